From an optimization exercise on the open Yosys and OpenROAD flow, aimed at small area, a short achievable clock period and few clock cycles per item; shortcuts taken in it are not production practice. Where RTL was checked, it was by simulation tests only, not by an equivalence proof against the original. Order is by start time. A run may have started before the one above it ended, and the first run may already hold edits. Not every run is shown, and edits may drop behaviour that the tests do not exercise. Function not checked in runs 3, 4, 9, 11 to 17, 19 and 22: the RTL went through the layout flow alone. No activity file was given, so power comes from the tool's default toggle rates.

<file path="flow/config.mk">
export PLATFORM = sky130hd
export DESIGN_NAME = HW3_FPMUL_754SP
export DESIGN_NICKNAME = HW3_FPMUL_754SP
export VERILOG_FILES = /design/flow/design.v
export SDC_FILE = /design/flow/constraint.sdc
export NUM_CORES = 4
export LEC_CHECK = 0
export CAP_MARGIN = 20
export CORE_MARGIN = 2
export CORE_UTILIZATION = 40
export SLEW_MARGIN = 20
</file>
<file path="flow/constraint.sdc">
create_clock -name core_clock -period 8.6 [get_ports {Clk}]
set_input_delay 1.7200 -clock core_clock [delete_from_list [all_inputs] [get_ports {Clk}]]
set_output_delay 1.7200 -clock core_clock [all_outputs]
set_load 0.01 [all_outputs]
</file>
<file path="flow/design.v">
module HW3_FPMUL_754SP(Clk, Rst, St, FPmplier, FPmcand, Done, Ovf, Unf, FPproduct);
	input Clk, Rst, St;
	input [31:0] FPmplier, FPmcand;
	output reg [31:0] FPproduct;
	output reg Ovf, Unf, Done;
	wire [47:0] mult_out;
	wire [8:0] expo_out;		 
	reg [22:0] F;
	reg [8:0] E, E_biased;
	reg S;
	reg [1:0] state;
	assign mult_out = ({1'b1, FPmplier[22:0]}) * ({1'b1, FPmcand[22:0]});
	assign expo_out = (FPmplier[30:23] - 8'd127) + (FPmcand[30:23] - 8'd127);
	always @ (posedge Clk)	begin
		Done <= 1'b0;
		Ovf <= 1'b0;
		Unf <= 1'b0;
		if(Rst == 1'b1) begin
			state <= 2'b00;
		end
		else
		case(state)
			0: begin
				if(St == 1'b0)
					state <= 2'b00;
				else
					state <= 2'b01;
			end
			1: begin
				state <= 2'b10;
				S <= FPmplier[31] ^ FPmcand[31];
				if(FPmplier == 32'b0 || FPmcand == 32'b0) begin
					E <= 9'b0;
					E_biased <= 9'b0;
					F <= mult_out[45:23];
				end
				else if(mult_out[47] == 1'b1) begin
					E <= expo_out + 9'b1;
					E_biased <= expo_out + 9'd128;
					F <= mult_out[46:24];
				end
				else begin
					E <= expo_out;
					E_biased <= expo_out + 9'd127;
					F <= mult_out[45:23];
				end
			end
			2: begin
				state <= 2'b0;
				Done <= 1'b1;
				if(E_biased > 8'b11111110)
					Ovf <= 1'b1;
				if(E_biased < 8'b00000001)
					Unf <= 1'b1;
				FPproduct <= {S, E_biased[7:0], F};
			end
			default: begin
				if(St == 1'b0)
					state <= 2'b00;
				else
					state <= 2'b01;
			end
		endcase
	end
endmodule
</file>
<file path="flow/run.sh">
#!/bin/bash
# synth_recipe.tcl (not shown) runs the flow's synth.tcl, then flattens the netlist and writes it again
# the make line also repeats each setting of config.mk as NAME=value (left out here)
make -C /OpenROAD-flow-scripts/flow DESIGN_CONFIG=/design/flow/config.mk WORK_HOME=/design/flow/orfs CLKGATE_MAP_FILE= SYNTH_SCRIPT=/design/flow/synth_recipe.tcl finish
</file>
==> impl_table.tex, run 1 <==
\begin{tabular}{lr}
\hline
Metric & Value \\
\hline
\multicolumn{2}{l}{\textbf{Global routing}} \\
\quad Grt total ovfl & 0 \\
\quad Pin count of the biggest net entering global routing & 35 \\
\quad Antenna violations before repair & 6 \\
\quad Global-route wire length before repair & 107 mm \\
\quad Via count of the first global-routing pass & approximately 19000 \\
\quad Global-route usage over all layers & 25.0\% \\
\multicolumn{2}{l}{\textbf{Setup path}} \\
\quad CP max stage cell & fa\_2 \\
\quad Endpoint of the most critical register-to-register path & Unf \\
\quad Crit. End Element & flip-flop \\
\quad Peak per-stage delay on the critical path & around 590 ps \\
\quad Startpoint type of the worst setup path & input pin \\
\quad Classification of the worst setup path & in -> reg \\
\quad Critical path fanouts, max & 5 \\
\quad Critical path data arrival time & 8660 ps \\
\quad CP required & 8750 ps \\
\quad Reg2reg setup slack & between 7000 and 8000 ps \\
\quad Reg2reg path depth & 6 \\
\quad Delay-heaviest family, CP & adder cells \\
\quad Dominant cell type by count on the critical path & fa\_1 \\
\quad Critical path buffer and inverter count & 7 \\
\quad Critical register-to-register path startpoint & state[0] \\
\multicolumn{2}{l}{\textbf{Clock tree}} \\
\quad Buffers from clock root to sink, at most & 2 \\
\quad Clock latency of the later-clocked register in the worst-skew pair & approximately 330 ps \\
\quad Clock tree from TritonCTS & done \\
\quad Clock root buffer & clkbuf\_16 \\
\quad Number of buffers added by the clock tree synthesis step & 9 \\
\quad H-Tree Depth & 3 \\
\quad Reg clk slew, reported paths & about 50 ps \\
\quad Sinks on the clock net & 70 \\
\multicolumn{2}{l}{\textbf{Min path}} \\
\quad Hold path startpoint & F[19] \\
\quad Worst Hold Depth & 0 \\
\quad Hold path endpoint & FPproduct[19] \\
\quad Tightest Hold Check Type & reg -> reg \\
\multicolumn{2}{l}{\textbf{Yosys}} \\
\quad Sequential element share of the synthesized area & 9.47\% \\
\quad Share of the synthesized area in the top cell type & 44.5\% \\
\quad Post-Synthesis Cells & 2346 \\
\quad Async set-or-reset flop fraction in the synthesized netlist & 0\% \\
\quad Leading post-synthesis cells by cell area & fa\_1 (45\%), ha\_1 (11\%), inv\_1 (10\%) \\
\quad Area of the mapped netlist & 21700 µm² \\
\quad Per-instance average area after synthesis & 9.24 µm² \\
\quad Compound-Gate Fraction of Synth Area & 4.70\% \\
\quad Cell with the most instances after synthesis & inv\_1 \\
\quad Flip-flop cell with the highest count after synthesis & edfxtp\_1 \\
\quad Mux share of post-synthesis cell area & 0.779\% \\
\quad Number of unique standard cell types used by synthesis & 63 \\
\quad Number of register bits inferred by synthesis & 70 \\
\quad Synth Area in Adders & 55.4\% \\
\quad Most used standard cells in the synthesized netlist & inv\_1 (601), fa\_1 (482), nand2\_1 (291) \\
\quad Dominant combinational cell family by area after synthesis & adder cells \\
\quad Most area-hungry cell type in the Yosys netlist & fa\_1 \\
\quad Count of flip-flops with a built-in enable after synthesis & 65 \\
\quad XOR/XNOR Fraction of Synth Area & 1.45\% \\
\quad Synth Area in Simple Gates & 15.9\% \\
\quad Synthesis warning total & 1 \\
\multicolumn{2}{l}{\textbf{STA}} \\
\quad Maximum achievable frequency & 118 MHz \\
\quad Unrepaired setup endpoints after global routing & yes \\
\quad Final Hold Viols & 0 \\
\quad Final critical-path required period & 8510 ps \\
\quad Worst Clk Skew & about 11 ps \\
\quad Final setup violation count & 0 \\
\quad Tightest slew margin relative to the limit & 34.9\% \\
\quad Number of pins with negative max-slew slack in the final report & 0 \\
\quad Hold Slack & 412 ps \\
\quad Crit share post-route & 99.0\% \\
\quad Measured slew at the worst slew-check pin & 977 ps \\
\multicolumn{2}{l}{\textbf{Final layout}} \\
\quad Fraction of layout instances using a drive strength above 1 & 19.9\% \\
\quad Post-Layout Cell Count & 3407 \\
\quad Post-synthesis to final-layout area growth & 27.3\% \\
\quad Net count of the finished layout & 3442 \\
\quad Final instance area & 27600 µm² \\
\multicolumn{2}{l}{\textbf{Place}} \\
\quad Post-DP Area & $\sim$26000 µm² \\
\quad Port Buffers & 101 \\
\quad Placed cell count & 3316 \\
\quad HPWL after detailed placement & about 55 mm \\
\quad Global placement routability congestion & 0.921 \\
\multicolumn{2}{l}{\textbf{Routing}} \\
\quad Detailed Routing Iterations Pass 1 & 7 \\
\quad DRC marker count from the first detailed-route iteration & between 1000 and 1500 \\
\quad Count of antenna-violating nets left after detailed routing & 0 \\
\quad Wire length reported by the detailed router & between 60 and 70 mm \\
\quad Post-detailed-route wirelength per cell & 20.3 µm \\
\quad Vias post-DR & 17500 \\
\quad Via count normalized by instance count & around 5.1 \\
\quad Total DRC errors in the routed layout & 0 \\
\multicolumn{2}{l}{\textbf{Floorplan}} \\
\quad Height of the chip & around 240 µm \\
\quad Area of the placeable core & 53700 µm² \\
\quad Ports placed on the boundary & slightly above 100 \\
\quad Initial cell density of the core & 40.4\% \\
\quad Die Width & 237 µm \\
\quad Num rows & 85 \\
\quad Overall die area & between 50000 and 60000 µm² \\
\multicolumn{2}{l}{\textbf{Run}} \\
\quad Max\_cap viols & 0 \\
\multicolumn{2}{l}{\textbf{Status}} \\
\quad Outcome & timing/DRC/antenna clean \\
\hline
\end{tabular}
[cells by family (layout without fill, tap and decap cells)]
group | count (synthesis) | count (layout)
XOR/XNOR | 36 | 36
adder cells (fa/ha/maj) | 670 | 670
AND/OR/NAND/NOR | 698 | 698
multiplexers | 16 | 16
buffers and inverters | 708 | 1072
other | 0 | 1
flip-flops | 70 | 70
AO/OA/AOI/OAI | 148 | 148
[worst reg2reg max path, cell delays in order (launching register included)]
cell	delay, ps
dfxtp_1	320
inv_1	60
ha_1	150
nor2b_2	130
buf_4	410
nand3_1	160
nor4_1	180
[worst max path at each step]
stage	startpoint	to	depth (start not counted)
after floorplan	FPmplier[22]	F[17]	26
after global placement	FPmcand[8]	F[22]	29
after detailed placement	FPmcand[8]	F[22]	27
after CTS	FPmcand[9]	F[17]	26
after global routing	FPmplier[21]	F[17]	26
final	FPmplier[5]	F[17]	26
[final cells by class]
class                   count  area (µm²)
diodes                      1        2.50
clock buffers              10         229
clock inverters             6        63.8
multi-input cells        1568       17500
flip-flops and latches     70        2050
fillers                  4882       26100
well taps                 696         871
repair buffers            453        4560
inverters                 603        2270
[cell usage in the layout, fill, tap and decap left out, drive strengths merged, types with 9 or more instances in the layout]
cell type	n
and2	241
buf	352
ha	188
fa	482
inv	601
a21o	19
nor2b	10
nor3	10
mux2i	9
xnor2	22
nor2	77
xor2	14
nor4	21
a21oi	45
clkdlybuf4s50	56
nand2	292
o21ai	26
nand4	17
edfxtp	65
clkbuf	35
[flip-flops by register name (all words and copies together) (netlist names)]
name / count
Ovf: 1
Unf: 1
Done: 1
E_biased: 9
FPproduct: 32
S: 1
state: 2
F: 23
[per-stage QoR]
stage                     worst slack (ps)  setup TNS [ps]  util, %
after floorplan                       89.6               0        -
after global placement                -666          -16330     47.8
after detailed placement              -760          -19150     47.8
after CTS                             3.00               0     50.1
after global routing                 -60.0            -186     51.4
final                                 90.0               0     51.4
[metal layers]
| metal | wire length [µm] | GRT usage [%] | vias up | part of all wire [%] |
|---|---|---|---|---|
| met5 | 26 | 0 | - | 0.038 |
| met2 | 32800 | 41.5 | 646 | 47 |
| met4 | 2550 | 7.35 | 4 | 3.7 |
| met3 | 5480 | 4.39 | 136 | 7.9 |
| met1 | 28500 | 33.5 | 9009 | 41 |
| li1 | - | - | 7677 | - |
[timing repair]
| action | in CTS | in global routing |
|---|---|---|
| cloned | 17 | 5 |
| setup buffers | 31 | 23 |
| pin swaps | 31 | 89 |
| hold buffers | 0 | 0 |
| setup endpoints to repair | 32 | 32 |
| resized for setup | 160 | 201 |
Testbench counts, summed over its fixed seeds: cycles 36,000, ops 12,000.
Power of run 1 is left out: the tool's default activity adds up to more than one toggle a clock period on the data nets, which glitch-free logic cannot reach.
==> run 2: changes to the inputs <==
==> flow/design.v (replaced) <==
module HW3_FPMUL_754SP(Clk, Rst, St, FPmplier, FPmcand, Done, Ovf, Unf, FPproduct);
	input Clk, Rst, St;
	input [31:0] FPmplier, FPmcand;
	output reg [31:0] FPproduct;
	output reg Ovf, Unf, Done;
	wire [47:0] mult_out;
	wire [8:0] esum, E;
	wire zero;
	assign mult_out = ({1'b1, FPmplier[22:0]}) * ({1'b1, FPmcand[22:0]});
	assign esum = {1'b0, FPmplier[30:23]} + {1'b0, FPmcand[30:23]} - 9'd127 + {8'd0, mult_out[47]};
	assign zero = (FPmplier == 32'b0) || (FPmcand == 32'b0);
	assign E = zero ? 9'd0 : esum;
	always @ (posedge Clk) begin
		Done <= St & ~Rst;
		if (St) begin
			Ovf <= (E > 9'd254);
			Unf <= (E == 9'd0);
			FPproduct <= {FPmplier[31] ^ FPmcand[31], E[7:0],
			              mult_out[47] ? mult_out[46:24] : mult_out[45:23]};
		end
	end
endmodule
==> impl_table.tex, run 2 <==
\begin{tabular}{lr}
\hline
Metric & Value \\
\hline
\multicolumn{2}{l}{\textbf{STA}} \\
\quad Final critical-path required period & 9450 ps \\
\quad Final setup violation count & 8 \\
\quad Tightest slew margin relative to the limit & around 34\% \\
\quad Crit share post-route & 110\% \\
\quad Maximum achievable frequency & 106 MHz \\
\quad Number of pins with negative max-slew slack in the final report & 0 \\
\quad Final Hold Viols & 0 \\
\quad Measured slew at the worst slew-check pin & 986 ps \\
\quad Unrepaired setup endpoints after global routing & yes \\
\quad Final worst slack & -849 ps \\
\multicolumn{2}{l}{\textbf{Floorplan}} \\
\quad Overall die area & 52800 µm² \\
\quad Ports placed on the boundary & $\sim$100 \\
\quad Area of the placeable core & 50300 µm² \\
\quad Die Width & about 230 µm \\
\quad Initial cell density of the core & 40.6\% \\
\quad Num rows & between 80 and 90 \\
\quad Height of the chip & 230 µm \\
\multicolumn{2}{l}{\textbf{Routing}} \\
\quad Detailed Routing Iterations Pass 1 & 5 \\
\quad DRC marker count from the first detailed-route iteration & 1273 \\
\quad Total DRC errors in the routed layout & 0 \\
\quad Post-detailed-route wirelength per cell & 20.7 µm \\
\quad Via count normalized by instance count & 5.13 \\
\quad Wire length reported by the detailed router & 69.1 mm \\
\quad Vias post-DR & $\sim$17000 \\
\quad Count of antenna-violating nets left after detailed routing & 0 \\
\multicolumn{2}{l}{\textbf{Final layout}} \\
\quad Fraction of layout instances using a drive strength above 1 & 25.6\% \\
\quad Final instance area & 27600 µm² \\
\quad Net count of the finished layout & 3400 \\
\quad Fraction of the core area covered by cells at the end of the flow & 54.8\% \\
\quad Count of fill cells added during filler insertion & 4471 \\
\quad Area occupied by multi-input gates & 17600 µm² \\
\quad Largest register FFs & 32 \\
\quad Top reg by flops & FPproduct \\
\quad Ant. Diodes & 0 \\
\quad Sequential cell area & about 1000 µm² \\
\quad Post-synthesis to final-layout area growth & 35.1\% \\
\quad Commonest non-fill, non-tap cell in the layout & inv\_1 \\
\quad Commonest non-fill, non-tap cells in the layout & inv\_1 (544), fa\_1 (446), buf\_4 (303), nand2\_1 (299), and2\_1 (187) \\
\multicolumn{2}{l}{\textbf{Setup path}} \\
\quad CP required & 8640 ps \\
\quad Startpoint type of the worst setup path & input pin \\
\quad Critical path fanouts, max & 4 \\
\quad Classification of the worst setup path & in -> reg \\
\quad Dominant cell type by count on the critical path & fa\_1 \\
\quad Crit. End Element & flip-flop \\
\quad Critical path data arrival time & 9480 ps \\
\quad CP max stage cell & fa\_1 \\
\quad Peak per-stage delay on the critical path & 560 ps \\
\multicolumn{2}{l}{\textbf{Yosys}} \\
\quad Count of flip-flops with a built-in enable after synthesis & 34 \\
\quad Area of the mapped netlist & approximately 20000 µm² \\
\quad Flip-flop cell with the highest count after synthesis & edfxtp\_1 \\
\quad Number of unique standard cell types used by synthesis & 77 \\
\quad Async set-or-reset flop fraction in the synthesized netlist & 0\% \\
\quad Synthesis warning total & 1 \\
\quad Per-instance average area after synthesis & 9.08 µm² \\
\quad Most area-hungry cell type in the Yosys netlist & fa\_1 \\
\quad Share of the synthesized area in the top cell type & 47.3\% \\
\quad Compound-Gate Fraction of Synth Area & roughly 5.5\% \\
\quad Post-Synthesis Cells & approximately 2200 \\
\quad Most used standard cells in the synthesized netlist & inv\_1 (577), fa\_1 (482), nand2\_1 (320) \\
\quad Dominant combinational cell family by area after synthesis & adder cells \\
\quad Synth Area in Simple Gates & 16.2\% \\
\quad Leading post-synthesis cells by cell area & fa\_1 (47\%), ha\_1 (11\%), inv\_1 (11\%) \\
\quad Number of register bits inferred by synthesis & 35 \\
\quad XOR/XNOR Fraction of Synth Area & 1.32\% \\
\quad Sequential element share of the synthesized area & 5.10\% \\
\quad Mux share of post-synthesis cell area & less than 1\% \\
\quad Synth Area in Adders & 58.6\% \\
\quad Cell with the most instances after synthesis & inv\_1 \\
\multicolumn{2}{l}{\textbf{Global routing}} \\
\quad Global-route usage over all layers & 27.0\% \\
\quad Antenna violations before repair & 3 \\
\quad Grt total ovfl & 0 \\
\quad Pin count of the biggest net entering global routing & 36 \\
\quad Via count of the first global-routing pass & 19200 \\
\quad Global-route wire length before repair & roughly 110 mm \\
\multicolumn{2}{l}{\textbf{Status}} \\
\quad Outcome & complete, but fails checks \\
\quad Layout check failures & setup timing \\
\multicolumn{2}{l}{\textbf{Place}} \\
\quad HPWL after detailed placement & roughly 52 mm \\
\quad Port Buffers & 101 \\
\quad Post-DP Area & 25100 µm² \\
\quad Global placement routability congestion & 0.925 \\
\multicolumn{2}{l}{\textbf{Min path}} \\
\quad Tightest Hold Check Type & in -> reg \\
\multicolumn{2}{l}{\textbf{Run}} \\
\quad Max\_cap viols & 0 \\
\multicolumn{2}{l}{\textbf{Clock tree}} \\
\quad Clock root buffer & clkbuf\_16 \\
\quad Sinks on the clock net & 35 \\
\quad Clock tree from TritonCTS & done \\
\quad Buffers from clock root to sink, at most & 2 \\
\quad H-Tree Depth & 2 \\
\quad Number of buffers added by the clock tree synthesis step & 5 \\
\quad Reg clk slew, reported paths & 50 ps \\
\hline
\end{tabular}
==> run 2: through the flow <==
stage                     hold WS (ps)  cells  worst slack [ps]  setup TNS, ps
final                             1980   3340              -849          -3820
after global routing              2000   3340             -1110          -5890
after CTS                         1970   3333              -725          -3170
after detailed placement          2270   3227             -1510         -17650
after global placement            2250   3227             -1400         -15730
after floorplan                   1790   2245              -587          -1410
==> run 2: final timing paths <==
check         from    to  slack [ps]  depth (start not counted)
max    FPmcand[15]   Unf        -850                         34
min            Rst  Done        1980                          2
==> run 2: critical path: cells and delay by family <==
kind / cells / cell delay [ps]
adders and majority gates: 10 / 4400
AOI/OAI and AO/OA: 11 / 1660
and+or+nand+nor: 6 / 670
buffers and inverters: 5 / 640
xor gates and xnor gates: 2 / 360
==> run 2: cell families (layout without fill, tap and decap cells) <==
group / Yosys count / after routing
buf+inv: 678 / 1101
simple gates: 676 / 676
fa+ha+maj: 666 / 666
compound gates: 149 / 149
flops: 35 / 35
xor+xnor: 29 / 29
mux: 12 / 12
==> run 2: routing by layer <==
layer / vias to the layer above / wire (µm) / GRT usage [%]
li1: 7496 / - / -
met1: 8702 / 26300 / 34.0
met2: 727 / 33200 / 45.6
met3: 213 / 6080 / 5.22
met4: 2 / 3530 / 10.9
met5: - / 13 / 0
==> run 2: final cells by class <==
class                      count  share of cell area [%]
clock inverter                 2                   0.127
tap                          672                    3.05
inverter                     579                    8.04
clock buffer                   6                   0.504
multi-input combinational   1532                    64.0
timing repair buffer         514                    20.5
sequential                    35                    3.78
==> run 2: timing repair <==
action	CTS	global route
hold buffers	0	0
gates resized for setup	341	78
hold endpoints to repair	0	0
pin swaps	137	33
setup endpoints to repair	23	22
setup buffers	69	8
cloned	32	1
Testbench counts for the RTL of run 2, summed over its fixed seeds: cycles 12,000, ops 12,000.
Power of run 2 is left out for the same reason.
## Run 3: large edit since run 2, in outline
flow/design.v: 22 -> 2795 lines; modules unchanged: 0
  HW3_FPMUL_754SP: edited, 22 -> 2795 lines, shown in part
==> module HW3_FPMUL_754SP, changes in run 3, first 106 of 2811 lines <==
@@ -1,22 +1,2795 @@
 module HW3_FPMUL_754SP(Clk, Rst, St, FPmplier, FPmcand, Done, Ovf, Unf, FPproduct);
 	input Clk, Rst, St;
 	input [31:0] FPmplier, FPmcand;
-	output reg [31:0] FPproduct;
-	output reg Ovf, Unf, Done;
-	wire [47:0] mult_out;
-	wire [8:0] esum, E;
-	wire zero;
-	assign mult_out = ({1'b1, FPmplier[22:0]}) * ({1'b1, FPmcand[22:0]});
-	assign esum = {1'b0, FPmplier[30:23]} + {1'b0, FPmcand[30:23]} - 9'd127 + {8'd0, mult_out[47]};
-	assign zero = (FPmplier == 32'b0) || (FPmcand == 32'b0);
-	assign E = zero ? 9'd0 : esum;
+	output [31:0] FPproduct;
+	output Ovf, Unf;
+	output reg Done;
+	reg [34:0] rx, ry;
+	reg rcin, rzero, rs;
+	reg [8:0] re0;
+	wire one1;
+	wire two2;
+	wire neg3;
+	wire bp4;
+	wire bp5;
+	wire bp6;
+	wire bp7;
+	wire bp8;
+	wire bp9;
+	wire bp10;
+	wire bp11;
+	wire bp12;
+	wire bp13;
+	wire bp14;
+	wire bp15;
+	wire bp16;
+	wire bp17;
+	wire bp18;
+	wire bp19;
+	wire bp20;
+	wire bp21;
+	wire bp22;
+	wire bp23;
+	wire bp24;
+	wire bp25;
+	wire bp26;
+	wire bp27;
+	wire bp28;
+	wire ns29;
+	wire one30;
+	wire two31;
+	wire neg32;
+	wire bp33;
+	wire bp34;
+	wire bp35;
+	wire bp36;
+	wire bp37;
+	wire bp38;
+	wire bp39;
+	wire bp40;
+	wire bp41;
+	wire bp42;
+	wire bp43;
+	wire bp44;
+	wire bp45;
+	wire bp46;
+	wire bp47;
+	wire bp48;
+	wire bp49;
+	wire bp50;
+	wire bp51;
+	wire bp52;
+	wire bp53;
+	wire bp54;
+	wire bp55;
+	wire bp56;
+	wire bp57;
+	wire ns58;
+	wire one59;
+	wire two60;
+	wire neg61;
+	wire bp62;
+	wire bp63;
+	wire bp64;
+	wire bp65;
+	wire bp66;
+	wire bp67;
+	wire bp68;
+	wire bp69;
+	wire bp70;
+	wire bp71;
+	wire bp72;
+	wire bp73;
+	wire bp74;
+	wire bp75;
+	wire bp76;
+	wire bp77;
+	wire bp78;
+	wire bp79;
+	wire bp80;
+	wire bp81;
+	wire bp82;
+	wire bp83;
+	wire bp84;
+	wire bp85;
+	wire bp86;
+	wire ns87;
==> impl_table.tex, run 3 <==
\begin{tabular}{lr}
\hline
Metric & Value \\
\hline
\multicolumn{2}{l}{\textbf{Final layout}} \\
\quad Commonest non-fill, non-tap cells in the layout & xnor2\_1 (285), inv\_1 (283), fa\_1 (252), a22oi\_1 (245), ha\_1 (108) \\
\quad Net count of the finished layout & about 2400 \\
\quad Largest register FFs & 35 \\
\quad Count of fill cells added during filler insertion & about 4000 \\
\quad Top Registers & ry: 35 flops, rx: 34 flops, re0: 9 flops \\
\quad Fraction of the core area covered by cells at the end of the flow & 45.0\% \\
\quad Post-synthesis to final-layout area growth & 10.5\% \\
\quad Top reg by flops & ry \\
\quad Fraction of layout instances using a drive strength above 1 & approximately 5.4\% \\
\quad Ant. Diodes & 0 \\
\quad Commonest non-fill, non-tap cell in the layout & xnor2\_1 \\
\multicolumn{2}{l}{\textbf{STA}} \\
\quad Final critical-path required period & 6970 ps \\
\quad Total negative slack for setup checks & 0 ps \\
\quad Measured slew at the worst slew-check pin & 1120 ps \\
\quad Number of pins with negative max-slew slack in the final report & 0 \\
\quad Crit share post-route & 81.0\% \\
\quad Maximum achievable frequency & approximately 140 MHz \\
\quad Tightest slew margin relative to the limit & 24.8\% \\
\quad Final Hold Viols & 0 \\
\quad Final setup violation count & 0 \\
\quad Unrepaired setup endpoints after global routing & no \\
\multicolumn{2}{l}{\textbf{Clock tree}} \\
\quad Post-CTS setup buffer count & 0 \\
\quad Reg clk slew, reported paths & 70 ps \\
\quad Sinks on the clock net & 82 \\
\quad Post-cts gate resize count & 0 \\
\quad Clock tree from TritonCTS & done \\
\quad Clock root buffer & clkbuf\_16 \\
\quad Number of buffers added by the clock tree synthesis step & 9 \\
\quad Buffers from clock root to sink, at most & 2 \\
\quad H-Tree Depth & 3 \\
\quad Number of buffers inserted for hold repair after clock tree synthesis & 0 \\
\multicolumn{2}{l}{\textbf{Run}} \\
\quad Max\_cap viols & 0 \\
\multicolumn{2}{l}{\textbf{Routing}} \\
\quad Detailed Routing Iterations Pass 1 & 6 \\
\quad Count of antenna-violating nets left after detailed routing & 0 \\
\quad Wire length reported by the detailed router & about 56 mm \\
\quad Via count normalized by instance count & 5.80 \\
\quad Post-detailed-route wirelength per cell & 22.6 µm \\
\quad DRC marker count from the first detailed-route iteration & 1460 \\
\quad Vias post-DR & 14400 \\
\quad Total DRC errors in the routed layout & 0 \\
\multicolumn{2}{l}{\textbf{Setup path}} \\
\quad Dominant cell type by count on the critical path & fa\_1 \\
\quad Crit. End Element & flip-flop \\
\quad Critical path data arrival time & about 7200 ps \\
\quad Classification of the worst setup path & in -> reg \\
\quad Startpoint type of the worst setup path & input pin \\
\quad CP max stage cell & buf\_2 \\
\quad Peak per-stage delay on the critical path & 670 ps \\
\quad CP required & $\sim$8900 ps \\
\quad Critical path fanouts, max & 35 \\
\quad Cell-by-cell trace of the critical path & buf\_2 > ha\_1 > nand2b\_1 > inv\_2 > xnor2\_1 > fa\_1 > inv\_1 > fa\_1 > fa\_1 > fa\_1 > inv\_1 > fa\_1 > ha\_1 > ha\_1 \\
\multicolumn{2}{l}{\textbf{Min path}} \\
\quad Tightest Hold Check Type & in -> reg \\
\multicolumn{2}{l}{\textbf{Floorplan}} \\
\quad Height of the chip & 211 µm \\
\quad Ports placed on the boundary & 102 \\
\quad Overall die area & 44500 µm² \\
\quad Num rows & 75 \\
\quad Area of the placeable core & 42100 µm² \\
\quad Die Width & roughly 210 µm \\
\quad Initial cell density of the core & 40.7\% \\
\multicolumn{2}{l}{\textbf{Power}} \\
\quad Power, Total & 0.00766 W \\
\quad Worst vdd ir & approximately 200 µV \\
\quad Total power density per cell area & around 400 nW/µm² \\
\quad Leakage Power & 7.99 nW \\
\multicolumn{2}{l}{\textbf{Yosys}} \\
\quad Async set-or-reset flop fraction in the synthesized netlist & 0\% \\
\quad Per-instance average area after synthesis & 8.88 µm² \\
\quad Cell with the most instances after synthesis & xnor2\_1 \\
\quad Leading post-synthesis cells by cell area & fa\_1 (29\%), xnor2\_1 (15\%), a22oi\_1 (11\%) \\
\quad Most used standard cells in the synthesized netlist & xnor2\_1 (285), inv\_1 (283), fa\_1 (252) \\
\quad Synthesis warning total & 1 \\
\quad Post-Synthesis Cells & 1930 \\
\quad Area of the mapped netlist & 17100 µm² \\
\quad Count of flip-flops with a built-in enable after synthesis & 0 \\
\quad Number of unique standard cell types used by synthesis & 73 \\
\quad Share of the synthesized area in the top cell type & 29.4\% \\
\quad Sequential element share of the synthesized area & 9.58\% \\
\quad Most area-hungry cell type in the Yosys netlist & fa\_1 \\
\quad Number of register bits inferred by synthesis & between 80 and 90 \\
\quad Flip-flop cell with the highest count after synthesis & dfxtp\_1 \\
\multicolumn{2}{l}{\textbf{Global routing}} \\
\quad Global-route usage over all layers & 25.5\% \\
\quad Antenna violations before repair & 0 \\
\quad Global-route wire length before repair & between 80 and 90 mm \\
\quad Pin count of the biggest net entering global routing & 36 \\
\quad Via count of the first global-routing pass & 14500 \\
\quad Grt total ovfl & 0 \\
\multicolumn{2}{l}{\textbf{Place}} \\
\quad HPWL after detailed placement & 43.6 mm \\
\quad Port Buffers & 101 \\
\quad Global placement routability congestion & approximately 0.97 \\
\multicolumn{2}{l}{\textbf{Status}} \\
\quad Outcome & timing/DRC/antenna clean \\
\hline
\end{tabular}
## run 3: power by group
part / internal [W] / switching, W / total, W
logic: 0.00286 / 0.00346 / 0.00633
registers: 0.000716 / 0.000202 / 0.000918
clock network: 0.000230 / 0.000185 / 0.000415
total: 0.00381 / 0.00385 / 0.00766
## run 3: routing by layer
metal / vias up / track usage, % / routed length [µm] / share of wire (%)
li1: 6401 / - / - / -
met5: - / 0 / 0 / 0
met3: 135 / 5.77 / 5650 / 10
met2: 782 / 39.2 / 24400 / 44
met1: 7052 / 34.7 / 23700 / 42
met4: 0 / 10.4 / 2280 / 4.1
## run 3: worst paths after layout
kind | from | to | slack [ps] | cells past startpoint
setup / recovery | FPmcand[1] | ry[7] | 1630 | 14
hold / removal | Rst | Done | 1880 | 2
## run 3: per-stage QoR
stage                     cells  setup WS [ps]  hold slack [ps]  instance area [µm²]
after floorplan            1930           2330             1790                17100
after global placement     2460           1330             2250                18600
after detailed placement   2460           1230             2260                18600
after CTS                  2476           1650             1870                18900
after global routing       2476           1410             1910                18900
final                      2476           1630             1880                18900
## run 3: critical path, delay by kind of cell
family,cells,cell delay (ps)
xor gates and xnor gates,1,280
buffers and inverters,4,1240
adders and majority gates,8,3330
and+or+nand+nor,1,650
## run 3: cell families after synthesis
| group | share of synthesized area, % |
|---|---|
| buffers and inverters | 10.3 |
| AO/OA/AOI/OAI | 18.8 |
| adder cells (fa/ha/maj) | 37.4 |
| XOR/XNOR | 16.5 |
| AND/OR/NAND/NOR | 7.01 |
| flip-flops | 9.58 |
| multiplexers | 0.482 |
## run 3: final cells by class
type / count / area, µm² / share of cell area [%]
multi-input cells: 1385 / 13700 / 72.5
flip-flops and latches: 82 / 1640 / 8.67
repair buffers: 167 / 1500 / 7.93
inverters: 287 / 1080 / 5.69
well taps: 539 / 674 / 3.56
clock buffers: 9 / 225 / 1.19
clock inverters: 7 / 83.8 / 0.443
==> run 4: changes to the inputs <==
--- a/flow/design.v
+++ b/flow/design.v
@@ -4,7 +4,7 @@
 	output [31:0] FPproduct;
 	output Ovf, Unf;
 	output reg Done;
-	reg [34:0] rx, ry;
+	reg [47:0] rx, ry;
 	reg rcin, rzero, rs;
 	reg [8:0] re0;
 	wire one1;
@@ -1046,32 +1046,32 @@
 	wire g1037;
 	wire p1038;
 	wire g1039;
-	wire p1040;
-	wire g1041;
-	wire p1042;
-	wire g1043;
-	wire p1044;
-	wire g1045;
-	wire p1046;
-	wire g1047;
-	wire p1048;
-	wire g1049;
-	wire p1050;
-	wire g1051;
-	wire p1052;
-	wire g1053;
-	wire p1054;
-	wire g1055;
-	wire p1056;
-	wire g1057;
-	wire p1058;
-	wire g1059;
-	wire p1060;
-	wire g1061;
-	wire p1062;
-	wire g1063;
-	wire p1064;
-	wire g1065;
+	wire g1040;
+	wire p1041;
+	wire g1042;
+	wire p1043;
+	wire g1044;
+	wire p1045;
+	wire g1046;
+	wire p1047;
+	wire g1048;
+	wire p1049;
+	wire g1050;
+	wire p1051;
+	wire g1052;
+	wire p1053;
+	wire g1054;
+	wire p1055;
+	wire g1056;
+	wire p1057;
+	wire g1058;
+	wire p1059;
+	wire g1060;
+	wire p1061;
+	wire g1062;
+	wire p1063;
+	wire g1064;
+	wire p1065;
 	wire g1066;
 	wire p1067;
 	wire g1068;
@@ -1366,31 +1366,161 @@
 	wire p1357;
 	wire g1358;
 	wire p1359;
-	wire sum1360;
-	wire sum1361;
-	wire sum1362;
-	wire sum1363;
-	wire sum1364;
-	wire sum1365;
-	wire sum1366;
-	wire sum1367;
-	wire sum1368;
-	wire sum1369;
-	wire sum1370;
-	wire sum1371;
-	wire sum1372;
-	wire sum1373;
-	wire sum1374;
-	wire sum1375;
-	wire sum1376;
-	wire sum1377;
-	wire sum1378;
-	wire sum1379;
-	wire sum1380;
-	wire sum1381;
-	wire sum1382;
-	wire sum1383;
-	wire sum1384;
+	wire g1360;
+	wire p1361;
+	wire g1362;
+	wire p1363;
+	wire g1364;
+	wire p1365;
+	wire g1366;
+	wire p1367;
+	wire g1368;
+	wire p1369;
+	wire g1370;
+	wire p1371;
+	wire g1372;
+	wire p1373;
+	wire g1374;
+	wire p1375;
+	wire g1376;
+	wire p1377;
+	wire g1378;
+	wire p1379;
+	wire g1380;
+	wire p1381;
+	wire g1382;
+	wire p1383;
+	wire g1384;
+	wire p1385;
+	wire g1386;
+	wire p1387;
+	wire g1388;
+	wire p1389;
+	wire g1390;
+	wire p1391;
+	wire g1392;
+	wire p1393;
+	wire g1394;
+	wire p1395;
+	wire g1396;
+	wire p1397;
+	wire g1398;
+	wire p1399;
+	wire g1400;
+	wire p1401;
+	wire g1402;
+	wire p1403;
+	wire g1404;
+	wire p1405;
+	wire g1406;
+	wire p1407;
+	wire g1408;
+	wire p1409;
+	wire g1410;
+	wire p1411;
+	wire g1412;
+	wire p1413;
+	wire g1414;
+	wire p1415;
+	wire g1416;
+	wire p1417;
+	wire g1418;
+	wire p1419;
+	wire g1420;
+	wire p1421;
+	wire g1422;
+	wire p1423;
+	wire g1424;
+	wire p1425;
+	wire g1426;
+	wire p1427;
+	wire g1428;
+	wire p1429;
+	wire g1430;
+	wire p1431;
+	wire g1432;
+	wire p1433;
+	wire g1434;
+	wire p1435;
+	wire g1436;
+	wire p1437;
+	wire g1438;
+	wire p1439;
+	wire g1440;
+	wire p1441;
+	wire g1442;
+	wire p1443;
+	wire g1444;
+	wire p1445;
+	wire g1446;
+	wire p1447;
+	wire g1448;
+	wire p1449;
+	wire g1450;
+	wire p1451;
+	wire g1452;
+	wire p1453;
+	wire g1454;
+	wire p1455;
+	wire g1456;
+	wire p1457;
+	wire g1458;
+	wire p1459;
+	wire g1460;
+	wire p1461;
+	wire g1462;
+	wire p1463;
+	wire g1464;
+	wire p1465;
+	wire g1466;
+	wire p1467;
+	wire g1468;
+	wire p1469;
+	wire g1470;
+	wire p1471;
+	wire g1472;
+	wire p1473;
+	wire g1474;
+	wire p1475;
+	wire g1476;
+	wire p1477;
+	wire g1478;
+	wire p1479;
+	wire g1480;
+	wire p1481;
+	wire g1482;
+	wire p1483;
+	wire g1484;
+	wire p1485;
+	wire g1486;
+	wire p1487;
+	wire g1488;
+	wire p1489;
+	wire sum1490;
+	wire sum1491;
+	wire sum1492;
+	wire sum1493;
+	wire sum1494;
+	wire sum1495;
+	wire sum1496;
+	wire sum1497;
+	wire sum1498;
+	wire sum1499;
+	wire sum1500;
+	wire sum1501;
+	wire sum1502;
+	wire sum1503;
+	wire sum1504;
+	wire sum1505;
+	wire sum1506;
+	wire sum1507;
+	wire sum1508;
+	wire sum1509;
+	wire sum1510;
+	wire sum1511;
+	wire sum1512;
+	wire sum1513;
+	wire sum1514;
 	assign one1 = FPmcand[0] ^ 1'b0;
 	assign two2 = (FPmcand[1] & ~FPmcand[0] & ~1'b0) | (~FPmcand[1] & FPmcand[0] & 1'b0);
 	assign neg3 = FPmcand[1] & ~(FPmcand[0] & 1'b0);
@@ -2336,457 +2466,587 @@
 	assign s943 = 1'b1 ^ ns348 ^ c940;
 	assign c944 = (1'b1 & ns348) | (1'b1 & c940) | (ns348 & c940);
 	assign g945 = neg3 & bp4;
-	assign p946 = neg3 | bp4;
-	assign g947 = bp5 & 1'b0;
-	assign p948 = bp5 | 1'b0;
-	assign g949 = bp33 & s349;
-	assign p950 = bp33 | s349;
-	assign g951 = c350 & s351;
-	assign p952 = c350 | s351;
-	assign g953 = s353 & s355;
-	assign p954 = s353 | s355;
-	assign g955 = s357 & s359;
-	assign p956 = s357 | s359;
-	assign g957 = s363 & s365;
-	assign p958 = s363 | s365;
-	assign g959 = s369 & s371;
-	assign p960 = s369 | s371;
-	assign g961 = c372 & s379;
-	assign p962 = c372 | s379;
-	assign g963 = s385 & s387;
-	assign p964 = s385 | s387;
-	assign g965 = s395 & s397;
-	assign p966 = s395 | s397;
-	assign g967 = c398 & s407;
-	assign p968 = c398 | s407;
-	assign g969 = c408 & s419;
-	assign p970 = c408 | s419;
-	assign g971 = g949 | (p950 & g947);
-	assign p972 = p950 & p948;
-	assign g973 = g971 | (p972 & g945);
-	assign p974 = p972 & p946;
-	assign g975 = g955 | (p956 & g953);
-	assign p976 = p956 & p954;
-	assign g977 = g975 | (p976 & g951);
-	assign p978 = p976 & p952;
-	assign g979 = g977 | (p978 & g973);
-	assign p980 = p978 & p974;
-	assign g981 = g961 | (p962 & g959);
-	assign p982 = p962 & p960;
-	assign g983 = g981 | (p982 & g957);
-	assign p984 = p982 & p958;
-	assign g985 = g965 | (p966 & g963);
-	assign p986 = p966 & p964;
-	assign g987 = g969 | (p970 & g967);
-	assign p988 = p970 & p968;
-	assign g989 = g987 | (p988 & g985);
-	assign p990 = p988 & p986;
-	assign g991 = g989 | (p990 & g983);
-	assign p992 = p990 & p984;
-	assign g993 = g991 | (p992 & g979);
-	assign p994 = p992 & p980;
-	assign g995 = s429 & s431;
-	assign p996 = s429 ^ s431;
-	assign g997 = c432 & s445;
-	assign p998 = c432 ^ s445;
-	assign g999 = c446 & s459;
-	assign p1000 = c446 ^ s459;
-	assign g1001 = c460 & s475;
-	assign p1002 = c460 ^ s475;
-	assign g1003 = c476 & s491;
-	assign p1004 = c476 ^ s491;
-	assign g1005 = c492 & s509;
-	assign p1006 = c492 ^ s509;
-	assign g1007 = c510 & s527;
-	assign p1008 = c510 ^ s527;
-	assign g1009 = c528 & s547;
-	assign p1010 = c528 ^ s547;
-	assign g1011 = c548 & s567;
-	assign p1012 = c548 ^ s567;
-	assign g1013 = c568 & s589;
-	assign p1014 = c568 ^ s589;
-	assign g1015 = c590 & s611;
-	assign p1016 = c590 ^ s611;
-	assign g1017 = c612 & s633;
-	assign p1018 = c612 ^ s633;
-	assign g1019 = c634 & s657;
-	assign p1020 = c634 ^ s657;
-	assign g1021 = c658 & s681;
-	assign p1022 = c658 ^ s681;
-	assign g1023 = c682 & s703;
-	assign p1024 = c682 ^ s703;
-	assign g1025 = s725 & c704;
-	assign p1026 = s725 ^ c704;
-	assign g1027 = c726 & s745;
-	assign p1028 = c726 ^ s745;
-	assign g1029 = c746 & s765;
-	assign p1030 = c746 ^ s765;
-	assign g1031 = c766 & s783;
-	assign p1032 = c766 ^ s783;
-	assign g1033 = c784 & s801;
-	assign p1034 = c784 ^ s801;
-	assign g1035 = c802 & s817;
-	assign p1036 = c802 ^ s817;
-	assign g1037 = s833 & c818;
-	assign p1038 = s833 ^ c818;
-	assign g1039 = c834 & s847;
-	assign p1040 = c834 ^ s847;
-	assign g1041 = c848 & s861;
-	assign p1042 = c848 ^ s861;
-	assign g1043 = c862 & s873;
-	assign p1044 = c862 ^ s873;
-	assign g1045 = s885 & c874;
-	assign p1046 = s885 ^ c874;
-	assign g1047 = c886 & s895;
-	assign p1048 = c886 ^ s895;
-	assign g1049 = s905 & c896;
-	assign p1050 = s905 ^ c896;
-	assign g1051 = c906 & s913;
-	assign p1052 = c906 ^ s913;
-	assign g1053 = s921 & c914;
-	assign p1054 = s921 ^ c914;
-	assign g1055 = c922 & s927;
-	assign p1056 = c922 ^ s927;
-	assign g1057 = s933 & c928;
-	assign p1058 = s933 ^ c928;
-	assign g1059 = c934 & s937;
-	assign p1060 = c934 ^ s937;
-	assign g1061 = s941 & c938;
-	assign p1062 = s941 ^ c938;
-	assign g1063 = c942 & s943;
-	assign p1064 = c942 ^ s943;
-	assign g1065 = rx[0] | (ry[0] & rcin);
-	assign g1066 = rx[1] | (ry[1] & g1065);
-	assign p1067 = ry[1] & ry[0];
-	assign g1068 = rx[2] | (ry[2] & rx[1]);
-	assign p1069 = ry[2] & ry[1];
-	assign g1070 = rx[3] | (ry[3] & rx[2]);
-	assign p1071 = ry[3] & ry[2];
-	assign g1072 = rx[4] | (ry[4] & rx[3]);
-	assign p1073 = ry[4] & ry[3];
-	assign g1074 = rx[5] | (ry[5] & rx[4]);
-	assign p1075 = ry[5] & ry[4];
-	assign g1076 = rx[6] | (ry[6] & rx[5]);
-	assign p1077 = ry[6] & ry[5];
-	assign g1078 = rx[7] | (ry[7] & rx[6]);
-	assign p1079 = ry[7] & ry[6];
-	assign g1080 = rx[8] | (ry[8] & rx[7]);
-	assign p1081 = ry[8] & ry[7];
-	assign g1082 = rx[9] | (ry[9] & rx[8]);
-	assign p1083 = ry[9] & ry[8];
-	assign g1084 = rx[10] | (ry[10] & rx[9]);
-	assign p1085 = ry[10] & ry[9];
-	assign g1086 = rx[11] | (ry[11] & rx[10]);
-	assign p1087 = ry[11] & ry[10];
-	assign g1088 = rx[12] | (ry[12] & rx[11]);
-	assign p1089 = ry[12] & ry[11];
-	assign g1090 = rx[13] | (ry[13] & rx[12]);
-	assign p1091 = ry[13] & ry[12];
-	assign g1092 = rx[14] | (ry[14] & rx[13]);
-	assign p1093 = ry[14] & ry[13];
-	assign g1094 = rx[15] | (ry[15] & rx[14]);
-	assign p1095 = ry[15] & ry[14];
-	assign g1096 = rx[16] | (ry[16] & rx[15]);
-	assign p1097 = ry[16] & ry[15];
-	assign g1098 = rx[17] | (ry[17] & rx[16]);
-	assign p1099 = ry[17] & ry[16];
-	assign g1100 = rx[18] | (ry[18] & rx[17]);
-	assign p1101 = ry[18] & ry[17];
-	assign g1102 = rx[19] | (ry[19] & rx[18]);
-	assign p1103 = ry[19] & ry[18];
-	assign g1104 = rx[20] | (ry[20] & rx[19]);
-	assign p1105 = ry[20] & ry[19];
-	assign g1106 = rx[21] | (ry[21] & rx[20]);
-	assign p1107 = ry[21] & ry[20];
-	assign g1108 = rx[22] | (ry[22] & rx[21]);
-	assign p1109 = ry[22] & ry[21];
-	assign g1110 = rx[23] | (ry[23] & rx[22]);
-	assign p1111 = ry[23] & ry[22];
-	assign g1112 = rx[24] | (ry[24] & rx[23]);
-	assign p1113 = ry[24] & ry[23];
-	assign g1114 = rx[25] | (ry[25] & rx[24]);
-	assign p1115 = ry[25] & ry[24];
-	assign g1116 = rx[26] | (ry[26] & rx[25]);
-	assign p1117 = ry[26] & ry[25];
-	assign g1118 = rx[27] | (ry[27] & rx[26]);
-	assign p1119 = ry[27] & ry[26];
-	assign g1120 = rx[28] | (ry[28] & rx[27]);
-	assign p1121 = ry[28] & ry[27];
-	assign g1122 = rx[29] | (ry[29] & rx[28]);
-	assign p1123 = ry[29] & ry[28];
-	assign g1124 = rx[30] | (ry[30] & rx[29]);
-	assign p1125 = ry[30] & ry[29];
-	assign g1126 = rx[31] | (ry[31] & rx[30]);
-	assign p1127 = ry[31] & ry[30];
-	assign g1128 = rx[32] | (ry[32] & rx[31]);
-	assign p1129 = ry[32] & ry[31];
-	assign g1130 = rx[33] | (ry[33] & rx[32]);
-	assign p1131 = ry[33] & ry[32];
-	assign g1132 = rx[34] | (ry[34] & rx[33]);
-	assign p1133 = ry[34] & ry[33];
-	assign g1134 = g1068 | (p1069 & g1065);
-	assign p1135 = p1069 & ry[0];
-	assign g1136 = g1070 | (p1071 & g1066);
-	assign p1137 = p1071 & p1067;
-	assign g1138 = g1072 | (p1073 & g1068);
-	assign p1139 = p1073 & p1069;
-	assign g1140 = g1074 | (p1075 & g1070);
-	assign p1141 = p1075 & p1071;
-	assign g1142 = g1076 | (p1077 & g1072);
-	assign p1143 = p1077 & p1073;
-	assign g1144 = g1078 | (p1079 & g1074);
-	assign p1145 = p1079 & p1075;
-	assign g1146 = g1080 | (p1081 & g1076);
-	assign p1147 = p1081 & p1077;
-	assign g1148 = g1082 | (p1083 & g1078);
-	assign p1149 = p1083 & p1079;
-	assign g1150 = g1084 | (p1085 & g1080);
-	assign p1151 = p1085 & p1081;
-	assign g1152 = g1086 | (p1087 & g1082);
-	assign p1153 = p1087 & p1083;
-	assign g1154 = g1088 | (p1089 & g1084);
-	assign p1155 = p1089 & p1085;
-	assign g1156 = g1090 | (p1091 & g1086);
-	assign p1157 = p1091 & p1087;
-	assign g1158 = g1092 | (p1093 & g1088);
-	assign p1159 = p1093 & p1089;
-	assign g1160 = g1094 | (p1095 & g1090);
-	assign p1161 = p1095 & p1091;
-	assign g1162 = g1096 | (p1097 & g1092);
-	assign p1163 = p1097 & p1093;
-	assign g1164 = g1098 | (p1099 & g1094);
-	assign p1165 = p1099 & p1095;
-	assign g1166 = g1100 | (p1101 & g1096);
-	assign p1167 = p1101 & p1097;
-	assign g1168 = g1102 | (p1103 & g1098);
-	assign p1169 = p1103 & p1099;
-	assign g1170 = g1104 | (p1105 & g1100);
-	assign p1171 = p1105 & p1101;
-	assign g1172 = g1106 | (p1107 & g1102);
-	assign p1173 = p1107 & p1103;
-	assign g1174 = g1108 | (p1109 & g1104);
-	assign p1175 = p1109 & p1105;
-	assign g1176 = g1110 | (p1111 & g1106);
-	assign p1177 = p1111 & p1107;
-	assign g1178 = g1112 | (p1113 & g1108);
-	assign p1179 = p1113 & p1109;
-	assign g1180 = g1114 | (p1115 & g1110);
-	assign p1181 = p1115 & p1111;
-	assign g1182 = g1116 | (p1117 & g1112);
-	assign p1183 = p1117 & p1113;
-	assign g1184 = g1118 | (p1119 & g1114);
-	assign p1185 = p1119 & p1115;
-	assign g1186 = g1120 | (p1121 & g1116);
-	assign p1187 = p1121 & p1117;
-	assign g1188 = g1122 | (p1123 & g1118);
-	assign p1189 = p1123 & p1119;
-	assign g1190 = g1124 | (p1125 & g1120);
-	assign p1191 = p1125 & p1121;
-	assign g1192 = g1126 | (p1127 & g1122);
-	assign p1193 = p1127 & p1123;
-	assign g1194 = g1128 | (p1129 & g1124);
-	assign p1195 = p1129 & p1125;
-	assign g1196 = g1130 | (p1131 & g1126);
-	assign p1197 = p1131 & p1127;
-	assign g1198 = g1132 | (p1133 & g1128);
-	assign p1199 = p1133 & p1129;
-	assign g1200 = g1138 | (p1139 & g1065);
-	assign p1201 = p1139 & ry[0];
-	assign g1202 = g1140 | (p1141 & g1066);
-	assign p1203 = p1141 & p1067;
-	assign g1204 = g1142 | (p1143 & g1134);
-	assign p1205 = p1143 & p1135;
-	assign g1206 = g1144 | (p1145 & g1136);
-	assign p1207 = p1145 & p1137;
-	assign g1208 = g1146 | (p1147 & g1138);
-	assign p1209 = p1147 & p1139;
-	assign g1210 = g1148 | (p1149 & g1140);
-	assign p1211 = p1149 & p1141;
-	assign g1212 = g1150 | (p1151 & g1142);
-	assign p1213 = p1151 & p1143;
-	assign g1214 = g1152 | (p1153 & g1144);
-	assign p1215 = p1153 & p1145;
-	assign g1216 = g1154 | (p1155 & g1146);
-	assign p1217 = p1155 & p1147;
-	assign g1218 = g1156 | (p1157 & g1148);
-	assign p1219 = p1157 & p1149;
-	assign g1220 = g1158 | (p1159 & g1150);
-	assign p1221 = p1159 & p1151;
-	assign g1222 = g1160 | (p1161 & g1152);
-	assign p1223 = p1161 & p1153;
-	assign g1224 = g1162 | (p1163 & g1154);
-	assign p1225 = p1163 & p1155;
-	assign g1226 = g1164 | (p1165 & g1156);
-	assign p1227 = p1165 & p1157;
-	assign g1228 = g1166 | (p1167 & g1158);
-	assign p1229 = p1167 & p1159;
-	assign g1230 = g1168 | (p1169 & g1160);
-	assign p1231 = p1169 & p1161;
-	assign g1232 = g1170 | (p1171 & g1162);
-	assign p1233 = p1171 & p1163;
-	assign g1234 = g1172 | (p1173 & g1164);
-	assign p1235 = p1173 & p1165;
-	assign g1236 = g1174 | (p1175 & g1166);
-	assign p1237 = p1175 & p1167;
-	assign g1238 = g1176 | (p1177 & g1168);
-	assign p1239 = p1177 & p1169;
-	assign g1240 = g1178 | (p1179 & g1170);
-	assign p1241 = p1179 & p1171;
-	assign g1242 = g1180 | (p1181 & g1172);
-	assign p1243 = p1181 & p1173;
-	assign g1244 = g1182 | (p1183 & g1174);
-	assign p1245 = p1183 & p1175;
-	assign g1246 = g1184 | (p1185 & g1176);
-	assign p1247 = p1185 & p1177;
-	assign g1248 = g1186 | (p1187 & g1178);
-	assign p1249 = p1187 & p1179;
-	assign g1250 = g1188 | (p1189 & g1180);
-	assign p1251 = p1189 & p1181;
-	assign g1252 = g1190 | (p1191 & g1182);
-	assign p1253 = p1191 & p1183;
-	assign g1254 = g1192 | (p1193 & g1184);
-	assign p1255 = p1193 & p1185;
-	assign g1256 = g1194 | (p1195 & g1186);
-	assign p1257 = p1195 & p1187;
-	assign g1258 = g1196 | (p1197 & g1188);
-	assign p1259 = p1197 & p1189;
-	assign g1260 = g1198 | (p1199 & g1190);
-	assign p1261 = p1199 & p1191;
-	assign g1262 = g1208 | (p1209 & g1065);
-	assign p1263 = p1209 & ry[0];
-	assign g1264 = g1210 | (p1211 & g1066);
-	assign p1265 = p1211 & p1067;
-	assign g1266 = g1212 | (p1213 & g1134);
-	assign p1267 = p1213 & p1135;
-	assign g1268 = g1214 | (p1215 & g1136);
-	assign p1269 = p1215 & p1137;
-	assign g1270 = g1216 | (p1217 & g1200);
-	assign p1271 = p1217 & p1201;
-	assign g1272 = g1218 | (p1219 & g1202);
-	assign p1273 = p1219 & p1203;
-	assign g1274 = g1220 | (p1221 & g1204);
-	assign p1275 = p1221 & p1205;
-	assign g1276 = g1222 | (p1223 & g1206);
-	assign p1277 = p1223 & p1207;
-	assign g1278 = g1224 | (p1225 & g1208);
-	assign p1279 = p1225 & p1209;
-	assign g1280 = g1226 | (p1227 & g1210);
-	assign p1281 = p1227 & p1211;
-	assign g1282 = g1228 | (p1229 & g1212);
-	assign p1283 = p1229 & p1213;
-	assign g1284 = g1230 | (p1231 & g1214);
-	assign p1285 = p1231 & p1215;
-	assign g1286 = g1232 | (p1233 & g1216);
-	assign p1287 = p1233 & p1217;
-	assign g1288 = g1234 | (p1235 & g1218);
-	assign p1289 = p1235 & p1219;
-	assign g1290 = g1236 | (p1237 & g1220);
-	assign p1291 = p1237 & p1221;
-	assign g1292 = g1238 | (p1239 & g1222);
-	assign p1293 = p1239 & p1223;
-	assign g1294 = g1240 | (p1241 & g1224);
-	assign p1295 = p1241 & p1225;
-	assign g1296 = g1242 | (p1243 & g1226);
-	assign p1297 = p1243 & p1227;
-	assign g1298 = g1244 | (p1245 & g1228);
-	assign p1299 = p1245 & p1229;
-	assign g1300 = g1246 | (p1247 & g1230);
-	assign p1301 = p1247 & p1231;
-	assign g1302 = g1248 | (p1249 & g1232);
-	assign p1303 = p1249 & p1233;
-	assign g1304 = g1250 | (p1251 & g1234);
-	assign p1305 = p1251 & p1235;
-	assign g1306 = g1252 | (p1253 & g1236);
-	assign p1307 = p1253 & p1237;
-	assign g1308 = g1254 | (p1255 & g1238);
-	assign p1309 = p1255 & p1239;
-	assign g1310 = g1256 | (p1257 & g1240);
-	assign p1311 = p1257 & p1241;
-	assign g1312 = g1258 | (p1259 & g1242);
-	assign p1313 = p1259 & p1243;
-	assign g1314 = g1260 | (p1261 & g1244);
-	assign p1315 = p1261 & p1245;
-	assign g1316 = g1278 | (p1279 & g1065);
-	assign p1317 = p1279 & ry[0];
-	assign g1318 = g1280 | (p1281 & g1066);
-	assign p1319 = p1281 & p1067;
-	assign g1320 = g1282 | (p1283 & g1134);
-	assign p1321 = p1283 & p1135;
-	assign g1322 = g1284 | (p1285 & g1136);
-	assign p1323 = p1285 & p1137;
-	assign g1324 = g1286 | (p1287 & g1200);
-	assign p1325 = p1287 & p1201;
-	assign g1326 = g1288 | (p1289 & g1202);
-	assign p1327 = p1289 & p1203;
-	assign g1328 = g1290 | (p1291 & g1204);
-	assign p1329 = p1291 & p1205;
-	assign g1330 = g1292 | (p1293 & g1206);
-	assign p1331 = p1293 & p1207;
-	assign g1332 = g1294 | (p1295 & g1262);
-	assign p1333 = p1295 & p1263;
-	assign g1334 = g1296 | (p1297 & g1264);
-	assign p1335 = p1297 & p1265;
-	assign g1336 = g1298 | (p1299 & g1266);
-	assign p1337 = p1299 & p1267;
-	assign g1338 = g1300 | (p1301 & g1268);
-	assign p1339 = p1301 & p1269;
-	assign g1340 = g1302 | (p1303 & g1270);
-	assign p1341 = p1303 & p1271;
-	assign g1342 = g1304 | (p1305 & g1272);
-	assign p1343 = p1305 & p1273;
-	assign g1344 = g1306 | (p1307 & g1274);
-	assign p1345 = p1307 & p1275;
-	assign g1346 = g1308 | (p1309 & g1276);
-	assign p1347 = p1309 & p1277;
-	assign g1348 = g1310 | (p1311 & g1278);
-	assign p1349 = p1311 & p1279;
-	assign g1350 = g1312 | (p1313 & g1280);
-	assign p1351 = p1313 & p1281;
-	assign g1352 = g1314 | (p1315 & g1282);
-	assign p1353 = p1315 & p1283;
-	assign g1354 = g1348 | (p1349 & g1065);
-	assign p1355 = p1349 & ry[0];
-	assign g1356 = g1350 | (p1351 & g1066);
-	assign p1357 = p1351 & p1067;
-	assign g1358 = g1352 | (p1353 & g1134);
-	assign p1359 = p1353 & p1135;
-	assign sum1360 = ry[10] ^ g1264;
-	assign sum1361 = ry[11] ^ g1266;
-	assign sum1362 = ry[12] ^ g1268;
-	assign sum1363 = ry[13] ^ g1270;
-	assign sum1364 = ry[14] ^ g1272;
-	assign sum1365 = ry[15] ^ g1274;
-	assign sum1366 = ry[16] ^ g1276;
-	assign sum1367 = ry[17] ^ g1316;
-	assign sum1368 = ry[18] ^ g1318;
-	assign sum1369 = ry[19] ^ g1320;
-	assign sum1370 = ry[20] ^ g1322;
-	assign sum1371 = ry[21] ^ g1324;
-	assign sum1372 = ry[22] ^ g1326;
-	assign sum1373 = ry[23] ^ g1328;
-	assign sum1374 = ry[24] ^ g1330;
-	assign sum1375 = ry[25] ^ g1332;
-	assign sum1376 = ry[26] ^ g1334;
-	assign sum1377 = ry[27] ^ g1336;
-	assign sum1378 = ry[28] ^ g1338;
-	assign sum1379 = ry[29] ^ g1340;
-	assign sum1380 = ry[30] ^ g1342;
-	assign sum1381 = ry[31] ^ g1344;
-	assign sum1382 = ry[32] ^ g1346;
-	assign sum1383 = ry[33] ^ g1354;
-	assign sum1384 = ry[34] ^ g1356;
-	wire [34:0] nx = {g1063, g1061, g1059, g1057, g1055, g1053, g1051, g1049, g1047, g1045, g1043, g1041, g1039, g1037, g1035, g1033, g1031, g1029, g1027, g1025, g1023, g1021, g1019, g1017, g1015, g1013, g1011, g1009, g1007, g1005, g1003, g1001, g999, g997, g995};
-	wire [34:0] ny = {p1064, p1062, p1060, p1058, p1056, p1054, p1052, p1050, p1048, p1046, p1044, p1042, p1040, p1038, p1036, p1034, p1032, p1030, p1028, p1026, p1024, p1022, p1020, p1018, p1016, p1014, p1012, p1010, p1008, p1006, p1004, p1002, p1000, p998, p996};
+	assign p946 = neg3 ^ bp4;
+	assign g947 = bp33 & s349;
+	assign p948 = bp33 ^ s349;
+	assign g949 = c350 & s351;
+	assign p950 = c350 ^ s351;
+	assign g951 = s353 & s355;
+	assign p952 = s353 ^ s355;
+	assign g953 = s357 & s359;
+	assign p954 = s357 ^ s359;
+	assign g955 = s363 & s365;
+	assign p956 = s363 ^ s365;
+	assign g957 = s369 & s371;
+	assign p958 = s369 ^ s371;
+	assign g959 = c372 & s379;
+	assign p960 = c372 ^ s379;
+	assign g961 = s385 & s387;
+	assign p962 = s385 ^ s387;
+	assign g963 = s395 & s397;
+	assign p964 = s395 ^ s397;
+	assign g965 = c398 & s407;
+	assign p966 = c398 ^ s407;
+	assign g967 = c408 & s419;
+	assign p968 = c408 ^ s419;
+	assign g969 = s429 & s431;
+	assign p970 = s429 ^ s431;
+	assign g971 = c432 & s445;
+	assign p972 = c432 ^ s445;
+	assign g973 = c446 & s459;
+	assign p974 = c446 ^ s459;
+	assign g975 = c460 & s475;
+	assign p976 = c460 ^ s475;
+	assign g977 = c476 & s491;
+	assign p978 = c476 ^ s491;
+	assign g979 = c492 & s509;
+	assign p980 = c492 ^ s509;
+	assign g981 = c510 & s527;
+	assign p982 = c510 ^ s527;
+	assign g983 = c528 & s547;
+	assign p984 = c528 ^ s547;
+	assign g985 = c548 & s567;
+	assign p986 = c548 ^ s567;
+	assign g987 = c568 & s589;
+	assign p988 = c568 ^ s589;
+	assign g989 = c590 & s611;
+	assign p990 = c590 ^ s611;
+	assign g991 = c612 & s633;
+	assign p992 = c612 ^ s633;
+	assign g993 = c634 & s657;
+	assign p994 = c634 ^ s657;
+	assign g995 = c658 & s681;
+	assign p996 = c658 ^ s681;
+	assign g997 = c682 & s703;
+	assign p998 = c682 ^ s703;
+	assign g999 = s725 & c704;
+	assign p1000 = s725 ^ c704;
+	assign g1001 = c726 & s745;
+	assign p1002 = c726 ^ s745;
+	assign g1003 = c746 & s765;
+	assign p1004 = c746 ^ s765;
+	assign g1005 = c766 & s783;
+	assign p1006 = c766 ^ s783;
+	assign g1007 = c784 & s801;
+	assign p1008 = c784 ^ s801;
+	assign g1009 = c802 & s817;
+	assign p1010 = c802 ^ s817;
+	assign g1011 = s833 & c818;
+	assign p1012 = s833 ^ c818;
+	assign g1013 = c834 & s847;
+	assign p1014 = c834 ^ s847;
+	assign g1015 = c848 & s861;
+	assign p1016 = c848 ^ s861;
+	assign g1017 = c862 & s873;
+	assign p1018 = c862 ^ s873;
+	assign g1019 = s885 & c874;
+	assign p1020 = s885 ^ c874;
+	assign g1021 = c886 & s895;
+	assign p1022 = c886 ^ s895;
+	assign g1023 = s905 & c896;
+	assign p1024 = s905 ^ c896;
+	assign g1025 = c906 & s913;
+	assign p1026 = c906 ^ s913;
+	assign g1027 = s921 & c914;
+	assign p1028 = s921 ^ c914;
+	assign g1029 = c922 & s927;
+	assign p1030 = c922 ^ s927;
+	assign g1031 = s933 & c928;
+	assign p1032 = s933 ^ c928;
+	assign g1033 = c934 & s937;
+	assign p1034 = c934 ^ s937;
+	assign g1035 = s941 & c938;
+	assign p1036 = s941 ^ c938;
+	assign g1037 = c942 & s943;
+	assign p1038 = c942 ^ s943;
+	assign g1039 = rx[0] | (ry[0] & rcin);
+	assign g1040 = rx[1] | (ry[1] & g1039);
+	assign p1041 = ry[1] & ry[0];
+	assign g1042 = rx[2] | (ry[2] & rx[1]);
+	assign p1043 = ry[2] & ry[1];
+	assign g1044 = rx[3] | (ry[3] & rx[2]);
+	assign p1045 = ry[3] & ry[2];
+	assign g1046 = rx[4] | (ry[4] & rx[3]);
+	assign p1047 = ry[4] & ry[3];
+	assign g1048 = rx[5] | (ry[5] & rx[4]);
+	assign p1049 = ry[5] & ry[4];
+	assign g1050 = rx[6] | (ry[6] & rx[5]);
+	assign p1051 = ry[6] & ry[5];
+	assign g1052 = rx[7] | (ry[7] & rx[6]);
+	assign p1053 = ry[7] & ry[6];
+	assign g1054 = rx[8] | (ry[8] & rx[7]);
+	assign p1055 = ry[8] & ry[7];
+	assign g1056 = rx[9] | (ry[9] & rx[8]);
+	assign p1057 = ry[9] & ry[8];
+	assign g1058 = rx[10] | (ry[10] & rx[9]);
+	assign p1059 = ry[10] & ry[9];
+	assign g1060 = rx[11] | (ry[11] & rx[10]);
+	assign p1061 = ry[11] & ry[10];
+	assign g1062 = rx[12] | (ry[12] & rx[11]);
+	assign p1063 = ry[12] & ry[11];
+	assign g1064 = rx[13] | (ry[13] & rx[12]);
+	assign p1065 = ry[13] & ry[12];
+	assign g1066 = rx[14] | (ry[14] & rx[13]);
+	assign p1067 = ry[14] & ry[13];
+	assign g1068 = rx[15] | (ry[15] & rx[14]);
+	assign p1069 = ry[15] & ry[14];
+	assign g1070 = rx[16] | (ry[16] & rx[15]);
+	assign p1071 = ry[16] & ry[15];
+	assign g1072 = rx[17] | (ry[17] & rx[16]);
+	assign p1073 = ry[17] & ry[16];
+	assign g1074 = rx[18] | (ry[18] & rx[17]);
+	assign p1075 = ry[18] & ry[17];
+	assign g1076 = rx[19] | (ry[19] & rx[18]);
+	assign p1077 = ry[19] & ry[18];
+	assign g1078 = rx[20] | (ry[20] & rx[19]);
+	assign p1079 = ry[20] & ry[19];
+	assign g1080 = rx[21] | (ry[21] & rx[20]);
+	assign p1081 = ry[21] & ry[20];
+	assign g1082 = rx[22] | (ry[22] & rx[21]);
+	assign p1083 = ry[22] & ry[21];
+	assign g1084 = rx[23] | (ry[23] & rx[22]);
+	assign p1085 = ry[23] & ry[22];
+	assign g1086 = rx[24] | (ry[24] & rx[23]);
+	assign p1087 = ry[24] & ry[23];
+	assign g1088 = rx[25] | (ry[25] & rx[24]);
+	assign p1089 = ry[25] & ry[24];
+	assign g1090 = rx[26] | (ry[26] & rx[25]);
+	assign p1091 = ry[26] & ry[25];
+	assign g1092 = rx[27] | (ry[27] & rx[26]);
+	assign p1093 = ry[27] & ry[26];
+	assign g1094 = rx[28] | (ry[28] & rx[27]);
+	assign p1095 = ry[28] & ry[27];
+	assign g1096 = rx[29] | (ry[29] & rx[28]);
+	assign p1097 = ry[29] & ry[28];
+	assign g1098 = rx[30] | (ry[30] & rx[29]);
+	assign p1099 = ry[30] & ry[29];
+	assign g1100 = rx[31] | (ry[31] & rx[30]);
+	assign p1101 = ry[31] & ry[30];
+	assign g1102 = rx[32] | (ry[32] & rx[31]);
+	assign p1103 = ry[32] & ry[31];
+	assign g1104 = rx[33] | (ry[33] & rx[32]);
+	assign p1105 = ry[33] & ry[32];
+	assign g1106 = rx[34] | (ry[34] & rx[33]);
+	assign p1107 = ry[34] & ry[33];
+	assign g1108 = rx[35] | (ry[35] & rx[34]);
+	assign p1109 = ry[35] & ry[34];
+	assign g1110 = rx[36] | (ry[36] & rx[35]);
+	assign p1111 = ry[36] & ry[35];
+	assign g1112 = rx[37] | (ry[37] & rx[36]);
+	assign p1113 = ry[37] & ry[36];
+	assign g1114 = rx[38] | (ry[38] & rx[37]);
+	assign p1115 = ry[38] & ry[37];
+	assign g1116 = rx[39] | (ry[39] & rx[38]);
+	assign p1117 = ry[39] & ry[38];
+	assign g1118 = rx[40] | (ry[40] & rx[39]);
+	assign p1119 = ry[40] & ry[39];
+	assign g1120 = rx[41] | (ry[41] & rx[40]);
+	assign p1121 = ry[41] & ry[40];
+	assign g1122 = rx[42] | (ry[42] & rx[41]);
+	assign p1123 = ry[42] & ry[41];
+	assign g1124 = rx[43] | (ry[43] & rx[42]);
+	assign p1125 = ry[43] & ry[42];
+	assign g1126 = rx[44] | (ry[44] & rx[43]);
+	assign p1127 = ry[44] & ry[43];
+	assign g1128 = rx[45] | (ry[45] & rx[44]);
+	assign p1129 = ry[45] & ry[44];
+	assign g1130 = rx[46] | (ry[46] & rx[45]);
+	assign p1131 = ry[46] & ry[45];
+	assign g1132 = rx[47] | (ry[47] & rx[46]);
+	assign p1133 = ry[47] & ry[46];
+	assign g1134 = g1042 | (p1043 & g1039);
+	assign p1135 = p1043 & ry[0];
+	assign g1136 = g1044 | (p1045 & g1040);
+	assign p1137 = p1045 & p1041;
+	assign g1138 = g1046 | (p1047 & g1042);
+	assign p1139 = p1047 & p1043;
+	assign g1140 = g1048 | (p1049 & g1044);
+	assign p1141 = p1049 & p1045;
+	assign g1142 = g1050 | (p1051 & g1046);
+	assign p1143 = p1051 & p1047;
+	assign g1144 = g1052 | (p1053 & g1048);
+	assign p1145 = p1053 & p1049;
+	assign g1146 = g1054 | (p1055 & g1050);
+	assign p1147 = p1055 & p1051;
+	assign g1148 = g1056 | (p1057 & g1052);
+	assign p1149 = p1057 & p1053;
+	assign g1150 = g1058 | (p1059 & g1054);
+	assign p1151 = p1059 & p1055;
+	assign g1152 = g1060 | (p1061 & g1056);
+	assign p1153 = p1061 & p1057;
+	assign g1154 = g1062 | (p1063 & g1058);
+	assign p1155 = p1063 & p1059;
+	assign g1156 = g1064 | (p1065 & g1060);
+	assign p1157 = p1065 & p1061;
+	assign g1158 = g1066 | (p1067 & g1062);
+	assign p1159 = p1067 & p1063;
+	assign g1160 = g1068 | (p1069 & g1064);
+	assign p1161 = p1069 & p1065;
+	assign g1162 = g1070 | (p1071 & g1066);
+	assign p1163 = p1071 & p1067;
+	assign g1164 = g1072 | (p1073 & g1068);
+	assign p1165 = p1073 & p1069;
+	assign g1166 = g1074 | (p1075 & g1070);
+	assign p1167 = p1075 & p1071;
+	assign g1168 = g1076 | (p1077 & g1072);
+	assign p1169 = p1077 & p1073;
+	assign g1170 = g1078 | (p1079 & g1074);
+	assign p1171 = p1079 & p1075;
+	assign g1172 = g1080 | (p1081 & g1076);
+	assign p1173 = p1081 & p1077;
+	assign g1174 = g1082 | (p1083 & g1078);
+	assign p1175 = p1083 & p1079;
+	assign g1176 = g1084 | (p1085 & g1080);
+	assign p1177 = p1085 & p1081;
+	assign g1178 = g1086 | (p1087 & g1082);
+	assign p1179 = p1087 & p1083;
+	assign g1180 = g1088 | (p1089 & g1084);
+	assign p1181 = p1089 & p1085;
+	assign g1182 = g1090 | (p1091 & g1086);
+	assign p1183 = p1091 & p1087;
+	assign g1184 = g1092 | (p1093 & g1088);
+	assign p1185 = p1093 & p1089;
+	assign g1186 = g1094 | (p1095 & g1090);
+	assign p1187 = p1095 & p1091;
+	assign g1188 = g1096 | (p1097 & g1092);
+	assign p1189 = p1097 & p1093;
+	assign g1190 = g1098 | (p1099 & g1094);
+	assign p1191 = p1099 & p1095;
+	assign g1192 = g1100 | (p1101 & g1096);
+	assign p1193 = p1101 & p1097;
+	assign g1194 = g1102 | (p1103 & g1098);
+	assign p1195 = p1103 & p1099;
+	assign g1196 = g1104 | (p1105 & g1100);
+	assign p1197 = p1105 & p1101;
+	assign g1198 = g1106 | (p1107 & g1102);
+	assign p1199 = p1107 & p1103;
+	assign g1200 = g1108 | (p1109 & g1104);
+	assign p1201 = p1109 & p1105;
+	assign g1202 = g1110 | (p1111 & g1106);
+	assign p1203 = p1111 & p1107;
+	assign g1204 = g1112 | (p1113 & g1108);
+	assign p1205 = p1113 & p1109;
+	assign g1206 = g1114 | (p1115 & g1110);
+	assign p1207 = p1115 & p1111;
+	assign g1208 = g1116 | (p1117 & g1112);
+	assign p1209 = p1117 & p1113;
+	assign g1210 = g1118 | (p1119 & g1114);
+	assign p1211 = p1119 & p1115;
+	assign g1212 = g1120 | (p1121 & g1116);
+	assign p1213 = p1121 & p1117;
+	assign g1214 = g1122 | (p1123 & g1118);
+	assign p1215 = p1123 & p1119;
+	assign g1216 = g1124 | (p1125 & g1120);
+	assign p1217 = p1125 & p1121;
+	assign g1218 = g1126 | (p1127 & g1122);
+	assign p1219 = p1127 & p1123;
+	assign g1220 = g1128 | (p1129 & g1124);
+	assign p1221 = p1129 & p1125;
+	assign g1222 = g1130 | (p1131 & g1126);
+	assign p1223 = p1131 & p1127;
+	assign g1224 = g1132 | (p1133 & g1128);
+	assign p1225 = p1133 & p1129;
+	assign g1226 = g1138 | (p1139 & g1039);
+	assign p1227 = p1139 & ry[0];
+	assign g1228 = g1140 | (p1141 & g1040);
+	assign p1229 = p1141 & p1041;
+	assign g1230 = g1142 | (p1143 & g1134);
+	assign p1231 = p1143 & p1135;
+	assign g1232 = g1144 | (p1145 & g1136);
+	assign p1233 = p1145 & p1137;
+	assign g1234 = g1146 | (p1147 & g1138);
+	assign p1235 = p1147 & p1139;
+	assign g1236 = g1148 | (p1149 & g1140);
+	assign p1237 = p1149 & p1141;
+	assign g1238 = g1150 | (p1151 & g1142);
+	assign p1239 = p1151 & p1143;
+	assign g1240 = g1152 | (p1153 & g1144);
+	assign p1241 = p1153 & p1145;
+	assign g1242 = g1154 | (p1155 & g1146);
+	assign p1243 = p1155 & p1147;
+	assign g1244 = g1156 | (p1157 & g1148);
+	assign p1245 = p1157 & p1149;
+	assign g1246 = g1158 | (p1159 & g1150);
+	assign p1247 = p1159 & p1151;
+	assign g1248 = g1160 | (p1161 & g1152);
+	assign p1249 = p1161 & p1153;
+	assign g1250 = g1162 | (p1163 & g1154);
+	assign p1251 = p1163 & p1155;
+	assign g1252 = g1164 | (p1165 & g1156);
+	assign p1253 = p1165 & p1157;
+	assign g1254 = g1166 | (p1167 & g1158);
+	assign p1255 = p1167 & p1159;
+	assign g1256 = g1168 | (p1169 & g1160);
+	assign p1257 = p1169 & p1161;
+	assign g1258 = g1170 | (p1171 & g1162);
+	assign p1259 = p1171 & p1163;
+	assign g1260 = g1172 | (p1173 & g1164);
+	assign p1261 = p1173 & p1165;
+	assign g1262 = g1174 | (p1175 & g1166);
+	assign p1263 = p1175 & p1167;
+	assign g1264 = g1176 | (p1177 & g1168);
+	assign p1265 = p1177 & p1169;
+	assign g1266 = g1178 | (p1179 & g1170);
+	assign p1267 = p1179 & p1171;
+	assign g1268 = g1180 | (p1181 & g1172);
+	assign p1269 = p1181 & p1173;
+	assign g1270 = g1182 | (p1183 & g1174);
+	assign p1271 = p1183 & p1175;
+	assign g1272 = g1184 | (p1185 & g1176);
+	assign p1273 = p1185 & p1177;
+	assign g1274 = g1186 | (p1187 & g1178);
+	assign p1275 = p1187 & p1179;
+	assign g1276 = g1188 | (p1189 & g1180);
+	assign p1277 = p1189 & p1181;
+	assign g1278 = g1190 | (p1191 & g1182);
+	assign p1279 = p1191 & p1183;
+	assign g1280 = g1192 | (p1193 & g1184);
+	assign p1281 = p1193 & p1185;
+	assign g1282 = g1194 | (p1195 & g1186);
+	assign p1283 = p1195 & p1187;
+	assign g1284 = g1196 | (p1197 & g1188);
+	assign p1285 = p1197 & p1189;
+	assign g1286 = g1198 | (p1199 & g1190);
+	assign p1287 = p1199 & p1191;
+	assign g1288 = g1200 | (p1201 & g1192);
+	assign p1289 = p1201 & p1193;
+	assign g1290 = g1202 | (p1203 & g1194);
+	assign p1291 = p1203 & p1195;
+	assign g1292 = g1204 | (p1205 & g1196);
+	assign p1293 = p1205 & p1197;
+	assign g1294 = g1206 | (p1207 & g1198);
+	assign p1295 = p1207 & p1199;
+	assign g1296 = g1208 | (p1209 & g1200);
+	assign p1297 = p1209 & p1201;
+	assign g1298 = g1210 | (p1211 & g1202);
+	assign p1299 = p1211 & p1203;
+	assign g1300 = g1212 | (p1213 & g1204);
+	assign p1301 = p1213 & p1205;
+	assign g1302 = g1214 | (p1215 & g1206);
+	assign p1303 = p1215 & p1207;
+	assign g1304 = g1216 | (p1217 & g1208);
+	assign p1305 = p1217 & p1209;
+	assign g1306 = g1218 | (p1219 & g1210);
+	assign p1307 = p1219 & p1211;
+	assign g1308 = g1220 | (p1221 & g1212);
+	assign p1309 = p1221 & p1213;
+	assign g1310 = g1222 | (p1223 & g1214);
+	assign p1311 = p1223 & p1215;
+	assign g1312 = g1224 | (p1225 & g1216);
+	assign p1313 = p1225 & p1217;
+	assign g1314 = g1234 | (p1235 & g1039);
+	assign p1315 = p1235 & ry[0];
+	assign g1316 = g1236 | (p1237 & g1040);
+	assign p1317 = p1237 & p1041;
+	assign g1318 = g1238 | (p1239 & g1134);
+	assign p1319 = p1239 & p1135;
+	assign g1320 = g1240 | (p1241 & g1136);
+	assign p1321 = p1241 & p1137;
+	assign g1322 = g1242 | (p1243 & g1226);
+	assign p1323 = p1243 & p1227;
+	assign g1324 = g1244 | (p1245 & g1228);
+	assign p1325 = p1245 & p1229;
+	assign g1326 = g1246 | (p1247 & g1230);
+	assign p1327 = p1247 & p1231;
+	assign g1328 = g1248 | (p1249 & g1232);
+	assign p1329 = p1249 & p1233;
+	assign g1330 = g1250 | (p1251 & g1234);
+	assign p1331 = p1251 & p1235;
+	assign g1332 = g1252 | (p1253 & g1236);
+	assign p1333 = p1253 & p1237;
+	assign g1334 = g1254 | (p1255 & g1238);
+	assign p1335 = p1255 & p1239;
+	assign g1336 = g1256 | (p1257 & g1240);
+	assign p1337 = p1257 & p1241;
+	assign g1338 = g1258 | (p1259 & g1242);
+	assign p1339 = p1259 & p1243;
+	assign g1340 = g1260 | (p1261 & g1244);
+	assign p1341 = p1261 & p1245;
+	assign g1342 = g1262 | (p1263 & g1246);
+	assign p1343 = p1263 & p1247;
+	assign g1344 = g1264 | (p1265 & g1248);
+	assign p1345 = p1265 & p1249;
+	assign g1346 = g1266 | (p1267 & g1250);
+	assign p1347 = p1267 & p1251;
+	assign g1348 = g1268 | (p1269 & g1252);
+	assign p1349 = p1269 & p1253;
+	assign g1350 = g1270 | (p1271 & g1254);
+	assign p1351 = p1271 & p1255;
+	assign g1352 = g1272 | (p1273 & g1256);
+	assign p1353 = p1273 & p1257;
+	assign g1354 = g1274 | (p1275 & g1258);
+	assign p1355 = p1275 & p1259;
+	assign g1356 = g1276 | (p1277 & g1260);
+	assign p1357 = p1277 & p1261;
+	assign g1358 = g1278 | (p1279 & g1262);
+	assign p1359 = p1279 & p1263;
+	assign g1360 = g1280 | (p1281 & g1264);
+	assign p1361 = p1281 & p1265;
+	assign g1362 = g1282 | (p1283 & g1266);
+	assign p1363 = p1283 & p1267;
+	assign g1364 = g1284 | (p1285 & g1268);
+	assign p1365 = p1285 & p1269;
+	assign g1366 = g1286 | (p1287 & g1270);
+	assign p1367 = p1287 & p1271;
+	assign g1368 = g1288 | (p1289 & g1272);
+	assign p1369 = p1289 & p1273;
+	assign g1370 = g1290 | (p1291 & g1274);
+	assign p1371 = p1291 & p1275;
+	assign g1372 = g1292 | (p1293 & g1276);
+	assign p1373 = p1293 & p1277;
+	assign g1374 = g1294 | (p1295 & g1278);
+	assign p1375 = p1295 & p1279;
+	assign g1376 = g1296 | (p1297 & g1280);
+	assign p1377 = p1297 & p1281;
+	assign g1378 = g1298 | (p1299 & g1282);
+	assign p1379 = p1299 & p1283;
+	assign g1380 = g1300 | (p1301 & g1284);
+	assign p1381 = p1301 & p1285;
+	assign g1382 = g1302 | (p1303 & g1286);
+	assign p1383 = p1303 & p1287;
+	assign g1384 = g1304 | (p1305 & g1288);
+	assign p1385 = p1305 & p1289;
+	assign g1386 = g1306 | (p1307 & g1290);
+	assign p1387 = p1307 & p1291;
+	assign g1388 = g1308 | (p1309 & g1292);
+	assign p1389 = p1309 & p1293;
+	assign g1390 = g1310 | (p1311 & g1294);
+	assign p1391 = p1311 & p1295;
+	assign g1392 = g1312 | (p1313 & g1296);
+	assign p1393 = p1313 & p1297;
+	assign g1394 = g1330 | (p1331 & g1039);
+	assign p1395 = p1331 & ry[0];
+	assign g1396 = g1332 | (p1333 & g1040);
+	assign p1397 = p1333 & p1041;
+	assign g1398 = g1334 | (p1335 & g1134);
+	assign p1399 = p1335 & p1135;
+	assign g1400 = g1336 | (p1337 & g1136);
+	assign p1401 = p1337 & p1137;
+	assign g1402 = g1338 | (p1339 & g1226);
+	assign p1403 = p1339 & p1227;
+	assign g1404 = g1340 | (p1341 & g1228);
+	assign p1405 = p1341 & p1229;
+	assign g1406 = g1342 | (p1343 & g1230);
+	assign p1407 = p1343 & p1231;
+	assign g1408 = g1344 | (p1345 & g1232);
+	assign p1409 = p1345 & p1233;
+	assign g1410 = g1346 | (p1347 & g1314);
+	assign p1411 = p1347 & p1315;
+	assign g1412 = g1348 | (p1349 & g1316);
+	assign p1413 = p1349 & p1317;
+	assign g1414 = g1350 | (p1351 & g1318);
+	assign p1415 = p1351 & p1319;
+	assign g1416 = g1352 | (p1353 & g1320);
+	assign p1417 = p1353 & p1321;
+	assign g1418 = g1354 | (p1355 & g1322);
+	assign p1419 = p1355 & p1323;
+	assign g1420 = g1356 | (p1357 & g1324);
+	assign p1421 = p1357 & p1325;
+	assign g1422 = g1358 | (p1359 & g1326);
+	assign p1423 = p1359 & p1327;
+	assign g1424 = g1360 | (p1361 & g1328);
+	assign p1425 = p1361 & p1329;
+	assign g1426 = g1362 | (p1363 & g1330);
+	assign p1427 = p1363 & p1331;
+	assign g1428 = g1364 | (p1365 & g1332);
+	assign p1429 = p1365 & p1333;
+	assign g1430 = g1366 | (p1367 & g1334);
+	assign p1431 = p1367 & p1335;
+	assign g1432 = g1368 | (p1369 & g1336);
+	assign p1433 = p1369 & p1337;
+	assign g1434 = g1370 | (p1371 & g1338);
+	assign p1435 = p1371 & p1339;
+	assign g1436 = g1372 | (p1373 & g1340);
+	assign p1437 = p1373 & p1341;
+	assign g1438 = g1374 | (p1375 & g1342);
+	assign p1439 = p1375 & p1343;
+	assign g1440 = g1376 | (p1377 & g1344);
+	assign p1441 = p1377 & p1345;
+	assign g1442 = g1378 | (p1379 & g1346);
+	assign p1443 = p1379 & p1347;
+	assign g1444 = g1380 | (p1381 & g1348);
+	assign p1445 = p1381 & p1349;
+	assign g1446 = g1382 | (p1383 & g1350);
+	assign p1447 = p1383 & p1351;
+	assign g1448 = g1384 | (p1385 & g1352);
+	assign p1449 = p1385 & p1353;
+	assign g1450 = g1386 | (p1387 & g1354);
+	assign p1451 = p1387 & p1355;
+	assign g1452 = g1388 | (p1389 & g1356);
+	assign p1453 = p1389 & p1357;
+	assign g1454 = g1390 | (p1391 & g1358);
+	assign p1455 = p1391 & p1359;
+	assign g1456 = g1392 | (p1393 & g1360);
+	assign p1457 = p1393 & p1361;
+	assign g1458 = g1426 | (p1427 & g1039);
+	assign p1459 = p1427 & ry[0];
+	assign g1460 = g1428 | (p1429 & g1040);
+	assign p1461 = p1429 & p1041;
+	assign g1462 = g1430 | (p1431 & g1134);
+	assign p1463 = p1431 & p1135;
+	assign g1464 = g1432 | (p1433 & g1136);
+	assign p1465 = p1433 & p1137;
+	assign g1466 = g1434 | (p1435 & g1226);
+	assign p1467 = p1435 & p1227;
+	assign g1468 = g1436 | (p1437 & g1228);
+	assign p1469 = p1437 & p1229;
+	assign g1470 = g1438 | (p1439 & g1230);
+	assign p1471 = p1439 & p1231;
+	assign g1472 = g1440 | (p1441 & g1232);
+	assign p1473 = p1441 & p1233;
+	assign g1474 = g1442 | (p1443 & g1314);
+	assign p1475 = p1443 & p1315;
+	assign g1476 = g1444 | (p1445 & g1316);
+	assign p1477 = p1445 & p1317;
+	assign g1478 = g1446 | (p1447 & g1318);
+	assign p1479 = p1447 & p1319;
+	assign g1480 = g1448 | (p1449 & g1320);
+	assign p1481 = p1449 & p1321;
+	assign g1482 = g1450 | (p1451 & g1322);
+	assign p1483 = p1451 & p1323;
+	assign g1484 = g1452 | (p1453 & g1324);
+	assign p1485 = p1453 & p1325;
+	assign g1486 = g1454 | (p1455 & g1326);
+	assign p1487 = p1455 & p1327;
+	assign g1488 = g1456 | (p1457 & g1328);
+	assign p1489 = p1457 & p1329;
+	assign sum1490 = ry[23] ^ g1406;
+	assign sum1491 = ry[24] ^ g1408;
+	assign sum1492 = ry[25] ^ g1410;
+	assign sum1493 = ry[26] ^ g1412;
+	assign sum1494 = ry[27] ^ g1414;
+	assign sum1495 = ry[28] ^ g1416;
+	assign sum1496 = ry[29] ^ g1418;
+	assign sum1497 = ry[30] ^ g1420;
+	assign sum1498 = ry[31] ^ g1422;
+	assign sum1499 = ry[32] ^ g1424;
+	assign sum1500 = ry[33] ^ g1458;
+	assign sum1501 = ry[34] ^ g1460;
+	assign sum1502 = ry[35] ^ g1462;
+	assign sum1503 = ry[36] ^ g1464;
+	assign sum1504 = ry[37] ^ g1466;
+	assign sum1505 = ry[38] ^ g1468;
+	assign sum1506 = ry[39] ^ g1470;
+	assign sum1507 = ry[40] ^ g1472;
+	assign sum1508 = ry[41] ^ g1474;
+	assign sum1509 = ry[42] ^ g1476;
+	assign sum1510 = ry[43] ^ g1478;
+	assign sum1511 = ry[44] ^ g1480;
+	assign sum1512 = ry[45] ^ g1482;
+	assign sum1513 = ry[46] ^ g1484;
+	assign sum1514 = ry[47] ^ g1486;
+	wire [47:0] nx = {g1037, g1035, g1033, g1031, g1029, g1027, g1025, g1023, g1021, g1019, g1017, g1015, g1013, g1011, g1009, g1007, g1005, g1003, g1001, g999, g997, g995, g993, g991, g989, g987, g985, g983, g981, g979, g977, g975, g973, g971, g969, g967, g965, g963, g961, g959, g957, g955, g953, g951, g949, g947, 1'b0, g945};
+	wire [47:0] ny = {p1038, p1036, p1034, p1032, p1030, p1028, p1026, p1024, p1022, p1020, p1018, p1016, p1014, p1012, p1010, p1008, p1006, p1004, p1002, p1000, p998, p996, p994, p992, p990, p988, p986, p984, p982, p980, p978, p976, p974, p972, p970, p968, p966, p964, p962, p960, p958, p956, p954, p952, p950, p948, bp5, p946};
 	always @ (posedge Clk) begin
 		Done <= St & ~Rst;
 		rx <= nx;
 		ry <= ny;
-		rcin <= g993;
+		rcin <= 1'b0;
 		rzero <= (FPmplier == 32'b0) || (FPmcand == 32'b0);
 		rs <= FPmplier[31] ^ FPmcand[31];
 		re0 <= {1'b0, FPmplier[30:23]} + {1'b0, FPmcand[30:23]} - 9'd127;
 	end
-	wire [47:23] m = {sum1384, sum1383, sum1382, sum1381, sum1380, sum1379, sum1378, sum1377, sum1376, sum1375, sum1374, sum1373, sum1372, sum1371, sum1370, sum1369, sum1368, sum1367, sum1366, sum1365, sum1364, sum1363, sum1362, sum1361, sum1360};
+	wire [47:23] m = {sum1514, sum1513, sum1512, sum1511, sum1510, sum1509, sum1508, sum1507, sum1506, sum1505, sum1504, sum1503, sum1502, sum1501, sum1500, sum1499, sum1498, sum1497, sum1496, sum1495, sum1494, sum1493, sum1492, sum1491, sum1490};
 	wire [8:0] re1 = re0 + 9'd1;
 	wire [8:0] E = rzero ? 9'd0 : (m[47] ? re1 : re0);
 	assign Ovf = (E > 9'd254);
==> impl_table.tex, run 4 <==
\begin{tabular}{lr}
\hline
Metric & Value \\
\hline
\multicolumn{2}{l}{\textbf{Status}} \\
\quad Outcome & timing/DRC/antenna clean \\
\multicolumn{2}{l}{\textbf{Clock tree}} \\
\quad Post-cts gate resize count & 0 \\
\quad Reg clk slew, reported paths & 70 ps \\
\quad Clock tree from TritonCTS & done \\
\quad Number of buffers inserted for hold repair after clock tree synthesis & 0 \\
\quad H-Tree Depth & 3 \\
\quad Post-CTS setup buffer count & 0 \\
\quad Number of buffers added by the clock tree synthesis step & 9 \\
\quad Buffers from clock root to sink, at most & 2 \\
\quad Clock root buffer & clkbuf\_16 \\
\quad Sinks on the clock net & 105 \\
\multicolumn{2}{l}{\textbf{Min path}} \\
\quad Tightest Hold Check Type & in -> reg \\
\multicolumn{2}{l}{\textbf{Floorplan}} \\
\quad Height of the chip & between 200 and 250 µm \\
\quad Area of the placeable core & 44100 µm² \\
\quad Initial cell density of the core & about two fifths \\
\quad Ports placed on the boundary & 102 \\
\quad Overall die area & 46300 µm² \\
\quad Die Width & between 200 and 250 µm \\
\quad Num rows & just under 80 \\
\multicolumn{2}{l}{\textbf{Yosys}} \\
\quad Most area-hungry cell type in the Yosys netlist & fa\_1 \\
\quad Most used standard cells in the synthesized netlist & inv\_1 (283), xnor2\_1 (283), fa\_1 (252) \\
\quad Number of unique standard cell types used by synthesis & 70 \\
\quad Async set-or-reset flop fraction in the synthesized netlist & 0\% \\
\quad Post-Synthesis Cells & 1981 \\
\quad Per-instance average area after synthesis & $\sim$9.0 µm² \\
\quad Synthesis warning total & 1 \\
\quad Share of the synthesized area in the top cell type & between 20\% and 30\% \\
\quad Sequential element share of the synthesized area & 11.8\% \\
\quad Number of register bits inferred by synthesis & 105 \\
\quad Count of flip-flops with a built-in enable after synthesis & 0 \\
\quad Flip-flop cell with the highest count after synthesis & dfxtp\_1 \\
\quad Area of the mapped netlist & between 15000 and 20000 µm² \\
\quad Leading post-synthesis cells by cell area & fa\_1 (28\%), xnor2\_1 (14\%), dfxtp\_1 (12\%) \\
\multicolumn{2}{l}{\textbf{Global routing}} \\
\quad Via count of the first global-routing pass & 14900 \\
\quad Pin count of the biggest net entering global routing & 50 \\
\quad Global-route usage over all layers & 25.2\% \\
\quad Global-route wire length before repair & just under 90 mm \\
\quad Grt total ovfl & 0 \\
\quad Antenna violations before repair & 0 \\
\multicolumn{2}{l}{\textbf{Routing}} \\
\quad Vias post-DR & 14600 \\
\quad Detailed Routing Iterations Pass 1 & 8 \\
\quad Post-detailed-route wirelength per cell & 22.2 µm \\
\quad DRC marker count from the first detailed-route iteration & 1516 \\
\quad Total DRC errors in the routed layout & 0 \\
\quad Wire length reported by the detailed router & between 50 and 60 mm \\
\quad Via count normalized by instance count & 5.64 \\
\quad Count of antenna-violating nets left after detailed routing & 0 \\
\multicolumn{2}{l}{\textbf{Final layout}} \\
\quad Top Registers & ry: 47 flops, rx: 44 flops, re0: 9 flops \\
\quad Top reg by flops & ry \\
\quad Count of fill cells added during filler insertion & 4351 \\
\quad Largest register FFs & 47 \\
\quad Post-Layout Cell Count & 2587 \\
\quad Commonest non-fill, non-tap cells in the layout & inv\_1 (283), xnor2\_1 (283), fa\_1 (252), a22oi\_1 (244), ha\_1 (119) \\
\quad Fraction of layout instances using a drive strength above 1 & 6.27\% \\
\quad Post-synthesis to final-layout area growth & 10.5\% \\
\quad Net count of the finished layout & 2428 \\
\quad Fraction of the core area covered by cells at the end of the flow & between 40 and 50\% \\
\quad Ant. Diodes & 0 \\
\multicolumn{2}{l}{\textbf{Place}} \\
\quad Global placement routability congestion & roughly 0.97 \\
\quad HPWL after detailed placement & 45.0 mm \\
\quad Placed cell count & about 2600 \\
\quad Port Buffers & 101 \\
\quad Pre-CTS setup slack & 1440 ps \\
\multicolumn{2}{l}{\textbf{STA}} \\
\quad Number of pins with negative max-slew slack in the final report & 0 \\
\quad Final Hold Viols & 0 \\
\quad Crit share post-route & 79.4\% \\
\quad Measured slew at the worst slew-check pin & $\sim$1200 ps \\
\quad Tightest slew margin relative to the limit & about 22\% \\
\quad Final critical-path required period & approximately 7000 ps \\
\quad Total negative slack for setup checks & 0 ps \\
\quad Maximum achievable frequency & 146 MHz \\
\quad Final worst slack & 1770 ps \\
\quad Unrepaired setup endpoints after global routing & no \\
\quad Final setup violation count & 0 \\
\multicolumn{2}{l}{\textbf{Setup path}} \\
\quad Classification of the worst setup path & in -> reg \\
\quad Startpoint type of the worst setup path & input pin \\
\quad Dominant cell type by count on the critical path & fa\_1 \\
\quad Delay-heaviest family, CP & adder cells \\
\quad CP max stage cell & o21ai\_1 \\
\quad CP required & 8860 ps \\
\quad Critical path fanouts, max & 14 \\
\quad Peak per-stage delay on the critical path & 780 ps \\
\quad Crit. End Element & flip-flop \\
\quad Critical path buffer and inverter count & 5 \\
\quad Critical path data arrival time & 7090 ps \\
\quad Cell-by-cell trace of the critical path & clkdlybuf4s50\_1 > nand2\_1 > o21ai\_1 > buf\_4 > a22oi\_1 > xnor2\_1 > fa\_1 > fa\_1 > inv\_1 > fa\_1 > inv\_1 > fa\_1 > fa\_1 > fa\_1 > inv\_1 > ha\_1 \\
\multicolumn{2}{l}{\textbf{Run}} \\
\quad Max\_cap viols & 0 \\
\hline
\end{tabular}
==> run 4: cell count changes in the layout (fill, tap and decap cells not counted), sizes merged, moves of 7 or more <==
| cell | previous run | this run |
|---|---|---|
| xor2 | 37 | 30 |
| dfxtp | 82 | 105 |
| o21ai | 34 | 67 |
| nand3 | 10 | 23 |
| ha | 108 | 119 |
| mux2i | 6 | 13 |
| nand2 | 63 | 86 |
| o31ai | 11 | 4 |
| nor3 | 23 | 13 |
| a21oi | 80 | 64 |
| nand2b | 10 | 18 |
==> run 4: layer usage <==
layer  routed length [µm]  vias to the layer above  GRT usage (%)
met2                25700                      711           39.8
met4                 1840                        0           8.21
li1                     -                     6549              -
met5                    0                        -              0
met3                 5330                      102           5.34
met1                24700                     7230           34.5
==> run 4: final timing paths <==
| kind | start | to | depth (start not counted) |
|---|---|---|---|
| worst min-delay path | Rst | Done | 2 |
| worst max-delay path | FPmcand[13] | ry[29] | 16 |
==> run 4: cell families after synthesis <==
family                     after synthesis  share of synthesized area (%)
and+or+nand+nor                        260                           7.26
xor gates and xnor gates               314                           15.5
muxes                                   15                          0.856
AOI/OAI and AO/OA                      457                           18.0
adders and majority gates              371                           36.6
buffers and inverters                  459                           9.91
DFF                                    105                           11.8
==> run 4: metrics by stage <==
step	hold WS, ps	cell area [µm²]
2_1_floorplan	1790	17800
3_3_place_gp	2250	19400
3_5_place_dp	2270	19400
4_1_cts	1860	19700
5_1_grt	1880	19700
6_report	1880	19700
==> run 4: cell type report <==
class | count | area (µm²) | area share, %
multi-input combinational | 1417 | 14000 | 70.9
timing repair buffer | 171 | 1530 | 7.75
sequential | 105 | 2100 | 10.7
inverter | 286 | 1070 | 5.45
clock buffer | 10 | 239 | 1.21
clock inverter | 6 | 47.5 | 0.241
tap | 592 | 741 | 3.76
Power of run 4 is not shown: the default activity estimate is doubtful for this run.
--- run 5: outline of the changes from run 4 ---
flow/design.v: 3055 -> 2522 lines; modules unchanged: 0
  HW3_FPMUL_754SP: edited, 3055 -> 2510 lines, shown in part
  fpm_fa: new, 6 lines
  fpm_ha: new, 6 lines
==> module HW3_FPMUL_754SP, changes in run 5, first 123 of 2168 lines <==
@@ -4,7 +4,7 @@
 	output [31:0] FPproduct;
 	output Ovf, Unf;
 	output reg Done;
-	reg [47:0] rx, ry;
+	reg [34:0] rx, ry;
 	reg rcin, rzero, rs;
 	reg [8:0] re0;
 	wire one1;
@@ -1046,32 +1046,32 @@
 	wire g1037;
 	wire p1038;
 	wire g1039;
-	wire g1040;
-	wire p1041;
-	wire g1042;
-	wire p1043;
-	wire g1044;
-	wire p1045;
-	wire g1046;
-	wire p1047;
-	wire g1048;
-	wire p1049;
-	wire g1050;
-	wire p1051;
-	wire g1052;
-	wire p1053;
-	wire g1054;
-	wire p1055;
-	wire g1056;
-	wire p1057;
-	wire g1058;
-	wire p1059;
-	wire g1060;
-	wire p1061;
-	wire g1062;
-	wire p1063;
-	wire g1064;
-	wire p1065;
+	wire p1040;
+	wire g1041;
+	wire p1042;
+	wire g1043;
+	wire p1044;
+	wire g1045;
+	wire p1046;
+	wire g1047;
+	wire p1048;
+	wire g1049;
+	wire p1050;
+	wire g1051;
+	wire p1052;
+	wire g1053;
+	wire p1054;
+	wire g1055;
+	wire p1056;
+	wire g1057;
+	wire p1058;
+	wire g1059;
+	wire p1060;
+	wire g1061;
+	wire p1062;
+	wire g1063;
+	wire p1064;
+	wire g1065;
 	wire g1066;
 	wire p1067;
 	wire g1068;
@@ -1366,161 +1366,31 @@
 	wire p1357;
 	wire g1358;
 	wire p1359;
-	wire g1360;
-	wire p1361;
-	wire g1362;
-	wire p1363;
-	wire g1364;
-	wire p1365;
-	wire g1366;
-	wire p1367;
-	wire g1368;
-	wire p1369;
-	wire g1370;
-	wire p1371;
-	wire g1372;
-	wire p1373;
-	wire g1374;
-	wire p1375;
-	wire g1376;
-	wire p1377;
-	wire g1378;
-	wire p1379;
-	wire g1380;
-	wire p1381;
-	wire g1382;
-	wire p1383;
-	wire g1384;
-	wire p1385;
-	wire g1386;
-	wire p1387;
-	wire g1388;
-	wire p1389;
-	wire g1390;
-	wire p1391;
-	wire g1392;
-	wire p1393;
-	wire g1394;
-	wire p1395;
-	wire g1396;
-	wire p1397;
-	wire g1398;
-	wire p1399;
-	wire g1400;
-	wire p1401;
-	wire g1402;
-	wire p1403;
-	wire g1404;
-	wire p1405;
-	wire g1406;
-	wire p1407;
-	wire g1408;
-	wire p1409;
-	wire g1410;
==> module fpm_fa as of run 5 <==
module fpm_fa(a, b, c, s, co);
	input a, b, c;
	output s, co;
	assign s = a ^ b ^ c;
	assign co = (a & b) | (a & c) | (b & c);
endmodule
==> module fpm_ha as of run 5 <==
module fpm_ha(a, b, s, co);
	input a, b;
	output s, co;
	assign s = a ^ b;
	assign co = a & b;
endmodule
--- a/flow/config.mk
+++ b/flow/config.mk
@@ -8,4 +8,7 @@
 export CAP_MARGIN = 20
 export CORE_MARGIN = 2
 export CORE_UTILIZATION = 40
+export SETUP_SLACK_MARGIN = 0
 export SLEW_MARGIN = 20
+export SYNTH_HIERARCHICAL = 1
+export SYNTH_MINIMUM_KEEP_SIZE = 0
==> impl_table.tex, run 5 <==
\begin{tabular}{lr}
\hline
Metric & Value \\
\hline
\multicolumn{2}{l}{\textbf{Setup path}} \\
\quad CP max stage cell & ha\_1 \\
\quad Crit. End Element & flip-flop \\
\quad Cell-by-cell trace of the critical path & clkdlybuf4s50\_1 > ha\_1 > a22oi\_1 > xnor2\_1 > fa\_1 > fa\_1 > fa\_1 > fa\_1 > fa\_1 > fa\_1 > ha\_1 \\
\quad Peak per-stage delay on the critical path & 1070 ps \\
\quad Delay-heaviest family, CP & adder cells \\
\quad Critical path launch point & FPmcand[13] \\
\quad Critical path data arrival time & 6910 ps \\
\quad CP required & 8860 ps \\
\quad Startpoint type of the worst setup path & input pin \\
\quad Dominant cell type by count on the critical path & fa\_1 \\
\quad Critical path fanouts, max & 24 \\
\quad Classification of the worst setup path & in -> reg \\
\quad Critical path buffer and inverter count & 1 \\
\multicolumn{2}{l}{\textbf{Yosys}} \\
\quad Most area-hungry cell type in the Yosys netlist & fa\_1 \\
\quad Mux share of post-synthesis cell area & 1.63\% \\
\quad Number of register bits inferred by synthesis & 82 \\
\quad Leading post-synthesis cells by cell area & fa\_1 (31\%), xnor2\_1 (15\%), a22oi\_1 (11\%) \\
\quad Sequential element share of the synthesized area & 10.2\% \\
\quad Count of flip-flops with a built-in enable after synthesis & 0 \\
\quad Post-Synthesis Cells & 1636 \\
\quad Compound-Gate Fraction of Synth Area & around a fifth \\
\quad Share of the synthesized area in the top cell type & 31.3\% \\
\quad Number of unique standard cell types used by synthesis & 69 \\
\quad Async set-or-reset flop fraction in the synthesized netlist & 0\% \\
\quad XOR/XNOR Fraction of Synth Area & $\sim$17\% \\
\quad Dominant combinational cell family by area after synthesis & adder cells \\
\quad Synth Area in Adders & 39.9\% \\
\quad Synth Area in Simple Gates & under 10\% \\
\quad Area of the mapped netlist & roughly 16000 µm² \\
\quad Most used standard cells in the synthesized netlist & xnor2\_1 (284), fa\_1 (252), a22oi\_1 (242) \\
\quad Flip-flop cell with the highest count after synthesis & dfxtp\_1 \\
\quad Cell with the most instances after synthesis & xnor2\_1 \\
\quad Per-instance average area after synthesis & 9.84 µm² \\
\quad Synthesis warning total & 7 \\
\multicolumn{2}{l}{\textbf{STA}} \\
\quad Final Hold Viols & 0 \\
\quad Final setup violation count & 0 \\
\quad Maximum achievable frequency & 150 MHz \\
\quad Crit share post-route & 77.3\% \\
\quad Final worst slack & 1960 ps \\
\quad Unrepaired setup endpoints after global routing & no \\
\quad Total negative slack for setup checks & 0 ps \\
\quad Tightest slew margin relative to the limit & 23.3\% \\
\quad Measured slew at the worst slew-check pin & approximately 1100 ps \\
\quad Final critical-path required period & 6640 ps \\
\quad Number of pins with negative max-slew slack in the final report & 0 \\
\quad Hold Slack & 1880 ps \\
\multicolumn{2}{l}{\textbf{Clock tree}} \\
\quad Clock tree from TritonCTS & done \\
\quad H-Tree Depth & 3 \\
\quad Reg clk slew, reported paths & 60 ps \\
\quad Clock root buffer & clkbuf\_16 \\
\quad Number of buffers added by the clock tree synthesis step & 9 \\
\quad Post-CTS setup buffer count & 0 \\
\quad Sinks on the clock net & between 80 and 90 \\
\quad Post-cts gate resize count & 0 \\
\quad Number of buffers inserted for hold repair after clock tree synthesis & 0 \\
\quad Buffers from clock root to sink, at most & 2 \\
\multicolumn{2}{l}{\textbf{Routing}} \\
\quad Total DRC errors in the routed layout & 0 \\
\quad Detailed Routing Iterations Pass 1 & 6 \\
\quad Wire length reported by the detailed router & 51.3 mm \\
\quad Vias post-DR & 13100 \\
\quad DRC marker count from the first detailed-route iteration & 1494 \\
\quad Count of antenna-violating nets left after detailed routing & 0 \\
\quad Via count normalized by instance count & 6.01 \\
\quad Post-detailed-route wirelength per cell & 23.6 µm \\
\multicolumn{2}{l}{\textbf{Final layout}} \\
\quad Commonest non-fill, non-tap cells in the layout & xnor2\_1 (284), fa\_1 (252), a22oi\_1 (242), ha\_1 (108), clkdlybuf4s50\_1 (101) \\
\quad Net count of the finished layout & 2070 \\
\quad Fraction of the core area covered by cells at the end of the flow & a little under half \\
\quad Ant. Diodes & 0 \\
\quad Commonest non-fill, non-tap cell in the layout & xnor2\_1 \\
\quad Largest register FFs & 35 \\
\quad Post-synthesis to final-layout area growth & 11.0\% \\
\quad Top reg by flops & ry \\
\quad Fraction of layout instances using a drive strength above 1 & 6.37\% \\
\quad Top Registers & ry: 35 flops, rx: 34 flops, re0: 9 flops \\
\multicolumn{2}{l}{\textbf{Global routing}} \\
\quad Grt total ovfl & 0 \\
\quad Global-route wire length before repair & roughly 80 mm \\
\quad Global-route usage over all layers & 25.0\% \\
\quad Pin count of the biggest net entering global routing & 43 \\
\quad Via count of the first global-routing pass & 13200 \\
\quad Antenna violations before repair & 0 \\
\multicolumn{2}{l}{\textbf{Min path}} \\
\quad Tightest Hold Check Type & in -> reg \\
\quad Hold path startpoint & Rst \\
\multicolumn{2}{l}{\textbf{Floorplan}} \\
\quad Ports placed on the boundary & 102 \\
\quad Overall die area & about 42000 µm² \\
\quad Initial cell density of the core & 40.5\% \\
\quad Die Width & 205 µm \\
\quad Height of the chip & 205 µm \\
\quad Num rows & 73 \\
\quad Area of the placeable core & 39700 µm² \\
\multicolumn{2}{l}{\textbf{Power}} \\
\quad Leakage Power & 6.82 nW \\
\quad Power, Total & roughly 0.0075 W \\
\quad Total power density per cell area & 421 nW/µm² \\
\quad Worst vdd ir & 225 µV \\
\multicolumn{2}{l}{\textbf{Place}} \\
\quad Global placement routability congestion & 0.908 \\
\quad Pre-CTS setup slack & between 1500 and 2000 ps \\
\quad Port Buffers & between 100 and 150 \\
\quad HPWL after detailed placement & 39.0 mm \\
\multicolumn{2}{l}{\textbf{Status}} \\
\quad Outcome & timing/DRC/antenna clean \\
\multicolumn{2}{l}{\textbf{Run}} \\
\quad Max\_cap viols & 0 \\
\hline
\end{tabular}
[run 5: Yosys stat by module (local to each module, per instance)]
module,cells inside,copies in the design,flops+latches
fpm_ha,1,34,0
HW3_FPMUL_754SP,1351,1,82
fpm_fa,1,251,0
[run 5: cell families (layout without fill, tap and decap cells)]
| logic type | count (synthesis) | after routing |
|---|---|---|
| AO/OA/AOI/OAI | 438 | 438 |
| XOR/XNOR | 308 | 308 |
| adder cells (fa/ha/maj) | 363 | 363 |
| buffers and inverters | 227 | 239 |
| flip-flops | 82 | 82 |
| multiplexers | 26 | 26 |
| AND/OR/NAND/NOR | 192 | 192 |
[run 5: metal layers]
metal,global-route usage (%),up-vias,wire length [µm]
li1,-,5733,-
met1,35.2,6502,21900
met2,39.5,750,23300
met3,4.74,77,4920
met4,6.26,0,1080
met5,0,-,0
[run 5: final timing paths]
path                  slack (ps)  endpoint  cells past startpoint
worst min-delay path        1880      Done                      2
worst max-delay path        1960    ry[16]                     11
[run 5: layout make-up]
cell class / instances / area (µm²)
clock buffers: 9 / 225
clock inverters: 7 / 76.3
fillers: 3811 / 21800
inverters: 65 / 244
multi-input cells: 1327 / 13600
flip-flops and latches: 82 / 1640
well taps: 525 / 657
repair buffers: 158 / 1440
[run 5: stage by stage]
step | instance area, µm² | cells
floorplan | 16100 | 1636
global placement | 17600 | 2157
global route | 17900 | 2173
detailed placement | 17600 | 2157
finish | 17900 | 2173
CTS | 17900 | 2173
[run 5: power breakdown]
| group | switching (W) | internal (W) |
|---|---|---|
| Clock | 0.000195 | 0.000207 |
| Combinational | 0.00328 | 0.00295 |
| Sequential | 0.000179 | 0.000716 |
| Total | 0.00365 | 0.00388 |
Testbench counts for the RTL of run 5, summed over its fixed seeds: cycles 12,000, ops 12,000.
==> run 6: changes to the inputs <==
--- a/flow/config.mk
+++ b/flow/config.mk
@@ -8,7 +8,7 @@
 export CAP_MARGIN = 20
 export CORE_MARGIN = 2
 export CORE_UTILIZATION = 40
-export SETUP_SLACK_MARGIN = 0
+export SETUP_SLACK_MARGIN = 2
 export SLEW_MARGIN = 20
 export SYNTH_HIERARCHICAL = 1
 export SYNTH_MINIMUM_KEEP_SIZE = 0
==> impl_table.tex, run 6 <==
\begin{tabular}{lr}
\hline
Metric & Value \\
\hline
\multicolumn{2}{l}{\textbf{Yosys}} \\
\quad Async set-or-reset flop fraction in the synthesized netlist & 0\% \\
\quad Number of unique standard cell types used by synthesis & 69 \\
\quad XOR/XNOR Fraction of Synth Area & around 17\% \\
\quad Post-Synthesis Cells & $\sim$1600 \\
\quad Synth Area in Adders & approximately two fifths \\
\quad Cell with the most instances after synthesis & xnor2\_1 \\
\quad Most area-hungry cell type in the Yosys netlist & fa\_1 \\
\quad Leading post-synthesis cells by cell area & fa\_1 (31\%), xnor2\_1 (15\%), a22oi\_1 (11\%) \\
\quad Share of the synthesized area in the top cell type & between 30\% and 40\% \\
\quad Per-instance average area after synthesis & 9.84 µm² \\
\quad Sequential element share of the synthesized area & 10.2\% \\
\quad Dominant combinational cell family by area after synthesis & adder cells \\
\quad Flip-flop cell with the highest count after synthesis & dfxtp\_1 \\
\quad Compound-Gate Fraction of Synth Area & 19.5\% \\
\quad Synth Area in Simple Gates & about 6.3\% \\
\quad Mux share of post-synthesis cell area & 1.63\% \\
\quad Area of the mapped netlist & 16100 µm² \\
\quad Count of flip-flops with a built-in enable after synthesis & 0 \\
\quad Number of register bits inferred by synthesis & 82 \\
\quad Synthesis warning total & 7 \\
\quad Most used standard cells in the synthesized netlist & xnor2\_1 (284), fa\_1 (252), a22oi\_1 (242) \\
\multicolumn{2}{l}{\textbf{Final layout}} \\
\quad Net count of the finished layout & 2070 \\
\quad Count of fill cells added during filler insertion & roughly 3800 \\
\quad Largest register FFs & 35 \\
\quad Top reg by flops & ry \\
\quad Top Registers & ry: 35 flops, rx: 34 flops, re0: 9 flops \\
\quad Fraction of the core area covered by cells at the end of the flow & between 40\% and 50\% \\
\quad Commonest non-fill, non-tap cell in the layout & xnor2\_1 \\
\quad Post-synthesis to final-layout area growth & 11.2\% \\
\quad Fraction of layout instances using a drive strength above 1 & around 6.6\% \\
\quad Commonest non-fill, non-tap cells in the layout & xnor2\_1 (284), fa\_1 (252), a22oi\_1 (242), ha\_1 (105), clkdlybuf4s50\_1 (101) \\
\quad Ant. Diodes & 0 \\
\multicolumn{2}{l}{\textbf{Clock tree}} \\
\quad Number of buffers added by the clock tree synthesis step & 9 \\
\quad Number of buffers inserted for hold repair after clock tree synthesis & 0 \\
\quad Clock tree from TritonCTS & done \\
\quad Clock root buffer & clkbuf\_16 \\
\quad Buffers from clock root to sink, at most & 2 \\
\quad Sinks on the clock net & 82 \\
\quad Reg clk slew, reported paths & 60 ps \\
\quad H-Tree Depth & 3 \\
\multicolumn{2}{l}{\textbf{Routing}} \\
\quad Total DRC errors in the routed layout & 0 \\
\quad Post-detailed-route wirelength per cell & 23.6 µm \\
\quad Wire length reported by the detailed router & slightly above 50 mm \\
\quad Vias post-DR & 13100 \\
\quad Via count normalized by instance count & 6.03 \\
\quad DRC marker count from the first detailed-route iteration & 1465 \\
\quad Count of antenna-violating nets left after detailed routing & 0 \\
\quad Detailed Routing Iterations Pass 1 & 6 \\
\multicolumn{2}{l}{\textbf{Global routing}} \\
\quad Pin count of the biggest net entering global routing & 43 \\
\quad Via count of the first global-routing pass & around 13000 \\
\quad Global-route usage over all layers & 25.0\% \\
\quad Global-route wire length before repair & 80.0 mm \\
\quad Antenna violations before repair & 0 \\
\quad Grt total ovfl & 0 \\
\multicolumn{2}{l}{\textbf{Power}} \\
\quad Worst vdd ir & 224 µV \\
\quad Internal Power & 0.00388 W \\
\quad Combinational fraction of design power & 82.8\% \\
\quad Leakage Power & 6.81 nW \\
\quad Clock Power Share & approximately 5.4\% \\
\quad Net load switching power & roughly 0.0037 W \\
\quad Part of the power in registers & a little under an eighth \\
\quad Total power density per cell area & 420 nW/µm² \\
\quad Switching power share of the total & 48.5\% \\
\multicolumn{2}{l}{\textbf{STA}} \\
\quad Unrepaired setup endpoints after global routing & no \\
\quad Tightest slew margin relative to the limit & between 20\% and 30\% \\
\quad Final setup violation count & 0 \\
\quad Final critical-path required period & around 6500 ps \\
\quad Measured slew at the worst slew-check pin & around 1100 ps \\
\quad Number of pins with negative max-slew slack in the final report & 0 \\
\quad Maximum achievable frequency & 154 MHz \\
\quad Crit share post-route & 75.5\% \\
\quad Final Hold Viols & 0 \\
\quad Total negative slack for setup checks & 0 ps \\
\multicolumn{2}{l}{\textbf{Setup path}} \\
\quad Crit. End Element & flip-flop \\
\quad Classification of the worst setup path & in -> reg \\
\quad Critical path data arrival time & between 6000 and 7000 ps \\
\quad Startpoint type of the worst setup path & input pin \\
\quad CP required & 8860 ps \\
\quad Critical path fanouts, max & 17 \\
\multicolumn{2}{l}{\textbf{Run}} \\
\quad Max\_cap viols & 0 \\
\multicolumn{2}{l}{\textbf{Floorplan}} \\
\quad Overall die area & about 42000 µm² \\
\quad Die Width & roughly 200 µm \\
\quad Height of the chip & 205 µm \\
\quad Initial cell density of the core & 40.5\% \\
\quad Ports placed on the boundary & 102 \\
\quad Num rows & 73 \\
\quad Area of the placeable core & 39700 µm² \\
\multicolumn{2}{l}{\textbf{Place}} \\
\quad Port Buffers & 101 \\
\quad HPWL after detailed placement & 39.0 mm \\
\quad Global placement routability congestion & 0.908 \\
\multicolumn{2}{l}{\textbf{Min path}} \\
\quad Tightest Hold Check Type & in -> reg \\
\multicolumn{2}{l}{\textbf{Status}} \\
\quad Outcome & timing/DRC/antenna clean \\
\hline
\end{tabular}
[run 6: cell counts after synthesis]
No cell type changed its count.
[run 6: modules after synthesis (local to each module, per instance)]
module	area, µm²	copies in the design
HW3_FPMUL_754SP	10700	1
fpm_ha	12.5	34
fpm_fa	20.0	251
[run 6: per-layer routing]
layer	vias up	global-route usage, %	wire length (µm)
met5	-	0	0
met4	0	6.26	1150
met3	77	4.74	4910
met2	751	39.5	23300
met1	6542	35.2	22000
li1	5730	-	-
[run 6: kinds of logic (layout without fill, tap and decap cells)]
group / after synthesis / after routing
xor gates and xnor gates: 308 / 308
buffers and inverters: 227 / 239
adders and majority gates: 363 / 363
muxes: 26 / 26
DFF: 82 / 82
and+or+nand+nor: 192 / 192
AOI/OAI and AO/OA: 438 / 438
[run 6: what timing repair did]
item / 4_1_cts / 5_1_grt
setup buffers: 0 / 0
resized for setup: 0 / 13
endpoints found under the setup margin: 0 / 22
[run 6: worst paths after layout]
path	from	end	depth (start not counted)
hold / removal	Rst	Done	2
setup / recovery	FPmcand[0]	ry[11]	11
[run 6: per-stage QoR]
step	hold WS [ps]	power, W	instance area [µm²]	std cells	setup WS, ps
6_report	1880	0.00753	17900	2173	2110
5_1_grt	1870	0.00853	17900	2173	2000
4_1_cts	1860	0.00766	17900	2173	2030
3_5_place_dp	2260	0.00720	17600	2157	1630
3_3_place_gp	2250	0.00692	17600	2157	1670
2_1_floorplan	1790	0.00509	16100	1636	2650
[run 6: worst max-delay path: stages]
cell,delay [ps]
clkdlybuf4s50_1,970
nor2b_1,400
buf_4,200
a22o_1,280
fa_1,570
fa_1,470
fa_1,450
fa_1,490
fa_1,430
fa_1,480
ha_1,270
[run 6: power by group through the flow]
stage	clock, W	combinational [W]	sequential (W)
after floorplan	0	0.00427	0.000816
after global placement	0	0.00603	0.000894
after detailed placement	0	0.00630	0.000899
after CTS	0.000419	0.00635	0.000890
after global routing	0.000430	0.00718	0.000918
final	0.000403	0.00623	0.000895
[run 6: cell type report]
type,instances,area [µm²],share of cell area (%)
Multi-Input combinational cell,1327,13600,76.0
Sequential cell,82,1640,9.16
Timing Repair Buffer,158,1440,8.03
Tap cell,525,657,3.67
Inverter,65,254,1.42
Clock buffer,9,225,1.26
Clock inverter,7,76.3,0.426
==> run 7: changes to the inputs <==
--- a/flow/config.mk
+++ b/flow/config.mk
@@ -8,7 +8,7 @@
 export CAP_MARGIN = 20
 export CORE_MARGIN = 2
 export CORE_UTILIZATION = 40
-export SETUP_SLACK_MARGIN = 2
+export SETUP_SLACK_MARGIN = 3.5
 export SLEW_MARGIN = 20
 export SYNTH_HIERARCHICAL = 1
 export SYNTH_MINIMUM_KEEP_SIZE = 0
==> impl_table.tex, run 7 <==
\begin{tabular}{lr}
\hline
Metric & Value \\
\hline
\multicolumn{2}{l}{\textbf{Yosys}} \\
\quad Flip-flop cell with the highest count after synthesis & dfxtp\_1 \\
\quad Area of the mapped netlist & approximately 16000 µm² \\
\quad Most used standard cells in the synthesized netlist & xnor2\_1 (284), fa\_1 (252), a22oi\_1 (242) \\
\quad Per-instance average area after synthesis & 9.84 µm² \\
\quad Async set-or-reset flop fraction in the synthesized netlist & 0\% \\
\quad Synthesis warning total & 7 \\
\quad Share of the synthesized area in the top cell type & 31.3\% \\
\quad Count of flip-flops with a built-in enable after synthesis & 0 \\
\quad Post-Synthesis Cells & $\sim$1600 \\
\quad Number of register bits inferred by synthesis & 82 \\
\quad Leading post-synthesis cells by cell area & fa\_1 (31\%), xnor2\_1 (15\%), a22oi\_1 (11\%) \\
\quad Cell with the most instances after synthesis & xnor2\_1 \\
\quad Most area-hungry cell type in the Yosys netlist & fa\_1 \\
\quad Sequential element share of the synthesized area & 10.2\% \\
\quad Number of unique standard cell types used by synthesis & a little under 70 \\
\multicolumn{2}{l}{\textbf{Global routing}} \\
\quad Busiest metal layer after global routing & met2 \\
\quad Met3 usage in global routing & 10.0\% \\
\quad Global-route wire length before repair & 94.1 mm \\
\quad Global-route usage over all layers & 30.3\% \\
\quad Pin count of the biggest net entering global routing & 28 \\
\quad Global-route track usage on met2 & about 46\% \\
\quad Antenna violations before repair & 0 \\
\quad Via count of the first global-routing pass & about 15000 \\
\quad Grt total ovfl & 0 \\
\quad GR met1 Demand/Resource & approximately 38\% \\
\multicolumn{2}{l}{\textbf{Clock tree}} \\
\quad Clock tree from TritonCTS & done \\
\quad Clock root buffer & clkbuf\_16 \\
\quad H-Tree Depth & 3 \\
\quad Number of buffers inserted for hold repair after clock tree synthesis & 0 \\
\quad Reg clk slew, reported paths & 80 ps \\
\quad Buffers from clock root to sink, at most & 2 \\
\quad Number of buffers added by the clock tree synthesis step & 9 \\
\quad Sinks on the clock net & 82 \\
\multicolumn{2}{l}{\textbf{Floorplan}} \\
\quad Ports placed on the boundary & 102 \\
\quad Num rows & 73 \\
\quad Height of the chip & between 200 and 250 µm \\
\quad Initial cell density of the core & 40.5\% \\
\quad Overall die area & 41900 µm² \\
\quad Area of the placeable core & 39700 µm² \\
\quad Die Width & 205 µm \\
\multicolumn{2}{l}{\textbf{STA}} \\
\quad Final setup violation count & 0 \\
\quad Number of pins with negative max-slew slack in the final report & 0 \\
\quad Measured slew at the worst slew-check pin & about 680 ps \\
\quad Maximum achievable frequency & 187 MHz \\
\quad Final worst slack & 3240 ps \\
\quad Total negative slack for setup checks & 0 ps \\
\quad Tightest slew margin relative to the limit & 54.3\% \\
\quad Final critical-path required period & between 5000 and 6000 ps \\
\quad Final Hold Viols & 0 \\
\quad Unrepaired setup endpoints after global routing & yes \\
\quad Crit share post-route & 62.3\% \\
\multicolumn{2}{l}{\textbf{Power}} \\
\quad Leakage Power & 8.54 nW \\
\quad Power, Total & 0.00982 W \\
\quad Internal Power & 0.00523 W \\
\quad Net load switching power & around 0.0046 W \\
\quad Worst vdd ir & around 430 µV \\
\quad Combinational fraction of design power & 86.4\% \\
\quad Switching power share of the total & between 40\% and 50\% \\
\quad Clock Power Share & 4.2\% \\
\quad Total power density per cell area & 441 nW/µm² \\
\quad Part of the power in registers & 9.4\% \\
\multicolumn{2}{l}{\textbf{Routing}} \\
\quad Count of antenna-violating nets left after detailed routing & 0 \\
\quad Post-detailed-route wirelength per cell & 27.4 µm \\
\quad Total DRC errors in the routed layout & 0 \\
\quad Via count normalized by instance count & 6.35 \\
\quad Wire length reported by the detailed router & 64.4 mm \\
\quad Detailed Routing Iterations Pass 1 & 6 \\
\quad Vias post-DR & 14900 \\
\quad DRC marker count from the first detailed-route iteration & 1933 \\
\multicolumn{2}{l}{\textbf{Setup path}} \\
\quad Classification of the worst setup path & in -> reg \\
\quad Critical path data arrival time & 5630 ps \\
\quad Crit. End Element & flip-flop \\
\quad Startpoint type of the worst setup path & input pin \\
\quad Critical path fanouts, max & 7 \\
\quad CP required & 8870 ps \\
\multicolumn{2}{l}{\textbf{Final layout}} \\
\quad Post-synthesis to final-layout area growth & 38.4\% \\
\quad Commonest non-fill, non-tap cells in the layout & xnor2\_1 (244), a22oi\_1 (174), buf\_4 (134), fa\_2 (130), fa\_1 (122) \\
\quad Top reg by flops & ry \\
\quad Net count of the finished layout & around 2200 \\
\quad Largest register FFs & 35 \\
\quad Top Registers & ry: 35 flops, rx: 34 flops, re0: 9 flops \\
\quad Fraction of layout instances using a drive strength above 1 & 36.1\% \\
\quad Commonest non-fill, non-tap cell in the layout & xnor2\_1 \\
\multicolumn{2}{l}{\textbf{Min path}} \\
\quad Tightest Hold Check Type & in -> reg \\
\multicolumn{2}{l}{\textbf{Place}} \\
\quad Global placement routability congestion & 0.904 \\
\quad HPWL after detailed placement & roughly 37 mm \\
\quad Pre-CTS setup slack & between 1500 and 2000 ps \\
\quad Port Buffers & 101 \\
\multicolumn{2}{l}{\textbf{Status}} \\
\quad Outcome & timing/DRC/antenna clean \\
\multicolumn{2}{l}{\textbf{Run}} \\
\quad Max\_cap viols & 0 \\
\hline
\end{tabular}
[run 7: cell types whose count changed in the layout (fill, tap and decap cells not counted), moves of 40 or more]
cell             previous run  this run
a22oi_1                   242       174
buf_6                       0        45
fa_1                      252       122
xnor2_1                   284       244
buf_4                      57       134
buf_12                      0        47
xnor2_2                     1        41
clkdlybuf4s50_1           101        35
fa_2                        0       130
a22oi_2                     1        69
[run 7: kinds of logic after synthesis]
kind of cell               after synthesis  synth area share (%)
AOI/OAI and AO/OA                      438                  19.5
adders and majority gates              363                  39.9
xor gates and xnor gates               308                  16.9
buffers and inverters                  227                  5.54
and+or+nand+nor                        192                  6.30
DFF                                     82                  10.2
muxes                                   26                  1.63
[run 7: critical path, stage by stage]
cell and delay [ps]:
buf_12 110, nand3b_1 200, o21ai_4 100, buf_12 150
buf_12 150, buf_8 110, a22oi_2 50, xnor2_1 290
fa_2 510, fa_2 380, fa_2 550, fa_1 460
fa_2 640, ha_4 220
[run 7: through the flow]
step / instances / instance area (µm²) / hold slack, ps / util (%)
2_1_floorplan: 1636 / 17200 / 1790 / -
3_3_place_gp: 2131 / 17900 / 2260 / 45.2
3_5_place_dp: 2132 / 18000 / 2270 / 45.2
4_1_cts: 2315 / 21400 / 1650 / 53.8
5_1_grt: 2351 / 22300 / 1650 / 56.1
6_report: 2352 / 22300 / 1650 / 56.1
[run 7: repair_timing]
item / 4_1_cts / 5_1_grt
gates resized for setup: 494 / 144
setup buffers: 146 / 34
endpoints found under the hold margin: 0 / 0
pin swaps: 180 / 121
cloned: 21 / 2
setup endpoints to repair: 101 / 81
[run 7: power groups by stage]
| stage | Combinational, W | Clock [W] | Sequential [W] |
|---|---|---|---|
| floorplan | 0.00474 | 0 | 0.000817 |
| global placement | 0.00661 | 0 | 0.000899 |
| detailed placement | 0.00680 | 0 | 0.000903 |
| CTS | 0.00795 | 0.000426 | 0.000905 |
| global route | 0.00948 | 0.000435 | 0.000941 |
| finish | 0.00848 | 0.000415 | 0.000922 |
[run 7: Yosys stat by module, one instance, submodules excluded]
module | times used | cell area, µm² | flip-flops and latches | cells inside
HW3_FPMUL_754SP | 1 | 10700 | 82 | 1351
fpm_fa | 251 | 20.0 | 0 | 1
fpm_ha | 34 | 12.5 | 0 | 1
[run 7: cell type report]
type	count	area, µm²
Antenna cell	1	2.50
Clock buffer	9	225
Clock inverter	7	76.3
Fill cell	3301	17400
Inverter	65	373
Multi-Input combinational cell	1332	15500
Sequential cell	82	1650
Tap cell	525	657
Timing Repair Buffer	327	3750
Timing Repair inverter	4	35.0
[run 7: worst paths after layout]
check / from / end / slack [ps] / cells after the start
max: FPmcand[11] / ry[20] / 3240 / 14
min: FPmcand[6] / rzero / 1650 / 4
[run 7: routing by layer]
| metal | vias to the layer above | wire length, µm |
|---|---|---|
| li1 | 6133 | - |
| met5 | - | 0 |
| met1 | 7406 | 23800 |
| met4 | 0 | 4440 |
| met2 | 1098 | 27900 |
| met3 | 304 | 8330 |
==> run 8: changes to the inputs <==
--- a/flow/config.mk
+++ b/flow/config.mk
@@ -8,7 +8,7 @@
 export CAP_MARGIN = 20
 export CORE_MARGIN = 2
 export CORE_UTILIZATION = 40
-export SETUP_SLACK_MARGIN = 3.5
+export SETUP_SLACK_MARGIN = 5
 export SLEW_MARGIN = 20
 export SYNTH_HIERARCHICAL = 1
 export SYNTH_MINIMUM_KEEP_SIZE = 0
==> impl_table.tex, run 8 <==
\begin{tabular}{lr}
\hline
Metric & Value \\
\hline
\multicolumn{2}{l}{\textbf{Status}} \\
\quad Outcome & timing/DRC/antenna clean \\
\multicolumn{2}{l}{\textbf{STA}} \\
\quad Crit share post-route & 63.9\% \\
\quad Measured slew at the worst slew-check pin & 736 ps \\
\quad Maximum achievable frequency & between 150 and 200 MHz \\
\quad Final Hold Viols & 0 \\
\quad Total negative slack for setup checks & 0 ps \\
\quad Hold Slack & approximately 1700 ps \\
\quad Tightest slew margin relative to the limit & 50.8\% \\
\quad Number of pins with negative max-slew slack in the final report & 0 \\
\quad Final setup violation count & 0 \\
\quad Final critical-path required period & 5490 ps \\
\quad Unrepaired setup endpoints after global routing & yes \\
\multicolumn{2}{l}{\textbf{Place}} \\
\quad Port Buffers & a little over 100 \\
\quad Post-DP Area & $\sim$18000 µm² \\
\quad Global placement routability congestion & 0.866 \\
\quad HPWL after detailed placement & approximately 37 mm \\
\multicolumn{2}{l}{\textbf{Global routing}} \\
\quad GR met1 Demand/Resource & 40.6\% \\
\quad Grt total ovfl & 0 \\
\quad Global-route track usage on met2 & 49.1\% \\
\quad Global-route usage over all layers & 32.1\% \\
\quad Pin count of the biggest net entering global routing & 28 \\
\quad Antenna violations before repair & 0 \\
\quad Busiest metal layer after global routing & met2 \\
\quad Via count of the first global-routing pass & approximately 16000 \\
\quad Met3 usage in global routing & 9.35\% \\
\quad Global-route wire length before repair & 100 mm \\
\multicolumn{2}{l}{\textbf{Setup path}} \\
\quad Critical path launch point & FPmcand[5] \\
\quad Critical path data arrival time & $\sim$5800 ps \\
\quad Startpoint type of the worst setup path & input pin \\
\quad CP required & 8870 ps \\
\quad Classification of the worst setup path & in -> reg \\
\quad CP max stage cell & fa\_2 \\
\quad Peak per-stage delay on the critical path & roughly 540 ps \\
\quad Crit. End Element & flip-flop \\
\quad Critical path capture point & ry[14] \\
\quad Delay-heaviest family, CP & adder cells \\
\quad Cell-by-cell trace of the critical path & buf\_12 > nand3b\_1 > o21ai\_4 > buf\_12 > buf\_16 > a22oi\_2 > xnor2\_1 > fa\_1 > fa\_2 > fa\_1 > fa\_2 > fa\_2 > fa\_2 > ha\_2 \\
\quad Dominant cell type by count on the critical path & fa\_2 \\
\quad Stages on the worst setup path & 14 \\
\quad Critical path buffer and inverter count & 3 \\
\quad Critical path fanouts, max & 6 \\
\multicolumn{2}{l}{\textbf{Final layout}} \\
\quad Top reg by flops & ry \\
\quad Top Registers & ry: 35 flops, rx: 34 flops, re0: 9 flops \\
\quad Commonest non-fill, non-tap cell in the layout & xnor2\_1 \\
\quad Final instance area & between 20000 and 25000 µm² \\
\quad Net count of the finished layout & 2351 \\
\quad Commonest non-fill, non-tap cells in the layout & xnor2\_1 (232), a22oi\_1 (162), fa\_2 (162), buf\_4 (153), buf\_6 (95) \\
\quad Post-synthesis to final-layout area growth & 53.3\% \\
\quad Ant. Diodes & 0 \\
\quad Fraction of layout instances using a drive strength above 1 & 49.2\% \\
\quad Largest register FFs & 35 \\
\multicolumn{2}{l}{\textbf{Clock tree}} \\
\quad Sinks on the clock net & 82 \\
\quad Number of buffers added by the clock tree synthesis step & 9 \\
\quad Buffers from clock root to sink, at most & 2 \\
\quad Reg clk slew, reported paths & $\sim$80 ps \\
\quad Clock tree from TritonCTS & done \\
\quad Clock root buffer & clkbuf\_16 \\
\quad H-Tree Depth & 3 \\
\quad Number of buffers inserted for hold repair after clock tree synthesis & 0 \\
\multicolumn{2}{l}{\textbf{Yosys}} \\
\quad Share of the synthesized area in the top cell type & 31.3\% \\
\quad Sequential element share of the synthesized area & 10.2\% \\
\quad Number of unique standard cell types used by synthesis & 69 \\
\quad Area of the mapped netlist & 16100 µm² \\
\quad Post-Synthesis Cells & 1636 \\
\quad Per-instance average area after synthesis & 9.84 µm² \\
\quad Most used standard cells in the synthesized netlist & xnor2\_1 (284), fa\_1 (252), a22oi\_1 (242) \\
\quad Leading post-synthesis cells by cell area & fa\_1 (31\%), xnor2\_1 (15\%), a22oi\_1 (11\%) \\
\quad Number of register bits inferred by synthesis & 82 \\
\quad Most area-hungry cell type in the Yosys netlist & fa\_1 \\
\quad Async set-or-reset flop fraction in the synthesized netlist & 0\% \\
\quad Count of flip-flops with a built-in enable after synthesis & 0 \\
\quad Synthesis warning total & 7 \\
\quad Flip-flop cell with the highest count after synthesis & dfxtp\_1 \\
\quad Cell with the most instances after synthesis & xnor2\_1 \\
\multicolumn{2}{l}{\textbf{Run}} \\
\quad Max\_cap viols & 0 \\
\multicolumn{2}{l}{\textbf{Routing}} \\
\quad Wire length reported by the detailed router & 68.2 mm \\
\quad Post-detailed-route wirelength per cell & 27.8 µm \\
\quad Vias post-DR & 15600 \\
\quad Count of antenna-violating nets left after detailed routing & 0 \\
\quad DRC marker count from the first detailed-route iteration & $\sim$1800 \\
\quad Detailed Routing Iterations Pass 1 & 9 \\
\quad Total DRC errors in the routed layout & 0 \\
\quad Via count normalized by instance count & 6.35 \\
\multicolumn{2}{l}{\textbf{Floorplan}} \\
\quad Initial cell density of the core & around 41\% \\
\quad Height of the chip & 205 µm \\
\quad Area of the placeable core & 39700 µm² \\
\quad Ports placed on the boundary & 102 \\
\quad Overall die area & 41900 µm² \\
\quad Die Width & 205 µm \\
\quad Num rows & 73 \\
\multicolumn{2}{l}{\textbf{Min path}} \\
\quad Tightest Hold Check Type & in -> reg \\
\hline
\end{tabular}
-- run 8: cell count changes in the layout (fill, tap and decap cells not counted), moves of 13 or more --
cell,before,now
ha_4,32,57
fa_1,122,90
clkdlybuf4s50_1,35,21
fa_2,130,162
buf_12,47,71
a21oi_1,46,27
buf_2,8,30
buf_4,134,153
buf_6,45,95
ha_1,73,45
nand2_1,52,39
-- run 8: cell families after synthesis --
family | count (synthesis) | synth area share [%]
AND/OR/NAND/NOR | 192 | 6.30
multiplexers | 26 | 1.63
buffers and inverters | 227 | 5.54
XOR/XNOR | 308 | 16.9
AO/OA/AOI/OAI | 438 | 19.5
adder cells (fa/ha/maj) | 363 | 39.9
flip-flops | 82 | 10.2
-- run 8: layout make-up --
type,instances,area (µm²)
clock inverter,7,81.3
sequential,82,1660
inverter,65,372
fill,2966,15000
timing repair inverter,3,23.8
clock buffer,9,225
tap,525,657
timing repair buffer,430,5130
multi-input combinational,1333,16500
-- run 8: routing by layer --
| metal | up-vias | part of all wire (%) | routed length, µm |
|---|---|---|---|
| met5 | - | 0.073 | 50 |
| met4 | 2 | 6.4 | 4390 |
| met3 | 335 | 12 | 8250 |
| met2 | 1142 | 44 | 30100 |
| met1 | 7768 | 37 | 25400 |
| li1 | 6345 | - | - |
-- run 8: worst min-delay path by stage --
stage	from	to	slack, ps	cells past startpoint
2_1_floorplan	Rst	Done	1790	1
3_3_place_gp	Rst	Done	2250	2
3_5_place_dp	Rst	Done	2250	2
4_1_cts	FPmcand[14]	rzero	1670	4
5_1_grt	FPmcand[10]	rzero	1690	4
6_report	FPmcand[15]	rzero	1690	4
-- run 8: through the flow --
step | instances | utilization [%] | worst slack (ps)
floorplan | 1636 | - | 3140
global placement | 2131 | 46.5 | 1810
detailed placement | 2131 | 46.5 | 1750
CTS | 2386 | 58.4 | 3250
global route | 2454 | 62.1 | 3020
finish | 2454 | 62.1 | 3110
-- run 8: Yosys stat by module (local to each module, per instance) --
| module | area [µm²] | cells |
|---|---|---|
| HW3_FPMUL_754SP | 10700 | 1351 |
| fpm_fa | 20.0 | 1 |
| fpm_ha | 12.5 | 1 |
-- run 8: timing repair --
action	4_1_cts	5_1_grt
gates cloned	29	1
resized for setup	754	188
setup endpoints to repair	105	104
setup buffers	210	67
pin swaps	264	187
Power of run 8 is not shown: the default activity estimate is doubtful for this run.
==> run 9: too many edits to list; what changed since run 8 <==
flow/design.v: 2522 -> 2529 lines; modules unchanged: 2
  HW3_FPMUL_754SP: edited, 2510 -> 1871 lines, shown in part
  fpm_cpa: new, 646 lines, not shown
==> module HW3_FPMUL_754SP, changes in run 9, first 127 of 664 lines <==
@@ -1071,326 +1071,6 @@
 	wire p1062;
 	wire g1063;
 	wire p1064;
-	wire g1065;
-	wire g1066;
-	wire p1067;
-	wire g1068;
-	wire p1069;
-	wire g1070;
-	wire p1071;
-	wire g1072;
-	wire p1073;
-	wire g1074;
-	wire p1075;
-	wire g1076;
-	wire p1077;
-	wire g1078;
-	wire p1079;
-	wire g1080;
-	wire p1081;
-	wire g1082;
-	wire p1083;
-	wire g1084;
-	wire p1085;
-	wire g1086;
-	wire p1087;
-	wire g1088;
-	wire p1089;
-	wire g1090;
-	wire p1091;
-	wire g1092;
-	wire p1093;
-	wire g1094;
-	wire p1095;
-	wire g1096;
-	wire p1097;
-	wire g1098;
-	wire p1099;
-	wire g1100;
-	wire p1101;
-	wire g1102;
-	wire p1103;
-	wire g1104;
-	wire p1105;
-	wire g1106;
-	wire p1107;
-	wire g1108;
-	wire p1109;
-	wire g1110;
-	wire p1111;
-	wire g1112;
-	wire p1113;
-	wire g1114;
-	wire p1115;
-	wire g1116;
-	wire p1117;
-	wire g1118;
-	wire p1119;
-	wire g1120;
-	wire p1121;
-	wire g1122;
-	wire p1123;
-	wire g1124;
-	wire p1125;
-	wire g1126;
-	wire p1127;
-	wire g1128;
-	wire p1129;
-	wire g1130;
-	wire p1131;
-	wire g1132;
-	wire p1133;
-	wire g1134;
-	wire p1135;
-	wire g1136;
-	wire p1137;
-	wire g1138;
-	wire p1139;
-	wire g1140;
-	wire p1141;
-	wire g1142;
-	wire p1143;
-	wire g1144;
-	wire p1145;
-	wire g1146;
-	wire p1147;
-	wire g1148;
-	wire p1149;
-	wire g1150;
-	wire p1151;
-	wire g1152;
-	wire p1153;
-	wire g1154;
-	wire p1155;
-	wire g1156;
-	wire p1157;
-	wire g1158;
-	wire p1159;
-	wire g1160;
-	wire p1161;
-	wire g1162;
-	wire p1163;
-	wire g1164;
-	wire p1165;
-	wire g1166;
-	wire p1167;
-	wire g1168;
-	wire p1169;
-	wire g1170;
-	wire p1171;
-	wire g1172;
-	wire p1173;
-	wire g1174;
-	wire p1175;
-	wire g1176;
-	wire p1177;
-	wire g1178;
-	wire p1179;
-	wire g1180;
-	wire p1181;
-	wire g1182;
-	wire p1183;
-	wire g1184;
-	wire p1185;
-	wire g1186;
-	wire p1187;
--- a/flow/config.mk
+++ b/flow/config.mk
@@ -8,7 +8,7 @@
 export CAP_MARGIN = 20
 export CORE_MARGIN = 2
 export CORE_UTILIZATION = 40
-export SETUP_SLACK_MARGIN = 5
+export SETUP_SLACK_MARGIN = 2
 export SLEW_MARGIN = 20
 export SYNTH_HIERARCHICAL = 1
 export SYNTH_MINIMUM_KEEP_SIZE = 0
==> impl_table.tex, run 9 <==
\begin{tabular}{lr}
\hline
Metric & Value \\
\hline
\multicolumn{2}{l}{\textbf{Global routing}} \\
\quad Busiest metal layer after global routing & met2 \\
\quad Grt total ovfl & 0 \\
\quad Antenna violations before repair & 0 \\
\quad Met3 usage in global routing & 5.02\% \\
\quad Global-route wire length before repair & 76.9 mm \\
\quad Global-route track usage on met2 & 37.3\% \\
\quad Global-route usage over all layers & around 24\% \\
\quad Via count of the first global-routing pass & 12900 \\
\quad GR met1 Demand/Resource & 33.2\% \\
\quad Pin count of the biggest net entering global routing & 30 \\
\multicolumn{2}{l}{\textbf{Clock tree}} \\
\quad Sinks on the clock net & 82 \\
\quad Number of buffers inserted for hold repair after clock tree synthesis & 0 \\
\quad Clock tree from TritonCTS & done \\
\quad Clock root buffer & clkbuf\_16 \\
\quad Buffers from clock root to sink, at most & 2 \\
\quad Reg clk slew, reported paths & 60 ps \\
\quad H-Tree Depth & 3 \\
\quad Number of buffers added by the clock tree synthesis step & 9 \\
\multicolumn{2}{l}{\textbf{Routing}} \\
\quad Post-detailed-route wirelength per cell & $\sim$23 µm \\
\quad Total DRC errors in the routed layout & 0 \\
\quad Wire length reported by the detailed router & 49.2 mm \\
\quad Via count normalized by instance count & 5.96 \\
\quad DRC marker count from the first detailed-route iteration & 1282 \\
\quad Detailed Routing Iterations Pass 1 & 5 \\
\quad Count of antenna-violating nets left after detailed routing & 0 \\
\quad Vias post-DR & 12700 \\
\multicolumn{2}{l}{\textbf{Floorplan}} \\
\quad Initial cell density of the core & 40.5\% \\
\quad Height of the chip & 204 µm \\
\quad Die Width & $\sim$200 µm \\
\quad Ports placed on the boundary & 102 \\
\quad Overall die area & between 40000 and 50000 µm² \\
\quad Num rows & 73 \\
\quad Area of the placeable core & 39600 µm² \\
\multicolumn{2}{l}{\textbf{Final layout}} \\
\quad Top Registers & ry: 35 flops, rx: 34 flops, re0: 9 flops \\
\quad Ant. Diodes & 0 \\
\quad Net count of the finished layout & 2025 \\
\quad Largest register FFs & 35 \\
\quad Top reg by flops & ry \\
\quad Commonest non-fill, non-tap cells in the layout & xnor2\_1 (282), fa\_1 (252), a22oi\_1 (243), ha\_1 (106), clkdlybuf4s50\_1 (101) \\
\quad Post-synthesis to final-layout area growth & 10.1\% \\
\quad Fraction of layout instances using a drive strength above 1 & 8.00\% \\
\quad Commonest non-fill, non-tap cell in the layout & xnor2\_1 \\
\multicolumn{2}{l}{\textbf{Yosys}} \\
\quad Area of the mapped netlist & 16100 µm² \\
\quad Post-Synthesis Cells & $\sim$1600 \\
\quad Per-instance average area after synthesis & 10.0 µm² \\
\quad Synthesis warning total & 7 \\
\multicolumn{2}{l}{\textbf{STA}} \\
\quad Tightest slew margin relative to the limit & between 20\% and 30\% \\
\quad Number of pins with negative max-slew slack in the final report & 0 \\
\quad Final critical-path required period & around 6500 ps \\
\quad Final setup violation count & 0 \\
\quad Unrepaired setup endpoints after global routing & no \\
\quad Maximum achievable frequency & 155 MHz \\
\quad Measured slew at the worst slew-check pin & between 1000 and 1500 ps \\
\quad Hold Slack & 1890 ps \\
\quad Final Hold Viols & 0 \\
\quad Crit share post-route & $\sim$75\% \\
\quad Total negative slack for setup checks & 0 ps \\
\multicolumn{2}{l}{\textbf{Power}} \\
\quad Worst vdd ir & around 210 µV \\
\quad Combinational fraction of design power & 83.1\% \\
\quad Internal Power & 0.00389 W \\
\quad Leakage Power & 6.64 nW \\
\quad Clock Power Share & 5.1\% \\
\quad Part of the power in registers & a little under an eighth \\
\quad Total power density per cell area & around 420 nW/µm² \\
\quad Net load switching power & 0.00347 W \\
\quad Switching power share of the total & 47.1\% \\
\multicolumn{2}{l}{\textbf{Min path}} \\
\quad Hold path startpoint & Rst \\
\quad Tightest Hold Check Type & in -> reg \\
\multicolumn{2}{l}{\textbf{Status}} \\
\quad Outcome & timing/DRC/antenna clean \\
\multicolumn{2}{l}{\textbf{Setup path}} \\
\quad Critical path data arrival time & 6700 ps \\
\quad Crit. End Element & flip-flop \\
\quad CP required & between 8000 and 9000 ps \\
\quad Critical path fanouts, max & 17 \\
\quad Classification of the worst setup path & in -> reg \\
\quad Startpoint type of the worst setup path & input pin \\
\quad Critical path launch point & FPmcand[7] \\
\multicolumn{2}{l}{\textbf{Place}} \\
\quad HPWL after detailed placement & 36.8 mm \\
\quad Global placement routability congestion & around 0.9 \\
\quad Port Buffers & 101 \\
\multicolumn{2}{l}{\textbf{Run}} \\
\quad Max\_cap viols & 0 \\
\hline
\end{tabular}
## run 9: path summary, 6_finish.rpt
path | slack [ps] | cells after the start | to
max | 2140 | 11 | ry[18]
min | 1890 | 2 | Done
## run 9: routing by layer
| layer | wire, µm | vias to the layer above |
|---|---|---|
| met3 | 5090 | 91 |
| met2 | 22000 | 712 |
| met1 | 20500 | 6302 |
| li1 | - | 5557 |
| met4 | 1570 | 0 |
| met5 | 0 | - |
## run 9: layout make-up
type	count	area (µm²)
clock buffers	10	239
clock inverters	5	38.8
fillers	3835	22000
inverters	63	251
multi-input cells	1282	13400
flip-flops and latches	82	1640
well taps	525	657
repair buffers	159	1450
## run 9: power groups by stage
stage / clock network [W] / registers [W] / logic [W]
4_1_cts: 0.000390 / 0.000863 / 0.00618
3_3_place_gp: 0 / 0.000871 / 0.00597
6_report: 0.000378 / 0.000865 / 0.00612
3_5_place_dp: 0 / 0.000873 / 0.00610
2_1_floorplan: 0 / 0.000823 / 0.00434
5_1_grt: 0.000404 / 0.000888 / 0.00715
## run 9: through the flow
step,setup slack [ps],power (W),cells,utilization (%),area (µm²)
floorplan,2860,0.00517,1601,-,16100
global placement,1670,0.00684,2107,43.7,17300
detailed placement,1630,0.00698,2107,43.7,17300
CTS,2020,0.00743,2122,44.4,17600
global route,2020,0.00845,2126,44.6,17700
finish,2140,0.00736,2126,44.6,17700
## run 9: critical path: stages
cell and delay, ps:
clkdlybuf4s50_1 510, ha_1 910, a22oi_1 230, xnor2_1 270
fa_1 480, fa_1 410, fa_1 440, fa_1 500
fa_1 410, fa_1 520, ha_1 290
## run 9: what timing repair did
item | in CTS | in global routing
pin swaps | 0 | 1
setup buffers | 0 | 4
endpoints found under the setup margin | 2 | 25
resized for setup | 1 | 20
==> run 10: changes to the inputs <==
==> flow/design.v: back to that of run 5 <==
==> flow/flow/run.sh (new file) <==
#!/bin/bash
set -euo pipefail
export BUFFER_PORTS_ARGS="-buffer_cell sky130_fd_sc_hd__buf_1"
bash standard.sh > standard.log 2>&1
==> flow/standard.sh (new file) <==
#!/bin/bash
# synth_recipe.tcl (not shown) runs the flow's synth.tcl, then flattens the netlist and writes it again
# the make line also repeats each setting of config.mk as NAME=value (left out here)
make -C /OpenROAD-flow-scripts/flow DESIGN_CONFIG=/design/flow/config.mk WORK_HOME=/design/flow/orfs CLKGATE_MAP_FILE= SYNTH_SCRIPT=/design/flow/synth_recipe.tcl "${@:-finish}"
removed: flow/run.sh
==> impl_table.tex, run 10 <==
\begin{tabular}{lr}
\hline
Metric & Value \\
\hline
\multicolumn{2}{l}{\textbf{STA}} \\
\quad Final setup violation count & 0 \\
\quad Total negative slack for setup checks & 0 ps \\
\quad Measured slew at the worst slew-check pin & 1210 ps \\
\quad Tightest slew margin relative to the limit & between 10\% and 20\% \\
\quad Final critical-path required period & 6310 ps \\
\quad Crit share post-route & 73.4\% \\
\quad Number of pins with negative max-slew slack in the final report & 0 \\
\quad Unrepaired setup endpoints after global routing & no \\
\quad Maximum achievable frequency & between 150 and 200 MHz \\
\quad Final Hold Viols & 0 \\
\multicolumn{2}{l}{\textbf{Power}} \\
\quad Total power density per cell area & 419 nW/µm² \\
\quad Leakage Power & 6.50 nW \\
\quad Worst vdd ir & 201 µV \\
\multicolumn{2}{l}{\textbf{Floorplan}} \\
\quad Area of the placeable core & 39700 µm² \\
\quad Height of the chip & 205 µm \\
\quad Die Width & 205 µm \\
\quad Initial cell density of the core & roughly two fifths \\
\quad Ports placed on the boundary & 102 \\
\quad Overall die area & 41900 µm² \\
\quad Num rows & 73 \\
\multicolumn{2}{l}{\textbf{Global routing}} \\
\quad Global-route wire length before repair & 79.6 mm \\
\quad Via count of the first global-routing pass & 13500 \\
\quad Antenna violations before repair & 2 \\
\quad Met3 usage in global routing & under 10\% \\
\quad Global-route track usage on met2 & a little under two fifths \\
\quad Global-route usage over all layers & between 20\% and 30\% \\
\quad GR met1 Demand/Resource & about a third \\
\quad Pin count of the biggest net entering global routing & 35 \\
\quad Busiest metal layer after global routing & met2 \\
\quad Grt total ovfl & 0 \\
\multicolumn{2}{l}{\textbf{Setup path}} \\
\quad Cell-by-cell trace of the critical path & buf\_1 > nand2b\_1 > o21ai\_2 > buf\_4 > a22oi\_1 > xnor2\_1 > fa\_1 > fa\_1 > fa\_1 > fa\_1 > fa\_1 > fa\_1 > ha\_1 \\
\quad Critical path fanouts, max & 13 \\
\quad Crit. End Element & flip-flop \\
\quad CP max stage cell & o21ai\_2 \\
\quad Critical path data arrival time & 6580 ps \\
\quad Classification of the worst setup path & in -> reg \\
\quad Startpoint type of the worst setup path & input pin \\
\quad Critical path launch point & FPmcand[13] \\
\quad Peak per-stage delay on the critical path & 710 ps \\
\quad CP required & 8870 ps \\
\quad Dominant cell type by count on the critical path & fa\_1 \\
\multicolumn{2}{l}{\textbf{Clock tree}} \\
\quad Reg clk slew, reported paths & 70 ps \\
\quad H-Tree Depth & 3 \\
\quad Buffers from clock root to sink, at most & 2 \\
\quad Number of buffers inserted for hold repair after clock tree synthesis & 0 \\
\quad Number of buffers added by the clock tree synthesis step & 9 \\
\quad Clock tree from TritonCTS & done \\
\quad Sinks on the clock net & 82 \\
\quad Post-cts gate resize count & 0 \\
\quad Clock root buffer & clkbuf\_16 \\
\quad Post-CTS setup buffer count & 0 \\
\multicolumn{2}{l}{\textbf{Yosys}} \\
\quad Number of unique standard cell types used by synthesis & between 60 and 70 \\
\quad Cell with the most instances after synthesis & xnor2\_1 \\
\quad Most area-hungry cell type in the Yosys netlist & fa\_1 \\
\quad Flip-flop cell with the highest count after synthesis & dfxtp\_1 \\
\quad Per-instance average area after synthesis & 9.84 µm² \\
\quad Number of register bits inferred by synthesis & 82 \\
\quad Count of flip-flops with a built-in enable after synthesis & 0 \\
\quad Area of the mapped netlist & approximately 16000 µm² \\
\quad Share of the synthesized area in the top cell type & 31.3\% \\
\quad Synthesis warning total & 7 \\
\quad Post-Synthesis Cells & $\sim$1600 \\
\quad Sequential element share of the synthesized area & between 10\% and 20\% \\
\quad Leading post-synthesis cells by cell area & fa\_1 (31\%), xnor2\_1 (15\%), a22oi\_1 (11\%) \\
\quad Async set-or-reset flop fraction in the synthesized netlist & 0\% \\
\quad Most used standard cells in the synthesized netlist & xnor2\_1 (284), fa\_1 (252), a22oi\_1 (242) \\
\multicolumn{2}{l}{\textbf{Final layout}} \\
\quad Post-synthesis to final-layout area growth & 6.73\% \\
\quad Top Registers & ry: 35 flops, rx: 34 flops, re0: 9 flops \\
\quad Count of fill cells added during filler insertion & approximately 3900 \\
\quad Commonest non-fill, non-tap cell in the layout & xnor2\_1 \\
\quad Sequential cell area & $\sim$1600 µm² \\
\quad Commonest non-fill, non-tap cells in the layout & xnor2\_1 (284), fa\_1 (252), a22oi\_1 (242), ha\_1 (108), buf\_1 (94) \\
\quad Largest register FFs & 35 \\
\quad Top reg by flops & ry \\
\quad Net count of the finished layout & just over 2000 \\
\quad Area occupied by multi-input gates & $\sim$14000 µm² \\
\quad Final instance area & 17200 µm² \\
\quad Fraction of layout instances using a drive strength above 1 & 6.18\% \\
\multicolumn{2}{l}{\textbf{Routing}} \\
\quad Wire length reported by the detailed router & $\sim$51 mm \\
\quad Vias post-DR & roughly 13000 \\
\quad DRC marker count from the first detailed-route iteration & 1245 \\
\quad Detailed Routing Iterations Pass 1 & 7 \\
\quad Via count normalized by instance count & 6.06 \\
\quad Post-detailed-route wirelength per cell & roughly 24 µm \\
\quad Total DRC errors in the routed layout & 0 \\
\quad Count of antenna-violating nets left after detailed routing & 0 \\
\multicolumn{2}{l}{\textbf{Min path}} \\
\quad Tightest Hold Check Type & in -> reg \\
\quad Hold path startpoint & Rst \\
\multicolumn{2}{l}{\textbf{Place}} \\
\quad Global placement routability congestion & 0.893 \\
\quad Port Buffers & 101 \\
\quad HPWL after detailed placement & 37.9 mm \\
\quad Post-DP Area & 16900 µm² \\
\multicolumn{2}{l}{\textbf{Status}} \\
\quad Outcome & timing/DRC/antenna clean \\
\multicolumn{2}{l}{\textbf{Run}} \\
\quad Max\_cap viols & 0 \\
\hline
\end{tabular}
[run 10: cell families (layout without fill, tap and decap cells)]
| kind of cell | Yosys count | in the layout | share of synthesized area (%) |
|---|---|---|---|
| multiplexers | 26 | 26 | 1.63 |
| other | 0 | 2 | 0 |
| buffers and inverters | 227 | 226 | 5.54 |
| XOR/XNOR | 308 | 308 | 16.9 |
| AO/OA/AOI/OAI | 438 | 438 | 19.5 |
| AND/OR/NAND/NOR | 192 | 192 | 6.30 |
| flip-flops | 82 | 82 | 10.2 |
| adder cells (fa/ha/maj) | 363 | 363 | 39.9 |
[run 10: metal layers]
layer	wire, µm	up-vias
li1	-	5711
met1	21900	6617
met2	23100	683
met3	4640	92
met4	1560	0
met5	0	-
[run 10: cell type report]
class	count	share of cell area (%)
Clock buffer	9	1.31
Clock inverter	7	0.473
Sequential cell	82	9.55
Inverter	65	1.42
Tap cell	525	3.82
Multi-Input combinational cell	1327	79.2
Timing Repair Buffer	145	4.18
Antenna cell	2	0.0291
[run 10: through the flow]
| step | hold slack [ps] | power, W | utilization [%] | cells | setup WS [ps] |
|---|---|---|---|---|---|
| after floorplan | 1790 | 0.00509 | - | 1636 | 2650 |
| after global placement | 1870 | 0.00666 | 42.5 | 2144 | 2030 |
| after detailed placement | 1880 | 0.00683 | 42.5 | 2144 | 1960 |
| after CTS | 1470 | 0.00731 | 43.2 | 2160 | 2370 |
| after global routing | 1480 | 0.00823 | 43.3 | 2162 | 2090 |
| final | 1490 | 0.00720 | 43.3 | 2162 | 2290 |
[run 10: worst paths after layout]
path                      to  slack, ps  cells after the start
worst max-delay path  ry[14]       2290                     13
worst min-delay path    Done       1490                      2
[run 10: where the power goes]
part / internal (W) / switching [W]
combinational: 0.00266 / 0.00324
clock: 0.000207 / 0.000197
sequential: 0.000716 / 0.000177
[run 10: Yosys stat by module (local to each module, per instance)]
module,cells,copies in the design,flops+latches,area [µm²]
fpm_ha,1,34,0,12.5
fpm_fa,1,251,0,20.0
HW3_FPMUL_754SP,1351,1,82,10700
[run 10: worst max-delay path: cells and delay by family]
kind	cells	cell delay (ps)
compound gates	2	810
buf+inv	2	630
fa+ha+maj	7	3020
xor+xnor	1	280
simple gates	1	120
Testbench counts for the RTL of run 10, summed over its fixed seeds: cycles 12,000, ops 12,000.
==> run 11: too many edits to list; what changed since run 10 <==
flow/design.v: 2522 -> 2520 lines; modules unchanged: 2
  HW3_FPMUL_754SP: edited, 2510 -> 1862 lines, shown in part
  fpm_cpa: new, 646 lines, not shown
==> module HW3_FPMUL_754SP, changes in run 11, first 128 of 1266 lines <==
@@ -947,10 +947,10 @@
 	wire c938;
 	wire s939;
 	wire c940;
-	wire s941;
-	wire c942;
-	wire s943;
-	wire c944;
+	wire g941;
+	wire p942;
+	wire g943;
+	wire p944;
 	wire g945;
 	wire p946;
 	wire g947;
@@ -1067,330 +1067,6 @@
 	wire p1058;
 	wire g1059;
 	wire p1060;
-	wire g1061;
-	wire p1062;
-	wire g1063;
-	wire p1064;
-	wire g1065;
-	wire g1066;
-	wire p1067;
-	wire g1068;
-	wire p1069;
-	wire g1070;
-	wire p1071;
-	wire g1072;
-	wire p1073;
-	wire g1074;
-	wire p1075;
-	wire g1076;
-	wire p1077;
-	wire g1078;
-	wire p1079;
-	wire g1080;
-	wire p1081;
-	wire g1082;
-	wire p1083;
-	wire g1084;
-	wire p1085;
-	wire g1086;
-	wire p1087;
-	wire g1088;
-	wire p1089;
-	wire g1090;
-	wire p1091;
-	wire g1092;
-	wire p1093;
-	wire g1094;
-	wire p1095;
-	wire g1096;
-	wire p1097;
-	wire g1098;
-	wire p1099;
-	wire g1100;
-	wire p1101;
-	wire g1102;
-	wire p1103;
-	wire g1104;
-	wire p1105;
-	wire g1106;
-	wire p1107;
-	wire g1108;
-	wire p1109;
-	wire g1110;
-	wire p1111;
-	wire g1112;
-	wire p1113;
-	wire g1114;
-	wire p1115;
-	wire g1116;
-	wire p1117;
-	wire g1118;
-	wire p1119;
-	wire g1120;
-	wire p1121;
-	wire g1122;
-	wire p1123;
-	wire g1124;
-	wire p1125;
-	wire g1126;
-	wire p1127;
-	wire g1128;
-	wire p1129;
-	wire g1130;
-	wire p1131;
-	wire g1132;
-	wire p1133;
-	wire g1134;
-	wire p1135;
-	wire g1136;
-	wire p1137;
-	wire g1138;
-	wire p1139;
-	wire g1140;
-	wire p1141;
-	wire g1142;
-	wire p1143;
-	wire g1144;
-	wire p1145;
-	wire g1146;
-	wire p1147;
-	wire g1148;
-	wire p1149;
-	wire g1150;
-	wire p1151;
-	wire g1152;
-	wire p1153;
-	wire g1154;
-	wire p1155;
-	wire g1156;
-	wire p1157;
-	wire g1158;
-	wire p1159;
-	wire g1160;
-	wire p1161;
-	wire g1162;
-	wire p1163;
-	wire g1164;
-	wire p1165;
-	wire g1166;
-	wire p1167;
-	wire g1168;
-	wire p1169;
==> impl_table.tex, run 11 <==
\begin{tabular}{lr}
\hline
Metric & Value \\
\hline
\multicolumn{2}{l}{\textbf{Power}} \\
\quad Part of the power in registers & about an eighth \\
\quad Leakage Power & 6.30 nW \\
\quad Internal Power & between 0.003 and 0.004 W \\
\quad Clock Power Share & under 10\% \\
\quad Total power density per cell area & just over 400 nW/µm² \\
\quad Switching power share of the total & 48.6\% \\
\quad Combinational fraction of design power & about four fifths \\
\quad Worst vdd ir & 227 µV \\
\quad Net load switching power & 0.00343 W \\
\multicolumn{2}{l}{\textbf{Routing}} \\
\quad Wire length reported by the detailed router & 50.5 mm \\
\quad Detailed Routing Iterations Pass 1 & 8 \\
\quad Post-detailed-route wirelength per cell & around 24 µm \\
\quad Via count normalized by instance count & 6.05 \\
\quad Vias post-DR & between 10000 and 15000 \\
\quad Total DRC errors in the routed layout & 0 \\
\quad DRC marker count from the first detailed-route iteration & about 1400 \\
\quad Count of antenna-violating nets left after detailed routing & 0 \\
\multicolumn{2}{l}{\textbf{Floorplan}} \\
\quad Ports placed on the boundary & 102 \\
\quad Overall die area & 41800 µm² \\
\quad Die Width & 204 µm \\
\quad Area of the placeable core & 39700 µm² \\
\quad Initial cell density of the core & 40.4\% \\
\quad Num rows & 73 \\
\quad Height of the chip & 204 µm \\
\multicolumn{2}{l}{\textbf{Yosys}} \\
\quad Post-Synthesis Cells & 1624 \\
\quad Area of the mapped netlist & between 15000 and 20000 µm² \\
\quad Per-instance average area after synthesis & 9.89 µm² \\
\quad Synthesis warning total & 7 \\
\multicolumn{2}{l}{\textbf{Final layout}} \\
\quad Fraction of layout instances using a drive strength above 1 & 7.60\% \\
\quad Top Registers & ry: 35 flops, rx: 34 flops, re0: 9 flops \\
\quad Top reg by flops & ry \\
\quad Commonest non-fill, non-tap cells in the layout & xnor2\_1 (282), fa\_1 (254), a22oi\_1 (243), ha\_1 (107), buf\_1 (95) \\
\quad Post-synthesis to final-layout area growth & 5.99\% \\
\quad Commonest non-fill, non-tap cell in the layout & xnor2\_1 \\
\quad Ant. Diodes & 0 \\
\quad Count of fill cells added during filler insertion & about 3900 \\
\quad Largest register FFs & 35 \\
\quad Net count of the finished layout & 2042 \\
\multicolumn{2}{l}{\textbf{Min path}} \\
\quad Worst Hold Depth & 2 \\
\quad Hold path startpoint & Rst \\
\quad Hold path endpoint & Done \\
\quad Tightest Hold Check Type & in -> reg \\
\multicolumn{2}{l}{\textbf{Setup path}} \\
\quad Peak per-stage delay on the critical path & 520 ps \\
\quad Cell-by-cell trace of the critical path & a2111oi\_1 > o21a\_1 > or4\_1 > nand3\_1 > o21ai\_2 > o2111ai\_1 > a21oi\_1 > xnor2\_2 > nand4\_1 > xor2\_1 > nor2\_1 > nor4\_1 > o21ai\_0 > nor4\_1 > buf\_1 \\
\quad Critical path fanouts, max & 8 \\
\quad Startpoint type of the worst setup path & flip-flop \\
\quad Classification of the worst setup path & reg -> out \\
\quad CP required & 6880 ps \\
\quad Crit. End Element & output pin \\
\quad CP max stage cell & a2111oi\_1 \\
\quad Dominant cell type by count on the critical path & nor4\_1 \\
\quad Critical path data arrival time & 4380 ps \\
\multicolumn{2}{l}{\textbf{Clock tree}} \\
\quad Sinks on the clock net & 82 \\
\quad Number of buffers inserted for hold repair after clock tree synthesis & 0 \\
\quad Reg clk slew, reported paths & roughly 60 ps \\
\quad Number of buffers added by the clock tree synthesis step & 9 \\
\quad Clock root buffer & clkbuf\_16 \\
\quad Buffers from clock root to sink, at most & 2 \\
\quad H-Tree Depth & 3 \\
\quad Clock tree from TritonCTS & done \\
\multicolumn{2}{l}{\textbf{STA}} \\
\quad Final worst slack & 2500 ps \\
\quad Number of pins with negative max-slew slack in the final report & 0 \\
\quad Crit share post-route & 71.0\% \\
\quad Hold Slack & 1510 ps \\
\quad Final setup violation count & 0 \\
\quad Unrepaired setup endpoints after global routing & no \\
\quad Final critical-path required period & 6100 ps \\
\quad Measured slew at the worst slew-check pin & 1030 ps \\
\quad Maximum achievable frequency & 164 MHz \\
\quad Tightest slew margin relative to the limit & 31.4\% \\
\quad Final Hold Viols & 0 \\
\quad Total negative slack for setup checks & 0 ps \\
\multicolumn{2}{l}{\textbf{Place}} \\
\quad HPWL after detailed placement & 37.4 mm \\
\quad Global placement routability congestion & 0.911 \\
\quad Port Buffers & between 100 and 150 \\
\quad Pre-CTS setup slack & 2190 ps \\
\multicolumn{2}{l}{\textbf{Global routing}} \\
\quad Global-route wire length before repair & approximately 78 mm \\
\quad Antenna violations before repair & 0 \\
\quad Pin count of the biggest net entering global routing & 48 \\
\quad Global-route usage over all layers & 24.5\% \\
\quad Grt total ovfl & 0 \\
\quad Via count of the first global-routing pass & 13000 \\
\multicolumn{2}{l}{\textbf{Run}} \\
\quad Max\_cap viols & 0 \\
\multicolumn{2}{l}{\textbf{Status}} \\
\quad Outcome & timing/DRC/antenna clean \\
\hline
\end{tabular}
-- run 11: cell types whose count changed in the layout (fill, tap and decap cells not counted), sizes merged, moves of 8 or more --
cell	change
o21ai	+11
mux2i	-20
a21o	-10
a21oi	-8
buf	+12
xor2	+8
nand3	+8
nand2b	+8
mux2	+21
inv	-8
a22o	-18
-- run 11: routing by layer --
| metal | vias to the layer above | GRT usage, % | routed length, µm |
|---|---|---|---|
| met5 | - | 0 | 0 |
| met4 | 0 | 8.62 | 1390 |
| met3 | 86 | 5.40 | 5510 |
| met2 | 794 | 37.7 | 22600 |
| met1 | 6497 | 33.9 | 21000 |
| li1 | 5604 | - | - |
-- run 11: how the worst max path moves through the flow --
stage | start | endpoint | slack, ps | depth (start not counted)
after detailed placement | FPmcand[3] | ry[18] | 2190 | 12
after global routing | ry[5] | Unf | 2090 | 15
after CTS | ry[5] | Unf | 2120 | 15
after global placement | FPmcand[15] | ry[18] | 2180 | 11
final | ry[5] | Unf | 2500 | 15
after floorplan | FPmcand[1] | ry[11] | 2850 | 13
-- run 11: area by class of cell --
cell class / instances / area (µm²) / share of cell area (%)
Timing Repair Buffer: 156 / 803 / 4.72
Clock inverter: 6 / 90.1 / 0.529
Tap cell: 525 / 657 / 3.86
Sequential cell: 82 / 1640 / 9.64
Multi-Input combinational cell: 1305 / 13400 / 78.6
Clock buffer: 10 / 229 / 1.34
Inverter: 60 / 225 / 1.32
-- run 11: worst max-delay path: cells and delay by family (launching register included) --
family	cells	cell delay [ps]
DFF	1	320
and+or+nand+nor	6	1140
AOI/OAI and AO/OA	6	1930
xor gates and xnor gates	2	420
buffers and inverters	1	180
-- run 11: per-stage QoR --
| stage | util, % | instances | power [W] | area [µm²] |
|---|---|---|---|---|
| 2_1_floorplan | - | 1624 | 0.00512 | 16100 |
| 5_1_grt | 42.9 | 2144 | 0.00803 | 17000 |
| 6_report | 42.9 | 2144 | 0.00705 | 17000 |
| 3_5_place_dp | 42.0 | 2127 | 0.00665 | 16700 |
| 4_1_cts | 42.8 | 2143 | 0.00715 | 17000 |
| 3_3_place_gp | 42.0 | 2127 | 0.00654 | 16700 |
-- run 11: power by group through the flow --
| stage | Combinational (W) | Sequential, W | Clock, W |
|---|---|---|---|
| floorplan | 0.00430 | 0.000821 | 0 |
| global placement | 0.00567 | 0.000869 | 0 |
| detailed placement | 0.00578 | 0.000872 | 0 |
| CTS | 0.00585 | 0.000863 | 0.000432 |
| global route | 0.00669 | 0.000886 | 0.000450 |
| finish | 0.00576 | 0.000866 | 0.000421 |
-- run 11: timing repair --
action,in CTS,in global routing
endpoints found under the setup margin,0,2
setup buffers,0,0
resized for setup,0,2
==> run 12: too many edits to list; what changed since run 11 <==
flow/design.v: 2520 -> 2549 lines; modules unchanged: 2
  HW3_FPMUL_754SP: edited, 1862 -> 1744 lines, shown in part
  fpm_cpa: edited, 646 -> 786 lines, not shown
  fpm_benc: new, 7 lines
==> module HW3_FPMUL_754SP, changes in run 12, first 130 of 3197 lines <==
@@ -10,9 +10,9 @@
 	wire one1;
 	wire two2;
 	wire neg3;
-	wire bp4;
-	wire bp5;
-	wire bp6;
+	wire one4;
+	wire two5;
+	wire neg6;
 	wire bp7;
 	wire bp8;
 	wire bp9;
@@ -35,16 +35,16 @@
 	wire bp26;
 	wire bp27;
 	wire bp28;
-	wire ns29;
-	wire one30;
-	wire two31;
-	wire neg32;
-	wire bp33;
-	wire bp34;
-	wire bp35;
-	wire bp36;
-	wire bp37;
-	wire bp38;
+	wire bp29;
+	wire bp30;
+	wire bp31;
+	wire ns32;
+	wire one33;
+	wire two34;
+	wire neg35;
+	wire one36;
+	wire two37;
+	wire neg38;
 	wire bp39;
 	wire bp40;
 	wire bp41;
@@ -64,19 +64,19 @@
 	wire bp55;
 	wire bp56;
 	wire bp57;
-	wire ns58;
-	wire one59;
-	wire two60;
-	wire neg61;
+	wire bp58;
+	wire bp59;
+	wire bp60;
+	wire bp61;
 	wire bp62;
 	wire bp63;
-	wire bp64;
-	wire bp65;
-	wire bp66;
-	wire bp67;
-	wire bp68;
-	wire bp69;
-	wire bp70;
+	wire ns64;
+	wire one65;
+	wire two66;
+	wire neg67;
+	wire one68;
+	wire two69;
+	wire neg70;
 	wire bp71;
 	wire bp72;
 	wire bp73;
@@ -93,22 +93,22 @@
 	wire bp84;
 	wire bp85;
 	wire bp86;
-	wire ns87;
-	wire one88;
-	wire two89;
-	wire neg90;
+	wire bp87;
+	wire bp88;
+	wire bp89;
+	wire bp90;
 	wire bp91;
 	wire bp92;
 	wire bp93;
 	wire bp94;
 	wire bp95;
-	wire bp96;
-	wire bp97;
-	wire bp98;
-	wire bp99;
-	wire bp100;
-	wire bp101;
-	wire bp102;
+	wire ns96;
+	wire one97;
+	wire two98;
+	wire neg99;
+	wire one100;
+	wire two101;
+	wire neg102;
 	wire bp103;
 	wire bp104;
 	wire bp105;
@@ -122,10 +122,10 @@
 	wire bp113;
 	wire bp114;
 	wire bp115;
-	wire ns116;
-	wire one117;
-	wire two118;
-	wire neg119;
+	wire bp116;
+	wire bp117;
+	wire bp118;
+	wire bp119;
 	wire bp120;
 	wire bp121;
 	wire bp122;
@@ -134,13 +134,13 @@
 	wire bp125;
 	wire bp126;
 	wire bp127;
-	wire bp128;
-	wire bp129;
-	wire bp130;
-	wire bp131;
-	wire bp132;
-	wire bp133;
==> module fpm_benc as of run 12 <==
module fpm_benc(b2, b1, b0, one, two, neg);
	input b2, b1, b0;
	output one, two, neg;
	assign one = b1 ^ b0;
	assign two = (b2 & ~b1 & ~b0) | (~b2 & b1 & b0);
	assign neg = b2 & ~(b1 & b0);
endmodule
==> impl_table.tex, run 12 <==
\begin{tabular}{lr}
\hline
Metric & Value \\
\hline
\multicolumn{2}{l}{\textbf{Final layout}} \\
\quad Count of fill cells added during filler insertion & around 4100 \\
\quad Net count of the finished layout & 2153 \\
\quad Area occupied by multi-input gates & 14200 µm² \\
\quad Top Registers & rx: 35 flops, ry: 35 flops, re0: 9 flops \\
\quad Sequential cell area & 1660 µm² \\
\quad Post-synthesis to final-layout area growth & 5.51\% \\
\quad Commonest non-fill, non-tap cells in the layout & xnor2\_1 (318), a22oi\_1 (263), fa\_1 (254), ha\_1 (118), buf\_1 (100) \\
\quad Ant. Diodes & 0 \\
\quad Fraction of layout instances using a drive strength above 1 & 8.20\% \\
\quad Post-Layout Cell Count & 2258 \\
\quad Commonest non-fill, non-tap cell in the layout & xnor2\_1 \\
\quad Final instance area & between 15000 and 20000 µm² \\
\multicolumn{2}{l}{\textbf{Yosys}} \\
\quad Synth Area in Adders & 38.7\% \\
\quad Flip-flop cell with the highest count after synthesis & dfxtp\_1 \\
\quad Async set-or-reset flop fraction in the synthesized netlist & 0\% \\
\quad Most area-hungry cell type in the Yosys netlist & fa\_1 \\
\quad Area of the mapped netlist & 16900 µm² \\
\quad Synthesis warning total & 7 \\
\quad Post-Synthesis Cells & 1743 \\
\quad Sequential element share of the synthesized area & 9.81\% \\
\quad Most used standard cells in the synthesized netlist & xnor2\_1 (319), a22oi\_1 (263), fa\_1 (254) \\
\quad Dominant combinational cell family by area after synthesis & adder cells \\
\quad Leading post-synthesis cells by cell area & fa\_1 (30\%), xnor2\_1 (16\%), a22oi\_1 (12\%) \\
\quad Cell with the most instances after synthesis & xnor2\_1 \\
\quad Share of the synthesized area in the top cell type & 30.0\% \\
\quad Number of register bits inferred by synthesis & 83 \\
\quad XOR/XNOR Fraction of Synth Area & 17.2\% \\
\quad Compound-Gate Fraction of Synth Area & 19.1\% \\
\quad Number of unique standard cell types used by synthesis & 69 \\
\quad Mux share of post-synthesis cell area & under 10\% \\
\quad Per-instance average area after synthesis & 9.72 µm² \\
\quad Count of flip-flops with a built-in enable after synthesis & 0 \\
\quad Synth Area in Simple Gates & 7.11\% \\
\multicolumn{2}{l}{\textbf{STA}} \\
\quad Final critical-path required period & 6140 ps \\
\quad Tightest slew margin relative to the limit & 31.2\% \\
\quad Number of pins with negative max-slew slack in the final report & 0 \\
\quad Unrepaired setup endpoints after global routing & no \\
\quad Final worst slack & 2460 ps \\
\quad Crit share post-route & a little under three quarters \\
\quad Maximum achievable frequency & 163 MHz \\
\quad Measured slew at the worst slew-check pin & 1030 ps \\
\quad Total negative slack for setup checks & 0 ps \\
\quad Final setup violation count & 0 \\
\quad Final Hold Viols & 0 \\
\multicolumn{2}{l}{\textbf{Routing}} \\
\quad DRC marker count from the first detailed-route iteration & 1337 \\
\quad Via count normalized by instance count & around 5.9 \\
\quad Vias post-DR & 13400 \\
\quad Wire length reported by the detailed router & 51.4 mm \\
\quad Detailed Routing Iterations Pass 1 & 6 \\
\quad Total DRC errors in the routed layout & 0 \\
\quad Count of antenna-violating nets left after detailed routing & 0 \\
\quad Post-detailed-route wirelength per cell & 22.8 µm \\
\multicolumn{2}{l}{\textbf{Place}} \\
\quad HPWL after detailed placement & 39.1 mm \\
\quad Post-DP Area & 17500 µm² \\
\quad Placed cell count & 2242 \\
\quad Port Buffers & approximately 100 \\
\quad Global placement routability congestion & 0.894 \\
\quad Pre-CTS setup slack & 2150 ps \\
\multicolumn{2}{l}{\textbf{Global routing}} \\
\quad Global-route usage over all layers & 23.8\% \\
\quad Grt total ovfl & 0 \\
\quad Met3 usage in global routing & 4.92\% \\
\quad Global-route track usage on met2 & 36.7\% \\
\quad Via count of the first global-routing pass & 13800 \\
\quad Busiest metal layer after global routing & met2 \\
\quad Global-route wire length before repair & approximately 81 mm \\
\quad Pin count of the biggest net entering global routing & 27 \\
\quad GR met1 Demand/Resource & 33.1\% \\
\quad Antenna violations before repair & 0 \\
\multicolumn{2}{l}{\textbf{Setup path}} \\
\quad Startpoint type of the worst setup path & input pin \\
\quad Critical path fanouts, max & 13 \\
\quad Critical path data arrival time & between 6000 and 7000 ps \\
\quad CP required & 8830 ps \\
\quad Crit. End Element & flip-flop \\
\quad Classification of the worst setup path & in -> reg \\
\multicolumn{2}{l}{\textbf{Floorplan}} \\
\quad Ports placed on the boundary & 102 \\
\quad Die Width & 210 µm \\
\quad Initial cell density of the core & around two fifths \\
\quad Overall die area & 44000 µm² \\
\quad Area of the placeable core & 41900 µm² \\
\quad Num rows & 75 \\
\quad Height of the chip & 210 µm \\
\multicolumn{2}{l}{\textbf{Status}} \\
\quad Outcome & timing/DRC/antenna clean \\
\multicolumn{2}{l}{\textbf{Clock tree}} \\
\quad Buffers from clock root to sink, at most & 2 \\
\quad Number of buffers added by the clock tree synthesis step & 9 \\
\quad Sinks on the clock net & 83 \\
\quad Number of buffers inserted for hold repair after clock tree synthesis & 0 \\
\quad H-Tree Depth & 3 \\
\quad Clock root buffer & clkbuf\_16 \\
\quad Clock tree from TritonCTS & done \\
\quad Post-cts gate resize count & 0 \\
\quad Post-CTS setup buffer count & 0 \\
\quad Reg clk slew, reported paths & 60 ps \\
\multicolumn{2}{l}{\textbf{Power}} \\
\quad Total power density per cell area & 413 nW/µm² \\
\quad Worst vdd ir & between 200 and 250 µV \\
\quad Leakage Power & between 6 and 7 nW \\
\multicolumn{2}{l}{\textbf{Run}} \\
\quad Max\_cap viols & 0 \\
\multicolumn{2}{l}{\textbf{Min path}} \\
\quad Tightest Hold Check Type & in -> reg \\
\hline
\end{tabular}
[run 12: path summary, 6_finish.rpt]
check / startpoint / endpoint / depth (start not counted)
setup / recovery: FPmcand[1] / ry[11] / 11
hold / removal: Rst / Done / 2
[run 12: Yosys stat by module, one instance, submodules excluded]
module / flops+latches / area (µm²) / times used
HW3_FPMUL_754SP: 83 / 8540 / 1
fpm_cpa: 0 / 2020 / 1
fpm_benc: 0 / 41.3 / 22
fpm_fa: 0 / 20.0 / 253
fpm_ha: 0 / 12.5 / 33
[run 12: cell families after synthesis]
family,after synthesis
other,1
AOI/OAI and AO/OA,438
and+or+nand+nor,235
adders and majority gates,372
muxes,25
DFF,83
xor gates and xnor gates,333
buffers and inverters,256
[run 12: power breakdown]
| group | switching [W] | internal, W | leakage (nW) |
|---|---|---|---|
| Clock | 0.000174 | 0.000259 | 0.159 |
| Sequential | 0.0000641 | 0.000685 | 0.697 |
| Combinational | 0.00349 | 0.00271 | 5.69 |
| Total | 0.00372 | 0.00365 | 6.55 |
[run 12: layout make-up]
type | instances | share of cell area [%]
tap | 539 | 3.77
clock inverter | 7 | 0.588
multi-input combinational | 1409 | 79.7
timing repair buffer | 146 | 4.02
clock buffer | 9 | 1.26
inverter | 65 | 1.37
sequential | 83 | 9.30
[run 12: critical path, stage by stage]
cell     delay [ps]
buf_1           600
nand2_1         140
o22ai_2         620
a22oi_1         180
xnor2_1         350
fa_1            520
fa_1            460
fa_1            430
fa_1            430
fa_1            430
fa_1            460
[run 12: through the flow]
step | util [%] | hold slack [ps] | power (W)
after floorplan | - | 1790 | 0.00538
after global placement | 41.9 | 1880 | 0.00683
after detailed placement | 41.9 | 1880 | 0.00695
after CTS | 42.7 | 1490 | 0.00744
after global routing | 42.7 | 1510 | 0.00823
final | 42.7 | 1510 | 0.00738
[run 12: metal layers]
layer  up-vias  part of all wire, %
met5         -                    0
met3       101                   10
li1       5967                    -
met2       718                   45
met1      6642                   42
met4         0                  2.9
==> run 13: changes to the inputs <==
--- a/flow/design.v
+++ b/flow/design.v
@@ -1030,6 +1030,76 @@
 	wire p1021;
 	wire g1022;
 	wire p1023;
+	wire g1024;
+	wire p1025;
+	wire g1026;
+	wire p1027;
+	wire g1028;
+	wire p1029;
+	wire g1030;
+	wire p1031;
+	wire g1032;
+	wire p1033;
+	wire g1034;
+	wire p1035;
+	wire g1036;
+	wire p1037;
+	wire g1038;
+	wire p1039;
+	wire g1040;
+	wire p1041;
+	wire g1042;
+	wire p1043;
+	wire g1044;
+	wire p1045;
+	wire g1046;
+	wire p1047;
+	wire g1048;
+	wire p1049;
+	wire g1050;
+	wire p1051;
+	wire g1052;
+	wire p1053;
+	wire g1054;
+	wire p1055;
+	wire g1056;
+	wire p1057;
+	wire g1058;
+	wire p1059;
+	wire g1060;
+	wire p1061;
+	wire g1062;
+	wire p1063;
+	wire g1064;
+	wire p1065;
+	wire g1066;
+	wire p1067;
+	wire g1068;
+	wire p1069;
+	wire g1070;
+	wire p1071;
+	wire g1072;
+	wire p1073;
+	wire g1074;
+	wire p1075;
+	wire g1076;
+	wire p1077;
+	wire g1078;
+	wire p1079;
+	wire g1080;
+	wire p1081;
+	wire g1082;
+	wire p1083;
+	wire g1084;
+	wire p1085;
+	wire g1086;
+	wire p1087;
+	wire g1088;
+	wire p1089;
+	wire g1090;
+	wire p1091;
+	wire g1092;
+	wire p1093;
 	assign bp7 = ((one1 & FPmplier[0])) ^ neg3;
 	assign bp8 = ((one1 & FPmplier[1]) | (two2 & FPmplier[0])) ^ neg3;
 	assign bp9 = ((one1 & FPmplier[2]) | (two2 & FPmplier[1])) ^ neg3;
@@ -1415,6 +1485,76 @@
 	assign p1021 = p1019 & p1013;
 	assign g1022 = g1020 | (p1021 & g1008);
 	assign p1023 = p1021 & p1009;
+	assign g1024 = s462 & s464;
+	assign p1025 = s462 ^ s464;
+	assign g1026 = c465 & s478;
+	assign p1027 = c465 ^ s478;
+	assign g1028 = c479 & s492;
+	assign p1029 = c479 ^ s492;
+	assign g1030 = c493 & s508;
+	assign p1031 = c493 ^ s508;
+	assign g1032 = c509 & s524;
+	assign p1033 = c509 ^ s524;
+	assign g1034 = c525 & s542;
+	assign p1035 = c525 ^ s542;
+	assign g1036 = c543 & s560;
+	assign p1037 = c543 ^ s560;
+	assign g1038 = c561 & s580;
+	assign p1039 = c561 ^ s580;
+	assign g1040 = c581 & s600;
+	assign p1041 = c581 ^ s600;
+	assign g1042 = c601 & s622;
+	assign p1043 = c601 ^ s622;
+	assign g1044 = c623 & s644;
+	assign p1045 = c623 ^ s644;
+	assign g1046 = c645 & s666;
+	assign p1047 = c645 ^ s666;
+	assign g1048 = c667 & s688;
+	assign p1049 = c667 ^ s688;
+	assign g1050 = s710 & c689;
+	assign p1051 = s710 ^ c689;
+	assign g1052 = c711 & s732;
+	assign p1053 = c711 ^ s732;
+	assign g1054 = s752 & s754;
+	assign p1055 = s752 ^ s754;
+	assign g1056 = c755 & s774;
+	assign p1057 = c755 ^ s774;
+	assign g1058 = c775 & s794;
+	assign p1059 = c775 ^ s794;
+	assign g1060 = c795 & s812;
+	assign p1061 = c795 ^ s812;
+	assign g1062 = c813 & s830;
+	assign p1063 = c813 ^ s830;
+	assign g1064 = c831 & s846;
+	assign p1065 = c831 ^ s846;
+	assign g1066 = s862 & c847;
+	assign p1067 = s862 ^ c847;
+	assign g1068 = c863 & s876;
+	assign p1069 = c863 ^ s876;
+	assign g1070 = c877 & s890;
+	assign p1071 = c877 ^ s890;
+	assign g1072 = c891 & s902;
+	assign p1073 = c891 ^ s902;
+	assign g1074 = s914 & c903;
+	assign p1075 = s914 ^ c903;
+	assign g1076 = c915 & s924;
+	assign p1077 = c915 ^ s924;
+	assign g1078 = s934 & c925;
+	assign p1079 = s934 ^ c925;
+	assign g1080 = c935 & s942;
+	assign p1081 = c935 ^ s942;
+	assign g1082 = s950 & c943;
+	assign p1083 = s950 ^ c943;
+	assign g1084 = c951 & s956;
+	assign p1085 = c951 ^ s956;
+	assign g1086 = s962 & c957;
+	assign p1087 = s962 ^ c957;
+	assign g1088 = c963 & s966;
+	assign p1089 = c963 ^ s966;
+	assign g1090 = s970 & c967;
+	assign p1091 = s970 ^ c967;
+	assign g1092 = s972 & c971;
+	assign p1093 = s972 ^ c971;
 	fpm_benc ue0_0 (.b2(FPmcand[1]), .b1(FPmcand[0]), .b0(1'b0), .one(one1), .two(two2), .neg(neg3));
 	fpm_benc ue0_1 (.b2(FPmcand[1]), .b1(FPmcand[0]), .b0(1'b0), .one(one4), .two(two5), .neg(neg6));
 	fpm_benc ue1_0 (.b2(FPmcand[3]), .b1(FPmcand[2]), .b0(FPmcand[1]), .one(one33), .two(two34), .neg(neg35));
@@ -1723,8 +1863,8 @@
 	fpm_fa us966 (.a(c959), .b(s964), .c(c961), .s(s966), .co(c967));
 	fpm_ha us970 (.a(c965), .b(s968), .s(s970), .co(c971));
 	fpm_ha us972 (.a(neg355), .b(c969), .s(s972), .co(c973));
-	wire [34:0] nx = {s972, s970, c963, s962, c951, s950, c935, s934, c915, s914, c891, c877, c863, s862, c831, c813, c795, c775, c755, s752, c711, s710, c667, c645, c623, c601, c581, c561, c543, c525, c509, c493, c479, c465, s462};
-	wire [34:0] ny = {c971, c967, s966, c957, s956, c943, s942, c925, s924, c903, s902, s890, s876, c847, s846, s830, s812, s794, s774, s754, s732, c689, s688, s666, s644, s622, s600, s580, s560, s542, s524, s508, s492, s478, s464};
+	wire [34:0] nx = {g1092, g1090, g1088, g1086, g1084, g1082, g1080, g1078, g1076, g1074, g1072, g1070, g1068, g1066, g1064, g1062, g1060, g1058, g1056, g1054, g1052, g1050, g1048, g1046, g1044, g1042, g1040, g1038, g1036, g1034, g1032, g1030, g1028, g1026, g1024};
+	wire [34:0] ny = {p1093, p1091, p1089, p1087, p1085, p1083, p1081, p1079, p1077, p1075, p1073, p1071, p1069, p1067, p1065, p1063, p1061, p1059, p1057, p1055, p1053, p1051, p1049, p1047, p1045, p1043, p1041, p1039, p1037, p1035, p1033, p1031, p1029, p1027, p1025};
 	always @ (posedge Clk) begin
 		Done <= St & ~Rst;
 		rx <= nx;
@@ -1746,76 +1886,6 @@
 	input [34:0] rx, ry;
 	input rcin;
 	output [47:23] m;
-	wire g1024;
-	wire p1025;
-	wire g1026;
-	wire p1027;
-	wire g1028;
-	wire p1029;
-	wire g1030;
-	wire p1031;
-	wire g1032;
-	wire p1033;
-	wire g1034;
-	wire p1035;
-	wire g1036;
-	wire p1037;
-	wire g1038;
-	wire p1039;
-	wire g1040;
-	wire p1041;
-	wire g1042;
-	wire p1043;
-	wire g1044;
-	wire p1045;
-	wire g1046;
-	wire p1047;
-	wire g1048;
-	wire p1049;
-	wire g1050;
-	wire p1051;
-	wire g1052;
-	wire p1053;
-	wire g1054;
-	wire p1055;
-	wire g1056;
-	wire p1057;
-	wire g1058;
-	wire p1059;
-	wire g1060;
-	wire p1061;
-	wire g1062;
-	wire p1063;
-	wire g1064;
-	wire p1065;
-	wire g1066;
-	wire p1067;
-	wire g1068;
-	wire p1069;
-	wire g1070;
-	wire p1071;
-	wire g1072;
-	wire p1073;
-	wire g1074;
-	wire p1075;
-	wire g1076;
-	wire p1077;
-	wire g1078;
-	wire p1079;
-	wire g1080;
-	wire p1081;
-	wire g1082;
-	wire p1083;
-	wire g1084;
-	wire p1085;
-	wire g1086;
-	wire p1087;
-	wire g1088;
-	wire p1089;
-	wire g1090;
-	wire p1091;
-	wire g1092;
-	wire p1093;
 	wire g1094;
 	wire g1095;
 	wire p1096;
@@ -2136,147 +2206,77 @@
 	wire sum1411;
 	wire sum1412;
 	wire sum1413;
-	assign g1024 = rx[0] & ry[0];
-	assign p1025 = rx[0] ^ ry[0];
-	assign g1026 = rx[1] & ry[1];
-	assign p1027 = rx[1] ^ ry[1];
-	assign g1028 = rx[2] & ry[2];
-	assign p1029 = rx[2] ^ ry[2];
-	assign g1030 = rx[3] & ry[3];
-	assign p1031 = rx[3] ^ ry[3];
-	assign g1032 = rx[4] & ry[4];
-	assign p1033 = rx[4] ^ ry[4];
-	assign g1034 = rx[5] & ry[5];
-	assign p1035 = rx[5] ^ ry[5];
-	assign g1036 = rx[6] & ry[6];
-	assign p1037 = rx[6] ^ ry[6];
-	assign g1038 = rx[7] & ry[7];
-	assign p1039 = rx[7] ^ ry[7];
-	assign g1040 = rx[8] & ry[8];
-	assign p1041 = rx[8] ^ ry[8];
-	assign g1042 = rx[9] & ry[9];
-	assign p1043 = rx[9] ^ ry[9];
-	assign g1044 = rx[10] & ry[10];
-	assign p1045 = rx[10] ^ ry[10];
-	assign g1046 = rx[11] & ry[11];
-	assign p1047 = rx[11] ^ ry[11];
-	assign g1048 = rx[12] & ry[12];
-	assign p1049 = rx[12] ^ ry[12];
-	assign g1050 = rx[13] & ry[13];
-	assign p1051 = rx[13] ^ ry[13];
-	assign g1052 = rx[14] & ry[14];
-	assign p1053 = rx[14] ^ ry[14];
-	assign g1054 = rx[15] & ry[15];
-	assign p1055 = rx[15] ^ ry[15];
-	assign g1056 = rx[16] & ry[16];
-	assign p1057 = rx[16] ^ ry[16];
-	assign g1058 = rx[17] & ry[17];
-	assign p1059 = rx[17] ^ ry[17];
-	assign g1060 = rx[18] & ry[18];
-	assign p1061 = rx[18] ^ ry[18];
-	assign g1062 = rx[19] & ry[19];
-	assign p1063 = rx[19] ^ ry[19];
-	assign g1064 = rx[20] & ry[20];
-	assign p1065 = rx[20] ^ ry[20];
-	assign g1066 = rx[21] & ry[21];
-	assign p1067 = rx[21] ^ ry[21];
-	assign g1068 = rx[22] & ry[22];
-	assign p1069 = rx[22] ^ ry[22];
-	assign g1070 = rx[23] & ry[23];
-	assign p1071 = rx[23] ^ ry[23];
-	assign g1072 = rx[24] & ry[24];
-	assign p1073 = rx[24] ^ ry[24];
-	assign g1074 = rx[25] & ry[25];
-	assign p1075 = rx[25] ^ ry[25];
-	assign g1076 = rx[26] & ry[26];
-	assign p1077 = rx[26] ^ ry[26];
-	assign g1078 = rx[27] & ry[27];
-	assign p1079 = rx[27] ^ ry[27];
-	assign g1080 = rx[28] & ry[28];
-	assign p1081 = rx[28] ^ ry[28];
-	assign g1082 = rx[29] & ry[29];
-	assign p1083 = rx[29] ^ ry[29];
-	assign g1084 = rx[30] & ry[30];
-	assign p1085 = rx[30] ^ ry[30];
-	assign g1086 = rx[31] & ry[31];
-	assign p1087 = rx[31] ^ ry[31];
-	assign g1088 = rx[32] & ry[32];
-	assign p1089 = rx[32] ^ ry[32];
-	assign g1090 = rx[33] & ry[33];
-	assign p1091 = rx[33] ^ ry[33];
-	assign g1092 = rx[34] & ry[34];
-	assign p1093 = rx[34] ^ ry[34];
-	assign g1094 = g1024 | (p1025 & rcin);
-	assign g1095 = g1026 | (p1027 & g1094);
-	assign p1096 = p1027 & p1025;
-	assign g1097 = g1028 | (p1029 & g1026);
-	assign p1098 = p1029 & p1027;
-	assign g1099 = g1030 | (p1031 & g1028);
-	assign p1100 = p1031 & p1029;
-	assign g1101 = g1032 | (p1033 & g1030);
-	assign p1102 = p1033 & p1031;
-	assign g1103 = g1034 | (p1035 & g1032);
-	assign p1104 = p1035 & p1033;
-	assign g1105 = g1036 | (p1037 & g1034);
-	assign p1106 = p1037 & p1035;
-	assign g1107 = g1038 | (p1039 & g1036);
-	assign p1108 = p1039 & p1037;
-	assign g1109 = g1040 | (p1041 & g1038);
-	assign p1110 = p1041 & p1039;
-	assign g1111 = g1042 | (p1043 & g1040);
-	assign p1112 = p1043 & p1041;
-	assign g1113 = g1044 | (p1045 & g1042);
-	assign p1114 = p1045 & p1043;
-	assign g1115 = g1046 | (p1047 & g1044);
-	assign p1116 = p1047 & p1045;
-	assign g1117 = g1048 | (p1049 & g1046);
-	assign p1118 = p1049 & p1047;
-	assign g1119 = g1050 | (p1051 & g1048);
-	assign p1120 = p1051 & p1049;
-	assign g1121 = g1052 | (p1053 & g1050);
-	assign p1122 = p1053 & p1051;
-	assign g1123 = g1054 | (p1055 & g1052);
-	assign p1124 = p1055 & p1053;
-	assign g1125 = g1056 | (p1057 & g1054);
-	assign p1126 = p1057 & p1055;
-	assign g1127 = g1058 | (p1059 & g1056);
-	assign p1128 = p1059 & p1057;
-	assign g1129 = g1060 | (p1061 & g1058);
-	assign p1130 = p1061 & p1059;
-	assign g1131 = g1062 | (p1063 & g1060);
-	assign p1132 = p1063 & p1061;
-	assign g1133 = g1064 | (p1065 & g1062);
-	assign p1134 = p1065 & p1063;
-	assign g1135 = g1066 | (p1067 & g1064);
-	assign p1136 = p1067 & p1065;
-	assign g1137 = g1068 | (p1069 & g1066);
-	assign p1138 = p1069 & p1067;
-	assign g1139 = g1070 | (p1071 & g1068);
-	assign p1140 = p1071 & p1069;
-	assign g1141 = g1072 | (p1073 & g1070);
-	assign p1142 = p1073 & p1071;
-	assign g1143 = g1074 | (p1075 & g1072);
-	assign p1144 = p1075 & p1073;
-	assign g1145 = g1076 | (p1077 & g1074);
-	assign p1146 = p1077 & p1075;
-	assign g1147 = g1078 | (p1079 & g1076);
-	assign p1148 = p1079 & p1077;
-	assign g1149 = g1080 | (p1081 & g1078);
-	assign p1150 = p1081 & p1079;
-	assign g1151 = g1082 | (p1083 & g1080);
-	assign p1152 = p1083 & p1081;
-	assign g1153 = g1084 | (p1085 & g1082);
-	assign p1154 = p1085 & p1083;
-	assign g1155 = g1086 | (p1087 & g1084);
-	assign p1156 = p1087 & p1085;
-	assign g1157 = g1088 | (p1089 & g1086);
-	assign p1158 = p1089 & p1087;
-	assign g1159 = g1090 | (p1091 & g1088);
-	assign p1160 = p1091 & p1089;
-	assign g1161 = g1092 | (p1093 & g1090);
-	assign p1162 = p1093 & p1091;
+	assign g1094 = rx[0] | (ry[0] & rcin);
+	assign g1095 = rx[1] | (ry[1] & g1094);
+	assign p1096 = ry[1] & ry[0];
+	assign g1097 = rx[2] | (ry[2] & rx[1]);
+	assign p1098 = ry[2] & ry[1];
+	assign g1099 = rx[3] | (ry[3] & rx[2]);
+	assign p1100 = ry[3] & ry[2];
+	assign g1101 = rx[4] | (ry[4] & rx[3]);
+	assign p1102 = ry[4] & ry[3];
+	assign g1103 = rx[5] | (ry[5] & rx[4]);
+	assign p1104 = ry[5] & ry[4];
+	assign g1105 = rx[6] | (ry[6] & rx[5]);
+	assign p1106 = ry[6] & ry[5];
+	assign g1107 = rx[7] | (ry[7] & rx[6]);
+	assign p1108 = ry[7] & ry[6];
+	assign g1109 = rx[8] | (ry[8] & rx[7]);
+	assign p1110 = ry[8] & ry[7];
+	assign g1111 = rx[9] | (ry[9] & rx[8]);
+	assign p1112 = ry[9] & ry[8];
+	assign g1113 = rx[10] | (ry[10] & rx[9]);
+	assign p1114 = ry[10] & ry[9];
+	assign g1115 = rx[11] | (ry[11] & rx[10]);
+	assign p1116 = ry[11] & ry[10];
+	assign g1117 = rx[12] | (ry[12] & rx[11]);
+	assign p1118 = ry[12] & ry[11];
+	assign g1119 = rx[13] | (ry[13] & rx[12]);
+	assign p1120 = ry[13] & ry[12];
+	assign g1121 = rx[14] | (ry[14] & rx[13]);
+	assign p1122 = ry[14] & ry[13];
+	assign g1123 = rx[15] | (ry[15] & rx[14]);
+	assign p1124 = ry[15] & ry[14];
+	assign g1125 = rx[16] | (ry[16] & rx[15]);
+	assign p1126 = ry[16] & ry[15];
+	assign g1127 = rx[17] | (ry[17] & rx[16]);
+	assign p1128 = ry[17] & ry[16];
+	assign g1129 = rx[18] | (ry[18] & rx[17]);
+	assign p1130 = ry[18] & ry[17];
+	assign g1131 = rx[19] | (ry[19] & rx[18]);
+	assign p1132 = ry[19] & ry[18];
+	assign g1133 = rx[20] | (ry[20] & rx[19]);
+	assign p1134 = ry[20] & ry[19];
+	assign g1135 = rx[21] | (ry[21] & rx[20]);
+	assign p1136 = ry[21] & ry[20];
+	assign g1137 = rx[22] | (ry[22] & rx[21]);
+	assign p1138 = ry[22] & ry[21];
+	assign g1139 = rx[23] | (ry[23] & rx[22]);
+	assign p1140 = ry[23] & ry[22];
+	assign g1141 = rx[24] | (ry[24] & rx[23]);
+	assign p1142 = ry[24] & ry[23];
+	assign g1143 = rx[25] | (ry[25] & rx[24]);
+	assign p1144 = ry[25] & ry[24];
+	assign g1145 = rx[26] | (ry[26] & rx[25]);
+	assign p1146 = ry[26] & ry[25];
+	assign g1147 = rx[27] | (ry[27] & rx[26]);
+	assign p1148 = ry[27] & ry[26];
+	assign g1149 = rx[28] | (ry[28] & rx[27]);
+	assign p1150 = ry[28] & ry[27];
+	assign g1151 = rx[29] | (ry[29] & rx[28]);
+	assign p1152 = ry[29] & ry[28];
+	assign g1153 = rx[30] | (ry[30] & rx[29]);
+	assign p1154 = ry[30] & ry[29];
+	assign g1155 = rx[31] | (ry[31] & rx[30]);
+	assign p1156 = ry[31] & ry[30];
+	assign g1157 = rx[32] | (ry[32] & rx[31]);
+	assign p1158 = ry[32] & ry[31];
+	assign g1159 = rx[33] | (ry[33] & rx[32]);
+	assign p1160 = ry[33] & ry[32];
+	assign g1161 = rx[34] | (ry[34] & rx[33]);
+	assign p1162 = ry[34] & ry[33];
 	assign g1163 = g1097 | (p1098 & g1094);
-	assign p1164 = p1098 & p1025;
+	assign p1164 = p1098 & ry[0];
 	assign g1165 = g1099 | (p1100 & g1095);
 	assign p1166 = p1100 & p1096;
 	assign g1167 = g1101 | (p1102 & g1097);
@@ -2342,7 +2342,7 @@
 	assign g1227 = g1161 | (p1162 & g1157);
 	assign p1228 = p1162 & p1158;
 	assign g1229 = g1167 | (p1168 & g1094);
-	assign p1230 = p1168 & p1025;
+	assign p1230 = p1168 & ry[0];
 	assign g1231 = g1169 | (p1170 & g1095);
 	assign p1232 = p1170 & p1096;
 	assign g1233 = g1171 | (p1172 & g1163);
@@ -2404,7 +2404,7 @@
 	assign g1289 = g1227 | (p1228 & g1219);
 	assign p1290 = p1228 & p1220;
 	assign g1291 = g1237 | (p1238 & g1094);
-	assign p1292 = p1238 & p1025;
+	assign p1292 = p1238 & ry[0];
 	assign g1293 = g1239 | (p1240 & g1095);
 	assign p1294 = p1240 & p1096;
 	assign g1295 = g1241 | (p1242 & g1163);
@@ -2458,7 +2458,7 @@
 	assign g1343 = g1289 | (p1290 & g1273);
 	assign p1344 = p1290 & p1274;
 	assign g1345 = g1307 | (p1308 & g1094);
-	assign p1346 = p1308 & p1025;
+	assign p1346 = p1308 & ry[0];
 	assign g1347 = g1309 | (p1310 & g1095);
 	assign p1348 = p1310 & p1096;
 	assign g1349 = g1311 | (p1312 & g1163);
@@ -2496,36 +2496,36 @@
 	assign g1381 = g1343 | (p1344 & g1311);
 	assign p1382 = p1344 & p1312;
 	assign g1383 = g1377 | (p1378 & g1094);
-	assign p1384 = p1378 & p1025;
+	assign p1384 = p1378 & ry[0];
 	assign g1385 = g1379 | (p1380 & g1095);
 	assign p1386 = p1380 & p1096;
 	assign g1387 = g1381 | (p1382 & g1163);
 	assign p1388 = p1382 & p1164;
-	assign sum1389 = p1045 ^ g1293;
-	assign sum1390 = p1047 ^ g1295;
-	assign sum1391 = p1049 ^ g1297;
-	assign sum1392 = p1051 ^ g1299;
-	assign sum1393 = p1053 ^ g1301;
-	assign sum1394 = p1055 ^ g1303;
-	assign sum1395 = p1057 ^ g1305;
-	assign sum1396 = p1059 ^ g1345;
-	assign sum1397 = p1061 ^ g1347;
-	assign sum1398 = p1063 ^ g1349;
-	assign sum1399 = p1065 ^ g1351;
-	assign sum1400 = p1067 ^ g1353;
-	assign sum1401 = p1069 ^ g1355;
-	assign sum1402 = p1071 ^ g1357;
-	assign sum1403 = p1073 ^ g1359;
-	assign sum1404 = p1075 ^ g1361;
-	assign sum1405 = p1077 ^ g1363;
-	assign sum1406 = p1079 ^ g1365;
-	assign sum1407 = p1081 ^ g1367;
-	assign sum1408 = p1083 ^ g1369;
-	assign sum1409 = p1085 ^ g1371;
-	assign sum1410 = p1087 ^ g1373;
-	assign sum1411 = p1089 ^ g1375;
-	assign sum1412 = p1091 ^ g1383;
-	assign sum1413 = p1093 ^ g1385;
+	assign sum1389 = ry[10] ^ g1293;
+	assign sum1390 = ry[11] ^ g1295;
+	assign sum1391 = ry[12] ^ g1297;
+	assign sum1392 = ry[13] ^ g1299;
+	assign sum1393 = ry[14] ^ g1301;
+	assign sum1394 = ry[15] ^ g1303;
+	assign sum1395 = ry[16] ^ g1305;
+	assign sum1396 = ry[17] ^ g1345;
+	assign sum1397 = ry[18] ^ g1347;
+	assign sum1398 = ry[19] ^ g1349;
+	assign sum1399 = ry[20] ^ g1351;
+	assign sum1400 = ry[21] ^ g1353;
+	assign sum1401 = ry[22] ^ g1355;
+	assign sum1402 = ry[23] ^ g1357;
+	assign sum1403 = ry[24] ^ g1359;
+	assign sum1404 = ry[25] ^ g1361;
+	assign sum1405 = ry[26] ^ g1363;
+	assign sum1406 = ry[27] ^ g1365;
+	assign sum1407 = ry[28] ^ g1367;
+	assign sum1408 = ry[29] ^ g1369;
+	assign sum1409 = ry[30] ^ g1371;
+	assign sum1410 = ry[31] ^ g1373;
+	assign sum1411 = ry[32] ^ g1375;
+	assign sum1412 = ry[33] ^ g1383;
+	assign sum1413 = ry[34] ^ g1385;
 	assign m = {sum1413, sum1412, sum1411, sum1410, sum1409, sum1408, sum1407, sum1406, sum1405, sum1404, sum1403, sum1402, sum1401, sum1400, sum1399, sum1398, sum1397, sum1396, sum1395, sum1394, sum1393, sum1392, sum1391, sum1390, sum1389};
 endmodule
 module fpm_benc(b2, b1, b0, one, two, neg);
==> impl_table.tex, run 13 <==
\begin{tabular}{lr}
\hline
Metric & Value \\
\hline
\multicolumn{2}{l}{\textbf{Status}} \\
\quad Outcome & timing/DRC/antenna clean \\
\multicolumn{2}{l}{\textbf{Setup path}} \\
\quad CP required & 8860 ps \\
\quad Critical path launch point & FPmcand[13] \\
\quad Delay-heaviest family, CP & adder cells \\
\quad Classification of the worst setup path & in -> reg \\
\quad CP max stage cell & o22ai\_2 \\
\quad Cell-by-cell trace of the critical path & buf\_1 > nand2b\_1 > o22ai\_2 > a22oi\_1 > xnor2\_1 > fa\_1 > fa\_1 > fa\_1 > fa\_1 > fa\_1 > fa\_1 > ha\_1 \\
\quad Crit. End Element & flip-flop \\
\quad Critical path buffer and inverter count & 1 \\
\quad Startpoint type of the worst setup path & input pin \\
\quad Dominant cell type by count on the critical path & fa\_1 \\
\quad Critical path fanouts, max & 13 \\
\quad Peak per-stage delay on the critical path & 640 ps \\
\quad Critical path data arrival time & approximately 6600 ps \\
\quad Stages on the worst setup path & 12 \\
\multicolumn{2}{l}{\textbf{Run}} \\
\quad Max\_cap viols & 0 \\
\multicolumn{2}{l}{\textbf{Final layout}} \\
\quad Largest register FFs & 35 \\
\quad Count of fill cells added during filler insertion & 3947 \\
\quad Post-synthesis to final-layout area growth & 5.44\% \\
\quad Top reg by flops & ry \\
\quad Commonest non-fill, non-tap cell in the layout & xnor2\_1 \\
\quad Commonest non-fill, non-tap cells in the layout & xnor2\_1 (307), a22oi\_1 (264), fa\_1 (254), ha\_1 (119), buf\_1 (96) \\
\quad Fraction of the core area covered by cells at the end of the flow & 42.9\% \\
\quad Top Registers & ry: 35 flops, rx: 34 flops, re0: 9 flops \\
\quad Fraction of layout instances using a drive strength above 1 & 8.18\% \\
\quad Ant. Diodes & 0 \\
\quad Net count of the finished layout & 2098 \\
\multicolumn{2}{l}{\textbf{STA}} \\
\quad Unrepaired setup endpoints after global routing & no \\
\quad Tightest slew margin relative to the limit & $\sim$28\% \\
\quad Final Hold Viols & 0 \\
\quad Number of pins with negative max-slew slack in the final report & 0 \\
\quad Crit share post-route & 73.7\% \\
\quad Maximum achievable frequency & 158 MHz \\
\quad Hold Slack & 1490 ps \\
\quad Final critical-path required period & 6330 ps \\
\quad Final setup violation count & 0 \\
\quad Total negative slack for setup checks & 0 ps \\
\quad Measured slew at the worst slew-check pin & about 1100 ps \\
\multicolumn{2}{l}{\textbf{Place}} \\
\quad Port Buffers & just over 100 \\
\quad HPWL after detailed placement & 38.0 mm \\
\quad Global placement routability congestion & roughly 0.93 \\
\multicolumn{2}{l}{\textbf{Routing}} \\
\quad Wire length reported by the detailed router & about 50 mm \\
\quad Met2 Wirelength & 22.1 mm \\
\quad Count of antenna-violating nets left after detailed routing & 0 \\
\quad Total DRC errors in the routed layout & 0 \\
\quad Vias post-DR & 13000 \\
\quad Highest layer used for signal routing & met4 \\
\quad Detailed Routing Iterations Pass 1 & 6 \\
\quad Post-detailed-route wirelength per cell & between 20 and 25 µm \\
\quad DRC marker count from the first detailed-route iteration & 1397 \\
\quad Routed metal-1 wirelength & between 20 and 25 mm \\
\quad Met3 Wirelength & 4.66 mm \\
\quad Via count normalized by instance count & 5.94 \\
\multicolumn{2}{l}{\textbf{Clock tree}} \\
\quad Buffers from clock root to sink, at most & 2 \\
\quad Number of buffers inserted for hold repair after clock tree synthesis & 0 \\
\quad Clock root buffer & clkbuf\_16 \\
\quad Post-cts gate resize count & 0 \\
\quad Post-CTS setup buffer count & 0 \\
\quad Clock tree from TritonCTS & done \\
\quad Sinks on the clock net & 82 \\
\quad Number of buffers added by the clock tree synthesis step & 9 \\
\quad H-Tree Depth & 3 \\
\quad Reg clk slew, reported paths & 70 ps \\
\multicolumn{2}{l}{\textbf{Power}} \\
\quad Leakage Power & between 6 and 7 nW \\
\quad Worst vdd ir & 249 µV \\
\quad Total power density per cell area & 415 nW/µm² \\
\multicolumn{2}{l}{\textbf{Floorplan}} \\
\quad Initial cell density of the core & between 40\% and 50\% \\
\quad Num rows & 74 \\
\quad Die Width & approximately 210 µm \\
\quad Height of the chip & 208 µm \\
\quad Area of the placeable core & 41000 µm² \\
\quad Overall die area & 43400 µm² \\
\quad Ports placed on the boundary & just over 100 \\
\multicolumn{2}{l}{\textbf{Global routing}} \\
\quad Global-route wire length before repair & 77.9 mm \\
\quad Via count of the first global-routing pass & $\sim$13000 \\
\quad Grt total ovfl & 0 \\
\quad Global-route usage over all layers & 23.2\% \\
\quad Pin count of the biggest net entering global routing & 27 \\
\quad Antenna violations before repair & 0 \\
\multicolumn{2}{l}{\textbf{Min path}} \\
\quad Tightest Hold Check Type & in -> reg \\
\quad Worst Hold Depth & 2 \\
\quad Hold path startpoint & Rst \\
\multicolumn{2}{l}{\textbf{Yosys}} \\
\quad Area of the mapped netlist & 16700 µm² \\
\quad Synthesis warning total & 7 \\
\quad Per-instance average area after synthesis & 9.93 µm² \\
\quad Post-Synthesis Cells & 1680 \\
\hline
\end{tabular}
[run 13: cell type report]
class                           count  area, µm²  share of cell area (%)
Multi-Input combinational cell   1354      14000                    79.5
Clock inverter                      6       97.6                   0.555
Timing Repair Buffer              149        746                    4.24
Inverter                           62        233                    1.32
Tap cell                          532        666                    3.78
Clock buffer                       10        229                    1.30
Sequential cell                    82       1640                    9.33
[run 13: path summary, 6_finish.rpt]
check	to	slack [ps]
min	Done	1490
max	ry[16]	2270
[run 13: metrics by stage]
step	cells	power, W	area (µm²)	worst slack, ps
after floorplan	1685	0.00528	16700	2840
after global placement	2179	0.00673	17300	2000
after detailed placement	2179	0.00688	17300	1890
after CTS	2195	0.00741	17600	2290
after global routing	2195	0.00830	17600	2080
final	2195	0.00730	17600	2270
[run 13: metal layers]
| layer | vias up | global-route usage, % |
|---|---|---|
| met1 | 6546 | 32.8 |
| met5 | - | 0 |
| met3 | 70 | 4.33 |
| met2 | 679 | 35.5 |
| li1 | 5752 | - |
| met4 | 0 | 7.89 |
[run 13: report_power, final]
group,total [W],internal (W),switching [W]
Sequential,0.000871,0.000720,0.000151
Clock,0.000427,0.000258,0.000169
Combinational,0.00600,0.00276,0.00325
## Run 14: large edit since run 13, in outline
flow/design.v: 2549 -> 2515 lines; modules unchanged: 2
  HW3_FPMUL_754SP: edited, 1884 -> 2503 lines, shown in part
  removed: fpm_cpa, fpm_benc
==> module HW3_FPMUL_754SP, changes in run 14, first 130 of 3934 lines <==
@@ -10,9 +10,9 @@
 	wire one1;
 	wire two2;
 	wire neg3;
-	wire one4;
-	wire two5;
-	wire neg6;
+	wire bp4;
+	wire bp5;
+	wire bp6;
 	wire bp7;
 	wire bp8;
 	wire bp9;
@@ -35,16 +35,16 @@
 	wire bp26;
 	wire bp27;
 	wire bp28;
-	wire bp29;
-	wire bp30;
-	wire bp31;
-	wire ns32;
-	wire one33;
-	wire two34;
-	wire neg35;
-	wire one36;
-	wire two37;
-	wire neg38;
+	wire ns29;
+	wire one30;
+	wire two31;
+	wire neg32;
+	wire bp33;
+	wire bp34;
+	wire bp35;
+	wire bp36;
+	wire bp37;
+	wire bp38;
 	wire bp39;
 	wire bp40;
 	wire bp41;
@@ -64,19 +64,19 @@
 	wire bp55;
 	wire bp56;
 	wire bp57;
-	wire bp58;
-	wire bp59;
-	wire bp60;
-	wire bp61;
+	wire ns58;
+	wire one59;
+	wire two60;
+	wire neg61;
 	wire bp62;
 	wire bp63;
-	wire ns64;
-	wire one65;
-	wire two66;
-	wire neg67;
-	wire one68;
-	wire two69;
-	wire neg70;
+	wire bp64;
+	wire bp65;
+	wire bp66;
+	wire bp67;
+	wire bp68;
+	wire bp69;
+	wire bp70;
 	wire bp71;
 	wire bp72;
 	wire bp73;
@@ -93,22 +93,22 @@
 	wire bp84;
 	wire bp85;
 	wire bp86;
-	wire bp87;
-	wire bp88;
-	wire bp89;
-	wire bp90;
+	wire ns87;
+	wire one88;
+	wire two89;
+	wire neg90;
 	wire bp91;
 	wire bp92;
 	wire bp93;
 	wire bp94;
 	wire bp95;
-	wire ns96;
-	wire one97;
-	wire two98;
-	wire neg99;
-	wire one100;
-	wire two101;
-	wire neg102;
+	wire bp96;
+	wire bp97;
+	wire bp98;
+	wire bp99;
+	wire bp100;
+	wire bp101;
+	wire bp102;
 	wire bp103;
 	wire bp104;
 	wire bp105;
@@ -122,10 +122,10 @@
 	wire bp113;
 	wire bp114;
 	wire bp115;
-	wire bp116;
-	wire bp117;
-	wire bp118;
-	wire bp119;
+	wire ns116;
+	wire one117;
+	wire two118;
+	wire neg119;
 	wire bp120;
 	wire bp121;
 	wire bp122;
@@ -134,13 +134,13 @@
 	wire bp125;
 	wire bp126;
 	wire bp127;
-	wire ns128;
-	wire one129;
-	wire two130;
-	wire neg131;
-	wire one132;
-	wire two133;
==> impl_table.tex, run 14 <==
\begin{tabular}{lr}
\hline
Metric & Value \\
\hline
\multicolumn{2}{l}{\textbf{Global routing}} \\
\quad Via count of the first global-routing pass & 13600 \\
\quad Global-route usage over all layers & 25.7\% \\
\quad Antenna violations before repair & 2 \\
\quad Grt total ovfl & 0 \\
\quad Pin count of the biggest net entering global routing & 52 \\
\quad Global-route wire length before repair & 81.6 mm \\
\multicolumn{2}{l}{\textbf{STA}} \\
\quad Total negative slack for setup checks & 0 ps \\
\quad Final setup violation count & 0 \\
\quad Maximum achievable frequency & 161 MHz \\
\quad Measured slew at the worst slew-check pin & 1160 ps \\
\quad Crit share post-route & around 72\% \\
\quad Tightest slew margin relative to the limit & 22.9\% \\
\quad Unrepaired setup endpoints after global routing & no \\
\quad Final critical-path required period & 6220 ps \\
\quad Number of pins with negative max-slew slack in the final report & 0 \\
\quad Final Hold Viols & 0 \\
\multicolumn{2}{l}{\textbf{Place}} \\
\quad HPWL after detailed placement & 39.3 mm \\
\quad Port Buffers & 101 \\
\quad Global placement routability congestion & around 0.9 \\
\multicolumn{2}{l}{\textbf{Setup path}} \\
\quad CP max stage cell & ha\_1 \\
\quad Classification of the worst setup path & in -> reg \\
\quad Peak per-stage delay on the critical path & 1000 ps \\
\quad Critical path data arrival time & 6470 ps \\
\quad Dominant cell type by count on the critical path & fa\_1 \\
\quad Crit. End Element & flip-flop \\
\quad Critical path fanouts, max & 19 \\
\quad Critical path buffer and inverter count & 1 \\
\quad Startpoint type of the worst setup path & input pin \\
\quad CP required & 8850 ps \\
\quad Delay-heaviest family, CP & adder cells \\
\quad Cell-by-cell trace of the critical path & buf\_1 > ha\_1 > a22oi\_1 > xnor2\_1 > fa\_1 > fa\_1 > fa\_1 > fa\_1 > fa\_1 > fa\_1 > ha\_1 \\
\multicolumn{2}{l}{\textbf{Final layout}} \\
\quad Count of fill cells added during filler insertion & 3832 \\
\quad Commonest non-fill, non-tap cells in the layout & xnor2\_1 (284), fa\_1 (254), a22oi\_1 (241), ha\_1 (109), buf\_1 (98) \\
\quad Fraction of the core area covered by cells at the end of the flow & 43.2\% \\
\quad Top reg by flops & ry \\
\quad Ant. Diodes & 0 \\
\quad Fraction of layout instances using a drive strength above 1 & 5.79\% \\
\quad Largest register FFs & 35 \\
\quad Commonest non-fill, non-tap cell in the layout & xnor2\_1 \\
\quad Top Registers & ry: 35 flops, rx: 34 flops, re0: 9 flops \\
\quad Net count of the finished layout & 2099 \\
\quad Post-synthesis to final-layout area growth & 6.66\% \\
\multicolumn{2}{l}{\textbf{Min path}} \\
\quad Worst Hold Depth & 2 \\
\quad Hold path endpoint & Done \\
\quad Hold path startpoint & Rst \\
\quad Tightest Hold Check Type & in -> reg \\
\multicolumn{2}{l}{\textbf{Power}} \\
\quad Total power density per cell area & roughly 430 nW/µm² \\
\quad Worst vdd ir & around 210 µV \\
\quad Leakage Power & 6.42 nW \\
\multicolumn{2}{l}{\textbf{Clock tree}} \\
\quad Sinks on the clock net & 82 \\
\quad Clock tree from TritonCTS & done \\
\quad Number of buffers added by the clock tree synthesis step & 9 \\
\quad Clock root buffer & clkbuf\_16 \\
\quad Number of buffers inserted for hold repair after clock tree synthesis & 0 \\
\quad H-Tree Depth & 3 \\
\quad Post-CTS setup buffer count & 0 \\
\quad Post-cts gate resize count & 0 \\
\quad Reg clk slew, reported paths & approximately 70 ps \\
\quad Buffers from clock root to sink, at most & 2 \\
\multicolumn{2}{l}{\textbf{Routing}} \\
\quad Total DRC errors in the routed layout & 0 \\
\quad Vias post-DR & $\sim$13000 \\
\quad Count of antenna-violating nets left after detailed routing & 0 \\
\quad DRC marker count from the first detailed-route iteration & 1434 \\
\quad Post-detailed-route wirelength per cell & about 24 µm \\
\quad Via count normalized by instance count & just over 6 \\
\quad Detailed Routing Iterations Pass 1 & 7 \\
\quad Wire length reported by the detailed router & about 53 mm \\
\multicolumn{2}{l}{\textbf{Yosys}} \\
\quad Sequential element share of the synthesized area & about 10\% \\
\quad Number of register bits inferred by synthesis & 82 \\
\quad Post-Synthesis Cells & 1668 \\
\quad Synthesis warning total & 7 \\
\quad Most area-hungry cell type in the Yosys netlist & fa\_1 \\
\quad Share of the synthesized area in the top cell type & 31.6\% \\
\quad Area of the mapped netlist & 16100 µm² \\
\quad Per-instance average area after synthesis & 9.65 µm² \\
\quad Number of unique standard cell types used by synthesis & a little over 70 \\
\quad Async set-or-reset flop fraction in the synthesized netlist & 0\% \\
\quad Leading post-synthesis cells by cell area & fa\_1 (32\%), xnor2\_1 (15\%), a22oi\_1 (11\%) \\
\quad Count of flip-flops with a built-in enable after synthesis & 0 \\
\quad Most used standard cells in the synthesized netlist & xnor2\_1 (284), fa\_1 (254), a22oi\_1 (241) \\
\quad Cell with the most instances after synthesis & xnor2\_1 \\
\quad Flip-flop cell with the highest count after synthesis & dfxtp\_1 \\
\multicolumn{2}{l}{\textbf{Status}} \\
\quad Outcome & timing/DRC/antenna clean \\
\multicolumn{2}{l}{\textbf{Floorplan}} \\
\quad Overall die area & between 40000 and 50000 µm² \\
\quad Die Width & about 200 µm \\
\quad Height of the chip & 205 µm \\
\quad Initial cell density of the core & between 40\% and 50\% \\
\quad Area of the placeable core & 39700 µm² \\
\quad Ports placed on the boundary & about 100 \\
\quad Num rows & 73 \\
\multicolumn{2}{l}{\textbf{Run}} \\
\quad Max\_cap viols & 0 \\
\hline
\end{tabular}
## run 14: cell types whose count changed in the layout (fill, tap and decap cells not counted), sizes merged, moves of 12 or more
cell	change
a21oi	+12
a22oi	-23
mux2	-16
nand3	+13
nor2b	-22
o21ai	+38
o22ai	-22
xnor2	-24
## run 14: worst max-delay path by stage
stage	cells past startpoint	slack, ps	from	to
after floorplan	13	2580	FPmcand[1]	ry[11]
after global placement	11	2090	FPmcand[2]	ry[11]
after detailed placement	12	2080	FPmcand[7]	ry[11]
after CTS	12	2450	FPmcand[7]	ry[11]
after global routing	15	2250	FPmcand[5]	rcin
final	11	2380	FPmcand[9]	ry[11]
## run 14: metal layers
| metal | vias to the layer above | wire length [µm] | track usage, % |
|---|---|---|---|
| met2 | 778 | 23500 | 39.3 |
| li1 | 5812 | - | - |
| met3 | 121 | 5550 | 6.54 |
| met1 | 6628 | 22400 | 34.9 |
| met5 | - | 0 | 0.476 |
| met4 | 0 | 1820 | 9.34 |
## run 14: report_power, final
group	internal, W	switching (W)	leakage (nW)	total [W]
logic	0.00271	0.00334	5.58	0.00605
registers	0.000713	0.000199	0.685	0.000912
clock network	0.000207	0.000202	0.149	0.000409
total	0.00363	0.00374	6.42	0.00737
## run 14: cell families (layout without fill, tap and decap cells)
group	count (synthesis)	after routing	synth area share (%)
flops	82	82	10.2
simple gates	235	235	7.53
xor+xnor	306	306	16.6
fa+ha+maj	366	366	40.2
compound gates	440	440	19.0
buf+inv	228	234	5.59
mux	11	11	0.785
## run 14: modules after synthesis, one instance, submodules excluded
module           cells  cell area, µm²  copies in the design
fpm_fa               1            20.0                   253
HW3_FPMUL_754SP   1382           10600                     1
fpm_ha               1            12.5                    33
## run 14: per-stage QoR
step | instance area [µm²] | instances | setup WS [ps] | hold WS (ps) | total power [W]
2_1_floorplan | 16100 | 1668 | 2580 | 1790 | 0.00498
3_3_place_gp | 16900 | 2183 | 2090 | 1870 | 0.00668
3_5_place_dp | 16900 | 2183 | 2080 | 1880 | 0.00692
4_1_cts | 17200 | 2199 | 2450 | 1490 | 0.00742
5_1_grt | 17200 | 2199 | 2250 | 1500 | 0.00832
6_report | 17200 | 2199 | 2380 | 1500 | 0.00737
## run 14: cell type report
cell class / instances / area, µm² / area share, %
multi-input combinational: 1358 / 13600 / 79.0
sequential: 82 / 1640 / 9.56
timing repair buffer: 152 / 766 / 4.46
tap: 525 / 657 / 3.82
inverter: 66 / 248 / 1.44
clock buffer: 9 / 225 / 1.31
clock inverter: 7 / 76.3 / 0.444
==> run 15: changes to the inputs <==
--- a/flow/config.mk
+++ b/flow/config.mk
@@ -8,7 +8,7 @@
 export CAP_MARGIN = 20
 export CORE_MARGIN = 2
 export CORE_UTILIZATION = 40
-export SETUP_SLACK_MARGIN = 2
+export SETUP_SLACK_MARGIN = 3
 export SLEW_MARGIN = 20
 export SYNTH_HIERARCHICAL = 1
 export SYNTH_MINIMUM_KEEP_SIZE = 0
==> impl_table.tex, run 15 <==
\begin{tabular}{lr}
\hline
Metric & Value \\
\hline
\multicolumn{2}{l}{\textbf{Status}} \\
\quad Outcome & timing/DRC/antenna clean \\
\multicolumn{2}{l}{\textbf{Setup path}} \\
\quad Crit. End Element & flip-flop \\
\quad Classification of the worst setup path & in -> reg \\
\quad Critical path capture point & ry[18] \\
\quad CP required & 8870 ps \\
\quad Startpoint type of the worst setup path & input pin \\
\quad Critical path launch point & FPmcand[15] \\
\quad Critical path data arrival time & 5790 ps \\
\quad Critical path fanouts, max & 7 \\
\multicolumn{2}{l}{\textbf{Power}} \\
\quad Total power density per cell area & 403 nW/µm² \\
\quad Leakage Power & 6.90 nW \\
\quad Worst vdd ir & 197 µV \\
\multicolumn{2}{l}{\textbf{Yosys}} \\
\quad Number of unique standard cell types used by synthesis & 71 \\
\quad Per-instance average area after synthesis & 9.65 µm² \\
\quad Share of the synthesized area in the top cell type & 31.6\% \\
\quad Sequential element share of the synthesized area & 10.2\% \\
\quad Most area-hungry cell type in the Yosys netlist & fa\_1 \\
\quad Flip-flop cell with the highest count after synthesis & dfxtp\_1 \\
\quad Synthesis warning total & 7 \\
\quad Post-Synthesis Cells & 1668 \\
\quad Async set-or-reset flop fraction in the synthesized netlist & 0\% \\
\quad Leading post-synthesis cells by cell area & fa\_1 (32\%), xnor2\_1 (15\%), a22oi\_1 (11\%) \\
\quad Number of register bits inferred by synthesis & 82 \\
\quad Area of the mapped netlist & roughly 16000 µm² \\
\quad Count of flip-flops with a built-in enable after synthesis & 0 \\
\quad Cell with the most instances after synthesis & xnor2\_1 \\
\quad Most used standard cells in the synthesized netlist & xnor2\_1 (284), fa\_1 (254), a22oi\_1 (241) \\
\multicolumn{2}{l}{\textbf{Routing}} \\
\quad Met2 Wirelength & about 25 mm \\
\quad Routed metal-1 wirelength & 22.5 mm \\
\quad Via count normalized by instance count & about 6.1 \\
\quad Met3 Wirelength & 6.48 mm \\
\quad Total DRC errors in the routed layout & 0 \\
\quad Detailed Routing Iterations Pass 1 & 6 \\
\quad Count of antenna-violating nets left after detailed routing & 0 \\
\quad DRC marker count from the first detailed-route iteration & 1624 \\
\quad Vias post-DR & about 14000 \\
\quad Post-detailed-route wirelength per cell & 24.9 µm \\
\quad Wire length reported by the detailed router & 55.9 mm \\
\quad Highest layer used for signal routing & met4 \\
\multicolumn{2}{l}{\textbf{Final layout}} \\
\quad Commonest non-fill, non-tap cell in the layout & xnor2\_1 \\
\quad Top reg by flops & ry \\
\quad Largest register FFs & 35 \\
\quad Top Registers & ry: 35 flops, rx: 34 flops, re0: 9 flops \\
\quad Net count of the finished layout & 2142 \\
\quad Count of fill cells added during filler insertion & 3745 \\
\quad Area occupied by multi-input gates & 14000 µm² \\
\quad Post-Layout Cell Count & $\sim$2200 \\
\quad Sequential cell area & about 1600 µm² \\
\quad Commonest non-fill, non-tap cells in the layout & xnor2\_1 (277), fa\_1 (244), a22oi\_1 (233), ha\_1 (100), dfxtp\_1 (82) \\
\quad Post-synthesis to final-layout area growth & 13.8\% \\
\quad Ant. Diodes & 0 \\
\quad Fraction of layout instances using a drive strength above 1 & 12.7\% \\
\multicolumn{2}{l}{\textbf{Clock tree}} \\
\quad Reg clk slew, reported paths & $\sim$80 ps \\
\quad Buffers from clock root to sink, at most & 2 \\
\quad Number of buffers added by the clock tree synthesis step & 9 \\
\quad Number of buffers inserted for hold repair after clock tree synthesis & 0 \\
\quad H-Tree Depth & 3 \\
\quad Clock root buffer & clkbuf\_16 \\
\quad Sinks on the clock net & 82 \\
\quad Clock tree from TritonCTS & done \\
\multicolumn{2}{l}{\textbf{STA}} \\
\quad Measured slew at the worst slew-check pin & 740 ps \\
\quad Maximum achievable frequency & approximately 180 MHz \\
\quad Hold Slack & between 1000 and 1500 ps \\
\quad Final worst slack & around 3000 ps \\
\quad Crit share post-route & 64.3\% \\
\quad Tightest slew margin relative to the limit & 49.4\% \\
\quad Unrepaired setup endpoints after global routing & yes \\
\quad Total negative slack for setup checks & 0 ps \\
\quad Final setup violation count & 0 \\
\quad Number of pins with negative max-slew slack in the final report & 0 \\
\quad Final critical-path required period & 5530 ps \\
\quad Final Hold Viols & 0 \\
\multicolumn{2}{l}{\textbf{Global routing}} \\
\quad Grt total ovfl & 0 \\
\quad Pin count of the biggest net entering global routing & 48 \\
\quad Via count of the first global-routing pass & 13900 \\
\quad Global-route usage over all layers & 26.6\% \\
\quad Global-route wire length before repair & 84.2 mm \\
\quad Antenna violations before repair & 0 \\
\multicolumn{2}{l}{\textbf{Min path}} \\
\quad Tightest Hold Check Type & in -> reg \\
\multicolumn{2}{l}{\textbf{Floorplan}} \\
\quad Height of the chip & 205 µm \\
\quad Die Width & 205 µm \\
\quad Initial cell density of the core & 40.5\% \\
\quad Num rows & 73 \\
\quad Ports placed on the boundary & just over 100 \\
\quad Area of the placeable core & 39700 µm² \\
\quad Overall die area & between 40000 and 50000 µm² \\
\multicolumn{2}{l}{\textbf{Run}} \\
\quad Max\_cap viols & 0 \\
\multicolumn{2}{l}{\textbf{Place}} \\
\quad Placed cell count & 2190 \\
\quad Port Buffers & 101 \\
\quad Global placement routability congestion & 0.950 \\
\quad HPWL after detailed placement & 40.2 mm \\
\quad Pre-CTS setup slack & 2060 ps \\
\hline
\end{tabular}
==> run 15: cell counts after synthesis <==
Identical to the previous run, type by type.
==> run 15: repair_timing <==
action / in CTS / in global routing
hold endpoints to repair: 0 / 0
gates resized for setup: 92 / 90
pin swaps: 6 / 23
endpoints found under the setup margin: 57 / 28
setup buffers: 18 / 11
cloned: 1 / 6
==> run 15: critical path, stage by stage <==
cell	delay, ps
buf_2	220
ha_4	150
nand2b_2	220
clkinv_4	130
buf_4	180
xnor2_1	170
fa_1	460
fa_1	460
fa_1	460
fa_1	490
fa_1	400
fa_1	470
ha_1	270
==> run 15: logic make-up after synthesis <==
family / after synthesis / share of synthesized area [%]
buffers and inverters: 228 / 5.59
AO/OA/AOI/OAI: 440 / 19.0
XOR/XNOR: 306 / 16.6
flip-flops: 82 / 10.2
adder cells (fa/ha/maj): 366 / 40.2
AND/OR/NAND/NOR: 235 / 7.53
multiplexers: 11 / 0.785
==> run 15: modules after synthesis (local to each module, per instance) <==
module | copies in the design | area [µm²] | cells
fpm_fa | 253 | 20.0 | 1
fpm_ha | 33 | 12.5 | 1
HW3_FPMUL_754SP | 1 | 10600 | 1382
==> run 15: worst min-delay path by stage <==
stage | start | to | slack, ps | cells past startpoint
3_3_place_gp | Rst | Done | 1870 | 2
3_5_place_dp | Rst | Done | 1880 | 2
6_report | Rst | Done | 1490 | 2
5_1_grt | Rst | Done | 1500 | 2
4_1_cts | Rst | Done | 1490 | 2
2_1_floorplan | Rst | Done | 1790 | 1
==> run 15: final cells by class <==
type / count / area share (%)
Clock buffer: 9 / 1.23
Timing Repair inverter: 3 / 0.143
Timing Repair Buffer: 192 / 7.48
Tap cell: 525 / 3.59
Inverter: 66 / 2.01
Sequential cell: 82 / 8.96
Multi-Input combinational cell: 1358 / 76.2
Clock inverter: 7 / 0.417
==> run 15: metal layers <==
layer | GRT usage (%) | vias to the layer above
met5 | 0 | -
met4 | 10.7 | 0
met3 | 6.75 | 126
met2 | 40.3 | 855
met1 | 36.0 | 6865
li1 | - | 5909
==> run 15: power breakdown <==
group | internal (W) | switching, W
combinational | 0.00274 | 0.00332
sequential | 0.000713 | 0.000203
clock | 0.000207 | 0.000203
total | 0.00366 | 0.00372
==> run 15: stage by stage <==
| step | utilization [%] | area (µm²) | total power, W |
|---|---|---|---|
| finish | 46.1 | 18300 | 0.00738 |
| detailed placement | 42.7 | 17000 | 0.00685 |
| CTS | 44.9 | 17800 | 0.00736 |
| floorplan | - | 16300 | 0.00499 |
| global placement | 42.7 | 17000 | 0.00663 |
| global route | 46.1 | 18300 | 0.00834 |
==> run 16: changes to the inputs <==
--- a/flow/config.mk
+++ b/flow/config.mk
@@ -8,7 +8,7 @@
 export CAP_MARGIN = 20
 export CORE_MARGIN = 2
 export CORE_UTILIZATION = 40
-export SETUP_SLACK_MARGIN = 3
+export SETUP_SLACK_MARGIN = 4
 export SLEW_MARGIN = 20
 export SYNTH_HIERARCHICAL = 1
 export SYNTH_MINIMUM_KEEP_SIZE = 0
==> impl_table.tex, run 16 <==
\begin{tabular}{lr}
\hline
Metric & Value \\
\hline
\multicolumn{2}{l}{\textbf{STA}} \\
\quad Maximum achievable frequency & 188 MHz \\
\quad Final critical-path required period & 5330 ps \\
\quad Final setup violation count & 0 \\
\quad Unrepaired setup endpoints after global routing & yes \\
\quad Crit share post-route & between 60 and 70\% \\
\quad Tightest slew margin relative to the limit & 57.4\% \\
\quad Final Hold Viols & 0 \\
\quad Number of pins with negative max-slew slack in the final report & 0 \\
\quad Total negative slack for setup checks & 0 ps \\
\quad Measured slew at the worst slew-check pin & between 600 and 700 ps \\
\multicolumn{2}{l}{\textbf{Final layout}} \\
\quad Commonest non-fill, non-tap cell in the layout & xnor2\_1 \\
\quad Commonest non-fill, non-tap cells in the layout & xnor2\_1 (234), a22oi\_1 (169), fa\_2 (153), buf\_4 (123), fa\_1 (101) \\
\quad Top Registers & ry: 35 flops, rx: 34 flops, re0: 9 flops \\
\quad Net count of the finished layout & 2313 \\
\quad Largest register FFs & 35 \\
\quad Post-synthesis to final-layout area growth & 40.9\% \\
\quad Top reg by flops & ry \\
\quad Fraction of layout instances using a drive strength above 1 & 42.2\% \\
\quad Count of fill cells added during filler insertion & 3217 \\
\multicolumn{2}{l}{\textbf{Clock tree}} \\
\quad H-Tree Depth & 3 \\
\quad Reg clk slew, reported paths & 70 ps \\
\quad Clock tree from TritonCTS & done \\
\quad Buffers from clock root to sink, at most & 2 \\
\quad Clock root buffer & clkbuf\_16 \\
\quad Number of buffers added by the clock tree synthesis step & 9 \\
\quad Sinks on the clock net & 82 \\
\quad Number of buffers inserted for hold repair after clock tree synthesis & 0 \\
\multicolumn{2}{l}{\textbf{Yosys}} \\
\quad Synth Area in Adders & between 40\% and 50\% \\
\quad Cell with the most instances after synthesis & xnor2\_1 \\
\quad Per-instance average area after synthesis & 9.65 µm² \\
\quad Most used standard cells in the synthesized netlist & xnor2\_1 (284), fa\_1 (254), a22oi\_1 (241) \\
\quad Number of unique standard cell types used by synthesis & 71 \\
\quad XOR/XNOR Fraction of Synth Area & around 17\% \\
\quad Post-Synthesis Cells & 1668 \\
\quad Compound-Gate Fraction of Synth Area & 19.0\% \\
\quad Count of flip-flops with a built-in enable after synthesis & 0 \\
\quad Share of the synthesized area in the top cell type & 31.6\% \\
\quad Mux share of post-synthesis cell area & 0.785\% \\
\quad Synthesis warning total & 7 \\
\quad Most area-hungry cell type in the Yosys netlist & fa\_1 \\
\quad Number of register bits inferred by synthesis & 82 \\
\quad Flip-flop cell with the highest count after synthesis & dfxtp\_1 \\
\quad Dominant combinational cell family by area after synthesis & adder cells \\
\quad Sequential element share of the synthesized area & 10.2\% \\
\quad Leading post-synthesis cells by cell area & fa\_1 (32\%), xnor2\_1 (15\%), a22oi\_1 (11\%) \\
\quad Async set-or-reset flop fraction in the synthesized netlist & 0\% \\
\quad Synth Area in Simple Gates & 7.53\% \\
\quad Area of the mapped netlist & 16100 µm² \\
\multicolumn{2}{l}{\textbf{Floorplan}} \\
\quad Ports placed on the boundary & 102 \\
\quad Area of the placeable core & 39700 µm² \\
\quad Initial cell density of the core & between 40\% and 50\% \\
\quad Overall die area & 41900 µm² \\
\quad Height of the chip & approximately 200 µm \\
\quad Die Width & 205 µm \\
\quad Num rows & 73 \\
\multicolumn{2}{l}{\textbf{Min path}} \\
\quad Worst Hold Depth & 2 \\
\quad Tightest Hold Check Type & in -> reg \\
\multicolumn{2}{l}{\textbf{Setup path}} \\
\quad Critical path fanouts, max & 7 \\
\quad Critical path data arrival time & 5590 ps \\
\quad Classification of the worst setup path & in -> reg \\
\quad Crit. End Element & flip-flop \\
\quad Startpoint type of the worst setup path & input pin \\
\quad CP required & 8860 ps \\
\multicolumn{2}{l}{\textbf{Routing}} \\
\quad Detailed Routing Iterations Pass 1 & 6 \\
\quad Total DRC errors in the routed layout & 0 \\
\quad Wire length reported by the detailed router & 67.8 mm \\
\quad Via count normalized by instance count & 6.38 \\
\quad Vias post-DR & 15400 \\
\quad Post-detailed-route wirelength per cell & 28.1 µm \\
\quad Count of antenna-violating nets left after detailed routing & 0 \\
\quad DRC marker count from the first detailed-route iteration & around 1800 \\
\multicolumn{2}{l}{\textbf{Global routing}} \\
\quad Pin count of the biggest net entering global routing & 48 \\
\quad Grt total ovfl & 0 \\
\quad Antenna violations before repair & 1 \\
\quad Global-route usage over all layers & approximately 32\% \\
\quad Via count of the first global-routing pass & roughly 15000 \\
\quad Global-route wire length before repair & 99.2 mm \\
\multicolumn{2}{l}{\textbf{Run}} \\
\quad Max\_cap viols & 0 \\
\multicolumn{2}{l}{\textbf{Place}} \\
\quad Global placement routability congestion & approximately 0.9 \\
\quad HPWL after detailed placement & 38.7 mm \\
\quad Port Buffers & slightly above 100 \\
\multicolumn{2}{l}{\textbf{Status}} \\
\quad Outcome & timing/DRC/antenna clean \\
\hline
\end{tabular}
==> run 16: changes by cell type in the layout (fill, tap and decap cells not counted), moves of 26 or more <==
cell,previous run,this run
fa_2,10,153
a22oi_2,8,72
buf_6,9,86
fa_1,244,101
xnor2_2,7,50
buf_1,76,33
buf_4,62,123
ha_4,9,41
buf_2,9,35
ha_1,100,54
xnor2_1,277,234
buf_12,12,51
a22oi_1,233,169
==> run 16: modules after synthesis (local to each module, per instance) <==
| module | cell area, µm² | cells inside |
|---|---|---|
| HW3_FPMUL_754SP | 10600 | 1382 |
| fpm_fa | 20.0 | 1 |
| fpm_ha | 12.5 | 1 |
==> run 16: layout make-up <==
cell class              instances  area (µm²)  share of cell area [%]
diodes                          2        5.00                  0.0221
multi-input cells            1375       16100                    71.0
flip-flops and latches         82        1660                    7.32
inverters                      66         385                    1.70
repair inverters                2        17.5                  0.0772
clock buffers                   9         225                   0.992
repair buffers                347        3560                    15.7
clock inverters                 7        81.3                   0.358
well taps                     525         657                    2.89
==> run 16: per-stage QoR <==
step	hold slack, ps	setup WS (ps)	cells	area (µm²)	util, %
after floorplan	1790	3200	1668	17500	-
after global placement	1880	2170	2159	17500	44.1
after detailed placement	1880	2090	2159	17500	44.1
after CTS	1470	3370	2368	21500	54.2
after global routing	1470	3240	2413	22700	57.1
final	1490	3270	2415	22700	57.1
==> run 16: metal layers <==
| metal | global-route usage [%] | up-vias | part of all wire, % |
|---|---|---|---|
| met1 | 40.3 | 7587 | 37 |
| li1 | - | 6283 | - |
| met3 | 9.42 | 345 | 12 |
| met5 | 0 | - | 0 |
| met2 | 48.5 | 1202 | 43 |
| met4 | 20.0 | 0 | 7.6 |
==> run 16: final timing paths <==
check             slack (ps)        start  endpoint
setup / recovery        3270  FPmcand[20]    ry[16]
hold / removal          1490          Rst      Done
==> run 16: timing repair <==
action,CTS,global route
cloned,22,1
pin swaps,193,127
endpoints found under the setup margin,99,98
buffers inserted,171,44
resized for setup,466,148
==> run 16: cell families (layout without fill, tap and decap cells) <==
group                    after synthesis  count (layout)
AO/OA/AOI/OAI                        440             451
XOR/XNOR                             306             306
adder cells (fa/ha/maj)              366             366
buffers and inverters                228             431
flip-flops                            82              82
multiplexers                          11              11
other                                  0               2
AND/OR/NAND/NOR                      235             241
==> run 16: worst max-delay path: stages <==
cell,delay [ps]
buf_4,150
nand2b_4,180
o21ai_4,170
buf_12,160
a22oi_2,70
xnor2_2,180
fa_1,600
fa_2,470
fa_2,360
fa_2,370
fa_2,350
fa_2,570
ha_1,230
Power of run 16 is not shown: the default activity estimate is doubtful for this run.
==> run 17: changes to the inputs <==
--- a/flow/config.mk
+++ b/flow/config.mk
@@ -8,7 +8,7 @@
 export CAP_MARGIN = 20
 export CORE_MARGIN = 2
 export CORE_UTILIZATION = 40
-export SETUP_SLACK_MARGIN = 4
+export SETUP_SLACK_MARGIN = 3.5
 export SLEW_MARGIN = 20
 export SYNTH_HIERARCHICAL = 1
 export SYNTH_MINIMUM_KEEP_SIZE = 0
==> impl_table.tex, run 17 <==
\begin{tabular}{lr}
\hline
Metric & Value \\
\hline
\multicolumn{2}{l}{\textbf{Status}} \\
\quad Outcome & timing/DRC/antenna clean \\
\multicolumn{2}{l}{\textbf{STA}} \\
\quad Total negative slack for setup checks & 0 ps \\
\quad Final Hold Viols & 0 \\
\quad Final critical-path required period & 5370 ps \\
\quad Tightest slew margin relative to the limit & between 50\% and 60\% \\
\quad Number of pins with negative max-slew slack in the final report & 0 \\
\quad Crit share post-route & 62.4\% \\
\quad Maximum achievable frequency & 186 MHz \\
\quad Measured slew at the worst slew-check pin & 703 ps \\
\quad Final setup violation count & 0 \\
\quad Unrepaired setup endpoints after global routing & yes \\
\multicolumn{2}{l}{\textbf{Power}} \\
\quad Worst vdd ir & roughly 320 µV \\
\quad Combinational fraction of design power & a little under nine tenths \\
\quad Clock Power Share & roughly 4.4\% \\
\quad Internal Power & 0.00477 W \\
\quad Part of the power in registers & 10.0\% \\
\quad Net load switching power & 0.00445 W \\
\quad Switching power share of the total & 48.3\% \\
\quad Total power density per cell area & 436 nW/µm² \\
\quad Leakage Power & 7.82 nW \\
\multicolumn{2}{l}{\textbf{Clock tree}} \\
\quad H-Tree Depth & 3 \\
\quad Number of buffers inserted for hold repair after clock tree synthesis & 0 \\
\quad Clock tree from TritonCTS & done \\
\quad Reg clk slew, reported paths & 70 ps \\
\quad Sinks on the clock net & 82 \\
\quad Number of buffers added by the clock tree synthesis step & 9 \\
\quad Buffers from clock root to sink, at most & 2 \\
\quad Clock root buffer & clkbuf\_16 \\
\multicolumn{2}{l}{\textbf{Place}} \\
\quad Global placement routability congestion & 0.899 \\
\quad Port Buffers & 101 \\
\quad HPWL after detailed placement & 38.3 mm \\
\quad Post-DP Area & 17400 µm² \\
\multicolumn{2}{l}{\textbf{Floorplan}} \\
\quad Area of the placeable core & 39700 µm² \\
\quad Initial cell density of the core & 40.5\% \\
\quad Num rows & 73 \\
\quad Overall die area & 41900 µm² \\
\quad Ports placed on the boundary & roughly 100 \\
\quad Die Width & 205 µm \\
\quad Height of the chip & 205 µm \\
\multicolumn{2}{l}{\textbf{Yosys}} \\
\quad Count of flip-flops with a built-in enable after synthesis & 0 \\
\quad Post-Synthesis Cells & 1668 \\
\quad Number of unique standard cell types used by synthesis & 71 \\
\quad Mux share of post-synthesis cell area & 0.785\% \\
\quad Synth Area in Adders & 40.2\% \\
\quad Per-instance average area after synthesis & 9.65 µm² \\
\quad Area of the mapped netlist & between 15000 and 20000 µm² \\
\quad Share of the synthesized area in the top cell type & 31.6\% \\
\quad Leading post-synthesis cells by cell area & fa\_1 (32\%), xnor2\_1 (15\%), a22oi\_1 (11\%) \\
\quad Number of register bits inferred by synthesis & 82 \\
\quad Compound-Gate Fraction of Synth Area & 19.0\% \\
\quad Dominant combinational cell family by area after synthesis & adder cells \\
\quad Sequential element share of the synthesized area & 10.2\% \\
\quad Cell with the most instances after synthesis & xnor2\_1 \\
\quad Async set-or-reset flop fraction in the synthesized netlist & 0\% \\
\quad Most used standard cells in the synthesized netlist & xnor2\_1 (284), fa\_1 (254), a22oi\_1 (241) \\
\quad Most area-hungry cell type in the Yosys netlist & fa\_1 \\
\quad Flip-flop cell with the highest count after synthesis & dfxtp\_1 \\
\quad Synthesis warning total & 7 \\
\quad XOR/XNOR Fraction of Synth Area & 16.6\% \\
\quad Synth Area in Simple Gates & under 10\% \\
\multicolumn{2}{l}{\textbf{Final layout}} \\
\quad Final instance area & 21200 µm² \\
\quad Largest register FFs & 35 \\
\quad Commonest non-fill, non-tap cell in the layout & xnor2\_1 \\
\quad Count of fill cells added during filler insertion & 3384 \\
\quad Fraction of layout instances using a drive strength above 1 & 32.2\% \\
\quad Net count of the finished layout & 2260 \\
\quad Top reg by flops & ry \\
\quad Commonest non-fill, non-tap cells in the layout & xnor2\_1 (255), a22oi\_1 (182), fa\_1 (127), fa\_2 (127), buf\_4 (125) \\
\quad Post-synthesis to final-layout area growth & 31.4\% \\
\quad Top Registers & ry: 35 flops, rx: 34 flops, re0: 9 flops \\
\quad Ant. Diodes & 0 \\
\multicolumn{2}{l}{\textbf{Setup path}} \\
\quad CP required & 8870 ps \\
\quad Critical path buffer and inverter count & 2 \\
\quad Crit. End Element & flip-flop \\
\quad Startpoint type of the worst setup path & input pin \\
\quad Peak per-stage delay on the critical path & 590 ps \\
\quad Critical path data arrival time & roughly 5600 ps \\
\quad CP max stage cell & fa\_2 \\
\quad Critical path fanouts, max & 9 \\
\quad Delay-heaviest family, CP & adder cells \\
\quad Classification of the worst setup path & in -> reg \\
\quad Cell-by-cell trace of the critical path & buf\_12 > nand3b\_1 > o21ai\_4 > buf\_12 > a22oi\_2 > xnor2\_1 > fa\_1 > fa\_2 > fa\_2 > fa\_2 > fa\_1 > fa\_2 > ha\_4 \\
\quad Dominant cell type by count on the critical path & fa\_2 \\
\multicolumn{2}{l}{\textbf{Run}} \\
\quad Max\_cap viols & 0 \\
\multicolumn{2}{l}{\textbf{Routing}} \\
\quad Wire length reported by the detailed router & 63.7 mm \\
\quad Count of antenna-violating nets left after detailed routing & 0 \\
\quad Post-detailed-route wirelength per cell & 27.0 µm \\
\quad Via count normalized by instance count & 6.27 \\
\quad Total DRC errors in the routed layout & 0 \\
\quad DRC marker count from the first detailed-route iteration & between 1500 and 2000 \\
\quad Vias post-DR & about 15000 \\
\quad Detailed Routing Iterations Pass 1 & 6 \\
\multicolumn{2}{l}{\textbf{Global routing}} \\
\quad Antenna violations before repair & 0 \\
\quad Grt total ovfl & 0 \\
\quad Global-route wire length before repair & 93.1 mm \\
\quad Global-route usage over all layers & 29.9\% \\
\quad Pin count of the biggest net entering global routing & 48 \\
\quad Via count of the first global-routing pass & 14900 \\
\multicolumn{2}{l}{\textbf{Min path}} \\
\quad Tightest Hold Check Type & in -> reg \\
\hline
\end{tabular}
[run 17: changes by cell type in the layout (fill, tap and decap cells not counted), sizes merged]
cell / previous run / this run
buf: 341 / 295
nand2: 70 / 64
diode: 2 / 0
clkbuf: 14 / 15
inv: 70 / 71
clkinvlp: 2 / 0
bufbuf: 1 / 0
[run 17: cells by family after synthesis]
logic type / count (synthesis)
DFF: 82
buffers and inverters: 228
and+or+nand+nor: 235
adders and majority gates: 366
muxes: 11
xor gates and xnor gates: 306
AOI/OAI and AO/OA: 440
[run 17: layout make-up]
class                   instances  area (µm²)  area share (%)
multi-input cells            1369       15400            72.8
repair buffers                301        2770            13.1
flip-flops and latches         82        1650            7.79
well taps                     525         657            3.10
inverters                      66         368            1.74
clock buffers                   9         225            1.06
clock inverters                 7        81.3           0.384
repair inverters                1        8.76          0.0414
[run 17: per-stage QoR]
step	std cells	hold slack, ps	power (W)	util, %	setup WS [ps]
after floorplan	1668	1790	0.00550	-	3200
after global placement	2158	1880	0.00722	43.8	2170
after detailed placement	2158	1880	0.00748	43.8	2090
after CTS	2316	1480	0.00844	50.2	3340
after global routing	2360	1500	0.0102	53.3	3220
final	2360	1490	0.00922	53.3	3230
[run 17: modules after synthesis, one instance, submodules excluded]
module,times used,area [µm²],flops+latches,cells
fpm_ha,33,12.5,0,1
HW3_FPMUL_754SP,1,10600,82,1382
fpm_fa,253,20.0,0,1
[run 17: final timing paths]
| kind | from | endpoint | slack, ps | cells after the start |
|---|---|---|---|---|
| max | FPmcand[17] | ry[16] | 3230 | 13 |
| min | Rst | Done | 1490 | 2 |
[run 17: repair_timing]
action | in CTS | in global routing
gates resized for setup | 236 | 186
gates cloned | 14 | 2
buffers inserted | 128 | 42
endpoints found under the setup margin | 94 | 67
pin swaps | 119 | 117
[run 17: power groups by stage]
stage	clock network (W)	logic (W)	registers, W
after floorplan	0	0.00467	0.000825
after global placement	0	0.00631	0.000910
after detailed placement	0	0.00657	0.000912
after CTS	0.000414	0.00712	0.000905
after global routing	0.000431	0.00885	0.000940
final	0.000404	0.00790	0.000919
[run 17: per-layer routing]
metal	track usage (%)	share of wire (%)	up-vias
li1	-	-	6165
met1	38.5	38	7319
met2	44.9	44	1055
met3	8.46	12	264
met4	17.0	6.0	0
met5	0	0	-
==> run 18: changes to the inputs <==
--- a/flow/design.v
+++ b/flow/design.v
@@ -1735,52 +1735,52 @@
 	assign bp346 = (one320 | (two321 & FPmplier[22])) ^ neg322;
 	assign bp347 = (two321) ^ neg322;
 	assign ns348 = ~neg322;
-	assign s701 = FPmplier[4] ^ 1'b1 ^ bp86;
-	assign c702 = (FPmplier[4] & 1'b1) | (FPmplier[4] & bp86) | (1'b1 & bp86);
-	assign s743 = FPmplier[6] ^ 1'b1 ^ bp115;
-	assign c744 = (FPmplier[6] & 1'b1) | (FPmplier[6] & bp115) | (1'b1 & bp115);
-	assign s781 = FPmplier[8] ^ 1'b1 ^ bp144;
-	assign c782 = (FPmplier[8] & 1'b1) | (FPmplier[8] & bp144) | (1'b1 & bp144);
-	assign s815 = FPmplier[10] ^ 1'b1 ^ bp173;
-	assign c816 = (FPmplier[10] & 1'b1) | (FPmplier[10] & bp173) | (1'b1 & bp173);
-	assign s845 = FPmplier[12] ^ 1'b1 ^ bp202;
-	assign c846 = (FPmplier[12] & 1'b1) | (FPmplier[12] & bp202) | (1'b1 & bp202);
-	assign s871 = FPmplier[14] ^ 1'b1 ^ bp231;
-	assign c872 = (FPmplier[14] & 1'b1) | (FPmplier[14] & bp231) | (1'b1 & bp231);
-	assign s893 = FPmplier[16] ^ 1'b1 ^ bp260;
-	assign c894 = (FPmplier[16] & 1'b1) | (FPmplier[16] & bp260) | (1'b1 & bp260);
-	assign s911 = FPmplier[18] ^ 1'b1 ^ bp289;
-	assign c912 = (FPmplier[18] & 1'b1) | (FPmplier[18] & bp289) | (1'b1 & bp289);
-	assign s925 = FPmplier[20] ^ 1'b1 ^ bp318;
-	assign c926 = (FPmplier[20] & 1'b1) | (FPmplier[20] & bp318) | (1'b1 & bp318);
-	assign s935 = FPmplier[22] ^ 1'b1 ^ bp347;
-	assign c936 = (FPmplier[22] & 1'b1) | (FPmplier[22] & bp347) | (1'b1 & bp347);
+	assign s421 = FPmplier[4] ^ 1'b1 ^ bp86;
+	assign c422 = (FPmplier[4] & 1'b1) | (FPmplier[4] & bp86) | (1'b1 & bp86);
+	assign s435 = FPmplier[6] ^ 1'b1 ^ bp115;
+	assign c436 = (FPmplier[6] & 1'b1) | (FPmplier[6] & bp115) | (1'b1 & bp115);
+	assign s445 = FPmplier[8] ^ 1'b1 ^ bp144;
+	assign c446 = (FPmplier[8] & 1'b1) | (FPmplier[8] & bp144) | (1'b1 & bp144);
+	assign s451 = FPmplier[10] ^ 1'b1;
+	assign c452 = FPmplier[10] & 1'b1;
+	assign s597 = FPmplier[12] ^ 1'b1 ^ bp202;
+	assign c598 = (FPmplier[12] & 1'b1) | (FPmplier[12] & bp202) | (1'b1 & bp202);
+	assign s607 = FPmplier[14] ^ 1'b1 ^ bp231;
+	assign c608 = (FPmplier[14] & 1'b1) | (FPmplier[14] & bp231) | (1'b1 & bp231);
+	assign s613 = FPmplier[16] ^ 1'b1;
+	assign c614 = FPmplier[16] & 1'b1;
+	assign s755 = FPmplier[18] ^ 1'b1 ^ bp289;
+	assign c756 = (FPmplier[18] & 1'b1) | (FPmplier[18] & bp289) | (1'b1 & bp289);
+	assign s761 = FPmplier[20] ^ 1'b1;
+	assign c762 = FPmplier[20] & 1'b1;
+	assign s847 = FPmplier[22] ^ 1'b1;
+	assign c848 = FPmplier[22] & 1'b1;
 	assign g941 = neg3 & bp4;
 	assign p942 = neg3 | bp4;
 	assign g943 = bp5 & 1'b0;
 	assign p944 = bp5 | 1'b0;
-	assign g945 = bp33 & s349;
-	assign p946 = bp33 | s349;
-	assign g947 = c350 & s351;
-	assign p948 = c350 | s351;
-	assign g949 = s353 & s355;
-	assign p950 = s353 | s355;
-	assign g951 = s357 & s359;
-	assign p952 = s357 | s359;
-	assign g953 = s363 & s365;
-	assign p954 = s363 | s365;
-	assign g955 = s369 & s371;
-	assign p956 = s369 | s371;
-	assign g957 = c372 & s379;
-	assign p958 = c372 | s379;
-	assign g959 = s385 & s387;
-	assign p960 = s385 | s387;
-	assign g961 = s395 & s397;
-	assign p962 = s395 | s397;
-	assign g963 = c398 & s407;
-	assign p964 = c398 | s407;
-	assign g965 = c408 & s419;
-	assign p966 = c408 | s419;
+	assign g945 = bp33 & s849;
+	assign p946 = bp33 | s849;
+	assign g947 = c850 & s851;
+	assign p948 = c850 | s851;
+	assign g949 = c852 & s853;
+	assign p950 = c852 | s853;
+	assign g951 = c854 & s855;
+	assign p952 = c854 | s855;
+	assign g953 = c856 & s857;
+	assign p954 = c856 | s857;
+	assign g955 = c858 & s859;
+	assign p956 = c858 | s859;
+	assign g957 = c860 & s861;
+	assign p958 = c860 | s861;
+	assign g959 = c862 & s863;
+	assign p960 = c862 | s863;
+	assign g961 = c864 & s865;
+	assign p962 = c864 | s865;
+	assign g963 = c866 & s867;
+	assign p964 = c866 | s867;
+	assign g965 = c868 & s869;
+	assign p966 = c868 | s869;
 	assign g967 = g945 | (p946 & g943);
 	assign p968 = p946 & p944;
 	assign g969 = g967 | (p968 & g941);
@@ -1805,74 +1805,74 @@
 	assign p988 = p986 & p980;
 	assign g989 = g987 | (p988 & g975);
 	assign p990 = p988 & p976;
-	assign g991 = s429 & s431;
-	assign p992 = s429 ^ s431;
-	assign g993 = c432 & s445;
-	assign p994 = c432 ^ s445;
-	assign g995 = c446 & s459;
-	assign p996 = c446 ^ s459;
-	assign g997 = c460 & s475;
-	assign p998 = c460 ^ s475;
-	assign g999 = c476 & s491;
-	assign p1000 = c476 ^ s491;
-	assign g1001 = c492 & s509;
-	assign p1002 = c492 ^ s509;
-	assign g1003 = c510 & s527;
-	assign p1004 = c510 ^ s527;
-	assign g1005 = c528 & s547;
-	assign p1006 = c528 ^ s547;
-	assign g1007 = c548 & s567;
-	assign p1008 = c548 ^ s567;
-	assign g1009 = c568 & s589;
-	assign p1010 = c568 ^ s589;
-	assign g1011 = c590 & s611;
-	assign p1012 = c590 ^ s611;
-	assign g1013 = c612 & s633;
-	assign p1014 = c612 ^ s633;
-	assign g1015 = c634 & s655;
-	assign p1016 = c634 ^ s655;
-	assign g1017 = s677 & c656;
-	assign p1018 = s677 ^ c656;
-	assign g1019 = c678 & s699;
-	assign p1020 = c678 ^ s699;
-	assign g1021 = s719 & s721;
-	assign p1022 = s719 ^ s721;
-	assign g1023 = c722 & s741;
-	assign p1024 = c722 ^ s741;
-	assign g1025 = c742 & s761;
-	assign p1026 = c742 ^ s761;
-	assign g1027 = c762 & s779;
-	assign p1028 = c762 ^ s779;
-	assign g1029 = c780 & s797;
-	assign p1030 = c780 ^ s797;
-	assign g1031 = c798 & s813;
-	assign p1032 = c798 ^ s813;
-	assign g1033 = s829 & c814;
-	assign p1034 = s829 ^ c814;
-	assign g1035 = c830 & s843;
-	assign p1036 = c830 ^ s843;
-	assign g1037 = c844 & s857;
-	assign p1038 = c844 ^ s857;
-	assign g1039 = c858 & s869;
-	assign p1040 = c858 ^ s869;
-	assign g1041 = s881 & c870;
-	assign p1042 = s881 ^ c870;
-	assign g1043 = c882 & s891;
-	assign p1044 = c882 ^ s891;
-	assign g1045 = s901 & c892;
-	assign p1046 = s901 ^ c892;
-	assign g1047 = c902 & s909;
-	assign p1048 = c902 ^ s909;
-	assign g1049 = s917 & c910;
-	assign p1050 = s917 ^ c910;
-	assign g1051 = c918 & s923;
-	assign p1052 = c918 ^ s923;
-	assign g1053 = s929 & c924;
-	assign p1054 = s929 ^ c924;
-	assign g1055 = c930 & s933;
-	assign p1056 = c930 ^ s933;
-	assign g1057 = s937 & c934;
-	assign p1058 = s937 ^ c934;
+	assign g991 = c870 & s871;
+	assign p992 = c870 ^ s871;
+	assign g993 = c872 & s873;
+	assign p994 = c872 ^ s873;
+	assign g995 = c874 & s875;
+	assign p996 = c874 ^ s875;
+	assign g997 = c876 & s877;
+	assign p998 = c876 ^ s877;
+	assign g999 = c878 & s879;
+	assign p1000 = c878 ^ s879;
+	assign g1001 = c880 & s881;
+	assign p1002 = c880 ^ s881;
+	assign g1003 = c882 & s883;
+	assign p1004 = c882 ^ s883;
+	assign g1005 = c884 & s885;
+	assign p1006 = c884 ^ s885;
+	assign g1007 = c886 & s887;
+	assign p1008 = c886 ^ s887;
+	assign g1009 = c888 & s889;
+	assign p1010 = c888 ^ s889;
+	assign g1011 = c890 & s891;
+	assign p1012 = c890 ^ s891;
+	assign g1013 = c892 & s893;
+	assign p1014 = c892 ^ s893;
+	assign g1015 = c894 & s895;
+	assign p1016 = c894 ^ s895;
+	assign g1017 = c896 & s897;
+	assign p1018 = c896 ^ s897;
+	assign g1019 = c898 & s899;
+	assign p1020 = c898 ^ s899;
+	assign g1021 = c900 & s901;
+	assign p1022 = c900 ^ s901;
+	assign g1023 = c902 & s903;
+	assign p1024 = c902 ^ s903;
+	assign g1025 = c904 & s905;
+	assign p1026 = c904 ^ s905;
+	assign g1027 = c906 & s907;
+	assign p1028 = c906 ^ s907;
+	assign g1029 = c908 & s909;
+	assign p1030 = c908 ^ s909;
+	assign g1031 = c910 & s911;
+	assign p1032 = c910 ^ s911;
+	assign g1033 = c912 & s913;
+	assign p1034 = c912 ^ s913;
+	assign g1035 = c914 & s915;
+	assign p1036 = c914 ^ s915;
+	assign g1037 = c916 & s917;
+	assign p1038 = c916 ^ s917;
+	assign g1039 = s919 & c918;
+	assign p1040 = s919 ^ c918;
+	assign g1041 = c920 & s921;
+	assign p1042 = c920 ^ s921;
+	assign g1043 = c922 & s923;
+	assign p1044 = c922 ^ s923;
+	assign g1045 = c924 & s925;
+	assign p1046 = c924 ^ s925;
+	assign g1047 = c926 & s927;
+	assign p1048 = c926 ^ s927;
+	assign g1049 = s929 & c928;
+	assign p1050 = s929 ^ c928;
+	assign g1051 = c930 & s931;
+	assign p1052 = c930 ^ s931;
+	assign g1053 = c932 & s933;
+	assign p1054 = c932 ^ s933;
+	assign g1055 = s935 & c934;
+	assign p1056 = s935 ^ c934;
+	assign g1057 = s937 & c936;
+	assign p1058 = s937 ^ c936;
 	assign g1059 = s939 & c938;
 	assign p1060 = s939 ^ c938;
 	assign g1061 = rx[0] | (ry[0] & rcin);
@@ -2195,292 +2195,292 @@
 	assign sum1378 = ry[32] ^ g1342;
 	assign sum1379 = ry[33] ^ g1350;
 	assign sum1380 = ry[34] ^ g1352;
-	fpm_ha us349 (.a(neg32), .b(bp6), .s(s349), .co(c350));
-	fpm_ha us351 (.a(bp7), .b(bp34), .s(s351), .co(c352));
-	fpm_fa us353 (.a(neg61), .b(bp8), .c(bp35), .s(s353), .co(c354));
-	fpm_ha us355 (.a(bp62), .b(c352), .s(s355), .co(c356));
-	fpm_fa us357 (.a(bp9), .b(bp36), .c(bp63), .s(s357), .co(c358));
-	fpm_ha us359 (.a(c354), .b(c356), .s(s359), .co(c360));
-	fpm_fa us361 (.a(neg90), .b(bp10), .c(bp37), .s(s361), .co(c362));
-	fpm_fa us363 (.a(bp64), .b(bp91), .c(c358), .s(s363), .co(c364));
-	fpm_ha us365 (.a(s361), .b(c360), .s(s365), .co(c366));
-	fpm_fa us367 (.a(bp11), .b(bp38), .c(bp65), .s(s367), .co(c368));
-	fpm_fa us369 (.a(bp92), .b(c362), .c(s367), .s(s369), .co(c370));
-	fpm_ha us371 (.a(c364), .b(c366), .s(s371), .co(c372));
-	fpm_fa us373 (.a(neg119), .b(bp12), .c(bp39), .s(s373), .co(c374));
-	fpm_fa us375 (.a(bp66), .b(bp93), .c(bp120), .s(s375), .co(c376));
-	fpm_fa us377 (.a(c368), .b(s373), .c(s375), .s(s377), .co(c378));
-	fpm_ha us379 (.a(c370), .b(s377), .s(s379), .co(c380));
-	fpm_fa us381 (.a(bp13), .b(bp40), .c(bp67), .s(s381), .co(c382));
-	fpm_fa us383 (.a(bp94), .b(bp121), .c(c374), .s(s383), .co(c384));
-	fpm_fa us385 (.a(c376), .b(s381), .c(c378), .s(s385), .co(c386));
-	fpm_ha us387 (.a(s383), .b(c380), .s(s387), .co(c388));
-	fpm_fa us389 (.a(neg148), .b(bp14), .c(bp41), .s(s389), .co(c390));
-	fpm_fa us391 (.a(bp68), .b(bp95), .c(bp122), .s(s391), .co(c392));
-	fpm_fa us393 (.a(bp149), .b(c382), .c(s389), .s(s393), .co(c394));
-	fpm_fa us395 (.a(s391), .b(c384), .c(s393), .s(s395), .co(c396));
-	fpm_ha us397 (.a(c386), .b(c388), .s(s397), .co(c398));
-	fpm_fa us399 (.a(bp15), .b(bp42), .c(bp69), .s(s399), .co(c400));
-	fpm_fa us401 (.a(bp96), .b(bp123), .c(bp150), .s(s401), .co(c402));
-	fpm_fa us403 (.a(c390), .b(c392), .c(s399), .s(s403), .co(c404));
-	fpm_fa us405 (.a(s401), .b(c394), .c(s403), .s(s405), .co(c406));
-	fpm_ha us407 (.a(c396), .b(s405), .s(s407), .co(c408));
-	fpm_fa us409 (.a(neg177), .b(bp16), .c(bp43), .s(s409), .co(c410));
-	fpm_fa us411 (.a(bp70), .b(bp97), .c(bp124), .s(s411), .co(c412));
-	fpm_fa us413 (.a(bp151), .b(bp178), .c(c400), .s(s413), .co(c414));
-	fpm_fa us415 (.a(c402), .b(s409), .c(s411), .s(s415), .co(c416));
-	fpm_fa us417 (.a(c404), .b(s413), .c(s415), .s(s417), .co(c418));
-	fpm_ha us419 (.a(c406), .b(s417), .s(s419), .co(c420));
-	fpm_fa us421 (.a(bp17), .b(bp44), .c(bp71), .s(s421), .co(c422));
-	fpm_fa us423 (.a(bp98), .b(bp125), .c(bp152), .s(s423), .co(c424));
-	fpm_fa us425 (.a(bp179), .b(c410), .c(c412), .s(s425), .co(c426));
-	fpm_fa us427 (.a(s421), .b(s423), .c(c414), .s(s427), .co(c428));
-	fpm_fa us429 (.a(c416), .b(s425), .c(s427), .s(s429), .co(c430));
-	fpm_ha us431 (.a(c418), .b(c420), .s(s431), .co(c432));
-	fpm_fa us433 (.a(neg206), .b(bp18), .c(bp45), .s(s433), .co(c434));
-	fpm_fa us435 (.a(bp72), .b(bp99), .c(bp126), .s(s435), .co(c436));
-	fpm_fa us437 (.a(bp153), .b(bp180), .c(bp207), .s(s437), .co(c438));
-	fpm_fa us439 (.a(c422), .b(c424), .c(s433), .s(s439), .co(c440));
-	fpm_fa us441 (.a(s435), .b(s437), .c(c426), .s(s441), .co(c442));
-	fpm_fa us443 (.a(s439), .b(c428), .c(s441), .s(s443), .co(c444));
-	fpm_ha us445 (.a(c430), .b(s443), .s(s445), .co(c446));
-	fpm_fa us447 (.a(bp19), .b(bp46), .c(bp73), .s(s447), .co(c448));
-	fpm_fa us449 (.a(bp100), .b(bp127), .c(bp154), .s(s449), .co(c450));
-	fpm_fa us451 (.a(bp181), .b(bp208), .c(c434), .s(s451), .co(c452));
-	fpm_fa us453 (.a(c436), .b(c438), .c(s447), .s(s453), .co(c454));
-	fpm_fa us455 (.a(s449), .b(c440), .c(s451), .s(s455), .co(c456));
-	fpm_fa us457 (.a(s453), .b(c442), .c(s455), .s(s457), .co(c458));
-	fpm_ha us459 (.a(c444), .b(s457), .s(s459), .co(c460));
-	fpm_fa us461 (.a(neg235), .b(bp20), .c(bp47), .s(s461), .co(c462));
-	fpm_fa us463 (.a(bp74), .b(bp101), .c(bp128), .s(s463), .co(c464));
-	fpm_fa us465 (.a(bp155), .b(bp182), .c(bp209), .s(s465), .co(c466));
-	fpm_fa us467 (.a(bp236), .b(c448), .c(c450), .s(s467), .co(c468));
-	fpm_fa us469 (.a(s461), .b(s463), .c(s465), .s(s469), .co(c470));
-	fpm_fa us471 (.a(c452), .b(c454), .c(s467), .s(s471), .co(c472));
-	fpm_fa us473 (.a(s469), .b(c456), .c(s471), .s(s473), .co(c474));
-	fpm_ha us475 (.a(c458), .b(s473), .s(s475), .co(c476));
-	fpm_fa us477 (.a(bp21), .b(bp48), .c(bp75), .s(s477), .co(c478));
-	fpm_fa us479 (.a(bp102), .b(bp129), .c(bp156), .s(s479), .co(c480));
-	fpm_fa us481 (.a(bp183), .b(bp210), .c(bp237), .s(s481), .co(c482));
-	fpm_fa us483 (.a(c462), .b(c464), .c(c466), .s(s483), .co(c484));
-	fpm_fa us485 (.a(s477), .b(s479), .c(s481), .s(s485), .co(c486));
-	fpm_fa us487 (.a(c468), .b(c470), .c(s483), .s(s487), .co(c488));
-	fpm_fa us489 (.a(s485), .b(c472), .c(s487), .s(s489), .co(c490));
-	fpm_ha us491 (.a(c474), .b(s489), .s(s491), .co(c492));
-	fpm_fa us493 (.a(neg264), .b(bp22), .c(bp49), .s(s493), .co(c494));
-	fpm_fa us495 (.a(bp76), .b(bp103), .c(bp130), .s(s495), .co(c496));
-	fpm_fa us497 (.a(bp157), .b(bp184), .c(bp211), .s(s497), .co(c498));
-	fpm_fa us499 (.a(bp238), .b(bp265), .c(c478), .s(s499), .co(c500));
-	fpm_fa us501 (.a(c480), .b(c482), .c(s493), .s(s501), .co(c502));
-	fpm_fa us503 (.a(s495), .b(s497), .c(c484), .s(s503), .co(c504));
-	fpm_fa us505 (.a(c486), .b(s499), .c(s501), .s(s505), .co(c506));
-	fpm_fa us507 (.a(c488), .b(s503), .c(s505), .s(s507), .co(c508));
-	fpm_ha us509 (.a(c490), .b(s507), .s(s509), .co(c510));
-	fpm_fa us511 (.a(bp23), .b(bp50), .c(bp77), .s(s511), .co(c512));
-	fpm_fa us513 (.a(bp104), .b(bp131), .c(bp158), .s(s513), .co(c514));
-	fpm_fa us515 (.a(bp185), .b(bp212), .c(bp239), .s(s515), .co(c516));
-	fpm_fa us517 (.a(bp266), .b(c494), .c(c496), .s(s517), .co(c518));
-	fpm_fa us519 (.a(c498), .b(s511), .c(s513), .s(s519), .co(c520));
-	fpm_fa us521 (.a(s515), .b(c500), .c(c502), .s(s521), .co(c522));
-	fpm_fa us523 (.a(s517), .b(s519), .c(c504), .s(s523), .co(c524));
-	fpm_fa us525 (.a(c506), .b(s521), .c(s523), .s(s525), .co(c526));
-	fpm_ha us527 (.a(c508), .b(s525), .s(s527), .co(c528));
-	fpm_fa us529 (.a(neg293), .b(bp24), .c(bp51), .s(s529), .co(c530));
-	fpm_fa us531 (.a(bp78), .b(bp105), .c(bp132), .s(s531), .co(c532));
-	fpm_fa us533 (.a(bp159), .b(bp186), .c(bp213), .s(s533), .co(c534));
-	fpm_fa us535 (.a(bp240), .b(bp267), .c(bp294), .s(s535), .co(c536));
-	fpm_fa us537 (.a(c512), .b(c514), .c(c516), .s(s537), .co(c538));
-	fpm_fa us539 (.a(s529), .b(s531), .c(s533), .s(s539), .co(c540));
-	fpm_fa us541 (.a(s535), .b(c518), .c(c520), .s(s541), .co(c542));
-	fpm_fa us543 (.a(s537), .b(s539), .c(c522), .s(s543), .co(c544));
-	fpm_fa us545 (.a(s541), .b(c524), .c(s543), .s(s545), .co(c546));
-	fpm_ha us547 (.a(c526), .b(s545), .s(s547), .co(c548));
-	fpm_fa us549 (.a(bp25), .b(bp52), .c(bp79), .s(s549), .co(c550));
-	fpm_fa us551 (.a(bp106), .b(bp133), .c(bp160), .s(s551), .co(c552));
-	fpm_fa us553 (.a(bp187), .b(bp214), .c(bp241), .s(s553), .co(c554));
-	fpm_fa us555 (.a(bp268), .b(bp295), .c(c530), .s(s555), .co(c556));
-	fpm_fa us557 (.a(c532), .b(c534), .c(c536), .s(s557), .co(c558));
-	fpm_fa us559 (.a(s549), .b(s551), .c(s553), .s(s559), .co(c560));
-	fpm_fa us561 (.a(c538), .b(c540), .c(s555), .s(s561), .co(c562));
-	fpm_fa us563 (.a(s557), .b(s559), .c(c542), .s(s563), .co(c564));
-	fpm_fa us565 (.a(s561), .b(c544), .c(s563), .s(s565), .co(c566));
-	fpm_ha us567 (.a(c546), .b(s565), .s(s567), .co(c568));
-	fpm_fa us569 (.a(neg322), .b(bp26), .c(bp53), .s(s569), .co(c570));
-	fpm_fa us571 (.a(bp80), .b(bp107), .c(bp134), .s(s571), .co(c572));
-	fpm_fa us573 (.a(bp161), .b(bp188), .c(bp215), .s(s573), .co(c574));
-	fpm_fa us575 (.a(bp242), .b(bp269), .c(bp296), .s(s575), .co(c576));
-	fpm_fa us577 (.a(bp323), .b(c550), .c(c552), .s(s577), .co(c578));
-	fpm_fa us579 (.a(c554), .b(s569), .c(s571), .s(s579), .co(c580));
-	fpm_fa us581 (.a(s573), .b(s575), .c(c556), .s(s581), .co(c582));
-	fpm_fa us583 (.a(c558), .b(c560), .c(s577), .s(s583), .co(c584));
-	fpm_fa us585 (.a(s579), .b(c562), .c(s581), .s(s585), .co(c586));
-	fpm_fa us587 (.a(s583), .b(c564), .c(s585), .s(s587), .co(c588));
-	fpm_ha us589 (.a(c566), .b(s587), .s(s589), .co(c590));
-	fpm_fa us591 (.a(bp27), .b(bp54), .c(bp81), .s(s591), .co(c592));
-	fpm_fa us593 (.a(bp108), .b(bp135), .c(bp162), .s(s593), .co(c594));
-	fpm_fa us595 (.a(bp189), .b(bp216), .c(bp243), .s(s595), .co(c596));
-	fpm_fa us597 (.a(bp270), .b(bp297), .c(bp324), .s(s597), .co(c598));
-	fpm_fa us599 (.a(c570), .b(c572), .c(c574), .s(s599), .co(c600));
-	fpm_fa us601 (.a(c576), .b(s591), .c(s593), .s(s601), .co(c602));
-	fpm_fa us603 (.a(s595), .b(s597), .c(c578), .s(s603), .co(c604));
-	fpm_fa us605 (.a(c580), .b(s599), .c(s601), .s(s605), .co(c606));
-	fpm_fa us607 (.a(c582), .b(c584), .c(s603), .s(s607), .co(c608));
-	fpm_fa us609 (.a(s605), .b(c586), .c(s607), .s(s609), .co(c610));
-	fpm_ha us611 (.a(c588), .b(s609), .s(s611), .co(c612));
-	fpm_fa us613 (.a(FPmplier[0]), .b(bp28), .c(bp55), .s(s613), .co(c614));
-	fpm_fa us615 (.a(bp82), .b(bp109), .c(bp136), .s(s615), .co(c616));
-	fpm_fa us617 (.a(bp163), .b(bp190), .c(bp217), .s(s617), .co(c618));
-	fpm_fa us619 (.a(bp244), .b(bp271), .c(bp298), .s(s619), .co(c620));
-	fpm_fa us621 (.a(bp325), .b(c592), .c(c594), .s(s621), .co(c622));
-	fpm_fa us623 (.a(c596), .b(c598), .c(s613), .s(s623), .co(c624));
-	fpm_fa us625 (.a(s615), .b(s617), .c(s619), .s(s625), .co(c626));
-	fpm_fa us627 (.a(c600), .b(c602), .c(s621), .s(s627), .co(c628));
-	fpm_fa us629 (.a(s623), .b(s625), .c(c604), .s(s629), .co(c630));
-	fpm_fa us631 (.a(c606), .b(s627), .c(c608), .s(s631), .co(c632));
-	fpm_fa us633 (.a(s629), .b(c610), .c(s631), .s(s633), .co(c634));
-	fpm_fa us635 (.a(FPmplier[1]), .b(neg3), .c(bp56), .s(s635), .co(c636));
-	fpm_fa us637 (.a(bp83), .b(bp110), .c(bp137), .s(s637), .co(c638));
-	fpm_fa us639 (.a(bp164), .b(bp191), .c(bp218), .s(s639), .co(c640));
-	fpm_fa us641 (.a(bp245), .b(bp272), .c(bp299), .s(s641), .co(c642));
-	fpm_fa us643 (.a(bp326), .b(c614), .c(c616), .s(s643), .co(c644));
-	fpm_fa us645 (.a(c618), .b(c620), .c(s635), .s(s645), .co(c646));
-	fpm_fa us647 (.a(s637), .b(s639), .c(s641), .s(s647), .co(c648));
-	fpm_fa us649 (.a(c622), .b(c624), .c(c626), .s(s649), .co(c650));
-	fpm_fa us651 (.a(s643), .b(s645), .c(s647), .s(s651), .co(c652));
-	fpm_fa us653 (.a(c628), .b(s649), .c(s651), .s(s653), .co(c654));
-	fpm_fa us655 (.a(c630), .b(s653), .c(c632), .s(s655), .co(c656));
-	fpm_fa us657 (.a(FPmplier[2]), .b(neg3), .c(bp57), .s(s657), .co(c658));
-	fpm_fa us659 (.a(bp84), .b(bp111), .c(bp138), .s(s659), .co(c660));
-	fpm_fa us661 (.a(bp165), .b(bp192), .c(bp219), .s(s661), .co(c662));
-	fpm_fa us663 (.a(bp246), .b(bp273), .c(bp300), .s(s663), .co(c664));
-	fpm_fa us665 (.a(bp327), .b(c636), .c(c638), .s(s665), .co(c666));
-	fpm_fa us667 (.a(c640), .b(c642), .c(s657), .s(s667), .co(c668));
-	fpm_fa us669 (.a(s659), .b(s661), .c(s663), .s(s669), .co(c670));
-	fpm_fa us671 (.a(c644), .b(c646), .c(c648), .s(s671), .co(c672));
-	fpm_fa us673 (.a(s665), .b(s667), .c(s669), .s(s673), .co(c674));
-	fpm_fa us675 (.a(c650), .b(c652), .c(s671), .s(s675), .co(c676));
-	fpm_fa us677 (.a(s673), .b(c654), .c(s675), .s(s677), .co(c678));
-	fpm_fa us679 (.a(FPmplier[3]), .b(ns58), .c(ns29), .s(s679), .co(c680));
-	fpm_fa us681 (.a(bp85), .b(bp112), .c(bp139), .s(s681), .co(c682));
-	fpm_fa us683 (.a(bp166), .b(bp193), .c(bp220), .s(s683), .co(c684));
-	fpm_fa us685 (.a(bp247), .b(bp274), .c(bp301), .s(s685), .co(c686));
-	fpm_fa us687 (.a(bp328), .b(s679), .c(c658), .s(s687), .co(c688));
-	fpm_fa us689 (.a(c660), .b(c662), .c(c664), .s(s689), .co(c690));
-	fpm_fa us691 (.a(s681), .b(s683), .c(s685), .s(s691), .co(c692));
-	fpm_fa us693 (.a(c666), .b(c668), .c(c670), .s(s693), .co(c694));
-	fpm_fa us695 (.a(s687), .b(s689), .c(s691), .s(s695), .co(c696));
-	fpm_fa us697 (.a(c672), .b(c674), .c(s693), .s(s697), .co(c698));
-	fpm_fa us699 (.a(s695), .b(c676), .c(s697), .s(s699), .co(c700));
-	fpm_fa us703 (.a(bp113), .b(bp140), .c(bp167), .s(s703), .co(c704));
-	fpm_fa us705 (.a(bp194), .b(bp221), .c(bp248), .s(s705), .co(c706));
-	fpm_fa us707 (.a(bp275), .b(bp302), .c(bp329), .s(s707), .co(c708));
-	fpm_fa us709 (.a(c680), .b(c682), .c(c684), .s(s709), .co(c710));
-	fpm_fa us711 (.a(c686), .b(s701), .c(s703), .s(s711), .co(c712));
-	fpm_fa us713 (.a(s705), .b(s707), .c(c688), .s(s713), .co(c714));
-	fpm_fa us715 (.a(c690), .b(c692), .c(s709), .s(s715), .co(c716));
-	fpm_fa us717 (.a(s711), .b(c694), .c(s713), .s(s717), .co(c718));
-	fpm_fa us719 (.a(c696), .b(s715), .c(c698), .s(s719), .co(c720));
-	fpm_ha us721 (.a(s717), .b(c700), .s(s721), .co(c722));
-	fpm_fa us723 (.a(FPmplier[5]), .b(ns87), .c(bp114), .s(s723), .co(c724));
-	fpm_fa us725 (.a(bp141), .b(bp168), .c(bp195), .s(s725), .co(c726));
-	fpm_fa us727 (.a(bp222), .b(bp249), .c(bp276), .s(s727), .co(c728));
-	fpm_fa us729 (.a(bp303), .b(bp330), .c(c702), .s(s729), .co(c730));
-	fpm_fa us731 (.a(c704), .b(c706), .c(c708), .s(s731), .co(c732));
-	fpm_fa us733 (.a(s723), .b(s725), .c(s727), .s(s733), .co(c734));
-	fpm_fa us735 (.a(c710), .b(c712), .c(s729), .s(s735), .co(c736));
-	fpm_fa us737 (.a(s731), .b(s733), .c(c714), .s(s737), .co(c738));
-	fpm_fa us739 (.a(c716), .b(s735), .c(c718), .s(s739), .co(c740));
-	fpm_fa us741 (.a(s737), .b(c720), .c(s739), .s(s741), .co(c742));
-	fpm_fa us745 (.a(bp142), .b(bp169), .c(bp196), .s(s745), .co(c746));
-	fpm_fa us747 (.a(bp223), .b(bp250), .c(bp277), .s(s747), .co(c748));
-	fpm_fa us749 (.a(bp304), .b(bp331), .c(c724), .s(s749), .co(c750));
-	fpm_fa us751 (.a(c726), .b(c728), .c(s743), .s(s751), .co(c752));
-	fpm_fa us753 (.a(s745), .b(s747), .c(c730), .s(s753), .co(c754));
-	fpm_fa us755 (.a(c732), .b(c734), .c(s749), .s(s755), .co(c756));
-	fpm_fa us757 (.a(s751), .b(c736), .c(s753), .s(s757), .co(c758));
-	fpm_fa us759 (.a(s755), .b(c738), .c(s757), .s(s759), .co(c760));
-	fpm_ha us761 (.a(c740), .b(s759), .s(s761), .co(c762));
-	fpm_fa us763 (.a(FPmplier[7]), .b(ns116), .c(bp143), .s(s763), .co(c764));
-	fpm_fa us765 (.a(bp170), .b(bp197), .c(bp224), .s(s765), .co(c766));
-	fpm_fa us767 (.a(bp251), .b(bp278), .c(bp305), .s(s767), .co(c768));
-	fpm_fa us769 (.a(bp332), .b(c744), .c(c746), .s(s769), .co(c770));
-	fpm_fa us771 (.a(c748), .b(s763), .c(s765), .s(s771), .co(c772));
-	fpm_fa us773 (.a(s767), .b(c750), .c(c752), .s(s773), .co(c774));
-	fpm_fa us775 (.a(s769), .b(s771), .c(c754), .s(s775), .co(c776));
-	fpm_fa us777 (.a(c756), .b(s773), .c(c758), .s(s777), .co(c778));
-	fpm_fa us779 (.a(s775), .b(c760), .c(s777), .s(s779), .co(c780));
-	fpm_fa us783 (.a(bp171), .b(bp198), .c(bp225), .s(s783), .co(c784));
-	fpm_fa us785 (.a(bp252), .b(bp279), .c(bp306), .s(s785), .co(c786));
-	fpm_fa us787 (.a(bp333), .b(c764), .c(c766), .s(s787), .co(c788));
-	fpm_fa us789 (.a(c768), .b(s781), .c(s783), .s(s789), .co(c790));
-	fpm_fa us791 (.a(s785), .b(c770), .c(c772), .s(s791), .co(c792));
-	fpm_fa us793 (.a(s787), .b(s789), .c(c774), .s(s793), .co(c794));
-	fpm_fa us795 (.a(s791), .b(c776), .c(s793), .s(s795), .co(c796));
-	fpm_ha us797 (.a(c778), .b(s795), .s(s797), .co(c798));
-	fpm_fa us799 (.a(FPmplier[9]), .b(ns145), .c(bp172), .s(s799), .co(c800));
-	fpm_fa us801 (.a(bp199), .b(bp226), .c(bp253), .s(s801), .co(c802));
-	fpm_fa us803 (.a(bp280), .b(bp307), .c(bp334), .s(s803), .co(c804));
-	fpm_fa us805 (.a(c782), .b(c784), .c(c786), .s(s805), .co(c806));
-	fpm_fa us807 (.a(s799), .b(s801), .c(s803), .s(s807), .co(c808));
-	fpm_fa us809 (.a(c788), .b(c790), .c(s805), .s(s809), .co(c810));
-	fpm_fa us811 (.a(s807), .b(c792), .c(s809), .s(s811), .co(c812));
-	fpm_fa us813 (.a(c794), .b(s811), .c(c796), .s(s813), .co(c814));
-	fpm_fa us817 (.a(bp200), .b(bp227), .c(bp254), .s(s817), .co(c818));
-	fpm_fa us819 (.a(bp281), .b(bp308), .c(bp335), .s(s819), .co(c820));
-	fpm_fa us821 (.a(c800), .b(c802), .c(c804), .s(s821), .co(c822));
-	fpm_fa us823 (.a(s815), .b(s817), .c(s819), .s(s823), .co(c824));
-	fpm_fa us825 (.a(c806), .b(c808), .c(s821), .s(s825), .co(c826));
-	fpm_fa us827 (.a(s823), .b(c810), .c(s825), .s(s827), .co(c828));
-	fpm_ha us829 (.a(c812), .b(s827), .s(s829), .co(c830));
-	fpm_fa us831 (.a(FPmplier[11]), .b(ns174), .c(bp201), .s(s831), .co(c832));
-	fpm_fa us833 (.a(bp228), .b(bp255), .c(bp282), .s(s833), .co(c834));
-	fpm_fa us835 (.a(bp309), .b(bp336), .c(c816), .s(s835), .co(c836));
-	fpm_fa us837 (.a(c818), .b(c820), .c(s831), .s(s837), .co(c838));
-	fpm_fa us839 (.a(s833), .b(c822), .c(c824), .s(s839), .co(c840));
-	fpm_fa us841 (.a(s835), .b(s837), .c(c826), .s(s841), .co(c842));
-	fpm_fa us843 (.a(s839), .b(c828), .c(s841), .s(s843), .co(c844));
-	fpm_fa us847 (.a(bp229), .b(bp256), .c(bp283), .s(s847), .co(c848));
-	fpm_fa us849 (.a(bp310), .b(bp337), .c(c832), .s(s849), .co(c850));
-	fpm_fa us851 (.a(c834), .b(s845), .c(s847), .s(s851), .co(c852));
-	fpm_fa us853 (.a(c836), .b(c838), .c(s849), .s(s853), .co(c854));
-	fpm_fa us855 (.a(s851), .b(c840), .c(s853), .s(s855), .co(c856));
-	fpm_ha us857 (.a(c842), .b(s855), .s(s857), .co(c858));
-	fpm_fa us859 (.a(FPmplier[13]), .b(ns203), .c(bp230), .s(s859), .co(c860));
-	fpm_fa us861 (.a(bp257), .b(bp284), .c(bp311), .s(s861), .co(c862));
-	fpm_fa us863 (.a(bp338), .b(c846), .c(c848), .s(s863), .co(c864));
-	fpm_fa us865 (.a(s859), .b(s861), .c(c850), .s(s865), .co(c866));
-	fpm_fa us867 (.a(c852), .b(s863), .c(c854), .s(s867), .co(c868));
-	fpm_fa us869 (.a(s865), .b(c856), .c(s867), .s(s869), .co(c870));
-	fpm_fa us873 (.a(bp258), .b(bp285), .c(bp312), .s(s873), .co(c874));
-	fpm_fa us875 (.a(bp339), .b(c860), .c(c862), .s(s875), .co(c876));
-	fpm_fa us877 (.a(s871), .b(s873), .c(c864), .s(s877), .co(c878));
-	fpm_fa us879 (.a(s875), .b(c866), .c(s877), .s(s879), .co(c880));
-	fpm_ha us881 (.a(c868), .b(s879), .s(s881), .co(c882));
-	fpm_fa us883 (.a(FPmplier[15]), .b(ns232), .c(bp259), .s(s883), .co(c884));
-	fpm_fa us885 (.a(bp286), .b(bp313), .c(bp340), .s(s885), .co(c886));
-	fpm_fa us887 (.a(c872), .b(c874), .c(s883), .s(s887), .co(c888));
-	fpm_fa us889 (.a(s885), .b(c876), .c(s887), .s(s889), .co(c890));
-	fpm_fa us891 (.a(c878), .b(s889), .c(c880), .s(s891), .co(c892));
-	fpm_fa us895 (.a(bp287), .b(bp314), .c(bp341), .s(s895), .co(c896));
-	fpm_fa us897 (.a(c884), .b(c886), .c(s893), .s(s897), .co(c898));
-	fpm_fa us899 (.a(s895), .b(c888), .c(s897), .s(s899), .co(c900));
-	fpm_ha us901 (.a(c890), .b(s899), .s(s901), .co(c902));
-	fpm_fa us903 (.a(FPmplier[17]), .b(ns261), .c(bp288), .s(s903), .co(c904));
-	fpm_fa us905 (.a(bp315), .b(bp342), .c(c894), .s(s905), .co(c906));
-	fpm_fa us907 (.a(c896), .b(s903), .c(c898), .s(s907), .co(c908));
-	fpm_fa us909 (.a(s905), .b(c900), .c(s907), .s(s909), .co(c910));
-	fpm_fa us913 (.a(bp316), .b(bp343), .c(c904), .s(s913), .co(c914));
-	fpm_fa us915 (.a(s911), .b(c906), .c(s913), .s(s915), .co(c916));
-	fpm_ha us917 (.a(c908), .b(s915), .s(s917), .co(c918));
-	fpm_fa us919 (.a(FPmplier[19]), .b(ns290), .c(bp317), .s(s919), .co(c920));
-	fpm_fa us921 (.a(bp344), .b(c912), .c(s919), .s(s921), .co(c922));
-	fpm_fa us923 (.a(c914), .b(s921), .c(c916), .s(s923), .co(c924));
-	fpm_fa us927 (.a(bp345), .b(c920), .c(s925), .s(s927), .co(c928));
-	fpm_ha us929 (.a(c922), .b(s927), .s(s929), .co(c930));
-	fpm_fa us931 (.a(FPmplier[21]), .b(ns319), .c(bp346), .s(s931), .co(c932));
-	fpm_fa us933 (.a(c926), .b(s931), .c(c928), .s(s933), .co(c934));
-	fpm_ha us937 (.a(c932), .b(s935), .s(s937), .co(c938));
-	fpm_ha us939 (.a(neg322), .b(c936), .s(s939), .co(c940));
+	fpm_ha us349 (.a(neg235), .b(bp20), .s(s349), .co(c350));
+	fpm_ha us351 (.a(bp21), .b(bp48), .s(s351), .co(c352));
+	fpm_fa us353 (.a(neg264), .b(bp22), .c(bp49), .s(s353), .co(c354));
+	fpm_ha us355 (.a(bp76), .b(bp103), .s(s355), .co(c356));
+	fpm_fa us357 (.a(bp23), .b(bp50), .c(bp77), .s(s357), .co(c358));
+	fpm_ha us359 (.a(bp104), .b(bp131), .s(s359), .co(c360));
+	fpm_fa us361 (.a(neg293), .b(bp24), .c(bp51), .s(s361), .co(c362));
+	fpm_fa us363 (.a(bp78), .b(bp105), .c(bp132), .s(s363), .co(c364));
+	fpm_ha us365 (.a(bp159), .b(bp186), .s(s365), .co(c366));
+	fpm_fa us367 (.a(bp25), .b(bp52), .c(bp79), .s(s367), .co(c368));
+	fpm_fa us369 (.a(bp106), .b(bp133), .c(bp160), .s(s369), .co(c370));
+	fpm_ha us371 (.a(bp187), .b(bp214), .s(s371), .co(c372));
+	fpm_fa us373 (.a(neg322), .b(bp26), .c(bp53), .s(s373), .co(c374));
+	fpm_fa us375 (.a(bp80), .b(bp107), .c(bp134), .s(s375), .co(c376));
+	fpm_fa us377 (.a(bp161), .b(bp188), .c(bp215), .s(s377), .co(c378));
+	fpm_ha us379 (.a(bp242), .b(bp269), .s(s379), .co(c380));
+	fpm_fa us381 (.a(bp27), .b(bp54), .c(bp81), .s(s381), .co(c382));
+	fpm_fa us383 (.a(bp108), .b(bp135), .c(bp162), .s(s383), .co(c384));
+	fpm_fa us385 (.a(bp189), .b(bp216), .c(bp243), .s(s385), .co(c386));
+	fpm_ha us387 (.a(bp270), .b(bp297), .s(s387), .co(c388));
+	fpm_fa us389 (.a(FPmplier[0]), .b(bp28), .c(bp55), .s(s389), .co(c390));
+	fpm_fa us391 (.a(bp82), .b(bp109), .c(bp136), .s(s391), .co(c392));
+	fpm_fa us393 (.a(bp163), .b(bp190), .c(bp217), .s(s393), .co(c394));
+	fpm_fa us395 (.a(bp244), .b(bp271), .c(bp298), .s(s395), .co(c396));
+	fpm_fa us397 (.a(FPmplier[1]), .b(neg3), .c(bp56), .s(s397), .co(c398));
+	fpm_fa us399 (.a(bp83), .b(bp110), .c(bp137), .s(s399), .co(c400));
+	fpm_fa us401 (.a(bp164), .b(bp191), .c(bp218), .s(s401), .co(c402));
+	fpm_fa us403 (.a(bp245), .b(bp272), .c(bp299), .s(s403), .co(c404));
+	fpm_fa us405 (.a(FPmplier[2]), .b(neg3), .c(bp57), .s(s405), .co(c406));
+	fpm_fa us407 (.a(bp84), .b(bp111), .c(bp138), .s(s407), .co(c408));
+	fpm_fa us409 (.a(bp165), .b(bp192), .c(bp219), .s(s409), .co(c410));
+	fpm_fa us411 (.a(bp246), .b(bp273), .c(bp300), .s(s411), .co(c412));
+	fpm_fa us413 (.a(FPmplier[3]), .b(ns58), .c(ns29), .s(s413), .co(c414));
+	fpm_fa us415 (.a(bp85), .b(bp112), .c(bp139), .s(s415), .co(c416));
+	fpm_fa us417 (.a(bp166), .b(bp193), .c(bp220), .s(s417), .co(c418));
+	fpm_fa us419 (.a(bp247), .b(bp274), .c(bp301), .s(s419), .co(c420));
+	fpm_fa us423 (.a(bp113), .b(bp140), .c(bp167), .s(s423), .co(c424));
+	fpm_fa us425 (.a(bp194), .b(bp221), .c(bp248), .s(s425), .co(c426));
+	fpm_ha us427 (.a(bp275), .b(bp302), .s(s427), .co(c428));
+	fpm_fa us429 (.a(FPmplier[5]), .b(ns87), .c(bp114), .s(s429), .co(c430));
+	fpm_fa us431 (.a(bp141), .b(bp168), .c(bp195), .s(s431), .co(c432));
+	fpm_fa us433 (.a(bp222), .b(bp249), .c(bp276), .s(s433), .co(c434));
+	fpm_fa us437 (.a(bp142), .b(bp169), .c(bp196), .s(s437), .co(c438));
+	fpm_ha us439 (.a(bp223), .b(bp250), .s(s439), .co(c440));
+	fpm_fa us441 (.a(FPmplier[7]), .b(ns116), .c(bp143), .s(s441), .co(c442));
+	fpm_fa us443 (.a(bp170), .b(bp197), .c(bp224), .s(s443), .co(c444));
+	fpm_ha us447 (.a(bp171), .b(bp198), .s(s447), .co(c448));
+	fpm_fa us449 (.a(FPmplier[9]), .b(ns145), .c(bp172), .s(s449), .co(c450));
+	fpm_ha us453 (.a(neg148), .b(bp14), .s(s453), .co(c454));
+	fpm_ha us455 (.a(bp15), .b(bp42), .s(s455), .co(c456));
+	fpm_fa us457 (.a(neg177), .b(bp16), .c(bp43), .s(s457), .co(c458));
+	fpm_ha us459 (.a(bp70), .b(bp97), .s(s459), .co(c460));
+	fpm_fa us461 (.a(bp17), .b(bp44), .c(bp71), .s(s461), .co(c462));
+	fpm_ha us463 (.a(bp98), .b(bp125), .s(s463), .co(c464));
+	fpm_fa us465 (.a(neg206), .b(bp18), .c(bp45), .s(s465), .co(c466));
+	fpm_fa us467 (.a(bp72), .b(bp99), .c(bp126), .s(s467), .co(c468));
+	fpm_ha us469 (.a(bp153), .b(bp180), .s(s469), .co(c470));
+	fpm_fa us471 (.a(bp19), .b(bp46), .c(bp73), .s(s471), .co(c472));
+	fpm_fa us473 (.a(bp100), .b(bp127), .c(bp154), .s(s473), .co(c474));
+	fpm_ha us475 (.a(bp181), .b(bp208), .s(s475), .co(c476));
+	fpm_fa us477 (.a(bp47), .b(bp74), .c(bp101), .s(s477), .co(c478));
+	fpm_fa us479 (.a(bp128), .b(bp155), .c(bp182), .s(s479), .co(c480));
+	fpm_fa us481 (.a(bp209), .b(bp236), .c(s349), .s(s481), .co(c482));
+	fpm_fa us483 (.a(bp75), .b(bp102), .c(bp129), .s(s483), .co(c484));
+	fpm_fa us485 (.a(bp156), .b(bp183), .c(bp210), .s(s485), .co(c486));
+	fpm_fa us487 (.a(bp237), .b(c350), .c(s351), .s(s487), .co(c488));
+	fpm_fa us489 (.a(bp130), .b(bp157), .c(bp184), .s(s489), .co(c490));
+	fpm_fa us491 (.a(bp211), .b(bp238), .c(bp265), .s(s491), .co(c492));
+	fpm_fa us493 (.a(c352), .b(s355), .c(s353), .s(s493), .co(c494));
+	fpm_fa us495 (.a(bp158), .b(bp185), .c(bp212), .s(s495), .co(c496));
+	fpm_fa us497 (.a(bp239), .b(bp266), .c(c356), .s(s497), .co(c498));
+	fpm_fa us499 (.a(s359), .b(c354), .c(s357), .s(s499), .co(c500));
+	fpm_fa us501 (.a(bp213), .b(bp240), .c(bp267), .s(s501), .co(c502));
+	fpm_fa us503 (.a(bp294), .b(c360), .c(s365), .s(s503), .co(c504));
+	fpm_fa us505 (.a(c358), .b(s361), .c(s363), .s(s505), .co(c506));
+	fpm_fa us507 (.a(bp241), .b(bp268), .c(bp295), .s(s507), .co(c508));
+	fpm_fa us509 (.a(c366), .b(s371), .c(c362), .s(s509), .co(c510));
+	fpm_fa us511 (.a(c364), .b(s367), .c(s369), .s(s511), .co(c512));
+	fpm_fa us513 (.a(bp296), .b(bp323), .c(c372), .s(s513), .co(c514));
+	fpm_fa us515 (.a(s379), .b(c368), .c(c370), .s(s515), .co(c516));
+	fpm_fa us517 (.a(s373), .b(s375), .c(s377), .s(s517), .co(c518));
+	fpm_fa us519 (.a(bp324), .b(c380), .c(s387), .s(s519), .co(c520));
+	fpm_fa us521 (.a(c374), .b(c376), .c(c378), .s(s521), .co(c522));
+	fpm_fa us523 (.a(s381), .b(s383), .c(s385), .s(s523), .co(c524));
+	fpm_fa us525 (.a(bp325), .b(c388), .c(c382), .s(s525), .co(c526));
+	fpm_fa us527 (.a(c384), .b(c386), .c(s389), .s(s527), .co(c528));
+	fpm_fa us529 (.a(s391), .b(s393), .c(s395), .s(s529), .co(c530));
+	fpm_fa us531 (.a(bp326), .b(c390), .c(c392), .s(s531), .co(c532));
+	fpm_fa us533 (.a(c394), .b(c396), .c(s397), .s(s533), .co(c534));
+	fpm_fa us535 (.a(s399), .b(s401), .c(s403), .s(s535), .co(c536));
+	fpm_fa us537 (.a(bp327), .b(c398), .c(c400), .s(s537), .co(c538));
+	fpm_fa us539 (.a(c402), .b(c404), .c(s405), .s(s539), .co(c540));
+	fpm_fa us541 (.a(s407), .b(s409), .c(s411), .s(s541), .co(c542));
+	fpm_fa us543 (.a(bp328), .b(s413), .c(c406), .s(s543), .co(c544));
+	fpm_fa us545 (.a(c408), .b(c410), .c(c412), .s(s545), .co(c546));
+	fpm_fa us547 (.a(s415), .b(s417), .c(s419), .s(s547), .co(c548));
+	fpm_fa us549 (.a(bp329), .b(c414), .c(s427), .s(s549), .co(c550));
+	fpm_fa us551 (.a(c416), .b(c418), .c(c420), .s(s551), .co(c552));
+	fpm_fa us553 (.a(s421), .b(s423), .c(s425), .s(s553), .co(c554));
+	fpm_fa us555 (.a(bp303), .b(bp330), .c(c428), .s(s555), .co(c556));
+	fpm_fa us557 (.a(c422), .b(c424), .c(c426), .s(s557), .co(c558));
+	fpm_fa us559 (.a(s429), .b(s431), .c(s433), .s(s559), .co(c560));
+	fpm_fa us561 (.a(bp277), .b(bp304), .c(bp331), .s(s561), .co(c562));
+	fpm_fa us563 (.a(s439), .b(c430), .c(c432), .s(s563), .co(c564));
+	fpm_fa us565 (.a(c434), .b(s435), .c(s437), .s(s565), .co(c566));
+	fpm_fa us567 (.a(bp251), .b(bp278), .c(bp305), .s(s567), .co(c568));
+	fpm_fa us569 (.a(bp332), .b(c440), .c(c436), .s(s569), .co(c570));
+	fpm_fa us571 (.a(c438), .b(s441), .c(s443), .s(s571), .co(c572));
+	fpm_fa us573 (.a(bp225), .b(bp252), .c(bp279), .s(s573), .co(c574));
+	fpm_fa us575 (.a(bp306), .b(bp333), .c(s447), .s(s575), .co(c576));
+	fpm_fa us577 (.a(c442), .b(c444), .c(s445), .s(s577), .co(c578));
+	fpm_fa us579 (.a(bp199), .b(bp226), .c(bp253), .s(s579), .co(c580));
+	fpm_fa us581 (.a(bp280), .b(bp307), .c(bp334), .s(s581), .co(c582));
+	fpm_fa us583 (.a(c448), .b(c446), .c(s449), .s(s583), .co(c584));
+	fpm_fa us585 (.a(s451), .b(bp173), .c(bp200), .s(s585), .co(c586));
+	fpm_fa us587 (.a(bp227), .b(bp254), .c(bp281), .s(s587), .co(c588));
+	fpm_fa us589 (.a(bp308), .b(bp335), .c(c450), .s(s589), .co(c590));
+	fpm_fa us591 (.a(FPmplier[11]), .b(c452), .c(ns174), .s(s591), .co(c592));
+	fpm_fa us593 (.a(bp201), .b(bp228), .c(bp255), .s(s593), .co(c594));
+	fpm_fa us595 (.a(bp282), .b(bp309), .c(bp336), .s(s595), .co(c596));
+	fpm_fa us599 (.a(bp229), .b(bp256), .c(bp283), .s(s599), .co(c600));
+	fpm_ha us601 (.a(bp310), .b(bp337), .s(s601), .co(c602));
+	fpm_fa us603 (.a(FPmplier[13]), .b(ns203), .c(bp230), .s(s603), .co(c604));
+	fpm_fa us605 (.a(bp257), .b(bp284), .c(bp311), .s(s605), .co(c606));
+	fpm_ha us609 (.a(bp258), .b(bp285), .s(s609), .co(c610));
+	fpm_fa us611 (.a(FPmplier[15]), .b(ns232), .c(bp259), .s(s611), .co(c612));
+	fpm_ha us615 (.a(neg90), .b(bp10), .s(s615), .co(c616));
+	fpm_ha us617 (.a(bp11), .b(bp38), .s(s617), .co(c618));
+	fpm_fa us619 (.a(neg119), .b(bp12), .c(bp39), .s(s619), .co(c620));
+	fpm_ha us621 (.a(bp66), .b(bp93), .s(s621), .co(c622));
+	fpm_fa us623 (.a(bp13), .b(bp40), .c(bp67), .s(s623), .co(c624));
+	fpm_ha us625 (.a(bp94), .b(bp121), .s(s625), .co(c626));
+	fpm_fa us627 (.a(bp41), .b(bp68), .c(bp95), .s(s627), .co(c628));
+	fpm_fa us629 (.a(bp122), .b(bp149), .c(s453), .s(s629), .co(c630));
+	fpm_fa us631 (.a(bp69), .b(bp96), .c(bp123), .s(s631), .co(c632));
+	fpm_fa us633 (.a(bp150), .b(c454), .c(s455), .s(s633), .co(c634));
+	fpm_fa us635 (.a(bp124), .b(bp151), .c(bp178), .s(s635), .co(c636));
+	fpm_fa us637 (.a(c456), .b(s459), .c(s457), .s(s637), .co(c638));
+	fpm_fa us639 (.a(bp152), .b(bp179), .c(c460), .s(s639), .co(c640));
+	fpm_fa us641 (.a(s463), .b(c458), .c(s461), .s(s641), .co(c642));
+	fpm_fa us643 (.a(bp207), .b(c464), .c(s469), .s(s643), .co(c644));
+	fpm_fa us645 (.a(c462), .b(s465), .c(s467), .s(s645), .co(c646));
+	fpm_fa us647 (.a(c470), .b(s475), .c(c466), .s(s647), .co(c648));
+	fpm_fa us649 (.a(c468), .b(s471), .c(s473), .s(s649), .co(c650));
+	fpm_fa us651 (.a(c476), .b(c472), .c(c474), .s(s651), .co(c652));
+	fpm_fa us653 (.a(s477), .b(s479), .c(s481), .s(s653), .co(c654));
+	fpm_fa us655 (.a(c478), .b(c480), .c(s483), .s(s655), .co(c656));
+	fpm_fa us657 (.a(s485), .b(c482), .c(s487), .s(s657), .co(c658));
+	fpm_fa us659 (.a(c484), .b(c486), .c(s489), .s(s659), .co(c660));
+	fpm_fa us661 (.a(s491), .b(c488), .c(s493), .s(s661), .co(c662));
+	fpm_fa us663 (.a(c490), .b(c492), .c(s495), .s(s663), .co(c664));
+	fpm_fa us665 (.a(s497), .b(c494), .c(s499), .s(s665), .co(c666));
+	fpm_fa us667 (.a(c496), .b(s501), .c(c498), .s(s667), .co(c668));
+	fpm_fa us669 (.a(s503), .b(c500), .c(s505), .s(s669), .co(c670));
+	fpm_fa us671 (.a(c502), .b(s507), .c(c504), .s(s671), .co(c672));
+	fpm_fa us673 (.a(c506), .b(s509), .c(s511), .s(s673), .co(c674));
+	fpm_fa us675 (.a(c508), .b(s513), .c(c510), .s(s675), .co(c676));
+	fpm_fa us677 (.a(c512), .b(s515), .c(s517), .s(s677), .co(c678));
+	fpm_fa us679 (.a(c514), .b(s519), .c(c516), .s(s679), .co(c680));
+	fpm_fa us681 (.a(c518), .b(s521), .c(s523), .s(s681), .co(c682));
+	fpm_fa us683 (.a(c520), .b(c522), .c(c524), .s(s683), .co(c684));
+	fpm_fa us685 (.a(s525), .b(s527), .c(s529), .s(s685), .co(c686));
+	fpm_fa us687 (.a(c526), .b(c528), .c(c530), .s(s687), .co(c688));
+	fpm_fa us689 (.a(s531), .b(s533), .c(s535), .s(s689), .co(c690));
+	fpm_fa us691 (.a(c532), .b(c534), .c(c536), .s(s691), .co(c692));
+	fpm_fa us693 (.a(s537), .b(s539), .c(s541), .s(s693), .co(c694));
+	fpm_fa us695 (.a(c538), .b(c540), .c(c542), .s(s695), .co(c696));
+	fpm_fa us697 (.a(s543), .b(s545), .c(s547), .s(s697), .co(c698));
+	fpm_fa us699 (.a(s549), .b(c544), .c(c546), .s(s699), .co(c700));
+	fpm_fa us701 (.a(c548), .b(s551), .c(s553), .s(s701), .co(c702));
+	fpm_fa us703 (.a(s555), .b(c550), .c(c552), .s(s703), .co(c704));
+	fpm_fa us705 (.a(c554), .b(s557), .c(s559), .s(s705), .co(c706));
+	fpm_fa us707 (.a(s561), .b(c556), .c(c558), .s(s707), .co(c708));
+	fpm_fa us709 (.a(c560), .b(s563), .c(s565), .s(s709), .co(c710));
+	fpm_fa us711 (.a(c562), .b(s567), .c(c564), .s(s711), .co(c712));
+	fpm_fa us713 (.a(c566), .b(s569), .c(s571), .s(s713), .co(c714));
+	fpm_fa us715 (.a(c568), .b(s573), .c(s575), .s(s715), .co(c716));
+	fpm_fa us717 (.a(c570), .b(c572), .c(s577), .s(s717), .co(c718));
+	fpm_fa us719 (.a(c574), .b(s579), .c(s581), .s(s719), .co(c720));
+	fpm_fa us721 (.a(c576), .b(c578), .c(s583), .s(s721), .co(c722));
+	fpm_fa us723 (.a(c580), .b(c582), .c(s585), .s(s723), .co(c724));
+	fpm_fa us725 (.a(s587), .b(c584), .c(s589), .s(s725), .co(c726));
+	fpm_fa us727 (.a(s591), .b(c586), .c(c588), .s(s727), .co(c728));
+	fpm_fa us729 (.a(s593), .b(s595), .c(c590), .s(s729), .co(c730));
+	fpm_fa us731 (.a(c592), .b(s601), .c(c594), .s(s731), .co(c732));
+	fpm_fa us733 (.a(c596), .b(s597), .c(s599), .s(s733), .co(c734));
+	fpm_fa us735 (.a(bp338), .b(c602), .c(c598), .s(s735), .co(c736));
+	fpm_fa us737 (.a(c600), .b(s603), .c(s605), .s(s737), .co(c738));
+	fpm_fa us739 (.a(bp312), .b(bp339), .c(s609), .s(s739), .co(c740));
+	fpm_fa us741 (.a(c604), .b(c606), .c(s607), .s(s741), .co(c742));
+	fpm_fa us743 (.a(bp286), .b(bp313), .c(bp340), .s(s743), .co(c744));
+	fpm_fa us745 (.a(c610), .b(c608), .c(s611), .s(s745), .co(c746));
+	fpm_fa us747 (.a(s613), .b(bp260), .c(bp287), .s(s747), .co(c748));
+	fpm_fa us749 (.a(bp314), .b(bp341), .c(c612), .s(s749), .co(c750));
+	fpm_fa us751 (.a(FPmplier[17]), .b(c614), .c(ns261), .s(s751), .co(c752));
+	fpm_fa us753 (.a(bp288), .b(bp315), .c(bp342), .s(s753), .co(c754));
+	fpm_ha us757 (.a(bp316), .b(bp343), .s(s757), .co(c758));
+	fpm_fa us759 (.a(FPmplier[19]), .b(ns290), .c(bp317), .s(s759), .co(c760));
+	fpm_ha us763 (.a(neg61), .b(bp8), .s(s763), .co(c764));
+	fpm_ha us765 (.a(bp9), .b(bp36), .s(s765), .co(c766));
+	fpm_fa us767 (.a(bp37), .b(bp64), .c(bp91), .s(s767), .co(c768));
+	fpm_fa us769 (.a(bp65), .b(bp92), .c(c616), .s(s769), .co(c770));
+	fpm_fa us771 (.a(bp120), .b(c618), .c(s621), .s(s771), .co(c772));
+	fpm_fa us773 (.a(c622), .b(s625), .c(c620), .s(s773), .co(c774));
+	fpm_fa us775 (.a(c626), .b(c624), .c(s627), .s(s775), .co(c776));
+	fpm_fa us777 (.a(c628), .b(s631), .c(c630), .s(s777), .co(c778));
+	fpm_fa us779 (.a(c632), .b(s635), .c(c634), .s(s779), .co(c780));
+	fpm_fa us781 (.a(c636), .b(s639), .c(c638), .s(s781), .co(c782));
+	fpm_fa us783 (.a(c640), .b(s643), .c(c642), .s(s783), .co(c784));
+	fpm_fa us785 (.a(c644), .b(c646), .c(s647), .s(s785), .co(c786));
+	fpm_fa us787 (.a(c648), .b(c650), .c(s651), .s(s787), .co(c788));
+	fpm_fa us789 (.a(c652), .b(s655), .c(c654), .s(s789), .co(c790));
+	fpm_fa us791 (.a(c656), .b(s659), .c(c658), .s(s791), .co(c792));
+	fpm_fa us793 (.a(c660), .b(s663), .c(c662), .s(s793), .co(c794));
+	fpm_fa us795 (.a(c664), .b(s667), .c(c666), .s(s795), .co(c796));
+	fpm_fa us797 (.a(c668), .b(s671), .c(c670), .s(s797), .co(c798));
+	fpm_fa us799 (.a(c672), .b(c674), .c(s675), .s(s799), .co(c800));
+	fpm_fa us801 (.a(c676), .b(c678), .c(s679), .s(s801), .co(c802));
+	fpm_fa us803 (.a(c680), .b(c682), .c(s683), .s(s803), .co(c804));
+	fpm_fa us805 (.a(c684), .b(c686), .c(s687), .s(s805), .co(c806));
+	fpm_fa us807 (.a(c688), .b(c690), .c(s691), .s(s807), .co(c808));
+	fpm_fa us809 (.a(c692), .b(c694), .c(s695), .s(s809), .co(c810));
+	fpm_fa us811 (.a(c696), .b(c698), .c(s699), .s(s811), .co(c812));
+	fpm_fa us813 (.a(c700), .b(c702), .c(s703), .s(s813), .co(c814));
+	fpm_fa us815 (.a(c704), .b(c706), .c(s707), .s(s815), .co(c816));
+	fpm_fa us817 (.a(c708), .b(c710), .c(s711), .s(s817), .co(c818));
+	fpm_fa us819 (.a(s715), .b(c712), .c(c714), .s(s819), .co(c820));
+	fpm_fa us821 (.a(s719), .b(c716), .c(c718), .s(s821), .co(c822));
+	fpm_fa us823 (.a(c720), .b(s723), .c(c722), .s(s823), .co(c824));
+	fpm_fa us825 (.a(c724), .b(s727), .c(c726), .s(s825), .co(c826));
+	fpm_fa us827 (.a(c728), .b(s731), .c(s733), .s(s827), .co(c828));
+	fpm_fa us829 (.a(c732), .b(c734), .c(s735), .s(s829), .co(c830));
+	fpm_fa us831 (.a(s739), .b(c736), .c(c738), .s(s831), .co(c832));
+	fpm_fa us833 (.a(s743), .b(c740), .c(c742), .s(s833), .co(c834));
+	fpm_fa us835 (.a(c744), .b(s747), .c(c746), .s(s835), .co(c836));
+	fpm_fa us837 (.a(s751), .b(c748), .c(s753), .s(s837), .co(c838));
+	fpm_fa us839 (.a(c752), .b(s757), .c(c754), .s(s839), .co(c840));
+	fpm_fa us841 (.a(bp344), .b(c758), .c(c756), .s(s841), .co(c842));
+	fpm_fa us843 (.a(s761), .b(bp318), .c(bp345), .s(s843), .co(c844));
+	fpm_fa us845 (.a(FPmplier[21]), .b(c762), .c(ns319), .s(s845), .co(c846));
+	fpm_ha us849 (.a(neg32), .b(bp6), .s(s849), .co(c850));
+	fpm_ha us851 (.a(bp7), .b(bp34), .s(s851), .co(c852));
+	fpm_fa us853 (.a(bp35), .b(bp62), .c(s763), .s(s853), .co(c854));
+	fpm_fa us855 (.a(bp63), .b(c764), .c(s765), .s(s855), .co(c856));
+	fpm_fa us857 (.a(c766), .b(s615), .c(s767), .s(s857), .co(c858));
+	fpm_fa us859 (.a(s617), .b(c768), .c(s769), .s(s859), .co(c860));
+	fpm_fa us861 (.a(s619), .b(c770), .c(s771), .s(s861), .co(c862));
+	fpm_fa us863 (.a(s623), .b(c772), .c(s773), .s(s863), .co(c864));
+	fpm_fa us865 (.a(s629), .b(c774), .c(s775), .s(s865), .co(c866));
+	fpm_fa us867 (.a(s633), .b(c776), .c(s777), .s(s867), .co(c868));
+	fpm_fa us869 (.a(s637), .b(c778), .c(s779), .s(s869), .co(c870));
+	fpm_fa us871 (.a(s641), .b(c780), .c(s781), .s(s871), .co(c872));
+	fpm_fa us873 (.a(s645), .b(c782), .c(s783), .s(s873), .co(c874));
+	fpm_fa us875 (.a(s649), .b(c784), .c(s785), .s(s875), .co(c876));
+	fpm_fa us877 (.a(s653), .b(c786), .c(s787), .s(s877), .co(c878));
+	fpm_fa us879 (.a(s657), .b(c788), .c(s789), .s(s879), .co(c880));
+	fpm_fa us881 (.a(s661), .b(c790), .c(s791), .s(s881), .co(c882));
+	fpm_fa us883 (.a(s665), .b(c792), .c(s793), .s(s883), .co(c884));
+	fpm_fa us885 (.a(s669), .b(c794), .c(s795), .s(s885), .co(c886));
+	fpm_fa us887 (.a(s673), .b(c796), .c(s797), .s(s887), .co(c888));
+	fpm_fa us889 (.a(s677), .b(c798), .c(s799), .s(s889), .co(c890));
+	fpm_fa us891 (.a(s681), .b(c800), .c(s801), .s(s891), .co(c892));
+	fpm_fa us893 (.a(s685), .b(c802), .c(s803), .s(s893), .co(c894));
+	fpm_fa us895 (.a(s689), .b(c804), .c(s805), .s(s895), .co(c896));
+	fpm_fa us897 (.a(s693), .b(c806), .c(s807), .s(s897), .co(c898));
+	fpm_fa us899 (.a(s697), .b(c808), .c(s809), .s(s899), .co(c900));
+	fpm_fa us901 (.a(s701), .b(c810), .c(s811), .s(s901), .co(c902));
+	fpm_fa us903 (.a(s705), .b(c812), .c(s813), .s(s903), .co(c904));
+	fpm_fa us905 (.a(s709), .b(c814), .c(s815), .s(s905), .co(c906));
+	fpm_fa us907 (.a(s713), .b(c816), .c(s817), .s(s907), .co(c908));
+	fpm_fa us909 (.a(s717), .b(c818), .c(s819), .s(s909), .co(c910));
+	fpm_fa us911 (.a(s721), .b(c820), .c(s821), .s(s911), .co(c912));
+	fpm_fa us913 (.a(s725), .b(c822), .c(s823), .s(s913), .co(c914));
+	fpm_fa us915 (.a(s729), .b(c824), .c(s825), .s(s915), .co(c916));
+	fpm_fa us917 (.a(s827), .b(c730), .c(c826), .s(s917), .co(c918));
+	fpm_fa us919 (.a(s737), .b(c828), .c(s829), .s(s919), .co(c920));
+	fpm_fa us921 (.a(s741), .b(c830), .c(s831), .s(s921), .co(c922));
+	fpm_fa us923 (.a(s745), .b(c832), .c(s833), .s(s923), .co(c924));
+	fpm_fa us925 (.a(s749), .b(c834), .c(s835), .s(s925), .co(c926));
+	fpm_fa us927 (.a(s837), .b(c750), .c(c836), .s(s927), .co(c928));
+	fpm_fa us929 (.a(s755), .b(c838), .c(s839), .s(s929), .co(c930));
+	fpm_fa us931 (.a(s759), .b(c840), .c(s841), .s(s931), .co(c932));
+	fpm_fa us933 (.a(s843), .b(c760), .c(c842), .s(s933), .co(c934));
+	fpm_fa us935 (.a(bp346), .b(s845), .c(c844), .s(s935), .co(c936));
+	fpm_fa us937 (.a(s847), .b(bp347), .c(c846), .s(s937), .co(c938));
+	fpm_ha us939 (.a(c848), .b(neg322), .s(s939), .co(c940));
 	wire [34:0] nx = {g1059, g1057, g1055, g1053, g1051, g1049, g1047, g1045, g1043, g1041, g1039, g1037, g1035, g1033, g1031, g1029, g1027, g1025, g1023, g1021, g1019, g1017, g1015, g1013, g1011, g1009, g1007, g1005, g1003, g1001, g999, g997, g995, g993, g991};
 	wire [34:0] ny = {p1060, p1058, p1056, p1054, p1052, p1050, p1048, p1046, p1044, p1042, p1040, p1038, p1036, p1034, p1032, p1030, p1028, p1026, p1024, p1022, p1020, p1018, p1016, p1014, p1012, p1010, p1008, p1006, p1004, p1002, p1000, p998, p996, p994, p992};
 	always @ (posedge Clk) begin
--- a/flow/config.mk
+++ b/flow/config.mk
@@ -8,7 +8,7 @@
 export CAP_MARGIN = 20
 export CORE_MARGIN = 2
 export CORE_UTILIZATION = 40
-export SETUP_SLACK_MARGIN = 3.5
+export SETUP_SLACK_MARGIN = 2.5
 export SLEW_MARGIN = 20
 export SYNTH_HIERARCHICAL = 1
 export SYNTH_MINIMUM_KEEP_SIZE = 0
==> impl_table.tex, run 18 <==
\begin{tabular}{lr}
\hline
Metric & Value \\
\hline
\multicolumn{2}{l}{\textbf{Setup path}} \\
\quad Critical path data arrival time & approximately 6200 ps \\
\quad Delay-heaviest family, CP & adder cells \\
\quad Dominant cell type by count on the critical path & fa\_1 \\
\quad Crit. End Element & flip-flop \\
\quad Cell-by-cell trace of the critical path & buf\_1 > ha\_1 > a22oi\_1 > xnor2\_1 > fa\_1 > fa\_1 > fa\_1 > fa\_1 > fa\_1 > ha\_1 \\
\quad CP required & 8840 ps \\
\quad Startpoint type of the worst setup path & input pin \\
\quad CP max stage cell & ha\_1 \\
\quad Peak per-stage delay on the critical path & 1000 ps \\
\quad Classification of the worst setup path & in -> reg \\
\quad Critical path fanouts, max & 24 \\
\quad Critical path buffer and inverter count & 1 \\
\multicolumn{2}{l}{\textbf{Clock tree}} \\
\quad Number of buffers inserted for hold repair after clock tree synthesis & 0 \\
\quad Reg clk slew, reported paths & around 70 ps \\
\quad Sinks on the clock net & 82 \\
\quad H-Tree Depth & 3 \\
\quad Clock tree from TritonCTS & done \\
\quad Buffers from clock root to sink, at most & 2 \\
\quad Clock root buffer & clkbuf\_16 \\
\quad Number of buffers added by the clock tree synthesis step & 9 \\
\quad Post-CTS setup buffer count & 0 \\
\multicolumn{2}{l}{\textbf{Final layout}} \\
\quad Top reg by flops & ry \\
\quad Ant. Diodes & 0 \\
\quad Count of fill cells added during filler insertion & 3859 \\
\quad Post-Layout Cell Count & 2158 \\
\quad Largest register FFs & 35 \\
\quad Post-synthesis to final-layout area growth & 6.72\% \\
\quad Commonest non-fill, non-tap cells in the layout & xnor2\_1 (278), fa\_1 (258), a22oi\_1 (242), ha\_1 (100), buf\_1 (99) \\
\quad Net count of the finished layout & 2053 \\
\quad Fraction of layout instances using a drive strength above 1 & 6.00\% \\
\quad Commonest non-fill, non-tap cell in the layout & xnor2\_1 \\
\quad Top Registers & ry: 35 flops, rx: 34 flops, re0: 9 flops \\
\multicolumn{2}{l}{\textbf{Routing}} \\
\quad Detailed Routing Iterations Pass 1 & 8 \\
\quad Via count normalized by instance count & 6.04 \\
\quad Wire length reported by the detailed router & 52.3 mm \\
\quad Total DRC errors in the routed layout & 0 \\
\quad Post-detailed-route wirelength per cell & 24.3 µm \\
\quad Vias post-DR & between 10000 and 15000 \\
\quad DRC marker count from the first detailed-route iteration & 1476 \\
\quad Count of antenna-violating nets left after detailed routing & 0 \\
\multicolumn{2}{l}{\textbf{Yosys}} \\
\quad Share of the synthesized area in the top cell type & 32.3\% \\
\quad Per-instance average area after synthesis & 9.83 µm² \\
\quad Most area-hungry cell type in the Yosys netlist & fa\_1 \\
\quad Flip-flop cell with the highest count after synthesis & dfxtp\_1 \\
\quad Area of the mapped netlist & roughly 16000 µm² \\
\quad Most used standard cells in the synthesized netlist & xnor2\_1 (278), fa\_1 (258), a22oi\_1 (242) \\
\quad Number of register bits inferred by synthesis & 82 \\
\quad Number of unique standard cell types used by synthesis & 70 \\
\quad Leading post-synthesis cells by cell area & fa\_1 (32\%), xnor2\_1 (15\%), a22oi\_1 (11\%) \\
\quad Cell with the most instances after synthesis & xnor2\_1 \\
\quad Synthesis warning total & 7 \\
\quad Post-Synthesis Cells & 1627 \\
\quad Count of flip-flops with a built-in enable after synthesis & 0 \\
\quad Sequential element share of the synthesized area & 10.3\% \\
\quad Async set-or-reset flop fraction in the synthesized netlist & 0\% \\
\multicolumn{2}{l}{\textbf{Floorplan}} \\
\quad Height of the chip & 204 µm \\
\quad Initial cell density of the core & 40.3\% \\
\quad Overall die area & 41600 µm² \\
\quad Die Width & 204 µm \\
\quad Ports placed on the boundary & 102 \\
\quad Num rows & 73 \\
\quad Area of the placeable core & 39600 µm² \\
\multicolumn{2}{l}{\textbf{Global routing}} \\
\quad Global-route wire length before repair & 80.9 mm \\
\quad Antenna violations before repair & 0 \\
\quad Pin count of the biggest net entering global routing & 48 \\
\quad Grt total ovfl & 0 \\
\quad Busiest metal layer after global routing & met2 \\
\quad GR met1 Demand/Resource & roughly 35\% \\
\quad Via count of the first global-routing pass & 13500 \\
\quad Global-route usage over all layers & roughly a quarter \\
\quad Met3 usage in global routing & 5.40\% \\
\quad Global-route track usage on met2 & 39.1\% \\
\multicolumn{2}{l}{\textbf{Place}} \\
\quad Global placement routability congestion & 0.903 \\
\quad Placed cell count & 2142 \\
\quad Port Buffers & 101 \\
\quad HPWL after detailed placement & 38.0 mm \\
\multicolumn{2}{l}{\textbf{STA}} \\
\quad Number of pins with negative max-slew slack in the final report & 0 \\
\quad Final setup violation count & 0 \\
\quad Final critical-path required period & 5960 ps \\
\quad Final Hold Viols & 0 \\
\quad Maximum achievable frequency & roughly 170 MHz \\
\quad Unrepaired setup endpoints after global routing & no \\
\quad Measured slew at the worst slew-check pin & 1060 ps \\
\quad Crit share post-route & between 60 and 70\% \\
\quad Tightest slew margin relative to the limit & 29.0\% \\
\quad Total negative slack for setup checks & 0 ps \\
\multicolumn{2}{l}{\textbf{Status}} \\
\quad Outcome & timing/DRC/antenna clean \\
\multicolumn{2}{l}{\textbf{Power}} \\
\quad Leakage Power & 6.28 nW \\
\quad Worst vdd ir & 242 µV \\
\quad Total power density per cell area & $\sim$400 nW/µm² \\
\quad Power, Total & around 0.0069 W \\
\multicolumn{2}{l}{\textbf{Min path}} \\
\quad Tightest Hold Check Type & in -> reg \\
\multicolumn{2}{l}{\textbf{Run}} \\
\quad Max\_cap viols & 0 \\
\hline
\end{tabular}
[run 18: cell types whose count changed in the layout (fill, tap and decap cells not counted), sizes merged, moves of 7 or more]
cell   delta
buf     -153
o21ai    -22
mux2     +17
nand2    -10
ha        -9
inv       -9
a21o      -8
a21oi     -7
[run 18: cells by family after synthesis]
logic type	share of synthesized area [%]
DFF	10.3
muxes	2.09
buffers and inverters	5.05
xor gates and xnor gates	16.5
and+or+nand+nor	7.17
adders and majority gates	40.2
AOI/OAI and AO/OA	18.7
[run 18: power by group]
group          switching, W  internal (W)  total, W  leakage, nW
logic               0.00308       0.00249   0.00557         5.45
clock network      0.000183      0.000204  0.000386        0.139
registers          0.000197      0.000706  0.000903        0.688
[run 18: metrics by stage]
step	hold WS (ps)	setup WS (ps)	utilization, %	area, µm²
after floorplan	1790	2970	-	16000
after global placement	1870	2340	42.3	16800
after detailed placement	1880	2300	42.3	16800
after CTS	1490	2690	43.0	17100
after global routing	1490	2550	43.1	17100
final	1510	2640	43.1	17100
[run 18: worst paths after layout]
check  startpoint  cells after the start  slack [ps]  endpoint
max    FPmcand[3]                     10        2640    ry[10]
min           Rst                      2        1510      Done
[run 18: what timing repair did]
action / 4_1_cts / 5_1_grt
hold endpoints to repair: 0 / 0
setup endpoints to repair: 0 / 1
resized for setup: 0 / 1
[run 18: final cells by class]
class                      instances  area (µm²)  area share (%)
multi-input combinational       1332       13500            79.4
sequential                        82        1640            9.62
timing repair buffer             144         704            4.13
tap                              525         657            3.85
clock buffer                       9         225            1.32
inverter                          59         221            1.30
clock inverter                     7        71.3           0.418
[run 18: Yosys stat by module, one instance, submodules excluded]
module	cells	copies in the design	cell area (µm²)
fpm_fa	1	257	20.0
HW3_FPMUL_754SP	1341	1	10500
fpm_ha	1	29	12.5
[run 18: layer usage]
metal  share of wire (%)  routed length, µm
met3                 9.8               5150
met4                 3.7               1950
met1                  43              22300
met2                  44              23000
met5                   0                  0
Testbench counts for the RTL of run 18, summed over its fixed seeds: cycles 12,000, ops 12,000.
==> run 19: too many edits to list; what changed since run 18 <==
flow/design.v: 2515 -> 2544 lines; modules unchanged: 2
  HW3_FPMUL_754SP: edited, 2503 -> 2525 lines, shown in part
  fpm_benc: new, 7 lines
==> module HW3_FPMUL_754SP, changes in run 19, first 130 of 4564 lines <==
@@ -10,9 +10,9 @@
 	wire one1;
 	wire two2;
 	wire neg3;
-	wire bp4;
-	wire bp5;
-	wire bp6;
+	wire one4;
+	wire two5;
+	wire neg6;
 	wire bp7;
 	wire bp8;
 	wire bp9;
@@ -35,16 +35,16 @@
 	wire bp26;
 	wire bp27;
 	wire bp28;
-	wire ns29;
-	wire one30;
-	wire two31;
-	wire neg32;
-	wire bp33;
-	wire bp34;
-	wire bp35;
-	wire bp36;
-	wire bp37;
-	wire bp38;
+	wire bp29;
+	wire bp30;
+	wire bp31;
+	wire ns32;
+	wire one33;
+	wire two34;
+	wire neg35;
+	wire one36;
+	wire two37;
+	wire neg38;
 	wire bp39;
 	wire bp40;
 	wire bp41;
@@ -64,19 +64,19 @@
 	wire bp55;
 	wire bp56;
 	wire bp57;
-	wire ns58;
-	wire one59;
-	wire two60;
-	wire neg61;
+	wire bp58;
+	wire bp59;
+	wire bp60;
+	wire bp61;
 	wire bp62;
 	wire bp63;
-	wire bp64;
-	wire bp65;
-	wire bp66;
-	wire bp67;
-	wire bp68;
-	wire bp69;
-	wire bp70;
+	wire ns64;
+	wire one65;
+	wire two66;
+	wire neg67;
+	wire one68;
+	wire two69;
+	wire neg70;
 	wire bp71;
 	wire bp72;
 	wire bp73;
@@ -93,22 +93,22 @@
 	wire bp84;
 	wire bp85;
 	wire bp86;
-	wire ns87;
-	wire one88;
-	wire two89;
-	wire neg90;
+	wire bp87;
+	wire bp88;
+	wire bp89;
+	wire bp90;
 	wire bp91;
 	wire bp92;
 	wire bp93;
 	wire bp94;
 	wire bp95;
-	wire bp96;
-	wire bp97;
-	wire bp98;
-	wire bp99;
-	wire bp100;
-	wire bp101;
-	wire bp102;
+	wire ns96;
+	wire one97;
+	wire two98;
+	wire neg99;
+	wire one100;
+	wire two101;
+	wire neg102;
 	wire bp103;
 	wire bp104;
 	wire bp105;
@@ -122,10 +122,10 @@
 	wire bp113;
 	wire bp114;
 	wire bp115;
-	wire ns116;
-	wire one117;
-	wire two118;
-	wire neg119;
+	wire bp116;
+	wire bp117;
+	wire bp118;
+	wire bp119;
 	wire bp120;
 	wire bp121;
 	wire bp122;
@@ -134,13 +134,13 @@
 	wire bp125;
 	wire bp126;
 	wire bp127;
-	wire bp128;
-	wire bp129;
-	wire bp130;
-	wire bp131;
-	wire bp132;
-	wire bp133;
==> module fpm_benc as of run 19 <==
module fpm_benc(b2, b1, b0, one, two, neg);
	input b2, b1, b0;
	output one, two, neg;
	assign one = b1 ^ b0;
	assign two = (b2 & ~b1 & ~b0) | (~b2 & b1 & b0);
	assign neg = b2 & ~(b1 & b0);
endmodule
--- a/flow/config.mk
+++ b/flow/config.mk
@@ -8,7 +8,7 @@
 export CAP_MARGIN = 20
 export CORE_MARGIN = 2
 export CORE_UTILIZATION = 40
-export SETUP_SLACK_MARGIN = 2.5
+export SETUP_SLACK_MARGIN = 3
 export SLEW_MARGIN = 20
 export SYNTH_HIERARCHICAL = 1
 export SYNTH_MINIMUM_KEEP_SIZE = 0
==> impl_table.tex, run 19 <==
\begin{tabular}{lr}
\hline
Metric & Value \\
\hline
\multicolumn{2}{l}{\textbf{Routing}} \\
\quad Count of antenna-violating nets left after detailed routing & 0 \\
\quad Via count normalized by instance count & approximately 6 \\
\quad Vias post-DR & approximately 13000 \\
\quad Total DRC errors in the routed layout & 0 \\
\quad Detailed Routing Iterations Pass 1 & 6 \\
\quad Post-detailed-route wirelength per cell & between 20 and 25 µm \\
\quad Wire length reported by the detailed router & around 50 mm \\
\quad DRC marker count from the first detailed-route iteration & $\sim$1200 \\
\multicolumn{2}{l}{\textbf{Clock tree}} \\
\quad Clock root buffer & clkbuf\_16 \\
\quad Clock tree from TritonCTS & done \\
\quad Reg clk slew, reported paths & 60 ps \\
\quad Sinks on the clock net & 82 \\
\quad H-Tree Depth & 3 \\
\quad Buffers from clock root to sink, at most & 2 \\
\quad Number of buffers added by the clock tree synthesis step & 9 \\
\multicolumn{2}{l}{\textbf{Global routing}} \\
\quad Global-route wire length before repair & 79.1 mm \\
\quad Antenna violations before repair & 1 \\
\quad Grt total ovfl & 0 \\
\quad Pin count of the biggest net entering global routing & 57 \\
\quad Global-route usage over all layers & 23.5\% \\
\quad Via count of the first global-routing pass & 13700 \\
\multicolumn{2}{l}{\textbf{STA}} \\
\quad Measured slew at the worst slew-check pin & $\sim$1100 ps \\
\quad Tightest slew margin relative to the limit & between 20 and 30\% \\
\quad Hold Slack & roughly 1500 ps \\
\quad Number of pins with negative max-slew slack in the final report & 0 \\
\quad Maximum achievable frequency & 182 MHz \\
\quad Crit share post-route & 63.8\% \\
\quad Final setup violation count & 0 \\
\quad Final critical-path required period & approximately 5500 ps \\
\quad Final Hold Viols & 0 \\
\quad Final worst slack & 3120 ps \\
\quad Unrepaired setup endpoints after global routing & yes \\
\quad Total negative slack for setup checks & 0 ps \\
\multicolumn{2}{l}{\textbf{Yosys}} \\
\quad Count of flip-flops with a built-in enable after synthesis & 0 \\
\quad Dominant combinational cell family by area after synthesis & adder cells \\
\quad Area of the mapped netlist & roughly 17000 µm² \\
\quad Synthesis warning total & 7 \\
\quad Per-instance average area after synthesis & 9.85 µm² \\
\quad Share of the synthesized area in the top cell type & 31.1\% \\
\quad Compound-Gate Fraction of Synth Area & 20.5\% \\
\quad Most area-hungry cell type in the Yosys netlist & fa\_1 \\
\quad Leading post-synthesis cells by cell area & fa\_1 (31\%), xnor2\_1 (16\%), a22oi\_1 (12\%) \\
\quad Async set-or-reset flop fraction in the synthesized netlist & 0\% \\
\quad Number of unique standard cell types used by synthesis & 68 \\
\quad Synth Area in Simple Gates & between 6 and 7\% \\
\quad Most used standard cells in the synthesized netlist & xnor2\_1 (309), a22oi\_1 (263), fa\_1 (258) \\
\quad Sequential element share of the synthesized area & under 10\% \\
\quad Flip-flop cell with the highest count after synthesis & dfxtp\_1 \\
\quad Number of register bits inferred by synthesis & a little over 80 \\
\quad Cell with the most instances after synthesis & xnor2\_1 \\
\quad Post-Synthesis Cells & 1687 \\
\quad XOR/XNOR Fraction of Synth Area & 17.1\% \\
\quad Synth Area in Adders & 39.7\% \\
\quad Mux share of post-synthesis cell area & 0.768\% \\
\multicolumn{2}{l}{\textbf{Place}} \\
\quad Pre-CTS setup slack & 2370 ps \\
\quad HPWL after detailed placement & 37.7 mm \\
\quad Port Buffers & a little over 100 \\
\quad Global placement routability congestion & a little over 0.9 \\
\quad Placed cell count & 2206 \\
\quad Post-DP Area & 17400 µm² \\
\multicolumn{2}{l}{\textbf{Power}} \\
\quad Leakage Power & 6.67 nW \\
\quad Total power density per cell area & 382 nW/µm² \\
\quad Worst vdd ir & 257 µV \\
\multicolumn{2}{l}{\textbf{Floorplan}} \\
\quad Num rows & 74 \\
\quad Die Width & 208 µm \\
\quad Area of the placeable core & between 40000 and 50000 µm² \\
\quad Height of the chip & 208 µm \\
\quad Ports placed on the boundary & slightly above 100 \\
\quad Overall die area & 43200 µm² \\
\quad Initial cell density of the core & $\sim$40\% \\
\multicolumn{2}{l}{\textbf{Final layout}} \\
\quad Net count of the finished layout & 2135 \\
\quad Post-Layout Cell Count & 2235 \\
\quad Largest register FFs & 35 \\
\quad Top Registers & ry: 35 flops, rx: 34 flops, re0: 9 flops \\
\quad Count of fill cells added during filler insertion & 3976 \\
\quad Final instance area & 18000 µm² \\
\quad Top reg by flops & ry \\
\quad Post-synthesis to final-layout area growth & 8.50\% \\
\quad Commonest non-fill, non-tap cells in the layout & xnor2\_1 (309), a22oi\_1 (263), fa\_1 (258), ha\_1 (107), buf\_1 (87) \\
\quad Commonest non-fill, non-tap cell in the layout & xnor2\_1 \\
\quad Ant. Diodes & 0 \\
\quad Fraction of layout instances using a drive strength above 1 & 8.81\% \\
\multicolumn{2}{l}{\textbf{Min path}} \\
\quad Tightest Hold Check Type & in -> reg \\
\quad Hold path startpoint & Rst \\
\multicolumn{2}{l}{\textbf{Setup path}} \\
\quad CP required & 8860 ps \\
\quad Critical path data arrival time & between 5000 and 6000 ps \\
\quad Crit. End Element & flip-flop \\
\quad Classification of the worst setup path & in -> reg \\
\quad Critical path fanouts, max & 13 \\
\quad Startpoint type of the worst setup path & input pin \\
\quad Critical path launch point & FPmcand[5] \\
\multicolumn{2}{l}{\textbf{Status}} \\
\quad Outcome & timing/DRC/antenna clean \\
\multicolumn{2}{l}{\textbf{Run}} \\
\quad Max\_cap viols & 0 \\
\hline
\end{tabular}
## run 19: cell types whose count changed after synthesis, sizes merged, moves of 13 or more
cell | before | now
xnor2 | 278 | 309
o22ai | 2 | 24
a22oi | 242 | 263
mux2 | 24 | 6
nor2b | 9 | 25
o21ai | 46 | 31
a21oi | 52 | 66
buf | 28 | 41
## run 19: worst paths after layout
check | endpoint | slack [ps] | depth (start not counted)
setup / recovery | ry[9] | 3120 | 11
hold / removal | Done | 1500 | 2
## run 19: modules after synthesis, one instance, submodules excluded
module / flip-flops and latches / copies in the design
fpm_fa: 0 / 257
fpm_ha: 0 / 29
HW3_FPMUL_754SP: 82 / 1
fpm_benc: 0 / 22
## run 19: kinds of logic (layout without fill, tap and decap cells)
group / count (synthesis) / after routing
AOI/OAI and AO/OA: 455 / 455
xor gates and xnor gates: 324 / 324
adders and majority gates: 372 / 372
buffers and inverters: 231 / 242
DFF: 82 / 82
muxes: 12 / 12
other: 1 / 6
and+or+nand+nor: 210 / 210
## run 19: repair_timing
action                     in CTS  in global routing
setup endpoints to repair      66                 33
pin swaps                       1                  8
buffers inserted                1                 11
hold buffers                    0                  0
gates cloned                    0                  1
resized for setup              26                 17
## run 19: power by group
part	internal, W	switching [W]
logic	0.00254	0.00302
registers	0.000711	0.000180
clock network	0.000259	0.000185
total	0.00351	0.00338
## run 19: area by class of cell
cell class	instances	area, µm²	share of cell area, %
clock buffers	9	225	1.25
clock inverters	7	106	0.590
inverters	65	244	1.35
multi-input cells	1379	14200	79.0
flip-flops and latches	82	1640	9.11
well taps	532	666	3.69
repair buffers	161	896	4.97
## run 19: worst max-delay path, cell delays in order
cell     delay [ps]
buf_2           290
nand2_1         160
o22ai_4         460
a22oi_1         200
xnor2_1         260
fa_1            470
fa_1            470
fa_1            470
fa_1            540
fa_1            420
ha_1            280
## run 19: per-stage QoR
step                      total power, W  utilization [%]
final                            0.00689             44.0
after CTS                        0.00697             43.6
after floorplan                  0.00481                -
after global placement           0.00627             42.5
after detailed placement         0.00643             42.5
after global routing             0.00787             44.0
## run 19: routing by layer
metal	share of wire, %	vias up	track usage, %
li1	-	5893	-
met1	43	6735	31.6
met2	47	592	37.8
met3	8.2	88	4.63
met4	2.4	2	8.14
met5	0.022	-	0
==> run 20: changes to the inputs <==
==> flow/design.v: back to that of run 18 <==
--- a/flow/config.mk
+++ b/flow/config.mk
@@ -8,7 +8,7 @@
 export CAP_MARGIN = 20
 export CORE_MARGIN = 2
 export CORE_UTILIZATION = 40
-export SETUP_SLACK_MARGIN = 3
+export SETUP_SLACK_MARGIN = 3.3
 export SLEW_MARGIN = 20
 export SYNTH_HIERARCHICAL = 1
 export SYNTH_MINIMUM_KEEP_SIZE = 0
==> impl_table.tex, run 20 <==
\begin{tabular}{lr}
\hline
Metric & Value \\
\hline
\multicolumn{2}{l}{\textbf{Yosys}} \\
\quad Area of the mapped netlist & 16000 µm² \\
\quad Async set-or-reset flop fraction in the synthesized netlist & 0\% \\
\quad Number of unique standard cell types used by synthesis & 70 \\
\quad Synthesis warning total & 7 \\
\quad Number of register bits inferred by synthesis & 82 \\
\quad Sequential element share of the synthesized area & 10.3\% \\
\quad Leading post-synthesis cells by cell area & fa\_1 (32\%), xnor2\_1 (15\%), a22oi\_1 (11\%) \\
\quad Flip-flop cell with the highest count after synthesis & dfxtp\_1 \\
\quad Cell with the most instances after synthesis & xnor2\_1 \\
\quad Per-instance average area after synthesis & 9.83 µm² \\
\quad Most area-hungry cell type in the Yosys netlist & fa\_1 \\
\quad Share of the synthesized area in the top cell type & 32.3\% \\
\quad Post-Synthesis Cells & 1627 \\
\quad Count of flip-flops with a built-in enable after synthesis & 0 \\
\quad Most used standard cells in the synthesized netlist & xnor2\_1 (278), fa\_1 (258), a22oi\_1 (242) \\
\multicolumn{2}{l}{\textbf{Global routing}} \\
\quad Grt total ovfl & 0 \\
\quad Global-route wire length before repair & 83.1 mm \\
\quad Antenna violations before repair & 1 \\
\quad Pin count of the biggest net entering global routing & 35 \\
\quad Global-route usage over all layers & about a quarter \\
\quad Via count of the first global-routing pass & between 10000 and 15000 \\
\multicolumn{2}{l}{\textbf{Routing}} \\
\quad Detailed Routing Iterations Pass 1 & 6 \\
\quad Via count normalized by instance count & 6.16 \\
\quad Post-detailed-route wirelength per cell & 25.8 µm \\
\quad Total DRC errors in the routed layout & 0 \\
\quad Wire length reported by the detailed router & 56.8 mm \\
\quad Count of antenna-violating nets left after detailed routing & 0 \\
\quad Vias post-DR & 13500 \\
\quad DRC marker count from the first detailed-route iteration & 1598 \\
\multicolumn{2}{l}{\textbf{STA}} \\
\quad Crit share post-route & between 60\% and 70\% \\
\quad Number of pins with negative max-slew slack in the final report & 0 \\
\quad Tightest slew margin relative to the limit & 22.4\% \\
\quad Final Hold Viols & 0 \\
\quad Total negative slack for setup checks & 0 ps \\
\quad Unrepaired setup endpoints after global routing & yes \\
\quad Final setup violation count & 0 \\
\quad Measured slew at the worst slew-check pin & $\sim$1200 ps \\
\quad Maximum achievable frequency & 190 MHz \\
\quad Final critical-path required period & roughly 5300 ps \\
\multicolumn{2}{l}{\textbf{Setup path}} \\
\quad Critical path data arrival time & 5520 ps \\
\quad CP required & between 8000 and 9000 ps \\
\quad Classification of the worst setup path & in -> reg \\
\quad Startpoint type of the worst setup path & input pin \\
\quad Crit. End Element & flip-flop \\
\quad Critical path fanouts, max & 7 \\
\multicolumn{2}{l}{\textbf{Status}} \\
\quad Outcome & timing/DRC/antenna clean \\
\multicolumn{2}{l}{\textbf{Clock tree}} \\
\quad Clock tree from TritonCTS & done \\
\quad Clock root buffer & clkbuf\_16 \\
\quad Sinks on the clock net & slightly above 80 \\
\quad Reg clk slew, reported paths & 80 ps \\
\quad Buffers from clock root to sink, at most & 2 \\
\quad Number of buffers added by the clock tree synthesis step & 9 \\
\quad H-Tree Depth & 3 \\
\quad Number of buffers inserted for hold repair after clock tree synthesis & 0 \\
\multicolumn{2}{l}{\textbf{Place}} \\
\quad Global placement routability congestion & 0.868 \\
\quad Post-DP Area & 16800 µm² \\
\quad HPWL after detailed placement & 38.3 mm \\
\quad Port Buffers & 101 \\
\multicolumn{2}{l}{\textbf{Floorplan}} \\
\quad Die Width & 204 µm \\
\quad Ports placed on the boundary & 102 \\
\quad Overall die area & 41600 µm² \\
\quad Num rows & 73 \\
\quad Initial cell density of the core & 40.3\% \\
\quad Area of the placeable core & 39600 µm² \\
\quad Height of the chip & 204 µm \\
\multicolumn{2}{l}{\textbf{Final layout}} \\
\quad Post-synthesis to final-layout area growth & 15.0\% \\
\quad Net count of the finished layout & about 2100 \\
\quad Commonest non-fill, non-tap cell in the layout & xnor2\_1 \\
\quad Fraction of the core area covered by cells at the end of the flow & 46.4\% \\
\quad Fraction of layout instances using a drive strength above 1 & a little over an eighth \\
\quad Commonest non-fill, non-tap cells in the layout & xnor2\_1 (263), fa\_1 (246), a22oi\_1 (236), ha\_1 (90), dfxtp\_1 (82) \\
\quad Final instance area & 18400 µm² \\
\quad Top Registers & ry: 35 flops, rx: 34 flops, re0: 9 flops \\
\quad Largest register FFs & 35 \\
\quad Top reg by flops & ry \\
\multicolumn{2}{l}{\textbf{Power}} \\
\quad Total power density per cell area & 385 nW/µm² \\
\quad Leakage Power & 6.83 nW \\
\quad Worst vdd ir & between 200 and 250 µV \\
\multicolumn{2}{l}{\textbf{Run}} \\
\quad Max\_cap viols & 0 \\
\multicolumn{2}{l}{\textbf{Min path}} \\
\quad Tightest Hold Check Type & in -> reg \\
\hline
\end{tabular}
## run 20: what timing repair did
action	4_1_cts	5_1_grt
pin swaps	2	44
gates resized for setup	89	134
buffers inserted	5	22
cloned	1	16
endpoints found under the setup margin	80	65
## run 20: metal layers
metal / vias up / track usage, % / wire, µm
li1: 5788 / - / -
met1: 6696 / 35.6 / 22500
met2: 886 / 41.2 / 25000
met3: 177 / 4.85 / 6370
met4: 0 / 10.8 / 2990
met5: - / 0 / 0
## run 20: final timing paths
check	cells past startpoint	start	end	slack [ps]
setup / recovery	13	FPmcand[9]	ry[17]	3340
hold / removal	2	Rst	Done	1500
## run 20: final cells by class
| class | instances | area [µm²] |
|---|---|---|
| timing repair buffer | 178 | 1320 |
| timing repair inverter | 6 | 52.6 |
| tap | 525 | 657 |
| sequential | 82 | 1640 |
| multi-input combinational | 1333 | 14000 |
| fill | 3711 | 21200 |
| antenna | 1 | 2.50 |
| clock buffer | 9 | 225 |
| inverter | 59 | 385 |
| clock inverter | 7 | 81.3 |
## run 20: power breakdown
group | internal, W | switching [W] | leakage, nW | total (W)
combinational | 0.00262 | 0.00317 | 6.00 | 0.00579
clock | 0.000207 | 0.000187 | 0.150 | 0.000394
sequential | 0.000706 | 0.000197 | 0.688 | 0.000903
total | 0.00354 | 0.00355 | 6.83 | 0.00709
## run 20: cell families (layout without fill, tap and decap cells)
logic type	Yosys count	count (layout)	share of synthesized area (%)
AO/OA/AOI/OAI	422	423	18.7
XOR/XNOR	302	302	16.5
adder cells (fa/ha/maj)	359	359	40.2
buffers and inverters	213	259	5.05
flip-flops	82	82	10.3
multiplexers	30	30	2.09
other	0	1	0
AND/OR/NAND/NOR	219	219	7.17
## run 20: through the flow
| step | cells | setup WS [ps] | power [W] | hold WS [ps] |
|---|---|---|---|---|
| 2_1_floorplan | 1627 | 3300 | 0.00461 | 1790 |
| 3_3_place_gp | 2139 | 2270 | 0.00620 | 1870 |
| 3_5_place_dp | 2139 | 2180 | 0.00645 | 1880 |
| 4_1_cts | 2161 | 3290 | 0.00695 | 1480 |
| 5_1_grt | 2199 | 3250 | 0.00789 | 1490 |
| 6_report | 2200 | 3340 | 0.00709 | 1500 |
## run 20: Yosys stat by module, one instance, submodules excluded
module           cells  times used  flops+latches
fpm_ha               1          29              0
fpm_fa               1         257              0
HW3_FPMUL_754SP   1341           1             82
## run 20: critical path, stage by stage
cell	delay (ps)
clkbuf_4	190
nand3b_1	230
o21ai_4	110
buf_12	140
clkbuf_16	140
a22oi_1	70
xnor2_1	250
fa_1	450
fa_1	480
fa_1	420
fa_1	540
fa_1	450
ha_1	300
Testbench counts for the RTL of run 20, summed over its fixed seeds: cycles 12,000, ops 12,000.
==> run 21: changes to the inputs <==
--- a/flow/config.mk
+++ b/flow/config.mk
@@ -8,7 +8,7 @@
 export CAP_MARGIN = 20
 export CORE_MARGIN = 2
 export CORE_UTILIZATION = 40
-export SETUP_SLACK_MARGIN = 3.3
+export SETUP_SLACK_MARGIN = 3
 export SLEW_MARGIN = 20
 export SYNTH_HIERARCHICAL = 1
 export SYNTH_MINIMUM_KEEP_SIZE = 0
==> impl_table.tex, run 21 <==
\begin{tabular}{lr}
\hline
Metric & Value \\
\hline
\multicolumn{2}{l}{\textbf{STA}} \\
\quad Measured slew at the worst slew-check pin & approximately 1000 ps \\
\quad Final setup violation count & 0 \\
\quad Crit share post-route & roughly 65\% \\
\quad Final critical-path required period & 5560 ps \\
\quad Number of pins with negative max-slew slack in the final report & 0 \\
\quad Tightest slew margin relative to the limit & slightly above 30\% \\
\quad Total negative slack for setup checks & 0 ps \\
\quad Final Hold Viols & 0 \\
\quad Maximum achievable frequency & 180 MHz \\
\quad Unrepaired setup endpoints after global routing & yes \\
\multicolumn{2}{l}{\textbf{Routing}} \\
\quad DRC marker count from the first detailed-route iteration & about 1500 \\
\quad Routed metal-1 wirelength & 22.2 mm \\
\quad Detailed Routing Iterations Pass 1 & 6 \\
\quad Met3 Wirelength & 5.24 mm \\
\quad Wire length reported by the detailed router & roughly 52 mm \\
\quad Total DRC errors in the routed layout & 0 \\
\quad Met2 Wirelength & 22.8 mm \\
\quad Via count normalized by instance count & about 6.0 \\
\quad Count of antenna-violating nets left after detailed routing & 0 \\
\quad Post-detailed-route wirelength per cell & 24.1 µm \\
\quad Highest layer used for signal routing & met5 \\
\quad Vias post-DR & 13000 \\
\multicolumn{2}{l}{\textbf{Final layout}} \\
\quad Commonest non-fill, non-tap cells in the layout & xnor2\_1 (277), fa\_1 (258), a22oi\_1 (242), buf\_1 (94), ha\_1 (93) \\
\quad Fraction of layout instances using a drive strength above 1 & 6.93\% \\
\quad Largest register FFs & 35 \\
\quad Post-synthesis to final-layout area growth & 7.65\% \\
\quad Top reg by flops & ry \\
\quad Top Registers & ry: 35 flops, rx: 34 flops, re0: 9 flops \\
\quad Fraction of the core area covered by cells at the end of the flow & 43.4\% \\
\quad Area occupied by multi-input gates & 13600 µm² \\
\quad Commonest non-fill, non-tap cell in the layout & xnor2\_1 \\
\quad Post-Layout Cell Count & roughly 2200 \\
\quad Count of fill cells added during filler insertion & around 3900 \\
\quad Sequential cell area & 1640 µm² \\
\quad Net count of the finished layout & 2051 \\
\multicolumn{2}{l}{\textbf{Place}} \\
\quad Port Buffers & 101 \\
\quad Global placement routability congestion & about 0.89 \\
\quad HPWL after detailed placement & 38.0 mm \\
\quad Placed cell count & 2139 \\
\multicolumn{2}{l}{\textbf{Clock tree}} \\
\quad Clock root buffer & clkbuf\_16 \\
\quad Number of buffers inserted for hold repair after clock tree synthesis & 0 \\
\quad Clock tree from TritonCTS & done \\
\quad Post-CTS setup buffer count & 0 \\
\quad Sinks on the clock net & 82 \\
\quad Buffers from clock root to sink, at most & 2 \\
\quad H-Tree Depth & 3 \\
\quad Reg clk slew, reported paths & 60 ps \\
\quad Number of buffers added by the clock tree synthesis step & 9 \\
\multicolumn{2}{l}{\textbf{Global routing}} \\
\quad Pin count of the biggest net entering global routing & 48 \\
\quad Via count of the first global-routing pass & 13200 \\
\quad Grt total ovfl & 0 \\
\quad Antenna violations before repair & 2 \\
\quad Global-route usage over all layers & 25.5\% \\
\quad Global-route wire length before repair & 80.5 mm \\
\multicolumn{2}{l}{\textbf{Power}} \\
\quad Leakage Power & 6.31 nW \\
\quad Worst vdd ir & roughly 260 µV \\
\quad Power, Total & about 0.0069 W \\
\quad Total power density per cell area & 400 nW/µm² \\
\multicolumn{2}{l}{\textbf{Min path}} \\
\quad Tightest Hold Check Type & in -> reg \\
\multicolumn{2}{l}{\textbf{Run}} \\
\quad Max\_cap viols & 0 \\
\multicolumn{2}{l}{\textbf{Setup path}} \\
\quad CP required & 8840 ps \\
\quad Crit. End Element & flip-flop \\
\quad Critical path data arrival time & 5800 ps \\
\quad Classification of the worst setup path & in -> reg \\
\quad Startpoint type of the worst setup path & input pin \\
\quad Critical path fanouts, max & 15 \\
\multicolumn{2}{l}{\textbf{Yosys}} \\
\quad Synthesis warning total & 7 \\
\quad Post-Synthesis Cells & 1627 \\
\quad Leading post-synthesis cells by cell area & fa\_1 (32\%), xnor2\_1 (15\%), a22oi\_1 (11\%) \\
\quad Share of the synthesized area in the top cell type & 32.3\% \\
\quad Flip-flop cell with the highest count after synthesis & dfxtp\_1 \\
\quad Number of register bits inferred by synthesis & 82 \\
\quad Most used standard cells in the synthesized netlist & xnor2\_1 (278), fa\_1 (258), a22oi\_1 (242) \\
\quad Most area-hungry cell type in the Yosys netlist & fa\_1 \\
\quad Sequential element share of the synthesized area & 10.3\% \\
\quad Cell with the most instances after synthesis & xnor2\_1 \\
\quad Number of unique standard cell types used by synthesis & 70 \\
\quad Per-instance average area after synthesis & 9.83 µm² \\
\quad Async set-or-reset flop fraction in the synthesized netlist & 0\% \\
\quad Count of flip-flops with a built-in enable after synthesis & 0 \\
\quad Area of the mapped netlist & $\sim$16000 µm² \\
\multicolumn{2}{l}{\textbf{Floorplan}} \\
\quad Height of the chip & 204 µm \\
\quad Num rows & 73 \\
\quad Die Width & 204 µm \\
\quad Ports placed on the boundary & 102 \\
\quad Overall die area & approximately 42000 µm² \\
\quad Area of the placeable core & 39600 µm² \\
\quad Initial cell density of the core & 40.3\% \\
\multicolumn{2}{l}{\textbf{Status}} \\
\quad Outcome & timing/DRC/antenna clean \\
\hline
\end{tabular}
run 21: where the power goes:
part / switching [W] / leakage (nW) / internal [W]
Clock: 0.000175 / 0.153 / 0.000230
Combinational: 0.00307 / 5.47 / 0.00250
Sequential: 0.000199 / 0.688 / 0.000706
run 21: cell families after synthesis:
| family | synth area share, % |
|---|---|
| mux | 2.09 |
| fa+ha+maj | 40.2 |
| flops | 10.3 |
| simple gates | 7.17 |
| xor+xnor | 16.5 |
| compound gates | 18.7 |
| buf+inv | 5.05 |
run 21: Yosys stat by module (local to each module, per instance):
module / flip-flops and latches / copies in the design / area (µm²) / cells inside
HW3_FPMUL_754SP: 82 / 1 / 10500 / 1341
fpm_fa: 0 / 257 / 20.0 / 1
fpm_ha: 0 / 29 / 12.5 / 1
run 21: timing repair:
| action | in CTS | in global routing |
|---|---|---|
| endpoints found under the setup margin | 54 | 37 |
| cloned | 0 | 0 |
| resized for setup | 19 | 25 |
run 21: layout make-up:
type	instances	area share, %
Multi-Input combinational cell	1332	79.2
Sequential cell	82	9.53
Timing Repair Buffer	142	4.11
Tap cell	525	3.82
Inverter	59	1.53
Clock buffer	9	1.31
Clock inverter	7	0.501
Antenna cell	1	0.0145
run 21: critical path, stage by stage:
cell and delay (ps):
clkdlybuf4s15_1 820, nand2_1 160, o21ai_0 480, fa_1 510, fa_1 440, fa_1 450
fa_1 530, fa_1 410, ha_1 280
run 21: final timing paths:
path,cells after the start,start,slack (ps),endpoint
hold / removal,2,Rst,1510,Done
setup / recovery,9,FPmplier[21],3040,ry[10]
run 21: per-stage QoR:
stage	hold slack (ps)	area (µm²)	setup slack, ps
final	1510	17200	3040
after global routing	1510	17200	2940
after CTS	1490	17100	2950
after detailed placement	1880	16700	2210
after global placement	1870	16700	2290
after floorplan	1790	16000	3010
run 21: layer usage:
layer,up-vias,GRT usage (%)
met4,2,8.70
li1,5692,-
met2,738,39.7
met5,-,0
met3,125,4.93
met1,6455,35.6
==> run 22: changes to the inputs <==
--- a/flow/design.v
+++ b/flow/design.v
@@ -4,7 +4,7 @@
 	output [31:0] FPproduct;
 	output Ovf, Unf;
 	output reg Done;
-	reg [34:0] rx, ry;
+	reg [30:0] rx, ry;
 	reg rcin, rzero, rs;
 	reg [8:0] re0;
 	wire one1;
@@ -1068,14 +1068,14 @@
 	wire g1059;
 	wire p1060;
 	wire g1061;
-	wire g1062;
-	wire p1063;
-	wire g1064;
-	wire p1065;
-	wire g1066;
-	wire p1067;
-	wire g1068;
-	wire p1069;
+	wire p1062;
+	wire g1063;
+	wire p1064;
+	wire g1065;
+	wire p1066;
+	wire g1067;
+	wire p1068;
+	wire g1069;
 	wire g1070;
 	wire p1071;
 	wire g1072;
@@ -1324,69 +1324,31 @@
 	wire p1315;
 	wire g1316;
 	wire p1317;
-	wire g1318;
-	wire p1319;
-	wire g1320;
-	wire p1321;
-	wire g1322;
-	wire p1323;
-	wire g1324;
-	wire p1325;
-	wire g1326;
-	wire p1327;
-	wire g1328;
-	wire p1329;
-	wire g1330;
-	wire p1331;
-	wire g1332;
-	wire p1333;
-	wire g1334;
-	wire p1335;
-	wire g1336;
-	wire p1337;
-	wire g1338;
-	wire p1339;
-	wire g1340;
-	wire p1341;
-	wire g1342;
-	wire p1343;
-	wire g1344;
-	wire p1345;
-	wire g1346;
-	wire p1347;
-	wire g1348;
-	wire p1349;
-	wire g1350;
-	wire p1351;
-	wire g1352;
-	wire p1353;
-	wire g1354;
-	wire p1355;
-	wire sum1356;
-	wire sum1357;
-	wire sum1358;
-	wire sum1359;
-	wire sum1360;
-	wire sum1361;
-	wire sum1362;
-	wire sum1363;
-	wire sum1364;
-	wire sum1365;
-	wire sum1366;
-	wire sum1367;
-	wire sum1368;
-	wire sum1369;
-	wire sum1370;
-	wire sum1371;
-	wire sum1372;
-	wire sum1373;
-	wire sum1374;
-	wire sum1375;
-	wire sum1376;
-	wire sum1377;
-	wire sum1378;
-	wire sum1379;
-	wire sum1380;
+	wire sum1318;
+	wire sum1319;
+	wire sum1320;
+	wire sum1321;
+	wire sum1322;
+	wire sum1323;
+	wire sum1324;
+	wire sum1325;
+	wire sum1326;
+	wire sum1327;
+	wire sum1328;
+	wire sum1329;
+	wire sum1330;
+	wire sum1331;
+	wire sum1332;
+	wire sum1333;
+	wire sum1334;
+	wire sum1335;
+	wire sum1336;
+	wire sum1337;
+	wire sum1338;
+	wire sum1339;
+	wire sum1340;
+	wire sum1341;
+	wire sum1342;
 	assign one1 = FPmcand[0] ^ 1'b0;
 	assign two2 = (FPmcand[1] & ~FPmcand[0] & ~1'b0) | (~FPmcand[1] & FPmcand[0] & 1'b0);
 	assign neg3 = FPmcand[1] & ~(FPmcand[0] & 1'b0);
@@ -1781,420 +1743,382 @@
 	assign p964 = c866 | s867;
 	assign g965 = c868 & s869;
 	assign p966 = c868 | s869;
-	assign g967 = g945 | (p946 & g943);
-	assign p968 = p946 & p944;
-	assign g969 = g967 | (p968 & g941);
-	assign p970 = p968 & p942;
-	assign g971 = g951 | (p952 & g949);
-	assign p972 = p952 & p950;
-	assign g973 = g971 | (p972 & g947);
-	assign p974 = p972 & p948;
-	assign g975 = g973 | (p974 & g969);
-	assign p976 = p974 & p970;
-	assign g977 = g957 | (p958 & g955);
-	assign p978 = p958 & p956;
-	assign g979 = g977 | (p978 & g953);
-	assign p980 = p978 & p954;
-	assign g981 = g961 | (p962 & g959);
-	assign p982 = p962 & p960;
-	assign g983 = g965 | (p966 & g963);
-	assign p984 = p966 & p964;
+	assign g967 = c870 & s871;
+	assign p968 = c870 | s871;
+	assign g969 = c872 & s873;
+	assign p970 = c872 | s873;
+	assign g971 = c874 & s875;
+	assign p972 = c874 | s875;
+	assign g973 = c876 & s877;
+	assign p974 = c876 | s877;
+	assign g975 = g943 | (p944 & g941);
+	assign p976 = p944 & p942;
+	assign g977 = g947 | (p948 & g945);
+	assign p978 = p948 & p946;
+	assign g979 = g977 | (p978 & g975);
+	assign p980 = p978 & p976;
+	assign g981 = g951 | (p952 & g949);
+	assign p982 = p952 & p950;
+	assign g983 = g955 | (p956 & g953);
+	assign p984 = p956 & p954;
 	assign g985 = g983 | (p984 & g981);
 	assign p986 = p984 & p982;
 	assign g987 = g985 | (p986 & g979);
 	assign p988 = p986 & p980;
-	assign g989 = g987 | (p988 & g975);
-	assign p990 = p988 & p976;
-	assign g991 = c870 & s871;
-	assign p992 = c870 ^ s871;
-	assign g993 = c872 & s873;
-	assign p994 = c872 ^ s873;
-	assign g995 = c874 & s875;
-	assign p996 = c874 ^ s875;
-	assign g997 = c876 & s877;
-	assign p998 = c876 ^ s877;
-	assign g999 = c878 & s879;
-	assign p1000 = c878 ^ s879;
-	assign g1001 = c880 & s881;
-	assign p1002 = c880 ^ s881;
-	assign g1003 = c882 & s883;
-	assign p1004 = c882 ^ s883;
-	assign g1005 = c884 & s885;
-	assign p1006 = c884 ^ s885;
-	assign g1007 = c886 & s887;
-	assign p1008 = c886 ^ s887;
-	assign g1009 = c888 & s889;
-	assign p1010 = c888 ^ s889;
-	assign g1011 = c890 & s891;
-	assign p1012 = c890 ^ s891;
-	assign g1013 = c892 & s893;
-	assign p1014 = c892 ^ s893;
-	assign g1015 = c894 & s895;
-	assign p1016 = c894 ^ s895;
-	assign g1017 = c896 & s897;
-	assign p1018 = c896 ^ s897;
-	assign g1019 = c898 & s899;
-	assign p1020 = c898 ^ s899;
-	assign g1021 = c900 & s901;
-	assign p1022 = c900 ^ s901;
-	assign g1023 = c902 & s903;
-	assign p1024 = c902 ^ s903;
-	assign g1025 = c904 & s905;
-	assign p1026 = c904 ^ s905;
-	assign g1027 = c906 & s907;
-	assign p1028 = c906 ^ s907;
-	assign g1029 = c908 & s909;
-	assign p1030 = c908 ^ s909;
-	assign g1031 = c910 & s911;
-	assign p1032 = c910 ^ s911;
-	assign g1033 = c912 & s913;
-	assign p1034 = c912 ^ s913;
-	assign g1035 = c914 & s915;
-	assign p1036 = c914 ^ s915;
-	assign g1037 = c916 & s917;
-	assign p1038 = c916 ^ s917;
-	assign g1039 = s919 & c918;
-	assign p1040 = s919 ^ c918;
-	assign g1041 = c920 & s921;
-	assign p1042 = c920 ^ s921;
-	assign g1043 = c922 & s923;
-	assign p1044 = c922 ^ s923;
-	assign g1045 = c924 & s925;
-	assign p1046 = c924 ^ s925;
-	assign g1047 = c926 & s927;
-	assign p1048 = c926 ^ s927;
-	assign g1049 = s929 & c928;
-	assign p1050 = s929 ^ c928;
-	assign g1051 = c930 & s931;
-	assign p1052 = c930 ^ s931;
-	assign g1053 = c932 & s933;
-	assign p1054 = c932 ^ s933;
-	assign g1055 = s935 & c934;
-	assign p1056 = s935 ^ c934;
-	assign g1057 = s937 & c936;
-	assign p1058 = s937 ^ c936;
-	assign g1059 = s939 & c938;
-	assign p1060 = s939 ^ c938;
-	assign g1061 = rx[0] | (ry[0] & rcin);
-	assign g1062 = rx[1] | (ry[1] & g1061);
-	assign p1063 = ry[1] & ry[0];
-	assign g1064 = rx[2] | (ry[2] & rx[1]);
-	assign p1065 = ry[2] & ry[1];
-	assign g1066 = rx[3] | (ry[3] & rx[2]);
-	assign p1067 = ry[3] & ry[2];
-	assign g1068 = rx[4] | (ry[4] & rx[3]);
-	assign p1069 = ry[4] & ry[3];
-	assign g1070 = rx[5] | (ry[5] & rx[4]);
-	assign p1071 = ry[5] & ry[4];
-	assign g1072 = rx[6] | (ry[6] & rx[5]);
-	assign p1073 = ry[6] & ry[5];
-	assign g1074 = rx[7] | (ry[7] & rx[6]);
-	assign p1075 = ry[7] & ry[6];
-	assign g1076 = rx[8] | (ry[8] & rx[7]);
-	assign p1077 = ry[8] & ry[7];
-	assign g1078 = rx[9] | (ry[9] & rx[8]);
-	assign p1079 = ry[9] & ry[8];
-	assign g1080 = rx[10] | (ry[10] & rx[9]);
-	assign p1081 = ry[10] & ry[9];
-	assign g1082 = rx[11] | (ry[11] & rx[10]);
-	assign p1083 = ry[11] & ry[10];
-	assign g1084 = rx[12] | (ry[12] & rx[11]);
-	assign p1085 = ry[12] & ry[11];
-	assign g1086 = rx[13] | (ry[13] & rx[12]);
-	assign p1087 = ry[13] & ry[12];
-	assign g1088 = rx[14] | (ry[14] & rx[13]);
-	assign p1089 = ry[14] & ry[13];
-	assign g1090 = rx[15] | (ry[15] & rx[14]);
-	assign p1091 = ry[15] & ry[14];
-	assign g1092 = rx[16] | (ry[16] & rx[15]);
-	assign p1093 = ry[16] & ry[15];
-	assign g1094 = rx[17] | (ry[17] & rx[16]);
-	assign p1095 = ry[17] & ry[16];
-	assign g1096 = rx[18] | (ry[18] & rx[17]);
-	assign p1097 = ry[18] & ry[17];
-	assign g1098 = rx[19] | (ry[19] & rx[18]);
-	assign p1099 = ry[19] & ry[18];
-	assign g1100 = rx[20] | (ry[20] & rx[19]);
-	assign p1101 = ry[20] & ry[19];
-	assign g1102 = rx[21] | (ry[21] & rx[20]);
-	assign p1103 = ry[21] & ry[20];
-	assign g1104 = rx[22] | (ry[22] & rx[21]);
-	assign p1105 = ry[22] & ry[21];
-	assign g1106 = rx[23] | (ry[23] & rx[22]);
-	assign p1107 = ry[23] & ry[22];
-	assign g1108 = rx[24] | (ry[24] & rx[23]);
-	assign p1109 = ry[24] & ry[23];
-	assign g1110 = rx[25] | (ry[25] & rx[24]);
-	assign p1111 = ry[25] & ry[24];
-	assign g1112 = rx[26] | (ry[26] & rx[25]);
-	assign p1113 = ry[26] & ry[25];
-	assign g1114 = rx[27] | (ry[27] & rx[26]);
-	assign p1115 = ry[27] & ry[26];
-	assign g1116 = rx[28] | (ry[28] & rx[27]);
-	assign p1117 = ry[28] & ry[27];
-	assign g1118 = rx[29] | (ry[29] & rx[28]);
-	assign p1119 = ry[29] & ry[28];
-	assign g1120 = rx[30] | (ry[30] & rx[29]);
-	assign p1121 = ry[30] & ry[29];
-	assign g1122 = rx[31] | (ry[31] & rx[30]);
-	assign p1123 = ry[31] & ry[30];
-	assign g1124 = rx[32] | (ry[32] & rx[31]);
-	assign p1125 = ry[32] & ry[31];
-	assign g1126 = rx[33] | (ry[33] & rx[32]);
-	assign p1127 = ry[33] & ry[32];
-	assign g1128 = rx[34] | (ry[34] & rx[33]);
-	assign p1129 = ry[34] & ry[33];
-	assign g1130 = g1064 | (p1065 & g1061);
-	assign p1131 = p1065 & ry[0];
-	assign g1132 = g1066 | (p1067 & g1062);
-	assign p1133 = p1067 & p1063;
-	assign g1134 = g1068 | (p1069 & g1064);
-	assign p1135 = p1069 & p1065;
-	assign g1136 = g1070 | (p1071 & g1066);
-	assign p1137 = p1071 & p1067;
-	assign g1138 = g1072 | (p1073 & g1068);
-	assign p1139 = p1073 & p1069;
-	assign g1140 = g1074 | (p1075 & g1070);
-	assign p1141 = p1075 & p1071;
-	assign g1142 = g1076 | (p1077 & g1072);
-	assign p1143 = p1077 & p1073;
-	assign g1144 = g1078 | (p1079 & g1074);
-	assign p1145 = p1079 & p1075;
-	assign g1146 = g1080 | (p1081 & g1076);
-	assign p1147 = p1081 & p1077;
-	assign g1148 = g1082 | (p1083 & g1078);
-	assign p1149 = p1083 & p1079;
-	assign g1150 = g1084 | (p1085 & g1080);
-	assign p1151 = p1085 & p1081;
-	assign g1152 = g1086 | (p1087 & g1082);
-	assign p1153 = p1087 & p1083;
-	assign g1154 = g1088 | (p1089 & g1084);
-	assign p1155 = p1089 & p1085;
-	assign g1156 = g1090 | (p1091 & g1086);
-	assign p1157 = p1091 & p1087;
-	assign g1158 = g1092 | (p1093 & g1088);
-	assign p1159 = p1093 & p1089;
-	assign g1160 = g1094 | (p1095 & g1090);
-	assign p1161 = p1095 & p1091;
-	assign g1162 = g1096 | (p1097 & g1092);
-	assign p1163 = p1097 & p1093;
-	assign g1164 = g1098 | (p1099 & g1094);
-	assign p1165 = p1099 & p1095;
-	assign g1166 = g1100 | (p1101 & g1096);
-	assign p1167 = p1101 & p1097;
-	assign g1168 = g1102 | (p1103 & g1098);
-	assign p1169 = p1103 & p1099;
-	assign g1170 = g1104 | (p1105 & g1100);
-	assign p1171 = p1105 & p1101;
-	assign g1172 = g1106 | (p1107 & g1102);
-	assign p1173 = p1107 & p1103;
-	assign g1174 = g1108 | (p1109 & g1104);
-	assign p1175 = p1109 & p1105;
-	assign g1176 = g1110 | (p1111 & g1106);
-	assign p1177 = p1111 & p1107;
-	assign g1178 = g1112 | (p1113 & g1108);
-	assign p1179 = p1113 & p1109;
-	assign g1180 = g1114 | (p1115 & g1110);
-	assign p1181 = p1115 & p1111;
-	assign g1182 = g1116 | (p1117 & g1112);
-	assign p1183 = p1117 & p1113;
-	assign g1184 = g1118 | (p1119 & g1114);
-	assign p1185 = p1119 & p1115;
-	assign g1186 = g1120 | (p1121 & g1116);
-	assign p1187 = p1121 & p1117;
-	assign g1188 = g1122 | (p1123 & g1118);
-	assign p1189 = p1123 & p1119;
-	assign g1190 = g1124 | (p1125 & g1120);
-	assign p1191 = p1125 & p1121;
-	assign g1192 = g1126 | (p1127 & g1122);
-	assign p1193 = p1127 & p1123;
-	assign g1194 = g1128 | (p1129 & g1124);
-	assign p1195 = p1129 & p1125;
-	assign g1196 = g1134 | (p1135 & g1061);
-	assign p1197 = p1135 & ry[0];
-	assign g1198 = g1136 | (p1137 & g1062);
-	assign p1199 = p1137 & p1063;
-	assign g1200 = g1138 | (p1139 & g1130);
-	assign p1201 = p1139 & p1131;
-	assign g1202 = g1140 | (p1141 & g1132);
-	assign p1203 = p1141 & p1133;
-	assign g1204 = g1142 | (p1143 & g1134);
-	assign p1205 = p1143 & p1135;
-	assign g1206 = g1144 | (p1145 & g1136);
-	assign p1207 = p1145 & p1137;
-	assign g1208 = g1146 | (p1147 & g1138);
-	assign p1209 = p1147 & p1139;
-	assign g1210 = g1148 | (p1149 & g1140);
-	assign p1211 = p1149 & p1141;
-	assign g1212 = g1150 | (p1151 & g1142);
-	assign p1213 = p1151 & p1143;
-	assign g1214 = g1152 | (p1153 & g1144);
-	assign p1215 = p1153 & p1145;
-	assign g1216 = g1154 | (p1155 & g1146);
-	assign p1217 = p1155 & p1147;
-	assign g1218 = g1156 | (p1157 & g1148);
-	assign p1219 = p1157 & p1149;
-	assign g1220 = g1158 | (p1159 & g1150);
-	assign p1221 = p1159 & p1151;
-	assign g1222 = g1160 | (p1161 & g1152);
-	assign p1223 = p1161 & p1153;
-	assign g1224 = g1162 | (p1163 & g1154);
-	assign p1225 = p1163 & p1155;
-	assign g1226 = g1164 | (p1165 & g1156);
-	assign p1227 = p1165 & p1157;
-	assign g1228 = g1166 | (p1167 & g1158);
-	assign p1229 = p1167 & p1159;
-	assign g1230 = g1168 | (p1169 & g1160);
-	assign p1231 = p1169 & p1161;
-	assign g1232 = g1170 | (p1171 & g1162);
-	assign p1233 = p1171 & p1163;
-	assign g1234 = g1172 | (p1173 & g1164);
-	assign p1235 = p1173 & p1165;
-	assign g1236 = g1174 | (p1175 & g1166);
-	assign p1237 = p1175 & p1167;
-	assign g1238 = g1176 | (p1177 & g1168);
-	assign p1239 = p1177 & p1169;
-	assign g1240 = g1178 | (p1179 & g1170);
-	assign p1241 = p1179 & p1171;
-	assign g1242 = g1180 | (p1181 & g1172);
-	assign p1243 = p1181 & p1173;
-	assign g1244 = g1182 | (p1183 & g1174);
-	assign p1245 = p1183 & p1175;
-	assign g1246 = g1184 | (p1185 & g1176);
-	assign p1247 = p1185 & p1177;
-	assign g1248 = g1186 | (p1187 & g1178);
-	assign p1249 = p1187 & p1179;
-	assign g1250 = g1188 | (p1189 & g1180);
-	assign p1251 = p1189 & p1181;
-	assign g1252 = g1190 | (p1191 & g1182);
-	assign p1253 = p1191 & p1183;
-	assign g1254 = g1192 | (p1193 & g1184);
-	assign p1255 = p1193 & p1185;
-	assign g1256 = g1194 | (p1195 & g1186);
-	assign p1257 = p1195 & p1187;
-	assign g1258 = g1204 | (p1205 & g1061);
-	assign p1259 = p1205 & ry[0];
-	assign g1260 = g1206 | (p1207 & g1062);
-	assign p1261 = p1207 & p1063;
-	assign g1262 = g1208 | (p1209 & g1130);
-	assign p1263 = p1209 & p1131;
-	assign g1264 = g1210 | (p1211 & g1132);
-	assign p1265 = p1211 & p1133;
-	assign g1266 = g1212 | (p1213 & g1196);
-	assign p1267 = p1213 & p1197;
-	assign g1268 = g1214 | (p1215 & g1198);
-	assign p1269 = p1215 & p1199;
-	assign g1270 = g1216 | (p1217 & g1200);
-	assign p1271 = p1217 & p1201;
-	assign g1272 = g1218 | (p1219 & g1202);
-	assign p1273 = p1219 & p1203;
-	assign g1274 = g1220 | (p1221 & g1204);
-	assign p1275 = p1221 & p1205;
-	assign g1276 = g1222 | (p1223 & g1206);
-	assign p1277 = p1223 & p1207;
-	assign g1278 = g1224 | (p1225 & g1208);
-	assign p1279 = p1225 & p1209;
-	assign g1280 = g1226 | (p1227 & g1210);
-	assign p1281 = p1227 & p1211;
-	assign g1282 = g1228 | (p1229 & g1212);
-	assign p1283 = p1229 & p1213;
-	assign g1284 = g1230 | (p1231 & g1214);
-	assign p1285 = p1231 & p1215;
-	assign g1286 = g1232 | (p1233 & g1216);
-	assign p1287 = p1233 & p1217;
-	assign g1288 = g1234 | (p1235 & g1218);
-	assign p1289 = p1235 & p1219;
-	assign g1290 = g1236 | (p1237 & g1220);
-	assign p1291 = p1237 & p1221;
-	assign g1292 = g1238 | (p1239 & g1222);
-	assign p1293 = p1239 & p1223;
-	assign g1294 = g1240 | (p1241 & g1224);
-	assign p1295 = p1241 & p1225;
-	assign g1296 = g1242 | (p1243 & g1226);
-	assign p1297 = p1243 & p1227;
-	assign g1298 = g1244 | (p1245 & g1228);
-	assign p1299 = p1245 & p1229;
-	assign g1300 = g1246 | (p1247 & g1230);
-	assign p1301 = p1247 & p1231;
-	assign g1302 = g1248 | (p1249 & g1232);
-	assign p1303 = p1249 & p1233;
-	assign g1304 = g1250 | (p1251 & g1234);
-	assign p1305 = p1251 & p1235;
-	assign g1306 = g1252 | (p1253 & g1236);
-	assign p1307 = p1253 & p1237;
-	assign g1308 = g1254 | (p1255 & g1238);
-	assign p1309 = p1255 & p1239;
-	assign g1310 = g1256 | (p1257 & g1240);
-	assign p1311 = p1257 & p1241;
-	assign g1312 = g1274 | (p1275 & g1061);
-	assign p1313 = p1275 & ry[0];
-	assign g1314 = g1276 | (p1277 & g1062);
-	assign p1315 = p1277 & p1063;
-	assign g1316 = g1278 | (p1279 & g1130);
-	assign p1317 = p1279 & p1131;
-	assign g1318 = g1280 | (p1281 & g1132);
-	assign p1319 = p1281 & p1133;
-	assign g1320 = g1282 | (p1283 & g1196);
-	assign p1321 = p1283 & p1197;
-	assign g1322 = g1284 | (p1285 & g1198);
-	assign p1323 = p1285 & p1199;
-	assign g1324 = g1286 | (p1287 & g1200);
-	assign p1325 = p1287 & p1201;
-	assign g1326 = g1288 | (p1289 & g1202);
-	assign p1327 = p1289 & p1203;
-	assign g1328 = g1290 | (p1291 & g1258);
-	assign p1329 = p1291 & p1259;
-	assign g1330 = g1292 | (p1293 & g1260);
-	assign p1331 = p1293 & p1261;
-	assign g1332 = g1294 | (p1295 & g1262);
-	assign p1333 = p1295 & p1263;
-	assign g1334 = g1296 | (p1297 & g1264);
-	assign p1335 = p1297 & p1265;
-	assign g1336 = g1298 | (p1299 & g1266);
-	assign p1337 = p1299 & p1267;
-	assign g1338 = g1300 | (p1301 & g1268);
-	assign p1339 = p1301 & p1269;
-	assign g1340 = g1302 | (p1303 & g1270);
-	assign p1341 = p1303 & p1271;
-	assign g1342 = g1304 | (p1305 & g1272);
-	assign p1343 = p1305 & p1273;
-	assign g1344 = g1306 | (p1307 & g1274);
-	assign p1345 = p1307 & p1275;
-	assign g1346 = g1308 | (p1309 & g1276);
-	assign p1347 = p1309 & p1277;
-	assign g1348 = g1310 | (p1311 & g1278);
-	assign p1349 = p1311 & p1279;
-	assign g1350 = g1344 | (p1345 & g1061);
-	assign p1351 = p1345 & ry[0];
-	assign g1352 = g1346 | (p1347 & g1062);
-	assign p1353 = p1347 & p1063;
-	assign g1354 = g1348 | (p1349 & g1130);
-	assign p1355 = p1349 & p1131;
-	assign sum1356 = ry[10] ^ g1260;
-	assign sum1357 = ry[11] ^ g1262;
-	assign sum1358 = ry[12] ^ g1264;
-	assign sum1359 = ry[13] ^ g1266;
-	assign sum1360 = ry[14] ^ g1268;
-	assign sum1361 = ry[15] ^ g1270;
-	assign sum1362 = ry[16] ^ g1272;
-	assign sum1363 = ry[17] ^ g1312;
-	assign sum1364 = ry[18] ^ g1314;
-	assign sum1365 = ry[19] ^ g1316;
-	assign sum1366 = ry[20] ^ g1318;
-	assign sum1367 = ry[21] ^ g1320;
-	assign sum1368 = ry[22] ^ g1322;
-	assign sum1369 = ry[23] ^ g1324;
-	assign sum1370 = ry[24] ^ g1326;
-	assign sum1371 = ry[25] ^ g1328;
-	assign sum1372 = ry[26] ^ g1330;
-	assign sum1373 = ry[27] ^ g1332;
-	assign sum1374 = ry[28] ^ g1334;
-	assign sum1375 = ry[29] ^ g1336;
-	assign sum1376 = ry[30] ^ g1338;
-	assign sum1377 = ry[31] ^ g1340;
-	assign sum1378 = ry[32] ^ g1342;
-	assign sum1379 = ry[33] ^ g1350;
-	assign sum1380 = ry[34] ^ g1352;
+	assign g989 = g959 | (p960 & g957);
+	assign p990 = p960 & p958;
+	assign g991 = g963 | (p964 & g961);
+	assign p992 = p964 & p962;
+	assign g993 = g991 | (p992 & g989);
+	assign p994 = p992 & p990;
+	assign g995 = g967 | (p968 & g965);
+	assign p996 = p968 & p966;
+	assign g997 = g973 | (p974 & g971);
+	assign p998 = p974 & p972;
+	assign g999 = g997 | (p998 & g969);
+	assign p1000 = p998 & p970;
+	assign g1001 = g999 | (p1000 & g995);
+	assign p1002 = p1000 & p996;
+	assign g1003 = g1001 | (p1002 & g993);
+	assign p1004 = p1002 & p994;
+	assign g1005 = g1003 | (p1004 & g987);
+	assign p1006 = p1004 & p988;
+	assign g1007 = c878 & s879;
+	assign p1008 = c878 ^ s879;
+	assign g1009 = c880 & s881;
+	assign p1010 = c880 ^ s881;
+	assign g1011 = c882 & s883;
+	assign p1012 = c882 ^ s883;
+	assign g1013 = c884 & s885;
+	assign p1014 = c884 ^ s885;
+	assign g1015 = c886 & s887;
+	assign p1016 = c886 ^ s887;
+	assign g1017 = c888 & s889;
+	assign p1018 = c888 ^ s889;
+	assign g1019 = c890 & s891;
+	assign p1020 = c890 ^ s891;
+	assign g1021 = c892 & s893;
+	assign p1022 = c892 ^ s893;
+	assign g1023 = c894 & s895;
+	assign p1024 = c894 ^ s895;
+	assign g1025 = c896 & s897;
+	assign p1026 = c896 ^ s897;
+	assign g1027 = c898 & s899;
+	assign p1028 = c898 ^ s899;
+	assign g1029 = c900 & s901;
+	assign p1030 = c900 ^ s901;
+	assign g1031 = c902 & s903;
+	assign p1032 = c902 ^ s903;
+	assign g1033 = c904 & s905;
+	assign p1034 = c904 ^ s905;
+	assign g1035 = c906 & s907;
+	assign p1036 = c906 ^ s907;
+	assign g1037 = c908 & s909;
+	assign p1038 = c908 ^ s909;
+	assign g1039 = c910 & s911;
+	assign p1040 = c910 ^ s911;
+	assign g1041 = c912 & s913;
+	assign p1042 = c912 ^ s913;
+	assign g1043 = c914 & s915;
+	assign p1044 = c914 ^ s915;
+	assign g1045 = c916 & s917;
+	assign p1046 = c916 ^ s917;
+	assign g1047 = s919 & c918;
+	assign p1048 = s919 ^ c918;
+	assign g1049 = c920 & s921;
+	assign p1050 = c920 ^ s921;
+	assign g1051 = c922 & s923;
+	assign p1052 = c922 ^ s923;
+	assign g1053 = c924 & s925;
+	assign p1054 = c924 ^ s925;
+	assign g1055 = c926 & s927;
+	assign p1056 = c926 ^ s927;
+	assign g1057 = s929 & c928;
+	assign p1058 = s929 ^ c928;
+	assign g1059 = c930 & s931;
+	assign p1060 = c930 ^ s931;
+	assign g1061 = c932 & s933;
+	assign p1062 = c932 ^ s933;
+	assign g1063 = s935 & c934;
+	assign p1064 = s935 ^ c934;
+	assign g1065 = s937 & c936;
+	assign p1066 = s937 ^ c936;
+	assign g1067 = s939 & c938;
+	assign p1068 = s939 ^ c938;
+	assign g1069 = rx[0] | (ry[0] & rcin);
+	assign g1070 = rx[1] | (ry[1] & g1069);
+	assign p1071 = ry[1] & ry[0];
+	assign g1072 = rx[2] | (ry[2] & rx[1]);
+	assign p1073 = ry[2] & ry[1];
+	assign g1074 = rx[3] | (ry[3] & rx[2]);
+	assign p1075 = ry[3] & ry[2];
+	assign g1076 = rx[4] | (ry[4] & rx[3]);
+	assign p1077 = ry[4] & ry[3];
+	assign g1078 = rx[5] | (ry[5] & rx[4]);
+	assign p1079 = ry[5] & ry[4];
+	assign g1080 = rx[6] | (ry[6] & rx[5]);
+	assign p1081 = ry[6] & ry[5];
+	assign g1082 = rx[7] | (ry[7] & rx[6]);
+	assign p1083 = ry[7] & ry[6];
+	assign g1084 = rx[8] | (ry[8] & rx[7]);
+	assign p1085 = ry[8] & ry[7];
+	assign g1086 = rx[9] | (ry[9] & rx[8]);
+	assign p1087 = ry[9] & ry[8];
+	assign g1088 = rx[10] | (ry[10] & rx[9]);
+	assign p1089 = ry[10] & ry[9];
+	assign g1090 = rx[11] | (ry[11] & rx[10]);
+	assign p1091 = ry[11] & ry[10];
+	assign g1092 = rx[12] | (ry[12] & rx[11]);
+	assign p1093 = ry[12] & ry[11];
+	assign g1094 = rx[13] | (ry[13] & rx[12]);
+	assign p1095 = ry[13] & ry[12];
+	assign g1096 = rx[14] | (ry[14] & rx[13]);
+	assign p1097 = ry[14] & ry[13];
+	assign g1098 = rx[15] | (ry[15] & rx[14]);
+	assign p1099 = ry[15] & ry[14];
+	assign g1100 = rx[16] | (ry[16] & rx[15]);
+	assign p1101 = ry[16] & ry[15];
+	assign g1102 = rx[17] | (ry[17] & rx[16]);
+	assign p1103 = ry[17] & ry[16];
+	assign g1104 = rx[18] | (ry[18] & rx[17]);
+	assign p1105 = ry[18] & ry[17];
+	assign g1106 = rx[19] | (ry[19] & rx[18]);
+	assign p1107 = ry[19] & ry[18];
+	assign g1108 = rx[20] | (ry[20] & rx[19]);
+	assign p1109 = ry[20] & ry[19];
+	assign g1110 = rx[21] | (ry[21] & rx[20]);
+	assign p1111 = ry[21] & ry[20];
+	assign g1112 = rx[22] | (ry[22] & rx[21]);
+	assign p1113 = ry[22] & ry[21];
+	assign g1114 = rx[23] | (ry[23] & rx[22]);
+	assign p1115 = ry[23] & ry[22];
+	assign g1116 = rx[24] | (ry[24] & rx[23]);
+	assign p1117 = ry[24] & ry[23];
+	assign g1118 = rx[25] | (ry[25] & rx[24]);
+	assign p1119 = ry[25] & ry[24];
+	assign g1120 = rx[26] | (ry[26] & rx[25]);
+	assign p1121 = ry[26] & ry[25];
+	assign g1122 = rx[27] | (ry[27] & rx[26]);
+	assign p1123 = ry[27] & ry[26];
+	assign g1124 = rx[28] | (ry[28] & rx[27]);
+	assign p1125 = ry[28] & ry[27];
+	assign g1126 = rx[29] | (ry[29] & rx[28]);
+	assign p1127 = ry[29] & ry[28];
+	assign g1128 = rx[30] | (ry[30] & rx[29]);
+	assign p1129 = ry[30] & ry[29];
+	assign g1130 = g1072 | (p1073 & g1069);
+	assign p1131 = p1073 & ry[0];
+	assign g1132 = g1074 | (p1075 & g1070);
+	assign p1133 = p1075 & p1071;
+	assign g1134 = g1076 | (p1077 & g1072);
+	assign p1135 = p1077 & p1073;
+	assign g1136 = g1078 | (p1079 & g1074);
+	assign p1137 = p1079 & p1075;
+	assign g1138 = g1080 | (p1081 & g1076);
+	assign p1139 = p1081 & p1077;
+	assign g1140 = g1082 | (p1083 & g1078);
+	assign p1141 = p1083 & p1079;
+	assign g1142 = g1084 | (p1085 & g1080);
+	assign p1143 = p1085 & p1081;
+	assign g1144 = g1086 | (p1087 & g1082);
+	assign p1145 = p1087 & p1083;
+	assign g1146 = g1088 | (p1089 & g1084);
+	assign p1147 = p1089 & p1085;
+	assign g1148 = g1090 | (p1091 & g1086);
+	assign p1149 = p1091 & p1087;
+	assign g1150 = g1092 | (p1093 & g1088);
+	assign p1151 = p1093 & p1089;
+	assign g1152 = g1094 | (p1095 & g1090);
+	assign p1153 = p1095 & p1091;
+	assign g1154 = g1096 | (p1097 & g1092);
+	assign p1155 = p1097 & p1093;
+	assign g1156 = g1098 | (p1099 & g1094);
+	assign p1157 = p1099 & p1095;
+	assign g1158 = g1100 | (p1101 & g1096);
+	assign p1159 = p1101 & p1097;
+	assign g1160 = g1102 | (p1103 & g1098);
+	assign p1161 = p1103 & p1099;
+	assign g1162 = g1104 | (p1105 & g1100);
+	assign p1163 = p1105 & p1101;
+	assign g1164 = g1106 | (p1107 & g1102);
+	assign p1165 = p1107 & p1103;
+	assign g1166 = g1108 | (p1109 & g1104);
+	assign p1167 = p1109 & p1105;
+	assign g1168 = g1110 | (p1111 & g1106);
+	assign p1169 = p1111 & p1107;
+	assign g1170 = g1112 | (p1113 & g1108);
+	assign p1171 = p1113 & p1109;
+	assign g1172 = g1114 | (p1115 & g1110);
+	assign p1173 = p1115 & p1111;
+	assign g1174 = g1116 | (p1117 & g1112);
+	assign p1175 = p1117 & p1113;
+	assign g1176 = g1118 | (p1119 & g1114);
+	assign p1177 = p1119 & p1115;
+	assign g1178 = g1120 | (p1121 & g1116);
+	assign p1179 = p1121 & p1117;
+	assign g1180 = g1122 | (p1123 & g1118);
+	assign p1181 = p1123 & p1119;
+	assign g1182 = g1124 | (p1125 & g1120);
+	assign p1183 = p1125 & p1121;
+	assign g1184 = g1126 | (p1127 & g1122);
+	assign p1185 = p1127 & p1123;
+	assign g1186 = g1128 | (p1129 & g1124);
+	assign p1187 = p1129 & p1125;
+	assign g1188 = g1134 | (p1135 & g1069);
+	assign p1189 = p1135 & ry[0];
+	assign g1190 = g1136 | (p1137 & g1070);
+	assign p1191 = p1137 & p1071;
+	assign g1192 = g1138 | (p1139 & g1130);
+	assign p1193 = p1139 & p1131;
+	assign g1194 = g1140 | (p1141 & g1132);
+	assign p1195 = p1141 & p1133;
+	assign g1196 = g1142 | (p1143 & g1134);
+	assign p1197 = p1143 & p1135;
+	assign g1198 = g1144 | (p1145 & g1136);
+	assign p1199 = p1145 & p1137;
+	assign g1200 = g1146 | (p1147 & g1138);
+	assign p1201 = p1147 & p1139;
+	assign g1202 = g1148 | (p1149 & g1140);
+	assign p1203 = p1149 & p1141;
+	assign g1204 = g1150 | (p1151 & g1142);
+	assign p1205 = p1151 & p1143;
+	assign g1206 = g1152 | (p1153 & g1144);
+	assign p1207 = p1153 & p1145;
+	assign g1208 = g1154 | (p1155 & g1146);
+	assign p1209 = p1155 & p1147;
+	assign g1210 = g1156 | (p1157 & g1148);
+	assign p1211 = p1157 & p1149;
+	assign g1212 = g1158 | (p1159 & g1150);
+	assign p1213 = p1159 & p1151;
+	assign g1214 = g1160 | (p1161 & g1152);
+	assign p1215 = p1161 & p1153;
+	assign g1216 = g1162 | (p1163 & g1154);
+	assign p1217 = p1163 & p1155;
+	assign g1218 = g1164 | (p1165 & g1156);
+	assign p1219 = p1165 & p1157;
+	assign g1220 = g1166 | (p1167 & g1158);
+	assign p1221 = p1167 & p1159;
+	assign g1222 = g1168 | (p1169 & g1160);
+	assign p1223 = p1169 & p1161;
+	assign g1224 = g1170 | (p1171 & g1162);
+	assign p1225 = p1171 & p1163;
+	assign g1226 = g1172 | (p1173 & g1164);
+	assign p1227 = p1173 & p1165;
+	assign g1228 = g1174 | (p1175 & g1166);
+	assign p1229 = p1175 & p1167;
+	assign g1230 = g1176 | (p1177 & g1168);
+	assign p1231 = p1177 & p1169;
+	assign g1232 = g1178 | (p1179 & g1170);
+	assign p1233 = p1179 & p1171;
+	assign g1234 = g1180 | (p1181 & g1172);
+	assign p1235 = p1181 & p1173;
+	assign g1236 = g1182 | (p1183 & g1174);
+	assign p1237 = p1183 & p1175;
+	assign g1238 = g1184 | (p1185 & g1176);
+	assign p1239 = p1185 & p1177;
+	assign g1240 = g1186 | (p1187 & g1178);
+	assign p1241 = p1187 & p1179;
+	assign g1242 = g1196 | (p1197 & g1069);
+	assign p1243 = p1197 & ry[0];
+	assign g1244 = g1198 | (p1199 & g1070);
+	assign p1245 = p1199 & p1071;
+	assign g1246 = g1200 | (p1201 & g1130);
+	assign p1247 = p1201 & p1131;
+	assign g1248 = g1202 | (p1203 & g1132);
+	assign p1249 = p1203 & p1133;
+	assign g1250 = g1204 | (p1205 & g1188);
+	assign p1251 = p1205 & p1189;
+	assign g1252 = g1206 | (p1207 & g1190);
+	assign p1253 = p1207 & p1191;
+	assign g1254 = g1208 | (p1209 & g1192);
+	assign p1255 = p1209 & p1193;
+	assign g1256 = g1210 | (p1211 & g1194);
+	assign p1257 = p1211 & p1195;
+	assign g1258 = g1212 | (p1213 & g1196);
+	assign p1259 = p1213 & p1197;
+	assign g1260 = g1214 | (p1215 & g1198);
+	assign p1261 = p1215 & p1199;
+	assign g1262 = g1216 | (p1217 & g1200);
+	assign p1263 = p1217 & p1201;
+	assign g1264 = g1218 | (p1219 & g1202);
+	assign p1265 = p1219 & p1203;
+	assign g1266 = g1220 | (p1221 & g1204);
+	assign p1267 = p1221 & p1205;
+	assign g1268 = g1222 | (p1223 & g1206);
+	assign p1269 = p1223 & p1207;
+	assign g1270 = g1224 | (p1225 & g1208);
+	assign p1271 = p1225 & p1209;
+	assign g1272 = g1226 | (p1227 & g1210);
+	assign p1273 = p1227 & p1211;
+	assign g1274 = g1228 | (p1229 & g1212);
+	assign p1275 = p1229 & p1213;
+	assign g1276 = g1230 | (p1231 & g1214);
+	assign p1277 = p1231 & p1215;
+	assign g1278 = g1232 | (p1233 & g1216);
+	assign p1279 = p1233 & p1217;
+	assign g1280 = g1234 | (p1235 & g1218);
+	assign p1281 = p1235 & p1219;
+	assign g1282 = g1236 | (p1237 & g1220);
+	assign p1283 = p1237 & p1221;
+	assign g1284 = g1238 | (p1239 & g1222);
+	assign p1285 = p1239 & p1223;
+	assign g1286 = g1240 | (p1241 & g1224);
+	assign p1287 = p1241 & p1225;
+	assign g1288 = g1258 | (p1259 & g1069);
+	assign p1289 = p1259 & ry[0];
+	assign g1290 = g1260 | (p1261 & g1070);
+	assign p1291 = p1261 & p1071;
+	assign g1292 = g1262 | (p1263 & g1130);
+	assign p1293 = p1263 & p1131;
+	assign g1294 = g1264 | (p1265 & g1132);
+	assign p1295 = p1265 & p1133;
+	assign g1296 = g1266 | (p1267 & g1188);
+	assign p1297 = p1267 & p1189;
+	assign g1298 = g1268 | (p1269 & g1190);
+	assign p1299 = p1269 & p1191;
+	assign g1300 = g1270 | (p1271 & g1192);
+	assign p1301 = p1271 & p1193;
+	assign g1302 = g1272 | (p1273 & g1194);
+	assign p1303 = p1273 & p1195;
+	assign g1304 = g1274 | (p1275 & g1242);
+	assign p1305 = p1275 & p1243;
+	assign g1306 = g1276 | (p1277 & g1244);
+	assign p1307 = p1277 & p1245;
+	assign g1308 = g1278 | (p1279 & g1246);
+	assign p1309 = p1279 & p1247;
+	assign g1310 = g1280 | (p1281 & g1248);
+	assign p1311 = p1281 & p1249;
+	assign g1312 = g1282 | (p1283 & g1250);
+	assign p1313 = p1283 & p1251;
+	assign g1314 = g1284 | (p1285 & g1252);
+	assign p1315 = p1285 & p1253;
+	assign g1316 = g1286 | (p1287 & g1254);
+	assign p1317 = p1287 & p1255;
+	assign sum1318 = ry[6] ^ g1190;
+	assign sum1319 = ry[7] ^ g1192;
+	assign sum1320 = ry[8] ^ g1194;
+	assign sum1321 = ry[9] ^ g1242;
+	assign sum1322 = ry[10] ^ g1244;
+	assign sum1323 = ry[11] ^ g1246;
+	assign sum1324 = ry[12] ^ g1248;
+	assign sum1325 = ry[13] ^ g1250;
+	assign sum1326 = ry[14] ^ g1252;
+	assign sum1327 = ry[15] ^ g1254;
+	assign sum1328 = ry[16] ^ g1256;
+	assign sum1329 = ry[17] ^ g1288;
+	assign sum1330 = ry[18] ^ g1290;
+	assign sum1331 = ry[19] ^ g1292;
+	assign sum1332 = ry[20] ^ g1294;
+	assign sum1333 = ry[21] ^ g1296;
+	assign sum1334 = ry[22] ^ g1298;
+	assign sum1335 = ry[23] ^ g1300;
+	assign sum1336 = ry[24] ^ g1302;
+	assign sum1337 = ry[25] ^ g1304;
+	assign sum1338 = ry[26] ^ g1306;
+	assign sum1339 = ry[27] ^ g1308;
+	assign sum1340 = ry[28] ^ g1310;
+	assign sum1341 = ry[29] ^ g1312;
+	assign sum1342 = ry[30] ^ g1314;
 	fpm_ha us349 (.a(neg235), .b(bp20), .s(s349), .co(c350));
 	fpm_ha us351 (.a(bp21), .b(bp48), .s(s351), .co(c352));
 	fpm_fa us353 (.a(neg264), .b(bp22), .c(bp49), .s(s353), .co(c354));
@@ -2481,18 +2405,18 @@
 	fpm_fa us935 (.a(bp346), .b(s845), .c(c844), .s(s935), .co(c936));
 	fpm_fa us937 (.a(s847), .b(bp347), .c(c846), .s(s937), .co(c938));
 	fpm_ha us939 (.a(c848), .b(neg322), .s(s939), .co(c940));
-	wire [34:0] nx = {g1059, g1057, g1055, g1053, g1051, g1049, g1047, g1045, g1043, g1041, g1039, g1037, g1035, g1033, g1031, g1029, g1027, g1025, g1023, g1021, g1019, g1017, g1015, g1013, g1011, g1009, g1007, g1005, g1003, g1001, g999, g997, g995, g993, g991};
-	wire [34:0] ny = {p1060, p1058, p1056, p1054, p1052, p1050, p1048, p1046, p1044, p1042, p1040, p1038, p1036, p1034, p1032, p1030, p1028, p1026, p1024, p1022, p1020, p1018, p1016, p1014, p1012, p1010, p1008, p1006, p1004, p1002, p1000, p998, p996, p994, p992};
+	wire [30:0] nx = {g1067, g1065, g1063, g1061, g1059, g1057, g1055, g1053, g1051, g1049, g1047, g1045, g1043, g1041, g1039, g1037, g1035, g1033, g1031, g1029, g1027, g1025, g1023, g1021, g1019, g1017, g1015, g1013, g1011, g1009, g1007};
+	wire [30:0] ny = {p1068, p1066, p1064, p1062, p1060, p1058, p1056, p1054, p1052, p1050, p1048, p1046, p1044, p1042, p1040, p1038, p1036, p1034, p1032, p1030, p1028, p1026, p1024, p1022, p1020, p1018, p1016, p1014, p1012, p1010, p1008};
 	always @ (posedge Clk) begin
 		Done <= St & ~Rst;
 		rx <= nx;
 		ry <= ny;
-		rcin <= g989;
+		rcin <= g1005;
 		rzero <= (FPmplier == 32'b0) || (FPmcand == 32'b0);
 		rs <= FPmplier[31] ^ FPmcand[31];
 		re0 <= {1'b0, FPmplier[30:23]} + {1'b0, FPmcand[30:23]} - 9'd127;
 	end
-	wire [47:23] m = {sum1380, sum1379, sum1378, sum1377, sum1376, sum1375, sum1374, sum1373, sum1372, sum1371, sum1370, sum1369, sum1368, sum1367, sum1366, sum1365, sum1364, sum1363, sum1362, sum1361, sum1360, sum1359, sum1358, sum1357, sum1356};
+	wire [47:23] m = {sum1342, sum1341, sum1340, sum1339, sum1338, sum1337, sum1336, sum1335, sum1334, sum1333, sum1332, sum1331, sum1330, sum1329, sum1328, sum1327, sum1326, sum1325, sum1324, sum1323, sum1322, sum1321, sum1320, sum1319, sum1318};
 	wire [8:0] re1 = re0 + 9'd1;
 	wire [8:0] E = rzero ? 9'd0 : (m[47] ? re1 : re0);
 	wire ovf0 = (re0 > 9'd254), ovf1 = (re0 > 9'd253) && (re0 != 9'd511);
==> impl_table.tex, run 22 <==
\begin{tabular}{lr}
\hline
Metric & Value \\
\hline
\multicolumn{2}{l}{\textbf{Status}} \\
\quad Outcome & timing/DRC/antenna clean \\
\multicolumn{2}{l}{\textbf{STA}} \\
\quad Maximum achievable frequency & approximately 180 MHz \\
\quad Final Hold Viols & 0 \\
\quad Crit share post-route & 64.6\% \\
\quad Final critical-path required period & around 5600 ps \\
\quad Measured slew at the worst slew-check pin & 873 ps \\
\quad Unrepaired setup endpoints after global routing & yes \\
\quad Final setup violation count & 0 \\
\quad Tightest slew margin relative to the limit & 41.8\% \\
\quad Number of pins with negative max-slew slack in the final report & 0 \\
\quad Total negative slack for setup checks & 0 ps \\
\multicolumn{2}{l}{\textbf{Power}} \\
\quad Net load switching power & approximately 0.0035 W \\
\quad Combinational fraction of design power & 81.7\% \\
\quad Clock Power Share & approximately 5.9\% \\
\quad Power, Total & between 0.006 and 0.007 W \\
\quad Total power density per cell area & 399 nW/µm² \\
\quad Part of the power in registers & 12.4\% \\
\quad Internal Power & about 0.0034 W \\
\quad Switching power share of the total & between 50\% and 60\% \\
\quad Leakage Power & 6.30 nW \\
\quad Worst vdd ir & 181 µV \\
\multicolumn{2}{l}{\textbf{Routing}} \\
\quad Via count normalized by instance count & 6.17 \\
\quad Total DRC errors in the routed layout & 0 \\
\quad Detailed Routing Iterations Pass 1 & 6 \\
\quad Post-detailed-route wirelength per cell & $\sim$25 µm \\
\quad Wire length reported by the detailed router & between 50 and 60 mm \\
\quad Count of antenna-violating nets left after detailed routing & 0 \\
\quad Vias post-DR & 13500 \\
\quad DRC marker count from the first detailed-route iteration & roughly 1400 \\
\multicolumn{2}{l}{\textbf{Place}} \\
\quad HPWL after detailed placement & 38.8 mm \\
\quad Port Buffers & 101 \\
\quad Global placement routability congestion & 0.880 \\
\multicolumn{2}{l}{\textbf{Yosys}} \\
\quad Area of the mapped netlist & 16000 µm² \\
\quad Leading post-synthesis cells by cell area & fa\_1 (32\%), xnor2\_1 (15\%), a22oi\_1 (11\%) \\
\quad Most area-hungry cell type in the Yosys netlist & fa\_1 \\
\quad Most used standard cells in the synthesized netlist & xnor2\_1 (280), fa\_1 (258), a22oi\_1 (244) \\
\quad Synthesis warning total & 7 \\
\quad Number of register bits inferred by synthesis & 74 \\
\quad Count of flip-flops with a built-in enable after synthesis & 0 \\
\quad Cell with the most instances after synthesis & xnor2\_1 \\
\quad Number of unique standard cell types used by synthesis & 70 \\
\quad Post-Synthesis Cells & 1659 \\
\quad Sequential element share of the synthesized area & between 9 and 10\% \\
\quad Async set-or-reset flop fraction in the synthesized netlist & 0\% \\
\quad Share of the synthesized area in the top cell type & 32.2\% \\
\quad Flip-flop cell with the highest count after synthesis & dfxtp\_1 \\
\quad Per-instance average area after synthesis & 9.66 µm² \\
\multicolumn{2}{l}{\textbf{Floorplan}} \\
\quad Initial cell density of the core & 40.4\% \\
\quad Num rows & 73 \\
\quad Height of the chip & $\sim$200 µm \\
\quad Area of the placeable core & just under 40000 µm² \\
\quad Overall die area & 41700 µm² \\
\quad Die Width & 204 µm \\
\quad Ports placed on the boundary & 102 \\
\multicolumn{2}{l}{\textbf{Clock tree}} \\
\quad Sinks on the clock net & 74 \\
\quad Reg clk slew, reported paths & 70 ps \\
\quad Number of buffers inserted for hold repair after clock tree synthesis & 0 \\
\quad H-Tree Depth & 3 \\
\quad Clock root buffer & clkbuf\_16 \\
\quad Clock tree from TritonCTS & done \\
\quad Number of buffers added by the clock tree synthesis step & 9 \\
\quad Buffers from clock root to sink, at most & 2 \\
\multicolumn{2}{l}{\textbf{Setup path}} \\
\quad Critical path data arrival time & 5800 ps \\
\quad CP required & 8840 ps \\
\quad Crit. End Element & flip-flop \\
\quad Critical path fanouts, max & 25 \\
\quad Classification of the worst setup path & in -> reg \\
\quad Startpoint type of the worst setup path & input pin \\
\multicolumn{2}{l}{\textbf{Global routing}} \\
\quad Global-route usage over all layers & 26.0\% \\
\quad Global-route wire length before repair & between 80 and 90 mm \\
\quad Antenna violations before repair & 0 \\
\quad Grt total ovfl & 0 \\
\quad Via count of the first global-routing pass & 13800 \\
\quad Pin count of the biggest net entering global routing & 51 \\
\multicolumn{2}{l}{\textbf{Final layout}} \\
\quad Net count of the finished layout & 2071 \\
\quad Commonest non-fill, non-tap cell in the layout & xnor2\_1 \\
\quad Commonest non-fill, non-tap cells in the layout & xnor2\_1 (280), fa\_1 (258), a22oi\_1 (244), buf\_1 (90), ha\_1 (89) \\
\quad Fraction of layout instances using a drive strength above 1 & 8.22\% \\
\quad Ant. Diodes & 0 \\
\quad Top reg by flops & ry \\
\quad Top Registers & ry: 31 flops, rx: 30 flops, re0: 9 flops \\
\quad Count of fill cells added during filler insertion & 3895 \\
\quad Largest register FFs & 31 \\
\quad Post-synthesis to final-layout area growth & 7.66\% \\
\multicolumn{2}{l}{\textbf{Run}} \\
\quad Max\_cap viols & 0 \\
\multicolumn{2}{l}{\textbf{Min path}} \\
\quad Tightest Hold Check Type & in -> reg \\
\hline
\end{tabular}
-- run 22: cell count changes in the layout (fill, tap and decap cells not counted), sizes merged, moves of 6 or more --
cell / before / now
dfxtp: 82 / 74
a21o: 8 / 15
nand3: 22 / 28
o21ai: 46 / 53
and3: 5 / 11
-- run 22: what timing repair did --
action                     in CTS  in global routing
setup buffers                   0                  3
pin swaps                       0                  1
resized for setup              21                 38
gates cloned                    0                  0
setup endpoints to repair      34                 31
-- run 22: logic make-up after synthesis --
group | count (synthesis) | synth area share (%)
AOI/OAI and AO/OA | 441 | 19.4
adders and majority gates | 356 | 39.9
xor gates and xnor gates | 302 | 16.5
and+or+nand+nor | 236 | 7.89
buffers and inverters | 228 | 5.55
DFF | 74 | 9.25
muxes | 22 | 1.54
-- run 22: area by class of cell --
type                       instances  area, µm²  share of cell area (%)
sequential                        74       1480                    8.59
multi-input combinational       1357      13800                    79.8
clock inverter                     7       82.6                   0.479
tap                              525        657                    3.81
timing repair buffer             147        766                    4.44
inverter                          61        272                    1.57
clock buffer                       9        225                    1.31
-- run 22: modules after synthesis (local to each module, per instance) --
module	copies in the design	area, µm²
fpm_ha	29	12.5
HW3_FPMUL_754SP	1	10500
fpm_fa	257	20.0
-- run 22: metrics by stage --
step | utilization (%) | std cells | setup WS [ps] | hold WS, ps | area [µm²]
floorplan | - | 1659 | 3010 | 1790 | 16000
global placement | 42.2 | 2161 | 2390 | 1870 | 16700
detailed placement | 42.2 | 2161 | 2250 | 1900 | 16700
CTS | 43.1 | 2177 | 3020 | 1510 | 17100
global route | 43.5 | 2180 | 2900 | 1530 | 17300
finish | 43.5 | 2180 | 3050 | 1520 | 17300
-- run 22: path summary, 6_finish.rpt --
check                   start  depth (start not counted)  slack, ps  endpoint
setup / recovery  FPmcand[17]                         11       3050     ry[8]
hold / removal            Rst                          2       1520      Done
-- run 22: power by group through the flow --
stage	Sequential, W	Clock [W]	Combinational (W)
final	0.000856	0.000405	0.00562
after global routing	0.000881	0.000427	0.00643
after CTS	0.000849	0.000413	0.00562
after detailed placement	0.000857	0	0.00557
after global placement	0.000855	0	0.00533
after floorplan	0.000746	0	0.00398
-- run 22: critical path: stages --
cell and delay, ps:
buf_1 300, ha_2 230, nand2b_1 310, inv_4 290
xnor2_1 230, fa_1 600, fa_1 460, fa_1 410
fa_1 530, fa_1 410, ha_1 270
-- run 22: routing by layer --
metal / GRT usage [%] / up-vias / share of wire, %
met5: 0 / - / 0
met4: 10.9 / 0 / 3.8
met3: 5.71 / 128 / 11
met2: 39.7 / 778 / 44
met1: 35.5 / 6757 / 41
li1: - / 5787 / -
==> run 23: changes to the inputs <==
==> flow/design.v: back to that of run 18 <==
--- a/flow/config.mk
+++ b/flow/config.mk
@@ -7,7 +7,8 @@
 export LEC_CHECK = 0
 export CAP_MARGIN = 20
 export CORE_MARGIN = 2
-export CORE_UTILIZATION = 40
+export CORE_UTILIZATION = 60
+export PLACE_DENSITY = 0.72
 export SETUP_SLACK_MARGIN = 3
 export SLEW_MARGIN = 20
 export SYNTH_HIERARCHICAL = 1
==> impl_table.tex, run 23 <==
\begin{tabular}{lr}
\hline
Metric & Value \\
\hline
\multicolumn{2}{l}{\textbf{Yosys}} \\
\quad Most used standard cells in the synthesized netlist & xnor2\_1 (278), fa\_1 (258), a22oi\_1 (242) \\
\quad Synthesis warning total & 7 \\
\quad Leading post-synthesis cells by cell area & fa\_1 (32\%), xnor2\_1 (15\%), a22oi\_1 (11\%) \\
\quad Flip-flop cell with the highest count after synthesis & dfxtp\_1 \\
\quad Sequential element share of the synthesized area & between 10\% and 20\% \\
\quad Share of the synthesized area in the top cell type & 32.3\% \\
\quad Number of register bits inferred by synthesis & 82 \\
\quad Async set-or-reset flop fraction in the synthesized netlist & 0\% \\
\quad Post-Synthesis Cells & 1627 \\
\quad Count of flip-flops with a built-in enable after synthesis & 0 \\
\quad Cell with the most instances after synthesis & xnor2\_1 \\
\quad Number of unique standard cell types used by synthesis & 70 \\
\quad Per-instance average area after synthesis & 9.83 µm² \\
\quad Most area-hungry cell type in the Yosys netlist & fa\_1 \\
\quad Area of the mapped netlist & 16000 µm² \\
\multicolumn{2}{l}{\textbf{Setup path}} \\
\quad Critical path data arrival time & 5780 ps \\
\quad Cell-by-cell trace of the critical path & buf\_1 > ha\_1 > nand2b\_2 > inv\_4 > xnor2\_1 > fa\_1 > fa\_1 > fa\_1 > fa\_1 > fa\_1 > ha\_1 \\
\quad CP max stage cell & fa\_1 \\
\quad Crit. End Element & flip-flop \\
\quad Classification of the worst setup path & in -> reg \\
\quad CP required & $\sim$8800 ps \\
\quad Peak per-stage delay on the critical path & $\sim$540 ps \\
\quad Dominant cell type by count on the critical path & fa\_1 \\
\quad Startpoint type of the worst setup path & input pin \\
\quad Critical path fanouts, max & 24 \\
\multicolumn{2}{l}{\textbf{STA}} \\
\quad Number of pins with negative max-slew slack in the final report & 0 \\
\quad Crit share post-route & 64.5\% \\
\quad Unrepaired setup endpoints after global routing & yes \\
\quad Maximum achievable frequency & 180 MHz \\
\quad Final critical-path required period & 5550 ps \\
\quad Total negative slack for setup checks & 0 ps \\
\quad Measured slew at the worst slew-check pin & 967 ps \\
\quad Tightest slew margin relative to the limit & between 30 and 40\% \\
\quad Final Hold Viols & 0 \\
\quad Hold Slack & 1510 ps \\
\quad Final setup violation count & 0 \\
\multicolumn{2}{l}{\textbf{Clock tree}} \\
\quad H-Tree Depth & 3 \\
\quad Reg clk slew, reported paths & around 70 ps \\
\quad Number of buffers added by the clock tree synthesis step & 9 \\
\quad Sinks on the clock net & 82 \\
\quad Clock root buffer & clkbuf\_16 \\
\quad Clock tree from TritonCTS & done \\
\quad Buffers from clock root to sink, at most & 2 \\
\multicolumn{2}{l}{\textbf{Final layout}} \\
\quad Commonest non-fill, non-tap cells in the layout & xnor2\_1 (278), fa\_1 (258), a22oi\_1 (242), ha\_1 (93), buf\_1 (93) \\
\quad Post-synthesis to final-layout area growth & 6.09\% \\
\quad Fraction of layout instances using a drive strength above 1 & under 10\% \\
\quad Top reg by flops & ry \\
\quad Area occupied by multi-input gates & 13700 µm² \\
\quad Commonest non-fill, non-tap cell in the layout & xnor2\_1 \\
\quad Count of fill cells added during filler insertion & 2185 \\
\quad Net count of the finished layout & 2046 \\
\quad Top Registers & ry: 35 flops, rx: 34 flops, re0: 9 flops \\
\quad Sequential cell area & 1640 µm² \\
\quad Ant. Diodes & 0 \\
\quad Largest register FFs & 35 \\
\multicolumn{2}{l}{\textbf{Min path}} \\
\quad Worst Hold Depth & 2 \\
\quad Hold path startpoint & Rst \\
\quad Tightest Hold Check Type & in -> reg \\
\quad Hold path endpoint & Done \\
\multicolumn{2}{l}{\textbf{Power}} \\
\quad Part of the power in registers & 13.6\% \\
\quad Total power density per cell area & 397 nW/µm² \\
\quad Worst vdd ir & 266 µV \\
\quad Leakage Power & 6.28 nW \\
\quad Combinational fraction of design power & 80.3\% \\
\quad Power, Total & 0.00674 W \\
\quad Net load switching power & 0.00336 W \\
\quad Internal Power & roughly 0.0034 W \\
\quad Clock Power Share & 6.1\% \\
\quad Switching power share of the total & between 40\% and 50\% \\
\multicolumn{2}{l}{\textbf{Floorplan}} \\
\quad Ports placed on the boundary & 102 \\
\quad Num rows & 59 \\
\quad Height of the chip & around 170 µm \\
\quad Area of the placeable core & between 20000 and 30000 µm² \\
\quad Initial cell density of the core & 61.2\% \\
\quad Overall die area & 28000 µm² \\
\quad Die Width & roughly 170 µm \\
\multicolumn{2}{l}{\textbf{Routing}} \\
\quad Total DRC errors in the routed layout & 0 \\
\quad Count of antenna-violating nets left after detailed routing & 0 \\
\quad Via count normalized by instance count & about 6.9 \\
\quad Post-detailed-route wirelength per cell & 25.6 µm \\
\quad Vias post-DR & $\sim$13000 \\
\quad DRC marker count from the first detailed-route iteration & 1582 \\
\quad Wire length reported by the detailed router & 50.2 mm \\
\quad Detailed Routing Iterations Pass 1 & 17 \\
\multicolumn{2}{l}{\textbf{Global routing}} \\
\quad Antenna violations before repair & 1 \\
\quad Pin count of the biggest net entering global routing & 29 \\
\quad Via count of the first global-routing pass & 13900 \\
\quad Global-route usage over all layers & 36.5\% \\
\quad Global-route wire length before repair & 78.8 mm \\
\quad Grt total ovfl & 0 \\
\multicolumn{2}{l}{\textbf{Place}} \\
\quad HPWL after detailed placement & approximately 36 mm \\
\quad Port Buffers & 101 \\
\quad Global placement routability congestion & 0.932 \\
\multicolumn{2}{l}{\textbf{Run}} \\
\quad Max\_cap viols & 0 \\
\multicolumn{2}{l}{\textbf{Status}} \\
\quad Outcome & timing/DRC/antenna clean \\
\hline
\end{tabular}
==> run 23: changes by cell type in the layout (fill, tap and decap cells not counted), moves of 6 or more <==
cell     previous run  this run
o21ai_0            43        31
mux2_1              1        12
mux2_2             20        11
dfxtp_1            74        82
a21o_1             15         8
buf_4              41        34
o21ai_1             5        12
nand3_1            28        22
==> run 23: power by group through the flow <==
| stage | sequential [W] | clock, W | combinational (W) |
|---|---|---|---|
| final | 0.000915 | 0.000414 | 0.00541 |
| after global routing | 0.000934 | 0.000435 | 0.00616 |
| after CTS | 0.000902 | 0.000418 | 0.00536 |
| after detailed placement | 0.000911 | 0 | 0.00533 |
| after global placement | 0.000908 | 0 | 0.00502 |
| after floorplan | 0.000829 | 0 | 0.00377 |
==> run 23: layout make-up <==
cell class,count,share of cell area [%]
timing repair buffer,137,3.94
clock inverter,7,0.450
inverter,59,1.65
sequential,82,9.67
clock buffer,9,1.33
multi-input combinational,1332,80.5
tap,335,2.47
==> run 23: worst max-delay path, delay by kind of cell <==
kind / cells / cell delay, ps
adder cells (fa/ha/maj): 7 / 2900
buffers and inverters: 2 / 630
XOR/XNOR: 1 / 220
AND/OR/NAND/NOR: 1 / 280
==> run 23: per-layer routing <==
layer  part of all wire (%)  GRT usage (%)  up-vias
li1                       -              -     5670
met1                     39           48.8     6618
met2                     44           55.8      958
met3                     13           9.55      185
met4                    4.9           17.4        2
met5                  0.024              0        -
==> run 23: cell families (layout without fill, tap and decap cells) <==
family / count (synthesis) / count (layout) / share of synthesized area, %
AO/OA/AOI/OAI: 422 / 422 / 18.7
XOR/XNOR: 302 / 302 / 16.5
adder cells (fa/ha/maj): 359 / 359 / 40.2
buffers and inverters: 213 / 212 / 5.05
flip-flops: 82 / 82 / 10.3
multiplexers: 30 / 30 / 2.09
AND/OR/NAND/NOR: 219 / 219 / 7.17
==> run 23: how the worst max path moves through the flow <==
stage,startpoint,end,slack [ps],cells after the start
4_1_cts,FPmcand[13],ry[13],3020,11
5_1_grt,FPmcand[15],ry[14],2950,11
3_3_place_gp,FPmcand[11],ry[15],2440,10
3_5_place_dp,FPmcand[9],ry[14],2390,10
2_1_floorplan,FPmcand[15],ry[12],3010,12
6_report,FPmcand[19],ry[14],3050,11
==> run 23: through the flow <==
stage	std cells	utilization (%)	setup WS [ps]	cell area [µm²]
2_1_floorplan	1627	-	3010	16000
3_3_place_gp	1945	63.1	2440	16500
3_5_place_dp	1945	63.1	2390	16500
4_1_cts	1961	64.4	3020	16800
5_1_grt	1961	64.9	2950	17000
6_report	1961	64.9	3050	17000
==> run 23: per-module statistics from Yosys (local to each module, per instance) <==
| module | cells | cell area, µm² | flops+latches | times used |
|---|---|---|---|---|
| HW3_FPMUL_754SP | 1341 | 10500 | 82 | 1 |
| fpm_fa | 1 | 20.0 | 0 | 257 |
| fpm_ha | 1 | 12.5 | 0 | 29 |
==> run 23: repair_timing <==
action | CTS | global route
endpoints found under the hold margin | 0 | 0
resized for setup | 19 | 30
hold buffers | 0 | 0
setup endpoints to repair | 55 | 33
buffers inserted | 0 | 0
Testbench counts for the RTL of run 23, summed over its fixed seeds: cycles 12,000, ops 12,000.
==> run 24: changes to the inputs <==
--- a/flow/design.v
+++ b/flow/design.v
@@ -1805,147 +1805,147 @@
 	assign p988 = p986 & p980;
 	assign g989 = g987 | (p988 & g975);
 	assign p990 = p988 & p976;
-	assign g991 = c870 & s871;
-	assign p992 = c870 ^ s871;
-	assign g993 = c872 & s873;
-	assign p994 = c872 ^ s873;
-	assign g995 = c874 & s875;
-	assign p996 = c874 ^ s875;
-	assign g997 = c876 & s877;
-	assign p998 = c876 ^ s877;
-	assign g999 = c878 & s879;
-	assign p1000 = c878 ^ s879;
-	assign g1001 = c880 & s881;
-	assign p1002 = c880 ^ s881;
-	assign g1003 = c882 & s883;
-	assign p1004 = c882 ^ s883;
-	assign g1005 = c884 & s885;
-	assign p1006 = c884 ^ s885;
-	assign g1007 = c886 & s887;
-	assign p1008 = c886 ^ s887;
-	assign g1009 = c888 & s889;
-	assign p1010 = c888 ^ s889;
-	assign g1011 = c890 & s891;
-	assign p1012 = c890 ^ s891;
-	assign g1013 = c892 & s893;
-	assign p1014 = c892 ^ s893;
-	assign g1015 = c894 & s895;
-	assign p1016 = c894 ^ s895;
-	assign g1017 = c896 & s897;
-	assign p1018 = c896 ^ s897;
-	assign g1019 = c898 & s899;
-	assign p1020 = c898 ^ s899;
-	assign g1021 = c900 & s901;
-	assign p1022 = c900 ^ s901;
-	assign g1023 = c902 & s903;
-	assign p1024 = c902 ^ s903;
-	assign g1025 = c904 & s905;
-	assign p1026 = c904 ^ s905;
-	assign g1027 = c906 & s907;
-	assign p1028 = c906 ^ s907;
-	assign g1029 = c908 & s909;
-	assign p1030 = c908 ^ s909;
-	assign g1031 = c910 & s911;
-	assign p1032 = c910 ^ s911;
-	assign g1033 = c912 & s913;
-	assign p1034 = c912 ^ s913;
-	assign g1035 = c914 & s915;
-	assign p1036 = c914 ^ s915;
-	assign g1037 = c916 & s917;
-	assign p1038 = c916 ^ s917;
-	assign g1039 = s919 & c918;
-	assign p1040 = s919 ^ c918;
-	assign g1041 = c920 & s921;
-	assign p1042 = c920 ^ s921;
-	assign g1043 = c922 & s923;
-	assign p1044 = c922 ^ s923;
-	assign g1045 = c924 & s925;
-	assign p1046 = c924 ^ s925;
-	assign g1047 = c926 & s927;
-	assign p1048 = c926 ^ s927;
-	assign g1049 = s929 & c928;
-	assign p1050 = s929 ^ c928;
-	assign g1051 = c930 & s931;
-	assign p1052 = c930 ^ s931;
-	assign g1053 = c932 & s933;
-	assign p1054 = c932 ^ s933;
-	assign g1055 = s935 & c934;
-	assign p1056 = s935 ^ c934;
-	assign g1057 = s937 & c936;
-	assign p1058 = s937 ^ c936;
-	assign g1059 = s939 & c938;
-	assign p1060 = s939 ^ c938;
-	assign g1061 = rx[0] | (ry[0] & rcin);
-	assign g1062 = rx[1] | (ry[1] & g1061);
-	assign p1063 = ry[1] & ry[0];
-	assign g1064 = rx[2] | (ry[2] & rx[1]);
-	assign p1065 = ry[2] & ry[1];
-	assign g1066 = rx[3] | (ry[3] & rx[2]);
-	assign p1067 = ry[3] & ry[2];
-	assign g1068 = rx[4] | (ry[4] & rx[3]);
-	assign p1069 = ry[4] & ry[3];
-	assign g1070 = rx[5] | (ry[5] & rx[4]);
-	assign p1071 = ry[5] & ry[4];
-	assign g1072 = rx[6] | (ry[6] & rx[5]);
-	assign p1073 = ry[6] & ry[5];
-	assign g1074 = rx[7] | (ry[7] & rx[6]);
-	assign p1075 = ry[7] & ry[6];
-	assign g1076 = rx[8] | (ry[8] & rx[7]);
-	assign p1077 = ry[8] & ry[7];
-	assign g1078 = rx[9] | (ry[9] & rx[8]);
-	assign p1079 = ry[9] & ry[8];
-	assign g1080 = rx[10] | (ry[10] & rx[9]);
-	assign p1081 = ry[10] & ry[9];
-	assign g1082 = rx[11] | (ry[11] & rx[10]);
-	assign p1083 = ry[11] & ry[10];
-	assign g1084 = rx[12] | (ry[12] & rx[11]);
-	assign p1085 = ry[12] & ry[11];
-	assign g1086 = rx[13] | (ry[13] & rx[12]);
-	assign p1087 = ry[13] & ry[12];
-	assign g1088 = rx[14] | (ry[14] & rx[13]);
-	assign p1089 = ry[14] & ry[13];
-	assign g1090 = rx[15] | (ry[15] & rx[14]);
-	assign p1091 = ry[15] & ry[14];
-	assign g1092 = rx[16] | (ry[16] & rx[15]);
-	assign p1093 = ry[16] & ry[15];
-	assign g1094 = rx[17] | (ry[17] & rx[16]);
-	assign p1095 = ry[17] & ry[16];
-	assign g1096 = rx[18] | (ry[18] & rx[17]);
-	assign p1097 = ry[18] & ry[17];
-	assign g1098 = rx[19] | (ry[19] & rx[18]);
-	assign p1099 = ry[19] & ry[18];
-	assign g1100 = rx[20] | (ry[20] & rx[19]);
-	assign p1101 = ry[20] & ry[19];
-	assign g1102 = rx[21] | (ry[21] & rx[20]);
-	assign p1103 = ry[21] & ry[20];
-	assign g1104 = rx[22] | (ry[22] & rx[21]);
-	assign p1105 = ry[22] & ry[21];
-	assign g1106 = rx[23] | (ry[23] & rx[22]);
-	assign p1107 = ry[23] & ry[22];
-	assign g1108 = rx[24] | (ry[24] & rx[23]);
-	assign p1109 = ry[24] & ry[23];
-	assign g1110 = rx[25] | (ry[25] & rx[24]);
-	assign p1111 = ry[25] & ry[24];
-	assign g1112 = rx[26] | (ry[26] & rx[25]);
-	assign p1113 = ry[26] & ry[25];
-	assign g1114 = rx[27] | (ry[27] & rx[26]);
-	assign p1115 = ry[27] & ry[26];
-	assign g1116 = rx[28] | (ry[28] & rx[27]);
-	assign p1117 = ry[28] & ry[27];
-	assign g1118 = rx[29] | (ry[29] & rx[28]);
-	assign p1119 = ry[29] & ry[28];
-	assign g1120 = rx[30] | (ry[30] & rx[29]);
-	assign p1121 = ry[30] & ry[29];
-	assign g1122 = rx[31] | (ry[31] & rx[30]);
-	assign p1123 = ry[31] & ry[30];
-	assign g1124 = rx[32] | (ry[32] & rx[31]);
-	assign p1125 = ry[32] & ry[31];
-	assign g1126 = rx[33] | (ry[33] & rx[32]);
-	assign p1127 = ry[33] & ry[32];
-	assign g1128 = rx[34] | (ry[34] & rx[33]);
-	assign p1129 = ry[34] & ry[33];
+	assign g991 = rx[0] & ry[0];
+	assign p992 = rx[0] ^ ry[0];
+	assign g993 = rx[1] & ry[1];
+	assign p994 = rx[1] ^ ry[1];
+	assign g995 = rx[2] & ry[2];
+	assign p996 = rx[2] ^ ry[2];
+	assign g997 = rx[3] & ry[3];
+	assign p998 = rx[3] ^ ry[3];
+	assign g999 = rx[4] & ry[4];
+	assign p1000 = rx[4] ^ ry[4];
+	assign g1001 = rx[5] & ry[5];
+	assign p1002 = rx[5] ^ ry[5];
+	assign g1003 = rx[6] & ry[6];
+	assign p1004 = rx[6] ^ ry[6];
+	assign g1005 = rx[7] & ry[7];
+	assign p1006 = rx[7] ^ ry[7];
+	assign g1007 = rx[8] & ry[8];
+	assign p1008 = rx[8] ^ ry[8];
+	assign g1009 = rx[9] & ry[9];
+	assign p1010 = rx[9] ^ ry[9];
+	assign g1011 = rx[10] & ry[10];
+	assign p1012 = rx[10] ^ ry[10];
+	assign g1013 = rx[11] & ry[11];
+	assign p1014 = rx[11] ^ ry[11];
+	assign g1015 = rx[12] & ry[12];
+	assign p1016 = rx[12] ^ ry[12];
+	assign g1017 = rx[13] & ry[13];
+	assign p1018 = rx[13] ^ ry[13];
+	assign g1019 = rx[14] & ry[14];
+	assign p1020 = rx[14] ^ ry[14];
+	assign g1021 = rx[15] & ry[15];
+	assign p1022 = rx[15] ^ ry[15];
+	assign g1023 = rx[16] & ry[16];
+	assign p1024 = rx[16] ^ ry[16];
+	assign g1025 = rx[17] & ry[17];
+	assign p1026 = rx[17] ^ ry[17];
+	assign g1027 = rx[18] & ry[18];
+	assign p1028 = rx[18] ^ ry[18];
+	assign g1029 = rx[19] & ry[19];
+	assign p1030 = rx[19] ^ ry[19];
+	assign g1031 = rx[20] & ry[20];
+	assign p1032 = rx[20] ^ ry[20];
+	assign g1033 = rx[21] & ry[21];
+	assign p1034 = rx[21] ^ ry[21];
+	assign g1035 = rx[22] & ry[22];
+	assign p1036 = rx[22] ^ ry[22];
+	assign g1037 = rx[23] & ry[23];
+	assign p1038 = rx[23] ^ ry[23];
+	assign g1039 = rx[24] & ry[24];
+	assign p1040 = rx[24] ^ ry[24];
+	assign g1041 = rx[25] & ry[25];
+	assign p1042 = rx[25] ^ ry[25];
+	assign g1043 = rx[26] & ry[26];
+	assign p1044 = rx[26] ^ ry[26];
+	assign g1045 = rx[27] & ry[27];
+	assign p1046 = rx[27] ^ ry[27];
+	assign g1047 = rx[28] & ry[28];
+	assign p1048 = rx[28] ^ ry[28];
+	assign g1049 = rx[29] & ry[29];
+	assign p1050 = rx[29] ^ ry[29];
+	assign g1051 = rx[30] & ry[30];
+	assign p1052 = rx[30] ^ ry[30];
+	assign g1053 = rx[31] & ry[31];
+	assign p1054 = rx[31] ^ ry[31];
+	assign g1055 = rx[32] & ry[32];
+	assign p1056 = rx[32] ^ ry[32];
+	assign g1057 = rx[33] & ry[33];
+	assign p1058 = rx[33] ^ ry[33];
+	assign g1059 = rx[34] & ry[34];
+	assign p1060 = rx[34] ^ ry[34];
+	assign g1061 = g991 | (p992 & rcin);
+	assign g1062 = g993 | (p994 & g1061);
+	assign p1063 = p994 & p992;
+	assign g1064 = g995 | (p996 & g993);
+	assign p1065 = p996 & p994;
+	assign g1066 = g997 | (p998 & g995);
+	assign p1067 = p998 & p996;
+	assign g1068 = g999 | (p1000 & g997);
+	assign p1069 = p1000 & p998;
+	assign g1070 = g1001 | (p1002 & g999);
+	assign p1071 = p1002 & p1000;
+	assign g1072 = g1003 | (p1004 & g1001);
+	assign p1073 = p1004 & p1002;
+	assign g1074 = g1005 | (p1006 & g1003);
+	assign p1075 = p1006 & p1004;
+	assign g1076 = g1007 | (p1008 & g1005);
+	assign p1077 = p1008 & p1006;
+	assign g1078 = g1009 | (p1010 & g1007);
+	assign p1079 = p1010 & p1008;
+	assign g1080 = g1011 | (p1012 & g1009);
+	assign p1081 = p1012 & p1010;
+	assign g1082 = g1013 | (p1014 & g1011);
+	assign p1083 = p1014 & p1012;
+	assign g1084 = g1015 | (p1016 & g1013);
+	assign p1085 = p1016 & p1014;
+	assign g1086 = g1017 | (p1018 & g1015);
+	assign p1087 = p1018 & p1016;
+	assign g1088 = g1019 | (p1020 & g1017);
+	assign p1089 = p1020 & p1018;
+	assign g1090 = g1021 | (p1022 & g1019);
+	assign p1091 = p1022 & p1020;
+	assign g1092 = g1023 | (p1024 & g1021);
+	assign p1093 = p1024 & p1022;
+	assign g1094 = g1025 | (p1026 & g1023);
+	assign p1095 = p1026 & p1024;
+	assign g1096 = g1027 | (p1028 & g1025);
+	assign p1097 = p1028 & p1026;
+	assign g1098 = g1029 | (p1030 & g1027);
+	assign p1099 = p1030 & p1028;
+	assign g1100 = g1031 | (p1032 & g1029);
+	assign p1101 = p1032 & p1030;
+	assign g1102 = g1033 | (p1034 & g1031);
+	assign p1103 = p1034 & p1032;
+	assign g1104 = g1035 | (p1036 & g1033);
+	assign p1105 = p1036 & p1034;
+	assign g1106 = g1037 | (p1038 & g1035);
+	assign p1107 = p1038 & p1036;
+	assign g1108 = g1039 | (p1040 & g1037);
+	assign p1109 = p1040 & p1038;
+	assign g1110 = g1041 | (p1042 & g1039);
+	assign p1111 = p1042 & p1040;
+	assign g1112 = g1043 | (p1044 & g1041);
+	assign p1113 = p1044 & p1042;
+	assign g1114 = g1045 | (p1046 & g1043);
+	assign p1115 = p1046 & p1044;
+	assign g1116 = g1047 | (p1048 & g1045);
+	assign p1117 = p1048 & p1046;
+	assign g1118 = g1049 | (p1050 & g1047);
+	assign p1119 = p1050 & p1048;
+	assign g1120 = g1051 | (p1052 & g1049);
+	assign p1121 = p1052 & p1050;
+	assign g1122 = g1053 | (p1054 & g1051);
+	assign p1123 = p1054 & p1052;
+	assign g1124 = g1055 | (p1056 & g1053);
+	assign p1125 = p1056 & p1054;
+	assign g1126 = g1057 | (p1058 & g1055);
+	assign p1127 = p1058 & p1056;
+	assign g1128 = g1059 | (p1060 & g1057);
+	assign p1129 = p1060 & p1058;
 	assign g1130 = g1064 | (p1065 & g1061);
-	assign p1131 = p1065 & ry[0];
+	assign p1131 = p1065 & p992;
 	assign g1132 = g1066 | (p1067 & g1062);
 	assign p1133 = p1067 & p1063;
 	assign g1134 = g1068 | (p1069 & g1064);
@@ -2011,7 +2011,7 @@
 	assign g1194 = g1128 | (p1129 & g1124);
 	assign p1195 = p1129 & p1125;
 	assign g1196 = g1134 | (p1135 & g1061);
-	assign p1197 = p1135 & ry[0];
+	assign p1197 = p1135 & p992;
 	assign g1198 = g1136 | (p1137 & g1062);
 	assign p1199 = p1137 & p1063;
 	assign g1200 = g1138 | (p1139 & g1130);
@@ -2073,7 +2073,7 @@
 	assign g1256 = g1194 | (p1195 & g1186);
 	assign p1257 = p1195 & p1187;
 	assign g1258 = g1204 | (p1205 & g1061);
-	assign p1259 = p1205 & ry[0];
+	assign p1259 = p1205 & p992;
 	assign g1260 = g1206 | (p1207 & g1062);
 	assign p1261 = p1207 & p1063;
 	assign g1262 = g1208 | (p1209 & g1130);
@@ -2127,7 +2127,7 @@
 	assign g1310 = g1256 | (p1257 & g1240);
 	assign p1311 = p1257 & p1241;
 	assign g1312 = g1274 | (p1275 & g1061);
-	assign p1313 = p1275 & ry[0];
+	assign p1313 = p1275 & p992;
 	assign g1314 = g1276 | (p1277 & g1062);
 	assign p1315 = p1277 & p1063;
 	assign g1316 = g1278 | (p1279 & g1130);
@@ -2165,36 +2165,36 @@
 	assign g1348 = g1310 | (p1311 & g1278);
 	assign p1349 = p1311 & p1279;
 	assign g1350 = g1344 | (p1345 & g1061);
-	assign p1351 = p1345 & ry[0];
+	assign p1351 = p1345 & p992;
 	assign g1352 = g1346 | (p1347 & g1062);
 	assign p1353 = p1347 & p1063;
 	assign g1354 = g1348 | (p1349 & g1130);
 	assign p1355 = p1349 & p1131;
-	assign sum1356 = ry[10] ^ g1260;
-	assign sum1357 = ry[11] ^ g1262;
-	assign sum1358 = ry[12] ^ g1264;
-	assign sum1359 = ry[13] ^ g1266;
-	assign sum1360 = ry[14] ^ g1268;
-	assign sum1361 = ry[15] ^ g1270;
-	assign sum1362 = ry[16] ^ g1272;
-	assign sum1363 = ry[17] ^ g1312;
-	assign sum1364 = ry[18] ^ g1314;
-	assign sum1365 = ry[19] ^ g1316;
-	assign sum1366 = ry[20] ^ g1318;
-	assign sum1367 = ry[21] ^ g1320;
-	assign sum1368 = ry[22] ^ g1322;
-	assign sum1369 = ry[23] ^ g1324;
-	assign sum1370 = ry[24] ^ g1326;
-	assign sum1371 = ry[25] ^ g1328;
-	assign sum1372 = ry[26] ^ g1330;
-	assign sum1373 = ry[27] ^ g1332;
-	assign sum1374 = ry[28] ^ g1334;
-	assign sum1375 = ry[29] ^ g1336;
-	assign sum1376 = ry[30] ^ g1338;
-	assign sum1377 = ry[31] ^ g1340;
-	assign sum1378 = ry[32] ^ g1342;
-	assign sum1379 = ry[33] ^ g1350;
-	assign sum1380 = ry[34] ^ g1352;
+	assign sum1356 = p1012 ^ g1260;
+	assign sum1357 = p1014 ^ g1262;
+	assign sum1358 = p1016 ^ g1264;
+	assign sum1359 = p1018 ^ g1266;
+	assign sum1360 = p1020 ^ g1268;
+	assign sum1361 = p1022 ^ g1270;
+	assign sum1362 = p1024 ^ g1272;
+	assign sum1363 = p1026 ^ g1312;
+	assign sum1364 = p1028 ^ g1314;
+	assign sum1365 = p1030 ^ g1316;
+	assign sum1366 = p1032 ^ g1318;
+	assign sum1367 = p1034 ^ g1320;
+	assign sum1368 = p1036 ^ g1322;
+	assign sum1369 = p1038 ^ g1324;
+	assign sum1370 = p1040 ^ g1326;
+	assign sum1371 = p1042 ^ g1328;
+	assign sum1372 = p1044 ^ g1330;
+	assign sum1373 = p1046 ^ g1332;
+	assign sum1374 = p1048 ^ g1334;
+	assign sum1375 = p1050 ^ g1336;
+	assign sum1376 = p1052 ^ g1338;
+	assign sum1377 = p1054 ^ g1340;
+	assign sum1378 = p1056 ^ g1342;
+	assign sum1379 = p1058 ^ g1350;
+	assign sum1380 = p1060 ^ g1352;
 	fpm_ha us349 (.a(neg235), .b(bp20), .s(s349), .co(c350));
 	fpm_ha us351 (.a(bp21), .b(bp48), .s(s351), .co(c352));
 	fpm_fa us353 (.a(neg264), .b(bp22), .c(bp49), .s(s353), .co(c354));
@@ -2481,8 +2481,8 @@
 	fpm_fa us935 (.a(bp346), .b(s845), .c(c844), .s(s935), .co(c936));
 	fpm_fa us937 (.a(s847), .b(bp347), .c(c846), .s(s937), .co(c938));
 	fpm_ha us939 (.a(c848), .b(neg322), .s(s939), .co(c940));
-	wire [34:0] nx = {g1059, g1057, g1055, g1053, g1051, g1049, g1047, g1045, g1043, g1041, g1039, g1037, g1035, g1033, g1031, g1029, g1027, g1025, g1023, g1021, g1019, g1017, g1015, g1013, g1011, g1009, g1007, g1005, g1003, g1001, g999, g997, g995, g993, g991};
-	wire [34:0] ny = {p1060, p1058, p1056, p1054, p1052, p1050, p1048, p1046, p1044, p1042, p1040, p1038, p1036, p1034, p1032, p1030, p1028, p1026, p1024, p1022, p1020, p1018, p1016, p1014, p1012, p1010, p1008, p1006, p1004, p1002, p1000, p998, p996, p994, p992};
+	wire [34:0] nx = {s939, s937, s935, c932, c930, s929, c926, c924, c922, c920, s919, c916, c914, c912, c910, c908, c906, c904, c902, c900, c898, c896, c894, c892, c890, c888, c886, c884, c882, c880, c878, c876, c874, c872, c870};
+	wire [34:0] ny = {c938, c936, c934, s933, s931, c928, s927, s925, s923, s921, c918, s917, s915, s913, s911, s909, s907, s905, s903, s901, s899, s897, s895, s893, s891, s889, s887, s885, s883, s881, s879, s877, s875, s873, s871};
 	always @ (posedge Clk) begin
 		Done <= St & ~Rst;
 		rx <= nx;
--- a/flow/config.mk
+++ b/flow/config.mk
@@ -7,8 +7,7 @@
 export LEC_CHECK = 0
 export CAP_MARGIN = 20
 export CORE_MARGIN = 2
-export CORE_UTILIZATION = 60
-export PLACE_DENSITY = 0.72
+export CORE_UTILIZATION = 40
 export SETUP_SLACK_MARGIN = 3
 export SLEW_MARGIN = 20
 export SYNTH_HIERARCHICAL = 1
==> impl_table.tex, run 24 <==
\begin{tabular}{lr}
\hline
Metric & Value \\
\hline
\multicolumn{2}{l}{\textbf{Final layout}} \\
\quad Ant. Diodes & 0 \\
\quad Fraction of the core area covered by cells at the end of the flow & 43.3\% \\
\quad Net count of the finished layout & $\sim$2100 \\
\quad Post-synthesis to final-layout area growth & 6.74\% \\
\quad Top Registers & rx: 35 flops, ry: 35 flops, re0: 9 flops \\
\quad Fraction of layout instances using a drive strength above 1 & 6.30\% \\
\quad Count of fill cells added during filler insertion & 3935 \\
\quad Area occupied by multi-input gates & 13700 µm² \\
\quad Commonest non-fill, non-tap cell in the layout & xnor2\_1 \\
\quad Sequential cell area & approximately 1700 µm² \\
\quad Commonest non-fill, non-tap cells in the layout & xnor2\_1 (282), fa\_1 (258), a22oi\_1 (244), buf\_1 (95), ha\_1 (94) \\
\multicolumn{2}{l}{\textbf{Global routing}} \\
\quad Antenna violations before repair & 1 \\
\quad Busiest metal layer after global routing & met2 \\
\quad Global-route track usage on met2 & 39.5\% \\
\quad Global-route wire length before repair & 82.4 mm \\
\quad Global-route usage over all layers & 25.8\% \\
\quad Pin count of the biggest net entering global routing & 50 \\
\quad Met3 usage in global routing & under 10\% \\
\quad Via count of the first global-routing pass & around 14000 \\
\quad Grt total ovfl & 0 \\
\quad GR met1 Demand/Resource & 34.7\% \\
\multicolumn{2}{l}{\textbf{Yosys}} \\
\quad Flip-flop cell with the highest count after synthesis & dfxtp\_1 \\
\quad Per-instance average area after synthesis & between 9 and 10 µm² \\
\quad Async set-or-reset flop fraction in the synthesized netlist & 0\% \\
\quad Area of the mapped netlist & 16200 µm² \\
\quad Most area-hungry cell type in the Yosys netlist & fa\_1 \\
\quad Post-Synthesis Cells & 1674 \\
\quad Synthesis warning total & 7 \\
\quad Leading post-synthesis cells by cell area & fa\_1 (32\%), xnor2\_1 (15\%), a22oi\_1 (11\%) \\
\quad Most used standard cells in the synthesized netlist & xnor2\_1 (282), fa\_1 (258), a22oi\_1 (244) \\
\quad Cell with the most instances after synthesis & xnor2\_1 \\
\quad Count of flip-flops with a built-in enable after synthesis & 0 \\
\quad Number of unique standard cell types used by synthesis & 73 \\
\quad Number of register bits inferred by synthesis & 83 \\
\quad Share of the synthesized area in the top cell type & 31.9\% \\
\quad Sequential element share of the synthesized area & 10.3\% \\
\multicolumn{2}{l}{\textbf{Routing}} \\
\quad DRC marker count from the first detailed-route iteration & approximately 1300 \\
\quad Via count normalized by instance count & 6.13 \\
\quad Detailed Routing Iterations Pass 1 & 8 \\
\quad Vias post-DR & 13400 \\
\quad Count of antenna-violating nets left after detailed routing & 0 \\
\quad Wire length reported by the detailed router & 53.1 mm \\
\quad Post-detailed-route wirelength per cell & 24.2 µm \\
\quad Total DRC errors in the routed layout & 0 \\
\multicolumn{2}{l}{\textbf{Run}} \\
\quad Max\_cap viols & 0 \\
\multicolumn{2}{l}{\textbf{Setup path}} \\
\quad Critical path fanouts, max & 24 \\
\quad Critical path data arrival time & 5740 ps \\
\quad Crit. End Element & flip-flop \\
\quad Classification of the worst setup path & in -> reg \\
\quad Startpoint type of the worst setup path & input pin \\
\quad CP required & 8860 ps \\
\multicolumn{2}{l}{\textbf{STA}} \\
\quad Final critical-path required period & roughly 5500 ps \\
\quad Number of pins with negative max-slew slack in the final report & 0 \\
\quad Unrepaired setup endpoints after global routing & yes \\
\quad Hold Slack & 1510 ps \\
\quad Maximum achievable frequency & 182 MHz \\
\quad Total negative slack for setup checks & 0 ps \\
\quad Final Hold Viols & 0 \\
\quad Final setup violation count & 0 \\
\quad Measured slew at the worst slew-check pin & 929 ps \\
\quad Tightest slew margin relative to the limit & 38.0\% \\
\quad Final worst slack & 3120 ps \\
\quad Crit share post-route & approximately 64\% \\
\multicolumn{2}{l}{\textbf{Power}} \\
\quad Total power density per cell area & roughly 400 nW/µm² \\
\quad Leakage Power & 6.36 nW \\
\quad Power, Total & 0.00687 W \\
\quad Worst vdd ir & 177 µV \\
\multicolumn{2}{l}{\textbf{Place}} \\
\quad Pre-CTS setup slack & 2480 ps \\
\quad Global placement routability congestion & 0.945 \\
\quad HPWL after detailed placement & 38.6 mm \\
\quad Port Buffers & 101 \\
\multicolumn{2}{l}{\textbf{Floorplan}} \\
\quad Overall die area & between 40000 and 50000 µm² \\
\quad Ports placed on the boundary & between 100 and 150 \\
\quad Initial cell density of the core & roughly two fifths \\
\quad Die Width & 205 µm \\
\quad Num rows & between 70 and 80 \\
\quad Area of the placeable core & between 30000 and 40000 µm² \\
\quad Height of the chip & 205 µm \\
\multicolumn{2}{l}{\textbf{Clock tree}} \\
\quad H-Tree Depth & 3 \\
\quad Post-CTS setup buffer count & 0 \\
\quad Number of buffers inserted for hold repair after clock tree synthesis & 0 \\
\quad Sinks on the clock net & 83 \\
\quad Number of buffers added by the clock tree synthesis step & 9 \\
\quad Clock root buffer & clkbuf\_16 \\
\quad Reg clk slew, reported paths & 70 ps \\
\quad Clock tree from TritonCTS & done \\
\quad Buffers from clock root to sink, at most & 2 \\
\multicolumn{2}{l}{\textbf{Status}} \\
\quad Outcome & timing/DRC/antenna clean \\
\multicolumn{2}{l}{\textbf{Min path}} \\
\quad Tightest Hold Check Type & in -> reg \\
\hline
\end{tabular}
==> run 24: per-stage QoR <==
step                      instances  instance area [µm²]
after floorplan                1674                16200
after global placement         2175                16900
after detailed placement       2175                16900
after CTS                      2191                17200
after global routing           2191                17300
final                          2191                17300
==> run 24: critical path, stage by stage <==
cell	delay (ps)
buf_1	160
ha_1	230
nand2b_1	230
inv_2	640
ha_1	370
fa_1	400
fa_1	510
fa_1	450
and2_1	170
a2111oi_0	390
nor3_1	110
maj3_1	350
==> run 24: path summary, 6_finish.rpt <==
path | slack [ps] | endpoint | startpoint | cells past startpoint
max | 3120 | rcin | FPmcand[9] | 12
min | 1510 | Done | Rst | 2
==> run 24: per-layer routing <==
metal,share of wire (%),vias to the layer above
li1,-,5818
met1,41,6714
met2,44,777
met3,11,119
met4,4.0,2
met5,0.024,-
==> run 24: cell families after synthesis <==
family / after synthesis / synth area share [%]
flip-flops: 83 / 10.3
AND/OR/NAND/NOR: 239 / 7.78
AO/OA/AOI/OAI: 456 / 20.0
buffers and inverters: 231 / 5.52
multiplexers: 7 / 0.433
adder cells (fa/ha/maj): 360 / 39.8
XOR/XNOR: 298 / 16.1
==> run 24: repair_timing <==
item                       CTS  global route
gates resized for setup      7            31
hold endpoints to repair     0             0
setup endpoints to repair    2            31
gates cloned                 0             0
==> run 24: power breakdown <==
group	switching, W	internal, W	leakage (nW)
sequential	0.0000743	0.000668	0.700
clock	0.000185	0.000209	0.142
combinational	0.00332	0.00241	5.52
==> run 24: cell type report <==
cell class | count | share of cell area (%)
well taps | 525 | 3.81
clock buffers | 10 | 1.38
multi-input cells | 1360 | 79.3
clock inverters | 6 | 0.312
inverters | 65 | 1.53
flip-flops and latches | 83 | 9.63
repair buffers | 142 | 4.09
==> run 24: per-module statistics from Yosys (local to each module, per instance) <==
module	area, µm²	flops+latches	cells	times used
HW3_FPMUL_754SP	10700	83	1388	1
fpm_fa	20.0	0	1	257
fpm_ha	12.5	0	1	29
Testbench counts for the RTL of run 24, summed over its fixed seeds: cycles 12,000, ops 12,000.
==> run 25: changes to the inputs <==
--- a/flow/config.mk
+++ b/flow/config.mk
@@ -7,7 +7,8 @@
 export LEC_CHECK = 0
 export CAP_MARGIN = 20
 export CORE_MARGIN = 2
-export CORE_UTILIZATION = 40
+export CORE_UTILIZATION = 60
+export PLACE_DENSITY = 0.72
 export SETUP_SLACK_MARGIN = 3
 export SLEW_MARGIN = 20
 export SYNTH_HIERARCHICAL = 1
==> impl_table.tex, run 25 <==
\begin{tabular}{lr}
\hline
Metric & Value \\
\hline
\multicolumn{2}{l}{\textbf{Status}} \\
\quad Outcome & timing/DRC/antenna clean \\
\multicolumn{2}{l}{\textbf{Floorplan}} \\
\quad Ports placed on the boundary & a little over 100 \\
\quad Height of the chip & 168 µm \\
\quad Num rows & 60 \\
\quad Overall die area & 28300 µm² \\
\quad Initial cell density of the core & 60.5\% \\
\quad Area of the placeable core & 26700 µm² \\
\quad Die Width & 168 µm \\
\multicolumn{2}{l}{\textbf{Final layout}} \\
\quad Top Registers & rx: 35 flops, ry: 35 flops, re0: 9 flops \\
\quad Post-synthesis to final-layout area growth & 5.24\% \\
\quad Net count of the finished layout & roughly 2100 \\
\quad Commonest non-fill, non-tap cells in the layout & xnor2\_1 (282), fa\_1 (258), a22oi\_1 (244), buf\_1 (96), ha\_1 (92) \\
\quad Count of fill cells added during filler insertion & $\sim$2200 \\
\quad Fraction of layout instances using a drive strength above 1 & 5.96\% \\
\quad Ant. Diodes & 0 \\
\quad Commonest non-fill, non-tap cell in the layout & xnor2\_1 \\
\multicolumn{2}{l}{\textbf{Power}} \\
\quad Worst vdd ir & $\sim$170 µV \\
\quad Switching power share of the total & 51.2\% \\
\quad Part of the power in registers & 11.0\% \\
\quad Clock Power Share & 6.4\% \\
\quad Combinational fraction of design power & 82.6\% \\
\quad Net load switching power & 0.00342 W \\
\quad Leakage Power & 6.35 nW \\
\quad Total power density per cell area & 393 nW/µm² \\
\quad Internal Power & 0.00326 W \\
\multicolumn{2}{l}{\textbf{Setup path}} \\
\quad Peak per-stage delay on the critical path & 710 ps \\
\quad CP max stage cell & ha\_2 \\
\quad CP required & 8850 ps \\
\quad Delay-heaviest family, CP & adder cells \\
\quad Classification of the worst setup path & in -> reg \\
\quad Crit. End Element & flip-flop \\
\quad Critical path fanouts, max & 24 \\
\quad Startpoint type of the worst setup path & input pin \\
\quad Critical path data arrival time & 5730 ps \\
\quad Cell-by-cell trace of the critical path & buf\_1 > ha\_2 > a22oi\_1 > xnor2\_1 > ha\_1 > fa\_1 > fa\_1 > a31oi\_1 > nor2\_1 > maj3\_1 > a41o\_1 > a2111oi\_0 > nor3\_1 > maj3\_1 \\
\quad Critical path buffer and inverter count & 1 \\
\multicolumn{2}{l}{\textbf{Place}} \\
\quad HPWL after detailed placement & roughly 35 mm \\
\quad Pre-CTS setup slack & about 2400 ps \\
\quad Port Buffers & 101 \\
\quad Global placement routability congestion & between 0.9 and 1 \\
\multicolumn{2}{l}{\textbf{Yosys}} \\
\quad Per-instance average area after synthesis & 9.66 µm² \\
\quad Synthesis warning total & 7 \\
\quad Sequential element share of the synthesized area & 10.3\% \\
\quad Flip-flop cell with the highest count after synthesis & dfxtp\_1 \\
\quad Leading post-synthesis cells by cell area & fa\_1 (32\%), xnor2\_1 (15\%), a22oi\_1 (11\%) \\
\quad Share of the synthesized area in the top cell type & 31.9\% \\
\quad Number of register bits inferred by synthesis & 83 \\
\quad Area of the mapped netlist & 16200 µm² \\
\quad Async set-or-reset flop fraction in the synthesized netlist & 0\% \\
\quad Post-Synthesis Cells & between 1500 and 2000 \\
\quad Most used standard cells in the synthesized netlist & xnor2\_1 (282), fa\_1 (258), a22oi\_1 (244) \\
\quad Most area-hungry cell type in the Yosys netlist & fa\_1 \\
\quad Number of unique standard cell types used by synthesis & 73 \\
\quad Cell with the most instances after synthesis & xnor2\_1 \\
\quad Count of flip-flops with a built-in enable after synthesis & 0 \\
\multicolumn{2}{l}{\textbf{Routing}} \\
\quad DRC marker count from the first detailed-route iteration & 1530 \\
\quad Detailed Routing Iterations Pass 1 & 7 \\
\quad Post-detailed-route wirelength per cell & 24.1 µm \\
\quad Wire length reported by the detailed router & 48.3 mm \\
\quad Count of antenna-violating nets left after detailed routing & 0 \\
\quad Total DRC errors in the routed layout & 0 \\
\quad Vias post-DR & 13400 \\
\quad Via count normalized by instance count & 6.71 \\
\multicolumn{2}{l}{\textbf{Clock tree}} \\
\quad Number of buffers added by the clock tree synthesis step & 9 \\
\quad H-Tree Depth & 3 \\
\quad Clock root buffer & clkbuf\_16 \\
\quad Buffers from clock root to sink, at most & 2 \\
\quad Reg clk slew, reported paths & 80 ps \\
\quad Number of buffers inserted for hold repair after clock tree synthesis & 0 \\
\quad Clock tree from TritonCTS & done \\
\quad Sinks on the clock net & 83 \\
\multicolumn{2}{l}{\textbf{STA}} \\
\quad Maximum achievable frequency & 183 MHz \\
\quad Total negative slack for setup checks & 0 ps \\
\quad Measured slew at the worst slew-check pin & 1130 ps \\
\quad Final critical-path required period & 5480 ps \\
\quad Final worst slack & 3120 ps \\
\quad Tightest slew margin relative to the limit & between 20\% and 30\% \\
\quad Final Hold Viols & 0 \\
\quad Unrepaired setup endpoints after global routing & yes \\
\quad Number of pins with negative max-slew slack in the final report & 0 \\
\quad Final setup violation count & 0 \\
\quad Crit share post-route & 63.7\% \\
\multicolumn{2}{l}{\textbf{Global routing}} \\
\quad Global-route usage over all layers & between 30\% and 40\% \\
\quad Pin count of the biggest net entering global routing & 51 \\
\quad Global-route track usage on met2 & 52.1\% \\
\quad GR met1 Demand/Resource & 46.7\% \\
\quad Antenna violations before repair & 0 \\
\quad Global-route wire length before repair & 74.8 mm \\
\quad Grt total ovfl & 0 \\
\quad Via count of the first global-routing pass & around 13000 \\
\quad Busiest metal layer after global routing & met2 \\
\quad Met3 usage in global routing & 9.61\% \\
\multicolumn{2}{l}{\textbf{Min path}} \\
\quad Tightest Hold Check Type & in -> reg \\
\multicolumn{2}{l}{\textbf{Run}} \\
\quad Max\_cap viols & 0 \\
\hline
\end{tabular}
-- run 25: cell counts after synthesis --
No cell type changed its count.
-- run 25: area by class of cell --
class	instances	area, µm²	share of cell area [%]
clock buffer	9	225	1.32
clock inverter	7	95.1	0.559
inverter	65	264	1.55
multi-input combinational	1361	13700	80.4
sequential	83	1660	9.76
tap	341	427	2.51
timing repair buffer	137	663	3.90
-- run 25: repair_timing --
item,4_1_cts,5_1_grt
buffers inserted,1,0
gates resized for setup,2,29
setup endpoints to repair,17,36
cloned,0,1
pin swaps,1,1
-- run 25: power by group through the flow --
stage	combinational [W]	sequential, W	clock (W)
final	0.00553	0.000735	0.000427
after global routing	0.00620	0.000753	0.000448
after CTS	0.00542	0.000736	0.000429
after detailed placement	0.00538	0.000743	0
after global placement	0.00520	0.000739	0
after floorplan	0.00393	0.000722	0
-- run 25: cell families (layout without fill, tap and decap cells) --
logic type / Yosys count / after routing / synth area share [%]
AOI/OAI and AO/OA: 456 / 456 / 20.0
xor gates and xnor gates: 298 / 298 / 16.1
adders and majority gates: 360 / 360 / 39.8
buffers and inverters: 231 / 218 / 5.52
DFF: 83 / 83 / 10.3
muxes: 7 / 7 / 0.433
and+or+nand+nor: 239 / 240 / 7.78
-- run 25: routing by layer --
metal	vias to the layer above	part of all wire, %
li1	5830	-
met1	6552	40
met2	923	44
met3	134	12
met4	0	3.5
met5	-	0
-- run 25: through the flow --
step / utilization (%) / std cells / area (µm²) / hold slack (ps) / total power [W]
3_3_place_gp: 62.1 / 1985 / 16600 / 1870 / 0.00594
4_1_cts: 63.4 / 2002 / 16900 / 1510 / 0.00659
6_report: 63.7 / 2003 / 17000 / 1510 / 0.00669
2_1_floorplan: - / 1674 / 16200 / 1790 / 0.00465
3_5_place_dp: 62.1 / 1985 / 16600 / 1880 / 0.00613
5_1_grt: 63.7 / 2003 / 17000 / 1530 / 0.00740
-- run 25: worst paths after layout --
| kind | from | end | slack [ps] | depth (start not counted) |
|---|---|---|---|---|
| max | FPmcand[5] | rcin | 3120 | 14 |
| min | Rst | Done | 1510 | 2 |
-- run 25: Yosys stat by module, one instance, submodules excluded --
module,area [µm²],flops+latches
fpm_fa,20.0,0
fpm_ha,12.5,0
HW3_FPMUL_754SP,10700,83
==> run 26: changes to the inputs <==
--- a/flow/config.mk
+++ b/flow/config.mk
@@ -9,7 +9,7 @@
 export CORE_MARGIN = 2
 export CORE_UTILIZATION = 60
 export PLACE_DENSITY = 0.72
-export SETUP_SLACK_MARGIN = 3
+export SETUP_SLACK_MARGIN = 3.3
 export SLEW_MARGIN = 20
 export SYNTH_HIERARCHICAL = 1
 export SYNTH_MINIMUM_KEEP_SIZE = 0
==> impl_table.tex, run 26 <==
\begin{tabular}{lr}
\hline
Metric & Value \\
\hline
\multicolumn{2}{l}{\textbf{Clock tree}} \\
\quad Clock root buffer & clkbuf\_16 \\
\quad Number of buffers inserted for hold repair after clock tree synthesis & 0 \\
\quad Buffers from clock root to sink, at most & 2 \\
\quad Number of buffers added by the clock tree synthesis step & 9 \\
\quad H-Tree Depth & 3 \\
\quad Clock tree from TritonCTS & done \\
\quad Reg clk slew, reported paths & 80 ps \\
\quad Sinks on the clock net & 83 \\
\multicolumn{2}{l}{\textbf{Setup path}} \\
\quad Peak per-stage delay on the critical path & 520 ps \\
\quad Critical path data arrival time & 3540 ps \\
\quad Startpoint type of the worst setup path & flip-flop \\
\quad CP max stage cell & or4\_1 \\
\quad Crit. End Element & output pin \\
\quad Classification of the worst setup path & reg -> out \\
\quad CP required & 6880 ps \\
\quad Cell-by-cell trace of the critical path & ha\_1 > o21ai\_1 > a211o\_1 > o211ai\_4 > o2111a\_2 > o211a\_4 > nor3\_4 > buf\_8 > or4\_1 > a21oi\_1 > buf\_1 \\
\quad Critical path fanouts, max & 41 \\
\multicolumn{2}{l}{\textbf{Floorplan}} \\
\quad Area of the placeable core & between 20000 and 30000 µm² \\
\quad Height of the chip & 168 µm \\
\quad Num rows & 60 \\
\quad Ports placed on the boundary & about 100 \\
\quad Die Width & roughly 170 µm \\
\quad Initial cell density of the core & between 60 and 70\% \\
\quad Overall die area & between 20000 and 30000 µm² \\
\multicolumn{2}{l}{\textbf{STA}} \\
\quad Total negative slack for setup checks & 0 ps \\
\quad Crit share post-route & 61.2\% \\
\quad Hold Slack & approximately 1500 ps \\
\quad Tightest slew margin relative to the limit & 42.7\% \\
\quad Final setup violation count & 0 \\
\quad Measured slew at the worst slew-check pin & 860 ps \\
\quad Final critical-path required period & 5260 ps \\
\quad Unrepaired setup endpoints after global routing & yes \\
\quad Final Hold Viols & 0 \\
\quad Maximum achievable frequency & 190 MHz \\
\quad Number of pins with negative max-slew slack in the final report & 0 \\
\multicolumn{2}{l}{\textbf{Final layout}} \\
\quad Top Registers & rx: 35 flops, ry: 35 flops, re0: 9 flops \\
\quad Commonest non-fill, non-tap cells in the layout & xnor2\_1 (282), fa\_1 (258), a22oi\_1 (244), buf\_1 (89), ha\_1 (87) \\
\quad Commonest non-fill, non-tap cell in the layout & xnor2\_1 \\
\quad Post-Layout Cell Count & between 2000 and 2500 \\
\quad Fraction of layout instances using a drive strength above 1 & 8.63\% \\
\quad Ant. Diodes & 0 \\
\quad Post-synthesis to final-layout area growth & 7.87\% \\
\quad Count of fill cells added during filler insertion & 2188 \\
\quad Net count of the finished layout & 2100 \\
\multicolumn{2}{l}{\textbf{Yosys}} \\
\quad Leading post-synthesis cells by cell area & fa\_1 (32\%), xnor2\_1 (15\%), a22oi\_1 (11\%) \\
\quad Cell with the most instances after synthesis & xnor2\_1 \\
\quad Number of register bits inferred by synthesis & 83 \\
\quad Most used standard cells in the synthesized netlist & xnor2\_1 (282), fa\_1 (258), a22oi\_1 (244) \\
\quad Per-instance average area after synthesis & 9.66 µm² \\
\quad Post-Synthesis Cells & 1674 \\
\quad Share of the synthesized area in the top cell type & 31.9\% \\
\quad Flip-flop cell with the highest count after synthesis & dfxtp\_1 \\
\quad Most area-hungry cell type in the Yosys netlist & fa\_1 \\
\quad Async set-or-reset flop fraction in the synthesized netlist & 0\% \\
\quad Sequential element share of the synthesized area & 10.3\% \\
\quad Synthesis warning total & 7 \\
\quad Number of unique standard cell types used by synthesis & 73 \\
\quad Count of flip-flops with a built-in enable after synthesis & 0 \\
\quad Area of the mapped netlist & 16200 µm² \\
\multicolumn{2}{l}{\textbf{Power}} \\
\quad Total power density per cell area & 391 nW/µm² \\
\quad Leakage Power & 6.49 nW \\
\quad Worst vdd ir & roughly 150 µV \\
\multicolumn{2}{l}{\textbf{Place}} \\
\quad Placed cell count & 1986 \\
\quad HPWL after detailed placement & approximately 35 mm \\
\quad Port Buffers & 101 \\
\quad Global placement routability congestion & around 0.97 \\
\multicolumn{2}{l}{\textbf{Routing}} \\
\quad Via count normalized by instance count & 6.83 \\
\quad Post-detailed-route wirelength per cell & 25.1 µm \\
\quad Wire length reported by the detailed router & slightly above 50 mm \\
\quad Vias post-DR & 13800 \\
\quad Count of antenna-violating nets left after detailed routing & 0 \\
\quad Detailed Routing Iterations Pass 1 & 6 \\
\quad DRC marker count from the first detailed-route iteration & 1692 \\
\quad Total DRC errors in the routed layout & 0 \\
\multicolumn{2}{l}{\textbf{Global routing}} \\
\quad Via count of the first global-routing pass & 13600 \\
\quad Antenna violations before repair & 0 \\
\quad Global-route usage over all layers & a little over a third \\
\quad Pin count of the biggest net entering global routing & 51 \\
\quad Grt total ovfl & 0 \\
\quad Global-route wire length before repair & 76.6 mm \\
\multicolumn{2}{l}{\textbf{Min path}} \\
\quad Tightest Hold Check Type & in -> reg \\
\multicolumn{2}{l}{\textbf{Run}} \\
\quad Max\_cap viols & 0 \\
\multicolumn{2}{l}{\textbf{Status}} \\
\quad Outcome & timing/DRC/antenna clean \\
\hline
\end{tabular}
==> run 26: final timing paths <==
path / from / end / slack (ps) / cells after the start
worst max-delay path: rx[7] / FPproduct[30] / 3340 / 11
worst min-delay path: Rst / Done / 1500 / 2
==> run 26: per-module statistics from Yosys (local to each module, per instance) <==
module	cells inside	flops+latches	times used
HW3_FPMUL_754SP	1388	83	1
fpm_fa	1	0	257
fpm_ha	1	0	29
==> run 26: routing by layer <==
metal	up-vias	routed length (µm)	track usage (%)	part of all wire [%]
met3	145	7030	11.2	14
li1	5868	-	-	-
met2	1025	22000	53.3	43
met4	0	2080	14.4	4.1
met5	-	0	0	0
met1	6775	19700	47.4	39
==> run 26: power breakdown <==
part / switching, W / internal (W)
Sequential: 0.0000728 / 0.000668
Combinational: 0.00324 / 0.00244
Clock: 0.000201 / 0.000207
==> run 26: repair_timing <==
action / in CTS / in global routing
setup endpoints to repair: 50 / 40
gates resized for setup: 36 / 59
buffers inserted: 4 / 7
gates cloned: 2 / 6
pin swaps: 4 / 8
==> run 26: cells by family (layout without fill, tap and decap cells) <==
logic type	count (synthesis)	count (layout)	synth area share [%]
compound gates	456	458	20.0
flops	83	83	10.3
xor+xnor	298	298	16.1
mux	7	7	0.433
fa+ha+maj	360	360	39.8
buf+inv	231	233	5.52
simple gates	239	241	7.78
==> run 26: final cells by class <==
type	instances	area [µm²]	area share [%]
Timing Repair inverter	3	26.3	0.151
Tap cell	341	427	2.45
Multi-Input combinational cell	1364	13900	79.6
Clock buffer	9	225	1.29
Clock inverter	7	76.3	0.438
Timing Repair Buffer	149	797	4.57
Inverter	65	337	1.93
Sequential cell	83	1660	9.53
==> run 26: worst max-delay path, delay by kind of cell, from the launching register on <==
kind | cells | cell delay [ps]
flops | 1 | 310
buf+inv | 2 | 390
simple gates | 2 | 580
compound gates | 6 | 1530
fa+ha+maj | 1 | 350
==> run 26: through the flow <==
stage / worst slack (ps) / total power (W) / instance area, µm² / utilization [%]
after CTS: 3250 / 0.00658 / 17100 / 64.0
after detailed placement: 2380 / 0.00613 / 16600 / 62.2
after floorplan: 3290 / 0.00465 / 16200 / -
after global routing: 3270 / 0.00752 / 17400 / 65.3
final: 3340 / 0.00682 / 17400 / 65.3
after global placement: 2430 / 0.00594 / 16600 / 62.2
==> run 27: changes to the inputs <==
--- a/flow/config.mk
+++ b/flow/config.mk
@@ -9,7 +9,7 @@
 export CORE_MARGIN = 2
 export CORE_UTILIZATION = 60
 export PLACE_DENSITY = 0.72
-export SETUP_SLACK_MARGIN = 3.3
+export SETUP_SLACK_MARGIN = 3.6
 export SLEW_MARGIN = 20
 export SYNTH_HIERARCHICAL = 1
 export SYNTH_MINIMUM_KEEP_SIZE = 0
==> impl_table.tex, run 27 <==
\begin{tabular}{lr}
\hline
Metric & Value \\
\hline
\multicolumn{2}{l}{\textbf{Status}} \\
\quad Outcome & timing/DRC/antenna clean \\
\multicolumn{2}{l}{\textbf{Global routing}} \\
\quad Global-route wire length before repair & 83.8 mm \\
\quad Global-route usage over all layers & 39.1\% \\
\quad Pin count of the biggest net entering global routing & 52 \\
\quad Antenna violations before repair & 0 \\
\quad Via count of the first global-routing pass & around 14000 \\
\quad Grt total ovfl & 0 \\
\multicolumn{2}{l}{\textbf{Yosys}} \\
\quad Post-Synthesis Cells & 1674 \\
\quad Async set-or-reset flop fraction in the synthesized netlist & 0\% \\
\quad Area of the mapped netlist & 16200 µm² \\
\quad Cell with the most instances after synthesis & xnor2\_1 \\
\quad Per-instance average area after synthesis & 9.66 µm² \\
\quad Number of unique standard cell types used by synthesis & 73 \\
\quad Share of the synthesized area in the top cell type & 31.9\% \\
\quad Flip-flop cell with the highest count after synthesis & dfxtp\_1 \\
\quad Leading post-synthesis cells by cell area & fa\_1 (32\%), xnor2\_1 (15\%), a22oi\_1 (11\%) \\
\quad Most used standard cells in the synthesized netlist & xnor2\_1 (282), fa\_1 (258), a22oi\_1 (244) \\
\quad Count of flip-flops with a built-in enable after synthesis & 0 \\
\quad Sequential element share of the synthesized area & 10.3\% \\
\quad Synthesis warning total & 7 \\
\quad Most area-hungry cell type in the Yosys netlist & fa\_1 \\
\quad Number of register bits inferred by synthesis & 83 \\
\multicolumn{2}{l}{\textbf{STA}} \\
\quad Tightest slew margin relative to the limit & between 40\% and 50\% \\
\quad Total negative slack for setup checks & 0 ps \\
\quad Crit share post-route & 58.5\% \\
\quad Final critical-path required period & 5030 ps \\
\quad Unrepaired setup endpoints after global routing & yes \\
\quad Number of pins with negative max-slew slack in the final report & 0 \\
\quad Hold Slack & 1490 ps \\
\quad Measured slew at the worst slew-check pin & 765 ps \\
\quad Final Hold Viols & 0 \\
\quad Final setup violation count & 0 \\
\quad Maximum achievable frequency & slightly below 200 MHz \\
\multicolumn{2}{l}{\textbf{Setup path}} \\
\quad Critical path data arrival time & roughly 5300 ps \\
\quad Critical path launch point & FPmcand[18] \\
\quad CP required & 8840 ps \\
\quad Startpoint type of the worst setup path & input pin \\
\quad Crit. End Element & flip-flop \\
\quad Critical path fanouts, max & 8 \\
\quad Classification of the worst setup path & in -> reg \\
\multicolumn{2}{l}{\textbf{Final layout}} \\
\quad Net count of the finished layout & 2189 \\
\quad Commonest non-fill, non-tap cells in the layout & xnor2\_1 (278), fa\_1 (240), a22oi\_1 (235), buf\_4 (90), nand2\_1 (73) \\
\quad Ant. Diodes & 0 \\
\quad Commonest non-fill, non-tap cell in the layout & xnor2\_1 \\
\quad Count of fill cells added during filler insertion & 1918 \\
\quad Post-synthesis to final-layout area growth & 19.4\% \\
\quad Post-Layout Cell Count & roughly 2100 \\
\quad Top Registers & rx: 35 flops, ry: 35 flops, re0: 9 flops \\
\quad Fraction of layout instances using a drive strength above 1 & 20.7\% \\
\multicolumn{2}{l}{\textbf{Min path}} \\
\quad Tightest Hold Check Type & in -> reg \\
\quad Hold path startpoint & Rst \\
\quad Worst Hold Depth & 2 \\
\quad Hold path endpoint & Done \\
\multicolumn{2}{l}{\textbf{Clock tree}} \\
\quad Clock tree from TritonCTS & done \\
\quad Number of buffers inserted for hold repair after clock tree synthesis & 0 \\
\quad Number of buffers added by the clock tree synthesis step & 9 \\
\quad Sinks on the clock net & 83 \\
\quad H-Tree Depth & 3 \\
\quad Reg clk slew, reported paths & roughly 70 ps \\
\quad Clock root buffer & clkbuf\_16 \\
\quad Buffers from clock root to sink, at most & 2 \\
\multicolumn{2}{l}{\textbf{Routing}} \\
\quad DRC marker count from the first detailed-route iteration & 2594 \\
\quad Post-detailed-route wirelength per cell & 28.5 µm \\
\quad Vias post-DR & 14900 \\
\quad Wire length reported by the detailed router & 60.1 mm \\
\quad Detailed Routing Iterations Pass 1 & 8 \\
\quad Via count normalized by instance count & a little over 7 \\
\quad Total DRC errors in the routed layout & 0 \\
\quad Count of antenna-violating nets left after detailed routing & 0 \\
\multicolumn{2}{l}{\textbf{Floorplan}} \\
\quad Height of the chip & between 150 and 200 µm \\
\quad Area of the placeable core & between 20000 and 30000 µm² \\
\quad Initial cell density of the core & 60.5\% \\
\quad Num rows & 60 \\
\quad Die Width & 168 µm \\
\quad Overall die area & 28300 µm² \\
\quad Ports placed on the boundary & 102 \\
\multicolumn{2}{l}{\textbf{Power}} \\
\quad Total power density per cell area & 398 nW/µm² \\
\quad Leakage Power & 7.28 nW \\
\quad Worst vdd ir & around 250 µV \\
\multicolumn{2}{l}{\textbf{Place}} \\
\quad Placed cell count & 1982 \\
\quad Global placement routability congestion & 0.972 \\
\quad HPWL after detailed placement & 34.7 mm \\
\quad Port Buffers & 101 \\
\multicolumn{2}{l}{\textbf{Run}} \\
\quad Max\_cap viols & 0 \\
\hline
\end{tabular}
run 27: cell count changes in the layout (fill, tap and decap cells not counted), moves of 11 or more:
cell	before	now
ha_1	87	68
buf_2	1	15
buf_12	1	18
fa_2	0	18
dfxtp_1	83	72
dfxtp_2	0	11
buf_1	89	60
buf_6	3	20
nand2b_4	2	17
ha_4	8	27
fa_1	258	240
buf_4	42	90
run 27: where the power goes:
| group | total (W) | internal, W | switching [W] |
|---|---|---|---|
| clock | 0.000417 | 0.000228 | 0.000189 |
| combinational | 0.00647 | 0.00296 | 0.00351 |
| sequential | 0.000794 | 0.000676 | 0.000118 |
run 27: routing by layer:
layer  GRT usage (%)  vias to the layer above  share of wire, %
li1                -                     6065                 -
met3            13.1                      326                14
met2            59.9                     1275                43
met4            19.6                        2               6.7
met5               0                        -             0.062
met1            49.8                     7247                36
run 27: cells by family after synthesis:
kind of cell    after synthesis  share of synthesized area [%]
simple gates                239                           7.78
xor+xnor                    298                           16.1
buf+inv                     231                           5.52
mux                           7                          0.433
compound gates              456                           20.0
fa+ha+maj                   360                           39.8
flops                        83                           10.3
run 27: final cells by class:
cell class | count | area (µm²) | share of cell area, %
inverter | 65 | 408 | 2.11
timing repair buffer | 232 | 1850 | 9.57
clock buffer | 11 | 233 | 1.21
multi-input combinational | 1365 | 14600 | 75.6
clock inverter | 5 | 61.3 | 0.318
tap | 341 | 427 | 2.21
sequential | 83 | 1680 | 8.68
timing repair inverter | 8 | 67.6 | 0.350
run 27: repair_timing:
action | 4_1_cts | 5_1_grt
pin swaps | 37 | 71
gates cloned | 9 | 10
gates resized for setup | 168 | 145
buffers inserted | 41 | 52
hold endpoints to repair | 0 | 0
setup endpoints to repair | 87 | 62
run 27: worst max-delay path by stage:
| stage | slack (ps) | endpoint | cells past startpoint |
|---|---|---|---|
| after floorplan | 3480 | rcin | 13 |
| after global placement | 2160 | rcin | 12 |
| after detailed placement | 2120 | rcin | 12 |
| after CTS | 3510 | rcin | 13 |
| after global routing | 3460 | FPproduct[28] | 11 |
| final | 3570 | ry[14] | 11 |
run 27: stage by stage:
stage	worst slack [ps]	utilization (%)	instance area, µm²	total power (W)
after floorplan	3480	-	16500	0.00470
after global placement	2160	62.6	16700	0.00591
after detailed placement	2120	62.6	16700	0.00615
after CTS	3510	67.8	18100	0.00719
after global routing	3460	72.2	19300	0.00833
final	3570	72.2	19300	0.00768
run 27: critical path, cell delays in order:
cell	delay, ps
clkbuf_2	190
nand2b_1	220
o21ai_2	240
buf_6	220
a22oi_1	90
xnor2_1	240
fa_1	470
fa_1	500
fa_1	410
fa_1	540
fa_1	420
run 27: Yosys stat by module, one instance, submodules excluded:
module,times used,area [µm²],flip-flops and latches,cells
fpm_ha,29,12.5,0,1
HW3_FPMUL_754SP,1,10700,83,1388
fpm_fa,257,20.0,0,1

==> re-timing with driven ports <==
No port has a modelled driver above. Below, the same layouts with a new extraction and two added sets of constraints. Step 1 assumes that a clkbuf_16 drives the clock port and a buf_2 every other input. Step 2, shift: input delay + t, output delay - t, t = (earliest + latest rising clock arrival at the registers) / 2. This alone moves slack from input paths to output paths. a / b / c = ideal ports / drivers / drivers and shift; a / b = the first two.
run | shift t [ns] | setup slack, ns | worst hold slack (ns) | worst register clock-pin slew, ns
run 1 | 0.364 | 0.090 / 0.096 / -0.269 | 0.412 / 0.412 / 0.412 | 0.06 / 0.06
run 2 | 0.312 | -0.849 / -0.859 / -1.171 | 1.977 / 1.966 / 2.278 | 0.05 / 0.05
run 3 | 0.427 | 1.632 / 1.661 / 1.233 | 1.875 / 1.842 / 2.270 | 0.07 / 0.07
run 4 | 0.431 | 1.772 / 1.801 / 1.369 | 1.885 / 1.853 / 2.284 | 0.09 / 0.09
run 5 | 0.421 | 1.955 / 1.965 / 1.544 | 1.878 / 1.858 / 2.279 | 0.08 / 0.08
run 6 | 0.421 | 2.111 / 2.135 / 1.713 | 1.877 / 1.858 / 2.279 | 0.08 / 0.08
run 7 | 0.431 | 3.240 / 3.241 / 2.810 | 1.650 / 1.639 / 2.070 | 0.08 / 0.08
run 8 | 0.420 | 3.106 / 3.115 / 2.694 | 1.687 / 1.675 / 2.095 | 0.08 / 0.08
run 9 | 0.413 | 2.141 / 2.171 / 1.757 | 1.891 / 1.859 / 2.272 | 0.08 / 0.08
run 10 | 0.426 | 2.289 / 2.305 / 1.879 | 1.488 / 1.461 / 1.888 | 0.08 / 0.08
run 11 | 0.415 | 2.495 / 2.446 / 2.123 | 1.507 / 1.482 / 1.897 | 0.06 / 0.06
run 12 | 0.414 | 2.461 / 2.488 / 2.074 | 1.511 / 1.478 / 1.893 | 0.07 / 0.07
run 13 | 0.412 | 2.265 / 2.279 / 1.867 | 1.494 / 1.472 / 1.885 | 0.07 / 0.07
run 14 | 0.412 | 2.381 / 2.410 / 1.998 | 1.501 / 1.474 / 1.887 | 0.08 / 0.08
run 15 | 0.422 | 3.074 / 3.095 / 2.673 | 1.494 / 1.462 / 1.885 | 0.08 / 0.08
run 16 | 0.431 | 3.270 / 3.293 / 2.862 | 1.489 / 1.456 / 1.888 | 0.08 / 0.08
run 17 | 0.425 | 3.232 / 3.237 / 2.812 | 1.493 / 1.466 / 1.892 | 0.08 / 0.08
run 18 | 0.406 | 2.643 / 2.665 / 2.259 | 1.507 / 1.486 / 1.892 | 0.08 / 0.08
run 19 | 0.428 | 3.117 / 3.122 / 2.694 | 1.497 / 1.464 / 1.892 | 0.07 / 0.07
run 20 | 0.409 | 3.341 / 3.366 / 2.957 | 1.504 / 1.481 / 1.890 | 0.08 / 0.08
run 21 | 0.407 | 3.040 / 3.056 / 2.649 | 1.509 / 1.484 / 1.891 | 0.08 / 0.08
run 22 | 0.398 | 3.046 / 3.067 / 2.669 | 1.520 / 1.499 / 1.897 | 0.08 / 0.08
run 23 | 0.401 | 3.052 / 3.069 / 2.668 | 1.511 / 1.488 / 1.889 | 0.09 / 0.09
run 24 | 0.419 | 3.118 / 3.142 / 2.723 | 1.508 / 1.477 / 1.896 | 0.08 / 0.08
run 25 | 0.401 | 3.123 / 3.088 / 2.746 | 1.513 / 1.489 / 1.890 | 0.08 / 0.08
run 26 | 0.405 | 3.336 / 3.287 / 3.031 | 1.503 / 1.477 / 1.882 | 0.08 / 0.08
run 27 | 0.416 | 3.566 / 3.524 / 3.177 | 1.493 / 1.465 / 1.881 | 0.08 / 0.08
Met with ideal ports but missed after step 2: setup timing in run 1. For run 7, which loses most, drivers alone change the setup slack by +0.001 ns; drivers and shift together by -0.430 ns.
